This is an optimization exercise on Yosys and OpenROAD, whose aim is small area, not a production implementation.
RTL that was checked went through simulation tests only; none was proved equivalent to the original.
Runs are listed by start time; runs that overlapped did not see each other's results, and the first one shown may already differ from the original design.
Some runs may be left out. An edit can pass the tests and still lose a function that they never use.
For runs 1 and 12, only the layout was checked, not whether the RTL still works.
Power and IR drop assume default switching activity.

===== run.sh =====
#!/bin/bash
# synth_recipe.tcl (not shown) runs the flow's synth.tcl, then flattens the netlist and writes it again
# the make line also repeats each setting of config.mk as NAME=value (left out here)
make -C /OpenROAD-flow-scripts/flow DESIGN_CONFIG=/design/flow/config.mk WORK_HOME=/design/flow/orfs CLKGATE_MAP_FILE= SYNTH_SCRIPT=/design/flow/synth_recipe.tcl finish

===== design.v =====
module top_mac_bfusion (clk, rst, accu_rst, a, w, config_aw, z);
	parameter HEADROOM = 4;
	input 				clk, rst, accu_rst;
	input         [31:0] a ;            
	input         [31:0] w ;            
	input         [2:0] config_aw;             
	output        [15+HEADROOM:0] z;
	reg			  [31:0] a_reg;
	reg			  [31:0] w_reg;
	reg                      rst_reg;
	reg                      accu_rst_reg;
	mac_bfusion #(
		.HEADROOM   (HEADROOM)
	)
	mac (
		.clk        (clk),
		.rst        (rst_reg),
		.accu_rst   (accu_rst_reg),
		.a          (a_reg),
		.w          (w_reg),
		.config_aw  (config_aw),
		.z          (z)
	);
	always_ff @(posedge clk) begin
		if (rst) begin
			a_reg  <= 0;
			w_reg  <= 0;
		end
		else begin
			a_reg  <= a;
			w_reg  <= w;
		end
	end
	always_ff @(posedge clk) begin
		rst_reg       <= rst;
		accu_rst_reg  <= accu_rst;
	end
endmodule  
module mac_bfusion (clk, rst, accu_rst, a, w, config_aw, z);
	parameter HEADROOM = 4;
	input 				clk, rst, accu_rst;
	input         [31:0] a ;            
	input         [31:0] w ;            
	input         [2:0] config_aw;             
	output        [15+HEADROOM:0] z;
	logic        [3:0][3:0][1:0] a_wrap;   
	logic        [3:0][3:0][1:0] w_wrap;   
	BitFusion_top #(
		.HEADROOM   (HEADROOM)
	)
	BitFusion_top (
		.clk        (clk),
		.rst        (rst),
		.accu_rst   (accu_rst),
		.a          (a_wrap),
		.w          (w_wrap),
		.config_aw       (config_aw),
		.z          (z)
	);
	always_comb begin
		case (config_aw)
			default: begin 
						a_wrap = {{a[7:6],a[7:6],a[7:6],a[7:6]},{a[5:4],a[5:4],a[5:4],a[5:4]},
							      {a[3:2],a[3:2],a[3:2],a[3:2]},{a[1:0],a[1:0],a[1:0],a[1:0]}};
						w_wrap = {{w[1:0],w[3:2],w[5:4],w[7:6]},{w[1:0],w[3:2],w[5:4],w[7:6]},
							      {w[1:0],w[3:2],w[5:4],w[7:6]},{w[1:0],w[3:2],w[5:4],w[7:6]}};
					end
			3'b010: begin 
						a_wrap = {{a[15:14],a[15:14],a[7:6],a[7:6]},{a[13:12],a[13:12],a[5:4],a[5:4]},
							      {a[11:10],a[11:10],a[3:2],a[3:2]},{a[ 9: 8],a[ 9: 8],a[1:0],a[1:0]}};
						w_wrap = {{w[13:12],w[15:14],w[5:4],w[7:6]},{w[13:12],w[15:14],w[5:4],w[7:6]},
							      {w[ 9: 8],w[11:10],w[1:0],w[3:2]},{w[ 9: 8],w[11:10],w[1:0],w[3:2]}};
					end
			3'b011: begin 
						a_wrap = {{a[31:30],a[29:28],a[27:26],a[25:24]},{a[23:22],a[21:20],a[19:18],a[17:16]},
							      {a[15:14],a[13:12],a[11:10],a[ 9: 8]},{a[ 7: 6],a[ 5: 4],a[ 3: 2],a[ 1: 0]}};
						w_wrap = {{w[31:30],w[29:28],w[27:26],w[25:24]},{w[23:22],w[21:20],w[19:18],w[17:16]},
							      {w[15:14],w[13:12],w[11:10],w[ 9: 8]},{w[ 7: 6],w[ 5: 4],w[ 3: 2],w[ 1: 0]}};
					end
			3'b110: begin 
						a_wrap = {{a[15:14],a[15:14],a[7:6],a[7:6]},{a[13:12],a[13:12],a[5:4],a[5:4]},
							      {a[11:10],a[11:10],a[3:2],a[3:2]},{a[ 9: 8],a[ 9: 8],a[1:0],a[1:0]}};
						w_wrap = {{w[5:4],w[7:6],w[1:0],w[3:2]},{w[5:4],w[7:6],w[1:0],w[3:2]},
							      {w[5:4],w[7:6],w[1:0],w[3:2]},{w[5:4],w[7:6],w[1:0],w[3:2]}};
					end
			3'b111: begin 
						a_wrap = {{a[31:30],a[23:22],a[15:14],a[7:6]},{a[29:28],a[21:20],a[13:12],a[5:4]},
							      {a[27:26],a[19:18],a[11:10],a[3:2]},{a[25:24],a[17:16],a[ 9: 8],a[1:0]}};
						w_wrap = {{w[ 7: 6],w[ 5: 4],w[ 3: 2],w[1:0]},{w[ 7: 6],w[ 5: 4],w[ 3: 2],w[1:0]},
							      {w[ 7: 6],w[ 5: 4],w[ 3: 2],w[1:0]},{w[ 7: 6],w[ 5: 4],w[ 3: 2],w[1:0]}};
					end
		endcase
	end	
endmodule  
module BitBrick22_v2 (a_22, w_22, pick_sign, p_22);
	input         [1:0] a_22;              
	input         [1:0] w_22;              
	input               pick_sign;         
	output        [3:0] p_22;
	logic         [2:0] w;
	always_comb begin		
		w = (pick_sign) ? {w_22[1],w_22} : {1'b0,w_22};
	end	
	assign p_22 = $signed(w)*$signed({1'b0,a_22});
endmodule  
module BitBrick44_c1 (a_44_11, a_44_12, a_44_21, a_44_22,
					  w_44_11, w_44_12, w_44_21, w_44_22, 
					  config_aw, p_44);
	input         [1:0] a_44_11, a_44_12, a_44_21, a_44_22;              
	input         [1:0] w_44_11, w_44_12, w_44_21, w_44_22;              
	input         [2:0] config_aw;             
	output        [7:0] p_44;
	logic         [3:0] pp11, pp12, pp21, pp22;        
	logic         [3+2:0] ex_pp11;                     
	logic         [3+0:0] ex_pp12;                     
	logic         [3+4:0] ex_pp21;                     
	logic         [3+2:0] ex_pp22;                     
	logic         [7:0] psum;	
	BitBrick22_v2  BB11 (
		.a_22(a_44_11), .w_22(w_44_11), 
		.pick_sign(1'b1),
		.p_22(pp11)
	);
	BitBrick22_v2  BB12 (
		.a_22(a_44_12), .w_22(w_44_12), 
		.pick_sign(config_aw[0]),
		.p_22(pp12)
	);
	BitBrick22_v2  BB21 (
		.a_22(a_44_21), .w_22(w_44_21), 
		.pick_sign(1'b1),
		.p_22(pp21)
	);
	BitBrick22_v2  BB22 (
		.a_22(a_44_22), .w_22(w_44_22), 
		.pick_sign(config_aw[0]),
		.p_22(pp22)
	);
	always_comb begin
		case (config_aw)
			default: begin ex_pp11 = {pp11,2'b0};                      
						  ex_pp12 = pp12;                             
						  ex_pp21 = {pp21,4'b0};                      
						  ex_pp22 = {pp22,2'b0};                      
						  psum = $signed(ex_pp11) + $signed({1'b0,ex_pp12}) + $signed(ex_pp21) + $signed({1'b0,ex_pp22});
					end
			3'b010: begin ex_pp11 = {pp11,2'b0}; 
						  ex_pp12 = pp12;
						  ex_pp21 = {pp21,4'b0};
						  ex_pp22 = {pp22,2'b0}; 
						  psum = $signed(ex_pp11) + $signed({1'b0,ex_pp12}) + $signed(ex_pp21) + $signed({1'b0,ex_pp22});
					end
			3'b011: begin ex_pp11 = {pp11[3],pp11[3],pp11};            
						  ex_pp12 = pp12;
						  ex_pp21 = {pp21[3],pp21[3],pp21[3],pp21[3],pp21};
						  ex_pp22 = {pp22[3],pp22[3],pp22};
						  psum = $signed(ex_pp11) + $signed(ex_pp12) + $signed(ex_pp21) + $signed(ex_pp22);
					end
			3'b110: begin ex_pp11 = {pp11,2'b0}; 
						  ex_pp12 = pp12;
						  ex_pp21 = {pp21,4'b0};
						  ex_pp22 = {pp22,2'b0};
						  psum = $signed(ex_pp11) + $signed({1'b0,ex_pp12}) + $signed(ex_pp21) + $signed({1'b0,ex_pp22});
					end
			3'b111: begin ex_pp11 = {pp11[3],pp11[3],pp11}; 
						  ex_pp12 = pp12;
						  ex_pp21 = {pp21[3],pp21[3],pp21,2'b0};
						  ex_pp22 = {pp22,2'b0};
						  psum = $signed(ex_pp11) + $signed(ex_pp12) + $signed(ex_pp21) + $signed(ex_pp22);
					end
		endcase
	end	
	assign p_44 = psum;
endmodule  
module BitBrick44_c2 (a_44_11, a_44_12, a_44_21, a_44_22,
					  w_44_11, w_44_12, w_44_21, w_44_22, 
					  config_aw, p_44);
	input         [1:0] a_44_11, a_44_12, a_44_21, a_44_22;              
	input         [1:0] w_44_11, w_44_12, w_44_21, w_44_22;              
	input         [2:0] config_aw;             
	output        [7:0] p_44;
	logic         [3:0] pp11, pp12, pp21, pp22;        
	logic         [3+2:0] ex_pp11;                     
	logic         [3+0:0] ex_pp12;                     
	logic         [3+4:0] ex_pp21;                     
	logic         [3+2:0] ex_pp22;                     
	logic         [7:0] psum;	
	BitBrick22_v2  BB11 (
		.a_22(a_44_11), .w_22(w_44_11), 
		.pick_sign(config_aw[1]),
		.p_22(pp11)
	);
	BitBrick22_v2  BB12 (
		.a_22(a_44_12), .w_22(w_44_12), 
		.pick_sign(config_aw[0]),
		.p_22(pp12)
	);
	BitBrick22_v2  BB21 (
		.a_22(a_44_21), .w_22(w_44_21), 
		.pick_sign(config_aw[1]),
		.p_22(pp21)
	);
	BitBrick22_v2  BB22 (
		.a_22(a_44_22), .w_22(w_44_22), 
		.pick_sign(config_aw[0]),
		.p_22(pp22)
	);
	always_comb begin
		case (config_aw)
			default: begin ex_pp11 = {pp11,2'b0};                      
						  ex_pp12 = pp12;                             
						  ex_pp21 = {pp21,4'b0};                      
						  ex_pp22 = {pp22,2'b0};                      
						  psum = $signed({1'b0,ex_pp11}) + $signed({1'b0,ex_pp12}) + $signed({1'b0,ex_pp21}) + $signed({1'b0,ex_pp22});
					end
			3'b010: begin ex_pp11 = {pp11,2'b0}; 
						  ex_pp12 = pp12;
						  ex_pp21 = {pp21,4'b0};
						  ex_pp22 = {pp22,2'b0}; 
						  psum = $signed(ex_pp11) + $signed({1'b0,ex_pp12}) + $signed(ex_pp21) + $signed({1'b0,ex_pp22});
					end
			3'b011: begin ex_pp11 = {pp11[3],pp11[3],pp11};            
						  ex_pp12 = pp12;
						  ex_pp21 = {pp21[3],pp21[3],pp21[3],pp21[3],pp21};
						  ex_pp22 = {pp22[3],pp22[3],pp22};
						  psum = $signed(ex_pp11) + $signed(ex_pp12) + $signed(ex_pp21) + $signed(ex_pp22);
					end
			3'b110: begin ex_pp11 = {pp11,2'b0}; 
						  ex_pp12 = pp12;
						  ex_pp21 = {pp21,4'b0};
						  ex_pp22 = {pp22,2'b0};
						  psum = $signed(ex_pp11) + $signed({1'b0,ex_pp12}) + $signed(ex_pp21) + $signed({1'b0,ex_pp22});
					end
			3'b111: begin ex_pp11 = {pp11[3],pp11[3],pp11}; 
						  ex_pp12 = pp12;
						  ex_pp21 = {pp21[3],pp21[3],pp21,2'b00};
						  ex_pp22 = {pp22,2'b0};
						  psum = $signed(ex_pp11) + $signed(ex_pp12) + $signed(ex_pp21) + $signed(ex_pp22);
					end
		endcase
	end	
	assign p_44 = psum;
endmodule  
module BitBrick88 (a_88_11, a_88_12, a_88_13, a_88_14,
				   a_88_21, a_88_22, a_88_23, a_88_24,
				   a_88_31, a_88_32, a_88_33, a_88_34,
				   a_88_41, a_88_42, a_88_43, a_88_44,
				   w_88_11, w_88_12, w_88_13, w_88_14,
				   w_88_21, w_88_22, w_88_23, w_88_24,
				   w_88_31, w_88_32, w_88_33, w_88_34,
				   w_88_41, w_88_42, w_88_43, w_88_44,
				   config_aw, p_88);
	input         [1:0] a_88_11, a_88_12, a_88_13, a_88_14,
				        a_88_21, a_88_22, a_88_23, a_88_24,
				   	    a_88_31, a_88_32, a_88_33, a_88_34,
				   		a_88_41, a_88_42, a_88_43, a_88_44;            
	input         [1:0] w_88_11, w_88_12, w_88_13, w_88_14,
				   		w_88_21, w_88_22, w_88_23, w_88_24,
				   		w_88_31, w_88_32, w_88_33, w_88_34,
				   		w_88_41, w_88_42, w_88_43, w_88_44;           
	input         [2:0] config_aw;             
	output        [15:0] p_88;
	logic         [7:0] pp11, pp12, pp21, pp22;        
	logic         [7+4:0] ex_pp11;                     
	logic         [7+0:0] ex_pp12;                     
	logic         [7+8:0] ex_pp21;                     
	logic         [7+4:0] ex_pp22;                     
	logic         [15:0] psum;	
	BitBrick44_c1 BB44_11 (
    	.a_44_11(a_88_11), .a_44_12(a_88_12), .a_44_21(a_88_21), .a_44_22(a_88_22),
		.w_44_11(w_88_11), .w_44_12(w_88_12), .w_44_21(w_88_21), .w_44_22(w_88_22),
		.config_aw(config_aw),
		.p_44(pp11)
    );
	BitBrick44_c2 BB44_12 (
    	.a_44_11(a_88_13), .a_44_12(a_88_14), .a_44_21(a_88_23), .a_44_22(a_88_24),
		.w_44_11(w_88_13), .w_44_12(w_88_14), .w_44_21(w_88_23), .w_44_22(w_88_24),
		.config_aw(config_aw),
		.p_44(pp12)
    );
	BitBrick44_c1 BB44_21 (
    	.a_44_11(a_88_31), .a_44_12(a_88_32), .a_44_21(a_88_41), .a_44_22(a_88_42),
		.w_44_11(w_88_31), .w_44_12(w_88_32), .w_44_21(w_88_41), .w_44_22(w_88_42),
		.config_aw(config_aw),
		.p_44(pp21)
    );
	BitBrick44_c2 BB44_22 (
    	.a_44_11(a_88_33), .a_44_12(a_88_34), .a_44_21(a_88_43), .a_44_22(a_88_44),
		.w_44_11(w_88_33), .w_44_12(w_88_34), .w_44_21(w_88_43), .w_44_22(w_88_44),
		.config_aw(config_aw),
		.p_44(pp22)
    );
	always_comb begin
		case (config_aw)
			default: begin ex_pp11 = {pp11,4'b0};                      
						  ex_pp12 = pp12;                             
						  ex_pp21 = {pp21,8'b0};                      
						  ex_pp22 = {pp22,4'b0};                      
						  psum = $signed(ex_pp11) + $signed({1'b0,ex_pp12}) + $signed(ex_pp21) + $signed({1'b0,ex_pp22});
					end
			3'b010: begin ex_pp11 = {{4{pp11[7]}},pp11};                
						  ex_pp12 = pp12;
						  ex_pp21 = {{8{pp21[7]}},pp21};
						  ex_pp22 = {{4{pp22[7]}},pp22}; 
						  psum = $signed(ex_pp11) + $signed(ex_pp12) + $signed(ex_pp21) + $signed(ex_pp22);
					end
			3'b011: begin ex_pp11 = {{4{pp11[7]}},pp11};                
						  ex_pp12 = pp12;
						  ex_pp21 = {{8{pp21[7]}},pp21};
						  ex_pp22 = {{4{pp22[7]}},pp22}; 
						  psum = $signed(ex_pp11) + $signed(ex_pp12) + $signed(ex_pp21) + $signed(ex_pp22);
					end
			3'b110: begin ex_pp11 = {{4{pp11[7]}},pp11}; 
						  ex_pp12 = pp12;
						  ex_pp21 = {{4{pp21[7]}},pp21,4'b0};
						  ex_pp22 = {pp22,4'b0};
						  psum = $signed(ex_pp11) + $signed(ex_pp12) + $signed(ex_pp21) + $signed(ex_pp22);
					end
			3'b111: begin ex_pp11 = {{4{pp11[7]}},pp11}; 
						  ex_pp12 = pp12;
						  ex_pp21 = {{4{pp21[7]}},pp21,4'b0};
						  ex_pp22 = {pp22,4'b0};
						  psum = $signed(ex_pp11) + $signed(ex_pp12) + $signed(ex_pp21) + $signed(ex_pp22);
					end
		endcase
	end	
	assign p_88 = psum;
endmodule  
module BitFusion_top (clk, rst, accu_rst, a, w, config_aw, z);
	parameter HEADROOM = 4;
	input 		  clk, rst, accu_rst;
	input         [3:0][3:0][1:0] a ;            
	input         [3:0][3:0][1:0] w ;            
	input         [2:0] config_aw;
	output   reg  [15+HEADROOM:0] z ;
	logic         [15+HEADROOM:0] z_tmp;
	reg			  [15:0] mult;
	logic         [15:0] mult_tmp, p_88;
	logic 		  [3:0]  gating;
	logic 		  en3, en2, en1, en0;
	BitBrick88 BitBrick88 (
    .a_88_11(a[0][0]), .a_88_12(a[0][1]), .a_88_13(a[0][2]), .a_88_14(a[0][3]),
	.a_88_21(a[1][0]), .a_88_22(a[1][1]), .a_88_23(a[1][2]), .a_88_24(a[1][3]),
	.a_88_31(a[2][0]), .a_88_32(a[2][1]), .a_88_33(a[2][2]), .a_88_34(a[2][3]),
	.a_88_41(a[3][0]), .a_88_42(a[3][1]), .a_88_43(a[3][2]), .a_88_44(a[3][3]),
	.w_88_11(w[0][0]), .w_88_12(w[0][1]), .w_88_13(w[0][2]), .w_88_14(w[0][3]),
	.w_88_21(w[1][0]), .w_88_22(w[1][1]), .w_88_23(w[1][2]), .w_88_24(w[1][3]),
	.w_88_31(w[2][0]), .w_88_32(w[2][1]), .w_88_33(w[2][2]), .w_88_34(w[2][3]),
	.w_88_41(w[3][0]), .w_88_42(w[3][1]), .w_88_43(w[3][2]), .w_88_44(w[3][3]),
	.config_aw(config_aw),
	.p_88(p_88)
    );
	always_comb begin
		case (config_aw)
			default: gating = 4'b0000;
			3'b010: gating = 4'b1110;
			3'b011: gating = 4'b1111;
			3'b110: gating = 4'b1000;
			3'b111: gating = 4'b1100;
		endcase
	end
	always_comb begin
		en3  = ~gating[3];
		en2  = ~gating[2];
		en1  = ~gating[1];
		en0  = ~gating[0];
	end
	always_ff @(posedge clk) begin
		if (rst) begin
			z    [7+HEADROOM:0]  <= 0;
			mult [7         :0]  <= 0;
		end
		else begin
			z    [7+HEADROOM:0]  <= z_tmp    [7+HEADROOM:0];
			mult [7         :0]  <= mult_tmp [7         :0];
		end
	end
	always_ff @(posedge clk) begin
		if (en3) begin
			if (rst) begin
				z    [15+HEADROOM:13+HEADROOM]  <= 0;
				mult [15         :13         ]  <= 0;
			end
			else begin
				z    [15+HEADROOM:13+HEADROOM]  <= z_tmp    [15+HEADROOM:13+HEADROOM];
				mult [15         :13         ]  <= mult_tmp [15         :13         ];
			end
		end
	end
	always_ff @(posedge clk) begin
		if (en2) begin
			if (rst) begin
				z    [12+HEADROOM]  <= 0;
				mult [12         ]  <= 0;
			end
			else begin
				z    [12+HEADROOM]  <= z_tmp    [12+HEADROOM];
				mult [12         ]  <= mult_tmp [12         ];
			end
		end
	end
	always_ff @(posedge clk) begin
		if (en1) begin
			if (rst) begin
				z    [11+HEADROOM:10+HEADROOM]  <= 0;
				mult [11         :10         ]  <= 0;
			end
			else begin
				z    [11+HEADROOM:10+HEADROOM]  <= z_tmp    [11+HEADROOM:10+HEADROOM];
				mult [11         :10         ]  <= mult_tmp [11         :10         ];
			end
		end
	end
	always_ff @(posedge clk) begin
		if (en0) begin
			if (rst) begin
				z    [9+HEADROOM:8+HEADROOM]  <= 0;
				mult [9         :8         ]  <= 0;
			end
			else begin
				z    [9+HEADROOM:8+HEADROOM]  <= z_tmp    [9+HEADROOM:8+HEADROOM];
				mult [9         :8         ]  <= mult_tmp [9         :8         ];
			end
		end
	end
	always_comb begin
		case (config_aw)
			default: z_tmp    = (accu_rst) ? '0 : $signed(z) + $signed({{HEADROOM{mult[15]}},mult});
			3'b010: z_tmp    = (accu_rst) ? '0 : $signed(z[9+HEADROOM:0]) + $signed({{HEADROOM{mult[9]}},mult[9:0]});
			3'b011: z_tmp    = (accu_rst) ? '0 : $signed(z[7+HEADROOM:0]) + $signed({{HEADROOM{mult[7]}},mult[7:0]});
			3'b110: z_tmp    = (accu_rst) ? '0 : $signed(z[12+HEADROOM:0]) + $signed({{HEADROOM{mult[12]}},mult[12:0]});
			3'b111: z_tmp    = (accu_rst) ? '0 : $signed(z[11+HEADROOM:0]) + $signed({{HEADROOM{mult[11]}},mult[11:0]});
		endcase
		mult_tmp = p_88;
	end
endmodule  

===== constraint.sdc =====
create_clock -name core_clock -period 10.0 [get_ports {clk}]
set_input_delay 2.0000 -clock core_clock [delete_from_list [all_inputs] [get_ports {clk}]]
set_output_delay 2.0000 -clock core_clock [all_outputs]
set_load 0.01 [all_outputs]

===== config.mk =====
export PLATFORM = sky130hd
export DESIGN_NAME = top_mac_bfusion
export DESIGN_NICKNAME = top_mac_bfusion
export VERILOG_FILES = /design/flow/design.v
export SDC_FILE = /design/flow/constraint.sdc
export NUM_CORES = 4
export LEC_CHECK = 0
export CAP_MARGIN = 20
export CORE_MARGIN = 2
export CORE_UTILIZATION = 40
export SLEW_MARGIN = 20

==> summary.txt, run 1 <==
CORE AREA - 33400 sq um
Mapped Cells - 1606
drt total wl - 37500 um
largest net degree at the start of global routing - 66
Ys Warns - 7
Slew HR - 38.0%
synth top area cells - ha_1 17%, fa_1 14%, dfxtp_1 13%
Initial Util - 40.4%
critical path type - in2reg
site row count - 67
maximum clock frequency - 106 MHz
CTS tree - built
crit path capture type - register
Clk pwr share - 9.3%
Clock transition at path regs - 0.09 ns
iteration count of the initial detailed-routing pass - 5
WP data required - 10.25 ns
Final Slew Violations - 0
DR vias - 11400
area grow syn2layout - 14.6%
Avg WL per Cell - 17.4 um
Sw Share - 47.9%
Comb pwr share - 77.2%
asr flop ratio synth - 0%
Slowest cell on crit path - o21ai_0
Cell Count, Final, Fillers Out - 2157
CTS buffer count - 9
Post-synth EDFFs - 16
hold crit path type - reg2reg
static leakage - 7.49 nW
CP dominant cell by count - nor2_1
Filler cells - 3265
Worst Tran Pin Value - 0.921 ns
clk_skew - 0.0188 ns
setup TNS - 0 ns
synthesized flop and latch total - 102
power per cell area - 257 nW/um^2
Routed Antenna Nets - 0
Max Cap Viol - 0
initial antenna violation count - 0
vias in the first global route - 11700
Die Width - 188 um
sequential share of power - 13.5%
crit path max fanout - 11
Final Hold Fails - 0
first-pass GRT wire length - 61300 um
CP peak stage delay - 0.54 ns
RSZ-0062 raised after global routing - no
status - finished clean
synth unique cells - 75
Diodes inserted - 0
dpl hpwl - 31300 um
Placed Area - 15100 sq um
grt total ovfl - 0
IO Pins - 90
Power Internal - 2.07 mW
startpoint types - primary input
CTS max path bufs - 2
Setup-failing EPs final - 0
final period utilization - 94.7%
Nets - 2053
Total Routing Usage GR - 21.9%
Min Clock Period, post-route - 9.47 ns
sw power - 1.90 mW
Die Area - 35300 sq um
number of placed instances, taps included - 2141
# port buffers - 89
DRC errors left - 0
Yosys top cell area share - 16.8%
layout cell share with drive strength beyond 1 - 6.55%
Top FF cell, synth - dfxtp_1
setup bufs post-CTS - 0
syn_area_per_cell - 8.42 sq um
post-synth top area cell - ha_1
1st-iter DRT viols - 603
Worst VDD drop - 0.198 mV
Syn Std Cell Area - 13500 sq um
Root Driver - clkbuf_16
Worst-Skew Late Latency - 0.38 ns
CTS H-tree depth - 3
TritonCTS Sinks - 102
fin area - 15500 sq um
Post-Syn Nets - 1955
vias per cell - 5.28
Seq/Total Area, Yosys - 16.3%
GPL Wtd Cong - 0.911
Die Y - 188 um
Worst Path Arrival - 9.72 ns
-- layout by cell type, fill, tap and decap left out, types with 9 or more instances in the layout --
cell | synthesis | routed
mux2i_1 | 38 | 38
clkdlybuf4s50_1 | 0 | 85
buf_4 | 1 | 58
nand2b_1 | 11 | 11
a21oi_1 | 151 | 149
a21o_1 | 55 | 55
or2_2 | 10 | 10
ha_1 | 182 | 182
edfxtp_1 | 16 | 16
xor2_1 | 47 | 46
nor3_1 | 27 | 27
clkbuf_16 | 0 | 9
or3_1 | 11 | 11
nor2_1 | 141 | 140
nor2b_1 | 80 | 80
xnor2_1 | 97 | 94
a31oi_1 | 9 | 9
o21ai_0 | 70 | 66
inv_1 | 166 | 166
dfxtp_1 | 86 | 86
a211oi_1 | 28 | 27
nand2_1 | 97 | 96
fa_1 | 97 | 97
o21a_1 | 14 | 14
-- per-stage QoR --
stage	worst slack, ns	hold WS [ns]	power, mW	utilization, %
4_1_cts	0.293	0.566	3.98	46.2
3_3_place_gp	-0.0116	0.529	3.55	45.3
2_1_floorplan	0.0564	0.516	2.86	-
3_5_place_dp	-0.0680	0.544	3.59	45.3
5_1_grt	0.000894	0.587	4.42	46.3
6_report	0.526	0.562	3.98	46.3
-- cells by family (layout without fill, tap and decap cells) --
group                    Yosys count  after routing  synth area share (%)
AND/OR/NAND/NOR                  413            413                  14.5
AO/OA/AOI/OAI                    394            394                  18.4
adder cells (fa/ha/maj)          279            279                  31.2
buffers and inverters            227            330                  6.43
XOR/XNOR                         147            147                  9.78
flip-flops                       102            102                  16.3
multiplexers                      44             44                  3.34
-- synth_stat cells, types with 9 or more instances --
master / count
nor2b_1: 80
a21oi_1: 151
edfxtp_1: 16
buf_1: 11
xnor2_1: 97
a31oi_1: 9
a21o_1: 55
o21ai_0: 70
a211oi_1: 28
nor2_1: 141
nand2_1: 97
clkbuf_1: 40
ha_1: 182
fa_1: 97
nor3_1: 27
dfxtp_1: 86
or2_2: 10
inv_1: 166
o21a_1: 14
mux2i_1: 38
or3_1: 11
xor2_1: 47
nand2b_1: 11
-- layout make-up --
class | instances | area [sq um] | area share (%)
Tap cell | 448 | 561 | 3.62
Clock buffer | 9 | 225 | 1.45
Clock inverter | 7 | 72.6 | 0.468
Multi-Input combinational cell | 1277 | 10500 | 67.8
Inverter | 169 | 634 | 4.10
Sequential cell | 102 | 2200 | 14.2
Timing Repair Buffer | 145 | 1300 | 8.37
-- final timing paths --
kind,from,endpoint,slack (ns),cells after the start
max reg2reg,a_reg[5],mac.BitFusion_top.mult[14],1.98,37
max,config_aw[0],mac.BitFusion_top.mult[14],0.53,38
min,mac.BitFusion_top.mult[0],mac.BitFusion_top.z[0],0.56,2
min reg2reg,mac.BitFusion_top.mult[0],mac.BitFusion_top.z[0],0.56,2
-- routing by layer --
metal  global-route usage [%]  vias up  part of all wire (%)
li1                         -     5671                     -
met1                     28.3     5368                    45
met2                     38.1      288                    48
met3                     2.94       55                   4.6
met5                        0        -                     0
met4                     6.00        0                   2.4
-- power groups by stage --
stage	Sequential (mW)	Clock, mW	Combinational [mW]
after global routing	0.544	0.390	3.48
after floorplan	0.531	0	2.33
after global placement	0.547	0	3.00
final	0.537	0.369	3.07
after CTS	0.537	0.377	3.07
after detailed placement	0.547	0	3.04
-- critical path: cells and delay by family --
family                   cells  cell delay (ns)
AO/OA/AOI/OAI               12             2.46
XOR/XNOR                     5             0.85
adder cells (fa/ha/maj)      8             2.92
buffers and inverters        5             0.78
AND/OR/NAND/NOR              8             0.73
-- what timing repair did --
action | 4_1_cts | 5_1_grt
hold buffers | 0 | 0
setup endpoints to repair | 0 | 8
gates resized for setup | 0 | 12
==> inputs of run 2 (changes only) <==
==> design.v (replaced) <==
module top_mac_bfusion (clk, rst, accu_rst, a, w, config_aw, z);
	input               clk, rst, accu_rst;
	input        [31:0] a;
	input        [31:0] w;
	input         [2:0] config_aw;
	output reg   [19:0] z;
	wire [15:0] p;
	bf_prod prod (.a(a), .w(w), .cfg(config_aw), .p(p));
	reg [15:0] m1, m2;
	reg        rst_d, clr;
	wire [19:0] addend = {{4{m2[15]}}, m2};
	wire [20:0] cy;
	wire [19:0] sum;
	assign cy[0] = 1'b0;
	genvar i;
	generate for (i = 0; i < 20; i = i + 1) begin : acc
		assign sum[i]  = z[i] ^ addend[i] ^ cy[i];
		assign cy[i+1] = (z[i] & addend[i]) | (cy[i] & (z[i] ^ addend[i]));
	end endgenerate
	always @(posedge clk) begin
		m1    <= p;
		m2    <= m1;
		rst_d <= rst;
		clr   <= rst | accu_rst | rst_d;
		z     <= clr ? 20'd0 : sum;
	end
endmodule
module bf_prod (input [31:0] a, input [31:0] w, input [2:0] cfg, output [15:0] p);
	wire m000 = ~cfg[1];
	wire m010 = (cfg[1] & ~cfg[2] & ~cfg[0]);
	wire m011 = (cfg[1] & ~cfg[2] & cfg[0]);
	wire m110 = (cfg[1] & cfg[2] & ~cfg[0]);
	wire m111 = (cfg[1] & cfg[2] & cfg[0]);
	wire as0 = a[0];
	wire ws1 = (((m000 | m010 | m110 | m111) & w[0]));
	wire pp2 = as0 & ws1;
	wire as3 = (((m000 | m010 | m011) & a[4]) | ((m110) & a[8]) | ((m111) & a[16]));
	wire ws4 = (((m010 | m110 | m111) & w[4]));
	wire pp5 = as3 & ws4;
	wire as6 = (((m010) & a[12]) | ((m111) & a[24]));
	wire ws7 = (((m000 | m010 | m011 | m110) & w[12]) | ((m111) & w[6]));
	wire pp8 = as6 & ws7;
	wire as9 = a[8];
	wire ws10 = (((m010) & w[8]) | ((m111) & w[2]));
	wire pp11 = as9 & ws10;
	wire as12 = a[1];
	wire pp13 = as12 & ws1;
	wire as14 = (((m000 | m010 | m011) & a[5]) | ((m110) & a[9]) | ((m111) & a[17]));
	wire pp15 = as14 & ws4;
	wire as16 = (((m010) & a[13]) | ((m111) & a[25]));
	wire pp17 = as16 & ws7;
	wire as18 = a[9];
	wire pp19 = as18 & ws10;
	wire ws20 = (((m000 | m010 | m110 | m111) & w[1]));
	wire pp21 = (as0 & ws20) ^ (m111);
	wire as22 = (((m010 | m111) & a[8]));
	wire ws23 = (((m000 | m010 | m011 | m110) & w[9]) | ((m111) & w[3]));
	wire pp24 = (as22 & ws23) ^ (m111);
	wire ws25 = (((m010 | m110 | m111) & w[5]));
	wire pp26 = (as3 & ws25) ^ (m111);
	wire ws27 = (((m000 | m010 | m011 | m110) & w[13]) | ((m111) & w[7]));
	wire pp28 = (as6 & ws27) ^ (m111);
	wire as29 = (((m000 | m010 | m110) & a[13]) | ((m011) & a[28]) | ((m111) & a[25]));
	wire ws30 = (((m010) & w[13]) | ((m011) & w[28]) | ((m111) & w[7]));
	wire pp31 = (as29 & ws30) ^ (m111);
	wire as32 = (((m000 | m010 | m110 | m111) & a[9]) | ((m011) & a[30]));
	wire ws33 = (((m010) & w[9]) | ((m011) & w[30]) | ((m111) & w[3]));
	wire pp34 = (as32 & ws33) ^ (m111);
	wire as35 = a[12];
	wire ws36 = (((m010) & w[14]) | ((m011) & w[12]));
	wire pp37 = as35 & ws36;
	wire as38 = (((m000 | m010 | m110 | m111) & a[1]) | ((m011) & a[18]));
	wire ws39 = (((m000 | m010 | m110 | m111) & w[1]) | ((m011) & w[18]));
	wire pp40 = (as38 & ws39) ^ (m111);
	wire as41 = a[6];
	wire ws42 = (((m010) & w[4]) | ((m011) & w[6]));
	wire pp43 = as41 & ws42;
	wire as44 = (((m000 | m010) & a[5]) | ((m011) & a[24]) | ((m110) & a[9]) | ((m111) & a[17]));
	wire ws45 = (((m010 | m110 | m111) & w[5]) | ((m011) & w[24]));
	wire pp46 = (as44 & ws45) ^ (m111);
	wire as47 = (((m000 | m010 | m110 | m111) & a[8]) | ((m011) & a[16]));
	wire ws48 = (((m010) & w[10]) | ((m011) & w[16]));
	wire pp49 = as47 & ws48;
	wire as50 = a[26];
	wire ws51 = (((m011) & w[26]) | ((m111) & w[6]));
	wire pp52 = as50 & ws51;
	wire as53 = a[14];
	wire ws54 = (((m010) & w[12]) | ((m011) & w[14]));
	wire pp55 = as53 & ws54;
	wire as56 = (((m011) & a[4]) | ((m111) & a[18]));
	wire ws57 = w[4];
	wire pp58 = as56 & ws57;
	wire as59 = a[10];
	wire ws60 = (((m011) & w[10]) | ((m110) & w[4]));
	wire pp61 = as59 & ws60;
	wire as62 = (((m000 | m010 | m110) & a[0]) | ((m011) & a[22]) | ((m111) & a[10]));
	wire ws63 = (((m000 | m010 | m110 | m111) & w[2]) | ((m011) & w[22]));
	wire pp64 = as62 & ws63;
	wire as65 = (((m011) & a[2]));
	wire ws66 = w[2];
	wire pp67 = as65 & ws66;
	wire as68 = (((m000 | m010 | m110 | m111) & a[4]) | ((m011) & a[20]));
	wire ws69 = (((m010) & w[6]) | ((m011) & w[20]));
	wire pp70 = as68 & ws69;
	wire as71 = (((m000 | m011 | m110 | m111) & a[8]) | ((m010) & a[10]));
	wire ws72 = (((cfg[1] & ~cfg[2]) & w[8]) | ((m110) & w[6]));
	wire pp73 = as71 & ws72;
	wire as74 = (((m000 | m010 | m110 | m111) & a[2]) | ((m011) & a[0]));
	wire ws75 = w[0];
	wire pp76 = as74 & ws75;
	wire as77 = (((m000 | m010 | m110) & a[1]) | ((m011) & a[23]) | ((m111) & a[11]));
	wire pp78 = as77 & ws63;
	wire as79 = a[7];
	wire pp80 = as79 & ws42;
	wire ws81 = (((m011) & w[27]) | ((m111) & w[7]));
	wire pp82 = ~(as50 & ws81);
	wire as83 = (((m011) & a[30]));
	wire ws84 = w[31];
	wire pp85 = ~(as83 & ws84);
	wire as86 = (((m000 | m010 | m110 | m111) & a[5]) | ((m011) & a[21]));
	wire pp87 = as86 & ws69;
	wire as88 = (((m000 | m010 | m110 | m111) & a[3]) | ((m011) & a[1]));
	wire pp89 = as88 & ws75;
	wire as90 = (((m000 | m010 | m110 | m111) & a[4]) | ((m011) & a[24]));
	wire ws91 = (((m010) & w[7]) | ((m011) & w[25]));
	wire pp92 = ~(as90 & ws91);
	wire ws93 = w[3];
	wire pp94 = ~(as65 & ws93);
	wire as95 = a[11];
	wire pp96 = as95 & ws60;
	wire as97 = (((m000 | m010 | m110 | m111) & a[9]) | ((m011) & a[17]));
	wire pp98 = as97 & ws48;
	wire as99 = a[13];
	wire pp100 = as99 & ws36;
	wire ws101 = (((m000 | m010 | m110 | m111) & w[3]) | ((m011) & w[23]));
	wire pp102 = (as62 & ws101) ^ cfg[1];
	wire ws103 = w[1];
	wire pp104 = (as74 & ws103) ^ (cfg[1] & cfg[0]);
	wire as105 = (((m011) & a[25]));
	wire ws106 = w[24];
	wire pp107 = as105 & ws106;
	wire as108 = (((m010 | m011 | m110) & a[8]));
	wire ws109 = (((m000 | m010 | m111) & w[11]) | ((m011) & w[9]) | ((m110) & w[7]));
	wire pp110 = ~(as108 & ws109);
	wire as111 = (((m010) & a[6]) | ((m011) & a[29]));
	wire ws112 = (((m000 | m010 | m110 | m111) & w[5]) | ((m011) & w[28]));
	wire pp113 = as111 & ws112;
	wire as114 = a[27];
	wire pp115 = as114 & ws51;
	wire ws116 = (((m010) & w[15]) | ((m011) & w[13]));
	wire pp117 = ~(as35 & ws116);
	wire as118 = a[20];
	wire ws119 = (((m011) & w[21]));
	wire pp120 = ~(as118 & ws119);
	wire as121 = (((m011) & a[28]));
	wire ws122 = w[29];
	wire pp123 = ~(as121 & ws122);
	wire as124 = (((m011) & a[6]));
	wire ws125 = w[7];
	wire pp126 = ~(as124 & ws125);
	wire as127 = a[19];
	wire ws128 = (((m011) & w[18]));
	wire pp129 = as127 & ws128;
	wire as130 = (((m011) & a[16]));
	wire ws131 = w[17];
	wire pp132 = ~(as130 & ws131);
	wire as133 = a[31];
	wire ws134 = (((m011) & w[30]));
	wire pp135 = as133 & ws134;
	wire as136 = (((m011) & a[5]) | ((m111) & a[19]));
	wire pp137 = as136 & ws57;
	wire as138 = a[15];
	wire pp139 = as138 & ws54;
	wire as140 = a[18];
	wire ws141 = (((m011) & w[19]));
	wire pp142 = ~(as140 & ws141);
	wire as143 = (((m000 | m011 | m110 | m111) & a[9]) | ((m010) & a[11]));
	wire pp144 = as143 & ws72;
	wire ws145 = w[5];
	wire pp146 = ~(as56 & ws145);
	wire as147 = (((m010 | m011 | m110) & a[10]));
	wire ws148 = (((m000 | m010 | m111) & w[9]) | ((m011) & w[11]) | ((m110) & w[5]));
	wire pp149 = (as147 & ws148) ^ (m011);
	wire as150 = (((m011) & a[14]));
	wire ws151 = w[15];
	wire pp152 = ~(as150 & ws151);
	wire as153 = (((m010) & a[14]) | ((m011) & a[3]));
	wire ws154 = (((m000 | m010 | m110 | m111) & w[13]) | ((m011) & w[2]));
	wire pp155 = as153 & ws154;
	wire ws156 = (((m000 | m010 | m110 | m111) & w[14]) | ((m011) & w[3]));
	wire pp157 = (as153 & ws156) ^ (m011);
	wire pp158 = (as88 & ws103) ^ (cfg[1] & cfg[0]);
	wire as159 = (((m000 | m110 | m111) & a[4]) | ((cfg[1] & ~cfg[2]) & a[7]));
	wire ws160 = (((m000 | m110 | m111) & w[0]) | ((m010) & w[5]) | ((m011) & w[7]));
	wire pp161 = (as159 & ws160) ^ (m011);
	wire as162 = (((m010 | m011 | m110) & a[9]));
	wire pp163 = ~(as162 & ws109);
	wire pp164 = ~(as136 & ws145);
	wire as165 = a[21];
	wire pp166 = ~(as165 & ws119);
	wire pp167 = ~(as99 & ws116);
	wire ws168 = (((m000 | m010 | m110 | m111) & w[6]) | ((m011) & w[29]));
	wire pp169 = (as111 & ws168) ^ (m011);
	wire as170 = (((m000) & a[0]) | ((cfg[1] & ~cfg[2]) & a[15]) | ((m110) & a[12]) | ((m111) & a[20]));
	wire ws171 = (((m000 | m110 | m111) & w[4]) | ((m010) & w[13]) | ((m011) & w[15]));
	wire pp172 = (as170 & ws171) ^ (m011);
	wire pp173 = ~(as127 & ws141);
	wire as174 = (((m000 | m010 | m110) & a[2]) | ((m011) & a[17]) | ((m111) & a[12]));
	wire ws175 = (((m000 | m010 | m110 | m111) & w[2]) | ((m011) & w[17]));
	wire pp176 = (as174 & ws175) ^ (m011);
	wire as177 = (((m010 | m011 | m110) & a[11]));
	wire pp178 = (as177 & ws148) ^ (m011);
	wire pp179 = ~(as114 & ws81);
	wire pp180 = (as77 & ws101) ^ cfg[1];
	wire as181 = (((m000 | m010 | m110 | m111) & a[5]) | ((m011) & a[25]));
	wire pp182 = ~(as181 & ws91);
	wire as183 = (((m000 | m010 | m110) & a[10]) | ((m011) & a[31]) | ((m111) & a[28]));
	wire ws184 = (((m010) & w[10]) | ((m011) & w[31]) | ((cfg[1] & cfg[2]) & w[6]));
	wire pp185 = (as183 & ws184) ^ (m011);
	wire as186 = (((m000 | m011) & a[0]) | ((m010) & a[14]) | ((m110) & a[12]) | ((m111) & a[20]));
	wire ws187 = (((m000 | m110 | m111) & w[5]) | ((m010) & w[15]));
	wire pp188 = (as186 & ws187) ^ (m010 | m111);
	wire as189 = (((m000 | m110 | m111) & a[4]) | ((m010) & a[6]));
	wire ws190 = (((m000 | m011 | m110 | m111) & w[1]) | ((m010) & w[7]));
	wire pp191 = (as189 & ws190) ^ (m010 | m111);
	wire as192 = (((cfg[1] & ~cfg[0]) & a[11]) | ((m111) & a[29]));
	wire ws193 = (((m000 | m011 | m110 | m111) & w[6]) | ((m010) & w[10]));
	wire pp194 = as192 & ws193;
	wire as195 = (((m000 | m010 | m110) & a[3]) | ((m111) & a[13]));
	wire ws196 = w[2];
	wire pp197 = as195 & ws196;
	wire as198 = (((m000 | m010 | m110) & a[2]) | ((m111) & a[12]));
	wire ws199 = w[3];
	wire pp200 = (as198 & ws199) ^ (m010 | m110 | m111);
	wire as201 = (((m000 | m011) & a[1]) | ((m010) & a[15]) | ((m110) & a[13]) | ((m111) & a[21]));
	wire ws202 = (((m000 | m110 | m111) & w[4]) | ((m010) & w[14]));
	wire pp203 = as201 & ws202;
	wire as204 = (((cfg[1] & ~cfg[0]) & a[10]) | ((m111) & a[28]));
	wire ws205 = (((m000 | m011 | m110 | m111) & w[7]) | ((m010) & w[11]));
	wire pp206 = ~(as204 & ws205);
	wire as207 = (((m000 | m110 | m111) & a[5]) | ((m010) & a[7]));
	wire ws208 = (((m000 | m011 | m110 | m111) & w[0]) | ((m010) & w[6]));
	wire pp209 = as207 & ws208;
	wire as210 = (((m000 | m110 | m111) & a[6]));
	wire ws211 = w[0];
	wire pp212 = as210 & ws211;
	wire pp213 = ~(as192 & ws205);
	wire pp214 = (as201 & ws187) ^ (m010 | m111);
	wire as215 = (((m000 | m010 | m011) & a[0]) | ((m110) & a[12]) | ((m111) & a[30]));
	wire ws216 = (((m000 | m110 | m111) & w[6]));
	wire pp217 = as215 & ws216;
	wire as218 = (((m000 | m010 | m011) & a[2]) | ((m110) & a[14]) | ((m111) & a[22]));
	wire ws219 = (((m000 | m110 | m111) & w[4]));
	wire pp220 = as218 & ws219;
	wire as221 = (((m000 | m110) & a[4]) | ((m111) & a[14]));
	wire ws222 = w[2];
	wire pp223 = as221 & ws222;
	wire pp224 = (as195 & ws199) ^ (m010 | m110 | m111);
	wire pp225 = (as207 & ws190) ^ (m010 | m111);
	wire ws226 = (((m000 | m110 | m111) & w[5]));
	wire pp227 = (as218 & ws226) ^ (m111);
	wire as228 = (((m000 | m010 | m011) & a[1]) | ((m110) & a[13]) | ((m111) & a[31]));
	wire pp229 = as228 & ws216;
	wire ws230 = (((m000 | m110 | m111) & w[7]));
	wire pp231 = ~(as215 & ws230);
	wire as232 = (((m000 | m110) & a[5]) | ((m111) & a[15]));
	wire pp233 = as232 & ws222;
	wire ws234 = w[3];
	wire pp235 = (as221 & ws234) ^ (cfg[1] & cfg[2]);
	wire ws236 = w[1];
	wire pp237 = (as210 & ws236) ^ (m111);
	wire as238 = (((m000 | m110 | m111) & a[7]));
	wire pp239 = as238 & ws211;
	wire as240 = (((m000 | m010 | m011) & a[3]) | ((m110) & a[15]) | ((m111) & a[23]));
	wire pp241 = as240 & ws219;
	wire pp242 = (as238 & ws236) ^ (m111);
	wire pp243 = (as232 & ws234) ^ (cfg[1] & cfg[2]);
	wire as244 = (((m000 | m010 | m011 | m111) & a[2]) | ((m110) & a[14]));
	wire ws245 = (((m000 | m110) & w[6]));
	wire pp246 = as244 & ws245;
	wire pp247 = (as240 & ws226) ^ (m111);
	wire as248 = (((m000 | m110) & a[6]));
	wire ws249 = w[2];
	wire pp250 = as248 & ws249;
	wire pp251 = ~(as228 & ws230);
	wire as252 = (((m000) & a[4]));
	wire ws253 = w[4];
	wire pp254 = as252 & ws253;
	wire ws255 = (((m000 | m110) & w[7]));
	wire pp256 = ~(as244 & ws255);
	wire ws257 = w[3];
	wire pp258 = (as248 & ws257) ^ (m110);
	wire as259 = (((m000) & a[5]));
	wire pp260 = as259 & ws253;
	wire as261 = (((m000 | m010 | m011 | m111) & a[3]) | ((m110) & a[15]));
	wire pp262 = as261 & ws245;
	wire ws263 = w[5];
	wire pp264 = as252 & ws263;
	wire as265 = (((m000 | m110) & a[7]));
	wire pp266 = as265 & ws249;
	wire pp267 = as259 & ws263;
	wire as268 = (((m000) & a[6]));
	wire pp269 = as268 & ws253;
	wire pp270 = (as265 & ws257) ^ (m110);
	wire ws271 = w[6];
	wire pp272 = as252 & ws271;
	wire pp273 = ~(as261 & ws255);
	wire as274 = (((m000) & a[7]));
	wire pp275 = as274 & ws253;
	wire ws276 = w[7];
	wire pp277 = ~(as252 & ws276);
	wire pp278 = as268 & ws263;
	wire pp279 = as259 & ws271;
	wire pp280 = ~(as259 & ws276);
	wire pp281 = as268 & ws271;
	wire pp282 = as274 & ws263;
	wire pp283 = as274 & ws271;
	wire pp284 = ~(as268 & ws276);
	wire pp285 = ~(as274 & ws276);
	wire k286 = (m000);
	wire k287 = (cfg[1] & ~cfg[0]);
	wire k288 = (cfg[1] & cfg[0]);
	wire k289 = (m000 | m110 | m111);
	wire k290 = (m011);
	wire k291 = (m000 | m110 | m111);
	wire k292 = (m000 | m010 | m011 | m110);
	wire k293 = (m000 | m010 | m011 | m110);
	wire k294 = (m000 | m010 | m011 | m111);
	wire s295 = pp2 ^ pp5 ^ pp8;
	wire c296 = (pp2 & pp5) | (pp2 & pp8) | (pp5 & pp8);
	wire s297 = pp11 ^ s295;
	wire c298 = pp11 & s295;
	wire s299 = pp13 ^ pp15 ^ pp17;
	wire c300 = (pp13 & pp15) | (pp13 & pp17) | (pp15 & pp17);
	wire s301 = pp19 ^ pp21 ^ pp24;
	wire c302 = (pp19 & pp21) | (pp19 & pp24) | (pp21 & pp24);
	wire s303 = pp26 ^ pp28 ^ c296;
	wire c304 = (pp26 & pp28) | (pp26 & c296) | (pp28 & c296);
	wire s305 = s299 ^ s301 ^ c298;
	wire c306 = (s299 & s301) | (s299 & c298) | (s301 & c298);
	wire s307 = s303 ^ s305;
	wire c308 = s303 & s305;
	wire s309 = pp31 ^ pp34 ^ pp37;
	wire c310 = (pp31 & pp34) | (pp31 & pp37) | (pp34 & pp37);
	wire s311 = pp40 ^ pp43 ^ pp46;
	wire c312 = (pp40 & pp43) | (pp40 & pp46) | (pp43 & pp46);
	wire s313 = pp49 ^ pp52 ^ pp55;
	wire c314 = (pp49 & pp52) | (pp49 & pp55) | (pp52 & pp55);
	wire s315 = pp58 ^ pp61 ^ pp64;
	wire c316 = (pp58 & pp61) | (pp58 & pp64) | (pp61 & pp64);
	wire s317 = pp67 ^ pp70 ^ pp73;
	wire c318 = (pp67 & pp70) | (pp67 & pp73) | (pp70 & pp73);
	wire s319 = pp76 ^ c300 ^ c302;
	wire c320 = (pp76 & c300) | (pp76 & c302) | (c300 & c302);
	wire s321 = s309 ^ s311 ^ s313;
	wire c322 = (s309 & s311) | (s309 & s313) | (s311 & s313);
	wire s323 = s315 ^ s317 ^ c304;
	wire c324 = (s315 & s317) | (s315 & c304) | (s317 & c304);
	wire s325 = s319 ^ s321 ^ c306;
	wire c326 = (s319 & s321) | (s319 & c306) | (s321 & c306);
	wire s327 = s323 ^ c308 ^ s325;
	wire c328 = (s323 & c308) | (s323 & s325) | (c308 & s325);
	wire s329 = k286 ^ pp78 ^ pp80;
	wire c330 = (k286 & pp78) | (k286 & pp80) | (pp78 & pp80);
	wire s331 = pp82 ^ pp85 ^ pp87;
	wire c332 = (pp82 & pp85) | (pp82 & pp87) | (pp85 & pp87);
	wire s333 = pp89 ^ pp92 ^ pp94;
	wire c334 = (pp89 & pp92) | (pp89 & pp94) | (pp92 & pp94);
	wire s335 = pp96 ^ pp98 ^ pp100;
	wire c336 = (pp96 & pp98) | (pp96 & pp100) | (pp98 & pp100);
	wire s337 = pp102 ^ pp104 ^ pp107;
	wire c338 = (pp102 & pp104) | (pp102 & pp107) | (pp104 & pp107);
	wire s339 = pp110 ^ pp113 ^ pp115;
	wire c340 = (pp110 & pp113) | (pp110 & pp115) | (pp113 & pp115);
	wire s341 = pp117 ^ pp120 ^ pp123;
	wire c342 = (pp117 & pp120) | (pp117 & pp123) | (pp120 & pp123);
	wire s343 = pp126 ^ pp129 ^ pp132;
	wire c344 = (pp126 & pp129) | (pp126 & pp132) | (pp129 & pp132);
	wire s345 = pp135 ^ pp137 ^ pp139;
	wire c346 = (pp135 & pp137) | (pp135 & pp139) | (pp137 & pp139);
	wire s347 = pp142 ^ pp144 ^ pp146;
	wire c348 = (pp142 & pp144) | (pp142 & pp146) | (pp144 & pp146);
	wire s349 = pp149 ^ pp152 ^ pp155;
	wire c350 = (pp149 & pp152) | (pp149 & pp155) | (pp152 & pp155);
	wire s351 = c310 ^ c312 ^ c314;
	wire c352 = (c310 & c312) | (c310 & c314) | (c312 & c314);
	wire s353 = c316 ^ c318 ^ s329;
	wire c354 = (c316 & c318) | (c316 & s329) | (c318 & s329);
	wire s355 = s331 ^ s333 ^ s335;
	wire c356 = (s331 & s333) | (s331 & s335) | (s333 & s335);
	wire s357 = s337 ^ s339 ^ s341;
	wire c358 = (s337 & s339) | (s337 & s341) | (s339 & s341);
	wire s359 = s343 ^ s345 ^ s347;
	wire c360 = (s343 & s345) | (s343 & s347) | (s345 & s347);
	wire s361 = s349 ^ c320 ^ c322;
	wire c362 = (s349 & c320) | (s349 & c322) | (c320 & c322);
	wire s363 = s351 ^ s353 ^ s355;
	wire c364 = (s351 & s353) | (s351 & s355) | (s353 & s355);
	wire s365 = s357 ^ s359 ^ c324;
	wire c366 = (s357 & s359) | (s357 & c324) | (s359 & c324);
	wire s367 = s361 ^ c326 ^ s363;
	wire c368 = (s361 & c326) | (s361 & s363) | (c326 & s363);
	wire s369 = s365 ^ c328 ^ s367;
	wire c370 = (s365 & c328) | (s365 & s367) | (c328 & s367);
	wire s371 = k287 ^ pp157 ^ pp158;
	wire c372 = (k287 & pp157) | (k287 & pp158) | (pp157 & pp158);
	wire s373 = pp161 ^ pp163 ^ pp164;
	wire c374 = (pp161 & pp163) | (pp161 & pp164) | (pp163 & pp164);
	wire s375 = pp166 ^ pp167 ^ pp169;
	wire c376 = (pp166 & pp167) | (pp166 & pp169) | (pp167 & pp169);
	wire s377 = pp172 ^ pp173 ^ pp176;
	wire c378 = (pp172 & pp173) | (pp172 & pp176) | (pp173 & pp176);
	wire s379 = pp178 ^ pp179 ^ pp180;
	wire c380 = (pp178 & pp179) | (pp178 & pp180) | (pp179 & pp180);
	wire s381 = pp182 ^ pp185 ^ c330;
	wire c382 = (pp182 & pp185) | (pp182 & c330) | (pp185 & c330);
	wire s383 = c332 ^ c334 ^ c336;
	wire c384 = (c332 & c334) | (c332 & c336) | (c334 & c336);
	wire s385 = c338 ^ c340 ^ c342;
	wire c386 = (c338 & c340) | (c338 & c342) | (c340 & c342);
	wire s387 = c344 ^ c346 ^ c348;
	wire c388 = (c344 & c346) | (c344 & c348) | (c346 & c348);
	wire s389 = c350 ^ s371 ^ s373;
	wire c390 = (c350 & s371) | (c350 & s373) | (s371 & s373);
	wire s391 = s375 ^ s377 ^ s379;
	wire c392 = (s375 & s377) | (s375 & s379) | (s377 & s379);
	wire s393 = c352 ^ c354 ^ c356;
	wire c394 = (c352 & c354) | (c352 & c356) | (c354 & c356);
	wire s395 = c358 ^ c360 ^ s381;
	wire c396 = (c358 & c360) | (c358 & s381) | (c360 & s381);
	wire s397 = s383 ^ s385 ^ s387;
	wire c398 = (s383 & s385) | (s383 & s387) | (s385 & s387);
	wire s399 = s389 ^ s391 ^ c362;
	wire c400 = (s389 & s391) | (s389 & c362) | (s391 & c362);
	wire s401 = c364 ^ s393 ^ s395;
	wire c402 = (c364 & s393) | (c364 & s395) | (s393 & s395);
	wire s403 = s397 ^ c366 ^ s399;
	wire c404 = (s397 & c366) | (s397 & s399) | (c366 & s399);
	wire s405 = c368 ^ s401 ^ s403;
	wire c406 = (c368 & s401) | (c368 & s403) | (s401 & s403);
	wire s407 = c370 ^ s405;
	wire c408 = c370 & s405;
	wire s409 = k288 ^ pp188 ^ pp191;
	wire c410 = (k288 & pp188) | (k288 & pp191) | (pp188 & pp191);
	wire s411 = pp194 ^ pp197 ^ pp200;
	wire c412 = (pp194 & pp197) | (pp194 & pp200) | (pp197 & pp200);
	wire s413 = pp203 ^ pp206 ^ pp209;
	wire c414 = (pp203 & pp206) | (pp203 & pp209) | (pp206 & pp209);
	wire s415 = c372 ^ c374 ^ c376;
	wire c416 = (c372 & c374) | (c372 & c376) | (c374 & c376);
	wire s417 = c378 ^ c380 ^ s409;
	wire c418 = (c378 & c380) | (c378 & s409) | (c380 & s409);
	wire s419 = s411 ^ s413 ^ c382;
	wire c420 = (s411 & s413) | (s411 & c382) | (s413 & c382);
	wire s421 = c384 ^ c386 ^ c388;
	wire c422 = (c384 & c386) | (c384 & c388) | (c386 & c388);
	wire s423 = c390 ^ c392 ^ s415;
	wire c424 = (c390 & c392) | (c390 & s415) | (c392 & s415);
	wire s425 = s417 ^ c394 ^ c396;
	wire c426 = (s417 & c394) | (s417 & c396) | (c394 & c396);
	wire s427 = c398 ^ s419 ^ s421;
	wire c428 = (c398 & s419) | (c398 & s421) | (s419 & s421);
	wire s429 = s423 ^ c400 ^ c402;
	wire c430 = (s423 & c400) | (s423 & c402) | (c400 & c402);
	wire s431 = s425 ^ s427 ^ c404;
	wire c432 = (s425 & s427) | (s425 & c404) | (s427 & c404);
	wire s433 = s429 ^ c406 ^ s431;
	wire c434 = (s429 & c406) | (s429 & s431) | (c406 & s431);
	wire s435 = c408 ^ s433;
	wire c436 = c408 & s433;
	wire s437 = k289 ^ pp212 ^ pp213;
	wire c438 = (k289 & pp212) | (k289 & pp213) | (pp212 & pp213);
	wire s439 = pp214 ^ pp217 ^ pp220;
	wire c440 = (pp214 & pp217) | (pp214 & pp220) | (pp217 & pp220);
	wire s441 = pp223 ^ pp224 ^ pp225;
	wire c442 = (pp223 & pp224) | (pp223 & pp225) | (pp224 & pp225);
	wire s443 = c410 ^ c412 ^ c414;
	wire c444 = (c410 & c412) | (c410 & c414) | (c412 & c414);
	wire s445 = s437 ^ s439 ^ s441;
	wire c446 = (s437 & s439) | (s437 & s441) | (s439 & s441);
	wire s447 = c416 ^ c418 ^ s443;
	wire c448 = (c416 & c418) | (c416 & s443) | (c418 & s443);
	wire s449 = s445 ^ c420 ^ c422;
	wire c450 = (s445 & c420) | (s445 & c422) | (c420 & c422);
	wire s451 = c424 ^ s447 ^ c426;
	wire c452 = (c424 & s447) | (c424 & c426) | (s447 & c426);
	wire s453 = c428 ^ s449 ^ c430;
	wire c454 = (c428 & s449) | (c428 & c430) | (s449 & c430);
	wire s455 = s451 ^ c432 ^ s453;
	wire c456 = (s451 & c432) | (s451 & s453) | (c432 & s453);
	wire s457 = c434 ^ s455 ^ c436;
	wire c458 = (c434 & s455) | (c434 & c436) | (s455 & c436);
	wire s459 = k290 ^ pp227 ^ pp229;
	wire c460 = (k290 & pp227) | (k290 & pp229) | (pp227 & pp229);
	wire s461 = pp231 ^ pp233 ^ pp235;
	wire c462 = (pp231 & pp233) | (pp231 & pp235) | (pp233 & pp235);
	wire s463 = pp237 ^ pp239 ^ pp241;
	wire c464 = (pp237 & pp239) | (pp237 & pp241) | (pp239 & pp241);
	wire s465 = c438 ^ c440 ^ c442;
	wire c466 = (c438 & c440) | (c438 & c442) | (c440 & c442);
	wire s467 = s459 ^ s461 ^ s463;
	wire c468 = (s459 & s461) | (s459 & s463) | (s461 & s463);
	wire s469 = c444 ^ c446 ^ s465;
	wire c470 = (c444 & c446) | (c444 & s465) | (c446 & s465);
	wire s471 = s467 ^ c448 ^ s469;
	wire c472 = (s467 & c448) | (s467 & s469) | (c448 & s469);
	wire s473 = c450 ^ s471 ^ c452;
	wire c474 = (c450 & s471) | (c450 & c452) | (s471 & c452);
	wire s475 = c454 ^ s473 ^ c456;
	wire c476 = (c454 & s473) | (c454 & c456) | (s473 & c456);
	wire s477 = s475 ^ c458;
	wire c478 = s475 & c458;
	wire s479 = k291 ^ pp242 ^ pp243;
	wire c480 = (k291 & pp242) | (k291 & pp243) | (pp242 & pp243);
	wire s481 = pp246 ^ pp247 ^ pp250;
	wire c482 = (pp246 & pp247) | (pp246 & pp250) | (pp247 & pp250);
	wire s483 = pp251 ^ pp254 ^ c460;
	wire c484 = (pp251 & pp254) | (pp251 & c460) | (pp254 & c460);
	wire s485 = c462 ^ c464 ^ s479;
	wire c486 = (c462 & c464) | (c462 & s479) | (c464 & s479);
	wire s487 = s481 ^ c466 ^ c468;
	wire c488 = (s481 & c466) | (s481 & c468) | (c466 & c468);
	wire s489 = s483 ^ s485 ^ c470;
	wire c490 = (s483 & s485) | (s483 & c470) | (s485 & c470);
	wire s491 = s487 ^ c472 ^ s489;
	wire c492 = (s487 & c472) | (s487 & s489) | (c472 & s489);
	wire s493 = s491 ^ c474 ^ c476;
	wire c494 = (s491 & c474) | (s491 & c476) | (c474 & c476);
	wire s495 = s493 ^ c478;
	wire c496 = s493 & c478;
	wire s497 = k292 ^ pp256 ^ pp258;
	wire c498 = (k292 & pp256) | (k292 & pp258) | (pp256 & pp258);
	wire s499 = pp260 ^ pp262 ^ pp264;
	wire c500 = (pp260 & pp262) | (pp260 & pp264) | (pp262 & pp264);
	wire s501 = pp266 ^ c480 ^ c482;
	wire c502 = (pp266 & c480) | (pp266 & c482) | (c480 & c482);
	wire s503 = s497 ^ s499 ^ c484;
	wire c504 = (s497 & s499) | (s497 & c484) | (s499 & c484);
	wire s505 = c486 ^ s501 ^ c488;
	wire c506 = (c486 & s501) | (c486 & c488) | (s501 & c488);
	wire s507 = s503 ^ c490 ^ s505;
	wire c508 = (s503 & c490) | (s503 & s505) | (c490 & s505);
	wire s509 = c492 ^ s507 ^ c494;
	wire c510 = (c492 & s507) | (c492 & c494) | (s507 & c494);
	wire s511 = c496 ^ s509;
	wire c512 = c496 & s509;
	wire s513 = k293 ^ pp267 ^ pp269;
	wire c514 = (k293 & pp267) | (k293 & pp269) | (pp267 & pp269);
	wire s515 = pp270 ^ pp272 ^ pp273;
	wire c516 = (pp270 & pp272) | (pp270 & pp273) | (pp272 & pp273);
	wire s517 = c498 ^ c500 ^ s513;
	wire c518 = (c498 & c500) | (c498 & s513) | (c500 & s513);
	wire s519 = s515 ^ c502 ^ s517;
	wire c520 = (s515 & c502) | (s515 & s517) | (c502 & s517);
	wire s521 = c504 ^ s519 ^ c506;
	wire c522 = (c504 & s519) | (c504 & c506) | (s519 & c506);
	wire s523 = c508 ^ s521 ^ c510;
	wire c524 = (c508 & s521) | (c508 & c510) | (s521 & c510);
	wire s525 = c512 ^ s523;
	wire c526 = c512 & s523;
	wire s527 = k294 ^ pp275 ^ pp277;
	wire c528 = (k294 & pp275) | (k294 & pp277) | (pp275 & pp277);
	wire s529 = pp278 ^ pp279 ^ c514;
	wire c530 = (pp278 & pp279) | (pp278 & c514) | (pp279 & c514);
	wire s531 = c516 ^ s527 ^ c518;
	wire c532 = (c516 & s527) | (c516 & c518) | (s527 & c518);
	wire s533 = s529 ^ c520 ^ s531;
	wire c534 = (s529 & c520) | (s529 & s531) | (c520 & s531);
	wire s535 = s533 ^ c522 ^ c524;
	wire c536 = (s533 & c522) | (s533 & c524) | (c522 & c524);
	wire s537 = c526 ^ s535;
	wire c538 = c526 & s535;
	wire s539 = 1'b1 ^ pp280 ^ pp281;
	wire c540 = (1'b1 & pp280) | (1'b1 & pp281) | (pp280 & pp281);
	wire s541 = pp282 ^ c528 ^ s539;
	wire c542 = (pp282 & c528) | (pp282 & s539) | (c528 & s539);
	wire s543 = c530 ^ s541 ^ c532;
	wire c544 = (c530 & s541) | (c530 & c532) | (s541 & c532);
	wire s545 = c534 ^ s543 ^ c536;
	wire c546 = (c534 & s543) | (c534 & c536) | (s543 & c536);
	wire s547 = c538 ^ s545;
	wire c548 = c538 & s545;
	wire s549 = 1'b1 ^ pp283 ^ pp284;
	wire c550 = (1'b1 & pp283) | (1'b1 & pp284) | (pp283 & pp284);
	wire s551 = c540 ^ s549 ^ c542;
	wire c552 = (c540 & s549) | (c540 & c542) | (s549 & c542);
	wire s553 = s551 ^ c544 ^ c546;
	wire c554 = (s551 & c544) | (s551 & c546) | (c544 & c546);
	wire s555 = c548 ^ s553;
	wire c556 = c548 & s553;
	wire s557 = 1'b1 ^ pp285 ^ c550;
	wire c558 = (1'b1 & pp285) | (1'b1 & c550) | (pp285 & c550);
	wire s559 = s557 ^ c552 ^ c554;
	wire c560 = (s557 & c552) | (s557 & c554) | (c552 & c554);
	wire s561 = c556 ^ s559;
	wire c562 = c556 & s559;
	wire s563 = c558 ^ c560 ^ c562;
	wire c564 = (c558 & c560) | (c558 & c562) | (c560 & c562);
	wire [17:0] s = {1'b0, c564, s563, s561, s555, s547, s537, s525, s511, s495, s477, s457, s435, s407, s369, s327, s307, s297};
	assign p = m011 ? s[17:2] : s[15:0];
endmodule
==> summary.txt, run 2 <==
DR vias - 6091 (-46%)
status - finished clean
fin area - 9340 sq um (-40%)
Yosys top cell area share - 39.3% (+22 points)
crit path max fanout - 2 (-9)
largest net degree at the start of global routing - 25 (-62%)
register area - 1080 sq um (-51%)
Worst Path Arrival - 9.89 ns (+0.17 ns)
Post-synth EDFFs - 0 (-16)
WP data required - 10.19 ns (-0.06 ns)
most flop-heavy register - z
asr flop ratio synth - 0% (unchanged)
top post-synthesis cells by count - 138 x fa_1, 115 x inv_1, 103 x nand2_1
DRC errors left - 0 (unchanged)
CTS buffer count - 5 (-4)
maximum clock frequency - 103 MHz (-2.3%)
CP Buf/Inv Count - 7 (+2)
Slowest cell on crit path - fa_1
min-delay src - m1[13]
most frequent cells in the layout - 138 x buf_4, 129 x fa_1, 115 x inv_1
crit path capture type - register
Mapped Cells - 768 (-52%)
IO Pins - 90 (unchanged)
Hold EP - m2[13]
synth unique cells - 54 (-28%)
Post-Syn Nets - 992 (-49%)
Seq/Total Area, Yosys - 15.4% (-0.93 points)
CTS tree - built
static leakage - 4.31 nW (-42%)
syn_area_per_cell - 9.16 sq um (+8.9%)
cell family with most CP delay - adder cells
CTS H-tree depth - 2 (-1)
Cell Count, Final, Fillers Out - 1192 (-45%)
first-pass GRT wire length - 34700 um (-43%)
1st-iter DRT viols - 525 (-13%)
Filler cells - 1638 (-50%)
Die Width - 137 um (-27%)
Die Area - 18700 sq um (-47%)
Slew HR - 55.0% (+17 points)
Initial Util - 40.8% (+0.41 points)
# port buffers - 89 (unchanged)
CP dominant cell by count - fa_1
CTS max path bufs - 2 (unchanged)
CORE AREA - 17200 sq um (-48%)
number of placed instances, taps included - 1182 (-45%)
area grow syn2layout - 32.7%
Nets - 1190 (-42%)
Max Cap Viol - 0 (unchanged)
site row count - 48 (-28%)
Top FF cell, synth - dfxtp_1
initial antenna violation count - 0 (unchanged)
startpoint types - primary input
hold crit path type - reg2reg
Reg-to-Reg Start - z[0]
Syn Std Cell Area - 7040 sq um (-48%)
clk_skew - 0.00611 ns (-0.0127 ns)
GPL Wtd Cong - 1.00 (+10%)
dpl hpwl - 19200 um (-38%)
Worst VDD drop - 0.287 mV (+45%)
synth top area cells - fa_1 39%, dfxtp_1 15%, inv_1 6.1%
post-synth top area cell - fa_1
Die Y - 137 um (-27%)
most common cell in the netlist - fa_1
Min Clock Period, post-route - 9.70 ns (+0.223 ns)
Avg WL per Cell - 18.4 um (+5.8%)
vias in the first global route - 6316 (-46%)
TritonCTS Sinks - 54 (-47%)
Final Slew Violations - 0 (unchanged)
vias per cell - 5.11 (-3.2%)
most common cell after layout, fill and taps aside - buf_4
max reg flops - 20
Final Hold Fails - 0 (unchanged)
iteration count of the initial detailed-routing pass - 6 (+1)
hold depth - 0 (-2)
Total Routing Usage GR - 24.8% (+2.9 points)
worst r2r dst - z[19]
Worst-Skew Late Latency - 0.29 ns (-0.09 ns)
Setup-failing EPs final - 0 (unchanged)
reg2reg setup slack - 2.13 ns (+0.15 ns)
RSZ-0062 raised after global routing - no
layout cell share with drive strength beyond 1 - 20.7% (+14 points)
origin of the worst setup path - a[22]
synthesized flop and latch total - 54 (-47%)
grt total ovfl - 0 (unchanged)
CP peak stage delay - 0.56 ns (+0.02 ns)
Worst Tran Pin Value - 0.675 ns (-0.246 ns)
Routed Antenna Nets - 0 (unchanged)
final period utilization - 97.0% (+2.2 points)
drt total wl - 22000 um (-42%)
Clock transition at path regs - 0.07 ns (-0.02 ns)
Root Driver - clkbuf_16
Placed Area - 9070 sq um (-40%)
Ys Warns - 1 (-6)
critical path type - in2reg
multi-input gate area in the final layout - 5360 sq um (-49%)
power per cell area - 212 nW/um^2 (-17%)
Diodes inserted - 0 (unchanged)
cells on worst reg2reg path - 23 (-38%)
run 2: cell families (layout without fill, tap and decap cells):
group                      count (synthesis)  count (layout)  synth area share (%)
adders and majority gates                154             154                  42.1
DFF                                       54              54                  15.4
AOI/OAI and AO/OA                        106             106                  9.39
buffers and inverters                    160             359                  9.72
and+or+nand+nor                          253             253                  17.6
muxes                                     30              30                  4.46
xor gates and xnor gates                  11              11                  1.37
run 2: area by class of cell:
cell class | count | area share [%]
Multi-Input combinational cell | 554 | 57.4
Clock inverter | 3 | 0.308
Timing Repair Buffer | 232 | 21.5
Sequential cell | 54 | 11.6
Tap cell | 225 | 3.02
Clock buffer | 5 | 1.34
Inverter | 119 | 4.81
run 2: routing by layer:
| layer | wire, um | up-vias | GRT usage [%] | share of wire [%] |
|---|---|---|---|---|
| met5 | 0 | - | 0 | 0 |
| met2 | 9790 | 271 | 39.8 | 45 |
| met4 | 607 | 0 | 6.25 | 2.8 |
| met1 | 9780 | 2936 | 34.7 | 45 |
| met3 | 1770 | 63 | 4.52 | 8.1 |
| li1 | - | 2821 | - | - |
run 2: through the flow:
step           setup slack (ns)  power, mW  utilization, %  hold WS (ns)  TNS [ns]
2_1_floorplan             0.249       1.42               -         0.310         0
3_3_place_gp             -0.422       1.77            52.6         0.310     -1.14
3_5_place_dp             -0.542       1.80            52.6         0.312     -1.58
4_1_cts                  0.0389       2.01            53.7         0.330         0
5_1_grt                  0.0514       2.31            54.2         0.335         0
6_report                  0.303       1.98            54.2         0.328         0
run 2: worst reg2reg max path, delay by kind of cell (launching register included):
kind,cells,cell delay (ns)
xor+xnor,1,0.17
fa+ha+maj,19,7.07
simple gates,1,0.05
buf+inv,2,0.11
flops,1,0.32
run 2: worst max-delay path by stage:
stage             end  slack (ns)  depth (start not counted)
2_1_floorplan  m1[15]        0.25                         30
3_3_place_gp   m1[15]       -0.42                         30
3_5_place_dp   m1[15]       -0.54                         30
4_1_cts        m1[15]        0.04                         30
5_1_grt        m1[15]        0.05                         29
6_report       m1[15]        0.30                         29
run 2: what timing repair did:
action / CTS / global route
hold buffers: 0 / 0
endpoints found under the setup margin: 3 / 3
pin swaps: 0 / 4
setup buffers: 0 / 2
gates resized for setup: 11 / 20
hold endpoints to repair: 0 / 0
run 2: power breakdown:
part           switching, mW  internal, mW
clock network         0.0777        0.0958
logic                  0.761         0.690
registers             0.0371         0.320
total                  0.876          1.11
==> inputs of run 3 (changes only) <==
--- a/config.mk
+++ b/config.mk
@@ -10,2 +10,3 @@
 export CORE_UTILIZATION = 40
+export GPL_TIMING_DRIVEN = 0
 export SLEW_MARGIN = 20
==> summary.txt, run 3 <==
CTS H-tree depth - 2 (unchanged)
CP peak stage delay - 0.53 ns (-0.03 ns)
Diodes inserted - 0 (unchanged)
asr flop ratio synth - 0% (unchanged)
IO Pins - 90 (unchanged)
DRC errors left - 0 (unchanged)
post-synth top area cell - fa_1
Worst VDD drop - 0.225 mV (-22%)
Post-Syn Nets - 992 (unchanged)
synth unique cells - 54 (unchanged)
final period utilization - 97.2% (+0.23 points)
Filler cells - 1704 (+4.0%)
crit path max fanout - 10 (+8)
most frequent cells in the layout - 130 x fa_1, 113 x inv_1, 103 x nand2_1
site row count - 48 (unchanged)
Initial Util - 40.8% (unchanged)
iteration count of the initial detailed-routing pass - 6 (unchanged)
area grow syn2layout - 22.8%
# port buffers - 85 (-4.5%)
CTS buffer count - 5 (unchanged)
clk_skew - 0.0111 ns (+0.00499 ns)
static leakage - 3.96 nW (-8.0%)
CTS max path bufs - 2 (unchanged)
Slew HR - 44.3% (-11 points)
critical path type - in2reg
first-pass GRT wire length - 35500 um (+2.4%)
status - finished clean
RSZ-0062 raised after global routing - no
Routed Antenna Nets - 0 (unchanged)
CORE AREA - 17200 sq um (unchanged)
origin of the worst setup path - w[6]
min-delay src - m1[4]
register area - 1080 sq um (unchanged)
Min Clock Period, post-route - 9.72 ns (+0.0230 ns)
Slowest cell on crit path - fa_1
Mapped Cells - 768 (unchanged)
Root Driver - clkbuf_16
dpl hpwl - 19300 um (+0.15%)
top post-synthesis cells by count - 138 x fa_1, 115 x inv_1, 103 x nand2_1
Final Slew Violations - 0 (unchanged)
synthesized flop and latch total - 54 (unchanged)
syn_area_per_cell - 9.16 sq um (unchanged)
hold crit path type - reg2reg
number of placed instances, taps included - 1078 (-8.8%)
multi-input gate area in the final layout - 5390 sq um (+0.49%)
synth top area cells - fa_1 39%, dfxtp_1 15%, inv_1 6.1%
Clock transition at path regs - 0.07 ns (about the same)
Worst Path Arrival - 9.91 ns (+0.02 ns)
Cell Count, Final, Fillers Out - 1094 (-8.2%)
layout cell share with drive strength beyond 1 - 12.7% (-8.0 points)
max reg flops - 20 (unchanged)
largest net degree at the start of global routing - 20 (-20%)
Total Routing Usage GR - 25.8% (+1.0 points)
maximum clock frequency - 103 MHz (-0.24%)
Setup-failing EPs final - 0 (unchanged)
setup TNS - 0 ns (unchanged)
Ys Warns - 1 (unchanged)
Placed Area - 8170 sq um (-9.9%)
Pwr Total - 1.98 mW (about the same)
Worst Tran Pin Value - 0.835 ns (+0.160 ns)
GPL Wtd Cong - 0.975 (-2.8%)
Syn Std Cell Area - 7040 sq um (unchanged)
CP dominant cell by count - fa_1
WP data required - 10.19 ns (about the same)
vias per cell - 5.37 (+5.0%)
Die Area - 18700 sq um (unchanged)
most flop-heavy register - z
Post-synth EDFFs - 0 (unchanged)
vias in the first global route - 6113 (-3.2%)
Die Width - 137 um (unchanged)
CTS tree - built
Top FF cell, synth - dfxtp_1
1st-iter DRT viols - 481 (-8.4%)
Seq/Total Area, Yosys - 15.4% (unchanged)
Die Y - 137 um (unchanged)
fin area - 8640 sq um (-7.4%)
Avg WL per Cell - 21.1 um (+15%)
TritonCTS Sinks - 54 (unchanged)
Yosys top cell area share - 39.3% (unchanged)
DR vias - 5872 (-3.6%)
crit path capture type - register
power per cell area - 229 nW/um^2 (+8.1%)
Reg-to-Reg Start - z[0]
initial antenna violation count - 0 (unchanged)
grt total ovfl - 0 (unchanged)
Max Cap Viol - 0 (unchanged)
startpoint types - primary input
Final Hold Fails - 0 (unchanged)
drt total wl - 23100 um (+5.3%)
most common cell in the netlist - fa_1
Nets - 1092 (-8.2%)
Worst-Skew Late Latency - 0.29 ns (about the same)
most common cell after layout, fill and taps aside - fa_1
-- run 3: final timing paths --
kind	to	slack (ns)	cells after the start
setup reg to reg	z[19]	2.25	23
hold reg to reg	m2[4]	0.33	0
setup / recovery	m1[15]	0.28	28
hold / removal	m2[4]	0.33	0
-- run 3: repair_timing --
item / in CTS / in global routing
setup endpoints to repair: 4 / 3
resized for setup: 41 / 68
setup buffers: 0 / 8
pin swaps: 1 / 8
hold endpoints to repair: 0 / 0
hold buffers: 0 / 0
cloned: 0 / 1
-- run 3: cells by family after synthesis --
| family | count (synthesis) | synth area share, % |
|---|---|---|
| compound gates | 106 | 9.39 |
| xor+xnor | 11 | 1.37 |
| fa+ha+maj | 154 | 42.1 |
| buf+inv | 160 | 9.72 |
| flops | 54 | 15.4 |
| mux | 30 | 4.46 |
| simple gates | 253 | 17.6 |
-- run 3: cell type report --
cell class              instances  share of cell area (%)
multi-input cells             554                    62.3
flip-flops and latches         54                    12.5
repair buffers                 94                    11.1
inverters                     119                    5.33
plain buffers                  40                    3.68
well taps                     225                    3.26
clock buffers                   5                    1.45
clock inverters                 3                   0.333
-- run 3: power by group --
group / leakage (nW) / total [mW] / switching, mW / internal, mW
registers: 0.449 / 0.354 / 0.0347 / 0.320
logic: 3.44 / 1.46 / 0.787 / 0.669
clock network: 0.0759 / 0.173 / 0.0775 / 0.0954
total: 3.96 / 1.98 / 0.899 / 1.08
-- run 3: critical path: cells and delay by family --
family	cells	cell delay [ns]
simple gates	3	0.36
fa+ha+maj	17	6.33
buf+inv	7	1.03
compound gates	1	0.18
-- run 3: layer usage --
metal / track usage (%) / share of wire, % / up-vias
li1: - / - / 2633
met1: 35.8 / 43 / 2875
met2: 41.9 / 46 / 319
met3: 5.19 / 9.4 / 45
met4: 5.61 / 2.2 / 0
met5: 0 / 0 / -
-- run 3: through the flow --
stage,hold slack [ns],worst slack (ns),utilization (%)
2_1_floorplan,0.310,0.249,-
3_3_place_gp,0.310,-0.961,47.4
3_5_place_dp,0.312,-0.930,47.4
4_1_cts,0.329,0.00237,48.9
5_1_grt,0.333,0.0193,50.1
6_report,0.327,0.280,50.1
==> inputs of run 4 (changes only) <==
==> flow/run.sh (new file) <==
#!/bin/bash
# Standard ORFS layout with two changes: the full adders of the synthesised
# netlist are re-polarised to drop inverters (fixpol.py, logic unchanged),
# and ports are buffered with the smallest buffer.
set -euo pipefail
W=$PWD
R=$W/orfs/results/${FLOW_PLATFORM}/top_mac_bfusion/base
export BUFFER_PORTS_ARGS="-buffer_cell sky130_fd_sc_hd__buf_1"
bash standard.sh "$R/1_2_yosys.v" > synth.log 2>&1
cp "$R/1_2_yosys.v" "$W/1_2_yosys.std.v"
python3 flow/fixpol.py "$R/1_2_yosys.v" > fixpol.log 2>&1
bash standard.sh > layout.log 2>&1
==> flow/fixpol.py (new file) <==
"""Re-polarise full adders in a mapped sky130 netlist to remove inverters.

A full adder is self-dual: FA(~a,~b,~c) = (~sum, ~cout). For each fa cell we
choose whether it works on the complements of its signals, so that as few
inverters as possible are needed between cells. The logic function of every
net that leaves the adders (flip-flop inputs, ports, other gates) is kept.
usage: fixpol.py netlist.v  (rewrites the file in place)
"""
import re, sys, random

path = sys.argv[1]
src = open(path).read()
inst_re = re.compile(r'^(\s*)(sky130_fd_sc_hd__\w+)\s+(\S+)\s*\((.*?)\);\n', re.S | re.M)
pin_re = re.compile(r'\.(\w+)\(\s*([^()]*?)\s*\)')
OUTS = {'X', 'Y', 'SUM', 'COUT', 'Q', 'Q_N', 'HI', 'LO'}

cells = []
for m in inst_re.finditer(src):
    pins = [(p, n.strip()) for p, n in pin_re.findall(m.group(4))]
    cells.append(dict(span=m.span(), ind=m.group(1), type=m.group(2), name=m.group(3), pins=pins))

drv = {}
for i, c in enumerate(cells):
    for p, n in c['pins']:
        if p in OUTS and n: drv[n] = (i, p)

def is_inv(c):
    return re.match(r'sky130_fd_sc_hd__(inv|clkinv)_\d+$', c['type']) is not None
def is_fa(c):
    return re.match(r'sky130_fd_sc_hd__fa_\d+$', c['type']) is not None

def pin(c, p):
    for q, n in c['pins']:
        if q == p: return n
    return None

# literal of a net: (base net, polarity) following inverters
def lit(n):
    pol = 0
    seen = 0
    while n in drv and is_inv(cells[drv[n][0]]) and seen < 50:
        n = pin(cells[drv[n][0]], 'A'); pol ^= 1; seen += 1
    return (n, pol)

fas = [i for i, c in enumerate(cells) if is_fa(c)]
fa_out = {}  # base net -> fa index (nets driven by fa outputs)
for i in fas:
    for p in ('SUM', 'COUT'):
        n = pin(cells[i], p)
        if n: fa_out[n] = i

# consumers: list of (kind, cellidx or None, pin, wanted literal)
# kind 'fa' -> wanted polarity toggles with flip of that fa; else fixed.
cons = []
port_outs = set()
for i, c in enumerate(cells):
    if is_inv(c): continue
    for p, n in c['pins']:
        if p in OUTS or not n: continue
        if n.startswith("1'b") or re.match(r"^\d+'", n): 
            continue
        cons.append(('fa' if is_fa(c) else 'fix', i, p, lit(n)))
# inverter outputs that feed ports/other non-cell sinks: keep inverters whose output
# is a module output port net (not consumed by cells). Find port names.
hdr = src[:cells[0]['span'][0]] if cells else src
outports = set()
for m in re.finditer(r'^\s*output\s+(\[(\d+):(\d+)\]\s*)?(\S+);', hdr, re.M):
    if m.group(1):
        for k in range(int(m.group(3)), int(m.group(2)) + 1): outports.add(f'{m.group(4)}[{k}]')
    else: outports.add(m.group(4))
for i, c in enumerate(cells):
    if is_inv(c):
        y = pin(c, 'Y')
        if y in outports: cons.append(('fix', None, None, lit(y)))
for n in outports:
    if n in drv and not is_inv(cells[drv[n][0]]):
        pass

flip = {i: 0 for i in fas}

def prod_pol(base):
    i = fa_out.get(base)
    return flip[i] if i is not None else 0

def need_set():
    s = set()
    for kind, i, p, (b, q) in cons:
        if kind == 'fa': q ^= flip[i]
        if b in fa_out or True:
            if q != prod_pol(b): s.add((b, q))
    return s

def cost():
    return len(need_set())

# local search
by_base = {}
for k, (kind, i, p, (b, q)) in enumerate(cons):
    by_base.setdefault(b, []).append(k)
def inv_needed_for(b):
    pp = prod_pol(b)
    qs = set()
    for k in by_base.get(b, []):
        kind, i, p, (bb, q) = cons[k]
        if kind == 'fa': q ^= flip[i]
        qs.add(q)
    return 1 if (pp ^ 1) in qs else 0
def touched(i):
    c = cells[i]
    bs = set()
    for p in ('SUM', 'COUT'):
        n = pin(c, p)
        if n: bs.add(n)
    for p in ('A', 'B', 'CIN'):
        bs.add(lit(pin(c, p))[0])
    return bs
T = {i: touched(i) for i in fas}
start = cost()
rnd = random.Random(1)
import math
cur = sum(inv_needed_for(b) for b in by_base)
best = cur; bestflip = dict(flip)
N = max(1, len(fas))
iters = 4000 * N
for it in range(iters):
    T0 = 2.0 * (0.02/2.0) ** (it/iters)
    i = fas[rnd.randrange(N)]
    before = sum(inv_needed_for(b) for b in T[i])
    flip[i] ^= 1
    d = sum(inv_needed_for(b) for b in T[i]) - before
    if d <= 0 or rnd.random() < math.exp(-d/T0):
        cur += d
        if cur < best: best = cur; bestflip = dict(flip)
    else:
        flip[i] ^= 1
flip.update(bestflip)
end = cost()

# rewrite
names = set(re.findall(r'^\s*wire\s+(?:\[[^\]]*\]\s*)?(\S+);', src, re.M))
cnt = [0]
def newnet():
    while True:
        cnt[0] += 1
        n = f'_pol{cnt[0]}_'
        if n not in names: names.add(n); return n
phys = {}     # base -> physical net carrying produced polarity
for i in fas:
    if flip[i]:
        for p in ('SUM', 'COUT'):
            n = pin(cells[i], p)
            if n: phys[n] = newnet()
lits = {}     # (base, pol) -> net carrying that literal
new_invs = []
def get(b, q):
    if (b, q) in lits: return lits[(b, q)]
    pp = prod_pol(b)
    pn = phys.get(b, b)
    if q == pp: lits[(b, q)] = pn; return pn
    # need an inverter from pn
    if pp == 1 and q == 0: out = b            # restore original net name
    else: out = newnet()
    new_invs.append((pn, out))
    lits[(b, q)] = out
    return out

edits = {}
for idx, c in enumerate(cells):
    if is_inv(c): continue
    newpins = []
    for p, n in c['pins']:
        if p in OUTS:
            if is_fa(c) and flip[idx] and n: n = phys[n]
            newpins.append((p, n)); continue
        if not n or n.startswith("1'b") or re.match(r"^\d+'", n):
            newpins.append((p, n)); continue
        b, q = lit(n)
        if is_fa(c): q ^= flip[idx]
        newpins.append((p, get(b, q)))
    edits[idx] = newpins
for n in outports:
    if n in drv and is_inv(cells[drv[n][0]]):
        b, q = lit(n)
        got = get(b, q)
        if got != n: new_invs.append((got, n)); 
# make sure flipped fa outputs that are original nets with consumers wanting pol 0 exist
for b in phys:
    pass

def fmt(n):
    return n + ' ' if n.startswith('\\') else n
out = []
pos = 0
first = cells[0]['span'][0]
decl = ''.join(f'  wire {n};\n' for n in sorted(names - set(re.findall(r'^\s*wire\s+(?:\[[^\]]*\]\s*)?(\S+);', src, re.M))))
out.append(src[:first]); out.append(decl)
pos = first
k = 0
for idx, c in enumerate(cells):
    s, e = c['span']
    out.append(src[pos:s]); pos = e
    if is_inv(c): continue
    body = ',\n'.join(f'    .{p}({fmt(n)})' for p, n in edits[idx])
    out.append(f"{c['ind']}{c['type']} {c['name']} (\n{body}\n  );\n")
for a, y in new_invs:
    k += 1
    out.append(f'  sky130_fd_sc_hd__inv_1 _polinv{k}_ (\n    .A({fmt(a)}),\n    .Y({fmt(y)})\n  );\n')
out.append(src[pos:])
open(path, 'w').write(''.join(out))
ninv_old = sum(1 for c in cells if is_inv(c))
print(f'fixpol: {len(fas)} full adders, {sum(flip.values())} flipped; inverters {ninv_old} -> {len(new_invs)} (needed literals {start} -> {end})')
==> standard.sh (new file) <==
#!/bin/bash
# synth_recipe.tcl (not shown) runs the flow's synth.tcl, then flattens the netlist and writes it again
# the make line also repeats each setting of config.mk as NAME=value (left out here)
make -C /OpenROAD-flow-scripts/flow DESIGN_CONFIG=/design/flow/config.mk WORK_HOME=/design/flow/orfs CLKGATE_MAP_FILE= SYNTH_SCRIPT=/design/flow/synth_recipe.tcl "${@:-finish}"
removed: run.sh
==> summary.txt, run 4 <==
Power Internal - 1.10 mW (+1.3%)
Min Clock Period, post-route - 9.76 ns (+0.0380 ns)
Cell Count, Final, Fillers Out - 1037 (-5.2%)
sw power - 0.870 mW (-3.3%)
Die Y - 135 um (-1.5%)
origin of the worst setup path - config_aw[2]
Root Driver - clkbuf_16
CTS max path bufs - 2 (unchanged)
Mapped Cells - 712 (-7.3%)
Nets - 1040 (-4.8%)
CP dominant cell by count - fa_1
CTS buffer count - 5 (unchanged)
site row count - 47 (-2.1%)
dpl hpwl - 18800 um (-2.5%)
Worst-Skew Late Latency - 0.29 ns (about the same)
Slew HR - 53.8% (+9.5 points)
number of placed instances, taps included - 1017 (-5.7%)
static leakage - 3.42 nW (-14%)
Avg WL per Cell - 22.0 um (+4.2%)
Max Cap Viol - 0 (unchanged)
startpoint types - primary input
Worst Tran Pin Value - 0.687 ns (-0.148 ns)
Final Slew Violations - 0 (unchanged)
critical path type - in2reg
Worst Path Arrival - 9.94 ns (+0.03 ns)
1st-iter DRT viols - 509 (+5.8%)
most frequent cells in the layout - 126 x fa_1, 103 x nand2_1, 81 x buf_1
syn_area_per_cell - 9.59 sq um (+4.6%)
Total Routing Usage GR - 26.2% (+0.38 points)
CP peak stage delay - 0.50 ns (-0.03 ns)
Slowest cell on crit path - fa_1
Final Hold Fails - 0 (unchanged)
DR vias - 5708 (-2.8%)
setup TNS - 0 ns (unchanged)
crit path capture type - register
max reg flops - 20 (unchanged)
Syn Std Cell Area - 6830 sq um (-3.0%)
hold slack - 0.320 ns (-0.00725 ns)
CTS tree - built
cells on worst reg2reg path - 21 (-8.7%)
GPL Wtd Cong - 1.01 (+3.5%)
power per cell area - 247 nW/um^2 (+7.6%)
Ys Warns - 1 (unchanged)
largest net degree at the start of global routing - 18 (-10%)
slack of the critical path - 0.242 ns (-0.0380 ns)
most common cell after layout, fill and taps aside - fa_1
Initial Util - 41.0% (+0.18 points)
crit path to - m1[15]
Worst VDD drop - 0.287 mV (+27%)
Pwr Total - 1.97 mW (-0.80%)
# port buffers - 85 (unchanged)
Filler cells - 1635 (-4.0%)
vias in the first global route - 5940 (-2.8%)
RSZ-0062 raised after global routing - no
layout cell share with drive strength beyond 1 - 14.7% (+2.0 points)
IO Pins - 90 (unchanged)
Sw Share - 44.2% (-1.1 points)
iteration count of the initial detailed-routing pass - 5 (-1)
Reg-to-Reg Start - z[0]
status - finished clean
TritonCTS Sinks - 54 (unchanged)
WP data required - 10.18 ns (about the same)
Setup-failing EPs final - 0 (unchanged)
clk_skew - 0.00921 ns (-0.00190 ns)
most flop-heavy register - z
grt total ovfl - 0 (unchanged)
drt total wl - 22800 um (-1.3%)
crit path max fanout - 10 (unchanged)
Post-CTS Hold Buffers - 0 (unchanged)
hold crit path type - reg2reg
Setup WS pre-CTS - -0.749 ns (+0.181 ns)
Die Width - 135 um (-1.5%)
Clock transition at path regs - 0.07 ns (about the same)
final period utilization - 97.6% (+0.38 points)
reg2reg setup slack - 2.07 ns (-0.18 ns)
Diodes inserted - 0 (unchanged)
Routed Antenna Nets - 0 (unchanged)
Clk pwr share - 9.7% (+1.0 points)
worst r2r dst - z[19]
first-pass GRT wire length - 35300 um (-0.72%)
sequential share of power - 18.1% (+0.2 points)
Post-Syn Nets - 936 (-5.6%)
Comb pwr share - 72.2% (-1.2 points)
vias per cell - 5.50 (+2.6%)
crit-path cells - clkbuf_4, and3b_1, buf_8, buf_8, mux2i_1, nor2_1, fa_1, fa_1, fa_1, fa_2, fa_2, fa_1, fa_1, fa_2, fa_2, fa_1, fa_1, fa_2, fa_2, fa_1, fa_1, ha_2, fa_1, and2_1
CTS H-tree depth - 2 (unchanged)
initial antenna violation count - 0 (unchanged)
Die Area - 18100 sq um (-2.9%)
maximum clock frequency - 102 MHz (-0.39%)
CORE AREA - 16600 sq um (-3.4%)
area grow syn2layout - 16.8%
DRC errors left - 0 (unchanged)
==> run 4: worst min-delay path by stage <==
stage               startpoint     end  slack [ns]  depth (start not counted)
floorplan                m1[0]   m2[0]        0.31                          0
global placement         m1[3]   m2[3]        0.31                          0
detailed placement       m1[9]   m2[9]        0.31                          0
CTS                      m1[5]   m2[5]        0.33                          0
global route            m1[11]  m2[11]        0.33                          0
finish                   m1[4]   m2[4]        0.32                          0
==> run 4: repair_timing <==
action,CTS,global route
gates resized for setup,53,36
buffers inserted,5,7
hold endpoints to repair,0,0
endpoints found under the setup margin,4,3
pin swaps,8,7
==> run 4: final cells by class <==
class | instances | area [sq um] | area share [%]
buffer | 41 | 330 | 4.14
inverter | 63 | 250 | 3.14
tap | 220 | 275 | 3.45
timing repair buffer | 97 | 417 | 5.23
clock buffer | 5 | 125 | 1.57
multi-input combinational | 554 | 5450 | 68.4
sequential | 54 | 1080 | 13.6
clock inverter | 3 | 43.8 | 0.549
==> run 4: through the flow <==
stage / util [%] / area [sq um]
2_1_floorplan: - / 6830
3_3_place_gp: 44.6 / 7420
3_5_place_dp: 44.6 / 7420
4_1_cts: 46.9 / 7800
5_1_grt: 47.9 / 7970
6_report: 47.9 / 7970
==> run 4: metal layers <==
| metal | GRT usage, % | up-vias | wire [um] |
|---|---|---|---|
| met5 | 0 | - | 0 |
| met2 | 40.1 | 323 | 10300 |
| met4 | 9.01 | 0 | 764 |
| li1 | - | 2526 | - |
| met3 | 5.37 | 69 | 2190 |
| met1 | 37.1 | 2790 | 9590 |
==> run 4: power by group through the flow <==
| stage | clock (mW) | combinational, mW | sequential, mW |
|---|---|---|---|
| after detailed placement | 0 | 1.38 | 0.362 |
| final | 0.192 | 1.42 | 0.356 |
| after global placement | 0 | 1.38 | 0.362 |
| after floorplan | 0 | 1.04 | 0.360 |
| after global routing | 0.207 | 1.66 | 0.365 |
| after CTS | 0.198 | 1.42 | 0.358 |
==> run 4: worst max-delay path, delay by kind of cell <==
| family | cells | cell delay, ns |
|---|---|---|
| adders and majority gates | 17 | 6.69 |
| buffers and inverters | 3 | 0.51 |
| muxes | 1 | 0.23 |
| and+or+nand+nor | 3 | 0.49 |
==> inputs of run 5 (changes only) <==
==> design.v (replaced) <==
module top_mac_bfusion (clk, rst, accu_rst, a, w, config_aw, z);
	input               clk, rst, accu_rst;
	input        [31:0] a;
	input        [31:0] w;
	input         [2:0] config_aw;
	output reg   [19:0] z;
	wire [15:0] p;
	bf_prod prod (.a(a), .w(w), .cfg(config_aw), .p(p));
	reg [15:0] m1, m2;
	reg        rst_d, clr;
	wire [19:0] addend = {{4{m2[15]}}, m2};
	wire [20:0] cy;
	wire [19:0] sum;
	assign cy[0] = 1'b0;
	genvar i;
	generate for (i = 0; i < 20; i = i + 1) begin : acc
		assign sum[i]  = z[i] ^ addend[i] ^ cy[i];
		assign cy[i+1] = (z[i] & addend[i]) | (cy[i] & (z[i] ^ addend[i]));
	end endgenerate
	always @(posedge clk) begin
		m1    <= p;
		m2    <= m1;
		rst_d <= rst;
		clr   <= rst | accu_rst | rst_d;
		z     <= clr ? 20'd0 : sum;
	end
endmodule
module bf_prod (input [31:0] a, input [31:0] w, input [2:0] cfg, output [15:0] p);
	wire m000 = ~cfg[1];
	wire m010 = (cfg[1] & ~cfg[2] & ~cfg[0]);
	wire m011 = (~cfg[2] & cfg[0]);
	wire m110 = (cfg[2] & ~cfg[0]);
	wire m111 = (cfg[2] & cfg[0]);
	wire as0 = (((~cfg[0] | ~cfg[2]) & a[12]) | (m111 & a[24]));
	wire ws1 = ((m010 & w[12]) | (m111 & w[6]));
	wire pp2 = as0 & ws1;
	wire as3 = (((~cfg[0] | cfg[2]) & a[0]));
	wire ws4 = w[0];
	wire pp5 = as3 & ws4;
	wire as6 = ((~cfg[2] & a[4]) | (m110 & a[8]) | (m111 & a[16]));
	wire ws7 = (((m010 | m110 | m111) & w[4]));
	wire pp8 = as6 & ws7;
	wire as9 = a[8];
	wire ws10 = ((m010 & w[8]) | (m111 & w[2]));
	wire pp11 = as9 & ws10;
	wire ws12 = (((m010 | m110 | m111) & w[5]));
	wire pp13 = (as6 & ws12) ^ m111;
	wire as14 = (((~cfg[0] | cfg[2]) & a[1]));
	wire pp15 = as14 & ws4;
	wire as16 = a[9];
	wire pp17 = as16 & ws10;
	wire ws18 = ((m010 & w[13]) | (m111 & w[7]));
	wire pp19 = (as0 & ws18) ^ m111;
	wire ws20 = w[1];
	wire pp21 = (as3 & ws20) ^ m111;
	wire as22 = ((~cfg[2] & a[5]) | (m110 & a[9]) | (m111 & a[17]));
	wire pp23 = as22 & ws7;
	wire as24 = (((~cfg[0] | ~cfg[2]) & a[13]) | (m111 & a[25]));
	wire pp25 = as24 & ws1;
	wire ws26 = ((m010 & w[9]) | (m111 & w[3]));
	wire pp27 = (as9 & ws26) ^ m111;
	wire as28 = ((m010 & a[5]) | (m011 & a[30]) | (cfg[2] & a[9]));
	wire ws29 = ((~cfg[0] & w[5]) | (m011 & w[30]) | (m111 & w[3]));
	wire pp30 = (as28 & ws29) ^ m111;
	wire as31 = a[8];
	wire ws32 = ((m011 & w[8]) | (m110 & w[6]));
	wire pp33 = as31 & ws32;
	wire as34 = (((~cfg[0] | cfg[2]) & a[12]) | (m011 & a[14]));
	wire ws35 = (((cfg[1] & ~cfg[2]) & w[14]));
	wire pp36 = as34 & ws35;
	wire as37 = (((~cfg[0] & ~cfg[2]) & a[6]) | (m011 & a[4]) | (m110 & a[10]) | (m111 & a[25]));
	wire ws38 = (((m010 | m011 | m110) & w[4]) | (m111 & w[7]));
	wire pp39 = (as37 & ws38) ^ m111;
	wire as40 = (((~cfg[0] | cfg[2]) & a[2]) | (m011 & a[0]));
	wire ws41 = w[0];
	wire pp42 = as40 & ws41;
	wire as43 = (((~cfg[0] | cfg[2]) & a[10]) | (m011 & a[16]));
	wire ws44 = ((m010 & w[8]) | (m011 & w[16]));
	wire pp45 = as43 & ws44;
	wire as46 = ((cfg[0] & a[26]));
	wire ws47 = (((~cfg[0] | ~cfg[2]) & w[26]) | (m111 & w[6]));
	wire pp48 = as46 & ws47;
	wire as49 = ((m010 & a[4]) | (m011 & a[6]));
	wire ws50 = w[6];
	wire pp51 = as49 & ws50;
	wire as52 = (((~cfg[0] | cfg[2]) & a[8]) | (m011 & a[10]));
	wire ws53 = (((cfg[1] & ~cfg[2]) & w[10]));
	wire pp54 = as52 & ws53;
	wire as55 = ((m011 & a[2]));
	wire ws56 = w[2];
	wire pp57 = as55 & ws56;
	wire as58 = ((m010 & a[13]) | (m011 & a[24]) | (m111 & a[17]));
	wire ws59 = ((~cfg[0] & w[13]) | (m011 & w[24]) | (m111 & w[5]));
	wire pp60 = (as58 & ws59) ^ m111;
	wire as61 = (((~cfg[0] | cfg[2]) & a[14]) | (m011 & a[12]));
	wire ws62 = (((cfg[1] & ~cfg[2]) & w[12]));
	wire pp63 = as61 & ws62;
	wire as64 = (((~cfg[0] | cfg[2]) & a[1]) | (m011 & a[28]));
	wire ws65 = (((~cfg[0] | cfg[2]) & w[1]) | (m011 & w[28]));
	wire pp66 = (as64 & ws65) ^ m111;
	wire as67 = ((~cfg[0] & a[0]) | (m011 & a[20]) | (m111 & a[10]));
	wire ws68 = (((~cfg[0] | cfg[2]) & w[2]) | (m011 & w[20]));
	wire pp69 = as67 & ws68;
	wire as70 = ((cfg[0] & a[18]));
	wire ws71 = (((~cfg[0] | ~cfg[2]) & w[18]) | (m111 & w[4]));
	wire pp72 = as70 & ws71;
	wire as73 = (((~cfg[0] | cfg[2]) & a[9]) | (m011 & a[22]));
	wire ws74 = ((m010 & w[9]) | (m011 & w[22]));
	wire pp75 = as73 & ws74;
	wire ws76 = (((cfg[1] & ~cfg[2]) & w[11]));
	wire pp77 = ~(as52 & ws76);
	wire as78 = ((m011 & a[21]));
	wire ws79 = w[20];
	wire pp80 = (as78 & ws79) ^ (m010 | m110 | m111);
	wire as81 = a[12];
	wire ws82 = ((m011 & w[13]));
	wire pp83 = ~(as81 & ws82);
	wire as84 = ((m010 & a[14]) | (m011 & a[25]));
	wire ws85 = (((~cfg[0] | cfg[2]) & w[13]) | (m011 & w[24]));
	wire pp86 = as84 & ws85;
	wire as87 = ((m010 & a[5]) | (m011 & a[7]));
	wire pp88 = as87 & ws50;
	wire ws89 = (((~cfg[0] | ~cfg[2]) & w[19]) | (m111 & w[5]));
	wire pp90 = ~(as70 & ws89);
	wire as91 = a[9];
	wire pp92 = as91 & ws32;
	wire as93 = (((~cfg[0] | cfg[2]) & a[10]) | (m011 & a[23]));
	wire pp94 = as93 & ws74;
	wire ws95 = (((~cfg[0] | cfg[2]) & w[3]) | (m011 & w[21]));
	wire pp96 = (as67 & ws95) ^ cfg[1];
	wire as97 = ((m011 & a[28]));
	wire ws98 = w[29];
	wire pp99 = ~(as97 & ws98);
	wire as100 = ((m011 & a[19]));
	wire ws101 = w[18];
	wire pp102 = as100 & ws101;
	wire ws103 = w[7];
	wire pp104 = ~(as49 & ws103);
	wire as105 = (((~cfg[0] | cfg[2]) & a[3]) | (m011 & a[1]));
	wire pp106 = as105 & ws41;
	wire as107 = (((~cfg[0] | cfg[2]) & a[13]) | (m011 & a[15]));
	wire pp108 = as107 & ws35;
	wire as109 = ((m010 & a[7]) | (m011 & a[5]) | (m110 & a[11]) | (m111 & a[19]));
	wire ws110 = w[4];
	wire pp111 = as109 & ws110;
	wire as112 = a[24];
	wire ws113 = ((m011 & w[25]));
	wire pp114 = ~(as112 & ws113);
	wire ws115 = w[1];
	wire pp116 = (as40 & ws115) ^ cfg[0];
	wire as117 = a[16];
	wire ws118 = ((m011 & w[17]));
	wire pp119 = ~(as117 & ws118);
	wire ws120 = (((cfg[1] & ~cfg[2]) & w[15]));
	wire pp121 = ~(as34 & ws120);
	wire as122 = (((~cfg[0] | cfg[2]) & a[11]) | (m011 & a[17]));
	wire pp123 = as122 & ws44;
	wire as124 = ((m011 & a[22]));
	wire ws125 = w[23];
	wire pp126 = ~(as124 & ws125);
	wire as127 = ((cfg[0] & a[27]));
	wire pp128 = as127 & ws47;
	wire as129 = ((m011 & a[30]));
	wire ws130 = w[31];
	wire pp131 = ~(as129 & ws130);
	wire as132 = ((~cfg[0] & a[1]) | (m011 & a[29]) | (m111 & a[11]));
	wire ws133 = (((~cfg[0] | cfg[2]) & w[2]) | (m011 & w[28]));
	wire pp134 = as132 & ws133;
	wire as135 = (((~cfg[0] | cfg[2]) & a[15]) | (m011 & a[13]));
	wire pp136 = as135 & ws62;
	wire as137 = ((m011 & a[4]));
	wire ws138 = w[5];
	wire pp139 = ~(as137 & ws138);
	wire ws140 = w[3];
	wire pp141 = ~(as55 & ws140);
	wire ws142 = (((~cfg[0] | ~cfg[2]) & w[27]) | (m111 & w[7]));
	wire pp143 = ~(as46 & ws142);
	wire as144 = (((~cfg[0] | cfg[2]) & a[9]) | (m011 & a[11]));
	wire pp145 = as144 & ws53;
	wire as146 = ((m011 & a[31]));
	wire ws147 = w[30];
	wire pp148 = as146 & ws147;
	wire ws149 = ((m011 & w[9]) | (m110 & w[7]));
	wire pp150 = ~(as31 & ws149);
	wire as151 = ((m010 & a[6]) | (m011 & a[3]) | (m110 & a[10]));
	wire ws152 = (((~cfg[0] | cfg[2]) & w[5]) | (m011 & w[2]));
	wire pp153 = as151 & ws152;
	wire ws154 = w[21];
	wire pp155 = ~(as78 & ws154);
	wire pp156 = (as127 & ws142) ^ cfg[1];
	wire pp157 = (as91 & ws149) ^ cfg[1];
	wire ws158 = w[5];
	wire pp159 = (as109 & ws158) ^ cfg[0];
	wire as160 = ((m000 & a[0]) | (m010 & a[11]) | (m011 & a[23]) | (m110 & a[12]) | (m111 & a[20]));
	wire ws161 = (((~cfg[1] | cfg[2]) & w[4]) | (m010 & w[9]) | (m011 & w[23]));
	wire pp162 = (as160 & ws161) ^ m011;
	wire pp163 = (as87 & ws103) ^ cfg[1];
	wire ws164 = w[19];
	wire pp165 = (as100 & ws164) ^ cfg[1];
	wire ws166 = (((~cfg[0] | cfg[2]) & w[3]) | (m011 & w[29]));
	wire pp167 = (as132 & ws166) ^ cfg[1];
	wire as168 = (((~cfg[1] | cfg[2]) & a[4]) | (m010 & a[10]) | (m011 & a[17]));
	wire ws169 = (((~cfg[1] | cfg[2]) & w[0]) | (m010 & w[10]) | (m011 & w[17]));
	wire pp170 = (as168 & ws169) ^ m011;
	wire ws171 = (((~cfg[0] | cfg[2]) & w[14]) | (m011 & w[25]));
	wire pp172 = (as84 & ws171) ^ m011;
	wire ws173 = (((~cfg[0] | cfg[2]) & w[6]) | (m011 & w[3]));
	wire pp174 = (as151 & ws173) ^ m011;
	wire as175 = ((m010 & a[15]) | (m011 & a[13]) | (m111 & a[28]));
	wire ws176 = (((~cfg[0] | ~cfg[2]) & w[13]) | (m111 & w[6]));
	wire pp177 = (as175 & ws176) ^ m011;
	wire pp178 = (as107 & ws120) ^ cfg[1];
	wire as179 = ((~cfg[0] & a[2]) | (m011 & a[31]) | (m111 & a[12]));
	wire ws180 = (((~cfg[0] | cfg[2]) & w[2]) | (m011 & w[31]));
	wire pp181 = (as179 & ws180) ^ m011;
	wire pp182 = (as144 & ws76) ^ cfg[1];
	wire pp183 = (as105 & ws115) ^ cfg[0];
	wire as184 = (((~cfg[1] | cfg[2]) & a[4]) | (m010 & a[14]));
	wire ws185 = (((m000 | m011 | m110 | m111) & w[1]) | (m010 & w[15]));
	wire pp186 = (as184 & ws185) ^ (m010 | m111);
	wire as187 = ((~cfg[0] & a[3]) | (m111 & a[13]));
	wire ws188 = w[2];
	wire pp189 = as187 & ws188;
	wire as190 = (((m000 | m011) & a[1]) | (m010 & a[11]) | (m110 & a[13]) | (m111 & a[21]));
	wire ws191 = (((~cfg[1] | cfg[2]) & w[4]) | (m010 & w[10]));
	wire pp192 = as190 & ws191;
	wire as193 = ((~cfg[2] & a[7]) | (m110 & a[11]) | (m111 & a[29]));
	wire ws194 = (((m010 | m110 | m111) & w[6]));
	wire pp195 = as193 & ws194;
	wire as196 = ((~cfg[0] & a[2]) | (m111 & a[12]));
	wire ws197 = w[3];
	wire pp198 = (as196 & ws197) ^ (m010 | m110 | m111);
	wire as199 = (((m000 | m011) & a[0]) | (m010 & a[10]) | (m110 & a[12]) | (m111 & a[20]));
	wire ws200 = (((~cfg[1] | cfg[2]) & w[5]) | (m010 & w[11]));
	wire pp201 = (as199 & ws200) ^ (m010 | m111);
	wire as202 = ((~cfg[2] & a[6]) | (m110 & a[10]) | (m111 & a[28]));
	wire ws203 = (((m010 | m110 | m111) & w[7]));
	wire pp204 = (as202 & ws203) ^ (m010 | m110 | m111);
	wire as205 = (((~cfg[1] | cfg[2]) & a[5]) | (m010 & a[15]));
	wire ws206 = (((m000 | m011 | m110 | m111) & w[0]) | (m010 & w[14]));
	wire pp207 = as205 & ws206;
	wire pp208 = (as190 & ws200) ^ (m010 | m111);
	wire pp209 = (as187 & ws197) ^ (m010 | m110 | m111);
	wire as210 = (((~cfg[0] | ~cfg[2]) & a[4]) | (m111 & a[14]));
	wire ws211 = (((~cfg[1] | cfg[2]) & w[2]));
	wire pp212 = as210 & ws211;
	wire as213 = ((m000 & a[0]) | (m110 & a[12]) | (m111 & a[30]));
	wire ws214 = w[6];
	wire pp215 = as213 & ws214;
	wire pp216 = (as205 & ws185) ^ (m010 | m111);
	wire pp217 = (as193 & ws203) ^ (m010 | m110 | m111);
	wire as218 = ((m000 & a[2]) | (m110 & a[14]) | (m111 & a[22]));
	wire ws219 = w[4];
	wire pp220 = as218 & ws219;
	wire as221 = a[6];
	wire ws222 = (((~cfg[1] | cfg[2]) & w[0]));
	wire pp223 = as221 & ws222;
	wire as224 = ((m000 & a[1]) | (m110 & a[13]) | (m111 & a[31]));
	wire pp225 = as224 & ws214;
	wire ws226 = (((~cfg[1] | cfg[2]) & w[1]));
	wire pp227 = (as221 & ws226) ^ m111;
	wire as228 = a[7];
	wire pp229 = as228 & ws222;
	wire ws230 = (((~cfg[1] | cfg[2]) & w[3]));
	wire pp231 = (as210 & ws230) ^ cfg[2];
	wire as232 = ((m000 & a[3]) | (m110 & a[15]) | (m111 & a[23]));
	wire pp233 = as232 & ws219;
	wire as234 = (((~cfg[0] | ~cfg[2]) & a[5]) | (m111 & a[15]));
	wire pp235 = as234 & ws211;
	wire ws236 = w[7];
	wire pp237 = ~(as213 & ws236);
	wire ws238 = w[5];
	wire pp239 = (as218 & ws238) ^ m111;
	wire pp240 = (as228 & ws226) ^ m111;
	wire as241 = ((m000 & a[2]) | (m110 & a[14]));
	wire ws242 = w[6];
	wire pp243 = (as241 & ws242) ^ m111;
	wire pp244 = (as224 & ws236) ^ (~cfg[0] | cfg[2]);
	wire as245 = a[4];
	wire ws246 = ((m000 & w[4]));
	wire pp247 = (as245 & ws246) ^ m110;
	wire as248 = (((m000 | m110) & a[6]));
	wire ws249 = w[2];
	wire pp250 = as248 & ws249;
	wire pp251 = (as232 & ws238) ^ m111;
	wire pp252 = (as234 & ws230) ^ cfg[2];
	wire as253 = a[5];
	wire pp254 = (as253 & ws246) ^ m110;
	wire ws255 = ((m000 & w[5]));
	wire pp256 = as245 & ws255;
	wire ws257 = w[3];
	wire pp258 = (as248 & ws257) ^ m110;
	wire ws259 = w[7];
	wire pp260 = (as241 & ws259) ^ (m000 | m011 | m110 | m111);
	wire as261 = (((m000 | m110) & a[7]));
	wire pp262 = as261 & ws249;
	wire as263 = ((m000 & a[3]) | (m110 & a[15]));
	wire pp264 = as263 & ws242;
	wire pp265 = ~(as263 & ws259);
	wire pp266 = (as261 & ws257) ^ m110;
	wire pp267 = (as253 & ws255) ^ m110;
	wire as268 = a[6];
	wire pp269 = as268 & ws246;
	wire ws270 = ((m000 & w[6]));
	wire pp271 = as245 & ws270;
	wire as272 = a[7];
	wire pp273 = as272 & ws246;
	wire pp274 = as253 & ws270;
	wire ws275 = ((m000 & w[7]));
	wire pp276 = (as245 & ws275) ^ (~cfg[0] | ~cfg[2]);
	wire pp277 = as268 & ws255;
	wire pp278 = as268 & ws270;
	wire pp279 = as272 & ws255;
	wire pp280 = (as253 & ws275) ^ (cfg[0] | ~cfg[2]);
	wire pp281 = as272 & ws270;
	wire pp282 = ~(as268 & ws275);
	wire pp283 = ~(as272 & ws275);
	wire k284 = cfg[2];
	wire s285 = pp2 ^ pp5 ^ pp8;
	wire c286 = (pp2 & pp5) | (pp8 & (pp2 ^ pp5));
	wire s287 = pp11 ^ s285;
	wire c288 = pp11 & s285;
	wire s289 = pp13 ^ pp15 ^ pp17;
	wire c290 = (pp13 & pp15) | (pp17 & (pp13 ^ pp15));
	wire s291 = pp19 ^ pp21 ^ pp23;
	wire c292 = (pp19 & pp21) | (pp23 & (pp19 ^ pp21));
	wire s293 = pp25 ^ pp27 ^ c286;
	wire c294 = (pp25 & pp27) | (c286 & (pp25 ^ pp27));
	wire s295 = s289 ^ s291 ^ c288;
	wire c296 = (s289 & s291) | (c288 & (s289 ^ s291));
	wire s297 = s293 ^ s295;
	wire c298 = s293 & s295;
	wire s299 = pp30 ^ pp33 ^ pp36;
	wire c300 = (pp30 & pp33) | (pp36 & (pp30 ^ pp33));
	wire s301 = pp39 ^ pp42 ^ pp45;
	wire c302 = (pp39 & pp42) | (pp45 & (pp39 ^ pp42));
	wire s303 = pp48 ^ pp51 ^ pp54;
	wire c304 = (pp48 & pp51) | (pp54 & (pp48 ^ pp51));
	wire s305 = pp57 ^ pp60 ^ pp63;
	wire c306 = (pp57 & pp60) | (pp63 & (pp57 ^ pp60));
	wire s307 = pp66 ^ pp69 ^ pp72;
	wire c308 = (pp66 & pp69) | (pp72 & (pp66 ^ pp69));
	wire s309 = pp75 ^ c290 ^ c292;
	wire c310 = (pp75 & c290) | (c292 & (pp75 ^ c290));
	wire s311 = s299 ^ s301 ^ s303;
	wire c312 = (s299 & s301) | (s303 & (s299 ^ s301));
	wire s313 = s305 ^ s307 ^ c294;
	wire c314 = (s305 & s307) | (c294 & (s305 ^ s307));
	wire s315 = s309 ^ s311 ^ c296;
	wire c316 = (s309 & s311) | (c296 & (s309 ^ s311));
	wire s317 = s313 ^ c298 ^ s315;
	wire c318 = (s313 & c298) | (s315 & (s313 ^ c298));
	wire s319 = pp77 ^ pp80 ^ pp83;
	wire c320 = (pp77 & pp80) | (pp83 & (pp77 ^ pp80));
	wire s321 = pp86 ^ pp88 ^ pp90;
	wire c322 = (pp86 & pp88) | (pp90 & (pp86 ^ pp88));
	wire s323 = pp92 ^ pp94 ^ pp96;
	wire c324 = (pp92 & pp94) | (pp96 & (pp92 ^ pp94));
	wire s325 = pp99 ^ pp102 ^ pp104;
	wire c326 = (pp99 & pp102) | (pp104 & (pp99 ^ pp102));
	wire s327 = pp106 ^ pp108 ^ pp111;
	wire c328 = (pp106 & pp108) | (pp111 & (pp106 ^ pp108));
	wire s329 = pp114 ^ pp116 ^ pp119;
	wire c330 = (pp114 & pp116) | (pp119 & (pp114 ^ pp116));
	wire s331 = pp121 ^ pp123 ^ pp126;
	wire c332 = (pp121 & pp123) | (pp126 & (pp121 ^ pp123));
	wire s333 = pp128 ^ pp131 ^ pp134;
	wire c334 = (pp128 & pp131) | (pp134 & (pp128 ^ pp131));
	wire s335 = pp136 ^ pp139 ^ pp141;
	wire c336 = (pp136 & pp139) | (pp141 & (pp136 ^ pp139));
	wire s337 = pp143 ^ pp145 ^ pp148;
	wire c338 = (pp143 & pp145) | (pp148 & (pp143 ^ pp145));
	wire s339 = pp150 ^ pp153 ^ c300;
	wire c340 = (pp150 & pp153) | (c300 & (pp150 ^ pp153));
	wire s341 = c302 ^ c304 ^ c306;
	wire c342 = (c302 & c304) | (c306 & (c302 ^ c304));
	wire s343 = c308 ^ s319 ^ s321;
	wire c344 = (c308 & s319) | (s321 & (c308 ^ s319));
	wire s345 = s323 ^ s325 ^ s327;
	wire c346 = (s323 & s325) | (s327 & (s323 ^ s325));
	wire s347 = s329 ^ s331 ^ s333;
	wire c348 = (s329 & s331) | (s333 & (s329 ^ s331));
	wire s349 = s335 ^ s337 ^ s339;
	wire c350 = (s335 & s337) | (s339 & (s335 ^ s337));
	wire s351 = c310 ^ c312 ^ s341;
	wire c352 = (c310 & c312) | (s341 & (c310 ^ c312));
	wire s353 = s343 ^ s345 ^ s347;
	wire c354 = (s343 & s345) | (s347 & (s343 ^ s345));
	wire s355 = c314 ^ s349 ^ c316;
	wire c356 = (c314 & s349) | (c316 & (c314 ^ s349));
	wire s357 = s351 ^ s353 ^ s355;
	wire c358 = (s351 & s353) | (s355 & (s351 ^ s353));
	wire s359 = c318 ^ s357;
	wire c360 = c318 & s357;
	wire s361 = pp155 ^ pp156 ^ pp157;
	wire c362 = (pp155 & pp156) | (pp157 & (pp155 ^ pp156));
	wire s363 = pp159 ^ pp162 ^ pp163;
	wire c364 = (pp159 & pp162) | (pp163 & (pp159 ^ pp162));
	wire s365 = pp165 ^ pp167 ^ pp170;
	wire c366 = (pp165 & pp167) | (pp170 & (pp165 ^ pp167));
	wire s367 = pp172 ^ pp174 ^ pp177;
	wire c368 = (pp172 & pp174) | (pp177 & (pp172 ^ pp174));
	wire s369 = pp178 ^ pp181 ^ pp182;
	wire c370 = (pp178 & pp181) | (pp182 & (pp178 ^ pp181));
	wire s371 = pp183 ^ c320 ^ c322;
	wire c372 = (pp183 & c320) | (c322 & (pp183 ^ c320));
	wire s373 = c324 ^ c326 ^ c328;
	wire c374 = (c324 & c326) | (c328 & (c324 ^ c326));
	wire s375 = c330 ^ c332 ^ c334;
	wire c376 = (c330 & c332) | (c334 & (c330 ^ c332));
	wire s377 = c336 ^ c338 ^ s361;
	wire c378 = (c336 & c338) | (s361 & (c336 ^ c338));
	wire s379 = s363 ^ s365 ^ s367;
	wire c380 = (s363 & s365) | (s367 & (s363 ^ s365));
	wire s381 = s369 ^ c340 ^ c342;
	wire c382 = (s369 & c340) | (c342 & (s369 ^ c340));
	wire s383 = c344 ^ c346 ^ c348;
	wire c384 = (c344 & c346) | (c348 & (c344 ^ c346));
	wire s385 = s371 ^ s373 ^ s375;
	wire c386 = (s371 & s373) | (s375 & (s371 ^ s373));
	wire s387 = s377 ^ s379 ^ c350;
	wire c388 = (s377 & s379) | (c350 & (s377 ^ s379));
	wire s389 = s381 ^ c352 ^ c354;
	wire c390 = (s381 & c352) | (c354 & (s381 ^ c352));
	wire s391 = s383 ^ s385 ^ s387;
	wire c392 = (s383 & s385) | (s387 & (s383 ^ s385));
	wire s393 = c356 ^ s389 ^ s391;
	wire c394 = (c356 & s389) | (s391 & (c356 ^ s389));
	wire s395 = c358 ^ s393 ^ c360;
	wire c396 = (c358 & s393) | (c360 & (c358 ^ s393));
	wire s397 = pp186 ^ pp189 ^ pp192;
	wire c398 = (pp186 & pp189) | (pp192 & (pp186 ^ pp189));
	wire s399 = pp195 ^ pp198 ^ pp201;
	wire c400 = (pp195 & pp198) | (pp201 & (pp195 ^ pp198));
	wire s401 = pp204 ^ pp207 ^ c362;
	wire c402 = (pp204 & pp207) | (c362 & (pp204 ^ pp207));
	wire s403 = c364 ^ c366 ^ c368;
	wire c404 = (c364 & c366) | (c368 & (c364 ^ c366));
	wire s405 = c370 ^ s397 ^ s399;
	wire c406 = (c370 & s397) | (s399 & (c370 ^ s397));
	wire s407 = s401 ^ c372 ^ c374;
	wire c408 = (s401 & c372) | (c374 & (s401 ^ c372));
	wire s409 = c376 ^ c378 ^ c380;
	wire c410 = (c376 & c378) | (c380 & (c376 ^ c378));
	wire s411 = s403 ^ s405 ^ c382;
	wire c412 = (s403 & s405) | (c382 & (s403 ^ s405));
	wire s413 = c384 ^ c386 ^ s407;
	wire c414 = (c384 & c386) | (s407 & (c384 ^ c386));
	wire s415 = s409 ^ c388 ^ s411;
	wire c416 = (s409 & c388) | (s411 & (s409 ^ c388));
	wire s417 = c390 ^ s413 ^ c392;
	wire c418 = (c390 & s413) | (c392 & (c390 ^ s413));
	wire s419 = s415 ^ c394 ^ s417;
	wire c420 = (s415 & c394) | (s417 & (s415 ^ c394));
	wire s421 = c396 ^ s419;
	wire c422 = c396 & s419;
	wire s423 = k284 ^ pp208 ^ pp209;
	wire c424 = (k284 & pp208) | (pp209 & (k284 ^ pp208));
	wire s425 = pp212 ^ pp215 ^ pp216;
	wire c426 = (pp212 & pp215) | (pp216 & (pp212 ^ pp215));
	wire s427 = pp217 ^ pp220 ^ pp223;
	wire c428 = (pp217 & pp220) | (pp223 & (pp217 ^ pp220));
	wire s429 = c398 ^ c400 ^ s423;
	wire c430 = (c398 & c400) | (s423 & (c398 ^ c400));
	wire s431 = s425 ^ s427 ^ c402;
	wire c432 = (s425 & s427) | (c402 & (s425 ^ s427));
	wire s433 = c404 ^ c406 ^ s429;
	wire c434 = (c404 & c406) | (s429 & (c404 ^ c406));
	wire s435 = s431 ^ c408 ^ c410;
	wire c436 = (s431 & c408) | (c410 & (s431 ^ c408));
	wire s437 = s433 ^ c412 ^ c414;
	wire c438 = (s433 & c412) | (c414 & (s433 ^ c412));
	wire s439 = s435 ^ c416 ^ s437;
	wire c440 = (s435 & c416) | (s437 & (s435 ^ c416));
	wire s441 = c418 ^ s439 ^ c420;
	wire c442 = (c418 & s439) | (c420 & (c418 ^ s439));
	wire s443 = c422 ^ s441;
	wire c444 = c422 & s441;
	wire s445 = pp225 ^ pp227 ^ pp229;
	wire c446 = (pp225 & pp227) | (pp229 & (pp225 ^ pp227));
	wire s447 = pp231 ^ pp233 ^ pp235;
	wire c448 = (pp231 & pp233) | (pp235 & (pp231 ^ pp233));
	wire s449 = pp237 ^ pp239 ^ c424;
	wire c450 = (pp237 & pp239) | (c424 & (pp237 ^ pp239));
	wire s451 = c426 ^ c428 ^ s445;
	wire c452 = (c426 & c428) | (s445 & (c426 ^ c428));
	wire s453 = s447 ^ s449 ^ c430;
	wire c454 = (s447 & s449) | (c430 & (s447 ^ s449));
	wire s455 = s451 ^ c432 ^ s453;
	wire c456 = (s451 & c432) | (s453 & (s451 ^ c432));
	wire s457 = c434 ^ s455 ^ c436;
	wire c458 = (c434 & s455) | (c436 & (c434 ^ s455));
	wire s459 = c438 ^ s457 ^ c440;
	wire c460 = (c438 & s457) | (c440 & (c438 ^ s457));
	wire s461 = s459 ^ c442 ^ c444;
	wire c462 = (s459 & c442) | (c444 & (s459 ^ c442));
	wire s463 = pp240 ^ pp243 ^ pp244;
	wire c464 = (pp240 & pp243) | (pp244 & (pp240 ^ pp243));
	wire s465 = pp247 ^ pp250 ^ pp251;
	wire c466 = (pp247 & pp250) | (pp251 & (pp247 ^ pp250));
	wire s467 = pp252 ^ c446 ^ c448;
	wire c468 = (pp252 & c446) | (c448 & (pp252 ^ c446));
	wire s469 = s463 ^ s465 ^ c450;
	wire c470 = (s463 & s465) | (c450 & (s463 ^ s465));
	wire s471 = c452 ^ s467 ^ s469;
	wire c472 = (c452 & s467) | (s469 & (c452 ^ s467));
	wire s473 = c454 ^ s471 ^ c456;
	wire c474 = (c454 & s471) | (c456 & (c454 ^ s471));
	wire s475 = s473 ^ c458 ^ c460;
	wire c476 = (s473 & c458) | (c460 & (s473 ^ c458));
	wire s477 = s475 ^ c462;
	wire c478 = s475 & c462;
	wire s479 = pp254 ^ pp256 ^ pp258;
	wire c480 = (pp254 & pp256) | (pp258 & (pp254 ^ pp256));
	wire s481 = pp260 ^ pp262 ^ pp264;
	wire c482 = (pp260 & pp262) | (pp264 & (pp260 ^ pp262));
	wire s483 = c464 ^ c466 ^ s479;
	wire c484 = (c464 & c466) | (s479 & (c464 ^ c466));
	wire s485 = s481 ^ c468 ^ s483;
	wire c486 = (s481 & c468) | (s483 & (s481 ^ c468));
	wire s487 = c470 ^ s485 ^ c472;
	wire c488 = (c470 & s485) | (c472 & (c470 ^ s485));
	wire s489 = s487 ^ c474 ^ c476;
	wire c490 = (s487 & c474) | (c476 & (s487 ^ c474));
	wire s491 = s489 ^ c478;
	wire c492 = s489 & c478;
	wire s493 = pp265 ^ pp266 ^ pp267;
	wire c494 = (pp265 & pp266) | (pp267 & (pp265 ^ pp266));
	wire s495 = pp269 ^ pp271 ^ c480;
	wire c496 = (pp269 & pp271) | (c480 & (pp269 ^ pp271));
	wire s497 = c482 ^ s493 ^ s495;
	wire c498 = (c482 & s493) | (s495 & (c482 ^ s493));
	wire s499 = c484 ^ s497 ^ c486;
	wire c500 = (c484 & s497) | (c486 & (c484 ^ s497));
	wire s501 = s499 ^ c488 ^ c490;
	wire c502 = (s499 & c488) | (c490 & (s499 ^ c488));
	wire s503 = s501 ^ c492;
	wire c504 = s501 & c492;
	wire s505 = pp273 ^ pp274 ^ pp276;
	wire c506 = (pp273 & pp274) | (pp276 & (pp273 ^ pp274));
	wire s507 = pp277 ^ c494 ^ s505;
	wire c508 = (pp277 & c494) | (s505 & (pp277 ^ c494));
	wire s509 = c496 ^ s507 ^ c498;
	wire c510 = (c496 & s507) | (c498 & (c496 ^ s507));
	wire s511 = s509 ^ c500 ^ c502;
	wire c512 = (s509 & c500) | (c502 & (s509 ^ c500));
	wire s513 = c504 ^ s511;
	wire c514 = c504 & s511;
	wire s515 = pp278 ^ pp279 ^ pp280;
	wire c516 = (pp278 & pp279) | (pp280 & (pp278 ^ pp279));
	wire s517 = c506 ^ s515 ^ c508;
	wire c518 = (c506 & s515) | (c508 & (c506 ^ s515));
	wire s519 = s517 ^ c510 ^ c512;
	wire c520 = (s517 & c510) | (c512 & (s517 ^ c510));
	wire s521 = c514 ^ s519;
	wire c522 = c514 & s519;
	wire s523 = pp281 ^ pp282 ^ c516;
	wire c524 = (pp281 & pp282) | (c516 & (pp281 ^ pp282));
	wire s525 = s523 ^ c518 ^ c520;
	wire c526 = (s523 & c518) | (c520 & (s523 ^ c518));
	wire s527 = c522 ^ s525;
	wire c528 = c522 & s525;
	wire s529 = pp283 ^ c524 ^ c526;
	wire c530 = (pp283 & c524) | (c526 & (pp283 ^ c524));
	wire s531 = c528 ^ s529;
	wire c532 = c528 & s529;
	wire s533 = 1'b1 ^ c530 ^ c532;
	wire c534 = (1'b1 & c530) | (c532 & (1'b1 ^ c530));
	wire [17:0] s = {1'b0, c534, s533, s531, s527, s521, s513, s503, s491, s477, s461, s443, s421, s395, s359, s317, s297, s287};
	assign p = m011 ? s[17:2] : s[15:0];
endmodule
==> flow/run.sh (replaced) <==
#!/bin/bash
# Standard ORFS layout with three changes, none of which touches the registers:
#  1. after the standard synthesis the full adders are re-polarised to drop
#     inverters between them (fixpol.py);
#  2. the remaining plain logic is mapped again by ABC for area (reabc.py);
#  3. ports are buffered with the smallest buffer.
set -euo pipefail
W=$PWD
R=$W/orfs/results/${FLOW_PLATFORM}/top_mac_bfusion/base
LIB=$FLOW_HOME/platforms/${FLOW_PLATFORM}/lib/sky130_fd_sc_hd__tt_025C_1v80.lib
YOSYS=$FLOW_HOME/../tools/install/yosys/bin/yosys
[ -x "$YOSYS" ] || YOSYS=yosys
export BUFFER_PORTS_ARGS="-buffer_cell sky130_fd_sc_hd__buf_1"
bash standard.sh "$R/1_2_yosys.v" > synth.log 2>&1
cp "$R/1_2_yosys.v" "$W/1_2_yosys.std.v"
python3 flow/fixpol.py "$R/1_2_yosys.v" > fixpol.log 2>&1
mkdir -p "$W/reabc"
python3 flow/reabc.py "$LIB" "$R/1_2_yosys.v" "$W/reabc/mid.v" > reabc_py.log 2>&1
printf 'strash\n&get -n\n&st\n&dch -f\n&nf -R 1000\n&put\ntopo\n' > "$W/reabc/area.script"
cat > "$W/reabc/r.ys" <<EOT
read_liberty -lib $LIB
read_verilog $W/reabc/mid.v
hierarchy -top $FLOW_TOP
proc; opt -fast; techmap; opt -fast
abc -liberty $LIB -script $W/reabc/area.script -dont_use *probe* -dont_use *lpflow* -dont_use *clkdly* -dont_use *dlygate* -dont_use *dlymetal*
opt_clean -purge
hilomap -singleton -hicell sky130_fd_sc_hd__conb_1 HI -locell sky130_fd_sc_hd__conb_1 LO
setundef -zero
splitnets
opt_clean -purge
write_verilog -noattr -noexpr -nohex -nodec $W/reabc/out.v
EOT
"$YOSYS" -l reabc_yosys.log -q "$W/reabc/r.ys" > /dev/null 2>&1
cp "$W/reabc/out.v" "$R/1_2_yosys.v"
python3 flow/fixpol.py "$R/1_2_yosys.v" > fixpol2.log 2>&1
bash standard.sh > layout.log 2>&1
==> flow/reabc.py (new file) <==
"""Turn every plain logic cell of a mapped sky130 netlist back into a Boolean
assign (from the liberty functions), keeping flip-flops, full and half adders
and tie cells as instances, so ABC can map that logic again.
usage: reabc.py lib in.v out.v"""
import re, sys
lib, src, dst = sys.argv[1:4]
L = open(lib).read()
func = {}
parts = re.split(r'\n\s*cell\s*\(\s*"?(sky130_fd_sc_hd__\w+)"?\s*\)', L)
for i in range(1, len(parts), 2):
    body = parts[i + 1]
    outs = {}
    for m in re.finditer(r'pin\s*\(\s*"?(\w+)"?\s*\)\s*\{', body):
        seg = body[m.end():m.end() + 4000]
        d = re.search(r'direction\s*:\s*"?(\w+)"?', seg)
        f = re.search(r'function\s*:\s*"([^"]*)"', seg.split('pin (')[0] if 'pin (' in seg else seg)
        if d and d.group(1) == 'output' and f:
            outs[m.group(1)] = f.group(1)
    func[parts[i]] = outs
KEEP = re.compile(r'sky130_fd_sc_hd__(fa|ha|df|conb|sdf|edf|dl)')
def conv(f, pins):
    f = f.replace('!', '~').replace('+', '|').replace('*', '&')
    toks = re.findall(r"[A-Za-z_][A-Za-z0-9_]*|[~&|^()]|'", f)
    out = []
    prev = None
    for t in toks:
        operand_start = re.match(r'[A-Za-z_]', t) or t in ('(', '~')
        if prev is not None and operand_start and (re.match(r'[A-Za-z_]', prev) or prev == ')' or prev == "'"):
            out.append('&')
        if t == "'":
            # postfix complement: wrap previous operand
            out[-1] = '~' + out[-1]; prev = "'"; continue
        out.append(f'({pins[t]})' if re.match(r'[A-Za-z_]', t) else t)
        prev = t
    return ' '.join(out)
v = open(src).read()
inst_re = re.compile(r'^(\s*)(sky130_fd_sc_hd__\w+)\s+(\S+)\s*\((.*?)\);\n', re.S | re.M)
pin_re = re.compile(r'\.(\w+)\(\s*([^()]*?)\s*\)')
def fmt(n): return n + ' ' if n.startswith('\\') else n
def repl(m):
    t = m.group(2)
    if KEEP.match(t) or t not in func or not func[t]:
        return m.group(0)
    pins = {p: fmt(n.strip()) for p, n in pin_re.findall(m.group(4))}
    s = ''
    for o, f in func[t].items():
        if o in pins and pins[o].strip():
            s += f'  assign {pins[o]} = {conv(f, pins)};\n'
    return s
open(dst, 'w').write(inst_re.sub(repl, v))
==> summary.txt, run 5 <==
status - finished clean
Cell Count, Final, Fillers Out - 994 (-4.1%)
Nets - 996 (-4.2%)
Final Hold Fails - 0 (unchanged)
TritonCTS Sinks - 54 (unchanged)
iteration count of the initial detailed-routing pass - 6 (+1)
max reg flops - 20 (unchanged)
Die Width - 129 um (-4.0%)
crit path max fanout - 15 (+5)
syn_area_per_cell - 9.69 sq um (+1.1%)
Total Routing Usage GR - 26.2% (about the same)
# port buffers - 89 (+4.7%)
fin area - 7550 sq um (-5.3%)
grt total ovfl - 0 (unchanged)
Diodes inserted - 0 (unchanged)
initial antenna violation count - 0 (unchanged)
Max Cap Viol - 0 (unchanged)
largest net degree at the start of global routing - 41 (+23)
Slew HR - 27.0% (-27 points)
GPL Wtd Cong - 1.00 (-0.88%)
maximum clock frequency - 102 MHz (-0.18%)
Die Y - 129 um (-4.0%)
Min Clock Period, post-route - 9.77 ns (+0.0171 ns)
Avg WL per Cell - 22.6 um (+2.5%)
DR vias - 5812 (+1.8%)
CTS max path bufs - 2 (unchanged)
Placed Area - 6960 sq um (-6.3%)
Syn Std Cell Area - 6270 sq um (-8.2%)
Initial Util - 41.1% (+0.070 points)
IO Pins - 90 (unchanged)
CP dominant cell by count - fa_1
Slowest cell on crit path - fa_1
Worst VDD drop - 0.300 mV (+4.5%)
Final Slew Violations - 0 (unchanged)
Die Area - 16700 sq um (-7.9%)
startpoint types - primary input
Worst Tran Pin Value - 1.09 ns (+0.408 ns)
site row count - 45 (-4.3%)
power per cell area - 297 nW/um^2 (+20%)
most frequent cells in the layout - 129 x fa_1, 85 x buf_1, 77 x nor2_1
Routed Antenna Nets - 0 (unchanged)
1st-iter DRT viols - 731 (+44%)
CP peak stage delay - 0.51 ns (about the same)
Filler cells - 1486 (-9.1%)
CTS tree - built
CTS H-tree depth - 2 (unchanged)
Post-Syn Nets - 861 (-8.0%)
Root Driver - clkbuf_16
most common cell after layout, fill and taps aside - fa_1
first-pass GRT wire length - 32400 um (-8.0%)
Mapped Cells - 647 (-9.1%)
static leakage - 3.17 nW (-7.5%)
CORE AREA - 15300 sq um (-8.3%)
Setup WS pre-CTS - -1.01 ns (-0.259 ns)
WP data required - 10.22 ns (+0.04 ns)
DRC errors left - 0 (unchanged)
multi-input gate area in the final layout - 5140 sq um (-5.7%)
cell family with most CP delay - adder cells
layout cell share with drive strength beyond 1 - 8.30% (-6.4 points)
Clock transition at path regs - 0.07 ns (about the same)
CTS buffer count - 5 (unchanged)
clk_skew - 0.00453 ns (-0.00468 ns)
vias per cell - 5.85 (+6.2%)
dpl hpwl - 16800 um (-11%)
Worst Path Arrival - 9.99 ns (+0.05 ns)
final period utilization - 97.7% (+0.17 points)
area grow syn2layout - 20.4%
number of placed instances, taps included - 951 (-6.5%)
critical path type - in2reg
drt total wl - 22400 um (-1.7%)
hold crit path type - reg2reg
Setup-failing EPs final - 0 (unchanged)
CP Buf/Inv Count - 6 (+3)
Worst-Skew Late Latency - 0.29 ns (about the same)
Post-CTS Hold Buffers - 0 (unchanged)
slack of the critical path - 0.225 ns (-0.0171 ns)
most flop-heavy register - z
Ys Warns - 1 (unchanged)
vias in the first global route - 5523 (-7.0%)
crit path capture type - register
register area - 1080 sq um (unchanged)
run 5: cell count changes in the layout (fill, tap and decap cells not counted), moves of 12 or more:
| cell | before | now |
|---|---|---|
| a31oi_1 | 8 | 23 |
| and2_1 | 20 | 0 |
| nand3_1 | 41 | 25 |
| buf_4 | 18 | 30 |
| nand2_1 | 103 | 66 |
| nor2_1 | 24 | 77 |
| inv_1 | 59 | 39 |
| and2_0 | 0 | 15 |
run 5: routing by layer:
metal / track usage, % / vias to the layer above / wire length, um
met5: 0 / - / 0
met1: 38.7 / 2862 / 9100
met4: 5.88 / 0 / 657
met3: 4.58 / 63 / 2490
li1: - / 2487 / -
met2: 40.6 / 400 / 10200
run 5: path summary, 6_finish.rpt:
check	from	slack, ns	cells past startpoint	endpoint
setup / recovery	config_aw[0]	0.23	27	m1[13]
hold / removal	m1[0]	0.33	0	m2[0]
setup reg to reg	z[0]	2.11	21	z[19]
hold reg to reg	m1[0]	0.33	0	m2[0]
run 5: where the power goes:
group | total, mW | leakage (nW) | internal [mW] | switching [mW]
Combinational | 1.69 | 2.64 | 0.801 | 0.886
Sequential | 0.363 | 0.449 | 0.326 | 0.0377
Clock | 0.193 | 0.0760 | 0.118 | 0.0751
run 5: repair_timing:
item | CTS | global route
gates resized for setup | 13 | 10
setup buffers | 7 | 22
gates cloned | 2 | 4
pin swaps | 2 | 6
endpoints found under the setup margin | 5 | 4
run 5: area by class of cell:
cell class / count / share of cell area (%)
clock inverters: 3 / 0.597
well taps: 211 / 3.50
multi-input cells: 554 / 68.0
inverters: 41 / 2.14
clock buffers: 5 / 1.66
flip-flops and latches: 54 / 14.3
repair buffers: 126 / 9.76
run 5: stage by stage:
step	utilization (%)	TNS [ns]	hold slack (ns)	power (mW)
after floorplan	-	0	0.310	1.67
after global placement	45.1	-27.30	0.314	2.04
after detailed placement	45.6	-4.23	0.312	2.06
after CTS	47.5	0	0.328	2.28
after global routing	49.5	-0.0321	0.334	2.59
final	49.5	0	0.328	2.24
==> inputs of run 6 (changes only) <==
--- a/config.mk
+++ b/config.mk
@@ -9,3 +9,4 @@
 export CORE_MARGIN = 2
-export CORE_UTILIZATION = 40
+export CORE_UTILIZATION = 60
+export CTS_BUF_LIST = sky130_fd_sc_hd__clkbuf_8
 export GPL_TIMING_DRIVEN = 0
==> summary.txt, run 6 <==
IO Pins - 90 (unchanged)
Worst Tran Pin Value - 1.15 ns (+0.0554 ns)
Slew HR - 23.3% (-3.7 points)
Initial Util - 61.3% (+20 points)
vias per cell - 6.41 (+9.6%)
power per cell area - 329 nW/um^2 (+11%)
Pwr Total - 2.38 mW (+6.1%)
Nets - 979 (-1.7%)
Reg-to-Reg Start - z[0]
hold depth - 0 (unchanged)
Total Routing Usage GR - 39.4% (+13 points)
Ys Warns - 1 (unchanged)
static leakage - 3.05 nW (-3.6%)
Die Area - 11300 sq um (-32%)
CP dominant cell by count - fa_1
CTS H-tree depth - 2 (unchanged)
crit path max fanout - 37 (+22)
Final Slew Violations - 0 (unchanged)
origin of the worst setup path - config_aw[2]
cells on worst reg2reg path - 21 (unchanged)
Setup-failing EPs final - 0 (unchanged)
initial antenna violation count - 0 (unchanged)
Met1 Wirelength - 7620 um (-16%)
Worst VDD drop - 0.423 mV (+41%)
Cell Count, Final, Fillers Out - 902 (-9.3%)
layout cell share with drive strength beyond 1 - 6.01% (-2.3 points)
GPL Wtd Cong - 1.03 (+3.0%)
wire length on met3 - 2580 um (+3.6%)
largest net degree at the start of global routing - 42 (+2.4%)
grt total ovfl - 0 (unchanged)
Die Width - 106 um (-18%)
Max Cap Viol - 0 (unchanged)
CTS max path bufs - 2 (unchanged)
most flop-heavy register - z
max reg flops - 20 (unchanged)
Post-Syn Nets - 861 (unchanged)
cell family with most CP delay - adder cells
CTS tree - built
Clock transition at path regs - 0.09 ns (+0.02 ns)
iteration count of the initial detailed-routing pass - 5 (-1)
top sig layer - met4
DRC errors left - 0 (unchanged)
vias in the first global route - 5971 (+8.1%)
most frequent cells in the layout - 129 x fa_1, 86 x buf_1, 77 x nor2_1
crit-path cells - buf_12, clkinvlp_4, buf_4, nand2_4, or4_1, fa_1, fa_1, fa_1, fa_1, fa_1, fa_1, fa_1, fa_1, fa_1, fa_1, fa_1, fa_1, fa_1, fa_1, ha_1, inv_1, ha_1, a21oi_1
Min Clock Period, post-route - 9.71 ns (-0.0630 ns)
setup TNS - 0 ns (unchanged)
CP Buf/Inv Count - 4 (-2)
Routed Antenna Nets - 0 (unchanged)
Slowest cell on crit path - or4_1
Final Hold Fails - 0 (unchanged)
min-delay src - m1[7]
Hold EP - m2[7]
WP data required - 10.25 ns (+0.03 ns)
critical path type - in2reg
crit path capture type - register
dpl hpwl - 16000 um (-4.9%)
status - finished clean
area grow syn2layout - 15.2%
final period utilization - 97.1% (-0.63 points)
startpoint types - primary input
number of placed instances, taps included - 874 (-8.1%)
clk_skew - 0.00577 ns (+0.00124 ns)
Die Y - 106 um (-18%)
CP peak stage delay - 0.62 ns (+0.11 ns)
1st-iter DRT viols - 669 (-8.5%)
CORE AREA - 10200 sq um (-33%)
DR vias - 5780 (-0.55%)
most common cell after layout, fill and taps aside - fa_1
maximum clock frequency - 103 MHz (+0.65%)
syn_area_per_cell - 9.69 sq um (unchanged)
Diodes inserted - 0 (unchanged)
Avg WL per Cell - 23.8 um (+5.6%)
CTS buffer count - 5 (unchanged)
worst r2r dst - z[19]
WL met2 - 9850 um (-3.1%)
# port buffers - 89 (unchanged)
first-pass GRT wire length - 32700 um (+0.94%)
Worst Path Arrival - 9.96 ns (-0.03 ns)
Syn Std Cell Area - 6270 sq um (unchanged)
drt total wl - 21500 um (-4.2%)
Mapped Cells - 647 (unchanged)
Root Driver - clkbuf_8
reg2reg setup slack - 2.06 ns (-0.05 ns)
hold crit path type - reg2reg
site row count - 37 (-18%)
Worst-Skew Late Latency - 0.31 ns (+0.02 ns)
RSZ-0062 raised after global routing - no
TritonCTS Sinks - 54 (unchanged)
[run 6: where the power goes]
part           switching, mW  internal, mW
Clock                 0.0704         0.107
Sequential            0.0399         0.325
Combinational          0.999         0.838
[run 6: worst max path at each step]
stage | cells after the start | to | slack, ns
3_3_place_gp | 23 | m1[13] | -2.80
2_1_floorplan | 22 | m1[13] | 0.15
3_5_place_dp | 24 | m1[13] | -1.41
6_report | 23 | m1[13] | 0.29
5_1_grt | 24 | m1[13] | 0.02
4_1_cts | 23 | m1[13] | 0.08
[run 6: worst reg2reg max path: stages, from the launching register on]
cell     delay [ns]
dfxtp_1        0.32
ha_1           0.20
fa_1           0.39
fa_1           0.40
fa_1           0.41
fa_1           0.41
fa_1           0.39
fa_1           0.38
fa_1           0.40
fa_1           0.40
fa_1           0.40
fa_1           0.38
fa_1           0.38
fa_1           0.39
fa_1           0.40
fa_1           0.39
fa_1           0.38
fa_1           0.39
fa_1           0.39
fa_1           0.38
xnor2_1        0.16
nor2_1         0.05
[run 6: what timing repair did]
action,4_1_cts,5_1_grt
cloned,1,1
hold buffers,0,0
pin swaps,1,5
setup endpoints to repair,6,4
buffers inserted,5,13
resized for setup,16,11
[run 6: metrics by stage]
step | instance area [sq um] | util (%) | hold slack, ns | setup slack (ns)
3_3_place_gp | 6780 | 66.3 | 0.314 | -2.80
4_1_cts | 7070 | 69.1 | 0.336 | 0.0768
2_1_floorplan | 6280 | - | 0.310 | 0.154
3_5_place_dp | 6820 | 66.7 | 0.312 | -1.41
6_report | 7220 | 70.6 | 0.334 | 0.288
5_1_grt | 7220 | 70.6 | 0.339 | 0.0189
[run 6: metal layers]
metal  up-vias  track usage (%)
met5         -                0
met4         0             20.2
met3       113             9.87
met2       417             61.3
met1      2796             51.4
li1       2454                -
[run 6: layout make-up]
cell class | instances | area [sq um]
fillers | 800 | 3010
well taps | 136 | 170
inverters | 41 | 161
repair buffers | 109 | 544
clock buffers | 6 | 82.6
flip-flops and latches | 54 | 1080
clock inverters | 2 | 60.1
multi-input cells | 554 | 5120
==> inputs of run 7 (changes only) <==
--- a/design.v
+++ b/design.v
@@ -10,3 +10,4 @@
 	reg        rst_d, clr;
-	wire [19:0] addend = {{4{m2[15]}}, m2};
+	wire        m011   = ~config_aw[2] & config_aw[0];
+	wire [19:0] addend = {{4{m2[15]}}, m2[15:12], m011 ? m2[13:2] : m2[11:0]};
 	wire [20:0] cy;
@@ -568,4 +569,4 @@
 	wire c534 = (1'b1 & c530) | (c532 & (1'b1 ^ c530));
-	wire [17:0] s = {1'b0, c534, s533, s531, s527, s521, s513, s503, s491, s477, s461, s443, s421, s395, s359, s317, s297, s287};
-	assign p = m011 ? s[17:2] : s[15:0];
+	wire [15:0] s = {s533, s531, s527, s521, s513, s503, s491, s477, s461, s443, s421, s395, s359, s317, s297, s287};
+	assign p = s[15:0];
 endmodule
--- a/flow/run.sh
+++ b/flow/run.sh
@@ -5,3 +5,4 @@
 #  2. the remaining plain logic is mapped again by ABC for area (reabc.py);
-#  3. ports are buffered with the smallest buffer.
+#  3. ports are buffered with the smallest buffer, and the clock tree is
+#     built without dummy loads.
 set -euo pipefail
@@ -13,2 +14,3 @@
 export BUFFER_PORTS_ARGS="-buffer_cell sky130_fd_sc_hd__buf_1"
+export CTS_ARGS="-sink_clustering_enable -repair_clock_nets -buf_list sky130_fd_sc_hd__clkbuf_8 -dont_use_dummy_load"
 bash standard.sh "$R/1_2_yosys.v" > synth.log 2>&1
==> summary.txt, run 7 <==
max reg flops - 20 (unchanged)
drt total wl - 21700 um (+0.82%)
# port buffers - 89 (unchanged)
Worst-Skew Late Latency - 0.31 ns (about the same)
RSZ-0062 raised after global routing - no
crit path max fanout - 33 (-11%)
setup TNS - 0 ns (unchanged)
vias in the first global route - 5887 (-1.4%)
Total Routing Usage GR - 38.7% (-0.74 points)
number of placed instances, taps included - 865 (-1.0%)
Clock transition at path regs - 0.11 ns (+0.02 ns)
CTS buffer count - 5 (unchanged)
CTS max path bufs - 2 (unchanged)
Worst Path Arrival - 9.99 ns (+0.03 ns)
Filler cells - 813 (+1.6%)
Syn Std Cell Area - 6230 sq um (-0.64%)
Final Slew Violations - 0 (unchanged)
iteration count of the initial detailed-routing pass - 9 (+4)
fin area - 7150 sq um (-0.95%)
Slew HR - 26.8% (+3.5 points)
Worst Tran Pin Value - 1.10 ns (-0.0529 ns)
CTS tree - built
site row count - 37 (unchanged)
Nets - 973 (-0.61%)
1st-iter DRT viols - 741 (+11%)
grt total ovfl - 0 (unchanged)
Final Hold Fails - 0 (unchanged)
Die Y - 106 um (-0.31%)
Slowest cell on crit path - nand2_1
Post-CTS Hold Buffers - 0 (unchanged)
Root Driver - clkbuf_8
power per cell area - 247 nW/um^2 (-25%)
slack of the critical path - 0.213 ns (-0.0752 ns)
CP dominant cell by count - fa_1
DRC errors left - 0 (unchanged)
Placed Area - 6810 sq um (-0.22%)
Die Area - 11200 sq um (-0.62%)
startpoint types - primary input
crit-path cells - clkbuf_4, buf_12, nand2_1, o21ai_0, a211oi_1, fa_1, fa_1, fa_1, fa_1, fa_1, fa_1, fa_1, fa_1, fa_1, fa_1, fa_1, fa_1, fa_1, inv_1, ha_1, xor2_1
hold crit path type - reg2reg
final period utilization - 97.9% (+0.75 points)
Diodes inserted - 0 (unchanged)
most flop-heavy register - z
crit path capture type - register
Min Clock Period, post-route - 9.79 ns (+0.0752 ns)
initial antenna violation count - 0 (unchanged)
CORE AREA - 10200 sq um (-0.45%)
Avg WL per Cell - 24.2 um (+1.7%)
Ys Warns - 1 (unchanged)
WP data required - 10.20 ns (-0.05 ns)
Setup-failing EPs final - 0 (unchanged)
Routed Antenna Nets - 0 (unchanged)
GPL Wtd Cong - 1.04 (+1.1%)
largest net degree at the start of global routing - 39 (-7.1%)
Worst VDD drop - 0.249 mV (-41%)
status - finished clean
Max Cap Viol - 0 (unchanged)
most common cell after layout, fill and taps aside - fa_1
Post-Syn Nets - 850 (-1.3%)
vias per cell - 6.62 (+3.3%)
Initial Util - 61.2% (-0.11 points)
maximum clock frequency - 102 MHz (-0.77%)
syn_area_per_cell - 9.78 sq um (+0.92%)
critical path type - in2reg
most frequent cells in the layout - 130 x fa_1, 86 x buf_1, 82 x nand2_1
DR vias - 5915 (+2.3%)
Die Width - 106 um (-0.31%)
CTS H-tree depth - 2 (unchanged)
layout cell share with drive strength beyond 1 - 6.07% (+0.063 points)
area grow syn2layout - 14.8%
IO Pins - 90 (unchanged)
CP peak stage delay - 0.67 ns (+0.05 ns)
fin util - 70.2% (-0.35 points)
static leakage - 2.86 nW (-6.2%)
Setup WS pre-CTS - -1.03 ns (+0.387 ns)
Mapped Cells - 637 (-1.5%)
dpl hpwl - 16000 um (+0.46%)
TritonCTS Sinks - 54 (unchanged)
clk_skew - 0.0318 ns (+0.0260 ns)
first-pass GRT wire length - 32200 um (-1.8%)
Cell Count, Final, Fillers Out - 894 (-0.89%)
==> run 7: per-layer routing <==
layer	wire length, um	vias to the layer above	track usage (%)
met5	0	-	0
met4	1450	0	17.8
met3	3100	148	12.9
met2	9970	523	60.7
met1	7140	2812	48.7
li1	-	2432	-
==> run 7: layout make-up <==
cell class | instances | area [sq um] | area share, %
multi-input cells | 533 | 5030 | 70.3
flip-flops and latches | 54 | 1080 | 15.1
repair buffers | 115 | 599 | 8.38
inverters | 51 | 203 | 2.83
well taps | 136 | 170 | 2.38
clock buffers | 5 | 68.8 | 0.962
==> run 7: final timing paths <==
path           startpoint  slack [ns]     end  cells past startpoint
max          config_aw[2]        0.21  m1[15]                     21
min                 m1[1]        0.30   m2[1]                      0
max reg2reg         m2[2]        3.02   z[18]                     24
min reg2reg         m1[1]        0.30   m2[1]                      0
==> run 7: report_power, final <==
group | internal [mW] | switching [mW]
clock network | 0.0454 | 0.0639
registers | 0.332 | 0.0389
logic | 0.582 | 0.707
total | 0.959 | 0.810
==> run 7: critical path: cells and delay by family <==
kind                       cells  cell delay [ns]
buffers and inverters          3             0.43
adders and majority gates     14             5.65
xor gates and xnor gates       1             0.14
AOI/OAI and AO/OA              2             1.08
and+or+nand+nor                1             0.67
==> run 7: repair_timing <==
action                                  in CTS  in global routing
gates resized for setup                     13                  8
buffers inserted                             5                 17
endpoints found under the hold margin        0                  0
gates cloned                                 0                  2
pin swaps                                    0                  4
endpoints found under the setup margin       4                  2
==> run 7: stage by stage <==
step / hold slack, ns / total power [mW]
after floorplan: 0.310 / 1.29
after global placement: 0.313 / 1.54
after detailed placement: 0.312 / 1.65
after CTS: 0.299 / 1.80
after global routing: 0.298 / 2.04
final: 0.302 / 1.77
==> inputs of run 8 (changes only) <==
--- a/flow/run.sh
+++ b/flow/run.sh
@@ -17,3 +17,3 @@
 cp "$R/1_2_yosys.v" "$W/1_2_yosys.std.v"
-python3 flow/fixpol.py "$R/1_2_yosys.v" > fixpol.log 2>&1
+python3 flow/fixpol.py "$R/1_2_yosys.v" --free-logic > fixpol.log 2>&1
 mkdir -p "$W/reabc"
--- a/flow/fixpol.py
+++ b/flow/fixpol.py
@@ -11,2 +11,3 @@
 path = sys.argv[1]
+FREE = '--free-logic' in sys.argv[2:]
 src = open(path).read()
@@ -30,2 +31,5 @@
     return re.match(r'sky130_fd_sc_hd__fa_\d+$', c['type']) is not None
+
+def is_logic(c):
+    return not re.match(r'sky130_fd_sc_hd__(fa|ha|df|sdf|edf|dl|conb|inv|clkinv)', c['type'])
 
@@ -61,3 +65,4 @@
             continue
-        cons.append(('fa' if is_fa(c) else 'fix', i, p, lit(n)))
+        kind = 'fa' if is_fa(c) else ('free' if FREE and is_logic(c) else 'fix')
+        cons.append((kind, i, p, lit(n)))
 # inverter outputs that feed ports/other non-cell sinks: keep inverters whose output
@@ -100,2 +105,3 @@
 def inv_needed_for(b):
+    if FREE and b in drv and is_logic(cells[drv[b][0]]): return 0
     pp = prod_pol(b)
@@ -104,2 +110,3 @@
         kind, i, p, (bb, q) = cons[k]
+        if kind == 'free': continue
         if kind == 'fa': q ^= flip[i]
==> summary.txt, run 8 <==
largest net degree at the start of global routing - 49 (+26%)
Nets - 970 (-0.31%)
vias per cell - 6.61 (about the same)
Total Routing Usage GR - 39.9% (+1.3 points)
Final Slew Violations - 0 (unchanged)
most common cell after layout, fill and taps aside - fa_1
number of placed instances, taps included - 863 (-0.23%)
Cell Count, Final, Fillers Out - 891 (-0.34%)
Routed Antenna Nets - 0 (unchanged)
Worst Path Arrival - 10.05 ns (+0.06 ns)
layout cell share with drive strength beyond 1 - 6.75% (+0.69 points)
Filler cells - 810 (-0.37%)
# port buffers - 89 (unchanged)
Mapped Cells - 635 (-0.31%)
DR vias - 5892 (-0.39%)
CTS H-tree depth - 2 (unchanged)
Worst-Skew Late Latency - 0.31 ns (about the same)
crit path capture type - register
initial antenna violation count - 0 (unchanged)
clk_skew - 0.0115 ns (-0.0203 ns)
CTS buffer count - 5 (unchanged)
Syn Std Cell Area - 6160 sq um (-1.0%)
max reg flops - 20 (unchanged)
maximum clock frequency - 102 MHz (-0.65%)
syn_area_per_cell - 9.71 sq um (-0.71%)
Setup-failing EPs final - 0 (unchanged)
Min Clock Period, post-route - 9.85 ns (+0.0644 ns)
critical path type - in2reg
Initial Util - 60.8% (-0.35 points)
dpl hpwl - 16000 um (-0.27%)
hold crit path type - reg2reg
fin area - 7120 sq um (-0.40%)
Diodes inserted - 0 (unchanged)
Worst Tran Pin Value - 1.10 ns (+0.00411 ns)
slack of the critical path - 0.148 ns (-0.0644 ns)
Die Area - 11100 sq um (-0.99%)
setup TNS - 0 ns (unchanged)
most flop-heavy register - z
status - finished clean
CTS tree - built
final period utilization - 98.5% (+0.64 points)
Placed Area - 6750 sq um (-0.79%)
TritonCTS Sinks - 54 (unchanged)
hold depth - 0 (unchanged)
DRC errors left - 0 (unchanged)
CORE AREA - 10100 sq um (-0.45%)
site row count - 37 (unchanged)
WP data required - 10.20 ns (about the same)
iteration count of the initial detailed-routing pass - 8 (-1)
power per cell area - 246 nW/um^2 (-0.60%)
first-pass GRT wire length - 32800 um (+1.8%)
1st-iter DRT viols - 764 (+3.1%)
Post-CTS Hold Buffers - 0 (unchanged)
Max Cap Viol - 0 (unchanged)
Clock transition at path regs - 0.09 ns (-0.02 ns)
drt total wl - 21800 um (+0.67%)
Final Hold Fails - 0 (unchanged)
startpoint types - primary input
Setup WS pre-CTS - -1.25 ns (-0.225 ns)
Post-Syn Nets - 848 (-0.24%)
static leakage - 2.91 nW (+1.7%)
Slew HR - 26.5% (-0.32 points)
Root Driver - clkbuf_8
crit path max fanout - 16 (-52%)
cells on worst reg2reg path - 23 (-4.2%)
Ys Warns - 1 (unchanged)
Die Y - 105 um (-0.50%)
area grow syn2layout - 15.6%
Avg WL per Cell - 24.5 um (+1.0%)
GPL Wtd Cong - 1.01 (-3.0%)
grt total ovfl - 0 (unchanged)
Pwr Total - 1.75 mW (-1.0%)
IO Pins - 90 (unchanged)
CTS max path bufs - 2 (unchanged)
vias in the first global route - 5904 (+0.29%)
Worst VDD drop - 0.251 mV (+0.58%)
most frequent cells in the layout - 123 x fa_1, 120 x nand2_1, 85 x buf_1
Die Width - 105 um (-0.50%)
[run 8: final timing paths]
check / startpoint / slack [ns] / to
setup / recovery: w[5] / 0.15 / m1[15]
hold / removal: m1[1] / 0.33 / m2[1]
hold reg to reg: m1[1] / 0.33 / m2[1]
setup reg to reg: m2[2] / 2.23 / z[19]
[run 8: per-layer routing]
metal	vias to the layer above	routed length [um]	GRT usage, %
li1	2437	-	-
met1	2828	7460	51.9
met2	499	9780	60.7
met3	128	3200	13.2
met4	0	1380	18.7
met5	-	0	0
[run 8: area by class of cell]
type	count	area [sq um]	area share (%)
inverters	9	41.3	0.580
well taps	136	170	2.39
clock buffers	5	68.8	0.966
multi-input cells	576	5150	72.3
flip-flops and latches	54	1080	15.2
repair buffers	111	609	8.55
[run 8: timing repair]
item,4_1_cts,5_1_grt
setup endpoints to repair,7,4
gates cloned,3,2
pin swaps,2,3
setup buffers,6,12
resized for setup,11,14
[run 8: per-stage QoR]
| step | hold WS (ns) | utilization (%) |
|---|---|---|
| after floorplan | 0.310 | - |
| after global placement | 0.313 | 65.8 |
| after detailed placement | 0.312 | 66.6 |
| after CTS | 0.333 | 68.7 |
| after global routing | 0.335 | 70.3 |
| final | 0.333 | 70.3 |
[run 8: worst max-delay path: stages]
cell and delay [ns]:
clkdlybuf4s15_1 0.70, inv_1 0.34, nor2_2 0.45, o21ai_0 0.17, a31oi_1 0.42, fa_1 0.51, fa_1 0.49, fa_1 0.53
fa_1 0.46, fa_1 0.42, fa_1 0.40, fa_1 0.40, fa_1 0.40, fa_1 0.39, fa_1 0.39, fa_1 0.40
fa_1 0.39, fa_1 0.45, ha_1 0.22, xnor2_1 0.12
[run 8: report_power, final]
part           switching, mW  internal (mW)  total, mW  leakage [nW]
sequential            0.0397          0.331      0.371         0.449
combinational          0.678          0.594       1.27          2.43
clock                 0.0631         0.0453      0.108        0.0359
==> inputs of run 9 (changes only) <==
--- a/config.mk
+++ b/config.mk
@@ -7,3 +7,3 @@
 export LEC_CHECK = 0
-export CAP_MARGIN = 20
+export CAP_MARGIN = 5
 export CORE_MARGIN = 2
@@ -12,2 +12,2 @@
 export GPL_TIMING_DRIVEN = 0
-export SLEW_MARGIN = 20
+export SLEW_MARGIN = 5
==> summary.txt, run 9 <==
DR vias - 5770 (-2.1%)
first-pass GRT wire length - 32700 um (-0.30%)
Mapped Cells - 635 (unchanged)
# port buffers - 89 (unchanged)
Syn Std Cell Area - 6160 sq um (unchanged)
Root Driver - clkbuf_8
worst r2r dst - z[19]
Ys Warns - 1 (unchanged)
origin of the worst setup path - config_aw[0]
max reg flops - 20 (unchanged)
met2 Use GR - 59.2% (-1.5 points)
Avg WL per Cell - 24.1 um (-1.7%)
most frequent cells in the layout - 124 x fa_1, 120 x nand2_1, 85 x buf_1
Max Cap Viol - 0 (unchanged)
grt total ovfl - 0 (unchanged)
Worst Path Arrival - 9.95 ns (-0.10 ns)
Die Width - 105 um (unchanged)
Filler cells - 805 (-0.62%)
Total Routing Usage GR - 39.7% (-0.21 points)
maximum clock frequency - 102 MHz (+0.61%)
reg2reg setup slack - 2.21 ns (-0.02 ns)
1st-iter DRT viols - 697 (-8.8%)
CTS H-tree depth - 2 (unchanged)
Worst VDD drop - 0.259 mV (+3.3%)
drt total wl - 21200 um (-2.7%)
initial antenna violation count - 0 (unchanged)
number of placed instances, taps included - 863 (unchanged)
multi-input gate area in the final layout - 5140 sq um (-0.17%)
crit path to - z[19]
met3 track demand over resource - 11.6% (-1.7 points)
Min Clock Period, post-route - 9.79 ns (-0.0599 ns)
CTS buffer count - 5 (unchanged)
Slew HR - 27.4% (+0.84 points)
hold crit path type - reg2reg
Die Area - 11100 sq um (unchanged)
Final Slew Violations - 0 (unchanged)
power per cell area - 242 nW/um^2 (-1.5%)
M1 GR Usage - 53.8% (+1.9 points)
cells on worst reg2reg path - 23 (unchanged)
IO Pins - 90 (unchanged)
Setup-failing EPs final - 0 (unchanged)
TritonCTS Sinks - 54 (unchanged)
crit path max fanout - 48 (+32)
vias per cell - 6.54 (-1.1%)
fin area - 7040 sq um (-1.2%)
layout cell share with drive strength beyond 1 - 5.50% (-1.3 points)
Die Y - 105 um (unchanged)
register area - 1080 sq um (unchanged)
area grow syn2layout - 14.1%
largest net degree at the start of global routing - 49 (unchanged)
syn_area_per_cell - 9.71 sq um (unchanged)
status - finished clean
Pwr Total - 1.70 mW (-2.7%)
CTS tree - built
CORE AREA - 10100 sq um (unchanged)
Worst Tran Pin Value - 1.09 ns (-0.0120 ns)
most common cell after layout, fill and taps aside - fa_1
Nets - 961 (-0.93%)
Final Hold Fails - 0 (unchanged)
static leakage - 2.86 nW (-1.7%)
clk_skew - 0.0176 ns (+0.00617 ns)
Initial Util - 60.8% (unchanged)
CTS max path bufs - 2 (unchanged)
hold slack - 0.334 ns (+0.000693 ns)
grt peak-use layer - met2
GPL Wtd Cong - 1.01 (unchanged)
Cell Count, Final, Fillers Out - 882 (-1.0%)
Worst-Skew Late Latency - 0.31 ns (about the same)
Routed Antenna Nets - 0 (unchanged)
Placed Area - 6750 sq um (about the same)
hold depth - 0 (unchanged)
iteration count of the initial detailed-routing pass - 6 (-2)
Diodes inserted - 0 (unchanged)
Clock transition at path regs - 0.09 ns (about the same)
dpl hpwl - 15900 um (-0.40%)
most flop-heavy register - z
startpoint types - primary input
final period utilization - 97.9% (-0.60 points)
vias in the first global route - 5885 (-0.32%)
critical path type - in2reg
DRC errors left - 0 (unchanged)
Reg-to-Reg Start - m2[2]
site row count - 37 (unchanged)
crit path capture type - register
setup TNS - 0 ns (unchanged)
Post-Syn Nets - 848 (unchanged)
WP data required - 10.16 ns (-0.04 ns)
Post-CTS Hold Buffers - 0 (unchanged)
## run 9: timing repair
item                       CTS  global route
pin swaps                    2             1
buffers inserted             6             4
resized for setup           12            12
gates cloned                 4             0
setup endpoints to repair    7             4
## run 9: area by class of cell
cell class                      count  area share (%)
Timing Repair Buffer              103            7.52
Inverter                            9           0.587
Sequential cell                    54            15.4
Multi-Input combinational cell    575            73.1
Clock buffer                        5           0.978
Tap cell                          136            2.42
## run 9: worst min-delay path by stage
stage | from | end
2_1_floorplan | m1[0] | m2[0]
3_3_place_gp | m1[7] | m2[7]
3_5_place_dp | m1[1] | m2[1]
4_1_cts | m1[1] | m2[1]
5_1_grt | m1[1] | m2[1]
6_report | m1[1] | m2[1]
## run 9: per-layer routing
| layer | part of all wire (%) | vias up |
|---|---|---|
| li1 | - | 2417 |
| met1 | 35 | 2780 |
| met2 | 45 | 464 |
| met3 | 14 | 109 |
| met4 | 5.5 | 0 |
| met5 | 0 | - |
## run 9: critical path, cell delays in order
cell	delay, ns
buf_4	0.22
buf_12	0.29
nand2_8	0.09
nor2_1	0.11
nor2_1	0.06
ha_1	0.19
fa_1	0.38
fa_1	0.39
fa_1	0.39
fa_1	0.39
fa_2	0.35
fa_2	0.34
fa_2	0.34
fa_1	0.39
fa_1	0.39
fa_2	0.36
fa_1	0.39
fa_1	0.39
fa_1	0.39
fa_2	0.36
fa_1	0.39
fa_2	0.35
fa_1	0.38
fa_1	0.39
xnor2_1	0.15
nor2_1	0.05
## run 9: power breakdown
part / total (mW) / leakage [nW] / internal (mW) / switching (mW)
combinational: 1.23 / 2.38 / 0.577 / 0.648
sequential: 0.370 / 0.449 / 0.331 / 0.0395
clock: 0.108 / 0.0359 / 0.0453 / 0.0627
## run 9: stage by stage
| stage | util [%] | worst slack (ns) |
|---|---|---|
| after floorplan | - | 0.0105 |
| after global placement | 65.8 | -2.55 |
| after detailed placement | 66.6 | -1.24 |
| after CTS | 68.8 | 0.00103 |
| after global routing | 69.4 | -0.00506 |
| final | 69.4 | 0.208 |
==> inputs of run 10 (changes only) <==
--- a/config.mk
+++ b/config.mk
@@ -9,3 +9,3 @@
 export CORE_MARGIN = 2
-export CORE_UTILIZATION = 60
+export CORE_UTILIZATION = 65
 export CTS_BUF_LIST = sky130_fd_sc_hd__clkbuf_8
==> summary.txt, run 10 <==
vias per cell - 6.76 (+3.3%)
Final Slew Violations - 0 (unchanged)
Setup-failing EPs final - 0 (unchanged)
hold depth - 0 (unchanged)
CP Buf/Inv Count - 4 (+2)
RSZ-0062 raised after global routing - no
critical path type - in2reg
Power Internal - 0.963 mW (+0.98%)
Worst Path Arrival - 10.04 ns (+0.09 ns)
Ys Warns - 1 (unchanged)
Die Y - 101 um (-3.8%)
CP dominant cell by count - fa_1
Routed Antenna Nets - 0 (unchanged)
CTS tree - built
largest net degree at the start of global routing - 49 (unchanged)
dpl hpwl - 15700 um (-1.2%)
Placed Area - 6730 sq um (-0.32%)
Worst Tran Pin Value - 1.28 ns (+0.194 ns)
Mapped Cells - 635 (unchanged)
Comb pwr share - 72.1% (+0.2 points)
Clock transition at path regs - 0.09 ns (about the same)
crit path max fanout - 48 (unchanged)
clk_skew - 0.0108 ns (-0.00687 ns)
most common cell after layout, fill and taps aside - fa_1
Nets - 961 (unchanged)
crit-path cells - buf_8, clkinvlp_4, buf_4, buf_4, nor2_4, a22o_1, nand2_1, xnor2_1, fa_1, fa_1, fa_1, fa_1, fa_1, fa_1, fa_1, fa_1, fa_1, fa_1, fa_1, fa_1, fa_1, fa_1, ha_1, xnor2_1
Final Hold Fails - 0 (unchanged)
Diodes inserted - 0 (unchanged)
site row count - 35 (-5.4%)
crit path capture type - register
GPL Wtd Cong - 1.04 (+3.1%)
Syn Std Cell Area - 6160 sq um (unchanged)
CTS H-tree depth - 2 (unchanged)
worst r2r dst - z[19]
Clk pwr share - 6.3% (about the same)
Reg-to-Reg Start - m2[2]
iteration count of the initial detailed-routing pass - 7 (+1)
Post-Syn Nets - 848 (unchanged)
vias in the first global route - 5925 (+0.68%)
cell family with most CP delay - adder cells
Root Driver - clkbuf_8
CORE AREA - 9240 sq um (-8.9%)
fin util - 76.2% (+6.8 points)
Max Cap Viol - 0 (unchanged)
status - finished clean
IO Pins - 90 (unchanged)
slack of the critical path - 0.162 ns (-0.0469 ns)
Pwr Total - 1.73 mW (+1.3%)
grt total ovfl - 0 (unchanged)
final period utilization - 98.4% (+0.47 points)
number of placed instances, taps included - 856 (-0.81%)
sequential share of power - 21.6% (about the same)
CTS max path bufs - 2 (unchanged)
static leakage - 2.88 nW (+0.68%)
fin area - 7040 sq um (about the same)
power per cell area - 245 nW/um^2 (+1.3%)
hold crit path type - reg2reg
Avg WL per Cell - 24.5 um (+1.8%)
hold slack - 0.334 ns (-0.000445 ns)
Die Width - 101 um (-3.8%)
WP data required - 10.20 ns (+0.04 ns)
1st-iter DRT viols - 637 (-8.6%)
most frequent cells in the layout - 125 x fa_1, 120 x nand2_1, 85 x buf_1
min-delay src - m1[5]
first-pass GRT wire length - 31900 um (-2.2%)
DR vias - 5914 (+2.5%)
syn_area_per_cell - 9.71 sq um (unchanged)
TritonCTS Sinks - 54 (unchanged)
area grow syn2layout - 14.1% (about the same)
# port buffers - 89 (unchanged)
layout cell share with drive strength beyond 1 - 5.23% (-0.27 points)
maximum clock frequency - 102 MHz (-0.48%)
Slew HR - 14.4% (-13 points)
Hold EP - m2[5]
setup TNS - 0 ns (unchanged)
initial antenna violation count - 0 (unchanged)
Total Routing Usage GR - 42.9% (+3.2 points)
startpoint types - primary input
max reg flops - 20 (unchanged)
Die Area - 10300 sq um (-7.4%)
Cell Count, Final, Fillers Out - 875 (-0.79%)
Min Clock Period, post-route - 9.84 ns (+0.0469 ns)
reg2reg setup slack - 2.22 ns (about the same)
Setup WS pre-CTS - -1.40 ns (-0.156 ns)
CP peak stage delay - 0.50 ns (+0.11 ns)
Sw Share - 44.2% (+0.19 points)
Slowest cell on crit path - fa_1
most flop-heavy register - z
DRC errors left - 0 (unchanged)
Initial Util - 66.7% (+5.9 points)
Worst VDD drop - 0.280 mV (+8.2%)
drt total wl - 21400 um (+1.0%)
cells on worst reg2reg path - 23 (unchanged)
CTS buffer count - 5 (unchanged)
sw power - 0.763 mW (+1.7%)
Worst-Skew Late Latency - 0.30 ns (about the same)
run 10: cell types whose count changed in the layout (fill, tap and decap cells not counted):
cell	change
buf_16	-1
buf_8	+2
bufbuf_16	+1
fa_1	+1
fa_2	-1
nor2_1	+1
nor2_2	-1
nor2_4	-1
nor2b_2	-1
run 10: worst max-delay path by stage:
stage                       startpoint     end  slack (ns)  cells past startpoint
after global routing      config_aw[2]  m1[15]        0.02                     24
after CTS                 config_aw[2]   z[19]        0.04                     26
after floorplan           config_aw[2]   z[19]        0.01                     25
final                     config_aw[2]  m1[15]        0.16                     24
after global placement    config_aw[0]  m1[15]       -2.62                     22
after detailed placement  config_aw[2]   z[19]       -1.40                     26
run 10: worst reg2reg max path, cell delays in order (launching register included):
cell and delay, ns:
dfxtp_1 0.31, nor2_1 0.10, nor2_1 0.05, ha_1 0.19, fa_1 0.38, fa_1 0.39, fa_1 0.38, fa_1 0.38
fa_1 0.39, fa_1 0.39, fa_1 0.39, fa_1 0.39, fa_1 0.39, fa_1 0.39, fa_1 0.40, fa_2 0.36
fa_2 0.35, fa_2 0.35, fa_2 0.34, fa_1 0.38, fa_2 0.35, fa_1 0.39, xnor2_1 0.15, nor2_1 0.05
run 10: layer usage:
| metal | wire, um | track usage (%) |
|---|---|---|
| met4 | 1510 | 20.8 |
| met5 | 0 | 0 |
| met3 | 3310 | 16.1 |
| met1 | 7020 | 54.6 |
| met2 | 9600 | 65.3 |
run 10: layout make-up:
type	instances	area [sq um]
Tap cell	129	161
Multi-Input combinational cell	573	5120
Fill cell	644	2200
Inverter	9	41.3
Timing Repair Buffer	105	564
Sequential cell	54	1080
Clock buffer	5	68.8
run 10: power groups by stage:
stage               Clock (mW)  Combinational, mW  Sequential (mW)
detailed placement           0               1.23            0.376
floorplan                    0              0.866            0.370
finish                   0.108               1.25            0.373
CTS                      0.111               1.26            0.372
global placement             0               1.12            0.371
global route             0.121               1.47            0.379
run 10: what timing repair did:
item                                    4_1_cts  5_1_grt
gates resized for setup                      13       10
hold endpoints to repair                      0        0
setup buffers                                 4        7
hold buffers                                  0        0
gates cloned                                  2        1
pin swaps                                     0        2
endpoints found under the setup margin        8        4
==> inputs of run 11 (changes only) <==
--- a/design.v
+++ b/design.v
@@ -114,3 +114,3 @@
 	wire ws79 = w[20];
-	wire pp80 = (as78 & ws79) ^ (m010 | m110 | m111);
+	wire pp80 = (as78 & ws79) | (m010 | m110 | m111);
 	wire as81 = a[12];
@@ -190,4 +190,4 @@
 	wire pp155 = ~(as78 & ws154);
-	wire pp156 = (as127 & ws142) ^ cfg[1];
-	wire pp157 = (as91 & ws149) ^ cfg[1];
+	wire pp156 = (~(as127 & ws142)) & ~m000;
+	wire pp157 = (~(as91 & ws149)) & ~m000;
 	wire ws158 = w[5];
@@ -197,5 +197,5 @@
 	wire pp162 = (as160 & ws161) ^ m011;
-	wire pp163 = (as87 & ws103) ^ cfg[1];
+	wire pp163 = (~(as87 & ws103)) & ~m000;
 	wire ws164 = w[19];
-	wire pp165 = (as100 & ws164) ^ cfg[1];
+	wire pp165 = (~(as100 & ws164)) & ~m000;
 	wire ws166 = (((~cfg[0] | cfg[2]) & w[3]) | (m011 & w[29]));
@@ -212,3 +212,3 @@
 	wire pp177 = (as175 & ws176) ^ m011;
-	wire pp178 = (as107 & ws120) ^ cfg[1];
+	wire pp178 = (~(as107 & ws120)) & ~m000;
 	wire as179 = ((~cfg[0] & a[2]) | (m011 & a[31]) | (m111 & a[12]));
@@ -216,3 +216,3 @@
 	wire pp181 = (as179 & ws180) ^ m011;
-	wire pp182 = (as144 & ws76) ^ cfg[1];
+	wire pp182 = (~(as144 & ws76)) & ~m000;
 	wire pp183 = (as105 & ws115) ^ cfg[0];
@@ -238,3 +238,3 @@
 	wire ws203 = (((m010 | m110 | m111) & w[7]));
-	wire pp204 = (as202 & ws203) ^ (m010 | m110 | m111);
+	wire pp204 = (~(as202 & ws203)) & ~(m000 | m011);
 	wire as205 = (((~cfg[1] | cfg[2]) & a[5]) | (m010 & a[15]));
@@ -251,3 +251,3 @@
 	wire pp216 = (as205 & ws185) ^ (m010 | m111);
-	wire pp217 = (as193 & ws203) ^ (m010 | m110 | m111);
+	wire pp217 = (~(as193 & ws203)) & ~(m000 | m011);
 	wire as218 = ((m000 & a[2]) | (m110 & a[14]) | (m111 & a[22]));
@@ -277,7 +277,7 @@
 	wire ws242 = w[6];
-	wire pp243 = (as241 & ws242) ^ m111;
-	wire pp244 = (as224 & ws236) ^ (~cfg[0] | cfg[2]);
+	wire pp243 = (as241 & ws242) | m111;
+	wire pp244 = (~(as224 & ws236)) & ~m011;
 	wire as245 = a[4];
 	wire ws246 = ((m000 & w[4]));
-	wire pp247 = (as245 & ws246) ^ m110;
+	wire pp247 = (as245 & ws246) | m110;
 	wire as248 = (((m000 | m110) & a[6]));
@@ -288,3 +288,3 @@
 	wire as253 = a[5];
-	wire pp254 = (as253 & ws246) ^ m110;
+	wire pp254 = (as253 & ws246) | m110;
 	wire ws255 = ((m000 & w[5]));
@@ -294,3 +294,3 @@
 	wire ws259 = w[7];
-	wire pp260 = (as241 & ws259) ^ (m000 | m011 | m110 | m111);
+	wire pp260 = (~(as241 & ws259)) & ~m010;
 	wire as261 = (((m000 | m110) & a[7]));
@@ -301,3 +301,3 @@
 	wire pp266 = (as261 & ws257) ^ m110;
-	wire pp267 = (as253 & ws255) ^ m110;
+	wire pp267 = (as253 & ws255) | m110;
 	wire as268 = a[6];
@@ -310,3 +310,3 @@
 	wire ws275 = ((m000 & w[7]));
-	wire pp276 = (as245 & ws275) ^ (~cfg[0] | ~cfg[2]);
+	wire pp276 = (~(as245 & ws275)) & ~m111;
 	wire pp277 = as268 & ws255;
@@ -314,3 +314,3 @@
 	wire pp279 = as272 & ws255;
-	wire pp280 = (as253 & ws275) ^ (cfg[0] | ~cfg[2]);
+	wire pp280 = (~(as253 & ws275)) & ~m110;
 	wire pp281 = as272 & ws270;
--- a/config.mk
+++ b/config.mk
@@ -9,3 +9,3 @@
 export CORE_MARGIN = 2
-export CORE_UTILIZATION = 65
+export CORE_UTILIZATION = 60
 export CTS_BUF_LIST = sky130_fd_sc_hd__clkbuf_8
==> summary.txt, run 11 <==
GPL Wtd Cong - 0.976 (-6.1%)
Die Y - 104 um (+2.5%)
Avg WL per Cell - 23.1 um (-5.7%)
Die Area - 10800 sq um (+5.0%)
area grow syn2layout - 12.7%
drt total wl - 19400 um (-9.7%)
initial antenna violation count - 0 (unchanged)
crit path capture type - register
CTS buffer count - 5 (unchanged)
CTS H-tree depth - 2 (unchanged)
crit path max fanout - 35 (-27%)
RSZ-0062 raised after global routing - no
Mapped Cells - 599 (-5.7%)
vias per cell - 6.51 (-3.7%)
Pwr Total - 1.64 mW (-5.1%)
syn_area_per_cell - 9.99 sq um (+2.9%)
Max Cap Viol - 0 (unchanged)
Filler cells - 790 (+23%)
Die Width - 104 um (+2.5%)
IO Pins - 90 (unchanged)
Worst Tran Pin Value - 1.07 ns (-0.214 ns)
Slew HR - 28.7% (+14 points)
critical path type - in2reg
Worst-Skew Late Latency - 0.31 ns (about the same)
CORE AREA - 9730 sq um (+5.3%)
CTS tree - built
dpl hpwl - 14800 um (-6.2%)
1st-iter DRT viols - 649 (+1.9%)
vias in the first global route - 5711 (-3.6%)
largest net degree at the start of global routing - 44 (-10%)
hold slack - 0.326 ns (-0.00739 ns)
grt total ovfl - 0 (unchanged)
clk_skew - 0.0184 ns (+0.00757 ns)
fin util - 69.3% (-6.8 points)
startpoint types - primary input
most common cell after layout, fill and taps aside - fa_1
hold crit path type - reg2reg
static leakage - 2.76 nW (-4.1%)
Clock transition at path regs - 0.08 ns (about the same)
Post-Syn Nets - 812 (-4.2%)
Setup-failing EPs final - 0 (unchanged)
TritonCTS Sinks - 54 (unchanged)
status - finished clean
maximum clock frequency - 102 MHz (+0.79%)
iteration count of the initial detailed-routing pass - 8 (+1)
Diodes inserted - 0 (unchanged)
most flop-heavy register - z
Ys Warns - 1 (unchanged)
final period utilization - 97.6% (-0.77 points)
Syn Std Cell Area - 5980 sq um (-2.9%)
DR vias - 5457 (-7.7%)
# port buffers - 89 (unchanged)
Post-CTS Hold Buffers - 0 (unchanged)
DRC errors left - 0 (unchanged)
CTS max path bufs - 2 (unchanged)
max reg flops - 20 (unchanged)
Nets - 920 (-4.3%)
most frequent cells in the layout - 128 x fa_1, 104 x nand2_1, 86 x buf_1
Final Hold Fails - 0 (unchanged)
first-pass GRT wire length - 30300 um (-5.3%)
Final Slew Violations - 0 (unchanged)
Worst VDD drop - 0.251 mV (-10%)
power per cell area - 243 nW/um^2 (-1.0%)
WP data required - 10.16 ns (-0.04 ns)
site row count - 36 (+2.9%)
Total Routing Usage GR - 36.8% (-6.1 points)
Initial Util - 61.5% (-5.2 points)
layout cell share with drive strength beyond 1 - 4.40% (-0.83 points)
Worst Path Arrival - 9.92 ns (-0.12 ns)
Root Driver - clkbuf_8
setup TNS - 0 ns (unchanged)
Routed Antenna Nets - 0 (unchanged)
Min Clock Period, post-route - 9.76 ns (-0.0771 ns)
-- run 11: cell count changes in the layout (fill, tap and decap cells not counted), sizes merged, moves of 5 or more --
cell	previous run	this run
nand2	123	108
a22oi	9	1
xnor2	16	8
nand3	36	27
a21oi	39	44
o21ai	30	24
-- run 11: final cells by class --
class / instances / area [sq um] / share of cell area, %
Clock buffer: 5 / 68.8 / 1.02
Inverter: 9 / 41.3 / 0.612
Multi-Input combinational cell: 538 / 4940 / 73.2
Sequential cell: 54 / 1080 / 16.0
Tap cell: 133 / 166 / 2.47
Timing Repair Buffer: 99 / 450 / 6.68
-- run 11: what timing repair did --
action                     CTS  global route
setup buffers                5             4
setup endpoints to repair    6             4
pin swaps                    0             2
cloned                       0             2
resized for setup           13             8
hold endpoints to repair     0             0
-- run 11: per-layer routing --
layer	up-vias	GRT usage [%]	routed length (um)
met1	2615	48.9	6800
met2	450	54.5	8710
met5	-	0	0
met4	0	19.0	1240
met3	103	11.6	2620
li1	2289	-	-
-- run 11: power breakdown --
part	leakage [nW]	internal (mW)	switching [mW]	total [mW]
combinational	2.28	0.549	0.612	1.16
sequential	0.449	0.330	0.0395	0.369
clock	0.0359	0.0453	0.0622	0.108
total	2.76	0.924	0.714	1.64
-- run 11: final timing paths --
kind | slack (ns) | startpoint | endpoint | cells after the start
max | 0.24 | config_aw[2] | z[19] | 26
min | 0.33 | m1[5] | m2[5] | 0
max reg2reg | 2.09 | m2[2] | z[19] | 23
min reg2reg | 0.33 | m1[5] | m2[5] | 0
-- run 11: stage by stage --
stage                     instance area [sq um]  cells  setup WS, ns
after floorplan                            5990    599        0.0276
after global placement                     6490    821         -2.17
after detailed placement                   6520    822         -1.13
after CTS                                  6670    832        0.0151
after global routing                       6750    838        0.0187
final                                      6750    838         0.239
-- run 11: critical path: stages --
cell and delay [ns]:
buf_8 0.17, clkinvlp_4 0.17, nand2_8 0.10, nor2_2 0.10, nor2_1 0.05, ha_1 0.18
fa_1 0.37, fa_1 0.39, fa_1 0.39, fa_1 0.38, fa_1 0.38, fa_1 0.39
fa_1 0.39, fa_1 0.40, fa_1 0.39, fa_1 0.40, fa_2 0.35, fa_2 0.34
fa_1 0.38, fa_1 0.40, fa_1 0.38, fa_1 0.39, fa_1 0.39, fa_1 0.39
xnor2_1 0.17, nor2_1 0.05
==> inputs of run 12 (changes only) <==
--- a/design.v
+++ b/design.v
@@ -319,12 +319,12 @@
 	wire k284 = cfg[2];
-	wire s285 = pp2 ^ pp5 ^ pp8;
-	wire c286 = (pp2 & pp5) | (pp8 & (pp2 ^ pp5));
+	wire s285 = pp5 ^ pp2 ^ pp8;
+	wire c286 = (pp5 & pp2) | (pp8 & (pp5 ^ pp2));
 	wire s287 = pp11 ^ s285;
 	wire c288 = pp11 & s285;
-	wire s289 = pp13 ^ pp15 ^ pp17;
-	wire c290 = (pp13 & pp15) | (pp17 & (pp13 ^ pp15));
-	wire s291 = pp19 ^ pp21 ^ pp23;
-	wire c292 = (pp19 & pp21) | (pp23 & (pp19 ^ pp21));
-	wire s293 = pp25 ^ pp27 ^ c286;
-	wire c294 = (pp25 & pp27) | (c286 & (pp25 ^ pp27));
+	wire s289 = pp15 ^ pp17 ^ pp23;
+	wire c290 = (pp15 & pp17) | (pp23 & (pp15 ^ pp17));
+	wire s291 = pp25 ^ pp21 ^ pp13;
+	wire c292 = (pp25 & pp21) | (pp13 & (pp25 ^ pp21));
+	wire s293 = pp19 ^ pp27 ^ c286;
+	wire c294 = (pp19 & pp27) | (c286 & (pp19 ^ pp27));
 	wire s295 = s289 ^ s291 ^ c288;
@@ -333,18 +333,18 @@
 	wire c298 = s293 & s295;
-	wire s299 = pp30 ^ pp33 ^ pp36;
-	wire c300 = (pp30 & pp33) | (pp36 & (pp30 ^ pp33));
-	wire s301 = pp39 ^ pp42 ^ pp45;
-	wire c302 = (pp39 & pp42) | (pp45 & (pp39 ^ pp42));
-	wire s303 = pp48 ^ pp51 ^ pp54;
-	wire c304 = (pp48 & pp51) | (pp54 & (pp48 ^ pp51));
-	wire s305 = pp57 ^ pp60 ^ pp63;
-	wire c306 = (pp57 & pp60) | (pp63 & (pp57 ^ pp60));
-	wire s307 = pp66 ^ pp69 ^ pp72;
-	wire c308 = (pp66 & pp69) | (pp72 & (pp66 ^ pp69));
-	wire s309 = pp75 ^ c290 ^ c292;
-	wire c310 = (pp75 & c290) | (c292 & (pp75 ^ c290));
-	wire s311 = s299 ^ s301 ^ s303;
-	wire c312 = (s299 & s301) | (s303 & (s299 ^ s301));
-	wire s313 = s305 ^ s307 ^ c294;
-	wire c314 = (s305 & s307) | (c294 & (s305 ^ s307));
+	wire s299 = pp36 ^ pp42 ^ pp48;
+	wire c300 = (pp36 & pp42) | (pp48 & (pp36 ^ pp42));
+	wire s301 = pp54 ^ pp57 ^ pp63;
+	wire c302 = (pp54 & pp57) | (pp63 & (pp54 ^ pp57));
+	wire s303 = pp72 ^ pp33 ^ pp45;
+	wire c304 = (pp72 & pp33) | (pp45 & (pp72 ^ pp33));
+	wire s305 = pp51 ^ pp69 ^ pp75;
+	wire c306 = (pp51 & pp69) | (pp75 & (pp51 ^ pp69));
+	wire s307 = pp66 ^ pp30 ^ pp39;
+	wire c308 = (pp66 & pp30) | (pp39 & (pp66 ^ pp30));
+	wire s309 = pp60 ^ s299 ^ s301;
+	wire c310 = (pp60 & s299) | (s301 & (pp60 ^ s299));
+	wire s311 = c290 ^ s303 ^ s305;
+	wire c312 = (c290 & s303) | (s305 & (c290 ^ s303));
+	wire s313 = c292 ^ c294 ^ s307;
+	wire c314 = (c292 & c294) | (s307 & (c292 ^ c294));
 	wire s315 = s309 ^ s311 ^ c296;
@@ -353,102 +353,102 @@
 	wire c318 = (s313 & c298) | (s315 & (s313 ^ c298));
-	wire s319 = pp77 ^ pp80 ^ pp83;
-	wire c320 = (pp77 & pp80) | (pp83 & (pp77 ^ pp80));
-	wire s321 = pp86 ^ pp88 ^ pp90;
-	wire c322 = (pp86 & pp88) | (pp90 & (pp86 ^ pp88));
-	wire s323 = pp92 ^ pp94 ^ pp96;
-	wire c324 = (pp92 & pp94) | (pp96 & (pp92 ^ pp94));
-	wire s325 = pp99 ^ pp102 ^ pp104;
-	wire c326 = (pp99 & pp102) | (pp104 & (pp99 ^ pp102));
-	wire s327 = pp106 ^ pp108 ^ pp111;
-	wire c328 = (pp106 & pp108) | (pp111 & (pp106 ^ pp108));
-	wire s329 = pp114 ^ pp116 ^ pp119;
-	wire c330 = (pp114 & pp116) | (pp119 & (pp114 ^ pp116));
-	wire s331 = pp121 ^ pp123 ^ pp126;
-	wire c332 = (pp121 & pp123) | (pp126 & (pp121 ^ pp123));
-	wire s333 = pp128 ^ pp131 ^ pp134;
-	wire c334 = (pp128 & pp131) | (pp134 & (pp128 ^ pp131));
-	wire s335 = pp136 ^ pp139 ^ pp141;
-	wire c336 = (pp136 & pp139) | (pp141 & (pp136 ^ pp139));
-	wire s337 = pp143 ^ pp145 ^ pp148;
-	wire c338 = (pp143 & pp145) | (pp148 & (pp143 ^ pp145));
-	wire s339 = pp150 ^ pp153 ^ c300;
-	wire c340 = (pp150 & pp153) | (c300 & (pp150 ^ pp153));
-	wire s341 = c302 ^ c304 ^ c306;
-	wire c342 = (c302 & c304) | (c306 & (c302 ^ c304));
-	wire s343 = c308 ^ s319 ^ s321;
-	wire c344 = (c308 & s319) | (s321 & (c308 ^ s319));
-	wire s345 = s323 ^ s325 ^ s327;
-	wire c346 = (s323 & s325) | (s327 & (s323 ^ s325));
-	wire s347 = s329 ^ s331 ^ s333;
-	wire c348 = (s329 & s331) | (s333 & (s329 ^ s331));
-	wire s349 = s335 ^ s337 ^ s339;
-	wire c350 = (s335 & s337) | (s339 & (s335 ^ s337));
-	wire s351 = c310 ^ c312 ^ s341;
-	wire c352 = (c310 & c312) | (s341 & (c310 ^ c312));
-	wire s353 = s343 ^ s345 ^ s347;
-	wire c354 = (s343 & s345) | (s347 & (s343 ^ s345));
-	wire s355 = c314 ^ s349 ^ c316;
-	wire c356 = (c314 & s349) | (c316 & (c314 ^ s349));
-	wire s357 = s351 ^ s353 ^ s355;
-	wire c358 = (s351 & s353) | (s355 & (s351 ^ s353));
+	wire s319 = pp77 ^ pp83 ^ pp90;
+	wire c320 = (pp77 & pp83) | (pp90 & (pp77 ^ pp83));
+	wire s321 = pp99 ^ pp102 ^ pp106;
+	wire c322 = (pp99 & pp102) | (pp106 & (pp99 ^ pp102));
+	wire s323 = pp108 ^ pp114 ^ pp119;
+	wire c324 = (pp108 & pp114) | (pp119 & (pp108 ^ pp114));
+	wire s325 = pp121 ^ pp126 ^ pp128;
+	wire c326 = (pp121 & pp126) | (pp128 & (pp121 ^ pp126));
+	wire s327 = pp131 ^ pp136 ^ pp139;
+	wire c328 = (pp131 & pp136) | (pp139 & (pp131 ^ pp136));
+	wire s329 = pp141 ^ pp143 ^ pp145;
+	wire c330 = (pp141 & pp143) | (pp145 & (pp141 ^ pp143));
+	wire s331 = pp148 ^ pp80 ^ pp86;
+	wire c332 = (pp148 & pp80) | (pp86 & (pp148 ^ pp80));
+	wire s333 = pp88 ^ pp92 ^ pp94;
+	wire c334 = (pp88 & pp92) | (pp94 & (pp88 ^ pp92));
+	wire s335 = pp104 ^ pp111 ^ pp123;
+	wire c336 = (pp104 & pp111) | (pp123 & (pp104 ^ pp111));
+	wire s337 = pp134 ^ pp150 ^ pp153;
+	wire c338 = (pp134 & pp150) | (pp153 & (pp134 ^ pp150));
+	wire s339 = pp116 ^ c300 ^ c302;
+	wire c340 = (pp116 & c300) | (c302 & (pp116 ^ c300));
+	wire s341 = pp96 ^ s319 ^ s321;
+	wire c342 = (pp96 & s319) | (s321 & (pp96 ^ s319));
+	wire s343 = s323 ^ s325 ^ s327;
+	wire c344 = (s323 & s325) | (s327 & (s323 ^ s325));
+	wire s345 = s329 ^ c304 ^ c306;
+	wire c346 = (s329 & c304) | (c306 & (s329 ^ c304));
+	wire s347 = s331 ^ s333 ^ s335;
+	wire c348 = (s331 & s333) | (s335 & (s331 ^ s333));
+	wire s349 = s337 ^ c308 ^ c310;
+	wire c350 = (s337 & c308) | (c310 & (s337 ^ c308));
+	wire s351 = s339 ^ s341 ^ s343;
+	wire c352 = (s339 & s341) | (s343 & (s339 ^ s341));
+	wire s353 = c312 ^ s345 ^ s347;
+	wire c354 = (c312 & s345) | (s347 & (c312 ^ s345));
+	wire s355 = c314 ^ s349 ^ s351;
+	wire c356 = (c314 & s349) | (s351 & (c314 ^ s349));
+	wire s357 = s353 ^ c316 ^ s355;
+	wire c358 = (s353 & c316) | (s355 & (s353 ^ c316));
 	wire s359 = c318 ^ s357;
 	wire c360 = c318 & s357;
-	wire s361 = pp155 ^ pp156 ^ pp157;
-	wire c362 = (pp155 & pp156) | (pp157 & (pp155 ^ pp156));
-	wire s363 = pp159 ^ pp162 ^ pp163;
-	wire c364 = (pp159 & pp162) | (pp163 & (pp159 ^ pp162));
-	wire s365 = pp165 ^ pp167 ^ pp170;
-	wire c366 = (pp165 & pp167) | (pp170 & (pp165 ^ pp167));
-	wire s367 = pp172 ^ pp174 ^ pp177;
-	wire c368 = (pp172 & pp174) | (pp177 & (pp172 ^ pp174));
-	wire s369 = pp178 ^ pp181 ^ pp182;
-	wire c370 = (pp178 & pp181) | (pp182 & (pp178 ^ pp181));
-	wire s371 = pp183 ^ c320 ^ c322;
-	wire c372 = (pp183 & c320) | (c322 & (pp183 ^ c320));
-	wire s373 = c324 ^ c326 ^ c328;
-	wire c374 = (c324 & c326) | (c328 & (c324 ^ c326));
-	wire s375 = c330 ^ c332 ^ c334;
-	wire c376 = (c330 & c332) | (c334 & (c330 ^ c332));
+	wire s361 = pp155 ^ pp156 ^ pp165;
+	wire c362 = (pp155 & pp156) | (pp165 & (pp155 ^ pp156));
+	wire s363 = pp178 ^ pp182 ^ pp157;
+	wire c364 = (pp178 & pp182) | (pp157 & (pp178 ^ pp182));
+	wire s365 = pp163 ^ pp183 ^ c320;
+	wire c366 = (pp163 & pp183) | (c320 & (pp163 ^ pp183));
+	wire s367 = c322 ^ c324 ^ c326;
+	wire c368 = (c322 & c324) | (c326 & (c322 ^ c324));
+	wire s369 = c328 ^ c330 ^ pp159;
+	wire c370 = (c328 & c330) | (pp159 & (c328 ^ c330));
+	wire s371 = pp162 ^ pp167 ^ pp170;
+	wire c372 = (pp162 & pp167) | (pp170 & (pp162 ^ pp167));
+	wire s373 = pp172 ^ pp174 ^ pp177;
+	wire c374 = (pp172 & pp174) | (pp177 & (pp172 ^ pp174));
+	wire s375 = pp181 ^ c332 ^ c334;
+	wire c376 = (pp181 & c332) | (c334 & (pp181 ^ c332));
 	wire s377 = c336 ^ c338 ^ s361;
 	wire c378 = (c336 & c338) | (s361 & (c336 ^ c338));
-	wire s379 = s363 ^ s365 ^ s367;
-	wire c380 = (s363 & s365) | (s367 & (s363 ^ s365));
-	wire s381 = s369 ^ c340 ^ c342;
-	wire c382 = (s369 & c340) | (c342 & (s369 ^ c340));
-	wire s383 = c344 ^ c346 ^ c348;
-	wire c384 = (c344 & c346) | (c348 & (c344 ^ c346));
-	wire s385 = s371 ^ s373 ^ s375;
-	wire c386 = (s371 & s373) | (s375 & (s371 ^ s373));
-	wire s387 = s377 ^ s379 ^ c350;
-	wire c388 = (s377 & s379) | (c350 & (s377 ^ s379));
-	wire s389 = s381 ^ c352 ^ c354;
-	wire c390 = (s381 & c352) | (c354 & (s381 ^ c352));
-	wire s391 = s383 ^ s385 ^ s387;
-	wire c392 = (s383 & s385) | (s387 & (s383 ^ s385));
+	wire s379 = s363 ^ s365 ^ c340;
+	wire c380 = (s363 & s365) | (c340 & (s363 ^ s365));
+	wire s381 = c342 ^ c344 ^ s367;
+	wire c382 = (c342 & c344) | (s367 & (c342 ^ c344));
+	wire s383 = s369 ^ s371 ^ s373;
+	wire c384 = (s369 & s371) | (s373 & (s369 ^ s371));
+	wire s385 = c346 ^ s375 ^ c348;
+	wire c386 = (c346 & s375) | (c348 & (c346 ^ s375));
+	wire s387 = s377 ^ c350 ^ s379;
+	wire c388 = (s377 & c350) | (s379 & (s377 ^ c350));
+	wire s389 = c352 ^ s381 ^ s383;
+	wire c390 = (c352 & s381) | (s383 & (c352 ^ s381));
+	wire s391 = c354 ^ s385 ^ s387;
+	wire c392 = (c354 & s385) | (s387 & (c354 ^ s385));
 	wire s393 = c356 ^ s389 ^ s391;
 	wire c394 = (c356 & s389) | (s391 & (c356 ^ s389));
-	wire s395 = c358 ^ s393 ^ c360;
-	wire c396 = (c358 & s393) | (c360 & (c358 ^ s393));
-	wire s397 = pp186 ^ pp189 ^ pp192;
-	wire c398 = (pp186 & pp189) | (pp192 & (pp186 ^ pp189));
-	wire s399 = pp195 ^ pp198 ^ pp201;
-	wire c400 = (pp195 & pp198) | (pp201 & (pp195 ^ pp198));
-	wire s401 = pp204 ^ pp207 ^ c362;
-	wire c402 = (pp204 & pp207) | (c362 & (pp204 ^ pp207));
-	wire s403 = c364 ^ c366 ^ c368;
-	wire c404 = (c364 & c366) | (c368 & (c364 ^ c366));
-	wire s405 = c370 ^ s397 ^ s399;
-	wire c406 = (c370 & s397) | (s399 & (c370 ^ s397));
-	wire s407 = s401 ^ c372 ^ c374;
-	wire c408 = (s401 & c372) | (c374 & (s401 ^ c372));
-	wire s409 = c376 ^ c378 ^ c380;
-	wire c410 = (c376 & c378) | (c380 & (c376 ^ c378));
-	wire s411 = s403 ^ s405 ^ c382;
-	wire c412 = (s403 & s405) | (c382 & (s403 ^ s405));
-	wire s413 = c384 ^ c386 ^ s407;
-	wire c414 = (c384 & c386) | (s407 & (c384 ^ c386));
-	wire s415 = s409 ^ c388 ^ s411;
-	wire c416 = (s409 & c388) | (s411 & (s409 ^ c388));
-	wire s417 = c390 ^ s413 ^ c392;
-	wire c418 = (c390 & s413) | (c392 & (c390 ^ s413));
+	wire s395 = c358 ^ c360 ^ s393;
+	wire c396 = (c358 & c360) | (s393 & (c358 ^ c360));
+	wire s397 = pp189 ^ pp192 ^ pp195;
+	wire c398 = (pp189 & pp192) | (pp195 & (pp189 ^ pp192));
+	wire s399 = pp207 ^ pp204 ^ pp186;
+	wire c400 = (pp207 & pp204) | (pp186 & (pp207 ^ pp204));
+	wire s401 = pp198 ^ pp201 ^ c362;
+	wire c402 = (pp198 & pp201) | (c362 & (pp198 ^ pp201));
+	wire s403 = c364 ^ s397 ^ c366;
+	wire c404 = (c364 & s397) | (c366 & (c364 ^ s397));
+	wire s405 = s399 ^ c368 ^ c370;
+	wire c406 = (s399 & c368) | (c370 & (s399 ^ c368));
+	wire s407 = c372 ^ c374 ^ c376;
+	wire c408 = (c372 & c374) | (c376 & (c372 ^ c374));
+	wire s409 = s401 ^ c378 ^ s403;
+	wire c410 = (s401 & c378) | (s403 & (s401 ^ c378));
+	wire s411 = c380 ^ c382 ^ s405;
+	wire c412 = (c380 & c382) | (s405 & (c380 ^ c382));
+	wire s413 = c384 ^ s407 ^ c386;
+	wire c414 = (c384 & s407) | (c386 & (c384 ^ s407));
+	wire s415 = s409 ^ c388 ^ c390;
+	wire c416 = (s409 & c388) | (c390 & (s409 ^ c388));
+	wire s417 = s411 ^ s413 ^ c392;
+	wire c418 = (s411 & s413) | (c392 & (s411 ^ s413));
 	wire s419 = s415 ^ c394 ^ s417;
@@ -457,16 +457,16 @@
 	wire c422 = c396 & s419;
-	wire s423 = k284 ^ pp208 ^ pp209;
-	wire c424 = (k284 & pp208) | (pp209 & (k284 ^ pp208));
-	wire s425 = pp212 ^ pp215 ^ pp216;
-	wire c426 = (pp212 & pp215) | (pp216 & (pp212 ^ pp215));
-	wire s427 = pp217 ^ pp220 ^ pp223;
-	wire c428 = (pp217 & pp220) | (pp223 & (pp217 ^ pp220));
-	wire s429 = c398 ^ c400 ^ s423;
-	wire c430 = (c398 & c400) | (s423 & (c398 ^ c400));
-	wire s431 = s425 ^ s427 ^ c402;
-	wire c432 = (s425 & s427) | (c402 & (s425 ^ s427));
-	wire s433 = c404 ^ c406 ^ s429;
-	wire c434 = (c404 & c406) | (s429 & (c404 ^ c406));
-	wire s435 = s431 ^ c408 ^ c410;
-	wire c436 = (s431 & c408) | (c410 & (s431 ^ c408));
+	wire s423 = k284 ^ pp212 ^ pp223;
+	wire c424 = (k284 & pp212) | (pp223 & (k284 ^ pp212));
+	wire s425 = pp215 ^ pp220 ^ pp217;
+	wire c426 = (pp215 & pp220) | (pp217 & (pp215 ^ pp220));
+	wire s427 = pp208 ^ pp209 ^ pp216;
+	wire c428 = (pp208 & pp209) | (pp216 & (pp208 ^ pp209));
+	wire s429 = s423 ^ c398 ^ s425;
+	wire c430 = (s423 & c398) | (s425 & (s423 ^ c398));
+	wire s431 = c400 ^ c402 ^ s427;
+	wire c432 = (c400 & c402) | (s427 & (c400 ^ c402));
+	wire s433 = s429 ^ c404 ^ c406;
+	wire c434 = (s429 & c404) | (c406 & (s429 ^ c404));
+	wire s435 = c408 ^ s431 ^ c410;
+	wire c436 = (c408 & s431) | (c410 & (c408 ^ s431));
 	wire s437 = s433 ^ c412 ^ c414;
@@ -479,12 +479,12 @@
 	wire c444 = c422 & s441;
-	wire s445 = pp225 ^ pp227 ^ pp229;
-	wire c446 = (pp225 & pp227) | (pp229 & (pp225 ^ pp227));
-	wire s447 = pp231 ^ pp233 ^ pp235;
-	wire c448 = (pp231 & pp233) | (pp235 & (pp231 ^ pp233));
-	wire s449 = pp237 ^ pp239 ^ c424;
-	wire c450 = (pp237 & pp239) | (c424 & (pp237 ^ pp239));
-	wire s451 = c426 ^ c428 ^ s445;
-	wire c452 = (c426 & c428) | (s445 & (c426 ^ c428));
-	wire s453 = s447 ^ s449 ^ c430;
-	wire c454 = (s447 & s449) | (c430 & (s447 ^ s449));
+	wire s445 = pp229 ^ pp235 ^ pp225;
+	wire c446 = (pp229 & pp235) | (pp225 & (pp229 ^ pp235));
+	wire s447 = pp233 ^ pp237 ^ pp227;
+	wire c448 = (pp233 & pp237) | (pp227 & (pp233 ^ pp237));
+	wire s449 = pp231 ^ c424 ^ pp239;
+	wire c450 = (pp231 & c424) | (pp239 & (pp231 ^ c424));
+	wire s451 = s445 ^ c426 ^ s447;
+	wire c452 = (s445 & c426) | (s447 & (s445 ^ c426));
+	wire s453 = c428 ^ s449 ^ c430;
+	wire c454 = (c428 & s449) | (c430 & (c428 ^ s449));
 	wire s455 = s451 ^ c432 ^ s453;
@@ -497,12 +497,12 @@
 	wire c462 = (s459 & c442) | (c444 & (s459 ^ c442));
-	wire s463 = pp240 ^ pp243 ^ pp244;
-	wire c464 = (pp240 & pp243) | (pp244 & (pp240 ^ pp243));
-	wire s465 = pp247 ^ pp250 ^ pp251;
-	wire c466 = (pp247 & pp250) | (pp251 & (pp247 ^ pp250));
-	wire s467 = pp252 ^ c446 ^ c448;
-	wire c468 = (pp252 & c446) | (c448 & (pp252 ^ c446));
-	wire s469 = s463 ^ s465 ^ c450;
-	wire c470 = (s463 & s465) | (c450 & (s463 ^ s465));
-	wire s471 = c452 ^ s467 ^ s469;
-	wire c472 = (c452 & s467) | (s469 & (c452 ^ s467));
+	wire s463 = pp250 ^ pp247 ^ pp243;
+	wire c464 = (pp250 & pp247) | (pp243 & (pp250 ^ pp247));
+	wire s465 = pp244 ^ pp240 ^ pp252;
+	wire c466 = (pp244 & pp240) | (pp252 & (pp244 ^ pp240));
+	wire s467 = pp251 ^ c446 ^ s463;
+	wire c468 = (pp251 & c446) | (s463 & (pp251 ^ c446));
+	wire s469 = c448 ^ s465 ^ c450;
+	wire c470 = (c448 & s465) | (c450 & (c448 ^ s465));
+	wire s471 = s467 ^ c452 ^ s469;
+	wire c472 = (s467 & c452) | (s469 & (s467 ^ c452));
 	wire s473 = c454 ^ s471 ^ c456;
@@ -513,8 +513,8 @@
 	wire c478 = s475 & c462;
-	wire s479 = pp254 ^ pp256 ^ pp258;
-	wire c480 = (pp254 & pp256) | (pp258 & (pp254 ^ pp256));
-	wire s481 = pp260 ^ pp262 ^ pp264;
-	wire c482 = (pp260 & pp262) | (pp264 & (pp260 ^ pp262));
-	wire s483 = c464 ^ c466 ^ s479;
-	wire c484 = (c464 & c466) | (s479 & (c464 ^ c466));
+	wire s479 = pp256 ^ pp262 ^ pp254;
+	wire c480 = (pp256 & pp262) | (pp254 & (pp256 ^ pp262));
+	wire s481 = pp264 ^ pp260 ^ pp258;
+	wire c482 = (pp264 & pp260) | (pp258 & (pp264 ^ pp260));
+	wire s483 = s479 ^ c464 ^ c466;
+	wire c484 = (s479 & c464) | (c466 & (s479 ^ c464));
 	wire s485 = s481 ^ c468 ^ s483;
@@ -527,8 +527,8 @@
 	wire c492 = s489 & c478;
-	wire s493 = pp265 ^ pp266 ^ pp267;
-	wire c494 = (pp265 & pp266) | (pp267 & (pp265 ^ pp266));
-	wire s495 = pp269 ^ pp271 ^ c480;
-	wire c496 = (pp269 & pp271) | (c480 & (pp269 ^ pp271));
-	wire s497 = c482 ^ s493 ^ s495;
-	wire c498 = (c482 & s493) | (s495 & (c482 ^ s493));
+	wire s493 = pp269 ^ pp271 ^ pp267;
+	wire c494 = (pp269 & pp271) | (pp267 & (pp269 ^ pp271));
+	wire s495 = pp265 ^ pp266 ^ c480;
+	wire c496 = (pp265 & pp266) | (c480 & (pp265 ^ pp266));
+	wire s497 = s493 ^ c482 ^ s495;
+	wire c498 = (s493 & c482) | (s495 & (s493 ^ c482));
 	wire s499 = c484 ^ s497 ^ c486;
@@ -539,6 +539,6 @@
 	wire c504 = s501 & c492;
-	wire s505 = pp273 ^ pp274 ^ pp276;
-	wire c506 = (pp273 & pp274) | (pp276 & (pp273 ^ pp274));
-	wire s507 = pp277 ^ c494 ^ s505;
-	wire c508 = (pp277 & c494) | (s505 & (pp277 ^ c494));
+	wire s505 = pp273 ^ pp274 ^ pp277;
+	wire c506 = (pp273 & pp274) | (pp277 & (pp273 ^ pp274));
+	wire s507 = pp276 ^ c494 ^ s505;
+	wire c508 = (pp276 & c494) | (s505 & (pp276 ^ c494));
 	wire s509 = c496 ^ s507 ^ c498;
==> summary.txt, run 12 <==
reg2reg setup slack - 2.07 ns (-0.02 ns)
crit path max fanout - 12 (-66%)
max reg flops - 20 (unchanged)
final period utilization - 98.5% (+0.91 points)
site row count - 36 (unchanged)
startpoint types - primary input
CTS max path bufs - 2 (unchanged)
# port buffers - 89 (unchanged)
Min Clock Period, post-route - 9.85 ns (+0.0913 ns)
Syn Std Cell Area - 6060 sq um (+1.3%)
critical path type - in2reg
grt total ovfl - 0 (unchanged)
Setup-failing EPs final - 0 (unchanged)
vias per cell - 6.69 (+2.7%)
CORE AREA - 9770 sq um (+0.46%)
Placed Area - 6620 sq um (+1.6%)
Worst Tran Pin Value - 1.07 ns (+0.00419 ns)
most common cell after layout, fill and taps aside - fa_1
Diodes inserted - 0 (unchanged)
Die Y - 105 um (+0.64%)
Initial Util - 62.0% (+0.54 points)
IO Pins - 90 (unchanged)
Avg WL per Cell - 25.4 um (+9.8%)
Ys Warns - 1 (unchanged)
CP peak stage delay - 0.45 ns (+0.05 ns)
iteration count of the initial detailed-routing pass - 8 (unchanged)
Clock transition at path regs - 0.10 ns (+0.02 ns)
Nets - 949 (+3.2%)
Mapped Cells - 618 (+3.2%)
1st-iter DRT viols - 804 (+24%)
CP Buf/Inv Count - 3 (+1)
clk_skew - 0.0350 ns (+0.0166 ns)
Root Driver - clkbuf_8
CTS H-tree depth - 2 (unchanged)
most frequent cells in the layout - 128 x fa_1, 112 x nand2_1, 86 x buf_1
Final Hold Fails - 0 (unchanged)
drt total wl - 22000 um (+14%)
Routed Antenna Nets - 0 (unchanged)
DR vias - 5801 (+6.3%)
TritonCTS Sinks - 54 (unchanged)
initial antenna violation count - 0 (unchanged)
power per cell area - 232 nW/um^2 (-4.6%)
layout cell share with drive strength beyond 1 - 5.59% (+1.2 points)
status - finished clean
CTS tree - built
DRC errors left - 0 (unchanged)
Post-CTS Hold Buffers - 0 (unchanged)
largest net degree at the start of global routing - 41 (-6.8%)
CP dominant cell by count - fa_1
Final Slew Violations - 0 (unchanged)
Worst Path Arrival - 10.03 ns (+0.11 ns)
Total Routing Usage GR - 40.2% (+3.4 points)
Slowest cell on crit path - fa_1
maximum clock frequency - 101 MHz (-0.93%)
cell family with most CP delay - adder cells
hold crit path type - reg2reg
Worst VDD drop - 0.289 mV (+15%)
hold slack - 0.331 ns (+0.00485 ns)
Die Area - 10900 sq um (+1.3%)
area grow syn2layout - 14.4%
Worst-Skew Late Latency - 0.32 ns (about the same)
most flop-heavy register - z
CTS buffer count - 5 (unchanged)
fin area - 6940 sq um (+2.8%)
static leakage - 2.90 nW (+4.7%)
WP data required - 10.18 ns (+0.02 ns)
first-pass GRT wire length - 32600 um (+7.7%)
setup TNS - 0 ns (unchanged)
Slew HR - 28.5% (-0.28 points)
Die Width - 105 um (+0.64%)
Post-Syn Nets - 831 (+2.3%)
GPL Wtd Cong - 1.03 (+5.4%)
dpl hpwl - 16000 um (+8.3%)
vias in the first global route - 5799 (+1.5%)
syn_area_per_cell - 9.81 sq um (-1.8%)
crit path capture type - register
Max Cap Viol - 0 (unchanged)
## run 12: path summary, 6_finish.rpt
path / depth (start not counted) / to / from
setup / recovery: 26 / z[18] / config_aw[0]
hold / removal: 0 / m2[0] / m1[0]
setup reg to reg: 22 / z[18] / m2[0]
hold reg to reg: 0 / m2[0] / m1[0]
## run 12: cell type report
class,instances,area (sq um)
Clock buffer,5,68.8
Fill cell,793,2840
Inverter,12,52.6
Multi-Input combinational cell,556,5020
Sequential cell,54,1080
Tap cell,133,166
Timing Repair Buffer,106,544
Timing Repair inverter,1,5.00
## run 12: per-layer routing
layer / vias to the layer above / global-route usage (%) / wire length (um)
li1: 2384 / - / -
met5: - / 0 / 0
met4: 0 / 18.1 / 1540
met1: 2739 / 50.9 / 7290
met2: 524 / 61.0 / 9780
met3: 154 / 15.8 / 3400
## run 12: worst reg2reg max path: cells and delay by family (launching register included)
family / cells / cell delay [ns]
adders and majority gates: 19 / 7.17
DFF: 1 / 0.31
and+or+nand+nor: 3 / 0.33
## run 12: report_power, final
part | total, mW | internal [mW] | switching (mW)
registers | 0.366 | 0.327 | 0.0389
logic | 1.13 | 0.529 | 0.605
clock network | 0.107 | 0.0452 | 0.0617
## run 12: metrics by stage
step	setup slack (ns)	std cells	total power [mW]	utilization, %
6_report	0.147	867	1.61	71.0
4_1_cts	0.0118	857	1.63	69.8
5_1_grt	-0.0569	867	1.82	71.0
2_1_floorplan	0.0275	618	1.15	-
3_5_place_dp	-1.20	842	1.51	67.8
3_3_place_gp	-3.05	840	1.40	67.4
## run 12: timing repair
item,in CTS,in global routing
endpoints found under the hold margin,0,0
cloned,4,3
setup buffers,6,7
gates resized for setup,10,6
pin swaps,2,3
endpoints found under the setup margin,8,4
==> inputs of run 13 (changes only) <==
==> design.v: back to that of run 11 <==
--- a/flow/run.sh
+++ b/flow/run.sh
@@ -14,3 +14,3 @@
 export BUFFER_PORTS_ARGS="-buffer_cell sky130_fd_sc_hd__buf_1"
-export CTS_ARGS="-sink_clustering_enable -repair_clock_nets -buf_list sky130_fd_sc_hd__clkbuf_8 -dont_use_dummy_load"
+export CTS_ARGS="-sink_clustering_enable -sink_clustering_size 60 -sink_clustering_max_diameter 400 -repair_clock_nets -buf_list sky130_fd_sc_hd__clkbuf_16 -dont_use_dummy_load"
 bash standard.sh "$R/1_2_yosys.v" > synth.log 2>&1
==> summary.txt, run 13 <==
status - finished clean
DR vias - 5548 (-4.4%)
Clk pwr share - 8.8% (+2.1 points)
Sw Share - 43.8% (-0.12 points)
min-delay src - m1[5]
vias per cell - 6.54 (-2.2%)
Nets - 930 (-2.0%)
CP dominant cell by count - fa_1
Reg-to-Reg Start - m2[2]
Slowest cell on crit path - fa_1
GPL Wtd Cong - 0.976 (-5.1%)
area grow syn2layout - 15.1%
Final Slew Violations - 0 (unchanged)
layout cell share with drive strength beyond 1 - 6.01% (+0.43 points)
setup TNS - 0 ns (unchanged)
WP data required - 10.14 ns (-0.04 ns)
cells on worst reg2reg path - 23 (+4.5%)
critical path type - in2reg
Die Area - 10800 sq um (-1.3%)
fin util - 70.8% (-0.19 points)
iteration count of the initial detailed-routing pass - 6 (-2)
Avg WL per Cell - 23.6 um (-7.2%)
crit path max fanout - 36 (+24)
Initial Util - 61.5% (-0.54 points)
Worst-Skew Late Latency - 0.29 ns (-0.03 ns)
Clock transition at path regs - 0.06 ns (-0.04 ns)
Post-CTS Hold Buffers - 0 (unchanged)
Die Y - 104 um (-0.64%)
Mapped Cells - 599 (-3.1%)
cell family with most CP delay - adder cells
Setup-failing EPs final - 0 (unchanged)
site row count - 36 (unchanged)
Total Routing Usage GR - 37.6% (-2.5 points)
initial antenna violation count - 0 (unchanged)
most frequent cells in the layout - 129 x fa_1, 103 x nand2_1, 86 x buf_1
hold depth - 0 (unchanged)
sw power - 0.788 mW (+12%)
startpoint types - primary input
Post-Syn Nets - 812 (-2.3%)
crit path capture type - register
# port buffers - 89 (unchanged)
first-pass GRT wire length - 30800 um (-5.4%)
Pwr Total - 1.80 mW (+12%)
number of placed instances, taps included - 822 (-2.4%)
dpl hpwl - 14800 um (-7.7%)
CP Buf/Inv Count - 2 (-1)
Worst VDD drop - 0.313 mV (+8.4%)
vias in the first global route - 5775 (-0.41%)
power per cell area - 261 nW/um^2 (+13%)
IO Pins - 90 (unchanged)
CTS H-tree depth - 2 (unchanged)
hold crit path type - reg2reg
Power Internal - 1.01 mW (+12%)
Hold EP - m2[5]
Routed Antenna Nets - 0 (unchanged)
Syn Std Cell Area - 5980 sq um (-1.3%)
worst r2r dst - z[19]
syn_area_per_cell - 9.99 sq um (+1.8%)
sequential share of power - 20.6% (-2.2 points)
grt total ovfl - 0 (unchanged)
max reg flops - 20 (unchanged)
static leakage - 2.84 nW (-1.8%)
clk_skew - 0.0121 ns (-0.0229 ns)
DRC errors left - 0 (unchanged)
TritonCTS Sinks - 54 (unchanged)
most common cell after layout, fill and taps aside - fa_1
origin of the worst setup path - config_aw[2]
Comb pwr share - 70.7% (about the same)
CTS buffer count - 5 (unchanged)
CTS tree - built
Slew HR - 29.0% (+0.58 points)
drt total wl - 20000 um (-9.2%)
CTS max path bufs - 2 (unchanged)
Worst Path Arrival - 9.93 ns (-0.10 ns)
CP peak stage delay - 0.40 ns (-0.05 ns)
Cell Count, Final, Fillers Out - 848 (-2.2%)
1st-iter DRT viols - 713 (-11%)
Worst Tran Pin Value - 1.06 ns (-0.00871 ns)
Die Width - 104 um (-0.64%)
reg2reg setup slack - 2.05 ns (-0.02 ns)
Max Cap Viol - 0 (unchanged)
maximum clock frequency - 102 MHz (+0.68%)
largest net degree at the start of global routing - 44 (+7.3%)
final period utilization - 97.9% (-0.67 points)
Root Driver - clkbuf_16
Ys Warns - 1 (unchanged)
Min Clock Period, post-route - 9.79 ns (-0.0667 ns)
Final Hold Fails - 0 (unchanged)
most flop-heavy register - z
Diodes inserted - 0 (unchanged)
CORE AREA - 9730 sq um (-0.46%)
## run 13: how the worst max path moves through the flow
stage,cells past startpoint,end,slack [ns]
after floorplan,25,z[19],0.03
after global placement,20,m1[15],-2.17
after detailed placement,25,z[19],-1.13
after CTS,26,z[19],-0.03
after global routing,26,z[19],-0.008
final,26,z[19],0.21
## run 13: worst register-to-register path, cell delays in order (launching register included)
cell	delay, ns
dfxtp_1	0.32
nor2_2	0.10
nor2_1	0.05
ha_1	0.18
fa_1	0.38
fa_1	0.39
fa_1	0.39
fa_1	0.38
fa_1	0.38
fa_1	0.39
fa_1	0.39
fa_1	0.39
fa_1	0.38
fa_1	0.39
fa_1	0.39
fa_2	0.35
fa_1	0.38
fa_1	0.40
fa_1	0.38
fa_1	0.39
fa_1	0.39
fa_1	0.39
xnor2_1	0.17
nor2_1	0.05
## run 13: final cells by class
type,instances,area (sq um)
fill,766,2840
tap,133,166
timing repair buffer,108,523
inverter,9,41.3
clock buffer,5,125
sequential,54,1080
multi-input combinational,539,4950
## run 13: per-stage QoR
| stage | setup WS (ns) | hold WS, ns | instance area (sq um) |
|---|---|---|---|
| final | 0.214 | 0.320 | 6890 |
| after global placement | -2.17 | 0.312 | 6490 |
| after detailed placement | -1.13 | 0.312 | 6520 |
| after CTS | -0.0267 | 0.322 | 6760 |
| after global routing | -0.00777 | 0.325 | 6890 |
| after floorplan | 0.0276 | 0.310 | 5990 |
## run 13: routing by layer
metal	global-route usage, %	share of wire (%)
met1	49.6	35
met2	56.6	45
met3	11.2	13
met4	20.0	7.2
met5	0	0.080
## run 13: power groups by stage
stage	logic, mW	clock network, mW	registers (mW)
2_1_floorplan	0.841	0	0.368
3_3_place_gp	1.11	0	0.371
3_5_place_dp	1.18	0	0.373
4_1_cts	1.29	0.158	0.370
5_1_grt	1.45	0.167	0.379
6_report	1.27	0.157	0.370
## run 13: timing repair
item / CTS / global route
gates cloned: 0 / 3
pin swaps: 0 / 3
setup endpoints to repair: 6 / 4
buffers inserted: 7 / 11
gates resized for setup: 17 / 8
==> inputs of run 14 (changes only) <==
--- a/flow/run.sh
+++ b/flow/run.sh
@@ -14,3 +14,3 @@
 export BUFFER_PORTS_ARGS="-buffer_cell sky130_fd_sc_hd__buf_1"
-export CTS_ARGS="-sink_clustering_enable -sink_clustering_size 60 -sink_clustering_max_diameter 400 -repair_clock_nets -buf_list sky130_fd_sc_hd__clkbuf_16 -dont_use_dummy_load"
+export CTS_ARGS="-sink_clustering_enable -sink_clustering_size 30 -sink_clustering_max_diameter 400 -repair_clock_nets -buf_list sky130_fd_sc_hd__clkbuf_8 -dont_use_dummy_load"
 bash standard.sh "$R/1_2_yosys.v" > synth.log 2>&1
==> summary.txt, run 14 <==
layout cell share with drive strength beyond 1 - 4.40% (-1.6 points)
iteration count of the initial detailed-routing pass - 8 (+2)
Syn Std Cell Area - 5980 sq um (unchanged)
CTS max path bufs - 2 (unchanged)
number of placed instances, taps included - 822 (unchanged)
multi-input gate area in the final layout - 4940 sq um (-0.25%)
Nets - 920 (-1.1%)
Worst Path Arrival - 9.92 ns (about the same)
CTS buffer count - 5 (unchanged)
Routed Antenna Nets - 0 (unchanged)
Ys Warns - 1 (unchanged)
Max Cap Viol - 0 (unchanged)
CORE AREA - 9730 sq um (unchanged)
Worst-Skew Late Latency - 0.31 ns (+0.02 ns)
Root Driver - clkbuf_8
hold crit path type - reg2reg
GPL Wtd Cong - 0.976 (unchanged)
critical path type - in2reg
RSZ-0062 raised after global routing - no
Clock transition at path regs - 0.08 ns (+0.02 ns)
Die Y - 104 um (unchanged)
startpoint types - primary input
Initial Util - 61.5% (unchanged)
final period utilization - 97.6% (-0.25 points)
Setup-failing EPs final - 0 (unchanged)
maximum clock frequency - 102 MHz (+0.25%)
syn_area_per_cell - 9.99 sq um (unchanged)
Die Width - 104 um (unchanged)
crit path capture type - register
# port buffers - 89 (unchanged)
Min Clock Period, post-route - 9.76 ns (-0.0246 ns)
largest net degree at the start of global routing - 44 (unchanged)
TritonCTS Sinks - 54 (unchanged)
Worst Tran Pin Value - 1.07 ns (+0.00452 ns)
hold slack - 0.326 ns (+0.00579 ns)
register area - 1080 sq um (unchanged)
Cell Count, Final, Fillers Out - 838 (-1.2%)
vias per cell - 6.51 (-0.47%)
static leakage - 2.76 nW (-2.7%)
Post-CTS Hold Buffers - 0 (unchanged)
max reg flops - 20 (unchanged)
initial antenna violation count - 0 (unchanged)
DR vias - 5457 (-1.6%)
status - finished clean
CTS tree - built
Worst VDD drop - 0.251 mV (-20%)
crit path max fanout - 35 (-2.8%)
most flop-heavy register - z
Final Slew Violations - 0 (unchanged)
Die Area - 10800 sq um (unchanged)
dpl hpwl - 14800 um (unchanged)
1st-iter DRT viols - 649 (-9.0%)
Pwr Total - 1.64 mW (-8.9%)
Final Hold Fails - 0 (unchanged)
most frequent cells in the layout - 128 x fa_1, 104 x nand2_1, 86 x buf_1
clk_skew - 0.0184 ns (+0.00628 ns)
Mapped Cells - 599 (unchanged)
drt total wl - 19400 um (-3.0%)
Post-Syn Nets - 812 (unchanged)
area grow syn2layout - 12.7%
fin util - 69.3% (-1.5 points)
IO Pins - 90 (unchanged)
power per cell area - 243 nW/um^2 (-7.0%)
WP data required - 10.16 ns (+0.02 ns)
Total Routing Usage GR - 36.8% (-0.89 points)
vias in the first global route - 5711 (-1.1%)
Diodes inserted - 0 (unchanged)
setup TNS - 0 ns (unchanged)
Filler cells - 790 (+3.1%)
first-pass GRT wire length - 30300 um (-1.8%)
site row count - 36 (unchanged)
Avg WL per Cell - 23.1 um (-1.9%)
most common cell after layout, fill and taps aside - fa_1
grt total ovfl - 0 (unchanged)
DRC errors left - 0 (unchanged)
Slew HR - 28.7% (-0.30 points)
CTS H-tree depth - 2 (unchanged)
-- run 14: area by class of cell --
class / count / area share (%)
Clock buffer: 5 / 1.02
Tap cell: 133 / 2.47
Sequential cell: 54 / 16.0
Multi-Input combinational cell: 538 / 73.2
Inverter: 9 / 0.612
Timing Repair Buffer: 99 / 6.68
-- run 14: per-layer routing --
metal | routed length (um) | part of all wire [%] | GRT usage [%] | vias up
met5 | 0 | 0 | 0 | -
met4 | 1240 | 6.4 | 19.0 | 0
met3 | 2620 | 14 | 11.6 | 103
met2 | 8710 | 45 | 54.5 | 450
met1 | 6800 | 35 | 48.9 | 2615
li1 | - | - | - | 2289
-- run 14: path summary, 6_finish.rpt --
| kind | start | end | slack, ns | depth (start not counted) |
|---|---|---|---|---|
| worst max-delay path | config_aw[2] | z[19] | 0.24 | 26 |
| worst max register to register | m2[2] | z[19] | 2.09 | 23 |
| worst min register to register | m1[5] | m2[5] | 0.33 | 0 |
| worst min-delay path | m1[5] | m2[5] | 0.33 | 0 |
-- run 14: power by group --
| group | total, mW | leakage (nW) | internal [mW] | switching [mW] |
|---|---|---|---|---|
| clock | 0.108 | 0.0359 | 0.0453 | 0.0622 |
| combinational | 1.16 | 2.28 | 0.549 | 0.612 |
| sequential | 0.369 | 0.449 | 0.330 | 0.0395 |
-- run 14: metrics by stage --
| step | worst slack, ns | cell area (sq um) |
|---|---|---|
| after floorplan | 0.0276 | 5990 |
| after global placement | -2.17 | 6490 |
| after detailed placement | -1.13 | 6520 |
| after CTS | 0.0151 | 6670 |
| after global routing | 0.0187 | 6750 |
| final | 0.239 | 6750 |
-- run 14: what timing repair did --
item | in CTS | in global routing
gates cloned | 0 | 2
pin swaps | 0 | 2
gates resized for setup | 13 | 8
setup buffers | 5 | 4
endpoints found under the setup margin | 6 | 4
-- run 14: critical path, cell delays in order --
cell        delay [ns]
buf_8             0.17
clkinvlp_4        0.17
nand2_8           0.10
nor2_2            0.10
nor2_1            0.05
ha_1              0.18
fa_1              0.37
fa_1              0.39
fa_1              0.39
fa_1              0.38
fa_1              0.38
fa_1              0.39
fa_1              0.39
fa_1              0.40
fa_1              0.39
fa_1              0.40
fa_2              0.35
fa_2              0.34
fa_1              0.38
fa_1              0.40
fa_1              0.38
fa_1              0.39
fa_1              0.39
fa_1              0.39
xnor2_1           0.17
nor2_1            0.05
==> inputs of run 15 (changes only) <==
==> run.sh (new file) <==
#!/bin/bash
# synth_recipe.tcl (not shown) runs the flow's synth.tcl, then flattens the netlist and writes it again
# the make line also repeats each setting of config.mk as NAME=value (left out here)
make -C /OpenROAD-flow-scripts/flow DESIGN_CONFIG=/design/flow/config.mk WORK_HOME=/design/flow/orfs CLKGATE_MAP_FILE= SYNTH_SCRIPT=/design/flow/synth_recipe.tcl finish
removed: flow/run.sh
removed: flow/fixpol.py
removed: flow/reabc.py
removed: standard.sh
==> summary.txt, run 15 <==
status - finished clean
worst r2r dst - z[18]
most flop-heavy register - z
DR vias - 6141 (+13%)
Yosys top cell area share - 39.1%
Post-Syn Nets - 909 (+12%)
most common cell in the netlist - fa_1
post-synth top area cell - fa_1
Filler cells - 783 (-0.89%)
WP data required - 10.20 ns (+0.04 ns)
Top FF cell, synth - dfxtp_1
Die Width - 109 um (+5.2%)
Initial Util - 61.3% (-0.19 points)
Max Cap Viol - 0 (unchanged)
Nets - 999 (+8.6%)
vias per cell - 6.62 (+1.6%)
IO Pins - 90 (unchanged)
static leakage - 3.23 nW (+17%)
area grow syn2layout - 17.2%
adder-cell share of the synthesized area - 41.6%
cells on worst reg2reg path - 24 (+4.3%)
Final Hold Fails - 0 (unchanged)
initial antenna violation count - 1 (+1)
Worst-Skew Late Latency - 0.31 ns (about the same)
synth top area cells - fa_1 39%, dfxtp_1 16%, nand2_1 4.3%
vias in the first global route - 6366 (+11%)
hold crit path type - reg2reg
synth unique cells - 61
slack of the critical path - 0.130 ns (-0.109 ns)
largest family of logic cells by synthesized area - adder cells
Slew HR - 48.5% (+20 points)
critical path type - in2reg
grt total ovfl - 0 (unchanged)
crit path max fanout - 10 (-71%)
Die Y - 109 um (+5.2%)
Ys Warns - 1 (unchanged)
min-delay src - m1[8]
startpoint types - primary input
Setup WS pre-CTS - -0.444 ns (+0.689 ns)
Syn Std Cell Area - 6650 sq um (+11%)
Final Slew Violations - 0 (unchanged)
# port buffers - 81 (-9.0%)
top post-synthesis cells by count - 130 x fa_1, 77 x nand2_1, 76 x inv_1
Worst VDD drop - 0.238 mV (-5.2%)
Clock transition at path regs - 0.09 ns (about the same)
largest net degree at the start of global routing - 16 (-64%)
dpl hpwl - 18500 um (+25%)
power per cell area - 230 nW/um^2 (-5.2%)
met2 Use GR - 62.1% (+7.6 points)
reg2reg setup slack - 3.25 ns (+1.16 ns)
most common cell after layout, fill and taps aside - fa_1
M1 GR Usage - 52.1% (+3.2 points)
Post-synth EDFFs - 0
Min Clock Period, post-route - 9.87 ns (+0.109 ns)
simple-gate share of the synthesized area - 14.9%
setup TNS - 0 ns (unchanged)
first-pass GRT wire length - 35700 um (+18%)
drt total wl - 23700 um (+23%)
syn_area_per_cell - 9.55 sq um (-4.4%)
CTS H-tree depth - 2 (unchanged)
GPL Wtd Cong - 1.06 (+8.3%)
maximum clock frequency - 101 MHz (-1.1%)
clk_skew - 0.00527 ns (-0.0131 ns)
Routed Antenna Nets - 0 (unchanged)
hold depth - 0 (unchanged)
Mapped Cells - 696 (+16%)
site row count - 38 (+5.6%)
grt peak-use layer - met2
Cell Count, Final, Fillers Out - 928 (+11%)
1st-iter DRT viols - 858 (+32%)
crit path capture type - register
synthesized flop and latch total - 54
Worst Path Arrival - 10.07 ns (+0.15 ns)
DRC errors left - 0 (unchanged)
fin area - 7790 sq um (+16%)
Setup-failing EPs final - 0 (unchanged)
Avg WL per Cell - 25.6 um (+11%)
mux share of post-synthesis cell area - 4.50%
Worst Tran Pin Value - 0.773 ns (-0.296 ns)
final period utilization - 98.7% (+1.1 points)
Hold EP - m2[8]
post-synthesis compound-gate area fraction - 13.6%
CTS max path bufs - 2 (unchanged)
CTS buffer count - 5 (unchanged)
layout cell share with drive strength beyond 1 - 7.62% (+3.2 points)
Die Area - 11900 sq um (+11%)
fin util - 71.9% (+2.6 points)
Reg-to-Reg Start - m2[2]
max reg flops - 20 (unchanged)
CORE AREA - 10800 sq um (+11%)
Root Driver - clkbuf_8
Total Routing Usage GR - 41.7% (+5.0 points)
iteration count of the initial detailed-routing pass - 9 (+1)
most frequent cells in the layout - 130 x fa_1, 80 x clkdlybuf4s50_1, 77 x inv_1, 77 x nand2_1, 54 x dfxtp_1
CTS tree - built
xor and xnor area share after synthesis - 1.05%
number of placed instances, taps included - 917 (+12%)
TritonCTS Sinks - 54 (unchanged)
met3 track demand over resource - 16.9% (+5.3 points)
asr flop ratio synth - 0%
Seq/Total Area, Yosys - 16.3%
Placed Area - 7630 sq um (+17%)
## run 15: how the worst max path moves through the flow
| stage | from | endpoint | depth (start not counted) |
|---|---|---|---|
| 5_1_grt | w[5] | m1[15] | 21 |
| 3_5_place_dp | config_aw[2] | m1[15] | 22 |
| 6_report | w[5] | m1[15] | 21 |
| 3_3_place_gp | config_aw[2] | m1[15] | 22 |
| 2_1_floorplan | config_aw[0] | m1[15] | 22 |
| 4_1_cts | config_aw[2] | m1[15] | 22 |
## run 15: power by group
| part | leakage [nW] | internal (mW) | switching [mW] | total [mW] |
|---|---|---|---|---|
| sequential | 0.449 | 0.329 | 0.0422 | 0.371 |
| clock | 0.0524 | 0.0549 | 0.0662 | 0.121 |
| combinational | 2.73 | 0.591 | 0.710 | 1.30 |
## run 15: cells by family after synthesis
family	after synthesis
multiplexers	29
AO/OA/AOI/OAI	136
flip-flops	54
XOR/XNOR	8
AND/OR/NAND/NOR	201
adder cells (fa/ha/maj)	143
buffers and inverters	125
## run 15: per-stage QoR
stage / hold WS [ns] / power, mW
6_report: 0.330 / 1.79
5_1_grt: 0.334 / 2.05
4_1_cts: 0.332 / 1.81
3_5_place_dp: 0.312 / 1.66
3_3_place_gp: 0.313 / 1.54
2_1_floorplan: 0.310 / 1.27
## run 15: timing repair
action                     4_1_cts  5_1_grt
setup buffers                    0        2
setup endpoints to repair        2        3
hold buffers                     0        0
gates resized for setup          3       13
## run 15: metal layers
metal	vias up	share of wire, %
met2	589	44
met1	2905	35
li1	2465	-
met5	-	0
met3	182	14
met4	0	7.1
## run 15: final cells by class
type	count	area (sq um)	share of cell area, %
Clock buffer	6	82.6	1.06
Buffer	48	270	3.47
Timing Repair Buffer	83	828	10.6
Tap cell	140	175	2.25
Sequential cell	54	1080	13.9
Clock inverter	2	8.76	0.112
Antenna cell	1	2.50	0.0321
Multi-Input combinational cell	517	5060	64.9
Inverter	77	289	3.71
## run 15: worst max-delay path: stages
cell and delay, ns:
clkdlybuf4s50_1 0.70, clkbuf_1 0.59, mux2i_1 0.23, nor2_2 0.22
fa_1 0.48, fa_1 0.43, fa_1 0.49, fa_1 0.45
fa_1 0.46, fa_1 0.39, fa_1 0.39, fa_1 0.39
fa_1 0.39, fa_1 0.38, fa_1 0.40, fa_1 0.40
fa_1 0.39, fa_1 0.49, inv_1 0.04, ha_1 0.20
xor2_1 0.16
==> inputs of run 16 (changes only) <==
==> flow/run.sh (new file) <==
#!/bin/bash
# Standard ORFS layout with a different synthesis of the same design:
#  1. the standard synthesis runs first; its flip-flop names are kept;
#  3. ports are buffered with the smallest buffer, and the clock tree is
#     built without dummy loads.
set -euo pipefail
W=$PWD
R=$W/orfs/results/${FLOW_PLATFORM}/top_mac_bfusion/base
LIB=$FLOW_HOME/platforms/${FLOW_PLATFORM}/lib/sky130_fd_sc_hd__tt_025C_1v80.lib
YOSYS=$FLOW_HOME/../tools/install/yosys/bin/yosys
[ -x "$YOSYS" ] || YOSYS=yosys
DU="-dont_use *probe* -dont_use *lpflow* -dont_use *clkdly* -dont_use *dlygate* -dont_use *dlymetal*"
export BUFFER_PORTS_ARGS="-buffer_cell sky130_fd_sc_hd__buf_1"
export CTS_ARGS="-sink_clustering_enable -repair_clock_nets -buf_list sky130_fd_sc_hd__clkbuf_8 -dont_use_dummy_load"
bash standard.sh "$R/1_2_yosys.v" > synth.log 2>&1
cp "$R/1_2_yosys.v" "$W/1_2_yosys.std.v"
printf 'strash\n&get -n\n&st\n&dch -f\n&nf -R 1000\n&put\ntopo\n' > "$W/area.script"
cat > "$W/struct.ys" <<EOT
read_liberty -lib $LIB
read_verilog -sv $W/flow/struct.v
synth -top $FLOW_TOP -flatten -nofsm -noshare
dfflibmap -liberty $LIB
opt -purge
abc -liberty $LIB -script $W/area.script $DU
opt_clean -purge
hilomap -singleton -hicell sky130_fd_sc_hd__conb_1 HI -locell sky130_fd_sc_hd__conb_1 LO
setundef -zero
splitnets
opt_clean -purge
write_verilog -noattr -noexpr -nohex -nodec $W/struct_net.v
EOT
if "$YOSYS" -l struct_yosys.log -q "$W/struct.ys" > /dev/null 2>&1 \
   && python3 flow/flopname.py "$W/1_2_yosys.std.v" "$W/struct_net.v" > flopname.log 2>&1; then
  cp "$W/struct_net.v" "$R/1_2_yosys.v"
  python3 flow/fixpol.py "$R/1_2_yosys.v" > fixpol.log 2>&1
else
  python3 flow/fixpol.py "$R/1_2_yosys.v" --free-logic > fixpol.log 2>&1
  mkdir -p "$W/reabc"
  python3 flow/reabc.py "$LIB" "$R/1_2_yosys.v" "$W/reabc/mid.v" > reabc_py.log 2>&1
  cat > "$W/reabc/r.ys" <<EOT
read_liberty -lib $LIB
read_verilog $W/reabc/mid.v
hierarchy -top $FLOW_TOP
proc; opt -fast; techmap; opt -fast
abc -liberty $LIB -script $W/area.script $DU
opt_clean -purge
hilomap -singleton -hicell sky130_fd_sc_hd__conb_1 HI -locell sky130_fd_sc_hd__conb_1 LO
setundef -zero
splitnets
opt_clean -purge
write_verilog -noattr -noexpr -nohex -nodec $W/reabc/out.v
EOT
  "$YOSYS" -l reabc_yosys.log -q "$W/reabc/r.ys" > /dev/null 2>&1
  cp "$W/reabc/out.v" "$R/1_2_yosys.v"
  python3 flow/fixpol.py "$R/1_2_yosys.v" > fixpol2.log 2>&1
fi
bash standard.sh > layout.log 2>&1
==> flow/fixpol.py: back to that of run 8 <==
==> flow/flopname.py (new file) <==
"""Give the flip-flops of netlist B the instance names that netlist A (the
standard synthesis) gives the same registers. A flip-flop of A is known by
its instance name up to the '$' Yosys appends; one of B by the net it drives.
usage: flopname.py A.v B.v   (rewrites B.v; exits 1 unless every flip-flop pairs up)"""
import re, sys
inst_re = re.compile(r'^(\s*)(sky130_fd_sc_hd__\w+)\s+(\S+)\s*\((.*?)\);', re.S | re.M)
def clean(n):
    return n.strip().lstrip('\\').strip()
def flops(v, by_name):
    out = {}
    for m in inst_re.finditer(v):
        if re.match(r'sky130_fd_sc_hd__(df|sdf|edf)', m.group(2)):
            if by_name:
                key = clean(m.group(3)).split('$')[0]
            else:
                key = clean(re.search(r'\.Q\(\s*([^()]*?)\s*\)', m.group(4)).group(1))
            if key in out: print('duplicate register', key); sys.exit(1)
            out[key] = (m.group(2), m.group(3))
    return out
A = open(sys.argv[1]).read(); B = open(sys.argv[2]).read()
fa, fb = flops(A, True), flops(B, False)
if set(fa) != set(fb) or any(fa[k][0] != fb[k][0] for k in fa):
    print('flip-flops do not pair up:', sorted(set(fa) ^ set(fb))[:10]); sys.exit(1)
names = {fb[k][1]: fa[k][1] for k in fb}
def repl(m):
    n = m.group(3)
    if n in names:
        new = names[n]
        if new.startswith('\\') and not new.endswith(' '): new += ' '
        return f'{m.group(1)}{m.group(2)} {new} ({m.group(4)});'
    return m.group(0)
open(sys.argv[2], 'w').write(inst_re.sub(repl, B))
print(f'flopname: renamed {len(names)} flip-flops')
==> flow/reabc.py (new file) <==
"""Turn every plain logic cell of a mapped sky130 netlist back into a Boolean
assign (from the liberty functions), keeping flip-flops, full and half adders
and tie cells as instances, so ABC can map that logic again.
usage: reabc.py lib in.v out.v"""
import re, sys
lib, src, dst = sys.argv[1:4]
L = open(lib).read()
func = {}
parts = re.split(r'\n\s*cell\s*\(\s*"?(sky130_fd_sc_hd__\w+)"?\s*\)', L)
for i in range(1, len(parts), 2):
    body = parts[i + 1]
    outs = {}
    for m in re.finditer(r'pin\s*\(\s*"?(\w+)"?\s*\)\s*\{', body):
        seg = body[m.end():m.end() + 4000]
        d = re.search(r'direction\s*:\s*"?(\w+)"?', seg)
        f = re.search(r'function\s*:\s*"([^"]*)"', seg.split('pin (')[0] if 'pin (' in seg else seg)
        if d and d.group(1) == 'output' and f:
            outs[m.group(1)] = f.group(1)
    func[parts[i]] = outs
KEEP = re.compile(r'sky130_fd_sc_hd__(fa|ha|df|conb|sdf|edf|dl)')
def conv(f, pins):
    f = f.replace('!', '~').replace('+', '|').replace('*', '&')
    toks = re.findall(r"[A-Za-z_][A-Za-z0-9_]*|[~&|^()]|'", f)
    out = []
    prev = None
    for t in toks:
        operand_start = re.match(r'[A-Za-z_]', t) or t in ('(', '~')
        if prev is not None and operand_start and (re.match(r'[A-Za-z_]', prev) or prev == ')' or prev == "'"):
            out.append('&')
        if t == "'":
            # postfix complement: wrap previous operand
            out[-1] = '~' + out[-1]; prev = "'"; continue
        out.append(f'({pins[t]})' if re.match(r'[A-Za-z_]', t) else t)
        prev = t
    return ' '.join(out)
v = open(src).read()
inst_re = re.compile(r'^(\s*)(sky130_fd_sc_hd__\w+)\s+(\S+)\s*\((.*?)\);\n', re.S | re.M)
pin_re = re.compile(r'\.(\w+)\(\s*([^()]*?)\s*\)')
def fmt(n): return n + ' ' if n.startswith('\\') else n
def repl(m):
    t = m.group(2)
    if KEEP.match(t) or t not in func or not func[t]:
        return m.group(0)
    pins = {p: fmt(n.strip()) for p, n in pin_re.findall(m.group(4))}
    s = ''
    for o, f in func[t].items():
        if o in pins and pins[o].strip():
            s += f'  assign {pins[o]} = {conv(f, pins)};\n'
    return s
open(dst, 'w').write(inst_re.sub(repl, v))
==> flow/struct.v (new file) <==
module top_mac_bfusion (clk, rst, accu_rst, a, w, config_aw, z);
	input               clk, rst, accu_rst;
	input        [31:0] a;
	input        [31:0] w;
	input         [2:0] config_aw;
	output reg   [19:0] z;

	wire [15:0] p;
	bf_prod prod (.a(a), .w(w), .cfg(config_aw), .p(p));

	reg [15:0] m1, m2;
	reg        rst_d, clr;

	wire        m011   = ~config_aw[2] & config_aw[0];
	wire [20:0] cy;
	wire [19:0] sum;
	genvar i;
	generate for (i = 0; i < 20; i = i + 1) begin : acc
		if (i == 0) begin : h
			sky130_fd_sc_hd__ha_1 ha (.A(z[i]), .B(m011 ? m2[i+2] : m2[i]), .COUT(cy[i+1]), .SUM(sum[i]));
		end else if (i < 12) begin : f
			sky130_fd_sc_hd__fa_1 fa (.A(z[i]), .B(m011 ? m2[i+2] : m2[i]), .CIN(cy[i]), .COUT(cy[i+1]), .SUM(sum[i]));
		end else if (i < 16) begin : g
			sky130_fd_sc_hd__fa_1 fa (.A(z[i]), .B(m2[i]), .CIN(cy[i]), .COUT(cy[i+1]), .SUM(sum[i]));
		end else begin : s
			sky130_fd_sc_hd__fa_1 fa (.A(z[i]), .B(m2[15]), .CIN(cy[i]), .COUT(cy[i+1]), .SUM(sum[i]));
		end
	end endgenerate

	always @(posedge clk) begin
		m1    <= p;
		m2    <= m1;
		rst_d <= rst;
		clr   <= rst | accu_rst | rst_d;
		z     <= clr ? 20'd0 : sum;
	end
endmodule

module bf_prod (input [31:0] a, input [31:0] w, input [2:0] cfg, output [15:0] p);
	wire m000 = ~cfg[1];
	wire m010 = (cfg[1] & ~cfg[2] & ~cfg[0]);
	wire m011 = (~cfg[2] & cfg[0]);
	wire m110 = (cfg[2] & ~cfg[0]);
	wire m111 = (cfg[2] & cfg[0]);
	wire as0 = (((~cfg[0] | ~cfg[2]) & a[12]) | (m111 & a[24]));
	wire ws1 = ((m010 & w[12]) | (m111 & w[6]));
	wire pp2 = as0 & ws1;
	wire as3 = (((~cfg[0] | cfg[2]) & a[0]));
	wire ws4 = w[0];
	wire pp5 = as3 & ws4;
	wire as6 = ((~cfg[2] & a[4]) | (m110 & a[8]) | (m111 & a[16]));
	wire ws7 = (((m010 | m110 | m111) & w[4]));
	wire pp8 = as6 & ws7;
	wire as9 = a[8];
	wire ws10 = ((m010 & w[8]) | (m111 & w[2]));
	wire pp11 = as9 & ws10;
	wire ws12 = (((m010 | m110 | m111) & w[5]));
	wire pp13 = (as6 & ws12) ^ m111;
	wire as14 = (((~cfg[0] | cfg[2]) & a[1]));
	wire pp15 = as14 & ws4;
	wire as16 = a[9];
	wire pp17 = as16 & ws10;
	wire ws18 = ((m010 & w[13]) | (m111 & w[7]));
	wire pp19 = (as0 & ws18) ^ m111;
	wire ws20 = w[1];
	wire pp21 = (as3 & ws20) ^ m111;
	wire as22 = ((~cfg[2] & a[5]) | (m110 & a[9]) | (m111 & a[17]));
	wire pp23 = as22 & ws7;
	wire as24 = (((~cfg[0] | ~cfg[2]) & a[13]) | (m111 & a[25]));
	wire pp25 = as24 & ws1;
	wire ws26 = ((m010 & w[9]) | (m111 & w[3]));
	wire pp27 = (as9 & ws26) ^ m111;
	wire as28 = ((m010 & a[5]) | (m011 & a[30]) | (cfg[2] & a[9]));
	wire ws29 = ((~cfg[0] & w[5]) | (m011 & w[30]) | (m111 & w[3]));
	wire pp30 = (as28 & ws29) ^ m111;
	wire as31 = a[8];
	wire ws32 = ((m011 & w[8]) | (m110 & w[6]));
	wire pp33 = as31 & ws32;
	wire as34 = (((~cfg[0] | cfg[2]) & a[12]) | (m011 & a[14]));
	wire ws35 = (((cfg[1] & ~cfg[2]) & w[14]));
	wire pp36 = as34 & ws35;
	wire as37 = (((~cfg[0] & ~cfg[2]) & a[6]) | (m011 & a[4]) | (m110 & a[10]) | (m111 & a[25]));
	wire ws38 = (((m010 | m011 | m110) & w[4]) | (m111 & w[7]));
	wire pp39 = (as37 & ws38) ^ m111;
	wire as40 = (((~cfg[0] | cfg[2]) & a[2]) | (m011 & a[0]));
	wire ws41 = w[0];
	wire pp42 = as40 & ws41;
	wire as43 = (((~cfg[0] | cfg[2]) & a[10]) | (m011 & a[16]));
	wire ws44 = ((m010 & w[8]) | (m011 & w[16]));
	wire pp45 = as43 & ws44;
	wire as46 = ((cfg[0] & a[26]));
	wire ws47 = (((~cfg[0] | ~cfg[2]) & w[26]) | (m111 & w[6]));
	wire pp48 = as46 & ws47;
	wire as49 = ((m010 & a[4]) | (m011 & a[6]));
	wire ws50 = w[6];
	wire pp51 = as49 & ws50;
	wire as52 = (((~cfg[0] | cfg[2]) & a[8]) | (m011 & a[10]));
	wire ws53 = (((cfg[1] & ~cfg[2]) & w[10]));
	wire pp54 = as52 & ws53;
	wire as55 = ((m011 & a[2]));
	wire ws56 = w[2];
	wire pp57 = as55 & ws56;
	wire as58 = ((m010 & a[13]) | (m011 & a[24]) | (m111 & a[17]));
	wire ws59 = ((~cfg[0] & w[13]) | (m011 & w[24]) | (m111 & w[5]));
	wire pp60 = (as58 & ws59) ^ m111;
	wire as61 = (((~cfg[0] | cfg[2]) & a[14]) | (m011 & a[12]));
	wire ws62 = (((cfg[1] & ~cfg[2]) & w[12]));
	wire pp63 = as61 & ws62;
	wire as64 = (((~cfg[0] | cfg[2]) & a[1]) | (m011 & a[28]));
	wire ws65 = (((~cfg[0] | cfg[2]) & w[1]) | (m011 & w[28]));
	wire pp66 = (as64 & ws65) ^ m111;
	wire as67 = ((~cfg[0] & a[0]) | (m011 & a[20]) | (m111 & a[10]));
	wire ws68 = (((~cfg[0] | cfg[2]) & w[2]) | (m011 & w[20]));
	wire pp69 = as67 & ws68;
	wire as70 = ((cfg[0] & a[18]));
	wire ws71 = (((~cfg[0] | ~cfg[2]) & w[18]) | (m111 & w[4]));
	wire pp72 = as70 & ws71;
	wire as73 = (((~cfg[0] | cfg[2]) & a[9]) | (m011 & a[22]));
	wire ws74 = ((m010 & w[9]) | (m011 & w[22]));
	wire pp75 = as73 & ws74;
	wire ws76 = (((cfg[1] & ~cfg[2]) & w[11]));
	wire pp77 = ~(as52 & ws76);
	wire as78 = ((m011 & a[21]));
	wire ws79 = w[20];
	wire pp80 = (as78 & ws79) | (m010 | m110 | m111);
	wire as81 = a[12];
	wire ws82 = ((m011 & w[13]));
	wire pp83 = ~(as81 & ws82);
	wire as84 = ((m010 & a[14]) | (m011 & a[25]));
	wire ws85 = (((~cfg[0] | cfg[2]) & w[13]) | (m011 & w[24]));
	wire pp86 = as84 & ws85;
	wire as87 = ((m010 & a[5]) | (m011 & a[7]));
	wire pp88 = as87 & ws50;
	wire ws89 = (((~cfg[0] | ~cfg[2]) & w[19]) | (m111 & w[5]));
	wire pp90 = ~(as70 & ws89);
	wire as91 = a[9];
	wire pp92 = as91 & ws32;
	wire as93 = (((~cfg[0] | cfg[2]) & a[10]) | (m011 & a[23]));
	wire pp94 = as93 & ws74;
	wire ws95 = (((~cfg[0] | cfg[2]) & w[3]) | (m011 & w[21]));
	wire pp96 = (as67 & ws95) ^ cfg[1];
	wire as97 = ((m011 & a[28]));
	wire ws98 = w[29];
	wire pp99 = ~(as97 & ws98);
	wire as100 = ((m011 & a[19]));
	wire ws101 = w[18];
	wire pp102 = as100 & ws101;
	wire ws103 = w[7];
	wire pp104 = ~(as49 & ws103);
	wire as105 = (((~cfg[0] | cfg[2]) & a[3]) | (m011 & a[1]));
	wire pp106 = as105 & ws41;
	wire as107 = (((~cfg[0] | cfg[2]) & a[13]) | (m011 & a[15]));
	wire pp108 = as107 & ws35;
	wire as109 = ((m010 & a[7]) | (m011 & a[5]) | (m110 & a[11]) | (m111 & a[19]));
	wire ws110 = w[4];
	wire pp111 = as109 & ws110;
	wire as112 = a[24];
	wire ws113 = ((m011 & w[25]));
	wire pp114 = ~(as112 & ws113);
	wire ws115 = w[1];
	wire pp116 = (as40 & ws115) ^ cfg[0];
	wire as117 = a[16];
	wire ws118 = ((m011 & w[17]));
	wire pp119 = ~(as117 & ws118);
	wire ws120 = (((cfg[1] & ~cfg[2]) & w[15]));
	wire pp121 = ~(as34 & ws120);
	wire as122 = (((~cfg[0] | cfg[2]) & a[11]) | (m011 & a[17]));
	wire pp123 = as122 & ws44;
	wire as124 = ((m011 & a[22]));
	wire ws125 = w[23];
	wire pp126 = ~(as124 & ws125);
	wire as127 = ((cfg[0] & a[27]));
	wire pp128 = as127 & ws47;
	wire as129 = ((m011 & a[30]));
	wire ws130 = w[31];
	wire pp131 = ~(as129 & ws130);
	wire as132 = ((~cfg[0] & a[1]) | (m011 & a[29]) | (m111 & a[11]));
	wire ws133 = (((~cfg[0] | cfg[2]) & w[2]) | (m011 & w[28]));
	wire pp134 = as132 & ws133;
	wire as135 = (((~cfg[0] | cfg[2]) & a[15]) | (m011 & a[13]));
	wire pp136 = as135 & ws62;
	wire as137 = ((m011 & a[4]));
	wire ws138 = w[5];
	wire pp139 = ~(as137 & ws138);
	wire ws140 = w[3];
	wire pp141 = ~(as55 & ws140);
	wire ws142 = (((~cfg[0] | ~cfg[2]) & w[27]) | (m111 & w[7]));
	wire pp143 = ~(as46 & ws142);
	wire as144 = (((~cfg[0] | cfg[2]) & a[9]) | (m011 & a[11]));
	wire pp145 = as144 & ws53;
	wire as146 = ((m011 & a[31]));
	wire ws147 = w[30];
	wire pp148 = as146 & ws147;
	wire ws149 = ((m011 & w[9]) | (m110 & w[7]));
	wire pp150 = ~(as31 & ws149);
	wire as151 = ((m010 & a[6]) | (m011 & a[3]) | (m110 & a[10]));
	wire ws152 = (((~cfg[0] | cfg[2]) & w[5]) | (m011 & w[2]));
	wire pp153 = as151 & ws152;
	wire ws154 = w[21];
	wire pp155 = ~(as78 & ws154);
	wire pp156 = (~(as127 & ws142)) & ~m000;
	wire pp157 = (~(as91 & ws149)) & ~m000;
	wire ws158 = w[5];
	wire pp159 = (as109 & ws158) ^ cfg[0];
	wire as160 = ((m000 & a[0]) | (m010 & a[11]) | (m011 & a[23]) | (m110 & a[12]) | (m111 & a[20]));
	wire ws161 = (((~cfg[1] | cfg[2]) & w[4]) | (m010 & w[9]) | (m011 & w[23]));
	wire pp162 = (as160 & ws161) ^ m011;
	wire pp163 = (~(as87 & ws103)) & ~m000;
	wire ws164 = w[19];
	wire pp165 = (~(as100 & ws164)) & ~m000;
	wire ws166 = (((~cfg[0] | cfg[2]) & w[3]) | (m011 & w[29]));
	wire pp167 = (as132 & ws166) ^ cfg[1];
	wire as168 = (((~cfg[1] | cfg[2]) & a[4]) | (m010 & a[10]) | (m011 & a[17]));
	wire ws169 = (((~cfg[1] | cfg[2]) & w[0]) | (m010 & w[10]) | (m011 & w[17]));
	wire pp170 = (as168 & ws169) ^ m011;
	wire ws171 = (((~cfg[0] | cfg[2]) & w[14]) | (m011 & w[25]));
	wire pp172 = (as84 & ws171) ^ m011;
	wire ws173 = (((~cfg[0] | cfg[2]) & w[6]) | (m011 & w[3]));
	wire pp174 = (as151 & ws173) ^ m011;
	wire as175 = ((m010 & a[15]) | (m011 & a[13]) | (m111 & a[28]));
	wire ws176 = (((~cfg[0] | ~cfg[2]) & w[13]) | (m111 & w[6]));
	wire pp177 = (as175 & ws176) ^ m011;
	wire pp178 = (~(as107 & ws120)) & ~m000;
	wire as179 = ((~cfg[0] & a[2]) | (m011 & a[31]) | (m111 & a[12]));
	wire ws180 = (((~cfg[0] | cfg[2]) & w[2]) | (m011 & w[31]));
	wire pp181 = (as179 & ws180) ^ m011;
	wire pp182 = (~(as144 & ws76)) & ~m000;
	wire pp183 = (as105 & ws115) ^ cfg[0];
	wire as184 = (((~cfg[1] | cfg[2]) & a[4]) | (m010 & a[14]));
	wire ws185 = (((m000 | m011 | m110 | m111) & w[1]) | (m010 & w[15]));
	wire pp186 = (as184 & ws185) ^ (m010 | m111);
	wire as187 = ((~cfg[0] & a[3]) | (m111 & a[13]));
	wire ws188 = w[2];
	wire pp189 = as187 & ws188;
	wire as190 = (((m000 | m011) & a[1]) | (m010 & a[11]) | (m110 & a[13]) | (m111 & a[21]));
	wire ws191 = (((~cfg[1] | cfg[2]) & w[4]) | (m010 & w[10]));
	wire pp192 = as190 & ws191;
	wire as193 = ((~cfg[2] & a[7]) | (m110 & a[11]) | (m111 & a[29]));
	wire ws194 = (((m010 | m110 | m111) & w[6]));
	wire pp195 = as193 & ws194;
	wire as196 = ((~cfg[0] & a[2]) | (m111 & a[12]));
	wire ws197 = w[3];
	wire pp198 = (as196 & ws197) ^ (m010 | m110 | m111);
	wire as199 = (((m000 | m011) & a[0]) | (m010 & a[10]) | (m110 & a[12]) | (m111 & a[20]));
	wire ws200 = (((~cfg[1] | cfg[2]) & w[5]) | (m010 & w[11]));
	wire pp201 = (as199 & ws200) ^ (m010 | m111);
	wire as202 = ((~cfg[2] & a[6]) | (m110 & a[10]) | (m111 & a[28]));
	wire ws203 = (((m010 | m110 | m111) & w[7]));
	wire pp204 = (~(as202 & ws203)) & ~(m000 | m011);
	wire as205 = (((~cfg[1] | cfg[2]) & a[5]) | (m010 & a[15]));
	wire ws206 = (((m000 | m011 | m110 | m111) & w[0]) | (m010 & w[14]));
	wire pp207 = as205 & ws206;
	wire pp208 = (as190 & ws200) ^ (m010 | m111);
	wire pp209 = (as187 & ws197) ^ (m010 | m110 | m111);
	wire as210 = (((~cfg[0] | ~cfg[2]) & a[4]) | (m111 & a[14]));
	wire ws211 = (((~cfg[1] | cfg[2]) & w[2]));
	wire pp212 = as210 & ws211;
	wire as213 = ((m000 & a[0]) | (m110 & a[12]) | (m111 & a[30]));
	wire ws214 = w[6];
	wire pp215 = as213 & ws214;
	wire pp216 = (as205 & ws185) ^ (m010 | m111);
	wire pp217 = (~(as193 & ws203)) & ~(m000 | m011);
	wire as218 = ((m000 & a[2]) | (m110 & a[14]) | (m111 & a[22]));
	wire ws219 = w[4];
	wire pp220 = as218 & ws219;
	wire as221 = a[6];
	wire ws222 = (((~cfg[1] | cfg[2]) & w[0]));
	wire pp223 = as221 & ws222;
	wire as224 = ((m000 & a[1]) | (m110 & a[13]) | (m111 & a[31]));
	wire pp225 = as224 & ws214;
	wire ws226 = (((~cfg[1] | cfg[2]) & w[1]));
	wire pp227 = (as221 & ws226) ^ m111;
	wire as228 = a[7];
	wire pp229 = as228 & ws222;
	wire ws230 = (((~cfg[1] | cfg[2]) & w[3]));
	wire pp231 = (as210 & ws230) ^ cfg[2];
	wire as232 = ((m000 & a[3]) | (m110 & a[15]) | (m111 & a[23]));
	wire pp233 = as232 & ws219;
	wire as234 = (((~cfg[0] | ~cfg[2]) & a[5]) | (m111 & a[15]));
	wire pp235 = as234 & ws211;
	wire ws236 = w[7];
	wire pp237 = ~(as213 & ws236);
	wire ws238 = w[5];
	wire pp239 = (as218 & ws238) ^ m111;
	wire pp240 = (as228 & ws226) ^ m111;
	wire as241 = ((m000 & a[2]) | (m110 & a[14]));
	wire ws242 = w[6];
	wire pp243 = (as241 & ws242) | m111;
	wire pp244 = (~(as224 & ws236)) & ~m011;
	wire as245 = a[4];
	wire ws246 = ((m000 & w[4]));
	wire pp247 = (as245 & ws246) | m110;
	wire as248 = (((m000 | m110) & a[6]));
	wire ws249 = w[2];
	wire pp250 = as248 & ws249;
	wire pp251 = (as232 & ws238) ^ m111;
	wire pp252 = (as234 & ws230) ^ cfg[2];
	wire as253 = a[5];
	wire pp254 = (as253 & ws246) | m110;
	wire ws255 = ((m000 & w[5]));
	wire pp256 = as245 & ws255;
	wire ws257 = w[3];
	wire pp258 = (as248 & ws257) ^ m110;
	wire ws259 = w[7];
	wire pp260 = (~(as241 & ws259)) & ~m010;
	wire as261 = (((m000 | m110) & a[7]));
	wire pp262 = as261 & ws249;
	wire as263 = ((m000 & a[3]) | (m110 & a[15]));
	wire pp264 = as263 & ws242;
	wire pp265 = ~(as263 & ws259);
	wire pp266 = (as261 & ws257) ^ m110;
	wire pp267 = (as253 & ws255) | m110;
	wire as268 = a[6];
	wire pp269 = as268 & ws246;
	wire ws270 = ((m000 & w[6]));
	wire pp271 = as245 & ws270;
	wire as272 = a[7];
	wire pp273 = as272 & ws246;
	wire pp274 = as253 & ws270;
	wire ws275 = ((m000 & w[7]));
	wire pp276 = (~(as245 & ws275)) & ~m111;
	wire pp277 = as268 & ws255;
	wire pp278 = as268 & ws270;
	wire pp279 = as272 & ws255;
	wire pp280 = (~(as253 & ws275)) & ~m110;
	wire pp281 = as272 & ws270;
	wire pp282 = ~(as268 & ws275);
	wire pp283 = ~(as272 & ws275);
	wire k284 = cfg[2];
	wire s285;
	wire c286;
	sky130_fd_sc_hd__fa_1 fa0 (.A(pp2), .B(pp5), .CIN(pp8), .COUT(c286), .SUM(s285));
	wire s287;
	wire c288;
	sky130_fd_sc_hd__ha_1 ha0 (.A(pp11), .B(s285), .COUT(c288), .SUM(s287));
	wire s289;
	wire c290;
	sky130_fd_sc_hd__fa_1 fa1 (.A(pp13), .B(pp15), .CIN(pp17), .COUT(c290), .SUM(s289));
	wire s291;
	wire c292;
	sky130_fd_sc_hd__fa_1 fa2 (.A(pp19), .B(pp21), .CIN(pp23), .COUT(c292), .SUM(s291));
	wire s293;
	wire c294;
	sky130_fd_sc_hd__fa_1 fa3 (.A(pp25), .B(pp27), .CIN(c286), .COUT(c294), .SUM(s293));
	wire s295;
	wire c296;
	sky130_fd_sc_hd__fa_1 fa4 (.A(s289), .B(s291), .CIN(c288), .COUT(c296), .SUM(s295));
	wire s297;
	wire c298;
	sky130_fd_sc_hd__ha_1 ha1 (.A(s293), .B(s295), .COUT(c298), .SUM(s297));
	wire s299;
	wire c300;
	sky130_fd_sc_hd__fa_1 fa5 (.A(pp30), .B(pp33), .CIN(pp36), .COUT(c300), .SUM(s299));
	wire s301;
	wire c302;
	sky130_fd_sc_hd__fa_1 fa6 (.A(pp39), .B(pp42), .CIN(pp45), .COUT(c302), .SUM(s301));
	wire s303;
	wire c304;
	sky130_fd_sc_hd__fa_1 fa7 (.A(pp48), .B(pp51), .CIN(pp54), .COUT(c304), .SUM(s303));
	wire s305;
	wire c306;
	sky130_fd_sc_hd__fa_1 fa8 (.A(pp57), .B(pp60), .CIN(pp63), .COUT(c306), .SUM(s305));
	wire s307;
	wire c308;
	sky130_fd_sc_hd__fa_1 fa9 (.A(pp66), .B(pp69), .CIN(pp72), .COUT(c308), .SUM(s307));
	wire s309;
	wire c310;
	sky130_fd_sc_hd__fa_1 fa10 (.A(pp75), .B(c290), .CIN(c292), .COUT(c310), .SUM(s309));
	wire s311;
	wire c312;
	sky130_fd_sc_hd__fa_1 fa11 (.A(s299), .B(s301), .CIN(s303), .COUT(c312), .SUM(s311));
	wire s313;
	wire c314;
	sky130_fd_sc_hd__fa_1 fa12 (.A(s305), .B(s307), .CIN(c294), .COUT(c314), .SUM(s313));
	wire s315;
	wire c316;
	sky130_fd_sc_hd__fa_1 fa13 (.A(s309), .B(s311), .CIN(c296), .COUT(c316), .SUM(s315));
	wire s317;
	wire c318;
	sky130_fd_sc_hd__fa_1 fa14 (.A(s313), .B(c298), .CIN(s315), .COUT(c318), .SUM(s317));
	wire s319;
	wire c320;
	sky130_fd_sc_hd__fa_1 fa15 (.A(pp77), .B(pp80), .CIN(pp83), .COUT(c320), .SUM(s319));
	wire s321;
	wire c322;
	sky130_fd_sc_hd__fa_1 fa16 (.A(pp86), .B(pp88), .CIN(pp90), .COUT(c322), .SUM(s321));
	wire s323;
	wire c324;
	sky130_fd_sc_hd__fa_1 fa17 (.A(pp92), .B(pp94), .CIN(pp96), .COUT(c324), .SUM(s323));
	wire s325;
	wire c326;
	sky130_fd_sc_hd__fa_1 fa18 (.A(pp99), .B(pp102), .CIN(pp104), .COUT(c326), .SUM(s325));
	wire s327;
	wire c328;
	sky130_fd_sc_hd__fa_1 fa19 (.A(pp106), .B(pp108), .CIN(pp111), .COUT(c328), .SUM(s327));
	wire s329;
	wire c330;
	sky130_fd_sc_hd__fa_1 fa20 (.A(pp114), .B(pp116), .CIN(pp119), .COUT(c330), .SUM(s329));
	wire s331;
	wire c332;
	sky130_fd_sc_hd__fa_1 fa21 (.A(pp121), .B(pp123), .CIN(pp126), .COUT(c332), .SUM(s331));
	wire s333;
	wire c334;
	sky130_fd_sc_hd__fa_1 fa22 (.A(pp128), .B(pp131), .CIN(pp134), .COUT(c334), .SUM(s333));
	wire s335;
	wire c336;
	sky130_fd_sc_hd__fa_1 fa23 (.A(pp136), .B(pp139), .CIN(pp141), .COUT(c336), .SUM(s335));
	wire s337;
	wire c338;
	sky130_fd_sc_hd__fa_1 fa24 (.A(pp143), .B(pp145), .CIN(pp148), .COUT(c338), .SUM(s337));
	wire s339;
	wire c340;
	sky130_fd_sc_hd__fa_1 fa25 (.A(pp150), .B(pp153), .CIN(c300), .COUT(c340), .SUM(s339));
	wire s341;
	wire c342;
	sky130_fd_sc_hd__fa_1 fa26 (.A(c302), .B(c304), .CIN(c306), .COUT(c342), .SUM(s341));
	wire s343;
	wire c344;
	sky130_fd_sc_hd__fa_1 fa27 (.A(c308), .B(s319), .CIN(s321), .COUT(c344), .SUM(s343));
	wire s345;
	wire c346;
	sky130_fd_sc_hd__fa_1 fa28 (.A(s323), .B(s325), .CIN(s327), .COUT(c346), .SUM(s345));
	wire s347;
	wire c348;
	sky130_fd_sc_hd__fa_1 fa29 (.A(s329), .B(s331), .CIN(s333), .COUT(c348), .SUM(s347));
	wire s349;
	wire c350;
	sky130_fd_sc_hd__fa_1 fa30 (.A(s335), .B(s337), .CIN(s339), .COUT(c350), .SUM(s349));
	wire s351;
	wire c352;
	sky130_fd_sc_hd__fa_1 fa31 (.A(c310), .B(c312), .CIN(s341), .COUT(c352), .SUM(s351));
	wire s353;
	wire c354;
	sky130_fd_sc_hd__fa_1 fa32 (.A(s343), .B(s345), .CIN(s347), .COUT(c354), .SUM(s353));
	wire s355;
	wire c356;
	sky130_fd_sc_hd__fa_1 fa33 (.A(c314), .B(s349), .CIN(c316), .COUT(c356), .SUM(s355));
	wire s357;
	wire c358;
	sky130_fd_sc_hd__fa_1 fa34 (.A(s351), .B(s353), .CIN(s355), .COUT(c358), .SUM(s357));
	wire s359;
	wire c360;
	sky130_fd_sc_hd__ha_1 ha2 (.A(c318), .B(s357), .COUT(c360), .SUM(s359));
	wire s361;
	wire c362;
	sky130_fd_sc_hd__fa_1 fa35 (.A(pp155), .B(pp156), .CIN(pp157), .COUT(c362), .SUM(s361));
	wire s363;
	wire c364;
	sky130_fd_sc_hd__fa_1 fa36 (.A(pp159), .B(pp162), .CIN(pp163), .COUT(c364), .SUM(s363));
	wire s365;
	wire c366;
	sky130_fd_sc_hd__fa_1 fa37 (.A(pp165), .B(pp167), .CIN(pp170), .COUT(c366), .SUM(s365));
	wire s367;
	wire c368;
	sky130_fd_sc_hd__fa_1 fa38 (.A(pp172), .B(pp174), .CIN(pp177), .COUT(c368), .SUM(s367));
	wire s369;
	wire c370;
	sky130_fd_sc_hd__fa_1 fa39 (.A(pp178), .B(pp181), .CIN(pp182), .COUT(c370), .SUM(s369));
	wire s371;
	wire c372;
	sky130_fd_sc_hd__fa_1 fa40 (.A(pp183), .B(c320), .CIN(c322), .COUT(c372), .SUM(s371));
	wire s373;
	wire c374;
	sky130_fd_sc_hd__fa_1 fa41 (.A(c324), .B(c326), .CIN(c328), .COUT(c374), .SUM(s373));
	wire s375;
	wire c376;
	sky130_fd_sc_hd__fa_1 fa42 (.A(c330), .B(c332), .CIN(c334), .COUT(c376), .SUM(s375));
	wire s377;
	wire c378;
	sky130_fd_sc_hd__fa_1 fa43 (.A(c336), .B(c338), .CIN(s361), .COUT(c378), .SUM(s377));
	wire s379;
	wire c380;
	sky130_fd_sc_hd__fa_1 fa44 (.A(s363), .B(s365), .CIN(s367), .COUT(c380), .SUM(s379));
	wire s381;
	wire c382;
	sky130_fd_sc_hd__fa_1 fa45 (.A(s369), .B(c340), .CIN(c342), .COUT(c382), .SUM(s381));
	wire s383;
	wire c384;
	sky130_fd_sc_hd__fa_1 fa46 (.A(c344), .B(c346), .CIN(c348), .COUT(c384), .SUM(s383));
	wire s385;
	wire c386;
	sky130_fd_sc_hd__fa_1 fa47 (.A(s371), .B(s373), .CIN(s375), .COUT(c386), .SUM(s385));
	wire s387;
	wire c388;
	sky130_fd_sc_hd__fa_1 fa48 (.A(s377), .B(s379), .CIN(c350), .COUT(c388), .SUM(s387));
	wire s389;
	wire c390;
	sky130_fd_sc_hd__fa_1 fa49 (.A(s381), .B(c352), .CIN(c354), .COUT(c390), .SUM(s389));
	wire s391;
	wire c392;
	sky130_fd_sc_hd__fa_1 fa50 (.A(s383), .B(s385), .CIN(s387), .COUT(c392), .SUM(s391));
	wire s393;
	wire c394;
	sky130_fd_sc_hd__fa_1 fa51 (.A(c356), .B(s389), .CIN(s391), .COUT(c394), .SUM(s393));
	wire s395;
	wire c396;
	sky130_fd_sc_hd__fa_1 fa52 (.A(c358), .B(s393), .CIN(c360), .COUT(c396), .SUM(s395));
	wire s397;
	wire c398;
	sky130_fd_sc_hd__fa_1 fa53 (.A(pp186), .B(pp189), .CIN(pp192), .COUT(c398), .SUM(s397));
	wire s399;
	wire c400;
	sky130_fd_sc_hd__fa_1 fa54 (.A(pp195), .B(pp198), .CIN(pp201), .COUT(c400), .SUM(s399));
	wire s401;
	wire c402;
	sky130_fd_sc_hd__fa_1 fa55 (.A(pp204), .B(pp207), .CIN(c362), .COUT(c402), .SUM(s401));
	wire s403;
	wire c404;
	sky130_fd_sc_hd__fa_1 fa56 (.A(c364), .B(c366), .CIN(c368), .COUT(c404), .SUM(s403));
	wire s405;
	wire c406;
	sky130_fd_sc_hd__fa_1 fa57 (.A(c370), .B(s397), .CIN(s399), .COUT(c406), .SUM(s405));
	wire s407;
	wire c408;
	sky130_fd_sc_hd__fa_1 fa58 (.A(s401), .B(c372), .CIN(c374), .COUT(c408), .SUM(s407));
	wire s409;
	wire c410;
	sky130_fd_sc_hd__fa_1 fa59 (.A(c376), .B(c378), .CIN(c380), .COUT(c410), .SUM(s409));
	wire s411;
	wire c412;
	sky130_fd_sc_hd__fa_1 fa60 (.A(s403), .B(s405), .CIN(c382), .COUT(c412), .SUM(s411));
	wire s413;
	wire c414;
	sky130_fd_sc_hd__fa_1 fa61 (.A(c384), .B(c386), .CIN(s407), .COUT(c414), .SUM(s413));
	wire s415;
	wire c416;
	sky130_fd_sc_hd__fa_1 fa62 (.A(s409), .B(c388), .CIN(s411), .COUT(c416), .SUM(s415));
	wire s417;
	wire c418;
	sky130_fd_sc_hd__fa_1 fa63 (.A(c390), .B(s413), .CIN(c392), .COUT(c418), .SUM(s417));
	wire s419;
	wire c420;
	sky130_fd_sc_hd__fa_1 fa64 (.A(s415), .B(c394), .CIN(s417), .COUT(c420), .SUM(s419));
	wire s421;
	wire c422;
	sky130_fd_sc_hd__ha_1 ha3 (.A(c396), .B(s419), .COUT(c422), .SUM(s421));
	wire s423;
	wire c424;
	sky130_fd_sc_hd__fa_1 fa65 (.A(k284), .B(pp208), .CIN(pp209), .COUT(c424), .SUM(s423));
	wire s425;
	wire c426;
	sky130_fd_sc_hd__fa_1 fa66 (.A(pp212), .B(pp215), .CIN(pp216), .COUT(c426), .SUM(s425));
	wire s427;
	wire c428;
	sky130_fd_sc_hd__fa_1 fa67 (.A(pp217), .B(pp220), .CIN(pp223), .COUT(c428), .SUM(s427));
	wire s429;
	wire c430;
	sky130_fd_sc_hd__fa_1 fa68 (.A(c398), .B(c400), .CIN(s423), .COUT(c430), .SUM(s429));
	wire s431;
	wire c432;
	sky130_fd_sc_hd__fa_1 fa69 (.A(s425), .B(s427), .CIN(c402), .COUT(c432), .SUM(s431));
	wire s433;
	wire c434;
	sky130_fd_sc_hd__fa_1 fa70 (.A(c404), .B(c406), .CIN(s429), .COUT(c434), .SUM(s433));
	wire s435;
	wire c436;
	sky130_fd_sc_hd__fa_1 fa71 (.A(s431), .B(c408), .CIN(c410), .COUT(c436), .SUM(s435));
	wire s437;
	wire c438;
	sky130_fd_sc_hd__fa_1 fa72 (.A(s433), .B(c412), .CIN(c414), .COUT(c438), .SUM(s437));
	wire s439;
	wire c440;
	sky130_fd_sc_hd__fa_1 fa73 (.A(s435), .B(c416), .CIN(s437), .COUT(c440), .SUM(s439));
	wire s441;
	wire c442;
	sky130_fd_sc_hd__fa_1 fa74 (.A(c418), .B(s439), .CIN(c420), .COUT(c442), .SUM(s441));
	wire s443;
	wire c444;
	sky130_fd_sc_hd__ha_1 ha4 (.A(c422), .B(s441), .COUT(c444), .SUM(s443));
	wire s445;
	wire c446;
	sky130_fd_sc_hd__fa_1 fa75 (.A(pp225), .B(pp227), .CIN(pp229), .COUT(c446), .SUM(s445));
	wire s447;
	wire c448;
	sky130_fd_sc_hd__fa_1 fa76 (.A(pp231), .B(pp233), .CIN(pp235), .COUT(c448), .SUM(s447));
	wire s449;
	wire c450;
	sky130_fd_sc_hd__fa_1 fa77 (.A(pp237), .B(pp239), .CIN(c424), .COUT(c450), .SUM(s449));
	wire s451;
	wire c452;
	sky130_fd_sc_hd__fa_1 fa78 (.A(c426), .B(c428), .CIN(s445), .COUT(c452), .SUM(s451));
	wire s453;
	wire c454;
	sky130_fd_sc_hd__fa_1 fa79 (.A(s447), .B(s449), .CIN(c430), .COUT(c454), .SUM(s453));
	wire s455;
	wire c456;
	sky130_fd_sc_hd__fa_1 fa80 (.A(s451), .B(c432), .CIN(s453), .COUT(c456), .SUM(s455));
	wire s457;
	wire c458;
	sky130_fd_sc_hd__fa_1 fa81 (.A(c434), .B(s455), .CIN(c436), .COUT(c458), .SUM(s457));
	wire s459;
	wire c460;
	sky130_fd_sc_hd__fa_1 fa82 (.A(c438), .B(s457), .CIN(c440), .COUT(c460), .SUM(s459));
	wire s461;
	wire c462;
	sky130_fd_sc_hd__fa_1 fa83 (.A(s459), .B(c442), .CIN(c444), .COUT(c462), .SUM(s461));
	wire s463;
	wire c464;
	sky130_fd_sc_hd__fa_1 fa84 (.A(pp240), .B(pp243), .CIN(pp244), .COUT(c464), .SUM(s463));
	wire s465;
	wire c466;
	sky130_fd_sc_hd__fa_1 fa85 (.A(pp247), .B(pp250), .CIN(pp251), .COUT(c466), .SUM(s465));
	wire s467;
	wire c468;
	sky130_fd_sc_hd__fa_1 fa86 (.A(pp252), .B(c446), .CIN(c448), .COUT(c468), .SUM(s467));
	wire s469;
	wire c470;
	sky130_fd_sc_hd__fa_1 fa87 (.A(s463), .B(s465), .CIN(c450), .COUT(c470), .SUM(s469));
	wire s471;
	wire c472;
	sky130_fd_sc_hd__fa_1 fa88 (.A(c452), .B(s467), .CIN(s469), .COUT(c472), .SUM(s471));
	wire s473;
	wire c474;
	sky130_fd_sc_hd__fa_1 fa89 (.A(c454), .B(s471), .CIN(c456), .COUT(c474), .SUM(s473));
	wire s475;
	wire c476;
	sky130_fd_sc_hd__fa_1 fa90 (.A(s473), .B(c458), .CIN(c460), .COUT(c476), .SUM(s475));
	wire s477;
	wire c478;
	sky130_fd_sc_hd__ha_1 ha5 (.A(s475), .B(c462), .COUT(c478), .SUM(s477));
	wire s479;
	wire c480;
	sky130_fd_sc_hd__fa_1 fa91 (.A(pp254), .B(pp256), .CIN(pp258), .COUT(c480), .SUM(s479));
	wire s481;
	wire c482;
	sky130_fd_sc_hd__fa_1 fa92 (.A(pp260), .B(pp262), .CIN(pp264), .COUT(c482), .SUM(s481));
	wire s483;
	wire c484;
	sky130_fd_sc_hd__fa_1 fa93 (.A(c464), .B(c466), .CIN(s479), .COUT(c484), .SUM(s483));
	wire s485;
	wire c486;
	sky130_fd_sc_hd__fa_1 fa94 (.A(s481), .B(c468), .CIN(s483), .COUT(c486), .SUM(s485));
	wire s487;
	wire c488;
	sky130_fd_sc_hd__fa_1 fa95 (.A(c470), .B(s485), .CIN(c472), .COUT(c488), .SUM(s487));
	wire s489;
	wire c490;
	sky130_fd_sc_hd__fa_1 fa96 (.A(s487), .B(c474), .CIN(c476), .COUT(c490), .SUM(s489));
	wire s491;
	wire c492;
	sky130_fd_sc_hd__ha_1 ha6 (.A(s489), .B(c478), .COUT(c492), .SUM(s491));
	wire s493;
	wire c494;
	sky130_fd_sc_hd__fa_1 fa97 (.A(pp265), .B(pp266), .CIN(pp267), .COUT(c494), .SUM(s493));
	wire s495;
	wire c496;
	sky130_fd_sc_hd__fa_1 fa98 (.A(pp269), .B(pp271), .CIN(c480), .COUT(c496), .SUM(s495));
	wire s497;
	wire c498;
	sky130_fd_sc_hd__fa_1 fa99 (.A(c482), .B(s493), .CIN(s495), .COUT(c498), .SUM(s497));
	wire s499;
	wire c500;
	sky130_fd_sc_hd__fa_1 fa100 (.A(c484), .B(s497), .CIN(c486), .COUT(c500), .SUM(s499));
	wire s501;
	wire c502;
	sky130_fd_sc_hd__fa_1 fa101 (.A(s499), .B(c488), .CIN(c490), .COUT(c502), .SUM(s501));
	wire s503;
	wire c504;
	sky130_fd_sc_hd__ha_1 ha7 (.A(s501), .B(c492), .COUT(c504), .SUM(s503));
	wire s505;
	wire c506;
	sky130_fd_sc_hd__fa_1 fa102 (.A(pp273), .B(pp274), .CIN(pp276), .COUT(c506), .SUM(s505));
	wire s507;
	wire c508;
	sky130_fd_sc_hd__fa_1 fa103 (.A(pp277), .B(c494), .CIN(s505), .COUT(c508), .SUM(s507));
	wire s509;
	wire c510;
	sky130_fd_sc_hd__fa_1 fa104 (.A(c496), .B(s507), .CIN(c498), .COUT(c510), .SUM(s509));
	wire s511;
	wire c512;
	sky130_fd_sc_hd__fa_1 fa105 (.A(s509), .B(c500), .CIN(c502), .COUT(c512), .SUM(s511));
	wire s513;
	wire c514;
	sky130_fd_sc_hd__ha_1 ha8 (.A(c504), .B(s511), .COUT(c514), .SUM(s513));
	wire s515;
	wire c516;
	sky130_fd_sc_hd__fa_1 fa106 (.A(pp278), .B(pp279), .CIN(pp280), .COUT(c516), .SUM(s515));
	wire s517;
	wire c518;
	sky130_fd_sc_hd__fa_1 fa107 (.A(c506), .B(s515), .CIN(c508), .COUT(c518), .SUM(s517));
	wire s519;
	wire c520;
	sky130_fd_sc_hd__fa_1 fa108 (.A(s517), .B(c510), .CIN(c512), .COUT(c520), .SUM(s519));
	wire s521;
	wire c522;
	sky130_fd_sc_hd__ha_1 ha9 (.A(c514), .B(s519), .COUT(c522), .SUM(s521));
	wire s523;
	wire c524;
	sky130_fd_sc_hd__fa_1 fa109 (.A(pp281), .B(pp282), .CIN(c516), .COUT(c524), .SUM(s523));
	wire s525;
	wire c526;
	sky130_fd_sc_hd__fa_1 fa110 (.A(s523), .B(c518), .CIN(c520), .COUT(c526), .SUM(s525));
	wire s527;
	wire c528;
	sky130_fd_sc_hd__ha_1 ha10 (.A(c522), .B(s525), .COUT(c528), .SUM(s527));
	wire s529;
	wire c530;
	sky130_fd_sc_hd__fa_1 fa111 (.A(pp283), .B(c524), .CIN(c526), .COUT(c530), .SUM(s529));
	wire s531;
	wire c532;
	sky130_fd_sc_hd__ha_1 ha11 (.A(c528), .B(s529), .COUT(c532), .SUM(s531));
	wire s533;
	wire c534;
	sky130_fd_sc_hd__fa_1 fa112 (.A(1'b1), .B(c530), .CIN(c532), .COUT(c534), .SUM(s533));
	wire [15:0] s = {s533, s531, s527, s521, s513, s503, s491, s477, s461, s443, s421, s395, s359, s317, s297, s287};
	assign p = s[15:0];
endmodule
==> standard.sh (new file) <==
#!/bin/bash
# synth_recipe.tcl (not shown) runs the flow's synth.tcl, then flattens the netlist and writes it again
# the make line also repeats each setting of config.mk as NAME=value (left out here)
make -C /OpenROAD-flow-scripts/flow DESIGN_CONFIG=/design/flow/config.mk WORK_HOME=/design/flow/orfs CLKGATE_MAP_FILE= SYNTH_SCRIPT=/design/flow/synth_recipe.tcl "${@:-finish}"
removed: run.sh
==> summary.txt, run 16 <==
status - finished clean
first-pass GRT wire length - 29100 um (-19%)
worst r2r dst - z[19]
final period utilization - 98.4% (-0.29 points)
crit path max fanout - 24 (+14)
GPL Wtd Cong - 1.04 (-1.5%)
CTS H-tree depth - 2 (unchanged)
TritonCTS Sinks - 54 (unchanged)
grt total ovfl - 0 (unchanged)
iteration count of the initial detailed-routing pass - 9 (unchanged)
CTS buffer count - 5 (unchanged)
slack of the critical path - 0.158 ns (+0.0286 ns)
area grow syn2layout - 17.8%
power per cell area - 252 nW/um^2 (+9.3%)
Setup WS pre-CTS - -1.97 ns (-1.53 ns)
Worst VDD drop - 0.274 mV (+15%)
DRC errors left - 0 (unchanged)
hold crit path type - reg2reg
Worst Path Arrival - 10.02 ns (-0.05 ns)
Root Driver - clkbuf_8
Die Width - 103 um (-5.4%)
clk_skew - 0.0131 ns (+0.00785 ns)
Nets - 919 (-8.0%)
fin area - 6970 sq um (-11%)
Die Y - 103 um (-5.4%)
cells on worst reg2reg path - 23 (-4.2%)
Worst Tran Pin Value - 0.848 ns (+0.0754 ns)
Avg WL per Cell - 23.4 um (-8.4%)
CTS max path bufs - 2 (unchanged)
Final Slew Violations - 0 (unchanged)
initial antenna violation count - 0 (-1)
number of placed instances, taps included - 797 (-13%)
origin of the worst setup path - config_aw[0]
Total Routing Usage GR - 37.7% (-4.0 points)
fin util - 72.0% (+0.12 points)
Post-Syn Nets - 789 (-13%)
Diodes inserted - 0 (-1)
# port buffers - 89 (+9.9%)
crit path to - m1[15]
Mapped Cells - 574 (-18%)
vias per cell - 6.37 (-3.8%)
setup TNS - 0 ns (unchanged)
max reg flops - 20 (unchanged)
DR vias - 5315 (-13%)
CORE AREA - 9680 sq um (-11%)
WP data required - 10.18 ns (-0.02 ns)
syn_area_per_cell - 10.3 sq um (+8.0%)
CTS tree - built
Routed Antenna Nets - 0 (unchanged)
largest net degree at the start of global routing - 24 (+8)
static leakage - 2.80 nW (-13%)
Min Clock Period, post-route - 9.84 ns (-0.0286 ns)
1st-iter DRT viols - 612 (-29%)
hold slack - 0.329 ns (-0.00174 ns)
Post-CTS Hold Buffers - 0 (unchanged)
critical path type - in2reg
most common cell after layout, fill and taps aside - fa_1
Max Cap Viol - 0 (unchanged)
Setup-failing EPs final - 0 (unchanged)
layout cell share with drive strength beyond 1 - 9.26% (+1.6 points)
Initial Util - 61.1% (-0.19 points)
Placed Area - 6480 sq um (-15%)
Worst-Skew Late Latency - 0.30 ns (about the same)
reg2reg setup slack - 2.10 ns (-1.15 ns)
vias in the first global route - 5329 (-16%)
Pwr Total - 1.75 mW (-2.2%)
most flop-heavy register - z
most frequent cells in the layout - 122 x fa_1, 86 x buf_1, 75 x nand2_1
Slew HR - 43.4% (-5.1 points)
dpl hpwl - 14200 um (-23%)
Final Hold Fails - 0 (unchanged)
Die Area - 10700 sq um (-11%)
Cell Count, Final, Fillers Out - 835 (-10%)
startpoint types - primary input
Ys Warns - 1 (unchanged)
maximum clock frequency - 102 MHz (+0.29%)
drt total wl - 19600 um (-18%)
crit path capture type - register
Syn Std Cell Area - 5920 sq um (-11%)
IO Pins - 90 (unchanged)
site row count - 36 (-5.3%)
Reg-to-Reg Start - m2[2]
Clock transition at path regs - 0.09 ns (about the same)
## run 16: cell count changes in the layout (fill, tap and decap cells not counted), moves of 19 or more
cell             previous run  this run
buf_1                       0        86
clkdlybuf4s50_1            80         0
inv_1                      77         3
nor2_1                     31        71
and2_0                      1        21
clkbuf_1                   19         0
## run 16: how the worst min path moves through the flow
stage               startpoint      to  slack, ns  cells after the start
finish                   m1[5]   m2[5]       0.33                      0
floorplan                m1[0]   m2[0]       0.31                      0
detailed placement      m1[14]  m2[14]       0.31                      0
global placement         m1[4]   m2[4]       0.31                      0
CTS                      m1[5]   m2[5]       0.33                      0
global route            m1[10]  m2[10]       0.33                      0
## run 16: cell type report
type | count | area (sq um)
clock buffer | 5 | 68.8
timing repair buffer | 118 | 664
multi-input combinational | 519 | 4960
sequential | 54 | 1080
tap | 133 | 166
inverter | 6 | 33.8
fill | 737 | 2710
## run 16: per-layer routing
| layer | up-vias | track usage (%) | share of wire, % |
|---|---|---|---|
| met5 | - | 0 | 0 |
| met4 | 0 | 18.8 | 7.1 |
| met3 | 132 | 11.8 | 13 |
| met2 | 445 | 57.0 | 45 |
| met1 | 2535 | 49.9 | 35 |
| li1 | 2203 | - | - |
## run 16: repair_timing
item                       CTS  global route
setup endpoints to repair    8             2
pin swaps                    3             3
setup buffers               15            11
gates cloned                 6             1
resized for setup           25            12
## run 16: report_power, final
group          total (mW)  internal (mW)  switching, mW  leakage, nW
combinational        1.27          0.607          0.667         2.31
sequential          0.373          0.332         0.0412        0.449
clock               0.107         0.0453         0.0615       0.0359
## run 16: critical path: stages
cell        delay, ns
buf_12           0.19
clkinvlp_4       0.15
buf_4            0.18
buf_4            0.18
a222oi_1         0.38
buf_4            0.20
nor3_1           0.06
xnor2_1          0.19
fa_1             0.48
fa_1             0.46
fa_1             0.45
fa_1             0.44
fa_1             0.46
fa_1             0.39
fa_1             0.39
fa_1             0.38
fa_1             0.38
fa_1             0.39
fa_1             0.39
fa_1             0.40
fa_1             0.39
fa_1             0.44
ha_1             0.20
fa_1             0.44
==> inputs of run 17 (changes only) <==
==> flow/run.sh (replaced) <==
#!/bin/bash
# Standard ORFS layout with three changes, none of which touches the registers:
#  1. after the standard synthesis the full adders are re-polarised to drop
#     inverters between them (fixpol.py);
#  2. the remaining plain logic is mapped again by ABC for area (reabc.py);
#  3. ports are buffered with the smallest buffer, and the clock tree is
#     built without dummy loads.
set -euo pipefail
W=$PWD
R=$W/orfs/results/${FLOW_PLATFORM}/top_mac_bfusion/base
LIB=$FLOW_HOME/platforms/${FLOW_PLATFORM}/lib/sky130_fd_sc_hd__tt_025C_1v80.lib
YOSYS=$FLOW_HOME/../tools/install/yosys/bin/yosys
[ -x "$YOSYS" ] || YOSYS=yosys
export BUFFER_PORTS_ARGS="-buffer_cell sky130_fd_sc_hd__buf_1"
export CTS_ARGS="-sink_clustering_enable -repair_clock_nets -buf_list sky130_fd_sc_hd__clkbuf_8 -dont_use_dummy_load"
bash standard.sh "$R/1_2_yosys.v" > synth.log 2>&1
cp "$R/1_2_yosys.v" "$W/1_2_yosys.std.v"
python3 flow/fixpol.py "$R/1_2_yosys.v" --free-logic > fixpol.log 2>&1
mkdir -p "$W/reabc"
python3 flow/reabc.py "$LIB" "$R/1_2_yosys.v" "$W/reabc/mid.v" > reabc_py.log 2>&1
printf 'strash\n&get -n\n&st\n&dch -f\n&nf -R 1000\n&put\ntopo\n' > "$W/reabc/area.script"
cat > "$W/reabc/r.ys" <<EOT
read_liberty -lib $LIB
read_verilog $W/reabc/mid.v
hierarchy -top $FLOW_TOP
proc; opt -fast; techmap; opt -fast
abc -liberty $LIB -script $W/reabc/area.script -dont_use *probe* -dont_use *lpflow* -dont_use *clkdly* -dont_use *dlygate* -dont_use *dlymetal*
opt_clean -purge
hilomap -singleton -hicell sky130_fd_sc_hd__conb_1 HI -locell sky130_fd_sc_hd__conb_1 LO
setundef -zero
splitnets
opt_clean -purge
write_verilog -noattr -noexpr -nohex -nodec $W/reabc/out.v
EOT
"$YOSYS" -l reabc_yosys.log -q "$W/reabc/r.ys" > /dev/null 2>&1
cp "$W/reabc/out.v" "$R/1_2_yosys.v"
python3 flow/fixpol.py "$R/1_2_yosys.v" > fixpol2.log 2>&1
bash standard.sh > layout.log 2>&1
--- a/config.mk
+++ b/config.mk
@@ -11,2 +11,3 @@
 export CTS_BUF_LIST = sky130_fd_sc_hd__clkbuf_8
+export GPL_ROUTABILITY_DRIVEN = 0
 export GPL_TIMING_DRIVEN = 0
removed: flow/flopname.py
removed: flow/struct.v
==> summary.txt, run 17 <==
cell family with most CP delay - adder cells
dpl hpwl - 13800 um (-2.8%)
WP data required - 10.16 ns (-0.02 ns)
CTS H-tree depth - 2 (unchanged)
Reg-to-Reg Start - m2[2]
origin of the worst setup path - config_aw[2]
Pwr Total - 1.61 mW (-8.0%)
Worst VDD drop - 0.265 mV (-3.4%)
IO Pins - 90 (unchanged)
vias per cell - 6.47 (+1.6%)
RSZ-0062 raised after global routing - no
Avg WL per Cell - 21.3 um (-9.0%)
static leakage - 2.76 nW (-1.5%)
vias in the first global route - 5428 (+1.9%)
# port buffers - 89 (unchanged)
Routed Antenna Nets - 0 (unchanged)
max reg flops - 20 (unchanged)
syn_area_per_cell - 9.99 sq um (-3.1%)
iteration count of the initial detailed-routing pass - 6 (-3)
CP dominant cell by count - fa_1
Final Slew Violations - 0 (unchanged)
status - finished clean
1st-iter DRT viols - 684 (+12%)
grt total ovfl - 0 (unchanged)
slack of the critical path - 0.245 ns (+0.0871 ns)
maximum clock frequency - 103 MHz (+0.89%)
Worst-Skew Late Latency - 0.31 ns (about the same)
CTS tree - built
multi-input gate area in the final layout - 4930 sq um (-0.50%)
clk_skew - 0.0254 ns (+0.0123 ns)
cells on worst reg2reg path - 23 (unchanged)
most common cell after layout, fill and taps aside - fa_1
Die Y - 104 um (+0.52%)
Diodes inserted - 0 (unchanged)
Worst Path Arrival - 9.91 ns (-0.11 ns)
Mapped Cells - 599 (+4.4%)
CTS buffer count - 5 (unchanged)
startpoint types - primary input
site row count - 36 (unchanged)
area grow syn2layout - 12.5%
most flop-heavy register - z
Max Cap Viol - 0 (unchanged)
power per cell area - 240 nW/um^2 (-4.8%)
Final Hold Fails - 0 (unchanged)
Die Area - 10800 sq um (+1.0%)
Hold EP - m2[6]
CORE AREA - 9730 sq um (+0.47%)
reg2reg setup slack - 2.14 ns (+0.04 ns)
Nets - 918 (-0.11%)
Ys Warns - 1 (unchanged)
crit path max fanout - 35 (+46%)
worst r2r dst - z[19]
CTS max path bufs - 2 (unchanged)
first-pass GRT wire length - 28400 um (-2.4%)
Post-Syn Nets - 812 (+2.9%)
Slowest cell on crit path - fa_1
Slew HR - 31.9% (-11 points)
DRC errors left - 0 (unchanged)
fin area - 6740 sq um (-3.4%)
Cell Count, Final, Fillers Out - 836 (+0.12%)
Total Routing Usage GR - 34.3% (-3.4 points)
Setup WS pre-CTS - -1.13 ns (+0.842 ns)
most frequent cells in the layout - 127 x fa_1, 104 x nand2_1, 86 x buf_1
largest net degree at the start of global routing - 44 (+83%)
drt total wl - 17800 um (-8.9%)
initial antenna violation count - 0 (unchanged)
DR vias - 5407 (+1.7%)
Worst Tran Pin Value - 1.02 ns (+0.173 ns)
Root Driver - clkbuf_8
number of placed instances, taps included - 822 (+3.1%)
Syn Std Cell Area - 5980 sq um (+1.1%)
CP Buf/Inv Count - 2 (-3)
Filler cells - 833 (+13%)
CP peak stage delay - 0.40 ns (-0.08 ns)
Setup-failing EPs final - 0 (unchanged)
Initial Util - 61.5% (+0.37 points)
Placed Area - 6520 sq um (+0.52%)
fin util - 69.2% (-2.8 points)
crit path capture type - register
hold crit path type - reg2reg
min-delay src - m1[6]
Die Width - 104 um (+0.52%)
final period utilization - 97.5% (-0.87 points)
Min Clock Period, post-route - 9.75 ns (-0.0871 ns)
Clock transition at path regs - 0.08 ns (about the same)
hold depth - 0 (unchanged)
register area - 1080 sq um (unchanged)
critical path type - in2reg
layout cell share with drive strength beyond 1 - 4.27% (-5.0 points)
TritonCTS Sinks - 54 (unchanged)
## run 17: metal layers
metal / track usage, % / wire length (um) / vias up
met3: 8.58 / 2350 / 99
met2: 51.4 / 8030 / 423
met1: 46.7 / 6330 / 2606
met5: 0 / 0 / -
li1: - / - / 2279
met4: 18.0 / 1100 / 0
## run 17: area by class of cell
| cell class | count | share of cell area, % |
|---|---|---|
| clock buffer | 5 | 1.02 |
| tap | 133 | 2.47 |
| multi-input combinational | 537 | 73.3 |
| inverter | 9 | 0.613 |
| timing repair buffer | 98 | 6.58 |
| sequential | 54 | 16.1 |
## run 17: what timing repair did
action	4_1_cts	5_1_grt
buffers inserted	7	1
pin swaps	0	2
endpoints found under the setup margin	6	4
gates resized for setup	12	11
gates cloned	0	1
hold buffers	0	0
## run 17: through the flow
| stage | TNS [ns] | hold WS [ns] |
|---|---|---|
| floorplan | 0 | 0.310 |
| global placement | -17.78 | 0.312 |
| detailed placement | -5.28 | 0.316 |
| CTS | 0 | 0.329 |
| global route | 0 | 0.337 |
| finish | 0 | 0.327 |
## run 17: worst max-delay path by stage
stage               endpoint  slack (ns)  cells after the start
global route           z[19]        0.03                     26
CTS                    z[19]       0.004                     26
detailed placement     z[19]       -1.13                     25
finish                 z[19]        0.25                     26
global placement      m1[15]       -2.12                     20
floorplan              z[19]        0.03                     25
## run 17: worst register-to-register path: stages (launching register included)
cell     delay, ns
dfxtp_1       0.32
nor2_1        0.10
nor2_1        0.05
ha_1          0.18
fa_1          0.38
fa_1          0.39
fa_1          0.38
fa_1          0.38
fa_1          0.38
fa_1          0.39
fa_1          0.39
fa_1          0.38
fa_1          0.40
fa_2          0.36
fa_1          0.39
fa_1          0.40
fa_2          0.35
fa_1          0.38
fa_1          0.39
fa_1          0.40
fa_2          0.35
fa_1          0.38
xnor2_1       0.16
nor2_1        0.05
## run 17: power breakdown
group          total, mW  internal (mW)  switching, mW  leakage, nW
sequential         0.369          0.330         0.0393        0.449
clock              0.106         0.0453         0.0605       0.0359
combinational       1.14          0.542          0.596         2.27
total               1.61          0.917          0.696         2.76
==> inputs of run 18 (changes only) <==
--- a/design.v
+++ b/design.v
@@ -10,4 +10,4 @@
 	reg        rst_d, clr;
-	wire        m011   = ~config_aw[2] & config_aw[0];
-	wire [19:0] addend = {{4{m2[15]}}, m2[15:12], m011 ? m2[13:2] : m2[11:0]};
+	reg         m011_q;
+	wire [19:0] addend = {{4{m2[15]}}, m2[15:12], m011_q ? m2[13:2] : m2[11:0]};
 	wire [20:0] cy;
@@ -23,2 +23,3 @@
 		m2    <= m1;
+		m011_q <= ~config_aw[2] & config_aw[0];
 		rst_d <= rst;
==> summary.txt, run 18 <==
cell family with most CP delay - adder cells
drt total wl - 18000 um (+0.99%)
Routed Antenna Nets - 0 (unchanged)
Worst Path Arrival - 9.98 ns (+0.07 ns)
TritonCTS Sinks - 55 (+1.9%)
CTS buffer count - 5 (unchanged)
CTS tree - built
Setup-failing EPs final - 0 (unchanged)
hold depth - 0 (unchanged)
area grow syn2layout - 12.0%
Slew HR - 26.2% (-5.7 points)
final period utilization - 97.7% (+0.19 points)
startpoint types - primary input
Die Area - 11000 sq um (+1.8%)
first-pass GRT wire length - 28700 um (+1.0%)
vias in the first global route - 5462 (+0.63%)
IO Pins - 90 (unchanged)
static leakage - 2.77 nW (+0.50%)
CTS H-tree depth - 2 (unchanged)
critical path type - in2reg
crit-path cells - clkdlybuf4s18_2, inv_1, nor2_2, nand2_1, nor3_1, fa_1, fa_1, fa_1, fa_1, fa_1, fa_1, fa_1, fa_1, fa_1, fa_1, fa_1, fa_1, fa_1, fa_1, ha_1, xnor2_1
Die Y - 105 um (+0.91%)
Worst Tran Pin Value - 1.11 ns (+0.0853 ns)
worst r2r dst - z[19]
Avg WL per Cell - 22.0 um (+3.2%)
min-delay src - m1[3]
Levels on crit path - 21 (-19%)
CP peak stage delay - 0.55 ns (+0.15 ns)
layout cell share with drive strength beyond 1 - 3.80% (-0.47 points)
Final Hold Fails - 0 (unchanged)
DRC errors left - 0 (unchanged)
most flop-heavy register - z
hold crit path type - reg2reg
crit path max fanout - 25 (-29%)
RSZ-0062 raised after global routing - no
vias per cell - 6.57 (+1.6%)
register area - 1100 sq um (+1.9%)
multi-input gate area in the final layout - 5010 sq um (+1.5%)
Worst-Skew Late Latency - 0.30 ns (about the same)
power per cell area - 241 nW/um^2 (+0.71%)
Initial Util - 62.1% (+0.60 points)
# port buffers - 89 (unchanged)
Pwr Total - 1.65 mW (+2.1%)
maximum clock frequency - 102 MHz (-0.19%)
CORE AREA - 9820 sq um (+0.93%)
Post-CTS Hold Buffers - 0 (unchanged)
Filler cells - 850 (+2.0%)
most common cell after layout, fill and taps aside - fa_1
Die Width - 105 um (+0.91%)
slack of the critical path - 0.226 ns (-0.0190 ns)
Reg-to-Reg Start - m011_q
Mapped Cells - 580 (-3.2%)
site row count - 36 (unchanged)
dpl hpwl - 14000 um (+1.9%)
cells on worst reg2reg path - 22 (-4.3%)
Min Clock Period, post-route - 9.77 ns (+0.0190 ns)
CP Buf/Inv Count - 2 (unchanged)
Diodes inserted - 0 (unchanged)
fin util - 69.5% (+0.32 points)
Post-Syn Nets - 793 (-2.3%)
1st-iter DRT viols - 955 (+40%)
Ys Warns - 1 (unchanged)
CTS max path bufs - 2 (unchanged)
largest net degree at the start of global routing - 58 (+32%)
Final Slew Violations - 0 (unchanged)
CP dominant cell by count - fa_1
Nets - 900 (-2.0%)
initial antenna violation count - 1 (+1)
Total Routing Usage GR - 34.1% (-0.29 points)
iteration count of the initial detailed-routing pass - 7 (+1)
Clock transition at path regs - 0.10 ns (+0.02 ns)
Root Driver - clkbuf_8
setup TNS - 0 ns (unchanged)
grt total ovfl - 0 (unchanged)
reg2reg setup slack - 1.42 ns (-0.72 ns)
Syn Std Cell Area - 6100 sq um (+1.9%)
clk_skew - 0.0177 ns (-0.00770 ns)
crit path capture type - register
Hold EP - m2[3]
status - finished clean
Setup WS pre-CTS - -1.65 ns (-0.520 ns)
Slowest cell on crit path - clkdlybuf4s18_2
max reg flops - 20 (unchanged)
Max Cap Viol - 0 (unchanged)
WP data required - 10.21 ns (+0.05 ns)
most frequent cells in the layout - 130 x fa_1, 86 x buf_1, 63 x nand2_1
DR vias - 5374 (-0.61%)
Worst VDD drop - 0.272 mV (+2.8%)
syn_area_per_cell - 10.5 sq um (+5.2%)
## run 18: layout make-up
| class | instances | area share (%) |
|---|---|---|
| Sequential cell | 55 | 16.1 |
| Multi-Input combinational cell | 516 | 73.3 |
| Tap cell | 133 | 2.44 |
| Timing Repair Buffer | 98 | 6.38 |
| Timing Repair inverter | 2 | 0.183 |
| Inverter | 9 | 0.550 |
| Clock buffer | 5 | 1.01 |
## run 18: worst max-delay path by stage
stage | slack, ns | to | start
3_5_place_dp | -1.65 | m1[15] | config_aw[1]
3_3_place_gp | -2.99 | m1[15] | config_aw[0]
6_report | 0.23 | m1[15] | config_aw[1]
2_1_floorplan | 0.13 | m1[15] | config_aw[2]
5_1_grt | 0.03 | m1[15] | config_aw[1]
4_1_cts | 0.04 | m1[15] | config_aw[0]
## run 18: through the flow
stage               instances  hold WS, ns  cell area, sq um
floorplan                 580        0.310              6100
global placement          802        0.313              6600
detailed placement        804        0.312              6640
CTS                       815        0.332              6780
global route              818        0.330              6830
finish                    818        0.330              6830
## run 18: timing repair
item / 4_1_cts / 5_1_grt
gates resized for setup: 10 / 6
cloned: 2 / 0
pin swaps: 1 / 0
setup buffers: 4 / 3
setup endpoints to repair: 5 / 2
## run 18: layer usage
metal | GRT usage, % | vias up | routed length (um)
met3 | 12.9 | 102 | 2600
met2 | 50.0 | 427 | 7940
met4 | 15.4 | 2 | 1080
met1 | 45.2 | 2590 | 6330
li1 | - | 2253 | -
met5 | 0 | - | 40
## run 18: where the power goes
group          internal (mW)  switching (mW)  total (mW)
registers              0.336          0.0401       0.376
clock network         0.0453          0.0613       0.107
logic                  0.561           0.604        1.16
total                  0.942           0.706        1.65
## run 18: worst reg2reg max path, stage by stage, from the launching register on
cell,delay [ns]
dfxtp_1,0.68
mux2_1,0.40
ha_1,0.21
fa_1,0.38
fa_1,0.39
fa_1,0.39
fa_1,0.39
fa_1,0.38
fa_1,0.38
fa_1,0.39
fa_1,0.38
fa_1,0.39
fa_1,0.39
fa_1,0.40
fa_1,0.39
fa_1,0.39
fa_1,0.39
fa_1,0.38
fa_1,0.39
fa_1,0.39
fa_1,0.39
xnor2_1,0.16
nor2_1,0.05
==> inputs of run 19 (changes only) <==
--- a/design.v
+++ b/design.v
@@ -10,4 +10,4 @@
 	reg        rst_d, clr;
-	reg         m011_q;
-	wire [19:0] addend = {{4{m2[15]}}, m2[15:12], m011_q ? m2[13:2] : m2[11:0]};
+	wire        m011   = ~config_aw[2] & config_aw[0];
+	wire [19:0] addend = {{4{m2[15]}}, m2[15:12], m011 ? m2[13:2] : m2[11:0]};
 	wire [20:0] cy;
@@ -23,3 +23,2 @@
 		m2    <= m1;
-		m011_q <= ~config_aw[2] & config_aw[0];
 		rst_d <= rst;
==> flow/run.sh (replaced) <==
#!/bin/bash
# Standard ORFS layout with a different synthesis of the same design:
#  1. the standard synthesis runs first; its flip-flop names are kept;
#  3. ports are buffered with the smallest buffer, and the clock tree is
#     built without dummy loads.
set -euo pipefail
W=$PWD
R=$W/orfs/results/${FLOW_PLATFORM}/top_mac_bfusion/base
LIB=$FLOW_HOME/platforms/${FLOW_PLATFORM}/lib/sky130_fd_sc_hd__tt_025C_1v80.lib
YOSYS=$FLOW_HOME/../tools/install/yosys/bin/yosys
[ -x "$YOSYS" ] || YOSYS=yosys
DU="-dont_use *probe* -dont_use *lpflow* -dont_use *clkdly* -dont_use *dlygate* -dont_use *dlymetal*"
export BUFFER_PORTS_ARGS="-buffer_cell sky130_fd_sc_hd__buf_1"
export CTS_ARGS="-sink_clustering_enable -repair_clock_nets -buf_list sky130_fd_sc_hd__clkbuf_8 -dont_use_dummy_load"
bash standard.sh "$R/1_2_yosys.v" > synth.log 2>&1
cp "$R/1_2_yosys.v" "$W/1_2_yosys.std.v"
printf 'strash\n&get -n\n&st\n&dch -f\n&nf -R 1000\n&put\ntopo\n' > "$W/area.script"
cat > "$W/struct.ys" <<EOT
read_liberty -lib $LIB
read_verilog -sv $W/flow/struct.v
synth -top $FLOW_TOP -flatten -nofsm -noshare
extract_fa
techmap -map $FLOW_HOME/platforms/${FLOW_PLATFORM}/cells_adders_hd.v
techmap
opt -fast -purge
dfflibmap -liberty $LIB
opt -purge
abc -liberty $LIB -script $W/area.script $DU
opt_clean -purge
hilomap -singleton -hicell sky130_fd_sc_hd__conb_1 HI -locell sky130_fd_sc_hd__conb_1 LO
setundef -zero
splitnets
opt_clean -purge
write_verilog -noattr -noexpr -nohex -nodec $W/struct_net.v
EOT
if "$YOSYS" -l struct_yosys.log -q "$W/struct.ys" > /dev/null 2>&1 \
   && python3 flow/flopname.py "$W/1_2_yosys.std.v" "$W/struct_net.v" > flopname.log 2>&1; then
  cp "$W/struct_net.v" "$R/1_2_yosys.v"
  python3 flow/fixpol.py "$R/1_2_yosys.v" > fixpol.log 2>&1
else
  python3 flow/fixpol.py "$R/1_2_yosys.v" --free-logic > fixpol.log 2>&1
  mkdir -p "$W/reabc"
  python3 flow/reabc.py "$LIB" "$R/1_2_yosys.v" "$W/reabc/mid.v" > reabc_py.log 2>&1
  cat > "$W/reabc/r.ys" <<EOT
read_liberty -lib $LIB
read_verilog $W/reabc/mid.v
hierarchy -top $FLOW_TOP
proc; opt -fast; techmap; opt -fast
abc -liberty $LIB -script $W/area.script $DU
opt_clean -purge
hilomap -singleton -hicell sky130_fd_sc_hd__conb_1 HI -locell sky130_fd_sc_hd__conb_1 LO
setundef -zero
splitnets
opt_clean -purge
write_verilog -noattr -noexpr -nohex -nodec $W/reabc/out.v
EOT
  "$YOSYS" -l reabc_yosys.log -q "$W/reabc/r.ys" > /dev/null 2>&1
  cp "$W/reabc/out.v" "$R/1_2_yosys.v"
  python3 flow/fixpol.py "$R/1_2_yosys.v" > fixpol2.log 2>&1
fi
bash standard.sh > layout.log 2>&1
==> flow/flopname.py (new file) <==
"""Give the flip-flops of netlist B the instance names that netlist A (the
standard synthesis) gives the same registers. A flip-flop of A is known by
its instance name up to the '$' Yosys appends; one of B by the net it drives.
usage: flopname.py A.v B.v   (rewrites B.v; exits 1 unless every flip-flop pairs up)"""
import re, sys
inst_re = re.compile(r'^(\s*)(sky130_fd_sc_hd__\w+)\s+(\S+)\s*\((.*?)\);', re.S | re.M)
def clean(n):
    return n.strip().lstrip('\\').strip()
def flops(v, by_name):
    out = {}
    for m in inst_re.finditer(v):
        if re.match(r'sky130_fd_sc_hd__(df|sdf|edf)', m.group(2)):
            if by_name:
                key = clean(m.group(3)).split('$')[0]
            else:
                key = clean(re.search(r'\.Q\(\s*([^()]*?)\s*\)', m.group(4)).group(1))
            if key in out: print('duplicate register', key); sys.exit(1)
            out[key] = (m.group(2), m.group(3))
    return out
A = open(sys.argv[1]).read(); B = open(sys.argv[2]).read()
fa, fb = flops(A, True), flops(B, False)
if set(fa) != set(fb) or any(fa[k][0] != fb[k][0] for k in fa):
    print('flip-flops do not pair up:', sorted(set(fa) ^ set(fb))[:10]); sys.exit(1)
names = {fb[k][1]: fa[k][1] for k in fb}
def repl(m):
    n = m.group(3)
    if n in names:
        new = names[n]
        if new.startswith('\\') and not new.endswith(' '): new += ' '
        return f'{m.group(1)}{m.group(2)} {new} ({m.group(4)});'
    return m.group(0)
open(sys.argv[2], 'w').write(inst_re.sub(repl, B))
print(f'flopname: renamed {len(names)} flip-flops')
==> flow/struct.v (new file) <==
module top_mac_bfusion (clk, rst, accu_rst, a, w, config_aw, z);
	input               clk, rst, accu_rst;
	input        [31:0] a;
	input        [31:0] w;
	input         [2:0] config_aw;
	output reg   [19:0] z;

	wire [15:0] p;
	bf_prod prod (.a(a), .w(w), .cfg(config_aw), .p(p));

	reg [15:0] m1, m2;
	reg        rst_d, clr;

	wire        m011   = ~config_aw[2] & config_aw[0];
	wire [20:0] cy;
	wire [19:0] sum;
	genvar i;
	generate for (i = 0; i < 20; i = i + 1) begin : acc
		if (i == 0) begin : h
			sky130_fd_sc_hd__ha_1 ha (.A(z[i]), .B(m011 ? m2[i+2] : m2[i]), .COUT(cy[i+1]), .SUM(sum[i]));
		end else if (i < 12) begin : f
			sky130_fd_sc_hd__fa_1 fa (.A(z[i]), .B(m011 ? m2[i+2] : m2[i]), .CIN(cy[i]), .COUT(cy[i+1]), .SUM(sum[i]));
		end else if (i < 16) begin : g
			sky130_fd_sc_hd__fa_1 fa (.A(z[i]), .B(m2[i]), .CIN(cy[i]), .COUT(cy[i+1]), .SUM(sum[i]));
		end else begin : s
			sky130_fd_sc_hd__fa_1 fa (.A(z[i]), .B(m2[15]), .CIN(cy[i]), .COUT(cy[i+1]), .SUM(sum[i]));
		end
	end endgenerate

	always @(posedge clk) begin
		m1    <= p;
		m2    <= m1;
		rst_d <= rst;
		clr   <= rst | accu_rst | rst_d;
		z     <= clr ? 20'd0 : sum;
	end
endmodule

module bf_prod (input [31:0] a, input [31:0] w, input [2:0] cfg, output [15:0] p);
	wire m000 = ~cfg[1];
	wire m010 = (cfg[1] & ~cfg[2] & ~cfg[0]);
	wire m011 = (~cfg[2] & cfg[0]);
	wire m110 = (cfg[2] & ~cfg[0]);
	wire m111 = (cfg[2] & cfg[0]);
	wire as0 = (((~cfg[0] | ~cfg[2]) & a[12]) | (m111 & a[24]));
	wire ws1 = ((m010 & w[12]) | (m111 & w[6]));
	wire pp2 = as0 & ws1;
	wire as3 = (((~cfg[0] | cfg[2]) & a[0]));
	wire ws4 = w[0];
	wire pp5 = as3 & ws4;
	wire as6 = ((~cfg[2] & a[4]) | (m110 & a[8]) | (m111 & a[16]));
	wire ws7 = (((m010 | m110 | m111) & w[4]));
	wire pp8 = as6 & ws7;
	wire as9 = a[8];
	wire ws10 = ((m010 & w[8]) | (m111 & w[2]));
	wire pp11 = as9 & ws10;
	wire ws12 = (((m010 | m110 | m111) & w[5]));
	wire pp13 = (as6 & ws12) ^ m111;
	wire as14 = (((~cfg[0] | cfg[2]) & a[1]));
	wire pp15 = as14 & ws4;
	wire as16 = a[9];
	wire pp17 = as16 & ws10;
	wire ws18 = ((m010 & w[13]) | (m111 & w[7]));
	wire pp19 = (as0 & ws18) ^ m111;
	wire ws20 = w[1];
	wire pp21 = (as3 & ws20) ^ m111;
	wire as22 = ((~cfg[2] & a[5]) | (m110 & a[9]) | (m111 & a[17]));
	wire pp23 = as22 & ws7;
	wire as24 = (((~cfg[0] | ~cfg[2]) & a[13]) | (m111 & a[25]));
	wire pp25 = as24 & ws1;
	wire ws26 = ((m010 & w[9]) | (m111 & w[3]));
	wire pp27 = (as9 & ws26) ^ m111;
	wire as28 = ((m010 & a[5]) | (m011 & a[30]) | (cfg[2] & a[9]));
	wire ws29 = ((~cfg[0] & w[5]) | (m011 & w[30]) | (m111 & w[3]));
	wire pp30 = (as28 & ws29) ^ m111;
	wire as31 = a[8];
	wire ws32 = ((m011 & w[8]) | (m110 & w[6]));
	wire pp33 = as31 & ws32;
	wire as34 = (((~cfg[0] | cfg[2]) & a[12]) | (m011 & a[14]));
	wire ws35 = (((cfg[1] & ~cfg[2]) & w[14]));
	wire pp36 = as34 & ws35;
	wire as37 = (((~cfg[0] & ~cfg[2]) & a[6]) | (m011 & a[4]) | (m110 & a[10]) | (m111 & a[25]));
	wire ws38 = (((m010 | m011 | m110) & w[4]) | (m111 & w[7]));
	wire pp39 = (as37 & ws38) ^ m111;
	wire as40 = (((~cfg[0] | cfg[2]) & a[2]) | (m011 & a[0]));
	wire ws41 = w[0];
	wire pp42 = as40 & ws41;
	wire as43 = (((~cfg[0] | cfg[2]) & a[10]) | (m011 & a[16]));
	wire ws44 = ((m010 & w[8]) | (m011 & w[16]));
	wire pp45 = as43 & ws44;
	wire as46 = ((cfg[0] & a[26]));
	wire ws47 = (((~cfg[0] | ~cfg[2]) & w[26]) | (m111 & w[6]));
	wire pp48 = as46 & ws47;
	wire as49 = ((m010 & a[4]) | (m011 & a[6]));
	wire ws50 = w[6];
	wire pp51 = as49 & ws50;
	wire as52 = (((~cfg[0] | cfg[2]) & a[8]) | (m011 & a[10]));
	wire ws53 = (((cfg[1] & ~cfg[2]) & w[10]));
	wire pp54 = as52 & ws53;
	wire as55 = ((m011 & a[2]));
	wire ws56 = w[2];
	wire pp57 = as55 & ws56;
	wire as58 = ((m010 & a[13]) | (m011 & a[24]) | (m111 & a[17]));
	wire ws59 = ((~cfg[0] & w[13]) | (m011 & w[24]) | (m111 & w[5]));
	wire pp60 = (as58 & ws59) ^ m111;
	wire as61 = (((~cfg[0] | cfg[2]) & a[14]) | (m011 & a[12]));
	wire ws62 = (((cfg[1] & ~cfg[2]) & w[12]));
	wire pp63 = as61 & ws62;
	wire as64 = (((~cfg[0] | cfg[2]) & a[1]) | (m011 & a[28]));
	wire ws65 = (((~cfg[0] | cfg[2]) & w[1]) | (m011 & w[28]));
	wire pp66 = (as64 & ws65) ^ m111;
	wire as67 = ((~cfg[0] & a[0]) | (m011 & a[20]) | (m111 & a[10]));
	wire ws68 = (((~cfg[0] | cfg[2]) & w[2]) | (m011 & w[20]));
	wire pp69 = as67 & ws68;
	wire as70 = ((cfg[0] & a[18]));
	wire ws71 = (((~cfg[0] | ~cfg[2]) & w[18]) | (m111 & w[4]));
	wire pp72 = as70 & ws71;
	wire as73 = (((~cfg[0] | cfg[2]) & a[9]) | (m011 & a[22]));
	wire ws74 = ((m010 & w[9]) | (m011 & w[22]));
	wire pp75 = as73 & ws74;
	wire ws76 = (((cfg[1] & ~cfg[2]) & w[11]));
	wire pp77 = ~(as52 & ws76);
	wire as78 = ((m011 & a[21]));
	wire ws79 = w[20];
	wire pp80 = (as78 & ws79) | (m010 | m110 | m111);
	wire as81 = a[12];
	wire ws82 = ((m011 & w[13]));
	wire pp83 = ~(as81 & ws82);
	wire as84 = ((m010 & a[14]) | (m011 & a[25]));
	wire ws85 = (((~cfg[0] | cfg[2]) & w[13]) | (m011 & w[24]));
	wire pp86 = as84 & ws85;
	wire as87 = ((m010 & a[5]) | (m011 & a[7]));
	wire pp88 = as87 & ws50;
	wire ws89 = (((~cfg[0] | ~cfg[2]) & w[19]) | (m111 & w[5]));
	wire pp90 = ~(as70 & ws89);
	wire as91 = a[9];
	wire pp92 = as91 & ws32;
	wire as93 = (((~cfg[0] | cfg[2]) & a[10]) | (m011 & a[23]));
	wire pp94 = as93 & ws74;
	wire ws95 = (((~cfg[0] | cfg[2]) & w[3]) | (m011 & w[21]));
	wire pp96 = (as67 & ws95) ^ cfg[1];
	wire as97 = ((m011 & a[28]));
	wire ws98 = w[29];
	wire pp99 = ~(as97 & ws98);
	wire as100 = ((m011 & a[19]));
	wire ws101 = w[18];
	wire pp102 = as100 & ws101;
	wire ws103 = w[7];
	wire pp104 = ~(as49 & ws103);
	wire as105 = (((~cfg[0] | cfg[2]) & a[3]) | (m011 & a[1]));
	wire pp106 = as105 & ws41;
	wire as107 = (((~cfg[0] | cfg[2]) & a[13]) | (m011 & a[15]));
	wire pp108 = as107 & ws35;
	wire as109 = ((m010 & a[7]) | (m011 & a[5]) | (m110 & a[11]) | (m111 & a[19]));
	wire ws110 = w[4];
	wire pp111 = as109 & ws110;
	wire as112 = a[24];
	wire ws113 = ((m011 & w[25]));
	wire pp114 = ~(as112 & ws113);
	wire ws115 = w[1];
	wire pp116 = (as40 & ws115) ^ cfg[0];
	wire as117 = a[16];
	wire ws118 = ((m011 & w[17]));
	wire pp119 = ~(as117 & ws118);
	wire ws120 = (((cfg[1] & ~cfg[2]) & w[15]));
	wire pp121 = ~(as34 & ws120);
	wire as122 = (((~cfg[0] | cfg[2]) & a[11]) | (m011 & a[17]));
	wire pp123 = as122 & ws44;
	wire as124 = ((m011 & a[22]));
	wire ws125 = w[23];
	wire pp126 = ~(as124 & ws125);
	wire as127 = ((cfg[0] & a[27]));
	wire pp128 = as127 & ws47;
	wire as129 = ((m011 & a[30]));
	wire ws130 = w[31];
	wire pp131 = ~(as129 & ws130);
	wire as132 = ((~cfg[0] & a[1]) | (m011 & a[29]) | (m111 & a[11]));
	wire ws133 = (((~cfg[0] | cfg[2]) & w[2]) | (m011 & w[28]));
	wire pp134 = as132 & ws133;
	wire as135 = (((~cfg[0] | cfg[2]) & a[15]) | (m011 & a[13]));
	wire pp136 = as135 & ws62;
	wire as137 = ((m011 & a[4]));
	wire ws138 = w[5];
	wire pp139 = ~(as137 & ws138);
	wire ws140 = w[3];
	wire pp141 = ~(as55 & ws140);
	wire ws142 = (((~cfg[0] | ~cfg[2]) & w[27]) | (m111 & w[7]));
	wire pp143 = ~(as46 & ws142);
	wire as144 = (((~cfg[0] | cfg[2]) & a[9]) | (m011 & a[11]));
	wire pp145 = as144 & ws53;
	wire as146 = ((m011 & a[31]));
	wire ws147 = w[30];
	wire pp148 = as146 & ws147;
	wire ws149 = ((m011 & w[9]) | (m110 & w[7]));
	wire pp150 = ~(as31 & ws149);
	wire as151 = ((m010 & a[6]) | (m011 & a[3]) | (m110 & a[10]));
	wire ws152 = (((~cfg[0] | cfg[2]) & w[5]) | (m011 & w[2]));
	wire pp153 = as151 & ws152;
	wire ws154 = w[21];
	wire pp155 = ~(as78 & ws154);
	wire pp156 = (~(as127 & ws142)) & ~m000;
	wire pp157 = (~(as91 & ws149)) & ~m000;
	wire ws158 = w[5];
	wire pp159 = (as109 & ws158) ^ cfg[0];
	wire as160 = ((m000 & a[0]) | (m010 & a[11]) | (m011 & a[23]) | (m110 & a[12]) | (m111 & a[20]));
	wire ws161 = (((~cfg[1] | cfg[2]) & w[4]) | (m010 & w[9]) | (m011 & w[23]));
	wire pp162 = (as160 & ws161) ^ m011;
	wire pp163 = (~(as87 & ws103)) & ~m000;
	wire ws164 = w[19];
	wire pp165 = (~(as100 & ws164)) & ~m000;
	wire ws166 = (((~cfg[0] | cfg[2]) & w[3]) | (m011 & w[29]));
	wire pp167 = (as132 & ws166) ^ cfg[1];
	wire as168 = (((~cfg[1] | cfg[2]) & a[4]) | (m010 & a[10]) | (m011 & a[17]));
	wire ws169 = (((~cfg[1] | cfg[2]) & w[0]) | (m010 & w[10]) | (m011 & w[17]));
	wire pp170 = (as168 & ws169) ^ m011;
	wire ws171 = (((~cfg[0] | cfg[2]) & w[14]) | (m011 & w[25]));
	wire pp172 = (as84 & ws171) ^ m011;
	wire ws173 = (((~cfg[0] | cfg[2]) & w[6]) | (m011 & w[3]));
	wire pp174 = (as151 & ws173) ^ m011;
	wire as175 = ((m010 & a[15]) | (m011 & a[13]) | (m111 & a[28]));
	wire ws176 = (((~cfg[0] | ~cfg[2]) & w[13]) | (m111 & w[6]));
	wire pp177 = (as175 & ws176) ^ m011;
	wire pp178 = (~(as107 & ws120)) & ~m000;
	wire as179 = ((~cfg[0] & a[2]) | (m011 & a[31]) | (m111 & a[12]));
	wire ws180 = (((~cfg[0] | cfg[2]) & w[2]) | (m011 & w[31]));
	wire pp181 = (as179 & ws180) ^ m011;
	wire pp182 = (~(as144 & ws76)) & ~m000;
	wire pp183 = (as105 & ws115) ^ cfg[0];
	wire as184 = (((~cfg[1] | cfg[2]) & a[4]) | (m010 & a[14]));
	wire ws185 = (((m000 | m011 | m110 | m111) & w[1]) | (m010 & w[15]));
	wire pp186 = (as184 & ws185) ^ (m010 | m111);
	wire as187 = ((~cfg[0] & a[3]) | (m111 & a[13]));
	wire ws188 = w[2];
	wire pp189 = as187 & ws188;
	wire as190 = (((m000 | m011) & a[1]) | (m010 & a[11]) | (m110 & a[13]) | (m111 & a[21]));
	wire ws191 = (((~cfg[1] | cfg[2]) & w[4]) | (m010 & w[10]));
	wire pp192 = as190 & ws191;
	wire as193 = ((~cfg[2] & a[7]) | (m110 & a[11]) | (m111 & a[29]));
	wire ws194 = (((m010 | m110 | m111) & w[6]));
	wire pp195 = as193 & ws194;
	wire as196 = ((~cfg[0] & a[2]) | (m111 & a[12]));
	wire ws197 = w[3];
	wire pp198 = (as196 & ws197) ^ (m010 | m110 | m111);
	wire as199 = (((m000 | m011) & a[0]) | (m010 & a[10]) | (m110 & a[12]) | (m111 & a[20]));
	wire ws200 = (((~cfg[1] | cfg[2]) & w[5]) | (m010 & w[11]));
	wire pp201 = (as199 & ws200) ^ (m010 | m111);
	wire as202 = ((~cfg[2] & a[6]) | (m110 & a[10]) | (m111 & a[28]));
	wire ws203 = (((m010 | m110 | m111) & w[7]));
	wire pp204 = (~(as202 & ws203)) & ~(m000 | m011);
	wire as205 = (((~cfg[1] | cfg[2]) & a[5]) | (m010 & a[15]));
	wire ws206 = (((m000 | m011 | m110 | m111) & w[0]) | (m010 & w[14]));
	wire pp207 = as205 & ws206;
	wire pp208 = (as190 & ws200) ^ (m010 | m111);
	wire pp209 = (as187 & ws197) ^ (m010 | m110 | m111);
	wire as210 = (((~cfg[0] | ~cfg[2]) & a[4]) | (m111 & a[14]));
	wire ws211 = (((~cfg[1] | cfg[2]) & w[2]));
	wire pp212 = as210 & ws211;
	wire as213 = ((m000 & a[0]) | (m110 & a[12]) | (m111 & a[30]));
	wire ws214 = w[6];
	wire pp215 = as213 & ws214;
	wire pp216 = (as205 & ws185) ^ (m010 | m111);
	wire pp217 = (~(as193 & ws203)) & ~(m000 | m011);
	wire as218 = ((m000 & a[2]) | (m110 & a[14]) | (m111 & a[22]));
	wire ws219 = w[4];
	wire pp220 = as218 & ws219;
	wire as221 = a[6];
	wire ws222 = (((~cfg[1] | cfg[2]) & w[0]));
	wire pp223 = as221 & ws222;
	wire as224 = ((m000 & a[1]) | (m110 & a[13]) | (m111 & a[31]));
	wire pp225 = as224 & ws214;
	wire ws226 = (((~cfg[1] | cfg[2]) & w[1]));
	wire pp227 = (as221 & ws226) ^ m111;
	wire as228 = a[7];
	wire pp229 = as228 & ws222;
	wire ws230 = (((~cfg[1] | cfg[2]) & w[3]));
	wire pp231 = (as210 & ws230) ^ cfg[2];
	wire as232 = ((m000 & a[3]) | (m110 & a[15]) | (m111 & a[23]));
	wire pp233 = as232 & ws219;
	wire as234 = (((~cfg[0] | ~cfg[2]) & a[5]) | (m111 & a[15]));
	wire pp235 = as234 & ws211;
	wire ws236 = w[7];
	wire pp237 = ~(as213 & ws236);
	wire ws238 = w[5];
	wire pp239 = (as218 & ws238) ^ m111;
	wire pp240 = (as228 & ws226) ^ m111;
	wire as241 = ((m000 & a[2]) | (m110 & a[14]));
	wire ws242 = w[6];
	wire pp243 = (as241 & ws242) | m111;
	wire pp244 = (~(as224 & ws236)) & ~m011;
	wire as245 = a[4];
	wire ws246 = ((m000 & w[4]));
	wire pp247 = (as245 & ws246) | m110;
	wire as248 = (((m000 | m110) & a[6]));
	wire ws249 = w[2];
	wire pp250 = as248 & ws249;
	wire pp251 = (as232 & ws238) ^ m111;
	wire pp252 = (as234 & ws230) ^ cfg[2];
	wire as253 = a[5];
	wire pp254 = (as253 & ws246) | m110;
	wire ws255 = ((m000 & w[5]));
	wire pp256 = as245 & ws255;
	wire ws257 = w[3];
	wire pp258 = (as248 & ws257) ^ m110;
	wire ws259 = w[7];
	wire pp260 = (~(as241 & ws259)) & ~m010;
	wire as261 = (((m000 | m110) & a[7]));
	wire pp262 = as261 & ws249;
	wire as263 = ((m000 & a[3]) | (m110 & a[15]));
	wire pp264 = as263 & ws242;
	wire pp265 = ~(as263 & ws259);
	wire pp266 = (as261 & ws257) ^ m110;
	wire pp267 = (as253 & ws255) | m110;
	wire as268 = a[6];
	wire pp269 = as268 & ws246;
	wire ws270 = ((m000 & w[6]));
	wire pp271 = as245 & ws270;
	wire as272 = a[7];
	wire pp273 = as272 & ws246;
	wire pp274 = as253 & ws270;
	wire ws275 = ((m000 & w[7]));
	wire pp276 = (~(as245 & ws275)) & ~m111;
	wire pp277 = as268 & ws255;
	wire pp278 = as268 & ws270;
	wire pp279 = as272 & ws255;
	wire pp280 = (~(as253 & ws275)) & ~m110;
	wire pp281 = as272 & ws270;
	wire pp282 = ~(as268 & ws275);
	wire pp283 = ~(as272 & ws275);
	wire k284 = cfg[2];
	wire s285;
	wire c286;
	sky130_fd_sc_hd__fa_1 fa0 (.A(pp2), .B(pp5), .CIN(pp8), .COUT(c286), .SUM(s285));
	wire s287;
	wire c288;
	sky130_fd_sc_hd__ha_1 ha0 (.A(pp11), .B(s285), .COUT(c288), .SUM(s287));
	wire s289;
	wire c290;
	sky130_fd_sc_hd__fa_1 fa1 (.A(pp13), .B(pp15), .CIN(pp17), .COUT(c290), .SUM(s289));
	wire s291;
	wire c292;
	sky130_fd_sc_hd__fa_1 fa2 (.A(pp19), .B(pp21), .CIN(pp23), .COUT(c292), .SUM(s291));
	wire s293;
	wire c294;
	sky130_fd_sc_hd__fa_1 fa3 (.A(pp25), .B(pp27), .CIN(c286), .COUT(c294), .SUM(s293));
	wire s295;
	wire c296;
	sky130_fd_sc_hd__fa_1 fa4 (.A(s289), .B(s291), .CIN(c288), .COUT(c296), .SUM(s295));
	wire s297;
	wire c298;
	sky130_fd_sc_hd__ha_1 ha1 (.A(s293), .B(s295), .COUT(c298), .SUM(s297));
	wire s299;
	wire c300;
	sky130_fd_sc_hd__fa_1 fa5 (.A(pp30), .B(pp33), .CIN(pp36), .COUT(c300), .SUM(s299));
	wire s301;
	wire c302;
	sky130_fd_sc_hd__fa_1 fa6 (.A(pp39), .B(pp42), .CIN(pp45), .COUT(c302), .SUM(s301));
	wire s303;
	wire c304;
	sky130_fd_sc_hd__fa_1 fa7 (.A(pp48), .B(pp51), .CIN(pp54), .COUT(c304), .SUM(s303));
	wire s305;
	wire c306;
	sky130_fd_sc_hd__fa_1 fa8 (.A(pp57), .B(pp60), .CIN(pp63), .COUT(c306), .SUM(s305));
	wire s307;
	wire c308;
	sky130_fd_sc_hd__fa_1 fa9 (.A(pp66), .B(pp69), .CIN(pp72), .COUT(c308), .SUM(s307));
	wire s309;
	wire c310;
	sky130_fd_sc_hd__fa_1 fa10 (.A(pp75), .B(c290), .CIN(c292), .COUT(c310), .SUM(s309));
	wire s311;
	wire c312;
	sky130_fd_sc_hd__fa_1 fa11 (.A(s299), .B(s301), .CIN(s303), .COUT(c312), .SUM(s311));
	wire s313;
	wire c314;
	sky130_fd_sc_hd__fa_1 fa12 (.A(s305), .B(s307), .CIN(c294), .COUT(c314), .SUM(s313));
	wire s315;
	wire c316;
	sky130_fd_sc_hd__fa_1 fa13 (.A(s309), .B(s311), .CIN(c296), .COUT(c316), .SUM(s315));
	wire s317;
	wire c318;
	sky130_fd_sc_hd__fa_1 fa14 (.A(s313), .B(c298), .CIN(s315), .COUT(c318), .SUM(s317));
	wire s319;
	wire c320;
	sky130_fd_sc_hd__fa_1 fa15 (.A(pp77), .B(pp80), .CIN(pp83), .COUT(c320), .SUM(s319));
	wire s321;
	wire c322;
	sky130_fd_sc_hd__fa_1 fa16 (.A(pp86), .B(pp88), .CIN(pp90), .COUT(c322), .SUM(s321));
	wire s323;
	wire c324;
	sky130_fd_sc_hd__fa_1 fa17 (.A(pp92), .B(pp94), .CIN(pp96), .COUT(c324), .SUM(s323));
	wire s325;
	wire c326;
	sky130_fd_sc_hd__fa_1 fa18 (.A(pp99), .B(pp102), .CIN(pp104), .COUT(c326), .SUM(s325));
	wire s327;
	wire c328;
	sky130_fd_sc_hd__fa_1 fa19 (.A(pp106), .B(pp108), .CIN(pp111), .COUT(c328), .SUM(s327));
	wire s329;
	wire c330;
	sky130_fd_sc_hd__fa_1 fa20 (.A(pp114), .B(pp116), .CIN(pp119), .COUT(c330), .SUM(s329));
	wire s331;
	wire c332;
	sky130_fd_sc_hd__fa_1 fa21 (.A(pp121), .B(pp123), .CIN(pp126), .COUT(c332), .SUM(s331));
	wire s333;
	wire c334;
	sky130_fd_sc_hd__fa_1 fa22 (.A(pp128), .B(pp131), .CIN(pp134), .COUT(c334), .SUM(s333));
	wire s335;
	wire c336;
	sky130_fd_sc_hd__fa_1 fa23 (.A(pp136), .B(pp139), .CIN(pp141), .COUT(c336), .SUM(s335));
	wire s337;
	wire c338;
	sky130_fd_sc_hd__fa_1 fa24 (.A(pp143), .B(pp145), .CIN(pp148), .COUT(c338), .SUM(s337));
	wire s339;
	wire c340;
	sky130_fd_sc_hd__fa_1 fa25 (.A(pp150), .B(pp153), .CIN(c300), .COUT(c340), .SUM(s339));
	wire s341;
	wire c342;
	sky130_fd_sc_hd__fa_1 fa26 (.A(c302), .B(c304), .CIN(c306), .COUT(c342), .SUM(s341));
	wire s343;
	wire c344;
	sky130_fd_sc_hd__fa_1 fa27 (.A(c308), .B(s319), .CIN(s321), .COUT(c344), .SUM(s343));
	wire s345;
	wire c346;
	sky130_fd_sc_hd__fa_1 fa28 (.A(s323), .B(s325), .CIN(s327), .COUT(c346), .SUM(s345));
	wire s347;
	wire c348;
	sky130_fd_sc_hd__fa_1 fa29 (.A(s329), .B(s331), .CIN(s333), .COUT(c348), .SUM(s347));
	wire s349;
	wire c350;
	sky130_fd_sc_hd__fa_1 fa30 (.A(s335), .B(s337), .CIN(s339), .COUT(c350), .SUM(s349));
	wire s351;
	wire c352;
	sky130_fd_sc_hd__fa_1 fa31 (.A(c310), .B(c312), .CIN(s341), .COUT(c352), .SUM(s351));
	wire s353;
	wire c354;
	sky130_fd_sc_hd__fa_1 fa32 (.A(s343), .B(s345), .CIN(s347), .COUT(c354), .SUM(s353));
	wire s355;
	wire c356;
	sky130_fd_sc_hd__fa_1 fa33 (.A(c314), .B(s349), .CIN(c316), .COUT(c356), .SUM(s355));
	wire s357;
	wire c358;
	sky130_fd_sc_hd__fa_1 fa34 (.A(s351), .B(s353), .CIN(s355), .COUT(c358), .SUM(s357));
	wire s359;
	wire c360;
	sky130_fd_sc_hd__ha_1 ha2 (.A(c318), .B(s357), .COUT(c360), .SUM(s359));
	wire s361;
	wire c362;
	sky130_fd_sc_hd__fa_1 fa35 (.A(pp155), .B(pp156), .CIN(pp157), .COUT(c362), .SUM(s361));
	wire s363;
	wire c364;
	sky130_fd_sc_hd__fa_1 fa36 (.A(pp159), .B(pp162), .CIN(pp163), .COUT(c364), .SUM(s363));
	wire s365;
	wire c366;
	sky130_fd_sc_hd__fa_1 fa37 (.A(pp165), .B(pp167), .CIN(pp170), .COUT(c366), .SUM(s365));
	wire s367;
	wire c368;
	sky130_fd_sc_hd__fa_1 fa38 (.A(pp172), .B(pp174), .CIN(pp177), .COUT(c368), .SUM(s367));
	wire s369;
	wire c370;
	sky130_fd_sc_hd__fa_1 fa39 (.A(pp178), .B(pp181), .CIN(pp182), .COUT(c370), .SUM(s369));
	wire s371;
	wire c372;
	sky130_fd_sc_hd__fa_1 fa40 (.A(pp183), .B(c320), .CIN(c322), .COUT(c372), .SUM(s371));
	wire s373;
	wire c374;
	sky130_fd_sc_hd__fa_1 fa41 (.A(c324), .B(c326), .CIN(c328), .COUT(c374), .SUM(s373));
	wire s375;
	wire c376;
	sky130_fd_sc_hd__fa_1 fa42 (.A(c330), .B(c332), .CIN(c334), .COUT(c376), .SUM(s375));
	wire s377;
	wire c378;
	sky130_fd_sc_hd__fa_1 fa43 (.A(c336), .B(c338), .CIN(s361), .COUT(c378), .SUM(s377));
	wire s379;
	wire c380;
	sky130_fd_sc_hd__fa_1 fa44 (.A(s363), .B(s365), .CIN(s367), .COUT(c380), .SUM(s379));
	wire s381;
	wire c382;
	sky130_fd_sc_hd__fa_1 fa45 (.A(s369), .B(c340), .CIN(c342), .COUT(c382), .SUM(s381));
	wire s383;
	wire c384;
	sky130_fd_sc_hd__fa_1 fa46 (.A(c344), .B(c346), .CIN(c348), .COUT(c384), .SUM(s383));
	wire s385;
	wire c386;
	sky130_fd_sc_hd__fa_1 fa47 (.A(s371), .B(s373), .CIN(s375), .COUT(c386), .SUM(s385));
	wire s387;
	wire c388;
	sky130_fd_sc_hd__fa_1 fa48 (.A(s377), .B(s379), .CIN(c350), .COUT(c388), .SUM(s387));
	wire s389;
	wire c390;
	sky130_fd_sc_hd__fa_1 fa49 (.A(s381), .B(c352), .CIN(c354), .COUT(c390), .SUM(s389));
	wire s391;
	wire c392;
	sky130_fd_sc_hd__fa_1 fa50 (.A(s383), .B(s385), .CIN(s387), .COUT(c392), .SUM(s391));
	wire s393;
	wire c394;
	sky130_fd_sc_hd__fa_1 fa51 (.A(c356), .B(s389), .CIN(s391), .COUT(c394), .SUM(s393));
	wire s395;
	wire c396;
	sky130_fd_sc_hd__fa_1 fa52 (.A(c358), .B(s393), .CIN(c360), .COUT(c396), .SUM(s395));
	wire s397;
	wire c398;
	sky130_fd_sc_hd__fa_1 fa53 (.A(pp186), .B(pp189), .CIN(pp192), .COUT(c398), .SUM(s397));
	wire s399;
	wire c400;
	sky130_fd_sc_hd__fa_1 fa54 (.A(pp195), .B(pp198), .CIN(pp201), .COUT(c400), .SUM(s399));
	wire s401;
	wire c402;
	sky130_fd_sc_hd__fa_1 fa55 (.A(pp204), .B(pp207), .CIN(c362), .COUT(c402), .SUM(s401));
	wire s403;
	wire c404;
	sky130_fd_sc_hd__fa_1 fa56 (.A(c364), .B(c366), .CIN(c368), .COUT(c404), .SUM(s403));
	wire s405;
	wire c406;
	sky130_fd_sc_hd__fa_1 fa57 (.A(c370), .B(s397), .CIN(s399), .COUT(c406), .SUM(s405));
	wire s407;
	wire c408;
	sky130_fd_sc_hd__fa_1 fa58 (.A(s401), .B(c372), .CIN(c374), .COUT(c408), .SUM(s407));
	wire s409;
	wire c410;
	sky130_fd_sc_hd__fa_1 fa59 (.A(c376), .B(c378), .CIN(c380), .COUT(c410), .SUM(s409));
	wire s411;
	wire c412;
	sky130_fd_sc_hd__fa_1 fa60 (.A(s403), .B(s405), .CIN(c382), .COUT(c412), .SUM(s411));
	wire s413;
	wire c414;
	sky130_fd_sc_hd__fa_1 fa61 (.A(c384), .B(c386), .CIN(s407), .COUT(c414), .SUM(s413));
	wire s415;
	wire c416;
	sky130_fd_sc_hd__fa_1 fa62 (.A(s409), .B(c388), .CIN(s411), .COUT(c416), .SUM(s415));
	wire s417;
	wire c418;
	sky130_fd_sc_hd__fa_1 fa63 (.A(c390), .B(s413), .CIN(c392), .COUT(c418), .SUM(s417));
	wire s419;
	wire c420;
	sky130_fd_sc_hd__fa_1 fa64 (.A(s415), .B(c394), .CIN(s417), .COUT(c420), .SUM(s419));
	wire s421;
	wire c422;
	sky130_fd_sc_hd__ha_1 ha3 (.A(c396), .B(s419), .COUT(c422), .SUM(s421));
	wire s423;
	wire c424;
	sky130_fd_sc_hd__fa_1 fa65 (.A(k284), .B(pp208), .CIN(pp209), .COUT(c424), .SUM(s423));
	wire s425;
	wire c426;
	sky130_fd_sc_hd__fa_1 fa66 (.A(pp212), .B(pp215), .CIN(pp216), .COUT(c426), .SUM(s425));
	wire s427;
	wire c428;
	sky130_fd_sc_hd__fa_1 fa67 (.A(pp217), .B(pp220), .CIN(pp223), .COUT(c428), .SUM(s427));
	wire s429;
	wire c430;
	sky130_fd_sc_hd__fa_1 fa68 (.A(c398), .B(c400), .CIN(s423), .COUT(c430), .SUM(s429));
	wire s431;
	wire c432;
	sky130_fd_sc_hd__fa_1 fa69 (.A(s425), .B(s427), .CIN(c402), .COUT(c432), .SUM(s431));
	wire s433;
	wire c434;
	sky130_fd_sc_hd__fa_1 fa70 (.A(c404), .B(c406), .CIN(s429), .COUT(c434), .SUM(s433));
	wire s435;
	wire c436;
	sky130_fd_sc_hd__fa_1 fa71 (.A(s431), .B(c408), .CIN(c410), .COUT(c436), .SUM(s435));
	wire s437;
	wire c438;
	sky130_fd_sc_hd__fa_1 fa72 (.A(s433), .B(c412), .CIN(c414), .COUT(c438), .SUM(s437));
	wire s439;
	wire c440;
	sky130_fd_sc_hd__fa_1 fa73 (.A(s435), .B(c416), .CIN(s437), .COUT(c440), .SUM(s439));
	wire s441;
	wire c442;
	sky130_fd_sc_hd__fa_1 fa74 (.A(c418), .B(s439), .CIN(c420), .COUT(c442), .SUM(s441));
	wire s443;
	wire c444;
	sky130_fd_sc_hd__ha_1 ha4 (.A(c422), .B(s441), .COUT(c444), .SUM(s443));
	wire s445;
	wire c446;
	sky130_fd_sc_hd__fa_1 fa75 (.A(pp225), .B(pp227), .CIN(pp229), .COUT(c446), .SUM(s445));
	wire s447;
	wire c448;
	sky130_fd_sc_hd__fa_1 fa76 (.A(pp231), .B(pp233), .CIN(pp235), .COUT(c448), .SUM(s447));
	wire s449;
	wire c450;
	sky130_fd_sc_hd__fa_1 fa77 (.A(pp237), .B(pp239), .CIN(c424), .COUT(c450), .SUM(s449));
	wire s451;
	wire c452;
	sky130_fd_sc_hd__fa_1 fa78 (.A(c426), .B(c428), .CIN(s445), .COUT(c452), .SUM(s451));
	wire s453;
	wire c454;
	sky130_fd_sc_hd__fa_1 fa79 (.A(s447), .B(s449), .CIN(c430), .COUT(c454), .SUM(s453));
	wire s455;
	wire c456;
	sky130_fd_sc_hd__fa_1 fa80 (.A(s451), .B(c432), .CIN(s453), .COUT(c456), .SUM(s455));
	wire s457;
	wire c458;
	sky130_fd_sc_hd__fa_1 fa81 (.A(c434), .B(s455), .CIN(c436), .COUT(c458), .SUM(s457));
	wire s459;
	wire c460;
	sky130_fd_sc_hd__fa_1 fa82 (.A(c438), .B(s457), .CIN(c440), .COUT(c460), .SUM(s459));
	wire s461;
	wire c462;
	sky130_fd_sc_hd__fa_1 fa83 (.A(s459), .B(c442), .CIN(c444), .COUT(c462), .SUM(s461));
	wire s463 = pp240 ^ pp243 ^ pp244;
	wire c464 = (pp240 & pp243) | (pp244 & (pp240 ^ pp243));
	wire s465 = pp247 ^ pp250 ^ pp251;
	wire c466 = (pp247 & pp250) | (pp251 & (pp247 ^ pp250));
	wire s467 = pp252 ^ c446 ^ c448;
	wire c468 = (pp252 & c446) | (c448 & (pp252 ^ c446));
	wire s469 = s463 ^ s465 ^ c450;
	wire c470 = (s463 & s465) | (c450 & (s463 ^ s465));
	wire s471 = c452 ^ s467 ^ s469;
	wire c472 = (c452 & s467) | (s469 & (c452 ^ s467));
	wire s473 = c454 ^ s471 ^ c456;
	wire c474 = (c454 & s471) | (c456 & (c454 ^ s471));
	wire s475 = s473 ^ c458 ^ c460;
	wire c476 = (s473 & c458) | (c460 & (s473 ^ c458));
	wire s477 = s475 ^ c462;
	wire c478 = s475 & c462;
	wire s479 = pp254 ^ pp256 ^ pp258;
	wire c480 = (pp254 & pp256) | (pp258 & (pp254 ^ pp256));
	wire s481 = pp260 ^ pp262 ^ pp264;
	wire c482 = (pp260 & pp262) | (pp264 & (pp260 ^ pp262));
	wire s483 = c464 ^ c466 ^ s479;
	wire c484 = (c464 & c466) | (s479 & (c464 ^ c466));
	wire s485 = s481 ^ c468 ^ s483;
	wire c486 = (s481 & c468) | (s483 & (s481 ^ c468));
	wire s487 = c470 ^ s485 ^ c472;
	wire c488 = (c470 & s485) | (c472 & (c470 ^ s485));
	wire s489 = s487 ^ c474 ^ c476;
	wire c490 = (s487 & c474) | (c476 & (s487 ^ c474));
	wire s491 = s489 ^ c478;
	wire c492 = s489 & c478;
	wire s493 = pp265 ^ pp266 ^ pp267;
	wire c494 = (pp265 & pp266) | (pp267 & (pp265 ^ pp266));
	wire s495 = pp269 ^ pp271 ^ c480;
	wire c496 = (pp269 & pp271) | (c480 & (pp269 ^ pp271));
	wire s497 = c482 ^ s493 ^ s495;
	wire c498 = (c482 & s493) | (s495 & (c482 ^ s493));
	wire s499 = c484 ^ s497 ^ c486;
	wire c500 = (c484 & s497) | (c486 & (c484 ^ s497));
	wire s501 = s499 ^ c488 ^ c490;
	wire c502 = (s499 & c488) | (c490 & (s499 ^ c488));
	wire s503 = s501 ^ c492;
	wire c504 = s501 & c492;
	wire s505 = pp273 ^ pp274 ^ pp276;
	wire c506 = (pp273 & pp274) | (pp276 & (pp273 ^ pp274));
	wire s507 = pp277 ^ c494 ^ s505;
	wire c508 = (pp277 & c494) | (s505 & (pp277 ^ c494));
	wire s509 = c496 ^ s507 ^ c498;
	wire c510 = (c496 & s507) | (c498 & (c496 ^ s507));
	wire s511 = s509 ^ c500 ^ c502;
	wire c512 = (s509 & c500) | (c502 & (s509 ^ c500));
	wire s513 = c504 ^ s511;
	wire c514 = c504 & s511;
	wire s515 = pp278 ^ pp279 ^ pp280;
	wire c516 = (pp278 & pp279) | (pp280 & (pp278 ^ pp279));
	wire s517 = c506 ^ s515 ^ c508;
	wire c518 = (c506 & s515) | (c508 & (c506 ^ s515));
	wire s519 = s517 ^ c510 ^ c512;
	wire c520 = (s517 & c510) | (c512 & (s517 ^ c510));
	wire s521 = c514 ^ s519;
	wire c522 = c514 & s519;
	wire s523 = pp281 ^ pp282 ^ c516;
	wire c524 = (pp281 & pp282) | (c516 & (pp281 ^ pp282));
	wire s525 = s523 ^ c518 ^ c520;
	wire c526 = (s523 & c518) | (c520 & (s523 ^ c518));
	wire s527 = c522 ^ s525;
	wire c528 = c522 & s525;
	wire s529 = pp283 ^ c524 ^ c526;
	wire c530 = (pp283 & c524) | (c526 & (pp283 ^ c524));
	wire s531 = c528 ^ s529;
	wire c532 = c528 & s529;
	wire s533 = 1'b1 ^ c530 ^ c532;
	wire c534 = (1'b1 & c530) | (c532 & (1'b1 ^ c530));
	wire [15:0] s = {s533, s531, s527, s521, s513, s503, s491, s477, s461, s443, s421, s395, s359, s317, s297, s287};
	assign p = s[15:0];
endmodule
==> summary.txt, run 19 <==
status - finished clean
critical path type - in2reg
Diodes inserted - 0 (unchanged)
CP Buf/Inv Count - 3 (+1)
CP peak stage delay - 0.42 ns (-0.13 ns)
Nets - 916 (+1.8%)
Die Area - 10700 sq um (-2.5%)
vias per cell - 6.22 (-5.4%)
Setup WS pre-CTS - -2.01 ns (-0.364 ns)
startpoint types - primary input
Worst Path Arrival - 9.92 ns (-0.06 ns)
CTS tree - built
first-pass GRT wire length - 27300 um (-4.7%)
Slew HR - 38.4% (+12 points)
Die Y - 103 um (-1.3%)
Reg-to-Reg Start - m2[2]
Final Hold Fails - 0 (unchanged)
grt total ovfl - 0 (unchanged)
most frequent cells in the layout - 122 x fa_1, 86 x buf_1, 74 x nand2_1
origin of the worst setup path - config_aw[0]
initial antenna violation count - 0 (-1)
CP dominant cell by count - fa_1
Initial Util - 61.3% (-0.77 points)
final period utilization - 97.6% (-0.14 points)
Pwr Total - 1.67 mW (+1.3%)
CORE AREA - 9680 sq um (-1.4%)
syn_area_per_cell - 10.2 sq um (-3.3%)
number of placed instances, taps included - 808 (+0.50%)
cells on worst reg2reg path - 23 (+4.5%)
crit path to - z[19]
Cell Count, Final, Fillers Out - 833 (+1.8%)
max reg flops - 20 (unchanged)
Die Width - 103 um (-1.3%)
dpl hpwl - 13200 um (-5.8%)
site row count - 36 (unchanged)
Syn Std Cell Area - 5940 sq um (-2.6%)
largest net degree at the start of global routing - 23 (-60%)
Final Slew Violations - 0 (unchanged)
crit path capture type - register
drt total wl - 18000 um (-0.18%)
worst r2r dst - z[19]
Post-Syn Nets - 798 (+0.63%)
cell family with most CP delay - adder cells
WP data required - 10.16 ns (-0.05 ns)
static leakage - 2.76 nW (-0.24%)
Routed Antenna Nets - 0 (unchanged)
CTS H-tree depth - 2 (unchanged)
slack of the critical path - 0.240 ns (+0.0137 ns)
clk_skew - 0.00801 ns (-0.00972 ns)
most common cell after layout, fill and taps aside - fa_1
vias in the first global route - 5187 (-5.0%)
DR vias - 5179 (-3.6%)
Slowest cell on crit path - fa_1
DRC errors left - 0 (unchanged)
CTS buffer count - 5 (unchanged)
IO Pins - 90 (unchanged)
RSZ-0062 raised after global routing - no
Max Cap Viol - 0 (unchanged)
layout cell share with drive strength beyond 1 - 7.43% (+3.6 points)
most flop-heavy register - z
Filler cells - 811 (-4.6%)
CTS max path bufs - 2 (unchanged)
Clock transition at path regs - 0.08 ns (-0.02 ns)
Worst-Skew Late Latency - 0.30 ns (about the same)
Worst Tran Pin Value - 0.921 ns (-0.185 ns)
Mapped Cells - 584 (+0.69%)
hold crit path type - reg2reg
power per cell area - 244 nW/um^2 (+1.2%)
hold depth - 0 (unchanged)
# port buffers - 89 (unchanged)
Avg WL per Cell - 21.6 um (-2.0%)
Worst VDD drop - 0.230 mV (-16%)
Root Driver - clkbuf_8
Min Clock Period, post-route - 9.76 ns (-0.0137 ns)
fin util - 70.6% (+1.0 points)
area grow syn2layout - 15.1%
1st-iter DRT viols - 603 (-37%)
Post-CTS Hold Buffers - 0 (unchanged)
Levels on crit path - 27 (+29%)
reg2reg setup slack - 2.06 ns (+0.64 ns)
maximum clock frequency - 102 MHz (+0.14%)
crit path max fanout - 23 (-8.0%)
TritonCTS Sinks - 54 (-1.8%)
iteration count of the initial detailed-routing pass - 7 (unchanged)
Total Routing Usage GR - 35.1% (+1.0 points)
Ys Warns - 1 (unchanged)
hold slack - 0.330 ns (+0.00000100 ns)
Setup-failing EPs final - 0 (unchanged)
[run 19: metrics by stage]
step                area, sq um  TNS, ns
floorplan                  5970        0
global placement           6470   -11.69
detailed placement         6510   -11.73
CTS                        6720        0
global route               6830        0
finish                     6830        0
[run 19: cell type report]
| cell class | count | area, sq um | area share (%) |
|---|---|---|---|
| multi-input combinational | 519 | 4920 | 72.0 |
| clock buffer | 5 | 68.8 | 1.01 |
| inverter | 16 | 71.3 | 1.04 |
| tap | 133 | 166 | 2.44 |
| timing repair buffer | 106 | 528 | 7.73 |
| sequential | 54 | 1080 | 15.8 |
[run 19: report_power, final]
part           leakage [nW]  total [mW]  internal [mW]  switching (mW)
clock                0.0359       0.106         0.0452          0.0607
combinational          2.28        1.19          0.574           0.616
sequential            0.449       0.373          0.333          0.0402
total                  2.76        1.67          0.952           0.717
[run 19: per-layer routing]
metal	routed length (um)	vias to the layer above	GRT usage (%)
li1	-	2208	-
met1	6300	2453	47.0
met2	8220	395	50.9
met3	2160	123	10.2
met4	1280	0	20.5
met5	0	-	2.40
[run 19: timing repair]
item | in CTS | in global routing
resized for setup | 17 | 15
cloned | 4 | 1
setup buffers | 9 | 6
endpoints found under the setup margin | 9 | 3
pin swaps | 3 | 5
[run 19: worst min-delay path by stage]
stage / start / to
2_1_floorplan: m1[0] / m2[0]
3_3_place_gp: m1[6] / m2[6]
3_5_place_dp: m1[0] / m2[0]
4_1_cts: m1[0] / m2[0]
5_1_grt: m1[11] / m2[11]
6_report: m1[0] / m2[0]
==> inputs of run 20 (changes only) <==
--- a/design.v
+++ b/design.v
@@ -10,4 +10,4 @@
 	reg        rst_d, clr;
-	wire        m011   = ~config_aw[2] & config_aw[0];
-	wire [19:0] addend = {{4{m2[15]}}, m2[15:12], m011 ? m2[13:2] : m2[11:0]};
+	reg         m011_q;
+	wire [19:0] addend = {{4{m2[15]}}, m2[15:12], m011_q ? m2[13:2] : m2[11:0]};
 	wire [20:0] cy;
@@ -23,2 +23,3 @@
 		m2    <= m1;
+		m011_q <= ~config_aw[2] & config_aw[0];
 		rst_d <= rst;
--- a/flow/run.sh
+++ b/flow/run.sh
@@ -21,6 +21,2 @@
 synth -top $FLOW_TOP -flatten -nofsm -noshare
-extract_fa
-techmap -map $FLOW_HOME/platforms/${FLOW_PLATFORM}/cells_adders_hd.v
-techmap
-opt -fast -purge
 dfflibmap -liberty $LIB
--- a/flow/struct.v
+++ b/flow/struct.v
@@ -13,3 +13,3 @@
 
-	wire        m011   = ~config_aw[2] & config_aw[0];
+	reg         m011_q;
 	wire [20:0] cy;
@@ -19,5 +19,5 @@
 		if (i == 0) begin : h
-			sky130_fd_sc_hd__ha_1 ha (.A(z[i]), .B(m011 ? m2[i+2] : m2[i]), .COUT(cy[i+1]), .SUM(sum[i]));
+			sky130_fd_sc_hd__ha_1 ha (.A(z[i]), .B(m011_q ? m2[i+2] : m2[i]), .COUT(cy[i+1]), .SUM(sum[i]));
 		end else if (i < 12) begin : f
-			sky130_fd_sc_hd__fa_1 fa (.A(z[i]), .B(m011 ? m2[i+2] : m2[i]), .CIN(cy[i]), .COUT(cy[i+1]), .SUM(sum[i]));
+			sky130_fd_sc_hd__fa_1 fa (.A(z[i]), .B(m011_q ? m2[i+2] : m2[i]), .CIN(cy[i]), .COUT(cy[i+1]), .SUM(sum[i]));
 		end else if (i < 16) begin : g
@@ -32,2 +32,3 @@
 		m2    <= m1;
+		m011_q <= ~config_aw[2] & config_aw[0];
 		rst_d <= rst;
@@ -596,74 +597,110 @@
 	sky130_fd_sc_hd__fa_1 fa83 (.A(s459), .B(c442), .CIN(c444), .COUT(c462), .SUM(s461));
-	wire s463 = pp240 ^ pp243 ^ pp244;
-	wire c464 = (pp240 & pp243) | (pp244 & (pp240 ^ pp243));
-	wire s465 = pp247 ^ pp250 ^ pp251;
-	wire c466 = (pp247 & pp250) | (pp251 & (pp247 ^ pp250));
-	wire s467 = pp252 ^ c446 ^ c448;
-	wire c468 = (pp252 & c446) | (c448 & (pp252 ^ c446));
-	wire s469 = s463 ^ s465 ^ c450;
-	wire c470 = (s463 & s465) | (c450 & (s463 ^ s465));
-	wire s471 = c452 ^ s467 ^ s469;
-	wire c472 = (c452 & s467) | (s469 & (c452 ^ s467));
-	wire s473 = c454 ^ s471 ^ c456;
-	wire c474 = (c454 & s471) | (c456 & (c454 ^ s471));
-	wire s475 = s473 ^ c458 ^ c460;
-	wire c476 = (s473 & c458) | (c460 & (s473 ^ c458));
-	wire s477 = s475 ^ c462;
-	wire c478 = s475 & c462;
-	wire s479 = pp254 ^ pp256 ^ pp258;
-	wire c480 = (pp254 & pp256) | (pp258 & (pp254 ^ pp256));
-	wire s481 = pp260 ^ pp262 ^ pp264;
-	wire c482 = (pp260 & pp262) | (pp264 & (pp260 ^ pp262));
-	wire s483 = c464 ^ c466 ^ s479;
-	wire c484 = (c464 & c466) | (s479 & (c464 ^ c466));
-	wire s485 = s481 ^ c468 ^ s483;
-	wire c486 = (s481 & c468) | (s483 & (s481 ^ c468));
-	wire s487 = c470 ^ s485 ^ c472;
-	wire c488 = (c470 & s485) | (c472 & (c470 ^ s485));
-	wire s489 = s487 ^ c474 ^ c476;
-	wire c490 = (s487 & c474) | (c476 & (s487 ^ c474));
-	wire s491 = s489 ^ c478;
-	wire c492 = s489 & c478;
-	wire s493 = pp265 ^ pp266 ^ pp267;
-	wire c494 = (pp265 & pp266) | (pp267 & (pp265 ^ pp266));
-	wire s495 = pp269 ^ pp271 ^ c480;
-	wire c496 = (pp269 & pp271) | (c480 & (pp269 ^ pp271));
-	wire s497 = c482 ^ s493 ^ s495;
-	wire c498 = (c482 & s493) | (s495 & (c482 ^ s493));
-	wire s499 = c484 ^ s497 ^ c486;
-	wire c500 = (c484 & s497) | (c486 & (c484 ^ s497));
-	wire s501 = s499 ^ c488 ^ c490;
-	wire c502 = (s499 & c488) | (c490 & (s499 ^ c488));
-	wire s503 = s501 ^ c492;
-	wire c504 = s501 & c492;
-	wire s505 = pp273 ^ pp274 ^ pp276;
-	wire c506 = (pp273 & pp274) | (pp276 & (pp273 ^ pp274));
-	wire s507 = pp277 ^ c494 ^ s505;
-	wire c508 = (pp277 & c494) | (s505 & (pp277 ^ c494));
-	wire s509 = c496 ^ s507 ^ c498;
-	wire c510 = (c496 & s507) | (c498 & (c496 ^ s507));
-	wire s511 = s509 ^ c500 ^ c502;
-	wire c512 = (s509 & c500) | (c502 & (s509 ^ c500));
-	wire s513 = c504 ^ s511;
-	wire c514 = c504 & s511;
-	wire s515 = pp278 ^ pp279 ^ pp280;
-	wire c516 = (pp278 & pp279) | (pp280 & (pp278 ^ pp279));
-	wire s517 = c506 ^ s515 ^ c508;
-	wire c518 = (c506 & s515) | (c508 & (c506 ^ s515));
-	wire s519 = s517 ^ c510 ^ c512;
-	wire c520 = (s517 & c510) | (c512 & (s517 ^ c510));
-	wire s521 = c514 ^ s519;
-	wire c522 = c514 & s519;
-	wire s523 = pp281 ^ pp282 ^ c516;
-	wire c524 = (pp281 & pp282) | (c516 & (pp281 ^ pp282));
-	wire s525 = s523 ^ c518 ^ c520;
-	wire c526 = (s523 & c518) | (c520 & (s523 ^ c518));
-	wire s527 = c522 ^ s525;
-	wire c528 = c522 & s525;
-	wire s529 = pp283 ^ c524 ^ c526;
-	wire c530 = (pp283 & c524) | (c526 & (pp283 ^ c524));
-	wire s531 = c528 ^ s529;
-	wire c532 = c528 & s529;
-	wire s533 = 1'b1 ^ c530 ^ c532;
-	wire c534 = (1'b1 & c530) | (c532 & (1'b1 ^ c530));
+	wire s463;
+	wire c464;
+	sky130_fd_sc_hd__fa_1 fa84 (.A(pp240), .B(pp243), .CIN(pp244), .COUT(c464), .SUM(s463));
+	wire s465;
+	wire c466;
+	sky130_fd_sc_hd__fa_1 fa85 (.A(pp247), .B(pp250), .CIN(pp251), .COUT(c466), .SUM(s465));
+	wire s467;
+	wire c468;
+	sky130_fd_sc_hd__fa_1 fa86 (.A(pp252), .B(c446), .CIN(c448), .COUT(c468), .SUM(s467));
+	wire s469;
+	wire c470;
+	sky130_fd_sc_hd__fa_1 fa87 (.A(s463), .B(s465), .CIN(c450), .COUT(c470), .SUM(s469));
+	wire s471;
+	wire c472;
+	sky130_fd_sc_hd__fa_1 fa88 (.A(c452), .B(s467), .CIN(s469), .COUT(c472), .SUM(s471));
+	wire s473;
+	wire c474;
+	sky130_fd_sc_hd__fa_1 fa89 (.A(c454), .B(s471), .CIN(c456), .COUT(c474), .SUM(s473));
+	wire s475;
+	wire c476;
+	sky130_fd_sc_hd__fa_1 fa90 (.A(s473), .B(c458), .CIN(c460), .COUT(c476), .SUM(s475));
+	wire s477;
+	wire c478;
+	sky130_fd_sc_hd__ha_1 ha5 (.A(s475), .B(c462), .COUT(c478), .SUM(s477));
+	wire s479;
+	wire c480;
+	sky130_fd_sc_hd__fa_1 fa91 (.A(pp254), .B(pp256), .CIN(pp258), .COUT(c480), .SUM(s479));
+	wire s481;
+	wire c482;
+	sky130_fd_sc_hd__fa_1 fa92 (.A(pp260), .B(pp262), .CIN(pp264), .COUT(c482), .SUM(s481));
+	wire s483;
+	wire c484;
+	sky130_fd_sc_hd__fa_1 fa93 (.A(c464), .B(c466), .CIN(s479), .COUT(c484), .SUM(s483));
+	wire s485;
+	wire c486;
+	sky130_fd_sc_hd__fa_1 fa94 (.A(s481), .B(c468), .CIN(s483), .COUT(c486), .SUM(s485));
+	wire s487;
+	wire c488;
+	sky130_fd_sc_hd__fa_1 fa95 (.A(c470), .B(s485), .CIN(c472), .COUT(c488), .SUM(s487));
+	wire s489;
+	wire c490;
+	sky130_fd_sc_hd__fa_1 fa96 (.A(s487), .B(c474), .CIN(c476), .COUT(c490), .SUM(s489));
+	wire s491;
+	wire c492;
+	sky130_fd_sc_hd__ha_1 ha6 (.A(s489), .B(c478), .COUT(c492), .SUM(s491));
+	wire s493;
+	wire c494;
+	sky130_fd_sc_hd__fa_1 fa97 (.A(pp265), .B(pp266), .CIN(pp267), .COUT(c494), .SUM(s493));
+	wire s495;
+	wire c496;
+	sky130_fd_sc_hd__fa_1 fa98 (.A(pp269), .B(pp271), .CIN(c480), .COUT(c496), .SUM(s495));
+	wire s497;
+	wire c498;
+	sky130_fd_sc_hd__fa_1 fa99 (.A(c482), .B(s493), .CIN(s495), .COUT(c498), .SUM(s497));
+	wire s499;
+	wire c500;
+	sky130_fd_sc_hd__fa_1 fa100 (.A(c484), .B(s497), .CIN(c486), .COUT(c500), .SUM(s499));
+	wire s501;
+	wire c502;
+	sky130_fd_sc_hd__fa_1 fa101 (.A(s499), .B(c488), .CIN(c490), .COUT(c502), .SUM(s501));
+	wire s503;
+	wire c504;
+	sky130_fd_sc_hd__ha_1 ha7 (.A(s501), .B(c492), .COUT(c504), .SUM(s503));
+	wire s505;
+	wire c506;
+	sky130_fd_sc_hd__fa_1 fa102 (.A(pp273), .B(pp274), .CIN(pp276), .COUT(c506), .SUM(s505));
+	wire s507;
+	wire c508;
+	sky130_fd_sc_hd__fa_1 fa103 (.A(pp277), .B(c494), .CIN(s505), .COUT(c508), .SUM(s507));
+	wire s509;
+	wire c510;
+	sky130_fd_sc_hd__fa_1 fa104 (.A(c496), .B(s507), .CIN(c498), .COUT(c510), .SUM(s509));
+	wire s511;
+	wire c512;
+	sky130_fd_sc_hd__fa_1 fa105 (.A(s509), .B(c500), .CIN(c502), .COUT(c512), .SUM(s511));
+	wire s513;
+	wire c514;
+	sky130_fd_sc_hd__ha_1 ha8 (.A(c504), .B(s511), .COUT(c514), .SUM(s513));
+	wire s515;
+	wire c516;
+	sky130_fd_sc_hd__fa_1 fa106 (.A(pp278), .B(pp279), .CIN(pp280), .COUT(c516), .SUM(s515));
+	wire s517;
+	wire c518;
+	sky130_fd_sc_hd__fa_1 fa107 (.A(c506), .B(s515), .CIN(c508), .COUT(c518), .SUM(s517));
+	wire s519;
+	wire c520;
+	sky130_fd_sc_hd__fa_1 fa108 (.A(s517), .B(c510), .CIN(c512), .COUT(c520), .SUM(s519));
+	wire s521;
+	wire c522;
+	sky130_fd_sc_hd__ha_1 ha9 (.A(c514), .B(s519), .COUT(c522), .SUM(s521));
+	wire s523;
+	wire c524;
+	sky130_fd_sc_hd__fa_1 fa109 (.A(pp281), .B(pp282), .CIN(c516), .COUT(c524), .SUM(s523));
+	wire s525;
+	wire c526;
+	sky130_fd_sc_hd__fa_1 fa110 (.A(s523), .B(c518), .CIN(c520), .COUT(c526), .SUM(s525));
+	wire s527;
+	wire c528;
+	sky130_fd_sc_hd__ha_1 ha10 (.A(c522), .B(s525), .COUT(c528), .SUM(s527));
+	wire s529;
+	wire c530;
+	sky130_fd_sc_hd__fa_1 fa111 (.A(pp283), .B(c524), .CIN(c526), .COUT(c530), .SUM(s529));
+	wire s531;
+	wire c532;
+	sky130_fd_sc_hd__ha_1 ha11 (.A(c528), .B(s529), .COUT(c532), .SUM(s531));
+	wire s533;
+	wire c534;
+	sky130_fd_sc_hd__fa_1 fa112 (.A(1'b1), .B(c530), .CIN(c532), .COUT(c534), .SUM(s533));
 	wire [15:0] s = {s533, s531, s527, s521, s513, s503, s491, s477, s461, s443, s421, s395, s359, s317, s297, s287};
==> summary.txt, run 20 <==
Final Hold Fails - 0 (unchanged)
first-pass GRT wire length - 27800 um (+1.6%)
vias per cell - 6.31 (+1.5%)
crit path max fanout - 13 (-43%)
final period utilization - 98.6% (+1.0 points)
Final Slew Violations - 0 (unchanged)
Nets - 888 (-3.1%)
Worst VDD drop - 0.245 mV (+6.7%)
Slew HR - 40.8% (+2.3 points)
CTS buffer count - 5 (unchanged)
area grow syn2layout - 13.9%
power per cell area - 244 nW/um^2 (about the same)
CTS max path bufs - 2 (unchanged)
critical path type - in2reg
Levels on crit path - 23 (-15%)
Hold EP - m2[4]
Clock transition at path regs - 0.10 ns (+0.02 ns)
cells on worst reg2reg path - 22 (-4.3%)
crit path capture type - register
Die Width - 104 um (about the same)
Setup-failing EPs final - 0 (unchanged)
largest net degree at the start of global routing - 28 (+22%)
vias in the first global route - 5243 (+1.1%)
hold crit path type - reg2reg
CORE AREA - 9680 sq um (unchanged)
DR vias - 5074 (-2.0%)
iteration count of the initial detailed-routing pass - 9 (+2)
site row count - 36 (unchanged)
Total Routing Usage GR - 33.4% (-1.7 points)
status - finished clean
maximum clock frequency - 101 MHz (-1.0%)
static leakage - 2.70 nW (-2.2%)
DRC errors left - 0 (unchanged)
layout cell share with drive strength beyond 1 - 7.00% (-0.42 points)
CTS H-tree depth - 2 (unchanged)
register area - 1100 sq um (+1.9%)
min-delay src - m1[4]
hold depth - 0 (unchanged)
slack of the critical path - 0.137 ns (-0.103 ns)
worst r2r dst - z[19]
Die Area - 10700 sq um (about the same)
multi-input gate area in the final layout - 4900 sq um (-0.41%)
max reg flops - 20 (unchanged)
Worst Tran Pin Value - 0.887 ns (-0.0338 ns)
# port buffers - 89 (unchanged)
hold slack - 0.325 ns (-0.00554 ns)
Syn Std Cell Area - 5940 sq um (about the same)
Setup WS pre-CTS - -1.71 ns (+0.306 ns)
initial antenna violation count - 0 (unchanged)
IO Pins - 90 (unchanged)
Mapped Cells - 554 (-5.1%)
setup TNS - 0 ns (unchanged)
Root Driver - clkbuf_8
Routed Antenna Nets - 0 (unchanged)
clk_skew - 0.0177 ns (+0.00972 ns)
most flop-heavy register - z
reg2reg setup slack - 1.00 ns (-1.06 ns)
CP peak stage delay - 0.49 ns (+0.07 ns)
Post-CTS Hold Buffers - 0 (unchanged)
grt total ovfl - 0 (unchanged)
Diodes inserted - 0 (unchanged)
startpoint types - primary input
Worst Path Arrival - 10.05 ns (+0.13 ns)
Max Cap Viol - 0 (unchanged)
Slowest cell on crit path - fa_1
crit-path cells - clkbuf_4, clkinvlp_4, buf_4, nor2_4, nand2_1, a21oi_1, xnor2_1, fa_1, fa_1, fa_1, fa_1, fa_1, fa_2, fa_1, fa_2, fa_1, fa_1, fa_1, fa_1, fa_2, fa_1, ha_1, fa_1
CTS tree - built
WP data required - 10.19 ns (+0.03 ns)
most frequent cells in the layout - 126 x fa_1, 86 x buf_1, 80 x nand2_1
syn_area_per_cell - 10.7 sq um (+5.4%)
1st-iter DRT viols - 641 (+6.3%)
Reg-to-Reg Start - m011_q
drt total wl - 17300 um (-3.5%)
Min Clock Period, post-route - 9.86 ns (+0.103 ns)
Filler cells - 770 (-5.1%)
Cell Count, Final, Fillers Out - 804 (-3.5%)
Die Y - 104 um (about the same)
CP Buf/Inv Count - 3 (unchanged)
TritonCTS Sinks - 55 (+1.9%)
number of placed instances, taps included - 777 (-3.8%)
Initial Util - 61.3% (about the same)
CP dominant cell by count - fa_1
Avg WL per Cell - 21.5 um (about the same)
most common cell after layout, fill and taps aside - fa_1
Post-Syn Nets - 769 (-3.6%)
dpl hpwl - 13100 um (-0.89%)
cell family with most CP delay - adder cells
Worst-Skew Late Latency - 0.30 ns (about the same)
Ys Warns - 1 (unchanged)
[run 20: what timing repair did]
action / 4_1_cts / 5_1_grt
gates resized for setup: 13 / 5
setup buffers: 6 / 11
pin swaps: 3 / 5
setup endpoints to repair: 4 / 1
gates cloned: 4 / 1
endpoints found under the hold margin: 0 / 0
[run 20: how the worst max path moves through the flow]
stage,from,end,slack [ns]
floorplan,config_aw[2],m1[15],0.02
global placement,config_aw[2],m1[15],-1.70
detailed placement,config_aw[2],m1[15],-1.71
CTS,config_aw[2],m1[15],0.01
global route,config_aw[2],m1[15],-0.03
finish,config_aw[2],m1[15],0.14
[run 20: final cells by class]
type,instances,share of cell area (%)
well taps,133,2.46
repair inverters,2,0.222
repair buffers,107,7.12
inverters,7,0.555
multi-input cells,495,72.4
clock buffers,5,1.02
flip-flops and latches,55,16.3
[run 20: routing by layer]
layer	wire, um	track usage [%]	up-vias
li1	-	-	2118
met1	6200	45.1	2422
met2	7680	49.7	403
met3	2190	11.0	131
met4	1250	15.0	0
met5	0	0	-
[run 20: stage by stage]
step	utilization, %	total power, mW	cell area (sq um)
floorplan	-	1.27	5980
global placement	67.0	1.55	6480
detailed placement	67.1	1.58	6500
CTS	68.8	1.70	6660
global route	69.9	1.93	6770
finish	69.9	1.65	6770
[run 20: power by group]
group	internal (mW)	switching, mW
registers	0.337	0.0394
logic	0.571	0.600
clock network	0.0453	0.0608
==> inputs of run 21 (changes only) <==
--- a/flow/run.sh
+++ b/flow/run.sh
@@ -21,2 +21,6 @@
 synth -top $FLOW_TOP -flatten -nofsm -noshare
+extract_fa
+techmap -map $FLOW_HOME/platforms/${FLOW_PLATFORM}/cells_adders_hd.v
+techmap
+opt -fast -purge
 dfflibmap -liberty $LIB
--- a/flow/struct.v
+++ b/flow/struct.v
@@ -597,110 +597,74 @@
 	sky130_fd_sc_hd__fa_1 fa83 (.A(s459), .B(c442), .CIN(c444), .COUT(c462), .SUM(s461));
-	wire s463;
-	wire c464;
-	sky130_fd_sc_hd__fa_1 fa84 (.A(pp240), .B(pp243), .CIN(pp244), .COUT(c464), .SUM(s463));
-	wire s465;
-	wire c466;
-	sky130_fd_sc_hd__fa_1 fa85 (.A(pp247), .B(pp250), .CIN(pp251), .COUT(c466), .SUM(s465));
-	wire s467;
-	wire c468;
-	sky130_fd_sc_hd__fa_1 fa86 (.A(pp252), .B(c446), .CIN(c448), .COUT(c468), .SUM(s467));
-	wire s469;
-	wire c470;
-	sky130_fd_sc_hd__fa_1 fa87 (.A(s463), .B(s465), .CIN(c450), .COUT(c470), .SUM(s469));
-	wire s471;
-	wire c472;
-	sky130_fd_sc_hd__fa_1 fa88 (.A(c452), .B(s467), .CIN(s469), .COUT(c472), .SUM(s471));
-	wire s473;
-	wire c474;
-	sky130_fd_sc_hd__fa_1 fa89 (.A(c454), .B(s471), .CIN(c456), .COUT(c474), .SUM(s473));
-	wire s475;
-	wire c476;
-	sky130_fd_sc_hd__fa_1 fa90 (.A(s473), .B(c458), .CIN(c460), .COUT(c476), .SUM(s475));
-	wire s477;
-	wire c478;
-	sky130_fd_sc_hd__ha_1 ha5 (.A(s475), .B(c462), .COUT(c478), .SUM(s477));
-	wire s479;
-	wire c480;
-	sky130_fd_sc_hd__fa_1 fa91 (.A(pp254), .B(pp256), .CIN(pp258), .COUT(c480), .SUM(s479));
-	wire s481;
-	wire c482;
-	sky130_fd_sc_hd__fa_1 fa92 (.A(pp260), .B(pp262), .CIN(pp264), .COUT(c482), .SUM(s481));
-	wire s483;
-	wire c484;
-	sky130_fd_sc_hd__fa_1 fa93 (.A(c464), .B(c466), .CIN(s479), .COUT(c484), .SUM(s483));
-	wire s485;
-	wire c486;
-	sky130_fd_sc_hd__fa_1 fa94 (.A(s481), .B(c468), .CIN(s483), .COUT(c486), .SUM(s485));
-	wire s487;
-	wire c488;
-	sky130_fd_sc_hd__fa_1 fa95 (.A(c470), .B(s485), .CIN(c472), .COUT(c488), .SUM(s487));
-	wire s489;
-	wire c490;
-	sky130_fd_sc_hd__fa_1 fa96 (.A(s487), .B(c474), .CIN(c476), .COUT(c490), .SUM(s489));
-	wire s491;
-	wire c492;
-	sky130_fd_sc_hd__ha_1 ha6 (.A(s489), .B(c478), .COUT(c492), .SUM(s491));
-	wire s493;
-	wire c494;
-	sky130_fd_sc_hd__fa_1 fa97 (.A(pp265), .B(pp266), .CIN(pp267), .COUT(c494), .SUM(s493));
-	wire s495;
-	wire c496;
-	sky130_fd_sc_hd__fa_1 fa98 (.A(pp269), .B(pp271), .CIN(c480), .COUT(c496), .SUM(s495));
-	wire s497;
-	wire c498;
-	sky130_fd_sc_hd__fa_1 fa99 (.A(c482), .B(s493), .CIN(s495), .COUT(c498), .SUM(s497));
-	wire s499;
-	wire c500;
-	sky130_fd_sc_hd__fa_1 fa100 (.A(c484), .B(s497), .CIN(c486), .COUT(c500), .SUM(s499));
-	wire s501;
-	wire c502;
-	sky130_fd_sc_hd__fa_1 fa101 (.A(s499), .B(c488), .CIN(c490), .COUT(c502), .SUM(s501));
-	wire s503;
-	wire c504;
-	sky130_fd_sc_hd__ha_1 ha7 (.A(s501), .B(c492), .COUT(c504), .SUM(s503));
-	wire s505;
-	wire c506;
-	sky130_fd_sc_hd__fa_1 fa102 (.A(pp273), .B(pp274), .CIN(pp276), .COUT(c506), .SUM(s505));
-	wire s507;
-	wire c508;
-	sky130_fd_sc_hd__fa_1 fa103 (.A(pp277), .B(c494), .CIN(s505), .COUT(c508), .SUM(s507));
-	wire s509;
-	wire c510;
-	sky130_fd_sc_hd__fa_1 fa104 (.A(c496), .B(s507), .CIN(c498), .COUT(c510), .SUM(s509));
-	wire s511;
-	wire c512;
-	sky130_fd_sc_hd__fa_1 fa105 (.A(s509), .B(c500), .CIN(c502), .COUT(c512), .SUM(s511));
-	wire s513;
-	wire c514;
-	sky130_fd_sc_hd__ha_1 ha8 (.A(c504), .B(s511), .COUT(c514), .SUM(s513));
-	wire s515;
-	wire c516;
-	sky130_fd_sc_hd__fa_1 fa106 (.A(pp278), .B(pp279), .CIN(pp280), .COUT(c516), .SUM(s515));
-	wire s517;
-	wire c518;
-	sky130_fd_sc_hd__fa_1 fa107 (.A(c506), .B(s515), .CIN(c508), .COUT(c518), .SUM(s517));
-	wire s519;
-	wire c520;
-	sky130_fd_sc_hd__fa_1 fa108 (.A(s517), .B(c510), .CIN(c512), .COUT(c520), .SUM(s519));
-	wire s521;
-	wire c522;
-	sky130_fd_sc_hd__ha_1 ha9 (.A(c514), .B(s519), .COUT(c522), .SUM(s521));
-	wire s523;
-	wire c524;
-	sky130_fd_sc_hd__fa_1 fa109 (.A(pp281), .B(pp282), .CIN(c516), .COUT(c524), .SUM(s523));
-	wire s525;
-	wire c526;
-	sky130_fd_sc_hd__fa_1 fa110 (.A(s523), .B(c518), .CIN(c520), .COUT(c526), .SUM(s525));
-	wire s527;
-	wire c528;
-	sky130_fd_sc_hd__ha_1 ha10 (.A(c522), .B(s525), .COUT(c528), .SUM(s527));
-	wire s529;
-	wire c530;
-	sky130_fd_sc_hd__fa_1 fa111 (.A(pp283), .B(c524), .CIN(c526), .COUT(c530), .SUM(s529));
-	wire s531;
-	wire c532;
-	sky130_fd_sc_hd__ha_1 ha11 (.A(c528), .B(s529), .COUT(c532), .SUM(s531));
-	wire s533;
-	wire c534;
-	sky130_fd_sc_hd__fa_1 fa112 (.A(1'b1), .B(c530), .CIN(c532), .COUT(c534), .SUM(s533));
+	wire s463 = pp240 ^ pp243 ^ pp244;
+	wire c464 = (pp240 & pp243) | (pp244 & (pp240 ^ pp243));
+	wire s465 = pp247 ^ pp250 ^ pp251;
+	wire c466 = (pp247 & pp250) | (pp251 & (pp247 ^ pp250));
+	wire s467 = pp252 ^ c446 ^ c448;
+	wire c468 = (pp252 & c446) | (c448 & (pp252 ^ c446));
+	wire s469 = s463 ^ s465 ^ c450;
+	wire c470 = (s463 & s465) | (c450 & (s463 ^ s465));
+	wire s471 = c452 ^ s467 ^ s469;
+	wire c472 = (c452 & s467) | (s469 & (c452 ^ s467));
+	wire s473 = c454 ^ s471 ^ c456;
+	wire c474 = (c454 & s471) | (c456 & (c454 ^ s471));
+	wire s475 = s473 ^ c458 ^ c460;
+	wire c476 = (s473 & c458) | (c460 & (s473 ^ c458));
+	wire s477 = s475 ^ c462;
+	wire c478 = s475 & c462;
+	wire s479 = pp254 ^ pp256 ^ pp258;
+	wire c480 = (pp254 & pp256) | (pp258 & (pp254 ^ pp256));
+	wire s481 = pp260 ^ pp262 ^ pp264;
+	wire c482 = (pp260 & pp262) | (pp264 & (pp260 ^ pp262));
+	wire s483 = c464 ^ c466 ^ s479;
+	wire c484 = (c464 & c466) | (s479 & (c464 ^ c466));
+	wire s485 = s481 ^ c468 ^ s483;
+	wire c486 = (s481 & c468) | (s483 & (s481 ^ c468));
+	wire s487 = c470 ^ s485 ^ c472;
+	wire c488 = (c470 & s485) | (c472 & (c470 ^ s485));
+	wire s489 = s487 ^ c474 ^ c476;
+	wire c490 = (s487 & c474) | (c476 & (s487 ^ c474));
+	wire s491 = s489 ^ c478;
+	wire c492 = s489 & c478;
+	wire s493 = pp265 ^ pp266 ^ pp267;
+	wire c494 = (pp265 & pp266) | (pp267 & (pp265 ^ pp266));
+	wire s495 = pp269 ^ pp271 ^ c480;
+	wire c496 = (pp269 & pp271) | (c480 & (pp269 ^ pp271));
+	wire s497 = c482 ^ s493 ^ s495;
+	wire c498 = (c482 & s493) | (s495 & (c482 ^ s493));
+	wire s499 = c484 ^ s497 ^ c486;
+	wire c500 = (c484 & s497) | (c486 & (c484 ^ s497));
+	wire s501 = s499 ^ c488 ^ c490;
+	wire c502 = (s499 & c488) | (c490 & (s499 ^ c488));
+	wire s503 = s501 ^ c492;
+	wire c504 = s501 & c492;
+	wire s505 = pp273 ^ pp274 ^ pp276;
+	wire c506 = (pp273 & pp274) | (pp276 & (pp273 ^ pp274));
+	wire s507 = pp277 ^ c494 ^ s505;
+	wire c508 = (pp277 & c494) | (s505 & (pp277 ^ c494));
+	wire s509 = c496 ^ s507 ^ c498;
+	wire c510 = (c496 & s507) | (c498 & (c496 ^ s507));
+	wire s511 = s509 ^ c500 ^ c502;
+	wire c512 = (s509 & c500) | (c502 & (s509 ^ c500));
+	wire s513 = c504 ^ s511;
+	wire c514 = c504 & s511;
+	wire s515 = pp278 ^ pp279 ^ pp280;
+	wire c516 = (pp278 & pp279) | (pp280 & (pp278 ^ pp279));
+	wire s517 = c506 ^ s515 ^ c508;
+	wire c518 = (c506 & s515) | (c508 & (c506 ^ s515));
+	wire s519 = s517 ^ c510 ^ c512;
+	wire c520 = (s517 & c510) | (c512 & (s517 ^ c510));
+	wire s521 = c514 ^ s519;
+	wire c522 = c514 & s519;
+	wire s523 = pp281 ^ pp282 ^ c516;
+	wire c524 = (pp281 & pp282) | (c516 & (pp281 ^ pp282));
+	wire s525 = s523 ^ c518 ^ c520;
+	wire c526 = (s523 & c518) | (c520 & (s523 ^ c518));
+	wire s527 = c522 ^ s525;
+	wire c528 = c522 & s525;
+	wire s529 = pp283 ^ c524 ^ c526;
+	wire c530 = (pp283 & c524) | (c526 & (pp283 ^ c524));
+	wire s531 = c528 ^ s529;
+	wire c532 = c528 & s529;
+	wire s533 = 1'b1 ^ c530 ^ c532;
+	wire c534 = (1'b1 & c530) | (c532 & (1'b1 ^ c530));
 	wire [15:0] s = {s533, s531, s527, s521, s513, s503, s491, s477, s461, s443, s421, s395, s359, s317, s297, s287};
==> summary.txt, run 21 <==
final period utilization - 97.4% (-1.2 points)
RSZ-0062 raised after global routing - no
initial antenna violation count - 0 (unchanged)
DRC errors left - 0 (unchanged)
vias per cell - 6.36 (+0.77%)
most flop-heavy register - z
IO Pins - 90 (unchanged)
crit path capture type - register
Clock transition at path regs - 0.09 ns (about the same)
site row count - 36 (unchanged)
CORE AREA - 9680 sq um (unchanged)
1st-iter DRT viols - 587 (-8.4%)
critical path type - in2reg
TritonCTS Sinks - 55 (unchanged)
Post-Syn Nets - 779 (+1.3%)
Worst VDD drop - 0.327 mV (+33%)
hold crit path type - reg2reg
drt total wl - 17100 um (-1.1%)
static leakage - 2.72 nW (+0.71%)
Slew HR - 36.0% (-4.8 points)
CP Buf/Inv Count - 4 (+1)
CP dominant cell by count - fa_1
power per cell area - 249 nW/um^2 (+2.0%)
Worst Path Arrival - 9.96 ns (-0.09 ns)
status - finished clean
crit path max fanout - 21 (+8)
Diodes inserted - 0 (unchanged)
Filler cells - 784 (+1.8%)
Die Y - 104 um (+0.10%)
maximum clock frequency - 103 MHz (+1.2%)
largest net degree at the start of global routing - 27 (-3.6%)
max reg flops - 20 (unchanged)
Max Cap Viol - 0 (unchanged)
Slowest cell on crit path - fa_1
CTS H-tree depth - 2 (unchanged)
Post-CTS Hold Buffers - 0 (unchanged)
Final Slew Violations - 0 (unchanged)
Avg WL per Cell - 21.2 um (-1.5%)
area grow syn2layout - 12.9%
Die Area - 10700 sq um (+0.20%)
Routed Antenna Nets - 0 (unchanged)
fin util - 69.4% (-0.48 points)
most frequent cells in the layout - 131 x fa_1, 87 x nand2_1, 86 x buf_1
grt total ovfl - 0 (unchanged)
WP data required - 10.21 ns (+0.02 ns)
Min Clock Period, post-route - 9.74 ns (-0.121 ns)
Nets - 890 (+0.23%)
CTS tree - built
Die Width - 104 um (+0.10%)
CTS max path bufs - 2 (unchanged)
hold slack - 0.328 ns (+0.00307 ns)
Total Routing Usage GR - 33.1% (-0.24 points)
iteration count of the initial detailed-routing pass - 6 (-3)
CP peak stage delay - 0.46 ns (-0.03 ns)
Initial Util - 61.5% (+0.13 points)
CTS buffer count - 5 (unchanged)
Mapped Cells - 565 (+2.0%)
Syn Std Cell Area - 5950 sq um (+0.21%)
most common cell after layout, fill and taps aside - fa_1
Worst Tran Pin Value - 0.957 ns (+0.0701 ns)
reg2reg setup slack - 1.09 ns (+0.09 ns)
layout cell share with drive strength beyond 1 - 4.60% (-2.4 points)
syn_area_per_cell - 10.5 sq um (-1.7%)
clk_skew - 0.00992 ns (-0.00781 ns)
startpoint types - primary input
Ys Warns - 1 (unchanged)
vias in the first global route - 5237 (-0.11%)
DR vias - 5132 (+1.1%)
first-pass GRT wire length - 27400 um (-1.3%)
# port buffers - 89 (unchanged)
dpl hpwl - 13400 um (+2.3%)
cell family with most CP delay - adder cells
Worst-Skew Late Latency - 0.31 ns (about the same)
Root Driver - clkbuf_8
slack of the critical path - 0.258 ns (+0.121 ns)
Final Hold Fails - 0 (unchanged)
Setup-failing EPs final - 0 (unchanged)
Setup WS pre-CTS - -1.80 ns (-0.0896 ns)
run 21: layout make-up:
type                       instances  area [sq um]  share of cell area, %
multi-input combinational        494          4840                   71.9
sequential                        55          1100                   16.4
timing repair buffer             101           460                   6.85
tap                              133           166                   2.48
inverter                          17          75.1                   1.12
clock buffer                       5          68.8                   1.02
timing repair inverter             2          15.0                  0.223
run 21: power by group:
part	switching, mW	internal [mW]	total [mW]
Clock	0.0626	0.0452	0.108
Combinational	0.616	0.576	1.19
Sequential	0.0393	0.337	0.376
run 21: path summary, 6_finish.rpt:
kind | depth (start not counted) | end | from
worst min-delay path | 0 | m2[7] | m1[7]
worst max-delay path | 25 | m1[15] | config_aw[2]
worst max register to register | 22 | z[19] | m011_q
worst min register to register | 0 | m2[7] | m1[7]
run 21: layer usage:
metal | global-route usage (%) | share of wire (%) | vias to the layer above
li1 | - | - | 2131
met1 | 42.5 | 34 | 2460
met2 | 50.5 | 45 | 411
met3 | 11.1 | 13 | 130
met4 | 16.9 | 7.6 | 0
met5 | 0 | 0 | -
run 21: what timing repair did:
item | CTS | global route
resized for setup | 13 | 6
hold endpoints to repair | 0 | 0
buffers inserted | 4 | 6
cloned | 2 | 1
endpoints found under the setup margin | 5 | 2
pin swaps | 1 | 3
run 21: through the flow:
| step | power, mW | instances | setup TNS, ns | area (sq um) |
|---|---|---|---|---|
| final | 1.68 | 807 | 0 | 6720 |
| after global placement | 1.54 | 787 | -7.06 | 6460 |
| after detailed placement | 1.62 | 789 | -6.74 | 6500 |
| after floorplan | 1.26 | 565 | 0 | 5960 |
| after CTS | 1.73 | 800 | 0 | 6640 |
| after global routing | 1.94 | 807 | 0 | 6720 |
==> inputs of run 22 (changes only) <==
--- a/flow/struct.v
+++ b/flow/struct.v
@@ -597,44 +597,65 @@
 	sky130_fd_sc_hd__fa_1 fa83 (.A(s459), .B(c442), .CIN(c444), .COUT(c462), .SUM(s461));
-	wire s463 = pp240 ^ pp243 ^ pp244;
-	wire c464 = (pp240 & pp243) | (pp244 & (pp240 ^ pp243));
-	wire s465 = pp247 ^ pp250 ^ pp251;
-	wire c466 = (pp247 & pp250) | (pp251 & (pp247 ^ pp250));
-	wire s467 = pp252 ^ c446 ^ c448;
-	wire c468 = (pp252 & c446) | (c448 & (pp252 ^ c446));
-	wire s469 = s463 ^ s465 ^ c450;
-	wire c470 = (s463 & s465) | (c450 & (s463 ^ s465));
-	wire s471 = c452 ^ s467 ^ s469;
-	wire c472 = (c452 & s467) | (s469 & (c452 ^ s467));
-	wire s473 = c454 ^ s471 ^ c456;
-	wire c474 = (c454 & s471) | (c456 & (c454 ^ s471));
-	wire s475 = s473 ^ c458 ^ c460;
-	wire c476 = (s473 & c458) | (c460 & (s473 ^ c458));
-	wire s477 = s475 ^ c462;
-	wire c478 = s475 & c462;
-	wire s479 = pp254 ^ pp256 ^ pp258;
-	wire c480 = (pp254 & pp256) | (pp258 & (pp254 ^ pp256));
-	wire s481 = pp260 ^ pp262 ^ pp264;
-	wire c482 = (pp260 & pp262) | (pp264 & (pp260 ^ pp262));
-	wire s483 = c464 ^ c466 ^ s479;
-	wire c484 = (c464 & c466) | (s479 & (c464 ^ c466));
-	wire s485 = s481 ^ c468 ^ s483;
-	wire c486 = (s481 & c468) | (s483 & (s481 ^ c468));
-	wire s487 = c470 ^ s485 ^ c472;
-	wire c488 = (c470 & s485) | (c472 & (c470 ^ s485));
-	wire s489 = s487 ^ c474 ^ c476;
-	wire c490 = (s487 & c474) | (c476 & (s487 ^ c474));
-	wire s491 = s489 ^ c478;
-	wire c492 = s489 & c478;
-	wire s493 = pp265 ^ pp266 ^ pp267;
-	wire c494 = (pp265 & pp266) | (pp267 & (pp265 ^ pp266));
-	wire s495 = pp269 ^ pp271 ^ c480;
-	wire c496 = (pp269 & pp271) | (c480 & (pp269 ^ pp271));
-	wire s497 = c482 ^ s493 ^ s495;
-	wire c498 = (c482 & s493) | (s495 & (c482 ^ s493));
-	wire s499 = c484 ^ s497 ^ c486;
-	wire c500 = (c484 & s497) | (c486 & (c484 ^ s497));
-	wire s501 = s499 ^ c488 ^ c490;
-	wire c502 = (s499 & c488) | (c490 & (s499 ^ c488));
-	wire s503 = s501 ^ c492;
-	wire c504 = s501 & c492;
+	wire s463;
+	wire c464;
+	sky130_fd_sc_hd__fa_1 fa84 (.A(pp240), .B(pp243), .CIN(pp244), .COUT(c464), .SUM(s463));
+	wire s465;
+	wire c466;
+	sky130_fd_sc_hd__fa_1 fa85 (.A(pp247), .B(pp250), .CIN(pp251), .COUT(c466), .SUM(s465));
+	wire s467;
+	wire c468;
+	sky130_fd_sc_hd__fa_1 fa86 (.A(pp252), .B(c446), .CIN(c448), .COUT(c468), .SUM(s467));
+	wire s469;
+	wire c470;
+	sky130_fd_sc_hd__fa_1 fa87 (.A(s463), .B(s465), .CIN(c450), .COUT(c470), .SUM(s469));
+	wire s471;
+	wire c472;
+	sky130_fd_sc_hd__fa_1 fa88 (.A(c452), .B(s467), .CIN(s469), .COUT(c472), .SUM(s471));
+	wire s473;
+	wire c474;
+	sky130_fd_sc_hd__fa_1 fa89 (.A(c454), .B(s471), .CIN(c456), .COUT(c474), .SUM(s473));
+	wire s475;
+	wire c476;
+	sky130_fd_sc_hd__fa_1 fa90 (.A(s473), .B(c458), .CIN(c460), .COUT(c476), .SUM(s475));
+	wire s477;
+	wire c478;
+	sky130_fd_sc_hd__ha_1 ha5 (.A(s475), .B(c462), .COUT(c478), .SUM(s477));
+	wire s479;
+	wire c480;
+	sky130_fd_sc_hd__fa_1 fa91 (.A(pp254), .B(pp256), .CIN(pp258), .COUT(c480), .SUM(s479));
+	wire s481;
+	wire c482;
+	sky130_fd_sc_hd__fa_1 fa92 (.A(pp260), .B(pp262), .CIN(pp264), .COUT(c482), .SUM(s481));
+	wire s483;
+	wire c484;
+	sky130_fd_sc_hd__fa_1 fa93 (.A(c464), .B(c466), .CIN(s479), .COUT(c484), .SUM(s483));
+	wire s485;
+	wire c486;
+	sky130_fd_sc_hd__fa_1 fa94 (.A(s481), .B(c468), .CIN(s483), .COUT(c486), .SUM(s485));
+	wire s487;
+	wire c488;
+	sky130_fd_sc_hd__fa_1 fa95 (.A(c470), .B(s485), .CIN(c472), .COUT(c488), .SUM(s487));
+	wire s489;
+	wire c490;
+	sky130_fd_sc_hd__fa_1 fa96 (.A(s487), .B(c474), .CIN(c476), .COUT(c490), .SUM(s489));
+	wire s491;
+	wire c492;
+	sky130_fd_sc_hd__ha_1 ha6 (.A(s489), .B(c478), .COUT(c492), .SUM(s491));
+	wire s493;
+	wire c494;
+	sky130_fd_sc_hd__fa_1 fa97 (.A(pp265), .B(pp266), .CIN(pp267), .COUT(c494), .SUM(s493));
+	wire s495;
+	wire c496;
+	sky130_fd_sc_hd__fa_1 fa98 (.A(pp269), .B(pp271), .CIN(c480), .COUT(c496), .SUM(s495));
+	wire s497;
+	wire c498;
+	sky130_fd_sc_hd__fa_1 fa99 (.A(c482), .B(s493), .CIN(s495), .COUT(c498), .SUM(s497));
+	wire s499;
+	wire c500;
+	sky130_fd_sc_hd__fa_1 fa100 (.A(c484), .B(s497), .CIN(c486), .COUT(c500), .SUM(s499));
+	wire s501;
+	wire c502;
+	sky130_fd_sc_hd__fa_1 fa101 (.A(s499), .B(c488), .CIN(c490), .COUT(c502), .SUM(s501));
+	wire s503;
+	wire c504;
+	sky130_fd_sc_hd__ha_1 ha7 (.A(s501), .B(c492), .COUT(c504), .SUM(s503));
 	wire s505 = pp273 ^ pp274 ^ pp276;
==> summary.txt, run 22 <==
Ys Warns - 1 (unchanged)
Die Y - 103 um (-0.12%)
iteration count of the initial detailed-routing pass - 5 (-1)
Clk pwr share - 6.4% (about the same)
Slowest cell on crit path - fa_1
CP Buf/Inv Count - 3 (-1)
hold crit path type - reg2reg
Worst-Skew Late Latency - 0.31 ns (about the same)
syn_area_per_cell - 10.6 sq um (+1.0%)
Clock transition at path regs - 0.10 ns (about the same)
crit path capture type - register
Die Area - 10700 sq um (-0.24%)
final period utilization - 98.0% (+0.54 points)
Comb pwr share - 70.8% (-0.3 points)
vias per cell - 6.25 (-1.7%)
sequential share of power - 22.7% (+0.2 points)
maximum clock frequency - 102 MHz (-0.55%)
first-pass GRT wire length - 26600 um (-2.9%)
most common cell after layout, fill and taps aside - fa_1
layout cell share with drive strength beyond 1 - 5.07% (+0.48 points)
number of placed instances, taps included - 781 (-1.0%)
Root Driver - clkbuf_8
crit path max fanout - 14 (-33%)
static leakage - 2.71 nW (-0.30%)
CP dominant cell by count - fa_1
Max Cap Viol - 0 (unchanged)
Power Internal - 0.955 mW (-0.37%)
max reg flops - 20 (unchanged)
Worst Path Arrival - 10.01 ns (+0.05 ns)
CORE AREA - 9680 sq um (unchanged)
CP peak stage delay - 0.51 ns (+0.05 ns)
area grow syn2layout - 13.3%
status - finished clean
CTS max path bufs - 2 (unchanged)
clk_skew - 0.0275 ns (+0.0176 ns)
most flop-heavy register - z
1st-iter DRT viols - 598 (+1.9%)
Final Slew Violations - 0 (unchanged)
Pwr Total - 1.66 mW (-0.75%)
startpoint types - primary input
largest net degree at the start of global routing - 29 (+7.4%)
grt total ovfl - 0 (unchanged)
IO Pins - 90 (unchanged)
Post-CTS Hold Buffers - 0 (unchanged)
TritonCTS Sinks - 55 (unchanged)
Die Width - 103 um (-0.12%)
Routed Antenna Nets - 0 (unchanged)
cell family with most CP delay - adder cells
Total Routing Usage GR - 34.0% (+0.91 points)
# port buffers - 89 (unchanged)
initial antenna violation count - 0 (unchanged)
sw power - 0.708 mW (-1.3%)
power per cell area - 247 nW/um^2 (-0.81%)
Worst Tran Pin Value - 0.856 ns (-0.101 ns)
Slew HR - 42.8% (+6.8 points)
DRC errors left - 0 (unchanged)
Worst VDD drop - 0.313 mV (-4.0%)
WP data required - 10.21 ns (about the same)
site row count - 36 (unchanged)
critical path type - in2reg
dpl hpwl - 13400 um (about the same)
Mapped Cells - 558 (-1.2%)
Initial Util - 61.3% (-0.16 points)
crit-path cells - clkbuf_4, clkinvlp_4, buf_4, nand2_2, nor2_4, nor2_1, nand2_1, fa_1, fa_1, fa_1, fa_1, fa_1, fa_1, fa_1, fa_1, fa_1, fa_1, fa_1, fa_1, fa_1, fa_1, ha_1, xnor2_1
Cell Count, Final, Fillers Out - 803 (-0.50%)
CTS H-tree depth - 2 (unchanged)
hold slack - 0.321 ns (-0.00645 ns)
DR vias - 5020 (-2.2%)
Nets - 886 (-0.45%)
Filler cells - 805 (+2.7%)
Setup-failing EPs final - 0 (unchanged)
drt total wl - 17500 um (+2.0%)
Final Hold Fails - 0 (unchanged)
Sw Share - 42.6% (-0.22 points)
Diodes inserted - 0 (unchanged)
Post-Syn Nets - 772 (-0.90%)
RSZ-0062 raised after global routing - no
Min Clock Period, post-route - 9.80 ns (+0.0541 ns)
most frequent cells in the layout - 131 x fa_1, 86 x buf_1, 84 x nand2_1
CTS buffer count - 5 (unchanged)
CTS tree - built
Avg WL per Cell - 21.8 um (+2.5%)
Syn Std Cell Area - 5940 sq um (-0.25%)
vias in the first global route - 5047 (-3.6%)
==> run 22: cell type report <==
type                    instances  area, sq um  area share (%)
inverters                      11         52.6           0.781
multi-input cells             494         4850            72.2
well taps                     133          166            2.47
repair inverters                2         15.0           0.223
repair buffers                103          468            6.96
clock buffers                   5         68.8            1.02
flip-flops and latches         55         1100            16.4
==> run 22: metrics by stage <==
stage	utilization, %	TNS (ns)	setup WS (ns)	area [sq um]
final	69.5	0	0.204	6730
after global routing	69.5	0	0.00251	6730
after CTS	68.9	0	0.102	6670
after detailed placement	67.0	-6.55	-1.80	6480
after global placement	66.6	-8.31	-2.07	6450
after floorplan	-	0	0.00994	5950
==> run 22: timing repair <==
action | in CTS | in global routing
setup buffers | 8 | 5
gates resized for setup | 14 | 3
cloned | 3 | 1
pin swaps | 2 | 2
endpoints found under the setup margin | 5 | 2
==> run 22: final timing paths <==
kind                                    from  cells after the start     end  slack (ns)
worst max register to register        m011_q                     22   z[19]        0.94
worst min-delay path                   m1[7]                      0   m2[7]        0.32
worst min register to register         m1[7]                      0   m2[7]        0.32
worst max-delay path            config_aw[2]                     23  m1[15]        0.20
==> run 22: power by group through the flow <==
| stage | combinational, mW | clock (mW) | sequential (mW) |
|---|---|---|---|
| floorplan | 0.890 | 0 | 0.376 |
| global placement | 1.16 | 0 | 0.382 |
| detailed placement | 1.22 | 0 | 0.385 |
| CTS | 1.23 | 0.111 | 0.380 |
| global route | 1.43 | 0.121 | 0.388 |
| finish | 1.18 | 0.107 | 0.378 |
==> run 22: routing by layer <==
metal	routed length [um]	part of all wire, %	up-vias	GRT usage [%]
met2	7670	44	407	48.3
met3	2250	13	124	11.4
met4	1450	8.3	0	20.1
met5	0	0	-	0
met1	6110	35	2367	45.7
li1	-	-	2122	-
==> inputs of run 23 (changes only) <==
--- a/flow/struct.v
+++ b/flow/struct.v
@@ -498,164 +498,110 @@
 	sky130_fd_sc_hd__fa_1 fa52 (.A(c358), .B(s393), .CIN(c360), .COUT(c396), .SUM(s395));
-	wire s397;
-	wire c398;
-	sky130_fd_sc_hd__fa_1 fa53 (.A(pp186), .B(pp189), .CIN(pp192), .COUT(c398), .SUM(s397));
-	wire s399;
-	wire c400;
-	sky130_fd_sc_hd__fa_1 fa54 (.A(pp195), .B(pp198), .CIN(pp201), .COUT(c400), .SUM(s399));
-	wire s401;
-	wire c402;
-	sky130_fd_sc_hd__fa_1 fa55 (.A(pp204), .B(pp207), .CIN(c362), .COUT(c402), .SUM(s401));
-	wire s403;
-	wire c404;
-	sky130_fd_sc_hd__fa_1 fa56 (.A(c364), .B(c366), .CIN(c368), .COUT(c404), .SUM(s403));
-	wire s405;
-	wire c406;
-	sky130_fd_sc_hd__fa_1 fa57 (.A(c370), .B(s397), .CIN(s399), .COUT(c406), .SUM(s405));
-	wire s407;
-	wire c408;
-	sky130_fd_sc_hd__fa_1 fa58 (.A(s401), .B(c372), .CIN(c374), .COUT(c408), .SUM(s407));
-	wire s409;
-	wire c410;
-	sky130_fd_sc_hd__fa_1 fa59 (.A(c376), .B(c378), .CIN(c380), .COUT(c410), .SUM(s409));
-	wire s411;
-	wire c412;
-	sky130_fd_sc_hd__fa_1 fa60 (.A(s403), .B(s405), .CIN(c382), .COUT(c412), .SUM(s411));
-	wire s413;
-	wire c414;
-	sky130_fd_sc_hd__fa_1 fa61 (.A(c384), .B(c386), .CIN(s407), .COUT(c414), .SUM(s413));
-	wire s415;
-	wire c416;
-	sky130_fd_sc_hd__fa_1 fa62 (.A(s409), .B(c388), .CIN(s411), .COUT(c416), .SUM(s415));
-	wire s417;
-	wire c418;
-	sky130_fd_sc_hd__fa_1 fa63 (.A(c390), .B(s413), .CIN(c392), .COUT(c418), .SUM(s417));
-	wire s419;
-	wire c420;
-	sky130_fd_sc_hd__fa_1 fa64 (.A(s415), .B(c394), .CIN(s417), .COUT(c420), .SUM(s419));
-	wire s421;
-	wire c422;
-	sky130_fd_sc_hd__ha_1 ha3 (.A(c396), .B(s419), .COUT(c422), .SUM(s421));
-	wire s423;
-	wire c424;
-	sky130_fd_sc_hd__fa_1 fa65 (.A(k284), .B(pp208), .CIN(pp209), .COUT(c424), .SUM(s423));
-	wire s425;
-	wire c426;
-	sky130_fd_sc_hd__fa_1 fa66 (.A(pp212), .B(pp215), .CIN(pp216), .COUT(c426), .SUM(s425));
-	wire s427;
-	wire c428;
-	sky130_fd_sc_hd__fa_1 fa67 (.A(pp217), .B(pp220), .CIN(pp223), .COUT(c428), .SUM(s427));
-	wire s429;
-	wire c430;
-	sky130_fd_sc_hd__fa_1 fa68 (.A(c398), .B(c400), .CIN(s423), .COUT(c430), .SUM(s429));
-	wire s431;
-	wire c432;
-	sky130_fd_sc_hd__fa_1 fa69 (.A(s425), .B(s427), .CIN(c402), .COUT(c432), .SUM(s431));
-	wire s433;
-	wire c434;
-	sky130_fd_sc_hd__fa_1 fa70 (.A(c404), .B(c406), .CIN(s429), .COUT(c434), .SUM(s433));
-	wire s435;
-	wire c436;
-	sky130_fd_sc_hd__fa_1 fa71 (.A(s431), .B(c408), .CIN(c410), .COUT(c436), .SUM(s435));
-	wire s437;
-	wire c438;
-	sky130_fd_sc_hd__fa_1 fa72 (.A(s433), .B(c412), .CIN(c414), .COUT(c438), .SUM(s437));
-	wire s439;
-	wire c440;
-	sky130_fd_sc_hd__fa_1 fa73 (.A(s435), .B(c416), .CIN(s437), .COUT(c440), .SUM(s439));
-	wire s441;
-	wire c442;
-	sky130_fd_sc_hd__fa_1 fa74 (.A(c418), .B(s439), .CIN(c420), .COUT(c442), .SUM(s441));
-	wire s443;
-	wire c444;
-	sky130_fd_sc_hd__ha_1 ha4 (.A(c422), .B(s441), .COUT(c444), .SUM(s443));
-	wire s445;
-	wire c446;
-	sky130_fd_sc_hd__fa_1 fa75 (.A(pp225), .B(pp227), .CIN(pp229), .COUT(c446), .SUM(s445));
-	wire s447;
-	wire c448;
-	sky130_fd_sc_hd__fa_1 fa76 (.A(pp231), .B(pp233), .CIN(pp235), .COUT(c448), .SUM(s447));
-	wire s449;
-	wire c450;
-	sky130_fd_sc_hd__fa_1 fa77 (.A(pp237), .B(pp239), .CIN(c424), .COUT(c450), .SUM(s449));
-	wire s451;
-	wire c452;
-	sky130_fd_sc_hd__fa_1 fa78 (.A(c426), .B(c428), .CIN(s445), .COUT(c452), .SUM(s451));
-	wire s453;
-	wire c454;
-	sky130_fd_sc_hd__fa_1 fa79 (.A(s447), .B(s449), .CIN(c430), .COUT(c454), .SUM(s453));
-	wire s455;
-	wire c456;
-	sky130_fd_sc_hd__fa_1 fa80 (.A(s451), .B(c432), .CIN(s453), .COUT(c456), .SUM(s455));
-	wire s457;
-	wire c458;
-	sky130_fd_sc_hd__fa_1 fa81 (.A(c434), .B(s455), .CIN(c436), .COUT(c458), .SUM(s457));
-	wire s459;
-	wire c460;
-	sky130_fd_sc_hd__fa_1 fa82 (.A(c438), .B(s457), .CIN(c440), .COUT(c460), .SUM(s459));
-	wire s461;
-	wire c462;
-	sky130_fd_sc_hd__fa_1 fa83 (.A(s459), .B(c442), .CIN(c444), .COUT(c462), .SUM(s461));
-	wire s463;
-	wire c464;
-	sky130_fd_sc_hd__fa_1 fa84 (.A(pp240), .B(pp243), .CIN(pp244), .COUT(c464), .SUM(s463));
-	wire s465;
-	wire c466;
-	sky130_fd_sc_hd__fa_1 fa85 (.A(pp247), .B(pp250), .CIN(pp251), .COUT(c466), .SUM(s465));
-	wire s467;
-	wire c468;
-	sky130_fd_sc_hd__fa_1 fa86 (.A(pp252), .B(c446), .CIN(c448), .COUT(c468), .SUM(s467));
-	wire s469;
-	wire c470;
-	sky130_fd_sc_hd__fa_1 fa87 (.A(s463), .B(s465), .CIN(c450), .COUT(c470), .SUM(s469));
-	wire s471;
-	wire c472;
-	sky130_fd_sc_hd__fa_1 fa88 (.A(c452), .B(s467), .CIN(s469), .COUT(c472), .SUM(s471));
-	wire s473;
-	wire c474;
-	sky130_fd_sc_hd__fa_1 fa89 (.A(c454), .B(s471), .CIN(c456), .COUT(c474), .SUM(s473));
-	wire s475;
-	wire c476;
-	sky130_fd_sc_hd__fa_1 fa90 (.A(s473), .B(c458), .CIN(c460), .COUT(c476), .SUM(s475));
-	wire s477;
-	wire c478;
-	sky130_fd_sc_hd__ha_1 ha5 (.A(s475), .B(c462), .COUT(c478), .SUM(s477));
-	wire s479;
-	wire c480;
-	sky130_fd_sc_hd__fa_1 fa91 (.A(pp254), .B(pp256), .CIN(pp258), .COUT(c480), .SUM(s479));
-	wire s481;
-	wire c482;
-	sky130_fd_sc_hd__fa_1 fa92 (.A(pp260), .B(pp262), .CIN(pp264), .COUT(c482), .SUM(s481));
-	wire s483;
-	wire c484;
-	sky130_fd_sc_hd__fa_1 fa93 (.A(c464), .B(c466), .CIN(s479), .COUT(c484), .SUM(s483));
-	wire s485;
-	wire c486;
-	sky130_fd_sc_hd__fa_1 fa94 (.A(s481), .B(c468), .CIN(s483), .COUT(c486), .SUM(s485));
-	wire s487;
-	wire c488;
-	sky130_fd_sc_hd__fa_1 fa95 (.A(c470), .B(s485), .CIN(c472), .COUT(c488), .SUM(s487));
-	wire s489;
-	wire c490;
-	sky130_fd_sc_hd__fa_1 fa96 (.A(s487), .B(c474), .CIN(c476), .COUT(c490), .SUM(s489));
-	wire s491;
-	wire c492;
-	sky130_fd_sc_hd__ha_1 ha6 (.A(s489), .B(c478), .COUT(c492), .SUM(s491));
-	wire s493;
-	wire c494;
-	sky130_fd_sc_hd__fa_1 fa97 (.A(pp265), .B(pp266), .CIN(pp267), .COUT(c494), .SUM(s493));
-	wire s495;
-	wire c496;
-	sky130_fd_sc_hd__fa_1 fa98 (.A(pp269), .B(pp271), .CIN(c480), .COUT(c496), .SUM(s495));
-	wire s497;
-	wire c498;
-	sky130_fd_sc_hd__fa_1 fa99 (.A(c482), .B(s493), .CIN(s495), .COUT(c498), .SUM(s497));
-	wire s499;
-	wire c500;
-	sky130_fd_sc_hd__fa_1 fa100 (.A(c484), .B(s497), .CIN(c486), .COUT(c500), .SUM(s499));
-	wire s501;
-	wire c502;
-	sky130_fd_sc_hd__fa_1 fa101 (.A(s499), .B(c488), .CIN(c490), .COUT(c502), .SUM(s501));
-	wire s503;
-	wire c504;
-	sky130_fd_sc_hd__ha_1 ha7 (.A(s501), .B(c492), .COUT(c504), .SUM(s503));
+	wire s397 = pp186 ^ pp189 ^ pp192;
+	wire c398 = (pp186 & pp189) | (pp192 & (pp186 ^ pp189));
+	wire s399 = pp195 ^ pp198 ^ pp201;
+	wire c400 = (pp195 & pp198) | (pp201 & (pp195 ^ pp198));
+	wire s401 = pp204 ^ pp207 ^ c362;
+	wire c402 = (pp204 & pp207) | (c362 & (pp204 ^ pp207));
+	wire s403 = c364 ^ c366 ^ c368;
+	wire c404 = (c364 & c366) | (c368 & (c364 ^ c366));
+	wire s405 = c370 ^ s397 ^ s399;
+	wire c406 = (c370 & s397) | (s399 & (c370 ^ s397));
+	wire s407 = s401 ^ c372 ^ c374;
+	wire c408 = (s401 & c372) | (c374 & (s401 ^ c372));
+	wire s409 = c376 ^ c378 ^ c380;
+	wire c410 = (c376 & c378) | (c380 & (c376 ^ c378));
+	wire s411 = s403 ^ s405 ^ c382;
+	wire c412 = (s403 & s405) | (c382 & (s403 ^ s405));
+	wire s413 = c384 ^ c386 ^ s407;
+	wire c414 = (c384 & c386) | (s407 & (c384 ^ c386));
+	wire s415 = s409 ^ c388 ^ s411;
+	wire c416 = (s409 & c388) | (s411 & (s409 ^ c388));
+	wire s417 = c390 ^ s413 ^ c392;
+	wire c418 = (c390 & s413) | (c392 & (c390 ^ s413));
+	wire s419 = s415 ^ c394 ^ s417;
+	wire c420 = (s415 & c394) | (s417 & (s415 ^ c394));
+	wire s421 = c396 ^ s419;
+	wire c422 = c396 & s419;
+	wire s423 = k284 ^ pp208 ^ pp209;
+	wire c424 = (k284 & pp208) | (pp209 & (k284 ^ pp208));
+	wire s425 = pp212 ^ pp215 ^ pp216;
+	wire c426 = (pp212 & pp215) | (pp216 & (pp212 ^ pp215));
+	wire s427 = pp217 ^ pp220 ^ pp223;
+	wire c428 = (pp217 & pp220) | (pp223 & (pp217 ^ pp220));
+	wire s429 = c398 ^ c400 ^ s423;
+	wire c430 = (c398 & c400) | (s423 & (c398 ^ c400));
+	wire s431 = s425 ^ s427 ^ c402;
+	wire c432 = (s425 & s427) | (c402 & (s425 ^ s427));
+	wire s433 = c404 ^ c406 ^ s429;
+	wire c434 = (c404 & c406) | (s429 & (c404 ^ c406));
+	wire s435 = s431 ^ c408 ^ c410;
+	wire c436 = (s431 & c408) | (c410 & (s431 ^ c408));
+	wire s437 = s433 ^ c412 ^ c414;
+	wire c438 = (s433 & c412) | (c414 & (s433 ^ c412));
+	wire s439 = s435 ^ c416 ^ s437;
+	wire c440 = (s435 & c416) | (s437 & (s435 ^ c416));
+	wire s441 = c418 ^ s439 ^ c420;
+	wire c442 = (c418 & s439) | (c420 & (c418 ^ s439));
+	wire s443 = c422 ^ s441;
+	wire c444 = c422 & s441;
+	wire s445 = pp225 ^ pp227 ^ pp229;
+	wire c446 = (pp225 & pp227) | (pp229 & (pp225 ^ pp227));
+	wire s447 = pp231 ^ pp233 ^ pp235;
+	wire c448 = (pp231 & pp233) | (pp235 & (pp231 ^ pp233));
+	wire s449 = pp237 ^ pp239 ^ c424;
+	wire c450 = (pp237 & pp239) | (c424 & (pp237 ^ pp239));
+	wire s451 = c426 ^ c428 ^ s445;
+	wire c452 = (c426 & c428) | (s445 & (c426 ^ c428));
+	wire s453 = s447 ^ s449 ^ c430;
+	wire c454 = (s447 & s449) | (c430 & (s447 ^ s449));
+	wire s455 = s451 ^ c432 ^ s453;
+	wire c456 = (s451 & c432) | (s453 & (s451 ^ c432));
+	wire s457 = c434 ^ s455 ^ c436;
+	wire c458 = (c434 & s455) | (c436 & (c434 ^ s455));
+	wire s459 = c438 ^ s457 ^ c440;
+	wire c460 = (c438 & s457) | (c440 & (c438 ^ s457));
+	wire s461 = s459 ^ c442 ^ c444;
+	wire c462 = (s459 & c442) | (c444 & (s459 ^ c442));
+	wire s463 = pp240 ^ pp243 ^ pp244;
+	wire c464 = (pp240 & pp243) | (pp244 & (pp240 ^ pp243));
+	wire s465 = pp247 ^ pp250 ^ pp251;
+	wire c466 = (pp247 & pp250) | (pp251 & (pp247 ^ pp250));
+	wire s467 = pp252 ^ c446 ^ c448;
+	wire c468 = (pp252 & c446) | (c448 & (pp252 ^ c446));
+	wire s469 = s463 ^ s465 ^ c450;
+	wire c470 = (s463 & s465) | (c450 & (s463 ^ s465));
+	wire s471 = c452 ^ s467 ^ s469;
+	wire c472 = (c452 & s467) | (s469 & (c452 ^ s467));
+	wire s473 = c454 ^ s471 ^ c456;
+	wire c474 = (c454 & s471) | (c456 & (c454 ^ s471));
+	wire s475 = s473 ^ c458 ^ c460;
+	wire c476 = (s473 & c458) | (c460 & (s473 ^ c458));
+	wire s477 = s475 ^ c462;
+	wire c478 = s475 & c462;
+	wire s479 = pp254 ^ pp256 ^ pp258;
+	wire c480 = (pp254 & pp256) | (pp258 & (pp254 ^ pp256));
+	wire s481 = pp260 ^ pp262 ^ pp264;
+	wire c482 = (pp260 & pp262) | (pp264 & (pp260 ^ pp262));
+	wire s483 = c464 ^ c466 ^ s479;
+	wire c484 = (c464 & c466) | (s479 & (c464 ^ c466));
+	wire s485 = s481 ^ c468 ^ s483;
+	wire c486 = (s481 & c468) | (s483 & (s481 ^ c468));
+	wire s487 = c470 ^ s485 ^ c472;
+	wire c488 = (c470 & s485) | (c472 & (c470 ^ s485));
+	wire s489 = s487 ^ c474 ^ c476;
+	wire c490 = (s487 & c474) | (c476 & (s487 ^ c474));
+	wire s491 = s489 ^ c478;
+	wire c492 = s489 & c478;
+	wire s493 = pp265 ^ pp266 ^ pp267;
+	wire c494 = (pp265 & pp266) | (pp267 & (pp265 ^ pp266));
+	wire s495 = pp269 ^ pp271 ^ c480;
+	wire c496 = (pp269 & pp271) | (c480 & (pp269 ^ pp271));
+	wire s497 = c482 ^ s493 ^ s495;
+	wire c498 = (c482 & s493) | (s495 & (c482 ^ s493));
+	wire s499 = c484 ^ s497 ^ c486;
+	wire c500 = (c484 & s497) | (c486 & (c484 ^ s497));
+	wire s501 = s499 ^ c488 ^ c490;
+	wire c502 = (s499 & c488) | (c490 & (s499 ^ c488));
+	wire s503 = s501 ^ c492;
+	wire c504 = s501 & c492;
 	wire s505 = pp273 ^ pp274 ^ pp276;
==> summary.txt, run 23 <==
multi-input gate area in the final layout - 4850 sq um (-0.10%)
drt total wl - 17100 um (-2.3%)
Initial Util - 61.7% (+0.42 points)
final period utilization - 97.5% (-0.51 points)
layout cell share with drive strength beyond 1 - 3.69% (-1.4 points)
DRC errors left - 0 (unchanged)
startpoint types - primary input
CTS tree - built
grt total ovfl - 0 (unchanged)
CTS max path bufs - 2 (unchanged)
register area - 1100 sq um (unchanged)
crit-path cells - clkbuf_4, nand2b_2, nor2_4, buf_8, nand2_1, a21oi_1, xnor2_1, fa_1, fa_1, fa_1, fa_1, fa_1, fa_1, fa_1, fa_1, fa_1, fa_1, fa_1, fa_1, fa_1, fa_1, ha_1, xnor2_1
Setup WS pre-CTS - -1.88 ns (-0.0797 ns)
first-pass GRT wire length - 26700 um (+0.41%)
Root Driver - clkbuf_8
crit path to - m1[15]
area grow syn2layout - 11.7%
TritonCTS Sinks - 55 (unchanged)
Final Slew Violations - 0 (unchanged)
static leakage - 2.77 nW (+1.9%)
Worst Path Arrival - 9.94 ns (-0.07 ns)
IO Pins - 90 (unchanged)
Mapped Cells - 574 (+2.9%)
Clk pwr share - 6.3% (about the same)
most frequent cells in the layout - 131 x fa_1, 88 x nand2_1, 86 x buf_1
CTS buffer count - 5 (unchanged)
Ys Warns - 1 (unchanged)
sequential share of power - 22.5% (-0.2 points)
vias per cell - 6.26 (+0.13%)
CORE AREA - 9730 sq um (+0.47%)
iteration count of the initial detailed-routing pass - 10 (+5)
maximum clock frequency - 103 MHz (+0.53%)
Routed Antenna Nets - 0 (unchanged)
Setup-failing EPs final - 0 (unchanged)
Slowest cell on crit path - fa_1
Worst-Skew Late Latency - 0.30 ns (about the same)
largest net degree at the start of global routing - 29 (unchanged)
hold depth - 0 (unchanged)
CTS H-tree depth - 2 (unchanged)
max reg flops - 20 (unchanged)
clk_skew - 0.00845 ns (-0.0191 ns)
Filler cells - 811 (+0.75%)
1st-iter DRT viols - 590 (-1.3%)
Sw Share - 42.8% (+0.18 points)
most common cell after layout, fill and taps aside - fa_1
Max Cap Viol - 0 (unchanged)
power per cell area - 250 nW/um^2 (+1.1%)
Comb pwr share - 71.2% (+0.4 points)
Final Hold Fails - 0 (unchanged)
Syn Std Cell Area - 6010 sq um (+1.2%)
WP data required - 10.19 ns (-0.02 ns)
Nets - 893 (+0.79%)
origin of the worst setup path - config_aw[2]
Slew HR - 46.0% (+3.2 points)
dpl hpwl - 13400 um (-0.12%)
Clock transition at path regs - 0.09 ns (about the same)
Placed Area - 6550 sq um (+0.98%)
Power Internal - 0.960 mW (+0.54%)
Die Area - 10800 sq um (+1.1%)
crit path capture type - register
Reg-to-Reg Start - m011_q
initial antenna violation count - 1 (+1)
cells on worst reg2reg path - 22 (unchanged)
# port buffers - 89 (unchanged)
syn_area_per_cell - 10.5 sq um (-1.7%)
hold crit path type - reg2reg
reg2reg setup slack - 1.08 ns (+0.14 ns)
Total Routing Usage GR - 32.1% (-1.9 points)
Die Width - 104 um (+0.56%)
RSZ-0062 raised after global routing - no
Min Clock Period, post-route - 9.75 ns (-0.0511 ns)
Worst VDD drop - 0.278 mV (-11%)
site row count - 36 (unchanged)
vias in the first global route - 5236 (+3.7%)
Post-Syn Nets - 788 (+2.1%)
Die Y - 104 um (+0.56%)
status - finished clean
critical path type - in2reg
Avg WL per Cell - 21.0 um (-3.3%)
worst r2r dst - z[19]
fin area - 6710 sq um (-0.28%)
crit path max fanout - 24 (+10)
Worst Tran Pin Value - 0.810 ns (-0.0466 ns)
most flop-heavy register - z
slack of the critical path - 0.255 ns (+0.0511 ns)
CP peak stage delay - 0.48 ns (-0.03 ns)
CP dominant cell by count - fa_1
sw power - 0.718 mW (+1.3%)
DR vias - 5083 (+1.3%)
==> run 23: cell count changes in the layout (fill, tap and decap cells not counted), sizes merged, moves of 4 or more <==
cell and change:
nand2b +5, buf -8, nand3 +4, nor2 -6
inv +17
==> run 23: how the worst min path moves through the flow <==
stage	to	start	slack [ns]
after floorplan	m2[0]	m1[0]	0.31
after global routing	m2[7]	m1[7]	0.32
after global placement	m2[5]	m1[5]	0.31
after CTS	m2[7]	m1[7]	0.32
after detailed placement	m2[12]	m1[12]	0.31
final	m2[7]	m1[7]	0.32
==> run 23: repair_timing <==
action | in CTS | in global routing
pin swaps | 1 | 0
buffers inserted | 4 | 0
hold buffers | 0 | 0
gates cloned | 3 | 0
endpoints found under the setup margin | 6 | 2
gates resized for setup | 13 | 7
==> run 23: power by group through the flow <==
stage	sequential [mW]	combinational (mW)	clock [mW]
2_1_floorplan	0.376	0.892	0
3_3_place_gp	0.382	1.17	0
3_5_place_dp	0.384	1.24	0
4_1_cts	0.379	1.25	0.111
5_1_grt	0.388	1.45	0.118
6_report	0.378	1.19	0.105
==> run 23: worst max-delay path, delay by kind of cell <==
kind                     cells  cell delay, ns
XOR/XNOR                     2            0.24
AO/OA/AOI/OAI                1            0.23
adder cells (fa/ha/maj)     15            6.09
buffers and inverters        2            0.48
AND/OR/NAND/NOR              3            0.87
==> run 23: metrics by stage <==
stage / setup TNS (ns) / power [mW] / util, % / hold WS [ns] / instances
2_1_floorplan: 0 / 1.27 / - / 0.310 / 574
3_3_place_gp: -7.01 / 1.55 / 66.9 / 0.313 / 796
3_5_place_dp: -7.19 / 1.63 / 67.3 / 0.312 / 798
4_1_cts: 0 / 1.74 / 68.8 / 0.315 / 810
5_1_grt: 0 / 1.96 / 68.9 / 0.323 / 811
6_report: 0 / 1.68 / 68.9 / 0.325 / 812
==> run 23: area by class of cell <==
class | instances | area share [%]
Multi-Input combinational cell | 494 | 72.3
Clock buffer | 5 | 1.03
Tap cell | 133 | 2.48
Antenna cell | 2 | 0.0746
Inverter | 26 | 1.51
Timing Repair Buffer | 95 | 5.97
Sequential cell | 55 | 16.4
Timing Repair inverter | 2 | 0.224
==> run 23: layer usage <==
layer / vias to the layer above / share of wire [%] / GRT usage, %
met3: 116 / 13 / 11.7
met5: - / 0 / 0
met1: 2411 / 34 / 40.4
li1: 2139 / - / -
met4: 0 / 7.6 / 16.6
met2: 417 / 45 / 49.1

port drivers added, routing unchanged:
The flow's constraints put no driver on any port. The routed layouts listed below were extracted and timed again, unchanged, in two steps.
Step 1 (the two cells are an assumption about what drives the block):
set clk [get_ports {clk}]
set_driving_cell -lib_cell sky130_fd_sc_hd__clkbuf_16 $clk
set_driving_cell -lib_cell sky130_fd_sc_hd__buf_2 [delete_from_list [all_inputs] $clk]
Step 2 times the ports against the registers' clock, not the clock port: input delays grow and output delays shrink by t, the midpoint of the rising clock arrivals with the driver on.
Three values: no drivers, after step 1, after step 2; two values: the first two.
| run | t (ns) | slack for setup (ns) | worst hold slack (ns) | clock arrival spread, ns |
|---|---|---|---|---|
| run 1 | 0.419 | 0.526 / 0.542 / 0.123 | 0.562 / 0.562 / 0.562 | 0.023 / 0.024 |
| run 2 | 0.317 | 0.303 / 0.314 / -0.003 | 0.328 / 0.328 / 0.328 | 0.007 / 0.008 |
| run 3 | 0.317 | 0.280 / 0.290 / -0.026 | 0.327 / 0.327 / 0.327 | 0.012 / 0.011 |
| run 4 | 0.318 | 0.242 / 0.246 / -0.072 | 0.320 / 0.320 / 0.320 | 0.009 / 0.009 |
| run 5 | 0.318 | 0.225 / 0.232 / -0.086 | 0.328 / 0.328 / 0.328 | 0.004 / 0.005 |
| run 6 | 0.335 | 0.288 / 0.244 / -0.091 | 0.334 / 0.334 / 0.334 | 0.006 / 0.006 |
| run 7 | 0.325 | 0.213 / 0.208 / -0.117 | 0.302 / 0.302 / 0.302 | 0.031 / 0.032 |
| run 8 | 0.328 | 0.148 / 0.153 / -0.174 | 0.333 / 0.333 / 0.333 | 0.012 / 0.011 |
| run 9 | 0.327 | 0.208 / 0.200 / -0.127 | 0.334 / 0.334 / 0.334 | 0.018 / 0.018 |
| run 10 | 0.325 | 0.162 / 0.134 / -0.190 | 0.334 / 0.334 / 0.334 | 0.010 / 0.011 |
| run 11 | 0.322 | 0.239 / 0.223 / -0.099 | 0.326 / 0.326 / 0.326 | 0.018 / 0.018 |
| run 12 | 0.331 | 0.147 / 0.133 / -0.198 | 0.331 / 0.331 / 0.331 | 0.035 / 0.035 |
| run 13 | 0.313 | 0.214 / 0.179 / -0.134 | 0.320 / 0.320 / 0.320 | 0.012 / 0.012 |
| run 14 | 0.322 | 0.239 / 0.223 / -0.099 | 0.326 / 0.326 / 0.326 | 0.018 / 0.018 |
| run 15 | 0.331 | 0.130 / 0.120 / -0.210 | 0.330 / 0.330 / 0.330 | 0.006 / 0.005 |
| run 16 | 0.317 | 0.158 / 0.114 / -0.203 | 0.329 / 0.329 / 0.329 | 0.013 / 0.014 |
| run 17 | 0.320 | 0.245 / 0.231 / -0.089 | 0.327 / 0.327 / 0.327 | 0.026 / 0.025 |
| run 18 | 0.319 | 0.226 / 0.227 / -0.091 | 0.330 / 0.330 / 0.330 | 0.019 / 0.019 |
| run 19 | 0.323 | 0.240 / 0.222 / -0.101 | 0.330 / 0.330 / 0.330 | 0.008 / 0.008 |
| run 20 | 0.317 | 0.137 / 0.139 / -0.178 | 0.325 / 0.325 / 0.325 | 0.017 / 0.018 |
| run 21 | 0.338 | 0.258 / 0.266 / -0.072 | 0.328 / 0.328 / 0.328 | 0.011 / 0.010 |
| run 22 | 0.323 | 0.204 / 0.209 / -0.114 | 0.321 / 0.321 / 0.321 | 0.028 / 0.028 |
| run 23 | 0.317 | 0.255 / 0.257 / -0.060 | 0.325 / 0.325 / 0.325 | 0.008 / 0.008 |
Met with ideal ports but missed after step 2: setup timing in 22 of these runs. For run 1, which loses most, drivers alone change the setup slack by +0.016 ns; drivers and shift together by -0.403 ns.
